From an optimization exercise on the open Yosys and OpenROAD flow, aimed at small area; shortcuts taken in it are not production practice. At most, simulation tests tie the RTL to the original design; equivalence was not proved. The runs stand in the order in which they began. Some may have run side by side, so a run need not build on the results above it, and the first need not be the original design. Some runs may be left out. An edit can pass the tests and still lose a function that they never use. Only the layout flow was run in runs 1, 2, 4, 15, 16, 18, 21, 40, 41, 47 and 48; the RTL was not checked for function there. Power is estimated from default activity; no workload was simulated.

[constraint.sdc]
create_clock -name core_clock -period 5.0 [get_ports {clock}]
set_input_delay 1.0000 -clock core_clock [delete_from_list [all_inputs] [get_ports {clock}]]
set_output_delay 1.0000 -clock core_clock [all_outputs]
set_load 0.01 [all_outputs]
[design.v]
module ANDarray (regDst, ALUSrc, memToReg, regWrite, memRead, memWrite, branch, ALUOp1, ALUOp2, op);
	input[5:0] op;
	output regDst, ALUSrc, memToReg, regWrite, memRead, memWrite, branch, ALUOp1, ALUOp2;
	wire Rformat, lw, sw, beq;
	assign Rformat = (~op[0]) & (~op[1]) & (~op[2]) & (~op[3]) & (~op[4]) & (~op[5]), lw = (op[0]) & (op[1]) & (~op[2]) & (~op[3]) & (~op[4]) & (op[5]), sw = (op[0]) & (op[1]) & (~op[2]) & (op[3]) & (~op[4]) & (op[5]), beq = (~op[0]) & (~op[1]) & (op[2]) & (~op[3]) & (~op[4]) & (~op[5]);
	assign regDst = Rformat;
	assign ALUSrc = lw | sw;
	assign memToReg =  lw;
	assign regWrite = Rformat | lw;
	assign memRead = lw;
	assign memWrite = sw;
	assign branch = beq;
	assign ALUOp1 = Rformat;
	assign ALUOp2 = beq;
endmodule
module ALUControl(operation, ALUOp, ff);
	input[1:0] ALUOp;
	input [5:0] ff;
	output [2:0] operation;
	wire w0, w1, w2, w3;
	assign w0 = ff[0] | ff[3];
	assign operation[0] = ALUOp[1] & w0;
	assign w1 = ~ff[2];
	assign w2 = ~ALUOp[1];
	assign operation[1] = w2 | w1;
	assign w3 = ff[1] & ALUOp[1];
	assign operation[2] = w3 | ALUOp[0];
endmodule
module ALU32Bit(zero, carryOut, result, a, b, op);
	input [31:0] a, b;
	input [2:0] op;
	output reg [31:0] result;
	output zero, carryOut;
	reg carryOut;
	assign zero = (result == 0) ? 1 : 0;
	always @(a or b or op)
	begin
		carryOut = 1'b0;
		case(op)
			0: result = a & b;
			1: result = a | b;
			2: {carryOut, result[31:0]} = a + b;
			6: {carryOut, result[31:0]} = a - b;
			7: result = a < b ? 1 : 0;
			default: result = 0;
		endcase
	end
endmodule
module ALUUnit(clock, ALUOp, funct, a, b, result, zero, carryOut);
	input clock;
	input [1:0] ALUOp;
	input [5:0] funct;
	input [31:0] a, b;
	output reg [31:0] result;
	output reg zero, carryOut;
	reg [1:0] aluOpQ;
	reg [5:0] functQ;
	reg [31:0] aQ, bQ;
	wire [2:0] operation;
	wire [31:0] aluResult;
	wire aluZero, aluCarry;
	ALUControl ctl(operation, aluOpQ, functQ);
	ALU32Bit alu(aluZero, aluCarry, aluResult, aQ, bQ, operation);
	always @(posedge clock)
	begin
		aluOpQ <= ALUOp;
		functQ <= funct;
		aQ <= a;
		bQ <= b;
		result <= aluResult;
		zero <= aluZero;
		if (operation == 3'd2 || operation == 3'd6)
			carryOut <= aluCarry;
	end
endmodule
[run.sh]
#!/bin/bash
# synth_recipe.tcl (not shown) runs the flow's synth.tcl, then flattens the netlist and writes it again
# the make line also repeats each setting of config.mk as NAME=value (left out here)
make -C /OpenROAD-flow-scripts/flow DESIGN_CONFIG=/design/flow/config.mk WORK_HOME=/design/flow/orfs CLKGATE_MAP_FILE= SYNTH_SCRIPT=/design/flow/synth_recipe.tcl finish
[config.mk]
export PLATFORM = sky130hd
export DESIGN_NAME = ALUUnit
export DESIGN_NICKNAME = ALUUnit
export VERILOG_FILES = /design/flow/design.v
export SDC_FILE = /design/flow/constraint.sdc
export NUM_CORES = 4
export LEC_CHECK = 0
export CAP_MARGIN = 20
export CORE_MARGIN = 2
export CORE_UTILIZATION = 40
export SLEW_MARGIN = 20
==> flow_summary.yaml, run 1 <==
status:
  status: "finished clean"
critical_path:
  worstPathArrival_ns: 4.57
  worstPathRequired_ns: 5.29
  worstSetupPathType: "reg -> reg"
  crit_slowest_cell: "or4_1"
  cp-startpoint: "aQ[10]"
  critical-path-max-stage-delay_ns: 0.63
  path_common_cell: "or4_1"
  startpoint_type: "register"
  r2r_start: "aQ[10]"
  end_kind: "register"
  rr_worst_depth: 13
  path_max_fanout: 11
  crit_chain: "inv_1, ha_1, or4_1, nand2b_1, a21oi_1, or4_1, o221ai_1, a221o_1, or4b_1, nor4b_2, and4b_1, nand3_1, nor3_2"
cts:
  clk_pin_slew_ns: 0.07
  ctsHoldBuffers: 0
  clockRootBuffer: "clkbuf_16"
  cts.repair.resized: 0
  cts_tree: "done"
  cts_max_path_buffers: 2
  cts_buffers: 9
  cts.sink_count: 104
  cts_setup_buffers: 0
  cts_max_level: 3
  clk_latency_ns: 0.36
power:
  total_power_mw: 2.49
  ir_worst_vdd_mv: 0.295
  power_density_nw_per_um2: 282
  leakagePower_nw: 3.89
hold_path:
  hold_start: "aluOpQ[1]"
  min_path_cells: 2
  worstHoldPathType: "reg -> reg"
layout:
  fin_util_pct: 49.2
  design_area_um2: 8810
  area_growth_pct: 21.4
  nets: 1143
  antenna-diode-count: 0
  drive_gt1_share_pct: 6.06
  fin_cells: 1202
logic_synthesis:
  synth_nets: 1057
  yosys_most_used_dff: "dfxtp_1"
  ys_seq_area_share_pct: 28.8
  syn_area_per_cell_um2: 8.23
  synth_edf_count: 1
  synth.area.top_cells: "dfxtp_1 (28%), ha_1 (17%), a21oi_1 (6.1%)"
  ys_ff_latch: 104
  syn-cell-area_um2: 7250
  yosys.area.top_type: "dfxtp_1"
  synthArstFlopShare_pct: 0
  synth_cells: 882
  netlist-cell-type-count: 78
  synth.top_cell.area_share_pct: 28.4
  yosys_warnings: 2
timing:
  slew_violations: 0
  slew_headroom_pct: 39.9
  finalCritPeriodShare_pct: 85.7
  fmax_mhz: 233
  setup_viol: 0
  whs_ns: 0.637
  worst_slew_pin_slew_ns: 0.899
  finClkSkew_ns: 0.0119
  setup_tns_ns: 0
  fin_ws_ns: 0.715
  fin_crit_ns: 4.28
  rsz0062_at_grt: "no"
  final_hold_viol_count: 0
global_routing:
  grt_overflow: 0
  grt_pass1_wl_mm: 34.2
  grt_pass1_vias: 6544
  track_usage_pct: 22.0
  antenna_found_initial: 0
  grt_max_degree: 33
route:
  postRouteAntennaNets: 0
  dr.first_iter.drc_count: 715
  viasPerCell: 5.77
  vias: 6937
  drc: 0
  wl_per_cell_um: 17.9
  routed_wirelength_mm: 21.5
  first_pass_iters: 5
die:
  rows: 49
  initial_utilization_pct: 40.5
  die_x_um: 139
  dieArea_um2: 19200
  die_h_um: 139
  core-area_um2: 17900
  pin_count: 107
place:
  dp_slack_ns: 0.810
  postPlaceCellArea_um2: 8490
  place_congestion: 0.960
  hpwl_mm: 16.3
  io_buffers: 104
  dp.cells: 1186
job:
  cap_viol_max_count: 0
layer usage:
metal,vias to the layer above,global-route usage [%],routed length (um)
met1,3227,31.1,10200
met2,303,33.9,9340
met4,0,6.65,404
met5,-,0,0
met3,33,4.35,1560
li1,3374,-,-
cell usage after synthesis, types with 3 or more instances:
master and count:
a211oi_1 13, o31ai_1 10, nor3_1 17, a2bb2oi_1 3, o211ai_1 15, nand4_1 4, a221o_1 6, nor2b_1 8
o21a_1 4, or2_2 8, clkbuf_1 30, nand2_1 50, a221oi_1 12, inv_1 90, o22ai_1 3, o221ai_1 12
buf_2 5, or3_1 5, o21bai_1 11, a211o_1 10, a31oi_1 10, nand2b_1 10, and2_1 4, o211a_1 3
and3_1 6, a21oi_1 88, o32ai_1 3, nor4_1 11, o221a_2 9, o21ai_0 35, dfxtp_1 103, a2111oi_0 6
xnor2_1 4, ha_1 100, buf_6 3, o2111ai_1 5, nand3_1 20, a21o_1 19, inv_2 3, nor2_1 71
or4_1 5
layout make-up:
| cell class | count | area (um^2) |
|---|---|---|
| Timing Repair Buffer | 116 | 1130 |
| Clock inverter | 6 | 75.1 |
| Fill cell | 1748 | 9090 |
| Multi-Input combinational cell | 644 | 4640 |
| Tap cell | 229 | 287 |
| Sequential cell | 104 | 2090 |
| Inverter | 93 | 349 |
| Clock buffer | 10 | 239 |
worst max-delay path: cells and delay by family, from the launching register on:
kind | cells | cell delay [ns]
adders and majority gates | 1 | 0.45
AOI/OAI and AO/OA | 3 | 0.78
and+or+nand+nor | 8 | 2.55
buffers and inverters | 1 | 0.06
DFF | 1 | 0.38
placed cells by master, fill, tap and decap left out, drive strengths merged, types with 5 or more instances in the layout:
cell           Yosys  routed
clkdlybuf4s50      0     104
dfxtp            103     103
ha               100     100
inv               93      95
a21oi             88      88
nor2              71      71
nand2             50      50
o21ai             36      36
nand3             20      20
a21o              19      19
nor3              18      18
o211ai            15      15
a221oi            14      14
a211oi            13      13
o221ai            12      12
buf               11      12
nor4              11      11
o21bai            11      11
o31ai             10      10
nand2b            10      10
a211o             10      10
a31oi             10      10
clkbuf            30      10
o221a              9       9
or2                9       9
nor2b              8       8
and3               6       6
a221o              6       6
a2111oi            6       6
o2111ai            5       5
or4                5       5
or3                5       5
final timing paths:
path	slack, ns	end
min reg2reg	0.64	result[0]
min	0.64	result[0]
max	0.72	zero
max reg2reg	0.72	zero
report_power, final:
| group | internal, mW | leakage, nW | switching [mW] |
|---|---|---|---|
| clock | 0.409 | 0.151 | 0.329 |
| sequential | 0.910 | 0.878 | 0.0376 |
| combinational | 0.353 | 2.86 | 0.447 |
| total | 1.67 | 3.89 | 0.814 |
state kept, by name, summed over array words and instances (netlist names):
name      cells
carryOut      1
aluOpQ        2
bQ           32
zero          1
functQ        4
aQ           32
result       32
kinds of logic (layout without fill, tap and decap cells):
| kind of cell | count (synthesis) | count (layout) | synth area share (%) |
|---|---|---|---|
| muxes | 3 | 3 | 0.431 |
| adders and majority gates | 102 | 102 | 17.8 |
| DFF | 104 | 104 | 28.8 |
| xor gates and xnor gates | 4 | 4 | 0.483 |
| AOI/OAI and AO/OA | 303 | 303 | 29.3 |
| and+or+nand+nor | 232 | 232 | 15.8 |
| buffers and inverters | 134 | 225 | 7.38 |
==> inputs of run 2 (changes only) <==
==> design.v (replaced) <==
module ALUControl(operation, ALUOp, ff);
	input [1:0] ALUOp;
	input [5:0] ff;
	output [2:0] operation;
	assign operation[0] = ALUOp[1] & (ff[0] | ff[3]);
	assign operation[1] = ~ALUOp[1] | ~ff[2];
	assign operation[2] = (ALUOp[1] & ff[1]) | ALUOp[0];
endmodule
module ALU32Bit(zero, carryOut, result, a, b, op);
	input [31:0] a, b;
	input [2:0] op;
	output [31:0] result;
	output zero, carryOut;
	wire sub = op[2];
	wire [31:0] bx = b ^ {32{sub}};
	wire [32:0] s = {1'b0, a} + {1'b0, bx} + {32'b0, sub};
	wire cout = s[32];
	wire [31:0] g = a & bx;
	wire [31:0] p = a ^ bx;
	wire logic_op = ~op[1] & ~op[2];
	wire arith = op[1] & ~op[0];
	wire slt = op[2] & op[1] & op[0];
	assign result = ({32{logic_op}} & (g | ({32{op[0]}} & p)))
		| ({32{arith}} & s[31:0])
		| {31'b0, slt & ~cout};
	assign carryOut = arith & (cout ^ sub);
	assign zero = ~|result;
endmodule
module ALUUnit(clock, ALUOp, funct, a, b, result, zero, carryOut);
	input clock;
	input [1:0] ALUOp;
	input [5:0] funct;
	input [31:0] a, b;
	output reg [31:0] result;
	output zero;
	output reg carryOut;
	wire [2:0] operation;
	wire [31:0] aluResult;
	wire aluZero, aluCarry;
	reg [31:0] resultQ;
	reg carryQ;
	ALUControl ctl(operation, ALUOp, funct);
	ALU32Bit alu(aluZero, aluCarry, aluResult, a, b, operation);
	always @(posedge clock)
	begin
		resultQ <= aluResult;
		if (operation == 3'd2 || operation == 3'd6)
			carryQ <= aluCarry;
		result <= resultQ;
		carryOut <= carryQ;
	end
	assign zero = ~|result;
endmodule
==> run 2 against run 1 <==
  * Sequential share of layout area is 0.57 points higher
  * Global-route usage fell by 1.3 points
  * Largest cell class unchanged
  * Cell area down 38%
  * First-iteration DRC count shrank 68%
  * Count of clock-buffer cells in the layout increased by 1
  * Non-clock buffer count is 7 lower
  * Still clean on timing, DRC and antenna
  * Critical path type is now in -> reg
  * Worst setup slack worse by 0.075 ns
  * Clock power down 42%
==> flow_summary.yaml, run 2 <==
power:
  ir_worst_vdd_mv: 0.159
  power_density_nw_per_um2: 344
  leakagePower_nw: 2.20
layout:
  largestRegisters: "resultQ x32, result x32"
  final_cell_mix: "clkdlybuf4s50_1 (104), dfxtp_1 (65), nand2_1 (41)"
  nets: 681
  area_growth_pct: 34.2
  antenna-diode-count: 0
  num-fill-cells: 950
  drive_gt1_share_pct: 5.06
  layout_commonest_cell: "clkdlybuf4s50_1"
  fin_util_pct: 55.7
  fin_cells: 706
  register_area_um2: 1330
  multi_input_comb_area_um2: 2670
place:
  dp.cells: 690
  hpwl_mm: 9.00
  place_congestion: 0.911
  io_buffers: 104
route:
  postRouteAntennaNets: 0
  routed_wirelength_mm: 11.5
  drc: 0
  viasPerCell: 5.54
  first_pass_iters: 4
  dr.first_iter.drc_count: 229
  vias: 3911
  wl_per_cell_um: 16.3
critical_path:
  worstPathArrival_ns: 4.55
  startpoint_type: "input port"
  rr_worst_depth: 0
  critical-path-max-stage-delay_ns: 0.56
  cp-startpoint: "funct[1]"
  path_depth: 13
  worstPathRequired_ns: 5.19
  end_kind: "register"
  r2r_end: "carryOut"
  worstSetupPathType: "in -> reg"
  crit_slowest_cell: "clkdlybuf4s50_1"
  path_max_fanout: 12
  critical_path_buf_inv_count: 2
  crit_chain: "clkdlybuf4s50_1, a21oi_4, buf_4, xnor2_1, ha_1, and3_1, o2111ai_1, a31oi_1, o211ai_1, a21oi_1, o2111ai_1, a31o_2, a221o_1"
  r2r_start: "carryQ"
  crit_family: "compound AO/OA/AOI/OAI gates"
  path_common_cell: "o2111ai_1"
  r2r_setup_slack_ns: 4.54
  worstSetupEndpoint: "resultQ[28]"
logic_synthesis:
  synth_cells: 468
  yosysMostFrequentCell: "dfxtp_1"
  synth_nets: 581
  synth_edf_count: 1
  syn-cell-area_um2: 4080
  synthArstFlopShare_pct: 0
  yosys_most_used_dff: "dfxtp_1"
  ys_seq_area_share_pct: 32.6
  syn_area_per_cell_um2: 8.71
  netlist-cell-type-count: 55
  synth.area.top_cells: "dfxtp_1 (32%), ha_1 (12%), xnor2_1 (8.2%)"
  synth_common_cells: "dfxtp_1 (65), nand2_1 (41), ha_1 (39)"
  ys_ff_latch: 66
  yosys.area.top_type: "dfxtp_1"
  synth.top_cell.area_share_pct: 31.9
  yosys_warnings: 1
timing:
  slew_violations: 0
  rsz0062_at_grt: "no"
  worst_slew_pin_slew_ns: 1.07
  finalCritPeriodShare_pct: 87.2
  fin_crit_ns: 4.36
  slew_headroom_pct: 28.0
  setup_viol: 0
  setup_tns_ns: 0
  fmax_mhz: 229
  finClkSkew_ns: 0.00354
  final_hold_viol_count: 0
status:
  status: "finished clean"
die:
  die_x_um: 105
  initial_utilization_pct: 41.5
  dieArea_um2: 11000
  pin_count: 107
  rows: 36
  core-area_um2: 9820
  die_h_um: 105
cts:
  cts_setup_buffers: 0
  clockRootBuffer: "clkbuf_8"
  clk_pin_slew_ns: 0.06
  cts_buffers: 9
  cts_max_path_buffers: 2
  cts_tree: "done"
  ctsHoldBuffers: 0
  clk_latency_ns: 0.31
  cts_max_level: 3
  cts.sink_count: 66
  cts.repair.resized: 0
global_routing:
  grt_overflow: 0
  grt_pass1_wl_mm: 18.1
  grt_max_degree: 38
  grt_pass1_vias: 3589
  antenna_found_initial: 0
  track_usage_pct: 20.7
job:
  cap_viol_max_count: 0
hold_path:
  worstHoldPathType: "reg -> reg"
## run 2: cell types whose count changed after synthesis, moves of 13 or more
| cell | change |
|---|---|
| nor2_1 | -48 |
| inv_1 | -83 |
| xnor2_1 | +34 |
| ha_1 | -61 |
| dfxtp_1 | -38 |
| a21oi_1 | -51 |
| clkbuf_1 | -13 |
## run 2: worst min path at each step
stage | start | to | slack [ns] | depth (start not counted)
after floorplan | resultQ[0] | result[0] | 0.31 | 0
after CTS | resultQ[5] | result[5] | 0.33 | 0
after global routing | resultQ[24] | result[24] | 0.33 | 0
after detailed placement | resultQ[19] | result[19] | 0.31 | 0
after global placement | resultQ[11] | result[11] | 0.31 | 0
final | resultQ[29] | result[29] | 0.33 | 0
## run 2: through the flow
stage	total power [mW]	setup slack, ns	instance area [um^2]	hold slack, ns
final	1.88	0.641	5470	0.325
after global routing	2.01	0.492	5470	0.331
after CTS	1.90	0.700	5470	0.325
after detailed placement	1.46	0.370	5270	0.312
after global placement	1.46	0.379	5270	0.312
after floorplan	1.15	0.986	4080	0.310
## run 2: report_power, final
part           total (mW)  internal [mW]  leakage (nW)  switching (mW)
Clock               0.427          0.255         0.109           0.172
Sequential          0.699          0.657         0.554          0.0424
Combinational       0.758          0.370          1.53           0.388
Total                1.88           1.28          2.20           0.603
## run 2: area by class of cell
class                      count  area share, %
clock inverter                 5          0.937
inverter                       8          0.549
multi-input combinational    374           48.7
clock buffer                  11           2.77
sequential                    66           24.3
timing repair buffer         109           19.7
tap                          133           3.04
## run 2: logic make-up (layout without fill, tap and decap cells)
logic type | Yosys count | after routing | synth area share (%)
AO/OA/AOI/OAI | 161 | 161 | 26.8
AND/OR/NAND/NOR | 126 | 126 | 15.4
flip-flops | 66 | 66 | 32.6
XOR/XNOR | 46 | 46 | 9.88
adder cells (fa/ha/maj) | 40 | 40 | 12.5
buffers and inverters | 28 | 133 | 2.64
multiplexers | 1 | 1 | 0.245
## run 2: layer usage
layer  routed length [um]  vias to the layer above  GRT usage [%]  part of all wire [%]
li1                     -                     1953              -                     -
met1                 5670                     1798           30.3                    49
met2                 5010                      154           32.0                    44
met3                  704                        6           2.62                   6.1
met4                   96                        0           5.05                  0.84
met5                    0                        -              0                     0
==> inputs of run 3 (changes only) <==
--- a/design.v
+++ b/design.v
@@ -13,15 +13,133 @@
 	output zero, carryOut;
 	wire sub = op[2];
 	wire [31:0] bx = b ^ {32{sub}};
-	wire [32:0] s = {1'b0, a} + {1'b0, bx} + {32'b0, sub};
-	wire cout = s[32];
 	wire [31:0] g = a & bx;
 	wire [31:0] p = a ^ bx;
+	wire G0_0 = g[0] | (p[0] & sub);
+	wire G1_1 = g[1] | (p[1] & G0_0);
+	wire G1_3 = g[3] | (p[3] & g[2]);
+	wire P1_3 = p[3] & p[2];
+	wire G1_5 = g[5] | (p[5] & g[4]);
+	wire P1_5 = p[5] & p[4];
+	wire G1_7 = g[7] | (p[7] & g[6]);
+	wire P1_7 = p[7] & p[6];
+	wire G1_9 = g[9] | (p[9] & g[8]);
+	wire P1_9 = p[9] & p[8];
+	wire G1_11 = g[11] | (p[11] & g[10]);
+	wire P1_11 = p[11] & p[10];
+	wire G1_13 = g[13] | (p[13] & g[12]);
+	wire P1_13 = p[13] & p[12];
+	wire G1_15 = g[15] | (p[15] & g[14]);
+	wire P1_15 = p[15] & p[14];
+	wire G1_17 = g[17] | (p[17] & g[16]);
+	wire P1_17 = p[17] & p[16];
+	wire G1_19 = g[19] | (p[19] & g[18]);
+	wire P1_19 = p[19] & p[18];
+	wire G1_21 = g[21] | (p[21] & g[20]);
+	wire P1_21 = p[21] & p[20];
+	wire G1_23 = g[23] | (p[23] & g[22]);
+	wire P1_23 = p[23] & p[22];
+	wire G1_25 = g[25] | (p[25] & g[24]);
+	wire P1_25 = p[25] & p[24];
+	wire G1_27 = g[27] | (p[27] & g[26]);
+	wire P1_27 = p[27] & p[26];
+	wire G1_29 = g[29] | (p[29] & g[28]);
+	wire P1_29 = p[29] & p[28];
+	wire G1_31 = g[31] | (p[31] & g[30]);
+	wire P1_31 = p[31] & p[30];
+	wire G2_3 = G1_3 | (P1_3 & G1_1);
+	wire G2_7 = G1_7 | (P1_7 & G1_5);
+	wire P2_7 = P1_7 & P1_5;
+	wire G2_11 = G1_11 | (P1_11 & G1_9);
+	wire P2_11 = P1_11 & P1_9;
+	wire G2_15 = G1_15 | (P1_15 & G1_13);
+	wire P2_15 = P1_15 & P1_13;
+	wire G2_19 = G1_19 | (P1_19 & G1_17);
+	wire P2_19 = P1_19 & P1_17;
+	wire G2_23 = G1_23 | (P1_23 & G1_21);
+	wire P2_23 = P1_23 & P1_21;
+	wire G2_27 = G1_27 | (P1_27 & G1_25);
+	wire P2_27 = P1_27 & P1_25;
+	wire G2_31 = G1_31 | (P1_31 & G1_29);
+	wire P2_31 = P1_31 & P1_29;
+	wire G3_7 = G2_7 | (P2_7 & G2_3);
+	wire G3_15 = G2_15 | (P2_15 & G2_11);
+	wire P3_15 = P2_15 & P2_11;
+	wire G3_23 = G2_23 | (P2_23 & G2_19);
+	wire P3_23 = P2_23 & P2_19;
+	wire G3_31 = G2_31 | (P2_31 & G2_27);
+	wire P3_31 = P2_31 & P2_27;
+	wire G4_15 = G3_15 | (P3_15 & G3_7);
+	wire G4_31 = G3_31 | (P3_31 & G3_23);
+	wire P4_31 = P3_31 & P3_23;
+	wire G5_31 = G4_31 | (P4_31 & G4_15);
+	wire G6_23 = G3_23 | (P3_23 & G4_15);
+	wire G7_11 = G2_11 | (P2_11 & G3_7);
+	wire G7_19 = G2_19 | (P2_19 & G4_15);
+	wire G7_27 = G2_27 | (P2_27 & G6_23);
+	wire G8_5 = G1_5 | (P1_5 & G2_3);
+	wire G8_9 = G1_9 | (P1_9 & G3_7);
+	wire G8_13 = G1_13 | (P1_13 & G7_11);
+	wire G8_17 = G1_17 | (P1_17 & G4_15);
+	wire G8_21 = G1_21 | (P1_21 & G7_19);
+	wire G8_25 = G1_25 | (P1_25 & G6_23);
+	wire G8_29 = G1_29 | (P1_29 & G7_27);
+	wire G9_2 = g[2] | (p[2] & G1_1);
+	wire G9_4 = g[4] | (p[4] & G2_3);
+	wire G9_6 = g[6] | (p[6] & G8_5);
+	wire G9_8 = g[8] | (p[8] & G3_7);
+	wire G9_10 = g[10] | (p[10] & G8_9);
+	wire G9_12 = g[12] | (p[12] & G7_11);
+	wire G9_14 = g[14] | (p[14] & G8_13);
+	wire G9_16 = g[16] | (p[16] & G4_15);
+	wire G9_18 = g[18] | (p[18] & G8_17);
+	wire G9_20 = g[20] | (p[20] & G7_19);
+	wire G9_22 = g[22] | (p[22] & G8_21);
+	wire G9_24 = g[24] | (p[24] & G6_23);
+	wire G9_26 = g[26] | (p[26] & G8_25);
+	wire G9_28 = g[28] | (p[28] & G7_27);
+	wire G9_30 = g[30] | (p[30] & G8_29);
+	wire [32:0] c;
+	assign c[0] = sub;
+	assign c[1] = G0_0;
+	assign c[2] = G1_1;
+	assign c[3] = G9_2;
+	assign c[4] = G2_3;
+	assign c[5] = G9_4;
+	assign c[6] = G8_5;
+	assign c[7] = G9_6;
+	assign c[8] = G3_7;
+	assign c[9] = G9_8;
+	assign c[10] = G8_9;
+	assign c[11] = G9_10;
+	assign c[12] = G7_11;
+	assign c[13] = G9_12;
+	assign c[14] = G8_13;
+	assign c[15] = G9_14;
+	assign c[16] = G4_15;
+	assign c[17] = G9_16;
+	assign c[18] = G8_17;
+	assign c[19] = G9_18;
+	assign c[20] = G7_19;
+	assign c[21] = G9_20;
+	assign c[22] = G8_21;
+	assign c[23] = G9_22;
+	assign c[24] = G6_23;
+	assign c[25] = G9_24;
+	assign c[26] = G8_25;
+	assign c[27] = G9_26;
+	assign c[28] = G7_27;
+	assign c[29] = G9_28;
+	assign c[30] = G8_29;
+	assign c[31] = G9_30;
+	assign c[32] = G5_31;
+	wire [31:0] s = p ^ c[31:0];
+	wire cout = c[32];
 	wire logic_op = ~op[1] & ~op[2];
 	wire arith = op[1] & ~op[0];
 	wire slt = op[2] & op[1] & op[0];
 	assign result = ({32{logic_op}} & (g | ({32{op[0]}} & p)))
-		| ({32{arith}} & s[31:0])
+		| ({32{arith}} & s)
 		| {31'b0, slt & ~cout};
 	assign carryOut = arith & (cout ^ sub);
 	assign zero = ~|result;
==> run 3 against run 2 <==
  * Worst hold slack worse by 0.0069 ns
  * Critical path type unchanged
  * First-iteration DRC count is 56% lower
  * Wire length is 20% lower
==> flow_summary.yaml, run 3 <==
status:
  status: "finished clean"
timing:
  setup_tns_ns: 0
  final_hold_viol_count: 0
  slew_headroom_pct: 53.1
  finClkSkew_ns: 0.00894
  slew_violations: 0
  fmax_mhz: 221
  worst_slew_pin_slew_ns: 0.697
  finalCritPeriodShare_pct: 90.7
  fin_crit_ns: 4.53
  setup_viol: 0
  rsz0062_at_grt: "no"
critical_path:
  end_kind: "register"
  path_max_fanout: 12
  worstPathRequired_ns: 5.23
  crit_slowest_cell: "clkdlybuf4s50_1"
  worstPathArrival_ns: 4.76
  critical-path-max-stage-delay_ns: 0.52
  crit_chain: "clkdlybuf4s50_1, a21oi_4, mux2i_1, fa_1, a211oi_2, o21ai_2, o2111ai_2, nand2_1, a21o_1, a21o_1, fa_1, nor3b_1, a221o_1"
  rr_worst_depth: 0
  worstSetupPathType: "in -> reg"
  startpoint_type: "input port"
die:
  die_x_um: 99.2
  dieArea_um2: 9840
  die_h_um: 99.2
  core-area_um2: 8760
  initial_utilization_pct: 41.3
  pin_count: 107
  rows: 34
hold_path:
  min_path_cells: 0
  worstHoldPathType: "reg -> reg"
route:
  postRouteAntennaNets: 0
  vias: 3089
  first_pass_iters: 4
  viasPerCell: 5.24
  routed_wirelength_mm: 9.17
  wl_per_cell_um: 15.5
  drc: 0
  dr.first_iter.drc_count: 100
layout:
  area_growth_pct: 38.8
  final_cell_mix: "clkdlybuf4s50_1 (104), dfxtp_1 (65), nand2_1 (34)"
  largestRegisters: "resultQ x32, result x32"
  design_area_um2: 5030
  drive_gt1_share_pct: 7.26
  num-fill-cells: 785
  layout_commonest_cell: "clkdlybuf4s50_1"
  nets: 598
  antenna-diode-count: 0
logic_synthesis:
  yosys_warnings: 1
  synth_nets: 489
  synth_cells: 368
  ys_ff_latch: 66
  netlist-cell-type-count: 45
  synth.top_cell.area_share_pct: 35.9
  synth_common_cells: "dfxtp_1 (65), nand2_1 (34), xnor2_1 (33)"
  ys_seq_area_share_pct: 36.7
  synthArstFlopShare_pct: 0
  yosys_most_used_dff: "dfxtp_1"
  yosys.area.top_type: "dfxtp_1"
  syn_area_per_cell_um2: 9.85
  yosysMostFrequentCell: "dfxtp_1"
  synth.area.top_cells: "dfxtp_1 (36%), ha_1 (11%), fa_1 (8.8%)"
  synth_edf_count: 1
  syn-cell-area_um2: 3620
power:
  leakagePower_nw: 2.03
  power_density_nw_per_um2: 346
  ir_worst_vdd_mv: 0.117
cts:
  cts.sink_count: 66
  cts.repair.resized: 0
  clk_latency_ns: 0.34
  cts_tree: "done"
  clockRootBuffer: "clkbuf_8"
  cts_max_path_buffers: 2
  cts_max_level: 3
  cts_buffers: 9
  cts_setup_buffers: 0
  clk_pin_slew_ns: 0.07
  ctsHoldBuffers: 0
global_routing:
  grt_overflow: 0
  antenna_found_initial: 0
  track_usage_pct: 19.5
  grt_max_degree: 33
  grt_pass1_wl_mm: 15.0
  grt_pass1_vias: 3030
place:
  io_buffers: 104
  place_congestion: 0.814
  hpwl_mm: 7.13
  postPlaceCellArea_um2: 4820
job:
  cap_viol_max_count: 0
[run 3: cell count changes after synthesis, sizes merged, moves of 7 or more]
cell    delta
nor2      -19
fa        +15
inv       +12
a21o      -11
clkbuf    -10
a22oi      -8
nand3      -8
xor2       -8
ha         -7
nand2      -7
[run 3: final timing paths]
check | start | end | slack, ns
setup reg to reg | carryQ | carryOut | 4.48
setup / recovery | ALUOp[1] | resultQ[19] | 0.47
hold / removal | resultQ[28] | result[28] | 0.32
hold reg to reg | resultQ[28] | result[28] | 0.32
[run 3: final cells by class]
cell class | instances | area, um^2 | area share, %
inverters | 21 | 78.8 | 1.57
clock inverters | 6 | 66.3 | 1.32
well taps | 108 | 135 | 2.69
flip-flops and latches | 66 | 1330 | 26.5
repair buffers | 112 | 1110 | 22.1
multi-input cells | 267 | 2170 | 43.1
clock buffers | 10 | 138 | 2.74
[run 3: cell families after synthesis]
group,share of synthesized area (%)
AO/OA/AOI/OAI,20.8
AND/OR/NAND/NOR,10.5
flip-flops,36.7
adder cells (fa/ha/maj),19.9
buffers and inverters,3.80
XOR/XNOR,7.98
multiplexers,0.276
[run 3: where the power goes]
group	switching (mW)	internal (mW)
sequential	0.0441	0.641
clock	0.205	0.243
combinational	0.290	0.317
[run 3: worst max-delay path, delay by kind of cell]
family | cells | cell delay (ns)
adder cells (fa/ha/maj) | 2 | 0.91
buffers and inverters | 1 | 0.52
AND/OR/NAND/NOR | 2 | 0.34
AO/OA/AOI/OAI | 7 | 1.78
multiplexers | 1 | 0.20
[run 3: metal layers]
metal	GRT usage [%]	vias up	part of all wire (%)
li1	-	1544	-
met1	26.9	1449	47
met2	31.2	85	47
met3	3.65	11	4.3
met4	6.43	0	1.4
met5	0	-	0
[run 3: stage by stage]
stage	worst slack, ns	utilization (%)	hold slack, ns	power (mW)	instances
2_1_floorplan	0.862	-	0.310	1.03	368
3_3_place_gp	0.123	55.1	0.310	1.29	574
3_5_place_dp	0.0800	55.1	0.312	1.31	574
4_1_cts	0.446	57.4	0.320	1.76	590
5_1_grt	0.148	57.4	0.326	1.85	590
6_report	0.465	57.4	0.318	1.74	590
==> inputs of run 4 (changes only) <==
==> design.v (replaced) <==
module ALUControl(operation, ALUOp, ff);
	input [1:0] ALUOp;
	input [5:0] ff;
	output [2:0] operation;
	assign operation[0] = ALUOp[1] & (ff[0] | ff[3]);
	assign operation[1] = ~ALUOp[1] | ~ff[2];
	assign operation[2] = (ALUOp[1] & ff[1]) | ALUOp[0];
endmodule
module ALU32Bit(zero, carryOut, result, a, b, op);
	input [31:0] a, b;
	input [2:0] op;
	output [31:0] result;
	output zero, carryOut;
	wire sub = op[2];
	wire [31:0] bx = b ^ {32{sub}};
	wire [31:0] g = a & bx;
	wire [31:0] p = a ^ bx;
	wire G0_0 = g[0] | (p[0] & sub);
	wire G1_1 = g[1] | (p[1] & G0_0);
	wire G2_2 = g[2] | (p[2] & G1_1);
	wire G3_3 = g[3] | (p[3] & G2_2);
	wire G4_4 = g[4] | (p[4] & G3_3);
	wire G5_5 = g[5] | (p[5] & G4_4);
	wire G6_6 = g[6] | (p[6] & G5_5);
	wire G7_7 = g[7] | (p[7] & G6_6);
	wire G8_8 = g[8] | (p[8] & G7_7);
	wire G9_9 = g[9] | (p[9] & G8_8);
	wire G10_10 = g[10] | (p[10] & G9_9);
	wire G11_11 = g[11] | (p[11] & G10_10);
	wire G12_12 = g[12] | (p[12] & G11_11);
	wire G13_13 = g[13] | (p[13] & G12_12);
	wire G14_14 = g[14] | (p[14] & G13_13);
	wire G15_15 = g[15] | (p[15] & G14_14);
	wire G16_16 = g[16] | (p[16] & G15_15);
	wire G17_17 = g[17] | (p[17] & G16_16);
	wire G18_18 = g[18] | (p[18] & G17_17);
	wire G19_19 = g[19] | (p[19] & G18_18);
	wire G20_20 = g[20] | (p[20] & G19_19);
	wire G21_21 = g[21] | (p[21] & G20_20);
	wire G22_22 = g[22] | (p[22] & G21_21);
	wire G23_23 = g[23] | (p[23] & G22_22);
	wire G24_24 = g[24] | (p[24] & G23_23);
	wire G25_25 = g[25] | (p[25] & G24_24);
	wire G26_26 = g[26] | (p[26] & G25_25);
	wire G27_27 = g[27] | (p[27] & G26_26);
	wire G28_28 = g[28] | (p[28] & G27_27);
	wire G29_29 = g[29] | (p[29] & G28_28);
	wire G30_30 = g[30] | (p[30] & G29_29);
	wire G31_31 = g[31] | (p[31] & G30_30);
	wire [32:0] c;
	assign c[0] = sub;
	assign c[1] = G0_0;
	assign c[2] = G1_1;
	assign c[3] = G2_2;
	assign c[4] = G3_3;
	assign c[5] = G4_4;
	assign c[6] = G5_5;
	assign c[7] = G6_6;
	assign c[8] = G7_7;
	assign c[9] = G8_8;
	assign c[10] = G9_9;
	assign c[11] = G10_10;
	assign c[12] = G11_11;
	assign c[13] = G12_12;
	assign c[14] = G13_13;
	assign c[15] = G14_14;
	assign c[16] = G15_15;
	assign c[17] = G16_16;
	assign c[18] = G17_17;
	assign c[19] = G18_18;
	assign c[20] = G19_19;
	assign c[21] = G20_20;
	assign c[22] = G21_21;
	assign c[23] = G22_22;
	assign c[24] = G23_23;
	assign c[25] = G24_24;
	assign c[26] = G25_25;
	assign c[27] = G26_26;
	assign c[28] = G27_27;
	assign c[29] = G28_28;
	assign c[30] = G29_29;
	assign c[31] = G30_30;
	assign c[32] = G31_31;
	wire [31:0] s = p ^ c[31:0];
	wire cout = c[32];
	wire logic_op = ~op[1] & ~op[2];
	wire arith = op[1] & ~op[0];
	wire slt = op[2] & op[1] & op[0];
	assign result = ({32{logic_op}} & (g | ({32{op[0]}} & p)))
		| ({32{arith}} & s)
		| {31'b0, slt & ~cout};
	assign carryOut = arith & (cout ^ sub);
	assign zero = ~|result;
endmodule
module ALUUnit(clock, ALUOp, funct, a, b, result, zero, carryOut);
	input clock;
	input [1:0] ALUOp;
	input [5:0] funct;
	input [31:0] a, b;
	output reg [31:0] result;
	output zero;
	output reg carryOut;
	wire [2:0] operation;
	wire [31:0] aluResult;
	wire aluZero, aluCarry;
	reg [31:0] resultQ;
	reg carryQ;
	ALUControl ctl(operation, ALUOp, funct);
	ALU32Bit alu(aluZero, aluCarry, aluResult, a, b, operation);
	always @(posedge clock)
	begin
		resultQ <= aluResult;
		if (operation == 3'd2 || operation == 3'd6)
			carryQ <= aluCarry;
		result <= resultQ;
		carryOut <= carryQ;
	end
	assign zero = ~|result;
endmodule
==> run 4 against run 3 <==
  * The layout now fails its checks (negative setup slack)
  * Non-clock buffer count is 31 higher
  * Combinational power down 6.8%
  * Sequential cell count unchanged
  * Count of clock-buffer cells in the layout is the same
  * Core utilization rose by 4.8 points
  * Clock skew up 0.0021 ns
  * Cell area grew 1.0%
  * Sequential share of layout area decreased by 0.27 points
  * Area after synthesis down 7.6%
  * Global-route usage down 0.92 points
  * Power rose by 3.4%
  * First-iteration DRC count is 57% lower
==> flow_summary.yaml, run 4 <==
power:
  power_density_nw_per_um2: 354
  p_sw_uw: 512
  p_sw_share_pct: 28.4
  ir_worst_vdd_mv: 0.150
  leakagePower_nw: 2.01
  power.share.clock_pct: 29.6
  p_int_mw: 1.29
  combPwrFrac_pct: 31.5
  total_power_mw: 1.80
  seq_power_share_pct: 38.9
die:
  dieArea_um2: 9120
  core-area_um2: 8180
  die_x_um: 95.5
  rows: 33
  pin_count: 107
  initial_utilization_pct: 41.0
  die_h_um: 95.5
logic_synthesis:
  synth_edf_count: 1
  yosys.area.top_type: "dfxtp_1"
  synth.area.top_cells: "dfxtp_1 (39%), fa_1 (19%), ha_1 (12%)"
  netlist-cell-type-count: 25
  yosys_most_used_dff: "dfxtp_1"
  synth.top_cell.area_share_pct: 38.8
  synth_nets: 429
  yosys_warnings: 1
  synth_cells: 293
  syn_area_per_cell_um2: 11.4
  synthArstFlopShare_pct: 0
  synth_common_cells: "dfxtp_1 (65), xnor2_1 (34), a21oi_1 (32), ha_1 (32)"
  syn-cell-area_um2: 3350
  yosysMostFrequentCell: "dfxtp_1"
  ys_ff_latch: 66
  ys_seq_area_share_pct: 39.7
cts:
  clockRootBuffer: "clkbuf_8"
  cts_max_level: 3
  cts_setup_buffers: 0
  cts_tree: "done"
  clk_latency_ns: 0.35
  cts_buffers: 9
  cts_max_path_buffers: 2
  clk_pin_slew_ns: 0.09
  ctsHoldBuffers: 0
  cts.sink_count: 66
status:
  status: "complete, but fails checks"
  failed_checks: "negative setup slack"
place:
  dp_slack_ns: -9.10
  hpwl_mm: 6.01
  place_congestion: 0.843
  io_buffers: 104
  dp.cells: 528
route:
  drc: 0
  postRouteAntennaNets: 0
  routed_wirelength_mm: 7.77
  viasPerCell: 4.75
  wl_per_cell_um: 14.3
  dr.first_iter.drc_count: 43
  first_pass_iters: 4
  vias: 2586
layout:
  largestRegisters: "resultQ x32, result x32"
  drive_gt1_share_pct: 22.8
  area_growth_pct: 51.7
  antenna-diode-count: 0
  final_cell_mix: "clkdlybuf4s50_1 (97), dfxtp_1 (65), buf_4 (39)"
  fin_util_pct: 62.1
  fin_cells: 544
  nets: 570
  layout_commonest_cell: "clkdlybuf4s50_1"
critical_path:
  r2r_setup_slack_ns: 4.52
  critical-path-max-stage-delay_ns: 0.41
  r2r_end: "carryOut"
  path_max_fanout: 4
  path_common_cell: "fa_2"
  rr_worst_depth: 0
  startpoint_type: "input port"
  worstPathArrival_ns: 13.40
  end_kind: "register"
  worstSetupPathType: "in -> reg"
  crit_slowest_cell: "fa_2"
  worstPathRequired_ns: 5.12
  r2r_start: "carryQ"
job:
  cap_viol_max_count: 0
timing:
  fmax_mhz: 75.3
  worst_slew_pin_slew_ns: 1.03
  setup_viol: 24
  slew_violations: 0
  fin_ws_ns: -8.29
  slew_headroom_pct: 31.3
  finClkSkew_ns: 0.0110
  setup_tns_ns: -108.92
  finalCritPeriodShare_pct: 266
  final_hold_viol_count: 0
  rsz0062_at_grt: "yes"
  fin_crit_ns: 13.29
global_routing:
  track_usage_pct: 18.6
  grt_overflow: 0
  antenna_found_initial: 0
  grt_pass1_vias: 2779
  grt_max_degree: 34
  grt_pass1_wl_mm: 12.7
hold_path:
  holdPathEnd: "result[11]"
  min_path_cells: 0
  worstHoldPathType: "reg -> reg"
  hold_start: "resultQ[11]"
==> run 4: cell count changes after synthesis, sizes merged, moves of 6 or more <==
cell	previous run	this run
inv	19	3
fa	16	31
a221o	15	0
nor3b	9	0
nor3	7	1
a21o	9	0
==> run 4: what timing repair did <==
item	4_1_cts	5_1_grt
pin swaps	5	3
gates resized for setup	20	6
endpoints found under the setup margin	25	24
gates cloned	0	0
==> run 4: how the worst max path moves through the flow <==
stage	start	end	slack (ns)	cells after the start
global route	ALUOp[1]	carryQ	-8.70	36
floorplan	funct[1]	carryQ	-8.46	37
detailed placement	funct[1]	carryQ	-9.10	36
CTS	ALUOp[1]	carryQ	-8.40	36
global placement	funct[1]	carryQ	-9.01	36
finish	ALUOp[1]	carryQ	-8.29	36
==> run 4: final cells by class <==
type                    instances  area (um^2)
repair buffers                143         1330
inverters                       3         11.3
clock inverters                 6         95.1
well taps                     105          131
fillers                       685         3100
clock buffers                  10          149
flip-flops and latches         66         1330
multi-input cells             211         2030
==> run 4: cell families after synthesis <==
group           share of synthesized area, %
xor+xnor                                8.89
simple gates                            6.28
flops                                   39.7
buf+inv                                 3.06
compound gates                          11.2
mux                                    0.299
fa+ha+maj                               30.5
==> run 4: worst max-delay path, delay by kind of cell <==
family	cells	cell delay, ns
buf+inv	1	0.10
fa+ha+maj	31	11.66
mux	1	0.11
simple gates	1	0.15
xor+xnor	1	0.13
compound gates	1	0.20
==> run 4: power groups by stage <==
stage / clock network [mW] / logic (mW) / registers (mW)
2_1_floorplan: 0 / 0.254 / 0.727
3_3_place_gp: 0 / 0.556 / 0.710
3_5_place_dp: 0 / 0.568 / 0.713
4_1_cts: 0.544 / 0.570 / 0.702
5_1_grt: 0.569 / 0.644 / 0.714
6_report: 0.533 / 0.566 / 0.700
==> run 4: metrics by stage <==
stage	hold WS (ns)	area [um^2]
floorplan	0.310	3460
global placement	0.310	4820
detailed placement	0.312	4820
CTS	0.329	5060
global route	0.332	5080
finish	0.327	5080
==> run 4: routing by layer <==
| layer | share of wire (%) | GRT usage, % |
|---|---|---|
| met4 | 1.6 | 8.57 |
| met3 | 4.0 | 2.69 |
| met5 | 0 | 0 |
| met2 | 49 | 31.9 |
| met1 | 45 | 23.2 |
==> inputs of run 5 (changes only) <==
==> design.v (replaced) <==
module ALUControl(operation, ALUOp, ff);
	input [1:0] ALUOp;
	input [5:0] ff;
	output [2:0] operation;
	assign operation[0] = ALUOp[1] & (ff[0] | ff[3]);
	assign operation[1] = ~ALUOp[1] | ~ff[2];
	assign operation[2] = (ALUOp[1] & ff[1]) | ALUOp[0];
endmodule
module ALU32Bit(zero, carryOut, result, a, b, op);
	input [31:0] a, b;
	input [2:0] op;
	output [31:0] result;
	output zero, carryOut;
	wire sub = op[2];
	wire [31:0] bx = b ^ {32{sub}};
	wire [31:0] g = a & bx;
	wire [31:0] p = a ^ bx;
	wire G0_0 = g[0] | (p[0] & sub);
	wire G1_1 = g[1] | (p[1] & G0_0);
	wire G1_3 = g[3] | (p[3] & g[2]);
	wire P1_3 = p[3] & p[2];
	wire G1_5 = g[5] | (p[5] & g[4]);
	wire P1_5 = p[5] & p[4];
	wire G1_7 = g[7] | (p[7] & g[6]);
	wire P1_7 = p[7] & p[6];
	wire G1_9 = g[9] | (p[9] & g[8]);
	wire P1_9 = p[9] & p[8];
	wire G1_11 = g[11] | (p[11] & g[10]);
	wire P1_11 = p[11] & p[10];
	wire G1_13 = g[13] | (p[13] & g[12]);
	wire P1_13 = p[13] & p[12];
	wire G1_15 = g[15] | (p[15] & g[14]);
	wire P1_15 = p[15] & p[14];
	wire G1_17 = g[17] | (p[17] & g[16]);
	wire P1_17 = p[17] & p[16];
	wire G1_19 = g[19] | (p[19] & g[18]);
	wire P1_19 = p[19] & p[18];
	wire G1_21 = g[21] | (p[21] & g[20]);
	wire P1_21 = p[21] & p[20];
	wire G1_23 = g[23] | (p[23] & g[22]);
	wire P1_23 = p[23] & p[22];
	wire G1_25 = g[25] | (p[25] & g[24]);
	wire P1_25 = p[25] & p[24];
	wire G1_27 = g[27] | (p[27] & g[26]);
	wire P1_27 = p[27] & p[26];
	wire G1_29 = g[29] | (p[29] & g[28]);
	wire P1_29 = p[29] & p[28];
	wire G1_31 = g[31] | (p[31] & g[30]);
	wire P1_31 = p[31] & p[30];
	wire G2_2 = g[2] | (p[2] & G1_1);
	wire G2_3 = G1_3 | (P1_3 & G1_1);
	wire G2_6 = g[6] | (p[6] & G1_5);
	wire P2_6 = p[6] & P1_5;
	wire G2_7 = G1_7 | (P1_7 & G1_5);
	wire P2_7 = P1_7 & P1_5;
	wire G2_10 = g[10] | (p[10] & G1_9);
	wire P2_10 = p[10] & P1_9;
	wire G2_11 = G1_11 | (P1_11 & G1_9);
	wire P2_11 = P1_11 & P1_9;
	wire G2_14 = g[14] | (p[14] & G1_13);
	wire P2_14 = p[14] & P1_13;
	wire G2_15 = G1_15 | (P1_15 & G1_13);
	wire P2_15 = P1_15 & P1_13;
	wire G2_18 = g[18] | (p[18] & G1_17);
	wire P2_18 = p[18] & P1_17;
	wire G2_19 = G1_19 | (P1_19 & G1_17);
	wire P2_19 = P1_19 & P1_17;
	wire G2_22 = g[22] | (p[22] & G1_21);
	wire P2_22 = p[22] & P1_21;
	wire G2_23 = G1_23 | (P1_23 & G1_21);
	wire P2_23 = P1_23 & P1_21;
	wire G2_26 = g[26] | (p[26] & G1_25);
	wire P2_26 = p[26] & P1_25;
	wire G2_27 = G1_27 | (P1_27 & G1_25);
	wire P2_27 = P1_27 & P1_25;
	wire G2_30 = g[30] | (p[30] & G1_29);
	wire P2_30 = p[30] & P1_29;
	wire G2_31 = G1_31 | (P1_31 & G1_29);
	wire P2_31 = P1_31 & P1_29;
	wire G3_4 = g[4] | (p[4] & G2_3);
	wire G3_5 = G1_5 | (P1_5 & G2_3);
	wire G3_6 = G2_6 | (P2_6 & G2_3);
	wire G3_7 = G2_7 | (P2_7 & G2_3);
	wire G3_12 = g[12] | (p[12] & G2_11);
	wire P3_12 = p[12] & P2_11;
	wire G3_13 = G1_13 | (P1_13 & G2_11);
	wire P3_13 = P1_13 & P2_11;
	wire G3_14 = G2_14 | (P2_14 & G2_11);
	wire P3_14 = P2_14 & P2_11;
	wire G3_15 = G2_15 | (P2_15 & G2_11);
	wire P3_15 = P2_15 & P2_11;
	wire G3_20 = g[20] | (p[20] & G2_19);
	wire P3_20 = p[20] & P2_19;
	wire G3_21 = G1_21 | (P1_21 & G2_19);
	wire P3_21 = P1_21 & P2_19;
	wire G3_22 = G2_22 | (P2_22 & G2_19);
	wire P3_22 = P2_22 & P2_19;
	wire G3_23 = G2_23 | (P2_23 & G2_19);
	wire P3_23 = P2_23 & P2_19;
	wire G3_28 = g[28] | (p[28] & G2_27);
	wire P3_28 = p[28] & P2_27;
	wire G3_29 = G1_29 | (P1_29 & G2_27);
	wire P3_29 = P1_29 & P2_27;
	wire G3_30 = G2_30 | (P2_30 & G2_27);
	wire P3_30 = P2_30 & P2_27;
	wire G3_31 = G2_31 | (P2_31 & G2_27);
	wire P3_31 = P2_31 & P2_27;
	wire G4_8 = g[8] | (p[8] & G3_7);
	wire G4_9 = G1_9 | (P1_9 & G3_7);
	wire G4_10 = G2_10 | (P2_10 & G3_7);
	wire G4_11 = G2_11 | (P2_11 & G3_7);
	wire G4_12 = G3_12 | (P3_12 & G3_7);
	wire G4_13 = G3_13 | (P3_13 & G3_7);
	wire G4_14 = G3_14 | (P3_14 & G3_7);
	wire G4_15 = G3_15 | (P3_15 & G3_7);
	wire G4_24 = g[24] | (p[24] & G3_23);
	wire P4_24 = p[24] & P3_23;
	wire G4_25 = G1_25 | (P1_25 & G3_23);
	wire P4_25 = P1_25 & P3_23;
	wire G4_26 = G2_26 | (P2_26 & G3_23);
	wire P4_26 = P2_26 & P3_23;
	wire G4_27 = G2_27 | (P2_27 & G3_23);
	wire P4_27 = P2_27 & P3_23;
	wire G4_28 = G3_28 | (P3_28 & G3_23);
	wire P4_28 = P3_28 & P3_23;
	wire G4_29 = G3_29 | (P3_29 & G3_23);
	wire P4_29 = P3_29 & P3_23;
	wire G4_30 = G3_30 | (P3_30 & G3_23);
	wire P4_30 = P3_30 & P3_23;
	wire G4_31 = G3_31 | (P3_31 & G3_23);
	wire P4_31 = P3_31 & P3_23;
	wire G5_16 = g[16] | (p[16] & G4_15);
	wire G5_17 = G1_17 | (P1_17 & G4_15);
	wire G5_18 = G2_18 | (P2_18 & G4_15);
	wire G5_19 = G2_19 | (P2_19 & G4_15);
	wire G5_20 = G3_20 | (P3_20 & G4_15);
	wire G5_21 = G3_21 | (P3_21 & G4_15);
	wire G5_22 = G3_22 | (P3_22 & G4_15);
	wire G5_23 = G3_23 | (P3_23 & G4_15);
	wire G5_24 = G4_24 | (P4_24 & G4_15);
	wire G5_25 = G4_25 | (P4_25 & G4_15);
	wire G5_26 = G4_26 | (P4_26 & G4_15);
	wire G5_27 = G4_27 | (P4_27 & G4_15);
	wire G5_28 = G4_28 | (P4_28 & G4_15);
	wire G5_29 = G4_29 | (P4_29 & G4_15);
	wire G5_30 = G4_30 | (P4_30 & G4_15);
	wire G5_31 = G4_31 | (P4_31 & G4_15);
	wire [32:0] c;
	assign c[0] = sub;
	assign c[1] = G0_0;
	assign c[2] = G1_1;
	assign c[3] = G2_2;
	assign c[4] = G2_3;
	assign c[5] = G3_4;
	assign c[6] = G3_5;
	assign c[7] = G3_6;
	assign c[8] = G3_7;
	assign c[9] = G4_8;
	assign c[10] = G4_9;
	assign c[11] = G4_10;
	assign c[12] = G4_11;
	assign c[13] = G4_12;
	assign c[14] = G4_13;
	assign c[15] = G4_14;
	assign c[16] = G4_15;
	assign c[17] = G5_16;
	assign c[18] = G5_17;
	assign c[19] = G5_18;
	assign c[20] = G5_19;
	assign c[21] = G5_20;
	assign c[22] = G5_21;
	assign c[23] = G5_22;
	assign c[24] = G5_23;
	assign c[25] = G5_24;
	assign c[26] = G5_25;
	assign c[27] = G5_26;
	assign c[28] = G5_27;
	assign c[29] = G5_28;
	assign c[30] = G5_29;
	assign c[31] = G5_30;
	assign c[32] = G5_31;
	wire [31:0] s = p ^ c[31:0];
	wire cout = c[32];
	wire logic_op = ~op[1] & ~op[2];
	wire arith = op[1] & ~op[0];
	wire slt = op[2] & op[1] & op[0];
	assign result = ({32{logic_op}} & (g | ({32{op[0]}} & p)))
		| ({32{arith}} & s)
		| {31'b0, slt & ~cout};
	assign carryOut = arith & (cout ^ sub);
	assign zero = ~|result;
endmodule
module ALUUnit(clock, ALUOp, funct, a, b, result, zero, carryOut);
	input clock;
	input [1:0] ALUOp;
	input [5:0] funct;
	input [31:0] a, b;
	output reg [31:0] result;
	output zero;
	output reg carryOut;
	wire [2:0] operation;
	wire [31:0] aluResult;
	wire aluZero, aluCarry;
	reg [31:0] resultQ;
	reg carryQ;
	ALUControl ctl(operation, ALUOp, funct);
	ALU32Bit alu(aluZero, aluCarry, aluResult, a, b, operation);
	always @(posedge clock)
	begin
		resultQ <= aluResult;
		if (operation == 3'd2 || operation == 3'd6)
			carryQ <= aluCarry;
		result <= resultQ;
		carryOut <= carryQ;
	end
	assign zero = ~|result;
endmodule
==> run 5 against run 4 <==
  * Highest routed layer unchanged
  * Sequential share of layout area fell by 0.11 points
  * Sequential cell count stayed put
  * The run now finishes clean
  * Via count is 33% higher
==> flow_summary.yaml, run 5 <==
die:
  die_h_um: 100
  rows: 35
  core-area_um2: 9110
  initial_utilization_pct: 40.6
  die_x_um: 100
  dieArea_um2: 10000
  pin_count: 107
place:
  hpwl_mm: 7.54
  postPlaceCellArea_um2: 4900
  io_buffers: 104
  dp.cells: 603
  place_congestion: 0.848
critical_path:
  r2r_setup_slack_ns: 4.53
  worstPathRequired_ns: 5.20
  path_max_fanout: 19
  worstPathArrival_ns: 4.45
  end_kind: "register"
  worstSetupPathType: "in -> reg"
  startpoint_type: "input port"
logic_synthesis:
  ys_ff_latch: 66
  yosys_warnings: 1
  synth_cells: 398
  synth.area.top_cells: "dfxtp_1 (35%), ha_1 (11%), xnor2_1 (7.8%)"
  synth_nets: 508
  synthAdderAreaFrac_pct: 13.5
  ys_seq_area_share_pct: 36.0
  synth-xor-area-share_pct: 8.77
  yosysMostFrequentCell: "dfxtp_1"
  synth_mux_area_share_pct: 0.271
  syn-cell-area_um2: 3690
  synthArstFlopShare_pct: 0
  synth.top_cell.area_share_pct: 35.2
  synth_compound_area_share_pct: 23.7
  synth_top_family_by_area: "compound AO/OA/AOI/OAI gates"
  yosys.area.top_type: "dfxtp_1"
  synth_common_cells: "dfxtp_1 (65), xnor2_1 (33), ha_1 (32)"
  netlist-cell-type-count: 54
  synth_edf_count: 1
  yosys_most_used_dff: "dfxtp_1"
  syn_area_per_cell_um2: 9.28
  synthSimpleGateAreaFrac_pct: 14.5
route:
  dr.first_iter.drc_count: 205
  drc: 0
  vias: 3430
  wl_per_cell_um: 16.2
  postRouteAntennaNets: 0
  first_pass_iters: 5
  viasPerCell: 5.54
  routed_wirelength_mm: 10.0
timing:
  slew_violations: 0
  finalCritPeriodShare_pct: 85.0
  setup_viol: 0
  slew_headroom_pct: 49.1
  fmax_mhz: 235
  final_hold_viol_count: 0
  worst_slew_pin_slew_ns: 0.760
  fin_crit_ns: 4.25
  setup_tns_ns: 0
  rsz0062_at_grt: "no"
  finClkSkew_ns: 0.00798
layout:
  final_cell_mix: "clkdlybuf4s50_1 (104), dfxtp_1 (65), xnor2_1 (33)"
  fin_util_pct: 56.0
  drive_gt1_share_pct: 6.10
  design_area_um2: 5100
  largestRegisters: "resultQ x32, result x32"
  num-fill-cells: 854
  antenna-diode-count: 0
  area_growth_pct: 38.1
  layout_commonest_cell: "clkdlybuf4s50_1"
  fin_cells: 619
  nets: 613
cts:
  cts_buffers: 9
  cts_max_level: 3
  clk_pin_slew_ns: 0.08
  ctsHoldBuffers: 0
  clockRootBuffer: "clkbuf_8"
  cts.sink_count: 66
  cts.repair.resized: 0
  cts_max_path_buffers: 2
  cts_setup_buffers: 0
  clk_latency_ns: 0.33
  cts_tree: "done"
global_routing:
  grt_pass1_vias: 3140
  track_usage_pct: 20.0
  grt_overflow: 0
  antenna_found_initial: 0
  grt_pass1_wl_mm: 15.6
  grt_max_degree: 49
power:
  power.share.clock_pct: 24.9
  p_sw_share_pct: 31.5
  power_density_nw_per_um2: 351
  leakagePower_nw: 2.04
  p_int_mw: 1.23
  ir_worst_vdd_mv: 0.157
  p_sw_uw: 564
  seq_power_share_pct: 39.3
  combPwrFrac_pct: 35.8
job:
  cap_viol_max_count: 0
hold_path:
  worstHoldPathType: "reg -> reg"
status:
  status: "finished clean"
## run 5: cell types whose count changed in the layout (fill, tap and decap cells not counted), moves of 9 or more
cell	before	now
fa_2	31	0
nor2_1	1	22
o21ai_0	0	26
inv_1	3	15
buf_4	39	5
o21ai_1	29	0
a221o_1	0	9
nand3_1	0	11
a21o_1	0	14
## run 5: path summary, 6_finish.rpt
kind              cells past startpoint           to       start
setup / recovery                     12  resultQ[29]    ALUOp[1]
hold / removal                        0    result[9]  resultQ[9]
setup reg to reg                      0     carryOut      carryQ
hold reg to reg                       0    result[9]  resultQ[9]
## run 5: cell type report
class | count | area, um^2 | area share, %
well taps | 111 | 139 | 2.72
repair buffers | 110 | 1100 | 21.5
flip-flops and latches | 66 | 1330 | 26.1
clock inverters | 6 | 65.1 | 1.28
multi-input cells | 301 | 2270 | 44.6
inverters | 15 | 56.3 | 1.10
clock buffers | 10 | 138 | 2.70
## run 5: power by group through the flow
stage          Clock [mW]  Sequential [mW]  Combinational (mW)
3_5_place_dp            0            0.718               0.637
4_1_cts             0.459            0.706               0.640
2_1_floorplan           0            0.730               0.338
3_3_place_gp            0            0.716               0.625
5_1_grt             0.483            0.719               0.701
6_report            0.446            0.705               0.641
## run 5: through the flow
stage	total power, mW	setup WS [ns]	hold slack, ns
after detailed placement	1.35	0.414	0.312
after global placement	1.34	0.460	0.310
after global routing	1.90	0.493	0.332
after floorplan	1.07	0.857	0.310
after CTS	1.81	0.771	0.329
final	1.79	0.750	0.327
## run 5: metal layers
metal  vias up  part of all wire [%]  track usage [%]
li1       1698                     -                -
met5         -                     0                0
met2       127                    46             31.7
met1      1587                    46             27.2
met4         0                   1.9             8.01
met3        18                   6.4             3.27
## run 5: worst max-delay path, stage by stage
cell and delay, ns:
clkdlybuf4s50_1 0.53, a21oi_4 0.45, buf_12 0.25, xnor2_1 0.08
ha_1 0.36, nand4_1 0.15, o22ai_1 0.33, o21ai_2 0.14
a2111oi_4 0.51, a211oi_2 0.22, a221oi_2 0.30, o211ai_1 0.12
## run 5: cells by family (layout without fill, tap and decap cells)
| kind of cell | Yosys count | in the layout |
|---|---|---|
| AOI/OAI and AO/OA | 123 | 123 |
| xor gates and xnor gates | 37 | 37 |
| adders and majority gates | 37 | 37 |
| buffers and inverters | 31 | 141 |
| DFF | 66 | 66 |
| muxes | 1 | 1 |
| and+or+nand+nor | 103 | 103 |
==> inputs of run 6 (changes only) <==
==> design.v: back to that of run 3 <==
--- a/config.mk
+++ b/config.mk
@@ -5,6 +5,7 @@
 export SDC_FILE = /design/flow/constraint.sdc
 export NUM_CORES = 4
 export LEC_CHECK = 0
+export ABC_AREA = 1
 export CAP_MARGIN = 20
 export CORE_MARGIN = 2
 export CORE_UTILIZATION = 40
==> run 6 against run 5 <==
  * Non-clock buffer count unchanged
  * Die area up 6.1%
  * First-iteration DRC count is 63% lower
  * Worst hold slack lost 0.012 ns
  * Core utilization decreased by 0.64 points
  * Count of clock-buffer cells in the layout grew 3
  * Synthesized cell count is 13% higher
  * Power rose by 1.4%
  * Final cell count rose by 13%
  * Sequential share of layout area fell by 1.2 points
==> flow_summary.yaml, run 6 <==
status:
  status: "finished clean"
route:
  dr.first_iter.drc_count: 75
  vias: 3236
  wl_per_cell_um: 12.7
  drc: 0
  viasPerCell: 4.64
  routed_wirelength_mm: 8.85
  first_pass_iters: 4
  postRouteAntennaNets: 0
global_routing:
  grt_max_degree: 35
  grt_overflow: 0
  track_usage_pct: 17.5
  grt_busiest_layer: "met2"
  met2_usage_pct: 30.5
  antenna_found_initial: 0
  grt_pass1_vias: 3204
  grt_use_met3_pct: 2.37
  grt_pass1_wl_mm: 14.3
  grt.met1_usage_pct: 21.4
layout:
  fin_util_pct: 55.4
  largestRegisters: "resultQ x32, result x32"
  drive_gt1_share_pct: 8.69
  nets: 680
  area_growth_pct: 35.8
  antenna-diode-count: 0
  layout_commonest_cell: "clkdlybuf4s50_1"
  final_cell_mix: "clkdlybuf4s50_1 (104), inv_1 (81), dfxtp_1 (65)"
  design_area_um2: 5340
  fin_cells: 697
logic_synthesis:
  syn-cell-area_um2: 3930
  synth_cells: 450
  synthArstFlopShare_pct: 0
  ys_ff_latch: 66
  synth_edf_count: 1
  yosys_most_used_dff: "dfxtp_1"
  netlist-cell-type-count: 39
  synth_nets: 571
  synth.top_cell.area_share_pct: 33.1
  syn_area_per_cell_um2: 8.73
  synth_common_cells: "inv_1 (81), dfxtp_1 (65), nand2_1 (48)"
  yosys_warnings: 1
  yosys.area.top_type: "dfxtp_1"
  synth.area.top_cells: "dfxtp_1 (33%), ha_1 (10%), xnor2_1 (8.7%)"
  ys_seq_area_share_pct: 33.9
  yosysMostFrequentCell: "inv_1"
critical_path:
  r2r_setup_slack_ns: 4.54
  end_kind: "register"
  startpoint_type: "input port"
  path_max_fanout: 13
  r2r_start: "carryQ"
  worstPathArrival_ns: 4.25
  worstSetupPathType: "in -> reg"
  rr_worst_depth: 0
  r2r_end: "carryOut"
  worstPathRequired_ns: 5.26
place:
  dp.cells: 681
  dp_slack_ns: 0.614
  place_congestion: 0.763
  postPlaceCellArea_um2: 5110
  io_buffers: 104
  hpwl_mm: 6.95
die:
  initial_utilization_pct: 40.8
  die_h_um: 103
  rows: 36
  dieArea_um2: 10600
  die_x_um: 103
  pin_count: 107
  core-area_um2: 9640
timing:
  final_hold_viol_count: 0
  fmax_mhz: 251
  fin_ws_ns: 1.01
  slew_headroom_pct: 60.5
  worst_slew_pin_slew_ns: 0.592
  whs_ns: 0.315
  finClkSkew_ns: 0.0122
  setup_viol: 0
  setup_tns_ns: 0
  fin_crit_ns: 3.99
  finalCritPeriodShare_pct: 79.7
  rsz0062_at_grt: "no"
  slew_violations: 0
cts:
  cts_setup_buffers: 0
  ctsHoldBuffers: 0
  clk_latency_ns: 0.34
  cts_max_level: 3
  clk_pin_slew_ns: 0.07
  cts.repair.resized: 0
  cts_max_path_buffers: 2
  cts_buffers: 9
  cts_tree: "done"
  cts.sink_count: 66
  clockRootBuffer: "clkbuf_8"
hold_path:
  min_path_cells: 0
  worstHoldPathType: "reg -> reg"
  holdPathEnd: "result[19]"
  hold_start: "resultQ[19]"
power:
  total_power_mw: 1.82
  power_density_nw_per_um2: 341
  leakagePower_nw: 2.38
  ir_worst_vdd_mv: 0.140
job:
  cap_viol_max_count: 0
run 6: cells by family after synthesis:
family	count (synthesis)	share of synthesized area, %
flip-flops	66	33.9
AO/OA/AOI/OAI	88	13.9
buffers and inverters	97	9.87
XOR/XNOR	45	10.0
AND/OR/NAND/NOR	106	13.9
adder cells (fa/ha/maj)	48	18.3
run 6: where the power goes:
part / switching [mW] / leakage [nW] / total, mW / internal [mW]
sequential: 0.0451 / 0.552 / 0.691 / 0.646
combinational: 0.310 / 1.71 / 0.639 / 0.329
clock: 0.199 / 0.115 / 0.487 / 0.288
total: 0.554 / 2.38 / 1.82 / 1.26
run 6: how the worst max path moves through the flow:
stage / to / startpoint / slack, ns / cells after the start
2_1_floorplan: resultQ[30] / funct[1] / 1.48 / 19
3_3_place_gp: resultQ[31] / ALUOp[1] / 0.68 / 21
3_5_place_dp: resultQ[31] / ALUOp[1] / 0.61 / 21
4_1_cts: resultQ[31] / ALUOp[1] / 0.97 / 21
5_1_grt: resultQ[29] / ALUOp[1] / 0.76 / 21
6_report: resultQ[31] / ALUOp[1] / 1.01 / 21
run 6: layout make-up:
| type | instances | area (um^2) |
|---|---|---|
| Fill cell | 945 | 4300 |
| Multi-Input combinational cell | 287 | 2210 |
| Sequential cell | 66 | 1330 |
| Timing Repair Buffer | 110 | 1090 |
| Inverter | 85 | 319 |
| Clock buffer | 13 | 180 |
| Tap cell | 133 | 166 |
| Clock inverter | 3 | 43.8 |
run 6: worst max-delay path, stage by stage:
cell and delay (ns):
clkdlybuf4s50_1 0.47, nand2_1 0.10, inv_2 0.06, nor2_8 0.24
buf_4 0.24, xnor2_1 0.08, ha_1 0.35, nand2_1 0.08
nor2_1 0.10, nand3_1 0.08, nand2_2 0.14, nand2_2 0.08
nand2_4 0.12, nand2_1 0.08, nand2_2 0.10, nand2_2 0.06
nand2_2 0.07, a21oi_2 0.06, fa_1 0.42, xor2_1 0.17
o21ai_0 0.14
run 6: per-layer routing:
metal | wire length (um) | part of all wire, % | vias up
li1 | - | - | 1663
met1 | 3990 | 45 | 1482
met2 | 4310 | 49 | 79
met3 | 372 | 4.2 | 12
met4 | 173 | 2.0 | 0
met5 | 0 | 0 | -
==> inputs of run 7 (changes only) <==
==> flow/run.sh (new file) <==
#!/bin/bash
# Standard ORFS layout, with the port buffers made from the smallest buffer
# instead of the default delay buffer.
set -euo pipefail
export BUFFER_PORTS_ARGS="-buffer_cell sky130_fd_sc_hd__buf_1"
bash standard.sh finish > standard_flow.log 2>&1
==> standard.sh (new file) <==
#!/bin/bash
# synth_recipe.tcl (not shown) runs the flow's synth.tcl, then flattens the netlist and writes it again
# the make line also repeats each setting of config.mk as NAME=value (left out here)
make -C /OpenROAD-flow-scripts/flow DESIGN_CONFIG=/design/flow/config.mk WORK_HOME=/design/flow/orfs CLKGATE_MAP_FILE= SYNTH_SCRIPT=/design/flow/synth_recipe.tcl "${@:-finish}"
--- a/config.mk
+++ b/config.mk
@@ -5,7 +5,6 @@
 export SDC_FILE = /design/flow/constraint.sdc
 export NUM_CORES = 4
 export LEC_CHECK = 0
-export ABC_AREA = 1
 export CAP_MARGIN = 20
 export CORE_MARGIN = 2
 export CORE_UTILIZATION = 40
removed: run.sh
==> run 7 against run 6 <==
  * Clock skew down 0.00093 ns
  * Non-clock buffer count down 1
  * Register-to-register slack worse by 0.07 ns
  * Core utilization down 5.8 points
  * Cell area down 19%
  * Critical path depth down 7
  * Clock power down 8.2%
  * Sequential share of layout area up 5.7 points
  * Wire length up 1.1%
  * Final cell count down 16%
==> flow_summary.yaml, run 7 <==
logic_synthesis:
  yosys_warnings: 1
  yosys_most_used_dff: "dfxtp_1"
  synth_common_cells: "dfxtp_1 (65), nand2_1 (34), xnor2_1 (33)"
  synthArstFlopShare_pct: 0
  syn-cell-area_um2: 3620
  yosys.area.top_type: "dfxtp_1"
  yosysMostFrequentCell: "dfxtp_1"
  ys_seq_area_share_pct: 36.7
  synth_edf_count: 1
  netlist-cell-type-count: 45
  synth_cells: 368
  synth.area.top_cells: "dfxtp_1 (36%), ha_1 (11%), fa_1 (8.8%)"
  ys_ff_latch: 66
  syn_area_per_cell_um2: 9.85
  synth.top_cell.area_share_pct: 35.9
  synth_nets: 489
cts:
  cts_max_level: 3
  cts_buffers: 9
  clockRootBuffer: "clkbuf_8"
  cts.repair.resized: 0
  cts_max_path_buffers: 2
  clk_pin_slew_ns: 0.08
  clk_latency_ns: 0.34
  cts.sink_count: 66
  cts_setup_buffers: 0
  ctsHoldBuffers: 0
  cts_tree: "done"
place:
  place_congestion: 0.840
  hpwl_mm: 6.86
  io_buffers: 104
  dp_slack_ns: 0.510
die:
  die_x_um: 99.2
  core-area_um2: 8760
  dieArea_um2: 9840
  initial_utilization_pct: 41.3
  rows: 34
  pin_count: 107
  die_h_um: 99.2
global_routing:
  grt_overflow: 0
  grt_pass1_wl_mm: 14.7
  grt_pass1_vias: 3071
  antenna_found_initial: 0
  grt_max_degree: 34
  track_usage_pct: 18.9
route:
  viasPerCell: 5.23
  drc: 0
  wl_per_cell_um: 15.2
  vias: 3072
  first_pass_iters: 4
  dr.first_iter.drc_count: 121
  postRouteAntennaNets: 0
  routed_wirelength_mm: 8.95
layout:
  nets: 595
  final_cell_mix: "buf_1 (104), dfxtp_1 (65), nand2_1 (34)"
  layout_commonest_cell: "buf_1"
  antenna-diode-count: 0
  largestRegisters: "resultQ x32, result x32"
  num-fill-cells: 846
  area_growth_pct: 19.8
  drive_gt1_share_pct: 6.68
critical_path:
  worstPathArrival_ns: 4.35
  r2r_end: "carryOut"
  path_max_fanout: 13
  startpoint_type: "input port"
  worstSetupPathType: "in -> reg"
  end_kind: "register"
  worstPathRequired_ns: 5.21
  r2r_start: "carryQ"
  rr_worst_depth: 0
  r2r_setup_slack_ns: 4.47
power:
  ir_worst_vdd_mv: 0.123
  power_density_nw_per_um2: 375
  p_sw_uw: 535
  leakagePower_nw: 1.74
  seq_power_share_pct: 42.0
  p_int_mw: 1.09
  combPwrFrac_pct: 30.5
  p_sw_share_pct: 32.8
  power.share.clock_pct: 27.5
timing:
  final_hold_viol_count: 0
  finalCritPeriodShare_pct: 82.7
  fin_crit_ns: 4.14
  worst_slew_pin_slew_ns: 0.794
  rsz0062_at_grt: "no"
  slew_violations: 0
  finClkSkew_ns: 0.0112
  slew_headroom_pct: 46.9
  setup_tns_ns: 0
  setup_viol: 0
  fmax_mhz: 242
  fin_ws_ns: 0.865
hold_path:
  worstHoldPathType: "reg -> reg"
  min_path_cells: 0
  holdPathEnd: "result[28]"
  hold_start: "resultQ[28]"
job:
  cap_viol_max_count: 0
status:
  status: "finished clean"
[run 7: layout make-up]
cell class / count / area [um^2] / area share (%)
clock buffers: 10 / 138 / 3.17
inverters: 21 / 78.8 / 1.82
well taps: 108 / 135 / 3.11
repair buffers: 109 / 428 / 9.86
flip-flops and latches: 66 / 1330 / 30.7
multi-input cells: 267 / 2170 / 49.9
clock inverters: 6 / 65.1 / 1.50
[run 7: routing by layer]
metal	GRT usage, %	part of all wire, %
met1	25.2	47
met2	31.2	47
met3	3.23	4.8
met4	6.43	1.4
met5	0	0
[run 7: cell families (layout without fill, tap and decap cells)]
kind of cell    count (synthesis)  after routing  share of synthesized area, %
compound gates                109            109                          20.8
simple gates                   76             76                          10.5
flops                          66             66                          36.7
fa+ha+maj                      48             48                          19.9
buf+inv                        35            146                          3.80
xor+xnor                       33             33                          7.98
mux                             1              1                         0.276
[run 7: worst max-delay path by stage]
stage	from	endpoint
finish	ALUOp[1]	resultQ[19]
global route	ALUOp[1]	resultQ[29]
CTS	ALUOp[1]	resultQ[19]
detailed placement	ALUOp[1]	resultQ[29]
global placement	ALUOp[1]	resultQ[19]
floorplan	funct[1]	resultQ[19]
[run 7: power groups by stage]
stage	clock network [mW]	logic (mW)	registers, mW
after floorplan	0	0.320	0.713
after CTS	0.456	0.498	0.685
after detailed placement	0	0.496	0.697
after global placement	0	0.484	0.693
after global routing	0.484	0.563	0.697
final	0.447	0.497	0.684
[run 7: metrics by stage]
stage	hold WS [ns]	cells	power, mW	cell area (um^2)	utilization [%]
3_5_place_dp	0.312	571	1.19	4140	47.2
6_report	0.314	587	1.63	4340	49.5
2_1_floorplan	0.310	368	1.03	3620	-
4_1_cts	0.318	587	1.64	4340	49.5
5_1_grt	0.321	587	1.74	4340	49.5
3_3_place_gp	0.311	571	1.18	4140	47.2
[run 7: critical path, stage by stage]
cell and delay, ns:
buf_1 0.15, a21oi_4 0.48, buf_4 0.31, xnor2_1 0.15
ha_1 0.31, a21oi_1 0.15, o21ai_0 0.11, a21oi_1 0.24
nand2_1 0.21, a21o_1 0.23, a21o_1 0.18, fa_1 0.40
nor3b_1 0.15, a221o_1 0.28
==> inputs of run 8 (changes only) <==
==> flow/run.sh (replaced) <==
#!/bin/bash
set -euo pipefail
export BUFFER_PORTS_ARGS="-buffer_cell sky130_fd_sc_hd__buf_1"
export CTS_ARGS="-sink_clustering_enable -repair_clock_nets -dont_use_dummy_load"
bash standard.sh finish > standard_flow.log 2>&1
==> run 8 against run 7 <==
  * Still clean on timing, DRC and antenna
  * Fmax fell by 0.16%
  * Via count down 1.0%
  * Worst setup slack got worse by 0.0067 ns
  * Wire length is 1.0% lower
  * Critical path type unchanged
==> flow_summary.yaml, run 8 <==
status:
  status: "finished clean"
layout:
  layout_commonest_cell: "buf_1"
  area_growth_pct: 17.6
  drive_gt1_share_pct: 5.30
  fin_util_pct: 48.6
  antenna-diode-count: 0
  largestRegisters: "resultQ x32, result x32"
  final_cell_mix: "buf_1 (104), dfxtp_1 (65), nand2_1 (34)"
  nets: 595
global_routing:
  track_usage_pct: 18.7
  grt_overflow: 0
  grt_max_degree: 34
  grt_pass1_vias: 3056
  antenna_found_initial: 0
  grt_pass1_wl_mm: 14.5
logic_synthesis:
  synthArstFlopShare_pct: 0
  synth_cells: 368
  yosys.area.top_type: "dfxtp_1"
  ys_ff_latch: 66
  synth_edf_count: 1
  synth_mux_area_share_pct: 0.276
  synth_top_family_by_area: "compound AO/OA/AOI/OAI gates"
  yosysMostFrequentCell: "dfxtp_1"
  synth-xor-area-share_pct: 7.98
  synth.area.top_cells: "dfxtp_1 (36%), ha_1 (11%), fa_1 (8.8%)"
  synthAdderAreaFrac_pct: 19.9
  synth_common_cells: "dfxtp_1 (65), nand2_1 (34), xnor2_1 (33)"
  yosys_most_used_dff: "dfxtp_1"
  ys_seq_area_share_pct: 36.7
  yosys_warnings: 1
  synth_nets: 489
  synth_compound_area_share_pct: 20.8
  syn-cell-area_um2: 3620
  synth.top_cell.area_share_pct: 35.9
  netlist-cell-type-count: 45
  syn_area_per_cell_um2: 9.85
  synthSimpleGateAreaFrac_pct: 10.5
place:
  io_buffers: 104
  place_congestion: 0.840
  dp_slack_ns: 0.510
  hpwl_mm: 6.86
route:
  dr.first_iter.drc_count: 134
  first_pass_iters: 6
  viasPerCell: 5.24
  vias: 3040
  drc: 0
  postRouteAntennaNets: 0
  routed_wirelength_mm: 8.86
  wl_per_cell_um: 15.3
timing:
  final_hold_viol_count: 0
  fin_ws_ns: 0.858
  fmax_mhz: 241
  slew_violations: 0
  slew_headroom_pct: 47.4
  rsz0062_at_grt: "no"
  fin_crit_ns: 4.14
  setup_tns_ns: 0
  worst_slew_pin_slew_ns: 0.787
  setup_viol: 0
  finalCritPeriodShare_pct: 82.8
  finClkSkew_ns: 0.0208
cts:
  cts_max_path_buffers: 2
  clk_latency_ns: 0.33
  ctsHoldBuffers: 0
  cts_buffers: 9
  clockRootBuffer: "clkbuf_8"
  cts_max_level: 3
  cts.sink_count: 66
  cts.repair.resized: 0
  cts_setup_buffers: 0
  cts_tree: "done"
  clk_pin_slew_ns: 0.07
die:
  die_h_um: 99.2
  rows: 34
  dieArea_um2: 9840
  die_x_um: 99.2
  initial_utilization_pct: 41.3
  core-area_um2: 8760
  pin_count: 107
critical_path:
  worstSetupPathType: "in -> reg"
  end_kind: "register"
  crit_slowest_cell: "a21oi_4"
  worstPathArrival_ns: 4.36
  path_common_cell: "nand2_1"
  worstPathRequired_ns: 5.22
  path_max_fanout: 13
  crit_chain: "buf_1, a21oi_4, buf_4, xnor2_1, ha_1, nand4_1, nor2_1, o2111ai_2, nand2_1, a21o_1, a41oi_1, fa_1, nand2_1, nand2_1, a221o_1"
  startpoint_type: "input port"
  critical-path-max-stage-delay_ns: 0.47
power:
  power_density_nw_per_um2: 353
  power.share.clock_pct: 21.5
  p_int_mw: 1.01
  seq_power_share_pct: 45.5
  p_sw_share_pct: 32.8
  leakagePower_nw: 1.71
  total_power_mw: 1.50
  p_sw_uw: 492
  ir_worst_vdd_mv: 0.114
  combPwrFrac_pct: 33.0
hold_path:
  worstHoldPathType: "reg -> reg"
job:
  cap_viol_max_count: 0
==> run 8: cell types whose count changed in the layout (fill, tap and decap cells not counted) <==
cell        change
inv_4           -1
clkinv_2        -1
clkinvlp_4      -2
clkinv_4        -1
clkbuf_8        -1
bufinv_16       -1
==> run 8: critical path: cells and delay by family <==
kind,cells,cell delay [ns]
compound gates,5,1.34
xor+xnor,1,0.13
fa+ha+maj,2,0.78
buf+inv,2,0.46
simple gates,5,0.65
==> run 8: metal layers <==
metal	share of wire, %	GRT usage [%]	wire length (um)
met1	46	24.8	4110
met2	47	30.9	4160
met3	5.6	3.51	496
met4	1.1	6.53	95
met5	0	0	0
==> run 8: power by group through the flow <==
stage	registers, mW	logic [mW]	clock network (mW)
5_1_grt	0.697	0.562	0.357
6_report	0.684	0.496	0.323
3_3_place_gp	0.693	0.484	0
3_5_place_dp	0.697	0.496	0
4_1_cts	0.685	0.498	0.333
2_1_floorplan	0.713	0.320	0
==> run 8: logic make-up (layout without fill, tap and decap cells) <==
kind of cell / count (synthesis) / in the layout
xor+xnor: 33 / 33
mux: 1 / 1
compound gates: 109 / 109
buf+inv: 35 / 139
simple gates: 76 / 76
flops: 66 / 66
fa+ha+maj: 48 / 48
==> run 8: final cells by class <==
class	count	area, um^2
Multi-Input combinational cell	267	2170
Inverter	21	78.8
Clock buffer	9	124
Sequential cell	66	1330
Timing Repair Buffer	109	428
Tap cell	108	135
Fill cell	857	4500
==> run 8: final timing paths <==
kind	from	cells past startpoint	slack [ns]	end
setup reg to reg	carryQ	0	4.47	carryOut
setup / recovery	ALUOp[1]	15	0.86	resultQ[29]
hold reg to reg	resultQ[9]	0	0.30	result[9]
hold / removal	resultQ[9]	0	0.30	result[9]
==> run 8: through the flow <==
stage / cell area (um^2) / std cells / hold WS, ns
floorplan: 3620 / 368 / 0.310
CTS: 4260 / 580 / 0.302
global route: 4260 / 580 / 0.297
global placement: 4140 / 571 / 0.311
finish: 4260 / 580 / 0.301
detailed placement: 4140 / 571 / 0.312
==> inputs of run 9 (changes only) <==
==> flow/run.sh (replaced) <==
#!/bin/bash
set -euo pipefail
export BUFFER_PORTS_ARGS="-buffer_cell sky130_fd_sc_hd__buf_1"
export CTS_ARGS="-sink_clustering_enable -repair_clock_nets -dont_use_dummy_load -buf_list sky130_fd_sc_hd__clkbuf_4 -sink_clustering_size 35 -sink_clustering_max_diameter 200"
bash standard.sh finish > standard_flow.log 2>&1
==> run 9 against run 8 <==
  * Register-to-register slack about the same
  * Clock skew up 0.013 ns
  * Global-route usage about the same
  * Sequential power about the same
  * Area after synthesis unchanged
  * Sequential share of layout area up 0.42 points
  * Fmax up 2.0%
  * Count of clock-buffer cells in the layout unchanged
  * First-iteration DRC count down 14%
  * Final cell count unchanged
==> flow_summary.yaml, run 9 <==
logic_synthesis:
  netlist-cell-type-count: 45
  synth_cells: 368
  syn_area_per_cell_um2: 9.85
  synthArstFlopShare_pct: 0
  synth_nets: 489
  synth_common_cells: "dfxtp_1 (65), nand2_1 (34), xnor2_1 (33)"
  syn-cell-area_um2: 3620
  ys_ff_latch: 66
  synth.top_cell.area_share_pct: 35.9
  synth_edf_count: 1
  yosys_most_used_dff: "dfxtp_1"
  yosysMostFrequentCell: "dfxtp_1"
  yosys_warnings: 1
  synth.area.top_cells: "dfxtp_1 (36%), ha_1 (11%), fa_1 (8.8%)"
  yosys.area.top_type: "dfxtp_1"
  ys_seq_area_share_pct: 36.7
route:
  dr.first_iter.drc_count: 115
  wl_per_cell_um: 15.2
  first_pass_iters: 4
  drc: 0
  vias: 3021
  postRouteAntennaNets: 0
  viasPerCell: 5.21
  routed_wirelength_mm: 8.83
layout:
  antenna-diode-count: 0
  largestRegisters: "resultQ x32, result x32"
  design_area_um2: 4210
  area_growth_pct: 16.1
  layout_commonest_cell: "buf_1"
  final_cell_mix: "buf_1 (104), dfxtp_1 (65), nand2_1 (34)"
  drive_gt1_share_pct: 5.30
  nets: 595
hold_path:
  min_path_cells: 0
  holdPathEnd: "result[9]"
  hold_start: "resultQ[9]"
  worstHoldPathType: "reg -> reg"
cts:
  cts.repair.resized: 0
  cts_max_level: 3
  cts_buffers: 9
  clk_latency_ns: 0.40
  cts_tree: "done"
  cts.sink_count: 66
  ctsHoldBuffers: 0
  clk_pin_slew_ns: 0.11
  cts_max_path_buffers: 2
  cts_setup_buffers: 0
  clockRootBuffer: "clkbuf_4"
global_routing:
  grt.met1_usage_pct: 25.1
  grt_pass1_vias: 3047
  grt_max_degree: 34
  antenna_found_initial: 0
  grt_overflow: 0
  grt_busiest_layer: "met2"
  grt_pass1_wl_mm: 14.6
  track_usage_pct: 18.8
  grt_use_met3_pct: 4.08
  met2_usage_pct: 30.6
power:
  p_int_uw: 933
  combPwrFrac_pct: 34.9
  p_sw_uw: 484
  ir_worst_vdd_mv: 0.114
  power_density_nw_per_um2: 337
  seq_power_share_pct: 48.2
  p_sw_share_pct: 34.2
  total_power_mw: 1.42
  power.share.clock_pct: 16.8
  leakagePower_nw: 1.68
place:
  io_buffers: 104
  place_congestion: 0.840
  postPlaceCellArea_um2: 4140
  hpwl_mm: 6.86
critical_path:
  worstPathArrival_ns: 4.33
  path_max_fanout: 13
  r2r_end: "carryOut"
  crit_chain: "buf_1, a21oi_4, mux2i_1, fa_1, a211oi_2, o21ai_2, o2111ai_2, nand2_1, a21o_1, a21o_1, fa_1, nor3b_1, a221o_1"
  rr_worst_depth: 0
  crit_slowest_cell: "fa_1"
  worstSetupPathType: "in -> reg"
  r2r_setup_slack_ns: 4.47
  cp-startpoint: "ALUOp[1]"
  end_kind: "register"
  worstPathRequired_ns: 5.26
  startpoint_type: "input port"
  critical-path-max-stage-delay_ns: 0.49
  r2r_start: "carryQ"
die:
  die_x_um: 99.2
  dieArea_um2: 9840
  pin_count: 107
  rows: 34
  die_h_um: 99.2
  initial_utilization_pct: 41.3
  core-area_um2: 8760
timing:
  slew_violations: 0
  rsz0062_at_grt: "no"
  setup_tns_ns: 0
  fin_crit_ns: 4.06
  setup_viol: 0
  worst_slew_pin_slew_ns: 0.792
  finClkSkew_ns: 0.0334
  finalCritPeriodShare_pct: 81.2
  fmax_mhz: 246
  whs_ns: 0.290
  slew_headroom_pct: 47.0
  final_hold_viol_count: 0
job:
  cap_viol_max_count: 0
status:
  status: "finished clean"
[run 9: power by group through the flow]
stage	Combinational [mW]	Clock (mW)	Sequential [mW]
after global routing	0.562	0.274	0.696
after detailed placement	0.496	0	0.697
after CTS	0.498	0.246	0.684
after global placement	0.484	0	0.693
final	0.495	0.239	0.684
after floorplan	0.320	0	0.713
[run 9: kinds of logic after synthesis]
kind of cell	Yosys count	synth area share [%]
adder cells (fa/ha/maj)	48	19.9
XOR/XNOR	33	7.98
flip-flops	66	36.7
AND/OR/NAND/NOR	76	10.5
buffers and inverters	35	3.80
AO/OA/AOI/OAI	109	20.8
multiplexers	1	0.276
[run 9: worst max-delay path by stage]
stage	end	slack, ns	cells past startpoint
finish	resultQ[19]	0.94	13
floorplan	resultQ[19]	0.86	14
detailed placement	resultQ[29]	0.51	15
CTS	resultQ[19]	0.92	13
global route	resultQ[29]	0.64	15
global placement	resultQ[19]	0.55	13
[run 9: metrics by stage]
stage | worst slack [ns] | util, % | cells
floorplan | 0.862 | - | 368
global placement | 0.553 | 47.2 | 571
detailed placement | 0.510 | 47.2 | 571
CTS | 0.919 | 48.0 | 580
global route | 0.640 | 48.0 | 580
finish | 0.938 | 48.0 | 580
[run 9: final cells by class]
| class | count | area, um^2 |
|---|---|---|
| repair buffers | 109 | 428 |
| clock buffers | 9 | 67.6 |
| flip-flops and latches | 66 | 1330 |
| multi-input cells | 267 | 2170 |
| fillers | 863 | 4560 |
| well taps | 108 | 135 |
| inverters | 21 | 78.8 |
[run 9: worst max-delay path: cells and delay by family]
family / cells / cell delay, ns
simple gates: 2 / 0.34
compound gates: 7 / 1.77
mux: 1 / 0.18
buf+inv: 1 / 0.15
fa+ha+maj: 2 / 0.89
[run 9: layer usage]
| metal | vias up | share of wire, % |
|---|---|---|
| li1 | 1537 | - |
| met1 | 1382 | 46 |
| met2 | 91 | 46 |
| met3 | 11 | 6.5 |
| met4 | 0 | 1.5 |
| met5 | - | 0 |
==> inputs of run 10 (changes only) <==
==> flow/run.sh (replaced) <==
#!/bin/bash
set -euo pipefail
export BUFFER_PORTS_ARGS="-buffer_cell sky130_fd_sc_hd__buf_1"
export CTS_ARGS="-repair_clock_nets -dont_use_dummy_load -buf_list sky130_fd_sc_hd__clkbuf_8"
bash standard.sh finish > standard_flow.log 2>&1
==> run 10 against run 9 <==
  * Largest power group unchanged
  * Final cell count did not move
  * Wire length rose by 0.27%
  * Largest cell class unchanged
  * Highest routed layer unchanged
  * Critical path type unchanged
  * Critical path depth rose by 2
==> flow_summary.yaml, run 10 <==
logic_synthesis:
  syn_area_per_cell_um2: 9.85
  synth_common_cells: "dfxtp_1 (65), nand2_1 (34), xnor2_1 (33)"
  synth.top_cell.area_share_pct: 35.9
  ys_ff_latch: 66
  yosysMostFrequentCell: "dfxtp_1"
  synth_cells: 368
  synth_edf_count: 1
  netlist-cell-type-count: 45
  yosys_most_used_dff: "dfxtp_1"
  synth_nets: 489
  syn-cell-area_um2: 3620
  yosys_warnings: 1
  synthArstFlopShare_pct: 0
  yosys.area.top_type: "dfxtp_1"
  synth.area.top_cells: "dfxtp_1 (36%), ha_1 (11%), fa_1 (8.8%)"
  ys_seq_area_share_pct: 36.7
timing:
  worst_slew_pin_slew_ns: 0.787
  final_hold_viol_count: 0
  rsz0062_at_grt: "no"
  fin_crit_ns: 4.14
  slew_headroom_pct: 47.4
  whs_ns: 0.301
  finalCritPeriodShare_pct: 82.8
  setup_viol: 0
  slew_violations: 0
  finClkSkew_ns: 0.0208
  setup_tns_ns: 0
  fmax_mhz: 241
layout:
  design_area_um2: 4260
  register_area_um2: 1330
  largestRegisters: "resultQ x32, result x32"
  final_cell_mix: "buf_1 (104), dfxtp_1 (65), nand2_1 (34)"
  num-fill-cells: 857
  fin_cells: 580
  multi_input_comb_area_um2: 2170
  drive_gt1_share_pct: 5.30
  area_growth_pct: 17.6
  layout_commonest_cell: "buf_1"
  antenna-diode-count: 0
  nets: 595
critical_path:
  end_kind: "register"
  worstSetupPathType: "in -> reg"
  worstPathRequired_ns: 5.22
  rr_worst_depth: 0
  r2r_setup_slack_ns: 4.47
  path_max_fanout: 13
  worstPathArrival_ns: 4.36
  worstSetupEndpoint: "resultQ[29]"
  r2r_start: "carryQ"
  cp-startpoint: "ALUOp[1]"
  startpoint_type: "input port"
  r2r_end: "carryOut"
die:
  die_h_um: 99.2
  die_x_um: 99.2
  pin_count: 107
  initial_utilization_pct: 41.3
  dieArea_um2: 9840
  core-area_um2: 8760
  rows: 34
route:
  drc: 0
  dr_wl_met3_um: 496
  wl_per_cell_um: 15.3
  route.met2.wl_mm: 4.16
  routedLengthMet1_mm: 4.11
  first_pass_iters: 6
  viasPerCell: 5.24
  routed_wirelength_mm: 8.86
  vias: 3040
  postRouteAntennaNets: 0
  dr.first_iter.drc_count: 134
  top_layer: "met4"
power:
  total_power_mw: 1.50
  ir_worst_vdd_mv: 0.114
  power_density_nw_per_um2: 353
  leakagePower_nw: 1.71
cts:
  cts.repair.resized: 0
  cts_max_path_buffers: 2
  clk_latency_ns: 0.33
  clockRootBuffer: "clkbuf_8"
  cts.sink_count: 66
  cts_setup_buffers: 0
  cts_tree: "done"
  clk_pin_slew_ns: 0.07
  ctsHoldBuffers: 0
  cts_buffers: 9
  cts_max_level: 3
global_routing:
  track_usage_pct: 18.7
  grt_pass1_wl_mm: 14.5
  grt_max_degree: 34
  grt_pass1_vias: 3056
  antenna_found_initial: 0
  grt_overflow: 0
hold_path:
  worstHoldPathType: "reg -> reg"
place:
  io_buffers: 104
  hpwl_mm: 6.86
  postPlaceCellArea_um2: 4140
  place_congestion: 0.840
  dp.cells: 571
status:
  status: "finished clean"
job:
  cap_viol_max_count: 0
[run 10: changes by cell type in the layout (fill, tap and decap cells not counted)]
cell      delta
clkbuf_4     -9
clkbuf_8     +9
[run 10: how the worst min path moves through the flow]
stage	from	end	slack (ns)	cells after the start
after floorplan	resultQ[0]	result[0]	0.31	0
after global placement	resultQ[25]	result[25]	0.31	0
after detailed placement	resultQ[12]	result[12]	0.31	0
after CTS	resultQ[9]	result[9]	0.30	0
after global routing	resultQ[9]	result[9]	0.30	0
final	resultQ[9]	result[9]	0.30	0
[run 10: where the power goes]
group / switching, mW / leakage, nW / internal (mW)
sequential: 0.0429 / 0.552 / 0.642
combinational: 0.287 / 1.09 / 0.209
clock: 0.163 / 0.0647 / 0.160
total: 0.492 / 1.71 / 1.01
[run 10: per-stage QoR]
step                setup WS (ns)  util (%)
floorplan                   0.862         -
global placement            0.553      47.2
detailed placement          0.510      47.2
CTS                         0.843      48.6
global route                0.546      48.6
finish                      0.858      48.6
[run 10: cell type report]
type,count,share of cell area (%)
clock buffers,9,2.91
flip-flops and latches,66,31.2
repair buffers,109,10.0
well taps,108,3.17
multi-input cells,267,50.8
inverters,21,1.85
[run 10: routing by layer]
layer | up-vias | global-route usage, %
met3 | 8 | 3.51
met5 | - | 0
met1 | 1409 | 24.8
met2 | 87 | 30.9
li1 | 1536 | -
met4 | 0 | 6.53
[run 10: cells by family after synthesis]
kind of cell	after synthesis	synth area share, %
buffers and inverters	35	3.80
xor gates and xnor gates	33	7.98
and+or+nand+nor	76	10.5
muxes	1	0.276
adders and majority gates	48	19.9
DFF	66	36.7
AOI/OAI and AO/OA	109	20.8
[run 10: worst max-delay path, stage by stage]
cell	delay [ns]
buf_1	0.15
a21oi_4	0.47
buf_4	0.31
xnor2_1	0.13
ha_1	0.35
nand4_1	0.13
nor2_1	0.15
o2111ai_2	0.16
nand2_1	0.21
a21o_1	0.23
a41oi_1	0.16
fa_1	0.43
nand2_1	0.08
nand2_1	0.08
a221o_1	0.32
==> inputs of run 11 (changes only) <==
==> flow/run.sh (replaced) <==
#!/bin/bash
set -euo pipefail
export BUFFER_PORTS_ARGS="-buffer_cell sky130_fd_sc_hd__buf_1"
export CTS_ARGS="-sink_clustering_enable -repair_clock_nets -dont_use_dummy_load -buf_list sky130_fd_sc_hd__clkbuf_4 -sink_clustering_size 64 -sink_clustering_max_diameter 500 -sink_clustering_levels 1"
bash standard.sh finish > standard_flow.log 2>&1
==> run 11 against run 10 <==
  * Global-route usage about the same
  * Synthesized cell count unchanged
  * Wire length decreased by 0.27%
  * Critical path type unchanged
  * Critical endpoint is now resultQ[19]
  * Largest power group unchanged
==> flow_summary.yaml, run 11 <==
logic_synthesis:
  synth_cells: 368
  synth-xor-area-share_pct: 7.98
  syn_area_per_cell_um2: 9.85
  synth_nets: 489
  synth_common_cells: "dfxtp_1 (65), nand2_1 (34), xnor2_1 (33)"
  ys_ff_latch: 66
  syn-cell-area_um2: 3620
  synth_mux_area_share_pct: 0.276
  synth.area.top_cells: "dfxtp_1 (36%), ha_1 (11%), fa_1 (8.8%)"
  synth_compound_area_share_pct: 20.8
  yosys.area.top_type: "dfxtp_1"
  yosys_warnings: 1
  ys_seq_area_share_pct: 36.7
  synthAdderAreaFrac_pct: 19.9
  synth.top_cell.area_share_pct: 35.9
  netlist-cell-type-count: 45
  synth_edf_count: 1
  synth_top_family_by_area: "compound AO/OA/AOI/OAI gates"
  synthSimpleGateAreaFrac_pct: 10.5
  synthArstFlopShare_pct: 0
  yosys_most_used_dff: "dfxtp_1"
  yosysMostFrequentCell: "dfxtp_1"
timing:
  worst_slew_pin_slew_ns: 0.792
  fin_crit_ns: 4.06
  finalCritPeriodShare_pct: 81.2
  final_hold_viol_count: 0
  slew_headroom_pct: 47.0
  setup_tns_ns: 0
  fin_ws_ns: 0.938
  rsz0062_at_grt: "no"
  setup_viol: 0
  finClkSkew_ns: 0.0334
  slew_violations: 0
  fmax_mhz: 246
critical_path:
  crit_family: "compound AO/OA/AOI/OAI gates"
  crit_slowest_cell: "fa_1"
  worstSetupPathType: "in -> reg"
  worstPathRequired_ns: 5.26
  end_kind: "register"
  crit_chain: "buf_1, a21oi_4, mux2i_1, fa_1, a211oi_2, o21ai_2, o2111ai_2, nand2_1, a21o_1, a21o_1, fa_1, nor3b_1, a221o_1"
  worstPathArrival_ns: 4.33
  critical_path_buf_inv_count: 1
  startpoint_type: "input port"
  r2r_setup_slack_ns: 4.47
  critical-path-max-stage-delay_ns: 0.49
  path_max_fanout: 13
route:
  first_pass_iters: 4
  vias: 3021
  postRouteAntennaNets: 0
  drc: 0
  viasPerCell: 5.21
  routed_wirelength_mm: 8.83
  dr.first_iter.drc_count: 115
  wl_per_cell_um: 15.2
job:
  cap_viol_max_count: 0
global_routing:
  grt_pass1_wl_mm: 14.6
  grt_pass1_vias: 3047
  grt_overflow: 0
  grt_max_degree: 34
  track_usage_pct: 18.8
  antenna_found_initial: 0
cts:
  cts_setup_buffers: 0
  clockRootBuffer: "clkbuf_4"
  cts_tree: "done"
  ctsHoldBuffers: 0
  clk_latency_ns: 0.40
  cts_max_path_buffers: 2
  cts_buffers: 9
  clk_pin_slew_ns: 0.11
  cts.repair.resized: 0
  cts_max_level: 3
  cts.sink_count: 66
layout:
  layout_commonest_cell: "buf_1"
  nets: 595
  antenna-diode-count: 0
  area_growth_pct: 16.1
  largestRegisters: "resultQ x32, result x32"
  final_cell_mix: "buf_1 (104), dfxtp_1 (65), nand2_1 (34)"
  drive_gt1_share_pct: 5.30
die:
  initial_utilization_pct: 41.3
  die_x_um: 99.2
  rows: 34
  dieArea_um2: 9840
  pin_count: 107
  die_h_um: 99.2
  core-area_um2: 8760
place:
  io_buffers: 104
  dp_slack_ns: 0.510
  place_congestion: 0.840
  hpwl_mm: 6.86
hold_path:
  worstHoldPathType: "reg -> reg"
status:
  status: "finished clean"
power:
  power_density_nw_per_um2: 337
  leakagePower_nw: 1.68
  ir_worst_vdd_mv: 0.114
  total_power_mw: 1.42
## run 11: final cells by class
| class | instances | area, um^2 |
|---|---|---|
| tap | 108 | 135 |
| multi-input combinational | 267 | 2170 |
| clock buffer | 9 | 67.6 |
| inverter | 21 | 78.8 |
| timing repair buffer | 109 | 428 |
| sequential | 66 | 1330 |
| fill | 863 | 4560 |
## run 11: worst paths after layout
check / startpoint / to / cells past startpoint
worst max register to register: carryQ / carryOut / 0
worst max-delay path: ALUOp[1] / resultQ[19] / 13
worst min-delay path: resultQ[9] / result[9] / 0
worst min register to register: resultQ[9] / result[9] / 0
## run 11: through the flow
| step | std cells | hold WS [ns] | instance area [um^2] | util [%] |
|---|---|---|---|---|
| finish | 580 | 0.290 | 4210 | 48.0 |
| global route | 580 | 0.281 | 4210 | 48.0 |
| CTS | 580 | 0.291 | 4210 | 48.0 |
| detailed placement | 571 | 0.312 | 4140 | 47.2 |
| global placement | 571 | 0.311 | 4140 | 47.2 |
| floorplan | 368 | 0.310 | 3620 | - |
## run 11: layer usage
metal	wire length [um]	track usage, %	up-vias
li1	-	-	1537
met1	4020	25.1	1382
met2	4110	30.6	91
met3	572	4.08	11
met4	130	5.80	0
met5	0	0	-
## run 11: power by group
group          leakage (nW)  switching, mW  internal [mW]
sequential            0.552         0.0433          0.640
clock                0.0414          0.155         0.0836
combinational          1.09          0.286          0.209
total                  1.68          0.484          0.933
## run 11: logic make-up (layout without fill, tap and decap cells)
| logic type | after synthesis | after routing |
|---|---|---|
| DFF | 66 | 66 |
| muxes | 1 | 1 |
| xor gates and xnor gates | 33 | 33 |
| adders and majority gates | 48 | 48 |
| AOI/OAI and AO/OA | 109 | 109 |
| buffers and inverters | 35 | 139 |
| and+or+nand+nor | 76 | 76 |
==> inputs of run 12 (changes only) <==
==> flow/run.sh (replaced) <==
#!/bin/bash
# Standard ORFS layout with three changes: the combinational logic of the
# standard synthesis is re-mapped by ABC for area (registers untouched),
# the port buffers use the smallest buffer, and CTS builds its tree from
# clkbuf_4 without dummy loads.
set -euo pipefail
export BUFFER_PORTS_ARGS="-buffer_cell sky130_fd_sc_hd__buf_1"
export CTS_ARGS="-sink_clustering_enable -repair_clock_nets -dont_use_dummy_load -buf_list sky130_fd_sc_hd__clkbuf_4"
R=orfs/results/${FLOW_PLATFORM}/ALUUnit/base
bash standard.sh synth > standard_synth.log 2>&1
cp $R/1_2_yosys.v $R/1_2_yosys_std.v
LIB=$FLOW_HOME/platforms/sky130hd/lib/sky130_fd_sc_hd__tt_025C_1v80.lib
DU=""
for c in $(grep -oE "cell *\( *\"?sky130_fd_sc_hd__(lpflow|probe)[a-z0-9_]*" $LIB | grep -oE "sky130_fd_sc_hd__\w+"); do DU="$DU -dont_use $c"; done
YOSYS=${YOSYS_EXE:-yosys}
$YOSYS -p "read_liberty -ignore_miss_func $LIB; \
  setattr -mod -set blackbox 1 sky130_fd_sc_hd__dfxtp_1 sky130_fd_sc_hd__edfxtp_1 sky130_fd_sc_hd__ha_1 sky130_fd_sc_hd__fa_1 sky130_fd_sc_hd__conb_1; \
  read_verilog $R/1_2_yosys_std.v; hierarchy -top $FLOW_TOP; flatten; opt -purge; \
  abc -liberty $LIB -script $PWD/flow/remap.abc $DU; \
  opt_clean -purge; rename -hide w:*.*; stat -liberty $LIB; \
  write_verilog -noattr -nohex -nodec $R/1_2_yosys.v" > remap.log 2>&1
rm -f $R/1_synth.odb $R/1_synth.sdc
bash standard.sh finish > standard_finish.log 2>&1
==> flow/remap.abc (new file) <==
&get -n
&st
&dch
&nf -R 100
&put
==> run 12 against run 11 <==
  * Core utilization up 2.2 points
  * Critical path depth up 8
  * Sequential share of layout area up 0.49 points
  * Sequential cell count unchanged
  * Register-to-register slack better by 0.06 ns
  * Critical path type unchanged
  * Critical endpoint is now resultQ[31]
==> flow_summary.yaml, run 12 <==
timing:
  slew_violations: 0
  worst_slew_pin_slew_ns: 0.795
  slew_headroom_pct: 47.0
  finClkSkew_ns: 0.0111
  whs_ns: 0.322
  setup_viol: 0
  rsz0062_at_grt: "no"
  fin_ws_ns: 0.490
  finalCritPeriodShare_pct: 90.2
  fmax_mhz: 222
  final_hold_viol_count: 0
  fin_crit_ns: 4.51
hold_path:
  worstHoldPathType: "reg -> reg"
power:
  leakagePower_nw: 1.63
  total_power_mw: 1.43
  power_density_nw_per_um2: 346
  ir_worst_vdd_mv: 0.0979
critical_path:
  crit_slowest_cell: "fa_2"
  crit_family: "simple AND/OR/NAND/NOR gates"
  startpoint_type: "input port"
  worstPathArrival_ns: 4.80
  worstSetupPathType: "in -> reg"
  critical_path_buf_inv_count: 4
  crit_chain: "buf_1, a21oi_4, buf_4, xor2_1, clkinv_1, ha_1, nand2_1, nor2_1, and4_1, nand4_1, and2_4, or3_1, nand2_1, clkinv_2, nor2_1, nor2_1, o21a_1, fa_2, xor2_1, nor2_1, a221o_1"
  critical-path-max-stage-delay_ns: 0.38
  path_common_cell: "nor2_1"
  worstPathRequired_ns: 5.29
  path_max_fanout: 8
  end_kind: "register"
global_routing:
  grt_max_degree: 22
  grt_pass1_vias: 2868
  track_usage_pct: 18.0
  antenna_found_initial: 0
  grt_pass1_wl_mm: 13.4
  grt_overflow: 0
logic_synthesis:
  yosys_warnings: 1
  synth_nets: 464
  syn-cell-area_um2: 3440
  synth_cells: 343
  syn_area_per_cell_um2: 10.0
layout:
  nets: 589
  drive_gt1_share_pct: 5.58
  design_area_um2: 4140
  area_growth_pct: 20.4
  final_cell_mix: "buf_1 (104), dfxtp_1 (65), xnor2_1 (33)"
  largestRegisters: "resultQ x32, result x32"
  antenna-diode-count: 0
  layout_commonest_cell: "buf_1"
job:
  cap_viol_max_count: 0
die:
  initial_utilization_pct: 41.7
  die_h_um: 96.7
  rows: 33
  core-area_um2: 8260
  pin_count: 107
  dieArea_um2: 9360
  die_x_um: 96.7
route:
  viasPerCell: 5.08
  vias: 2900
  postRouteAntennaNets: 0
  routed_wirelength_mm: 8.13
  drc: 0
  first_pass_iters: 4
  dr.first_iter.drc_count: 77
  wl_per_cell_um: 14.2
cts:
  ctsHoldBuffers: 0
  cts.repair.resized: 0
  clk_latency_ns: 0.40
  clockRootBuffer: "clkbuf_4"
  cts_setup_buffers: 0
  cts_max_path_buffers: 2
  clk_pin_slew_ns: 0.09
  cts_tree: "done"
  cts_buffers: 9
  cts_max_level: 3
  cts.sink_count: 66
place:
  postPlaceCellArea_um2: 4080
  hpwl_mm: 6.30
  dp_slack_ns: 0.0551
  place_congestion: 0.822
  io_buffers: 104
status:
  status: "finished clean"
run 12: final timing paths:
| kind | from | endpoint | slack (ns) | depth (start not counted) |
|---|---|---|---|---|
| setup reg to reg | carryQ | carryOut | 4.53 | 0 |
| hold / removal | resultQ[25] | result[25] | 0.32 | 0 |
| hold reg to reg | resultQ[25] | result[25] | 0.32 | 0 |
| setup / recovery | ALUOp[1] | resultQ[31] | 0.49 | 21 |
run 12: cell type report:
class | count | area, um^2
multi-input cells | 262 | 2090
flip-flops and latches | 66 | 1330
inverters | 15 | 57.6
clock buffers | 9 | 67.6
fillers | 824 | 4120
repair buffers | 114 | 465
well taps | 105 | 131
run 12: routing by layer:
metal	global-route usage, %	wire (um)	up-vias
met2	31.6	4040	81
met1	22.0	3610	1330
li1	-	-	1478
met3	4.55	355	11
met4	4.88	126	0
met5	0	0	-
run 12: stage by stage:
step	util, %	setup TNS (ns)	instances
5_1_grt	50.2	0	571
2_1_floorplan	-	-0.106	343
6_report	50.2	0	571
4_1_cts	50.2	0	571
3_5_place_dp	49.3	0	562
3_3_place_gp	49.3	0	562
run 12: where the power goes:
group | total, mW | internal, mW | leakage, nW | switching, mW
clock | 0.238 | 0.0834 | 0.0414 | 0.154
combinational | 0.504 | 0.220 | 1.03 | 0.284
sequential | 0.692 | 0.647 | 0.552 | 0.0441
total | 1.43 | 0.951 | 1.63 | 0.483
==> inputs of run 13 (changes only) <==
==> flow/remap.abc (replaced) <==
&get -n
&st
&syn2
&dch -f
&nf -R 30 -p
&put
==> run 13 against run 12 <==
  * Final cell count grew 3.5%
  * Global-route usage up 0.61 points
  * Register-to-register slack got worse by 0.04 ns
  * Sequential cell count unchanged
  * Worst setup slack gained 0.14 ns
  * Worst hold slack better by 0.0018 ns
  * Area after synthesis is the same
  * Highest routed layer unchanged
==> flow_summary.yaml, run 13 <==
route:
  postRouteAntennaNets: 0
  first_pass_iters: 4
  viasPerCell: 5.13
  vias: 3034
  dr.first_iter.drc_count: 135
  drc: 0
  wl_per_cell_um: 14.7
  routed_wirelength_mm: 8.69
critical_path:
  startpoint_type: "input port"
  path_max_fanout: 10
  r2r_start: "carryQ"
  crit_family: "compound AO/OA/AOI/OAI gates"
  end_kind: "register"
  crit_chain: "buf_1, a21oi_4, buf_4, xor2_1, clkinv_1, ha_1, nand2_1, nor2_1, nand3_1, o21ai_0, nand3_1, and2_0, o21a_1, o21a_1, fa_1, nor3_1, a21oi_1, o21ai_0"
  critical_path_buf_inv_count: 3
  worstSetupPathType: "in -> reg"
  worstPathRequired_ns: 5.30
  worstPathArrival_ns: 4.67
  critical-path-max-stage-delay_ns: 0.42
  crit_slowest_cell: "a21oi_4"
  path_depth: 18
  r2r_end: "carryOut"
  r2r_setup_slack_ns: 4.49
  rr_worst_depth: 0
global_routing:
  grt_overflow: 0
  grt_pass1_wl_mm: 14.0
  antenna_found_initial: 0
  track_usage_pct: 18.6
  grt_max_degree: 27
  grt_pass1_vias: 2925
job:
  cap_viol_max_count: 0
cts:
  clockRootBuffer: "clkbuf_4"
  cts_buffers: 9
  clk_latency_ns: 0.37
  clk_pin_slew_ns: 0.10
  ctsHoldBuffers: 0
  cts_tree: "done"
  cts_setup_buffers: 0
  cts.repair.resized: 0
  cts_max_path_buffers: 2
  cts.sink_count: 66
  cts_max_level: 3
hold_path:
  holdPathEnd: "result[29]"
  hold_start: "resultQ[29]"
  min_path_cells: 0
  worstHoldPathType: "reg -> reg"
layout:
  area_growth_pct: 19.9
  antenna-diode-count: 0
  final_cell_mix: "buf_1 (104), dfxtp_1 (65), a21oi_1 (52)"
  drive_gt1_share_pct: 4.32
  layout_commonest_cell: "buf_1"
  largestRegisters: "resultQ x32, result x32"
  nets: 609
die:
  pin_count: 107
  rows: 33
  dieArea_um2: 9360
  die_x_um: 96.7
  die_h_um: 96.7
  core-area_um2: 8260
  initial_utilization_pct: 41.7
timing:
  slew_violations: 0
  setup_tns_ns: 0
  whs_ns: 0.323
  finClkSkew_ns: 0.0122
  worst_slew_pin_slew_ns: 0.869
  rsz0062_at_grt: "no"
  slew_headroom_pct: 41.7
  fmax_mhz: 229
  setup_viol: 0
  finalCritPeriodShare_pct: 87.4
  final_hold_viol_count: 0
  fin_crit_ns: 4.37
logic_synthesis:
  synth_nets: 483
  syn-cell-area_um2: 3440
  yosys_warnings: 1
  synth_cells: 362
  syn_area_per_cell_um2: 9.50
power:
  power_density_nw_per_um2: 339
  ir_worst_vdd_mv: 0.101
  leakagePower_nw: 1.60
  total_power_mw: 1.40
place:
  place_congestion: 0.814
  hpwl_mm: 6.68
  io_buffers: 104
status:
  status: "finished clean"
run 13: cell types whose count changed in the layout (fill, tap and decap cells not counted), sizes merged, moves of 3 or more:
cell	previous run	this run
nor2b	1	4
o21a	2	6
nand2	29	35
o21ai	20	29
nor2	23	19
a221o	13	0
a21o	2	5
a21oi	30	53
xnor2	35	28
xor2	14	6
clkinv	15	18
nor3	1	4
run 13: where the power goes:
part | internal [mW] | total (mW) | leakage, nW | switching [mW]
clock | 0.0838 | 0.240 | 0.0414 | 0.156
combinational | 0.198 | 0.471 | 1.00 | 0.273
sequential | 0.638 | 0.686 | 0.552 | 0.0478
total | 0.920 | 1.40 | 1.60 | 0.477
run 13: worst max-delay path by stage:
stage                   from  slack, ns     endpoint
floorplan           ALUOp[1]       0.05  resultQ[31]
global placement    ALUOp[1]       0.27  resultQ[31]
detailed placement  ALUOp[1]       0.19  resultQ[31]
CTS                 ALUOp[1]       0.61  resultQ[31]
global route        ALUOp[1]       0.23  resultQ[31]
finish              ALUOp[1]       0.63  resultQ[31]
run 13: final cells by class:
class                           instances  area [um^2]
Inverter                               18         67.6
Timing Repair Buffer                  115          473
Sequential cell                        66         1330
Fill cell                             812         4130
Clock buffer                            9         67.6
Tap cell                              105          131
Multi-Input combinational cell        278         2050
run 13: metal layers:
layer | track usage (%) | routed length (um)
met4 | 5.31 | 42
met1 | 25.8 | 3970
met3 | 2.89 | 578
met5 | 0 | 0
met2 | 30.3 | 4100
run 13: stage by stage:
step	cell area (um^2)	worst slack [ns]	utilization (%)	cells
after global routing	4120	0.232	49.9	591
after global placement	4060	0.270	49.1	582
after CTS	4120	0.609	49.9	591
after detailed placement	4060	0.194	49.1	582
after floorplan	3450	0.0459	-	362
final	4120	0.629	49.9	591
==> inputs of run 14 (changes only) <==
==> flow/remap.abc (replaced) <==
&get -n
&st
&deepsyn -T 20
&dch -f
&nf -R 100 -p
&put
==> run 14 against run 13 <==
  * The layout now fails its checks (negative setup slack)
  * Area after synthesis is 4.0% lower
  * Critical path depth is 20 higher
  * Worst setup slack worse by 2.1 ns
  * Cell area is 9.1% higher
  * Power is 7.2% higher
  * Register-to-register slack hardly changed
  * Largest cell class unchanged
  * Largest power group unchanged
  * Highest routed layer unchanged
==> flow_summary.yaml, run 14 <==
logic_synthesis:
  yosys_warnings: 1
  syn-cell-area_um2: 3300
  synth_nets: 440
  synth_cells: 319
  syn_area_per_cell_um2: 10.4
status:
  failed_checks: "negative setup slack"
  status: "complete, but fails checks"
power:
  leakagePower_nw: 1.97
  ir_worst_vdd_mv: 0.123
  power_density_nw_per_um2: 333
die:
  die_h_um: 94.9
  dieArea_um2: 9000
  pin_count: 107
  core-area_um2: 8090
  initial_utilization_pct: 40.8
  rows: 33
  die_x_um: 94.9
timing:
  fmax_mhz: 155
  rsz0062_at_grt: "yes"
  finalCritPeriodShare_pct: 129
  fin_crit_ns: 6.44
  slew_violations: 0
  fin_ws_ns: -1.44
  finClkSkew_ns: 0.0242
  setup_viol: 14
  final_hold_viol_count: 0
  slew_headroom_pct: 51.3
  worst_slew_pin_slew_ns: 0.726
layout:
  design_area_um2: 4500
  layout_commonest_cell: "buf_1"
  fin_util_pct: 55.6
  final_cell_mix: "buf_1 (101), dfxtp_1 (65), buf_4 (59)"
  drive_gt1_share_pct: 19.8
  nets: 617
  largestRegisters: "resultQ x32, result x32"
  register_area_um2: 1330
  fin_cells: 599
  multi_input_comb_area_um2: 2010
  area_growth_pct: 36.3
  antenna-diode-count: 0
  num-fill-cells: 775
route:
  vias: 2951
  viasPerCell: 4.93
  wl_per_cell_um: 14.6
  routed_wirelength_mm: 8.77
  drc: 0
  dr.first_iter.drc_count: 64
  first_pass_iters: 4
  postRouteAntennaNets: 0
critical_path:
  r2r_setup_slack_ns: 4.50
  worstSetupPathType: "in -> reg"
  critical-path-max-stage-delay_ns: 0.35
  end_kind: "register"
  startpoint_type: "input port"
  worstPathRequired_ns: 5.14
  worstPathArrival_ns: 6.58
  path_max_fanout: 5
  path_common_cell: "a21o_1"
  crit_slowest_cell: "fa_2"
  rr_worst_depth: 0
cts:
  cts_max_level: 3
  cts.sink_count: 66
  clk_latency_ns: 0.41
  cts_buffers: 9
  ctsHoldBuffers: 0
  cts_max_path_buffers: 2
  cts_tree: "done"
  clk_pin_slew_ns: 0.10
  clockRootBuffer: "clkbuf_4"
global_routing:
  grt_max_degree: 27
  track_usage_pct: 20.2
  antenna_found_initial: 0
  grt_pass1_wl_mm: 13.6
  grt_pass1_vias: 2948
  grt_overflow: 0
hold_path:
  worstHoldPathType: "reg -> reg"
  min_path_cells: 0
place:
  hpwl_mm: 6.70
  place_congestion: 0.852
  postPlaceCellArea_um2: 4260
  dp_slack_ns: -2.00
  dp.cells: 579
  io_buffers: 104
job:
  cap_viol_max_count: 0
run 14: cell types whose count changed in the layout (fill, tap and decap cells not counted), sizes merged, moves of 4 or more:
cell,previous run,this run
a22o,0,9
nand2,35,25
o21bai,0,4
o21a,6,0
xnor2,28,35
nor2,19,10
o31ai,4,0
a21oi,53,29
o21ai,29,19
buf,115,165
a21o,5,22
run 14: cell type report:
class / count / share of cell area (%)
Clock buffer: 9 / 1.50
Inverter: 18 / 1.50
Multi-Input combinational cell: 235 / 44.7
Sequential cell: 66 / 29.6
Tap cell: 105 / 2.92
Timing Repair Buffer: 166 / 19.8
run 14: repair_timing:
action,in CTS,in global routing
pin swaps,17,22
gates resized for setup,17,7
setup buffers,11,5
setup endpoints to repair,15,16
run 14: worst paths after layout:
path                                   end   startpoint
worst max-delay path                carryQ     ALUOp[1]
worst min-delay path            result[21]  resultQ[21]
worst max register to register    carryOut       carryQ
worst min register to register  result[21]  resultQ[21]
run 14: layer usage:
metal | vias to the layer above | part of all wire [%] | GRT usage [%]
met1 | 1392 | 43 | 23.4
met5 | - | 0 | 0
met4 | 0 | 1.6 | 8.21
li1 | 1469 | - | -
met3 | 15 | 4.2 | 4.47
met2 | 75 | 51 | 36.0
run 14: metrics by stage:
step | hold slack, ns | TNS (ns) | power (mW)
6_report | 0.309 | -12.89 | 1.50
5_1_grt | 0.324 | -17.31 | 1.60
4_1_cts | 0.311 | -13.31 | 1.49
3_5_place_dp | 0.312 | -20.53 | 1.22
3_3_place_gp | 0.310 | -18.95 | 1.21
2_1_floorplan | 0.310 | -28.11 | 0.998
run 14: where the power goes:
part,switching (mW),internal (mW),total (mW)
clock network,0.164,0.0835,0.248
registers,0.0477,0.641,0.688
logic,0.280,0.281,0.561
run 14: critical path: cells and delay by family:
family / cells / cell delay (ns)
buffers and inverters: 2 / 0.24
AND/OR/NAND/NOR: 4 / 0.26
adder cells (fa/ha/maj): 1 / 0.35
XOR/XNOR: 2 / 0.22
AO/OA/AOI/OAI: 29 / 4.51
==> inputs of run 15 (changes only) <==
==> design.v (replaced) <==
module ALUControl(operation, ALUOp, ff);
	input [1:0] ALUOp;
	input [5:0] ff;
	output [2:0] operation;
	assign operation[0] = ALUOp[1] & (ff[0] | ff[3]);
	assign operation[1] = ~ALUOp[1] | ~ff[2];
	assign operation[2] = (ALUOp[1] & ff[1]) | ALUOp[0];
endmodule
module ALU32Bit(zero, carryOut, result, a, b, op);
	input [31:0] a, b;
	input [2:0] op;
	output [31:0] result;
	output zero, carryOut;
	wire sub = op[2];
	wire [31:0] bx = b ^ {32{sub}};
	wire [31:0] g = a & bx;
	wire [31:0] p = a ^ bx;
	wire G0_0 = g[0] | (p[0] & sub);
	wire G1_1 = g[1] | (p[1] & G0_0);
	wire G1_3 = g[3] | (p[3] & g[2]);
	wire P1_3 = p[3] & p[2];
	wire G1_5 = g[5] | (p[5] & g[4]);
	wire P1_5 = p[5] & p[4];
	wire G1_7 = g[7] | (p[7] & g[6]);
	wire P1_7 = p[7] & p[6];
	wire G1_9 = g[9] | (p[9] & g[8]);
	wire P1_9 = p[9] & p[8];
	wire G1_11 = g[11] | (p[11] & g[10]);
	wire P1_11 = p[11] & p[10];
	wire G1_13 = g[13] | (p[13] & g[12]);
	wire P1_13 = p[13] & p[12];
	wire G1_15 = g[15] | (p[15] & g[14]);
	wire P1_15 = p[15] & p[14];
	wire G1_17 = g[17] | (p[17] & g[16]);
	wire P1_17 = p[17] & p[16];
	wire G1_19 = g[19] | (p[19] & g[18]);
	wire P1_19 = p[19] & p[18];
	wire G1_21 = g[21] | (p[21] & g[20]);
	wire P1_21 = p[21] & p[20];
	wire G1_23 = g[23] | (p[23] & g[22]);
	wire P1_23 = p[23] & p[22];
	wire G1_25 = g[25] | (p[25] & g[24]);
	wire P1_25 = p[25] & p[24];
	wire G1_27 = g[27] | (p[27] & g[26]);
	wire P1_27 = p[27] & p[26];
	wire G1_29 = g[29] | (p[29] & g[28]);
	wire P1_29 = p[29] & p[28];
	wire G1_31 = g[31] | (p[31] & g[30]);
	wire P1_31 = p[31] & p[30];
	wire G2_3 = G1_3 | (P1_3 & G1_1);
	wire G2_5 = G1_5 | (P1_5 & G2_3);
	wire G2_7 = G1_7 | (P1_7 & G2_5);
	wire G2_9 = G1_9 | (P1_9 & G2_7);
	wire G2_11 = G1_11 | (P1_11 & G2_9);
	wire G2_13 = G1_13 | (P1_13 & G2_11);
	wire G2_15 = G1_15 | (P1_15 & G2_13);
	wire G2_17 = G1_17 | (P1_17 & G2_15);
	wire G2_19 = G1_19 | (P1_19 & G2_17);
	wire G2_21 = G1_21 | (P1_21 & G2_19);
	wire G2_23 = G1_23 | (P1_23 & G2_21);
	wire G2_25 = G1_25 | (P1_25 & G2_23);
	wire G2_27 = G1_27 | (P1_27 & G2_25);
	wire G2_29 = G1_29 | (P1_29 & G2_27);
	wire G2_31 = G1_31 | (P1_31 & G2_29);
	wire G6_2 = g[2] | (p[2] & G1_1);
	wire G6_4 = g[4] | (p[4] & G2_3);
	wire G6_6 = g[6] | (p[6] & G2_5);
	wire G6_8 = g[8] | (p[8] & G2_7);
	wire G6_10 = g[10] | (p[10] & G2_9);
	wire G6_12 = g[12] | (p[12] & G2_11);
	wire G6_14 = g[14] | (p[14] & G2_13);
	wire G6_16 = g[16] | (p[16] & G2_15);
	wire G6_18 = g[18] | (p[18] & G2_17);
	wire G6_20 = g[20] | (p[20] & G2_19);
	wire G6_22 = g[22] | (p[22] & G2_21);
	wire G6_24 = g[24] | (p[24] & G2_23);
	wire G6_26 = g[26] | (p[26] & G2_25);
	wire G6_28 = g[28] | (p[28] & G2_27);
	wire G6_30 = g[30] | (p[30] & G2_29);
	wire [32:0] c;
	assign c[0] = sub;
	assign c[1] = G0_0;
	assign c[2] = G1_1;
	assign c[3] = G6_2;
	assign c[4] = G2_3;
	assign c[5] = G6_4;
	assign c[6] = G2_5;
	assign c[7] = G6_6;
	assign c[8] = G2_7;
	assign c[9] = G6_8;
	assign c[10] = G2_9;
	assign c[11] = G6_10;
	assign c[12] = G2_11;
	assign c[13] = G6_12;
	assign c[14] = G2_13;
	assign c[15] = G6_14;
	assign c[16] = G2_15;
	assign c[17] = G6_16;
	assign c[18] = G2_17;
	assign c[19] = G6_18;
	assign c[20] = G2_19;
	assign c[21] = G6_20;
	assign c[22] = G2_21;
	assign c[23] = G6_22;
	assign c[24] = G2_23;
	assign c[25] = G6_24;
	assign c[26] = G2_25;
	assign c[27] = G6_26;
	assign c[28] = G2_27;
	assign c[29] = G6_28;
	assign c[30] = G2_29;
	assign c[31] = G6_30;
	assign c[32] = G2_31;
	wire [31:0] s = p ^ c[31:0];
	wire cout = c[32];
	wire logic_op = ~op[1] & ~op[2];
	wire arith = op[1] & ~op[0];
	wire slt = op[2] & op[1] & op[0];
	assign result = ({32{logic_op}} & (g | ({32{op[0]}} & p)))
		| ({32{arith}} & s)
		| {31'b0, slt & ~cout};
	assign carryOut = arith & (cout ^ sub);
	assign zero = ~|result;
endmodule
module ALUUnit(clock, ALUOp, funct, a, b, result, zero, carryOut);
	input clock;
	input [1:0] ALUOp;
	input [5:0] funct;
	input [31:0] a, b;
	output reg [31:0] result;
	output zero;
	output reg carryOut;
	wire [2:0] operation;
	wire [31:0] aluResult;
	wire aluZero, aluCarry;
	reg [31:0] resultQ;
	reg carryQ;
	ALUControl ctl(operation, ALUOp, funct);
	ALU32Bit alu(aluZero, aluCarry, aluResult, a, b, operation);
	always @(posedge clock)
	begin
		resultQ <= aluResult;
		if (operation == 3'd2 || operation == 3'd6)
			carryQ <= aluCarry;
		result <= resultQ;
		carryOut <= carryQ;
	end
	assign zero = ~|result;
endmodule
==> flow/remap.abc (replaced) <==
&get -n
&st
&syn2
&dch -f
&nf -R 30 -p
&put
==> run 15 against run 14 <==
  * The run now finishes clean
  * Area after synthesis grew 5.3%
  * Cell area shrank 6.6%
  * Worst hold slack gained 0.0090 ns
  * First-iteration DRC count grew 100%
  * Die area grew 5.1%
  * Critical endpoint is now resultQ[29]
  * Non-clock buffer count shrank 48
  * Worst setup slack gained 1.9 ns
  * Synthesized cell count grew 12%
==> flow_summary.yaml, run 15 <==
status:
  status: "finished clean"
critical_path:
  startpoint_type: "input port"
  worstPathRequired_ns: 5.26
  end_kind: "register"
  worstPathArrival_ns: 4.81
  worstSetupPathType: "in -> reg"
  path_max_fanout: 4
timing:
  worst_slew_pin_slew_ns: 0.803
  setup_tns_ns: 0
  finClkSkew_ns: 0.0112
  slew_headroom_pct: 46.3
  setup_viol: 0
  fmax_mhz: 220
  slew_violations: 0
  finalCritPeriodShare_pct: 91.0
  final_hold_viol_count: 0
  rsz0062_at_grt: "no"
  fin_crit_ns: 4.55
layout:
  design_area_um2: 4200
  drive_gt1_share_pct: 4.95
  layout_commonest_cell: "buf_1"
  area_growth_pct: 20.8
  largestRegisters: "resultQ x32, result x32"
  antenna-diode-count: 0
  final_cell_mix: "buf_1 (104), dfxtp_1 (65), a21oi_1 (43)"
  nets: 608
cts:
  clk_pin_slew_ns: 0.10
  ctsHoldBuffers: 0
  clockRootBuffer: "clkbuf_4"
  cts.repair.resized: 0
  cts_buffers: 9
  cts_tree: "done"
  cts.sink_count: 66
  cts_max_path_buffers: 2
  cts_setup_buffers: 0
  cts_max_level: 3
  clk_latency_ns: 0.38
die:
  die_h_um: 97.3
  die_x_um: 97.3
  rows: 34
  core-area_um2: 8590
  dieArea_um2: 9460
  initial_utilization_pct: 40.5
  pin_count: 107
power:
  power_density_nw_per_um2: 339
  power.share.clock_pct: 16.8
  seq_power_share_pct: 48.7
  p_sw_uw: 483
  combPwrFrac_pct: 34.5
  total_power_mw: 1.42
  leakagePower_nw: 1.62
  p_sw_share_pct: 33.9
  ir_worst_vdd_mv: 0.108
  p_int_uw: 941
global_routing:
  track_usage_pct: 19.8
  antenna_found_initial: 0
  grt_pass1_vias: 3163
  grt_max_degree: 32
  grt_overflow: 0
  grt_pass1_wl_mm: 14.8
logic_synthesis:
  synth_nets: 479
  synth_cells: 358
  syn_area_per_cell_um2: 9.72
  yosys_warnings: 1
  syn-cell-area_um2: 3480
place:
  io_buffers: 104
  hpwl_mm: 6.94
  place_congestion: 0.793
  postPlaceCellArea_um2: 4130
route:
  viasPerCell: 5.19
  drc: 0
  first_pass_iters: 4
  wl_per_cell_um: 15.0
  top_layer: "met4"
  dr.first_iter.drc_count: 128
  route.met2.wl_mm: 4.36
  dr_wl_met3_um: 411
  routed_wirelength_mm: 8.90
  vias: 3080
  postRouteAntennaNets: 0
  routedLengthMet1_mm: 3.97
hold_path:
  worstHoldPathType: "reg -> reg"
job:
  cap_viol_max_count: 0
run 15: worst max-delay path, stage by stage:
cell	delay, ns
buf_1	0.11
a21o_1	0.22
buf_4	0.18
xnor2_1	0.20
clkinv_1	0.10
ha_1	0.29
nand2_1	0.06
nand2_1	0.09
and3_1	0.16
a221oi_1	0.10
a31o_1	0.28
o41ai_1	0.75
o21bai_1	0.21
o21a_1	0.22
fa_1	0.41
a21o_1	0.17
a22oi_1	0.14
o31ai_1	0.10
run 15: final cells by class:
type                       instances  area (um^2)
clock buffer                       9         67.6
fill                             856         4390
inverter                          34          128
multi-input combinational        258         2030
sequential                        66         1330
tap                              108          135
timing repair buffer             118          508
run 15: final timing paths:
check / cells after the start / endpoint / from / slack, ns
min: 0 / result[16] / resultQ[16] / 0.32
max reg2reg: 0 / carryOut / carryQ / 4.53
min reg2reg: 0 / result[16] / resultQ[16] / 0.32
max: 18 / resultQ[29] / funct[1] / 0.45
run 15: routing by layer:
metal,GRT usage (%),vias up
met2,34.9,95
met1,24.1,1426
met5,0,-
li1,-,1547
met3,3.67,12
met4,7.26,0
run 15: per-stage QoR:
step	utilization, %	setup slack, ns	hold WS (ns)	cells
after floorplan	-	0.0670	0.310	358
after global placement	48.1	0.0905	0.311	584
after detailed placement	48.1	0.0283	0.312	584
after CTS	48.9	0.429	0.315	593
after global routing	48.9	0.234	0.317	593
final	48.9	0.448	0.318	593
run 15: power by group through the flow:
stage	sequential [mW]	combinational (mW)	clock (mW)
after floorplan	0.716	0.302	0
after global placement	0.705	0.480	0
after detailed placement	0.707	0.494	0
after CTS	0.694	0.497	0.249
after global routing	0.706	0.561	0.273
final	0.693	0.492	0.239
==> inputs of run 16 (changes only) <==
--- a/design.v
+++ b/design.v
@@ -48,75 +48,98 @@
 	wire G1_31 = g[31] | (p[31] & g[30]);
 	wire P1_31 = p[31] & p[30];
 	wire G2_3 = G1_3 | (P1_3 & G1_1);
-	wire G2_5 = G1_5 | (P1_5 & G2_3);
-	wire G2_7 = G1_7 | (P1_7 & G2_5);
-	wire G2_9 = G1_9 | (P1_9 & G2_7);
-	wire G2_11 = G1_11 | (P1_11 & G2_9);
-	wire G2_13 = G1_13 | (P1_13 & G2_11);
-	wire G2_15 = G1_15 | (P1_15 & G2_13);
-	wire G2_17 = G1_17 | (P1_17 & G2_15);
-	wire G2_19 = G1_19 | (P1_19 & G2_17);
-	wire G2_21 = G1_21 | (P1_21 & G2_19);
-	wire G2_23 = G1_23 | (P1_23 & G2_21);
-	wire G2_25 = G1_25 | (P1_25 & G2_23);
-	wire G2_27 = G1_27 | (P1_27 & G2_25);
-	wire G2_29 = G1_29 | (P1_29 & G2_27);
-	wire G2_31 = G1_31 | (P1_31 & G2_29);
-	wire G6_2 = g[2] | (p[2] & G1_1);
-	wire G6_4 = g[4] | (p[4] & G2_3);
-	wire G6_6 = g[6] | (p[6] & G2_5);
-	wire G6_8 = g[8] | (p[8] & G2_7);
-	wire G6_10 = g[10] | (p[10] & G2_9);
-	wire G6_12 = g[12] | (p[12] & G2_11);
-	wire G6_14 = g[14] | (p[14] & G2_13);
-	wire G6_16 = g[16] | (p[16] & G2_15);
-	wire G6_18 = g[18] | (p[18] & G2_17);
-	wire G6_20 = g[20] | (p[20] & G2_19);
-	wire G6_22 = g[22] | (p[22] & G2_21);
-	wire G6_24 = g[24] | (p[24] & G2_23);
-	wire G6_26 = g[26] | (p[26] & G2_25);
-	wire G6_28 = g[28] | (p[28] & G2_27);
-	wire G6_30 = g[30] | (p[30] & G2_29);
+	wire G2_7 = G1_7 | (P1_7 & G1_5);
+	wire P2_7 = P1_7 & P1_5;
+	wire G2_11 = G1_11 | (P1_11 & G1_9);
+	wire P2_11 = P1_11 & P1_9;
+	wire G2_15 = G1_15 | (P1_15 & G1_13);
+	wire P2_15 = P1_15 & P1_13;
+	wire G2_19 = G1_19 | (P1_19 & G1_17);
+	wire P2_19 = P1_19 & P1_17;
+	wire G2_23 = G1_23 | (P1_23 & G1_21);
+	wire P2_23 = P1_23 & P1_21;
+	wire G2_27 = G1_27 | (P1_27 & G1_25);
+	wire P2_27 = P1_27 & P1_25;
+	wire G2_31 = G1_31 | (P1_31 & G1_29);
+	wire P2_31 = P1_31 & P1_29;
+	wire G3_7 = G2_7 | (P2_7 & G2_3);
+	wire G3_15 = G2_15 | (P2_15 & G2_11);
+	wire P3_15 = P2_15 & P2_11;
+	wire G3_23 = G2_23 | (P2_23 & G2_19);
+	wire P3_23 = P2_23 & P2_19;
+	wire G3_31 = G2_31 | (P2_31 & G2_27);
+	wire P3_31 = P2_31 & P2_27;
+	wire G4_15 = G3_15 | (P3_15 & G3_7);
+	wire G4_31 = G3_31 | (P3_31 & G3_23);
+	wire P4_31 = P3_31 & P3_23;
+	wire G5_31 = G4_31 | (P4_31 & G4_15);
+	wire G6_23 = G3_23 | (P3_23 & G4_15);
+	wire G7_11 = G2_11 | (P2_11 & G3_7);
+	wire G7_19 = G2_19 | (P2_19 & G4_15);
+	wire G7_27 = G2_27 | (P2_27 & G6_23);
+	wire G8_5 = G1_5 | (P1_5 & G2_3);
+	wire G8_9 = G1_9 | (P1_9 & G3_7);
+	wire G8_13 = G1_13 | (P1_13 & G7_11);
+	wire G8_17 = G1_17 | (P1_17 & G4_15);
+	wire G8_21 = G1_21 | (P1_21 & G7_19);
+	wire G8_25 = G1_25 | (P1_25 & G6_23);
+	wire G8_29 = G1_29 | (P1_29 & G7_27);
+	wire G9_2 = g[2] | (p[2] & G1_1);
+	wire G9_4 = g[4] | (p[4] & G2_3);
+	wire G9_6 = g[6] | (p[6] & G8_5);
+	wire G9_8 = g[8] | (p[8] & G3_7);
+	wire G9_10 = g[10] | (p[10] & G8_9);
+	wire G9_12 = g[12] | (p[12] & G7_11);
+	wire G9_14 = g[14] | (p[14] & G8_13);
+	wire G9_16 = g[16] | (p[16] & G4_15);
+	wire G9_18 = g[18] | (p[18] & G8_17);
+	wire G9_20 = g[20] | (p[20] & G7_19);
+	wire G9_22 = g[22] | (p[22] & G8_21);
+	wire G9_24 = g[24] | (p[24] & G6_23);
+	wire G9_26 = g[26] | (p[26] & G8_25);
+	wire G9_28 = g[28] | (p[28] & G7_27);
+	wire G9_30 = g[30] | (p[30] & G8_29);
 	wire [32:0] c;
 	assign c[0] = sub;
 	assign c[1] = G0_0;
 	assign c[2] = G1_1;
-	assign c[3] = G6_2;
+	assign c[3] = G9_2;
 	assign c[4] = G2_3;
-	assign c[5] = G6_4;
-	assign c[6] = G2_5;
-	assign c[7] = G6_6;
-	assign c[8] = G2_7;
-	assign c[9] = G6_8;
-	assign c[10] = G2_9;
-	assign c[11] = G6_10;
-	assign c[12] = G2_11;
-	assign c[13] = G6_12;
-	assign c[14] = G2_13;
-	assign c[15] = G6_14;
-	assign c[16] = G2_15;
-	assign c[17] = G6_16;
-	assign c[18] = G2_17;
-	assign c[19] = G6_18;
-	assign c[20] = G2_19;
-	assign c[21] = G6_20;
-	assign c[22] = G2_21;
-	assign c[23] = G6_22;
-	assign c[24] = G2_23;
-	assign c[25] = G6_24;
-	assign c[26] = G2_25;
-	assign c[27] = G6_26;
-	assign c[28] = G2_27;
-	assign c[29] = G6_28;
-	assign c[30] = G2_29;
-	assign c[31] = G6_30;
-	assign c[32] = G2_31;
+	assign c[5] = G9_4;
+	assign c[6] = G8_5;
+	assign c[7] = G9_6;
+	assign c[8] = G3_7;
+	assign c[9] = G9_8;
+	assign c[10] = G8_9;
+	assign c[11] = G9_10;
+	assign c[12] = G7_11;
+	assign c[13] = G9_12;
+	assign c[14] = G8_13;
+	assign c[15] = G9_14;
+	assign c[16] = G4_15;
+	assign c[17] = G9_16;
+	assign c[18] = G8_17;
+	assign c[19] = G9_18;
+	assign c[20] = G7_19;
+	assign c[21] = G9_20;
+	assign c[22] = G8_21;
+	assign c[23] = G9_22;
+	assign c[24] = G6_23;
+	assign c[25] = G9_24;
+	assign c[26] = G8_25;
+	assign c[27] = G9_26;
+	assign c[28] = G7_27;
+	assign c[29] = G9_28;
+	assign c[30] = G8_29;
+	assign c[31] = G9_30;
+	assign c[32] = G5_31;
 	wire [31:0] s = p ^ c[31:0];
 	wire cout = c[32];
 	wire logic_op = ~op[1] & ~op[2];
 	wire arith = op[1] & ~op[0];
 	wire slt = op[2] & op[1] & op[0];
-	assign result = ({32{logic_op}} & (g | ({32{op[0]}} & p)))
+	wire [31:0] lg = (a & b) | ({32{op[0]}} & (a | b));
+	assign result = ({32{logic_op}} & lg)
 		| ({32{arith}} & s)
 		| {31'b0, slt & ~cout};
 	assign carryOut = arith & (cout ^ sub);
==> run 16 against run 15 <==
  * Still clean
  * Cell area down 0.77%
  * Non-clock buffer count shrank 7
  * Sequential power about the same
  * Clock skew rose by 0.020 ns
  * Sequential cell count is the same
  * Wire length is 4.2% lower
  * Sequential share of layout area increased by 0.25 points
  * Area after synthesis up 0.86%
  * Worst hold slack got worse by 0.0083 ns
  * Critical endpoint is now resultQ[31]
  * Highest routed layer unchanged
==> flow_summary.yaml, run 16 <==
logic_synthesis:
  synth_nets: 486
  syn-cell-area_um2: 3510
  synth_cells: 365
  syn_area_per_cell_um2: 9.61
  yosys_warnings: 1
critical_path:
  worstPathArrival_ns: 4.58
  end_kind: "register"
  startpoint_type: "input port"
  r2r_start: "carryQ"
  path_common_cell: "o21a_1"
  r2r_setup_slack_ns: 4.52
  worstPathRequired_ns: 5.26
  crit_slowest_cell: "o311ai_0"
  worstSetupPathType: "in -> reg"
  path_max_fanout: 8
  rr_worst_depth: 0
  critical-path-max-stage-delay_ns: 0.42
  crit_chain: "buf_1, a21oi_4, xnor2_1, ha_1, nand2_1, o311ai_0, nand4_1, o31ai_1, a21o_1, a41oi_1, o21a_1, o21a_1, fa_1, xor2_1, o22ai_1"
  crit_family: "compound AO/OA/AOI/OAI gates"
  r2r_end: "carryOut"
  critical_path_buf_inv_count: 1
timing:
  setup_tns_ns: 0
  fmax_mhz: 231
  rsz0062_at_grt: "no"
  final_hold_viol_count: 0
  slew_headroom_pct: 44.5
  whs_ns: 0.310
  fin_crit_ns: 4.32
  finalCritPeriodShare_pct: 86.4
  worst_slew_pin_slew_ns: 0.833
  setup_viol: 0
  finClkSkew_ns: 0.0316
  slew_violations: 0
layout:
  area_growth_pct: 18.8
  multi_input_comb_area_um2: 2140
  fin_util_pct: 48.5
  num-fill-cells: 869
  layout_commonest_cell: "buf_1"
  largestRegisters: "resultQ x32, result x32"
  drive_gt1_share_pct: 3.71
  final_cell_mix: "buf_1 (104), dfxtp_1 (65), o21ai_0 (48)"
  register_area_um2: 1330
  antenna-diode-count: 0
  nets: 608
cts:
  cts_tree: "done"
  cts_buffers: 9
  ctsHoldBuffers: 0
  cts_max_path_buffers: 2
  cts_setup_buffers: 0
  cts_max_level: 3
  cts.sink_count: 66
  clk_pin_slew_ns: 0.11
  clk_latency_ns: 0.41
  cts.repair.resized: 0
  clockRootBuffer: "clkbuf_4"
route:
  first_pass_iters: 4
  wl_per_cell_um: 14.4
  postRouteAntennaNets: 0
  viasPerCell: 5.22
  routed_wirelength_mm: 8.52
  vias: 3095
  drc: 0
  dr.first_iter.drc_count: 53
die:
  rows: 34
  die_h_um: 97.7
  pin_count: 107
  initial_utilization_pct: 40.8
  die_x_um: 97.7
  core-area_um2: 8590
  dieArea_um2: 9540
job:
  cap_viol_max_count: 0
power:
  ir_worst_vdd_mv: 0.107
  power_density_nw_per_um2: 338
  leakagePower_nw: 1.53
  total_power_mw: 1.41
global_routing:
  grt_max_degree: 25
  grt_pass1_vias: 2983
  grt_overflow: 0
  track_usage_pct: 18.4
  antenna_found_initial: 0
  grt_pass1_wl_mm: 14.0
hold_path:
  min_path_cells: 0
  holdPathEnd: "result[31]"
  worstHoldPathType: "reg -> reg"
  hold_start: "resultQ[31]"
place:
  hpwl_mm: 6.51
  io_buffers: 104
  place_congestion: 0.831
status:
  status: "finished clean"
-- run 16: cell types whose count changed in the layout (fill, tap and decap cells not counted), sizes merged, moves of 5 or more --
| cell | before | now |
|---|---|---|
| clkinv | 34 | 14 |
| a21o | 10 | 1 |
| xor2 | 0 | 10 |
| nand2 | 25 | 30 |
| nor3 | 10 | 2 |
| buf | 118 | 111 |
| o22ai | 13 | 20 |
| o21ai | 16 | 48 |
-- run 16: per-layer routing --
metal  part of all wire, %  GRT usage (%)  wire [um]
met3                   4.8           3.24        413
met2                    47           30.5       4030
met5                     0              0          0
met1                    46           23.9       3940
met4                   1.6           6.84        133
-- run 16: area by class of cell --
class / count / area share [%]
clock buffer: 9 / 1.62
inverter: 14 / 1.26
multi-input combinational: 285 / 51.3
sequential: 66 / 31.9
tap: 108 / 3.24
timing repair buffer: 111 / 10.6
-- run 16: worst max path at each step --
stage / slack (ns) / cells past startpoint / from / endpoint
5_1_grt: 0.35 / 15 / ALUOp[1] / resultQ[31]
2_1_floorplan: 0.05 / 14 / ALUOp[1] / resultQ[31]
6_report: 0.68 / 15 / ALUOp[1] / resultQ[31]
3_5_place_dp: 0.25 / 15 / ALUOp[1] / resultQ[31]
3_3_place_gp: 0.27 / 15 / ALUOp[1] / resultQ[31]
4_1_cts: 0.64 / 15 / ALUOp[1] / resultQ[31]
-- run 16: per-stage QoR --
stage | std cells | setup slack [ns] | area, um^2
floorplan | 365 | 0.0506 | 3520
global placement | 584 | 0.271 | 4100
detailed placement | 584 | 0.248 | 4100
CTS | 593 | 0.639 | 4170
global route | 593 | 0.346 | 4170
finish | 593 | 0.679 | 4170
-- run 16: where the power goes --
group | total (mW) | switching, mW | internal [mW]
registers | 0.695 | 0.0500 | 0.645
clock network | 0.244 | 0.161 | 0.0836
logic | 0.468 | 0.270 | 0.198
total | 1.41 | 0.480 | 0.927
==> inputs of run 17 (changes only) <==
==> design.v: back to that of run 5 <==
==> run 17 against run 16 <==
  * Clock power decreased by 3%
  * Global-route usage grew 0.67 points
  * Cell area down 4.1%
  * Critical path depth rose by 1
  * Worst hold slack better by 0.020 ns
  * Count of clock-buffer cells in the layout unchanged
  * Clock skew shrank 0.019 ns
  * Area after synthesis is 4.9% lower
  * Core utilization increased by 0.62 points
  * Highest routed layer unchanged
==> flow_summary.yaml, run 17 <==
status:
  status: "finished clean"
logic_synthesis:
  syn-cell-area_um2: 3340
  synth_nets: 456
  yosys_warnings: 1
  synth_cells: 346
  syn_area_per_cell_um2: 9.64
timing:
  rsz0062_at_grt: "no"
  setup_viol: 0
  finalCritPeriodShare_pct: 86.8
  finClkSkew_ns: 0.0130
  slew_violations: 0
  slew_headroom_pct: 44.4
  setup_tns_ns: 0
  fmax_mhz: 230
  worst_slew_pin_slew_ns: 0.829
  final_hold_viol_count: 0
  fin_crit_ns: 4.34
critical_path:
  worstSetupPathType: "in -> reg"
  crit_slowest_cell: "fa_1"
  path_max_fanout: 8
  worstPathRequired_ns: 5.27
  end_kind: "register"
  rr_worst_depth: 0
  critical-path-max-stage-delay_ns: 0.46
  startpoint_type: "input port"
  crit_chain: "buf_1, a21oi_4, mux2i_1, fa_1, a211oi_1, o31ai_1, and2_0, a41o_1, a41oi_1, buf_4, o31ai_1, and2_0, a21boi_0, buf_4, nor3_1, a221o_1"
  worstPathArrival_ns: 4.61
cts:
  cts_max_path_buffers: 2
  clk_latency_ns: 0.39
  cts_max_level: 3
  cts_buffers: 9
  cts.sink_count: 66
  cts.repair.resized: 0
  cts_setup_buffers: 0
  clockRootBuffer: "clkbuf_4"
  clk_pin_slew_ns: 0.08
  cts_tree: "done"
  ctsHoldBuffers: 0
global_routing:
  grt_pass1_vias: 2751
  track_usage_pct: 19.0
  antenna_found_initial: 0
  grt_max_degree: 36
  grt_pass1_wl_mm: 13.0
  grt_overflow: 0
route:
  viasPerCell: 5.22
  drc: 0
  routed_wirelength_mm: 8.42
  dr.first_iter.drc_count: 93
  wl_per_cell_um: 14.7
  first_pass_iters: 4
  postRouteAntennaNets: 0
  vias: 2978
job:
  cap_viol_max_count: 0
die:
  pin_count: 107
  initial_utilization_pct: 41.0
  dieArea_um2: 9090
  die_h_um: 95.3
  core-area_um2: 8130
  die_x_um: 95.3
  rows: 33
power:
  p_sw_uw: 463
  seq_power_share_pct: 49.4
  p_sw_share_pct: 33.5
  power.share.clock_pct: 17.1
  combPwrFrac_pct: 33.5
  p_int_uw: 919
  leakagePower_nw: 1.52
  power_density_nw_per_um2: 346
  ir_worst_vdd_mv: 0.116
place:
  postPlaceCellArea_um2: 3930
  place_congestion: 0.896
  hpwl_mm: 6.54
  io_buffers: 104
layout:
  register_area_um2: 1330
  design_area_um2: 4000
  num-fill-cells: 801
  layout_commonest_cell: "buf_1"
  multi_input_comb_area_um2: 1980
  antenna-diode-count: 0
  nets: 578
  drive_gt1_share_pct: 3.86
  area_growth_pct: 19.7
  largestRegisters: "resultQ x32, result x32"
  final_cell_mix: "buf_1 (104), dfxtp_1 (65), xnor2_1 (37)"
hold_path:
  min_path_cells: 0
  worstHoldPathType: "reg -> reg"
==> run 17: worst max-delay path, delay by kind of cell <==
family / cells / cell delay [ns]
and+or+nand+nor: 3 / 0.48
adders and majority gates: 1 / 0.46
buffers and inverters: 3 / 0.51
muxes: 1 / 0.16
AOI/OAI and AO/OA: 8 / 2.01
==> run 17: final timing paths <==
path	from	to	slack (ns)
worst max register to register	carryQ	carryOut	4.54
worst min-delay path	resultQ[28]	result[28]	0.33
worst min register to register	resultQ[28]	result[28]	0.33
worst max-delay path	funct[1]	resultQ[26]	0.66
==> run 17: metal layers <==
metal | vias up | part of all wire, % | GRT usage (%)
met5 | - | 0 | 0
met4 | 0 | 1.6 | 7.85
met3 | 9 | 6.5 | 3.32
met2 | 96 | 48 | 31.5
met1 | 1346 | 44 | 24.5
li1 | 1527 | - | -
==> run 17: cell type report <==
type	count	area share [%]
timing repair buffer	111	11.1
inverter	12	1.13
sequential	66	33.3
clock buffer	9	1.69
multi-input combinational	268	49.5
tap	105	3.29
==> run 17: through the flow <==
step,std cells,utilization [%],hold slack (ns),total power [mW],setup slack [ns]
4_1_cts,571,49.1,0.329,1.39,0.686
3_3_place_gp,562,48.3,0.311,1.15,0.344
5_1_grt,571,49.1,0.330,1.48,0.458
2_1_floorplan,346,-,0.310,1.00,0.104
6_report,571,49.1,0.330,1.38,0.661
3_5_place_dp,562,48.3,0.312,1.16,0.293
==> run 17: power by group through the flow <==
stage / logic [mW] / registers (mW) / clock network (mW)
final: 0.463 / 0.683 / 0.236
after global routing: 0.520 / 0.694 / 0.264
after CTS: 0.464 / 0.686 / 0.242
after detailed placement: 0.462 / 0.698 / 0
after global placement: 0.453 / 0.695 / 0
after floorplan: 0.290 / 0.709 / 0
==> inputs of run 18 (changes only) <==
==> design.v (replaced) <==
module ALUControl(operation, ALUOp, ff);
	input [1:0] ALUOp;
	input [5:0] ff;
	output [2:0] operation;
	assign operation[0] = ALUOp[1] & (ff[0] | ff[3]);
	assign operation[1] = ~ALUOp[1] | ~ff[2];
	assign operation[2] = (ALUOp[1] & ff[1]) | ALUOp[0];
endmodule
module ALU32Bit(zero, carryOut, result, a, b, op);
	input [31:0] a, b;
	input [2:0] op;
	output [31:0] result;
	output zero, carryOut;
	wire sub = op[2];
	wire [31:0] bx = b ^ {32{sub}};
	wire [31:0] g = a & bx;
	wire [31:0] p = a ^ bx;
	wire G0_0 = g[0] | (p[0] & sub);
	wire G1_1 = g[1] | (p[1] & G0_0);
	wire G1_2 = g[2] | (p[2] & G1_1);
	wire G1_3 = g[3] | (p[3] & G1_2);
	wire G1_4 = g[4] | (p[4] & G1_3);
	wire G1_5 = g[5] | (p[5] & G1_4);
	wire G1_6 = g[6] | (p[6] & G1_5);
	wire G1_7 = g[7] | (p[7] & G1_6);
	wire G1_8 = g[8] | (p[8] & G1_7);
	wire G1_9 = g[9] | (p[9] & G1_8);
	wire G1_10 = g[10] | (p[10] & G1_9);
	wire G1_11 = g[11] | (p[11] & G1_10);
	wire G1_12 = g[12] | (p[12] & G1_11);
	wire G1_13 = g[13] | (p[13] & G1_12);
	wire G1_14 = g[14] | (p[14] & G1_13);
	wire G1_15 = g[15] | (p[15] & G1_14);
	wire G1_16 = g[16] | (p[16] & G1_15);
	wire G1_17 = g[17] | (p[17] & G1_16);
	wire G1_18 = g[18] | (p[18] & G1_17);
	wire G1_19 = g[19] | (p[19] & G1_18);
	wire G1_20 = g[20] | (p[20] & G1_19);
	wire G1_21 = g[21] | (p[21] & G1_20);
	wire G1_22 = g[22] | (p[22] & G1_21);
	wire G1_23 = g[23] | (p[23] & G1_22);
	wire G1_24 = g[24] | (p[24] & G1_23);
	wire G1_25 = g[25] | (p[25] & G1_24);
	wire G1_26 = g[26] | (p[26] & G1_25);
	wire G1_27 = g[27] | (p[27] & G1_26);
	wire G1_28 = g[28] | (p[28] & G1_27);
	wire G1_29 = g[29] | (p[29] & G1_28);
	wire G1_30 = g[30] | (p[30] & G1_29);
	wire G1_31 = g[31] | (p[31] & G1_30);
	wire [32:0] c;
	assign c[0] = sub;
	assign c[1] = G0_0;
	assign c[2] = G1_1;
	assign c[3] = G1_2;
	assign c[4] = G1_3;
	assign c[5] = G1_4;
	assign c[6] = G1_5;
	assign c[7] = G1_6;
	assign c[8] = G1_7;
	assign c[9] = G1_8;
	assign c[10] = G1_9;
	assign c[11] = G1_10;
	assign c[12] = G1_11;
	assign c[13] = G1_12;
	assign c[14] = G1_13;
	assign c[15] = G1_14;
	assign c[16] = G1_15;
	assign c[17] = G1_16;
	assign c[18] = G1_17;
	assign c[19] = G1_18;
	assign c[20] = G1_19;
	assign c[21] = G1_20;
	assign c[22] = G1_21;
	assign c[23] = G1_22;
	assign c[24] = G1_23;
	assign c[25] = G1_24;
	assign c[26] = G1_25;
	assign c[27] = G1_26;
	assign c[28] = G1_27;
	assign c[29] = G1_28;
	assign c[30] = G1_29;
	assign c[31] = G1_30;
	assign c[32] = G1_31;
	wire [31:0] s = p ^ c[31:0];
	wire cout = c[32];
	wire logic_op = ~op[1] & ~op[2];
	wire arith = op[1] & ~op[0];
	wire slt = op[2] & op[1] & op[0];
	assign result = ({32{logic_op}} & (g | ({32{op[0]}} & p)))
		| ({32{arith}} & s)
		| {31'b0, slt & ~cout};
	assign carryOut = arith & (cout ^ sub);
	assign zero = ~|result;
endmodule
module ALUUnit(clock, ALUOp, funct, a, b, result, zero, carryOut);
	input clock;
	input [1:0] ALUOp;
	input [5:0] funct;
	input [31:0] a, b;
	output reg [31:0] result;
	output zero;
	output reg carryOut;
	wire [2:0] operation;
	wire [31:0] aluResult;
	wire aluZero, aluCarry;
	reg [31:0] resultQ;
	reg carryQ;
	ALUControl ctl(operation, ALUOp, funct);
	ALU32Bit alu(aluZero, aluCarry, aluResult, a, b, operation);
	always @(posedge clock)
	begin
		resultQ <= aluResult;
		if (operation == 3'd2 || operation == 3'd6)
			carryQ <= aluCarry;
		result <= resultQ;
		carryOut <= carryQ;
	end
	assign zero = ~|result;
endmodule
==> run 18 against run 17 <==
  * Now fails the layout checks on negative setup slack
  * Power grew 1.0%
  * Count of clock-buffer cells in the layout is the same
  * Sequential cell count is the same
  * Sequential power grew 2%
  * Via count shrank 14%
  * Critical path type unchanged
==> flow_summary.yaml, run 18 <==
timing:
  finalCritPeriodShare_pct: 266
  setup_viol: 24
  fin_ws_ns: -8.28
  final_hold_viol_count: 0
  fin_crit_ns: 13.28
  worst_slew_pin_slew_ns: 0.527
  slew_violations: 0
  rsz0062_at_grt: "yes"
  slew_headroom_pct: 64.6
  finClkSkew_ns: 0.0219
  fmax_mhz: 75.3
  setup_tns_ns: -107.49
layout:
  largestRegisters: "resultQ x32, result x32"
  antenna-diode-count: 0
  drive_gt1_share_pct: 21.9
  area_growth_pct: 33.4
  multi_input_comb_area_um2: 2010
  num-fill-cells: 747
  final_cell_mix: "buf_1 (102), dfxtp_1 (65), buf_4 (47)"
  design_area_um2: 4310
  register_area_um2: 1330
  nets: 577
  layout_commonest_cell: "buf_1"
logic_synthesis:
  synth_cells: 279
  syn_area_per_cell_um2: 11.6
  synth_nets: 415
  syn-cell-area_um2: 3230
  yosys_warnings: 1
power:
  power_density_nw_per_um2: 324
  leakagePower_nw: 1.68
  total_power_mw: 1.40
  combPwrFrac_pct: 32.6
  ir_worst_vdd_mv: 0.127
  seq_power_share_pct: 50.1
  p_sw_share_pct: 32.1
  power.share.clock_pct: 17.3
  p_int_uw: 948
  p_sw_uw: 448
cts:
  cts_tree: "done"
  clk_latency_ns: 0.40
  cts.sink_count: 66
  clockRootBuffer: "clkbuf_4"
  cts_max_path_buffers: 2
  cts_buffers: 9
  cts_max_level: 3
  clk_pin_slew_ns: 0.10
  ctsHoldBuffers: 0
global_routing:
  track_usage_pct: 18.3
  grt_pass1_vias: 2622
  grt_pass1_wl_mm: 12.2
  antenna_found_initial: 0
  grt_max_degree: 35
  grt_overflow: 0
die:
  core-area_um2: 7770
  die_h_um: 93.8
  die_x_um: 93.8
  pin_count: 107
  dieArea_um2: 8810
  initial_utilization_pct: 41.6
  rows: 32
status:
  status: "complete, but fails checks"
  failed_checks: "negative setup slack"
critical_path:
  worstPathRequired_ns: 5.15
  startpoint_type: "input port"
  end_kind: "register"
  crit_slowest_cell: "fa_2"
  path_max_fanout: 4
  worstPathArrival_ns: 13.43
  worstSetupPathType: "in -> reg"
  crit_family: "adder cells"
  critical-path-max-stage-delay_ns: 0.41
  path_common_cell: "fa_2"
  critical_path_buf_inv_count: 1
route:
  first_pass_iters: 4
  drc: 0
  routed_wirelength_mm: 7.47
  postRouteAntennaNets: 0
  vias: 2569
  wl_per_cell_um: 13.8
  dr.first_iter.drc_count: 42
  viasPerCell: 4.75
place:
  dp_slack_ns: -8.82
  hpwl_mm: 5.74
  io_buffers: 104
  place_congestion: 0.784
  postPlaceCellArea_um2: 4190
job:
  cap_viol_max_count: 0
hold_path:
  worstHoldPathType: "reg -> reg"
[run 18: timing repair]
| action | CTS | global route |
|---|---|---|
| buffers inserted | 1 | 1 |
| pin swaps | 3 | 1 |
| endpoints found under the setup margin | 24 | 24 |
| resized for setup | 30 | 4 |
[run 18: path summary, 6_finish.rpt]
kind	depth (start not counted)	slack, ns	end	start
max	36	-8.28	carryQ	ALUOp[1]
max reg2reg	0	4.47	carryOut	carryQ
min	0	0.31	result[8]	resultQ[8]
min reg2reg	0	0.31	result[8]	resultQ[8]
[run 18: layout make-up]
cell class                 count  share of cell area, %
timing repair buffer         151                   17.7
inverter                       2                  0.174
sequential                    66                   30.9
tap                          102                   2.96
clock buffer                   9                   1.57
multi-input combinational    211                   46.7
[run 18: metrics by stage]
step                util [%]  hold WS [ns]  std cells
floorplan                  -         0.310        279
global placement        53.9         0.310        530
detailed placement      53.9         0.312        530
CTS                     55.2         0.308        540
global route            55.5         0.318        541
finish                  55.5         0.306        541
[run 18: metal layers]
metal  global-route usage, %  share of wire (%)  vias to the layer above  routed length [um]
met2                    29.2                 49                       62                3640
met4                    9.06                2.2                        0                 168
met3                    3.69                4.9                       12                 367
met1                    23.5                 44                     1203                3300
met5                       0                  0                        -                   0
li1                        -                  -                     1292                   -
[run 18: power groups by stage]
stage	clock [mW]	sequential, mW	combinational, mW
2_1_floorplan	0	0.727	0.232
3_3_place_gp	0	0.710	0.433
3_5_place_dp	0	0.713	0.447
4_1_cts	0.254	0.702	0.458
5_1_grt	0.273	0.714	0.528
6_report	0.242	0.699	0.455
==> inputs of run 19 (changes only) <==
==> design.v: back to that of run 5 <==
==> flow/run.sh (replaced) <==
#!/bin/bash
# Standard ORFS layout with three changes: synthesis maps the logic with
# an area-oriented ABC script (flow/synth.abc) in place of ORFS's speed
# script (the registers come out as in the standard synthesis), the port
# buffers use the smallest buffer, and CTS builds its tree from clkbuf_4
# without dummy loads.
set -euo pipefail
export BUFFER_PORTS_ARGS="-buffer_cell sky130_fd_sc_hd__buf_1"
export CTS_ARGS="-sink_clustering_enable -repair_clock_nets -dont_use_dummy_load -buf_list sky130_fd_sc_hd__clkbuf_4"
export MY_ABC_SCRIPT=$PWD/flow/synth.abc
# synth_recipe.tcl with ORFS's ABC script swapped for flow/synth.abc
{
  head -n 1 synth_recipe.tcl
  cat flow/abc_override.tcl
  tail -n +2 synth_recipe.tcl
} > my_synth.tcl
sed -e "s#$PWD/synth_recipe.tcl#$PWD/my_synth.tcl#g" standard.sh > my_standard.sh
grep -q my_synth.tcl my_standard.sh
bash my_standard.sh finish > standard_flow.log 2>&1
==> flow/abc_override.tcl (new file) <==
proc abc {args} {
  set i [lsearch -exact $args -script]
  if { $i >= 0 } { lset args [expr {$i + 1}] $::env(MY_ABC_SCRIPT) }
  yosys abc {*}$args
}
==> flow/synth.abc (new file) <==
&get -n
&st
&dch
&nf -R 1000 -p
&put
removed: flow/remap.abc
==> run 19 against run 18 <==
  * Largest cell class unchanged
  * Now clean on timing, DRC and antenna
  * Fmax grew to 3.3 times the previous value
  * Critical path depth decreased by 22
  * Wire length rose by 11%
  * Critical endpoint unchanged
  * Register-to-register slack gained 0.06 ns
  * Combinational power up 18%
  * Worst hold slack worse by 0.0068 ns
==> flow_summary.yaml, run 19 <==
status:
  status: "finished clean"
logic_synthesis:
  synth_nets: 473
  synth_cells: 363
  synth_edf_count: 1
  yosys_warnings: 1
  synth.area.top_cells: "dfxtp_1 (38%), ha_1 (12%), xnor2_1 (12%)"
  synth.top_cell.area_share_pct: 38.0
  yosys_most_used_dff: "dfxtp_1"
  ys_seq_area_share_pct: 38.9
  synth_common_cells: "dfxtp_1 (65), a21oi_1 (55), xnor2_1 (45)"
  ys_ff_latch: 66
  yosys.area.top_type: "dfxtp_1"
  syn-cell-area_um2: 3420
  synthArstFlopShare_pct: 0
  netlist-cell-type-count: 35
  yosysMostFrequentCell: "dfxtp_1"
  syn_area_per_cell_um2: 9.43
die:
  rows: 33
  initial_utilization_pct: 41.5
  pin_count: 107
  core-area_um2: 8260
  die_x_um: 96.5
  dieArea_um2: 9320
  die_h_um: 96.5
global_routing:
  grt_pass1_wl_mm: 13.0
  grt_pass1_vias: 2823
  antenna_found_initial: 0
  grt_max_degree: 35
  track_usage_pct: 18.1
  grt_overflow: 0
route:
  routedLengthMet1_mm: 3.78
  viasPerCell: 5.30
  postRouteAntennaNets: 0
  wl_per_cell_um: 14.0
  dr.first_iter.drc_count: 102
  route.met2.wl_mm: 3.77
  first_pass_iters: 4
  top_layer: "met4"
  routed_wirelength_mm: 8.27
  drc: 0
  dr_wl_met3_um: 504
  vias: 3123
place:
  place_congestion: 0.791
  dp.cells: 580
  hpwl_mm: 6.20
  dp_slack_ns: 0.523
  io_buffers: 104
job:
  cap_viol_max_count: 0
hold_path:
  worstHoldPathType: "reg -> reg"
layout:
  drive_gt1_share_pct: 3.72
  fin_cells: 589
  antenna-diode-count: 0
  largestRegisters: "resultQ x32, result x32"
  nets: 596
  final_cell_mix: "buf_1 (104), dfxtp_1 (65), a21oi_1 (54)"
  num-fill-cells: 830
  layout_commonest_cell: "buf_1"
  area_growth_pct: 19.7
critical_path:
  end_kind: "register"
  r2r_setup_slack_ns: 4.53
  path_common_cell: "xnor2_1"
  worstPathArrival_ns: 4.18
  path_max_fanout: 10
  crit_chain: "buf_1, a21oi_4, buf_4, xnor2_1, ha_1, nand2_1, nand4b_1, o211a_1, o31ai_1, clkinv_1, nor3b_1, a21oi_1, xnor2_1, nor2_1"
  worstPathRequired_ns: 5.14
  startpoint_type: "input port"
  critical-path-max-stage-delay_ns: 0.40
  worstSetupPathType: "in -> reg"
  crit_slowest_cell: "o31ai_1"
timing:
  fin_crit_ns: 4.04
  worst_slew_pin_slew_ns: 0.562
  slew_violations: 0
  finClkSkew_ns: 0.0222
  setup_tns_ns: 0
  setup_viol: 0
  final_hold_viol_count: 0
  fmax_mhz: 247
  rsz0062_at_grt: "no"
  slew_headroom_pct: 62.3
  fin_ws_ns: 0.959
  finalCritPeriodShare_pct: 80.8
cts:
  ctsHoldBuffers: 0
  cts_max_path_buffers: 2
  cts_tree: "done"
  cts_max_level: 3
  clk_latency_ns: 0.38
  cts.repair.resized: 0
  cts_setup_buffers: 0
  clockRootBuffer: "clkbuf_4"
  cts_buffers: 9
  cts.sink_count: 66
  clk_pin_slew_ns: 0.09
power:
  leakagePower_nw: 1.52
  power_density_nw_per_um2: 357
  ir_worst_vdd_mv: 0.130
==> run 19: final timing paths <==
path,startpoint,end,cells after the start
worst max-delay path,ALUOp[1],carryQ,14
worst max register to register,carryQ,carryOut,0
worst min register to register,resultQ[18],result[18],0
worst min-delay path,resultQ[18],result[18],0
==> run 19: critical path: cells and delay by family <==
kind | cells | cell delay, ns
AOI/OAI and AO/OA | 4 | 1.16
adders and majority gates | 1 | 0.34
buffers and inverters | 3 | 0.76
and+or+nand+nor | 4 | 0.65
xor gates and xnor gates | 2 | 0.25
==> run 19: power breakdown <==
part / switching, mW / total, mW / leakage (nW) / internal, mW
registers: 0.0433 / 0.690 / 0.552 / 0.646
logic: 0.309 / 0.538 / 0.921 / 0.229
clock network: 0.151 / 0.234 / 0.0414 / 0.0834
total: 0.504 / 1.46 / 1.52 / 0.959
==> run 19: per-stage QoR <==
step	hold slack (ns)	instance area, um^2	utilization (%)	power [mW]
6_report	0.299	4100	49.6	1.46
5_1_grt	0.316	4100	49.6	1.58
4_1_cts	0.300	4100	49.6	1.48
3_5_place_dp	0.312	4030	48.8	1.24
3_3_place_gp	0.312	4030	48.8	1.23
2_1_floorplan	0.310	3440	-	1.07
==> run 19: per-layer routing <==
layer / GRT usage [%] / vias to the layer above
met2: 28.7 / 104
met5: 0 / -
met1: 23.6 / 1414
li1: - / 1587
met4: 8.92 / 0
met3: 3.49 / 18
==> run 19: layout make-up <==
class | instances | area (um^2) | share of cell area [%]
Multi-Input combinational cell | 283 | 2050 | 50.1
Sequential cell | 66 | 1330 | 32.5
Timing Repair Buffer | 112 | 463 | 11.3
Tap cell | 105 | 131 | 3.21
Clock buffer | 9 | 67.6 | 1.65
Inverter | 14 | 52.6 | 1.28
==> run 19: cell families after synthesis <==
logic type | synth area share [%]
buf+inv | 1.53
fa+ha+maj | 14.6
mux | 0.292
compound gates | 20.2
xor+xnor | 14.6
flops | 38.9
simple gates | 9.94
==> inputs of run 20 (changes only) <==
==> design.v: back to that of run 3 <==
==> run 20 against run 19 <==
  * Still clean on timing, DRC and antenna
  * Count of clock-buffer cells in the layout stayed put
  * Non-clock buffer count shrank 3
  * Core utilization down 0.65 points
  * Worst setup slack got worse by 0.44 ns
  * Area after synthesis decreased by 1.3%
  * Critical path depth is 2 higher
  * Critical path type unchanged
==> flow_summary.yaml, run 20 <==
die:
  dieArea_um2: 9200
  core-area_um2: 8220
  die_h_um: 95.9
  rows: 33
  initial_utilization_pct: 41.1
  die_x_um: 95.9
  pin_count: 107
layout:
  drive_gt1_share_pct: 3.52
  design_area_um2: 4020
  largestRegisters: "resultQ x32, result x32"
  num-fill-cells: 842
  area_growth_pct: 19.0
  nets: 578
  final_cell_mix: "buf_1 (104), dfxtp_1 (65), a21oi_1 (46)"
  fin_cells: 560
  layout_commonest_cell: "buf_1"
  multi_input_comb_area_um2: 2010
  register_area_um2: 1330
  antenna-diode-count: 0
route:
  drc: 0
  wl_per_cell_um: 13.3
  viasPerCell: 4.91
  vias: 2752
  postRouteAntennaNets: 0
  dr.first_iter.drc_count: 41
  first_pass_iters: 4
  routed_wirelength_mm: 7.42
logic_synthesis:
  yosys_most_used_dff: "dfxtp_1"
  synth_cells: 337
  synth_nets: 458
  synth.area.top_cells: "dfxtp_1 (38%), ha_1 (12%), xnor2_1 (11%)"
  syn_area_per_cell_um2: 10.0
  synthArstFlopShare_pct: 0
  synth_edf_count: 1
  syn-cell-area_um2: 3380
  synth.top_cell.area_share_pct: 38.5
  yosys.area.top_type: "dfxtp_1"
  yosys_warnings: 1
  yosysMostFrequentCell: "dfxtp_1"
  ys_seq_area_share_pct: 39.4
  netlist-cell-type-count: 26
  synth_common_cells: "dfxtp_1 (65), a21oi_1 (47), xnor2_1 (43)"
  ys_ff_latch: 66
place:
  dp.cells: 551
  dp_slack_ns: 0.0947
  hpwl_mm: 5.92
  place_congestion: 0.868
  io_buffers: 104
  postPlaceCellArea_um2: 3960
timing:
  finClkSkew_ns: 0.0130
  setup_tns_ns: 0
  fin_ws_ns: 0.515
  setup_viol: 0
  fin_crit_ns: 4.49
  slew_violations: 0
  rsz0062_at_grt: "no"
  finalCritPeriodShare_pct: 89.7
  worst_slew_pin_slew_ns: 0.776
  fmax_mhz: 223
  slew_headroom_pct: 47.8
  final_hold_viol_count: 0
critical_path:
  critical-path-max-stage-delay_ns: 0.67
  crit_chain: "buf_1, a21oi_4, buf_4, xnor2_1, ha_1, nand2_1, o31ai_1, a31o_1, and3_1, nor2b_1, o21a_1, nor2_1, nor2_1, fa_1, xor2_1, o22ai_1"
  worstSetupPathType: "in -> reg"
  startpoint_type: "input port"
  path_common_cell: "nor2_1"
  worstPathArrival_ns: 4.73
  crit_slowest_cell: "o31ai_1"
  end_kind: "register"
  path_max_fanout: 13
  worstPathRequired_ns: 5.24
global_routing:
  grt_max_degree: 35
  grt_overflow: 0
  track_usage_pct: 17.0
  grt_pass1_wl_mm: 12.0
  grt_pass1_vias: 2608
  antenna_found_initial: 0
power:
  power.share.clock_pct: 16.3
  p_int_uw: 940
  power_density_nw_per_um2: 349
  p_sw_uw: 465
  p_sw_share_pct: 33.1
  combPwrFrac_pct: 34.8
  leakagePower_nw: 1.52
  seq_power_share_pct: 48.9
  ir_worst_vdd_mv: 0.102
status:
  status: "finished clean"
cts:
  cts_buffers: 9
  clk_pin_slew_ns: 0.08
  cts.repair.resized: 0
  cts_max_level: 3
  ctsHoldBuffers: 0
  cts.sink_count: 66
  cts_setup_buffers: 0
  cts_max_path_buffers: 2
  cts_tree: "done"
  clk_latency_ns: 0.38
  clockRootBuffer: "clkbuf_4"
job:
  cap_viol_max_count: 0
hold_path:
  worstHoldPathType: "reg -> reg"
run 20: final cells by class:
| class | count | share of cell area (%) |
|---|---|---|
| Timing Repair Buffer | 109 | 10.6 |
| Sequential cell | 66 | 33.1 |
| Tap cell | 105 | 3.26 |
| Multi-Input combinational cell | 256 | 49.9 |
| Clock buffer | 9 | 1.68 |
| Inverter | 15 | 1.40 |
run 20: final timing paths:
| check | from | to | slack (ns) | cells after the start |
|---|---|---|---|---|
| max | ALUOp[1] | resultQ[31] | 0.51 | 16 |
| min | resultQ[13] | result[13] | 0.33 | 0 |
| max reg2reg | carryQ | carryOut | 4.50 | 0 |
| min reg2reg | resultQ[13] | result[13] | 0.33 | 0 |
run 20: layer usage:
layer  GRT usage [%]  share of wire [%]  vias up
met5               0                  0        -
met4            6.79                1.5        0
met3            2.27                3.6        9
met2            28.3                 48       65
met1            22.4                 47     1235
li1                -                  -     1443
run 20: power by group through the flow:
stage | registers (mW) | logic [mW] | clock network (mW)
2_1_floorplan | 0.723 | 0.311 | 0
3_3_place_gp | 0.699 | 0.479 | 0
3_5_place_dp | 0.702 | 0.491 | 0
4_1_cts | 0.689 | 0.494 | 0.243
5_1_grt | 0.700 | 0.559 | 0.263
6_report | 0.687 | 0.489 | 0.229
run 20: kinds of logic (layout without fill, tap and decap cells):
logic type,after synthesis,in the layout,synth area share [%]
XOR/XNOR,49,49,12.7
AND/OR/NAND/NOR,57,57,7.59
adder cells (fa/ha/maj),48,48,21.3
multiplexers,1,1,0.296
flip-flops,66,66,39.4
AO/OA/AOI/OAI,101,101,17.1
buffers and inverters,15,133,1.67
run 20: through the flow:
step	hold WS [ns]	utilization, %	power, mW
6_report	0.328	49.0	1.40
5_1_grt	0.334	49.0	1.52
4_1_cts	0.329	49.0	1.43
3_5_place_dp	0.312	48.1	1.19
3_3_place_gp	0.310	48.1	1.18
2_1_floorplan	0.310	-	1.03
run 20: worst max-delay path, delay by kind of cell:
kind / cells / cell delay [ns]
compound gates: 5 / 1.69
xor+xnor: 2 / 0.29
fa+ha+maj: 2 / 0.71
buf+inv: 2 / 0.49
simple gates: 5 / 0.54
==> inputs of run 21 (changes only) <==
--- a/design.v
+++ b/design.v
@@ -47,99 +47,145 @@
 	wire P1_29 = p[29] & p[28];
 	wire G1_31 = g[31] | (p[31] & g[30]);
 	wire P1_31 = p[31] & p[30];
+	wire G2_2 = g[2] | (p[2] & G1_1);
 	wire G2_3 = G1_3 | (P1_3 & G1_1);
+	wire G2_6 = g[6] | (p[6] & G1_5);
+	wire P2_6 = p[6] & P1_5;
 	wire G2_7 = G1_7 | (P1_7 & G1_5);
 	wire P2_7 = P1_7 & P1_5;
+	wire G2_10 = g[10] | (p[10] & G1_9);
+	wire P2_10 = p[10] & P1_9;
 	wire G2_11 = G1_11 | (P1_11 & G1_9);
 	wire P2_11 = P1_11 & P1_9;
+	wire G2_14 = g[14] | (p[14] & G1_13);
+	wire P2_14 = p[14] & P1_13;
 	wire G2_15 = G1_15 | (P1_15 & G1_13);
 	wire P2_15 = P1_15 & P1_13;
+	wire G2_18 = g[18] | (p[18] & G1_17);
+	wire P2_18 = p[18] & P1_17;
 	wire G2_19 = G1_19 | (P1_19 & G1_17);
 	wire P2_19 = P1_19 & P1_17;
+	wire G2_22 = g[22] | (p[22] & G1_21);
+	wire P2_22 = p[22] & P1_21;
 	wire G2_23 = G1_23 | (P1_23 & G1_21);
 	wire P2_23 = P1_23 & P1_21;
+	wire G2_26 = g[26] | (p[26] & G1_25);
+	wire P2_26 = p[26] & P1_25;
 	wire G2_27 = G1_27 | (P1_27 & G1_25);
 	wire P2_27 = P1_27 & P1_25;
+	wire G2_30 = g[30] | (p[30] & G1_29);
+	wire P2_30 = p[30] & P1_29;
 	wire G2_31 = G1_31 | (P1_31 & G1_29);
 	wire P2_31 = P1_31 & P1_29;
+	wire G3_4 = g[4] | (p[4] & G2_3);
+	wire G3_5 = G1_5 | (P1_5 & G2_3);
+	wire G3_6 = G2_6 | (P2_6 & G2_3);
 	wire G3_7 = G2_7 | (P2_7 & G2_3);
+	wire G3_12 = g[12] | (p[12] & G2_11);
+	wire P3_12 = p[12] & P2_11;
+	wire G3_13 = G1_13 | (P1_13 & G2_11);
+	wire P3_13 = P1_13 & P2_11;
+	wire G3_14 = G2_14 | (P2_14 & G2_11);
+	wire P3_14 = P2_14 & P2_11;
 	wire G3_15 = G2_15 | (P2_15 & G2_11);
 	wire P3_15 = P2_15 & P2_11;
+	wire G3_20 = g[20] | (p[20] & G2_19);
+	wire P3_20 = p[20] & P2_19;
+	wire G3_21 = G1_21 | (P1_21 & G2_19);
+	wire P3_21 = P1_21 & P2_19;
+	wire G3_22 = G2_22 | (P2_22 & G2_19);
+	wire P3_22 = P2_22 & P2_19;
 	wire G3_23 = G2_23 | (P2_23 & G2_19);
 	wire P3_23 = P2_23 & P2_19;
+	wire G3_28 = g[28] | (p[28] & G2_27);
+	wire P3_28 = p[28] & P2_27;
+	wire G3_29 = G1_29 | (P1_29 & G2_27);
+	wire P3_29 = P1_29 & P2_27;
+	wire G3_30 = G2_30 | (P2_30 & G2_27);
+	wire P3_30 = P2_30 & P2_27;
 	wire G3_31 = G2_31 | (P2_31 & G2_27);
 	wire P3_31 = P2_31 & P2_27;
+	wire G4_8 = g[8] | (p[8] & G3_7);
+	wire G4_9 = G1_9 | (P1_9 & G3_7);
+	wire G4_10 = G2_10 | (P2_10 & G3_7);
+	wire G4_11 = G2_11 | (P2_11 & G3_7);
+	wire G4_12 = G3_12 | (P3_12 & G3_7);
+	wire G4_13 = G3_13 | (P3_13 & G3_7);
+	wire G4_14 = G3_14 | (P3_14 & G3_7);
 	wire G4_15 = G3_15 | (P3_15 & G3_7);
+	wire G4_24 = g[24] | (p[24] & G3_23);
+	wire P4_24 = p[24] & P3_23;
+	wire G4_25 = G1_25 | (P1_25 & G3_23);
+	wire P4_25 = P1_25 & P3_23;
+	wire G4_26 = G2_26 | (P2_26 & G3_23);
+	wire P4_26 = P2_26 & P3_23;
+	wire G4_27 = G2_27 | (P2_27 & G3_23);
+	wire P4_27 = P2_27 & P3_23;
+	wire G4_28 = G3_28 | (P3_28 & G3_23);
+	wire P4_28 = P3_28 & P3_23;
+	wire G4_29 = G3_29 | (P3_29 & G3_23);
+	wire P4_29 = P3_29 & P3_23;
+	wire G4_30 = G3_30 | (P3_30 & G3_23);
+	wire P4_30 = P3_30 & P3_23;
 	wire G4_31 = G3_31 | (P3_31 & G3_23);
 	wire P4_31 = P3_31 & P3_23;
+	wire G5_16 = g[16] | (p[16] & G4_15);
+	wire G5_17 = G1_17 | (P1_17 & G4_15);
+	wire G5_18 = G2_18 | (P2_18 & G4_15);
+	wire G5_19 = G2_19 | (P2_19 & G4_15);
+	wire G5_20 = G3_20 | (P3_20 & G4_15);
+	wire G5_21 = G3_21 | (P3_21 & G4_15);
+	wire G5_22 = G3_22 | (P3_22 & G4_15);
+	wire G5_23 = G3_23 | (P3_23 & G4_15);
+	wire G5_24 = G4_24 | (P4_24 & G4_15);
+	wire G5_25 = G4_25 | (P4_25 & G4_15);
+	wire G5_26 = G4_26 | (P4_26 & G4_15);
+	wire G5_27 = G4_27 | (P4_27 & G4_15);
+	wire G5_28 = G4_28 | (P4_28 & G4_15);
+	wire G5_29 = G4_29 | (P4_29 & G4_15);
+	wire G5_30 = G4_30 | (P4_30 & G4_15);
 	wire G5_31 = G4_31 | (P4_31 & G4_15);
-	wire G6_23 = G3_23 | (P3_23 & G4_15);
-	wire G7_11 = G2_11 | (P2_11 & G3_7);
-	wire G7_19 = G2_19 | (P2_19 & G4_15);
-	wire G7_27 = G2_27 | (P2_27 & G6_23);
-	wire G8_5 = G1_5 | (P1_5 & G2_3);
-	wire G8_9 = G1_9 | (P1_9 & G3_7);
-	wire G8_13 = G1_13 | (P1_13 & G7_11);
-	wire G8_17 = G1_17 | (P1_17 & G4_15);
-	wire G8_21 = G1_21 | (P1_21 & G7_19);
-	wire G8_25 = G1_25 | (P1_25 & G6_23);
-	wire G8_29 = G1_29 | (P1_29 & G7_27);
-	wire G9_2 = g[2] | (p[2] & G1_1);
-	wire G9_4 = g[4] | (p[4] & G2_3);
-	wire G9_6 = g[6] | (p[6] & G8_5);
-	wire G9_8 = g[8] | (p[8] & G3_7);
-	wire G9_10 = g[10] | (p[10] & G8_9);
-	wire G9_12 = g[12] | (p[12] & G7_11);
-	wire G9_14 = g[14] | (p[14] & G8_13);
-	wire G9_16 = g[16] | (p[16] & G4_15);
-	wire G9_18 = g[18] | (p[18] & G8_17);
-	wire G9_20 = g[20] | (p[20] & G7_19);
-	wire G9_22 = g[22] | (p[22] & G8_21);
-	wire G9_24 = g[24] | (p[24] & G6_23);
-	wire G9_26 = g[26] | (p[26] & G8_25);
-	wire G9_28 = g[28] | (p[28] & G7_27);
-	wire G9_30 = g[30] | (p[30] & G8_29);
 	wire [32:0] c;
 	assign c[0] = sub;
 	assign c[1] = G0_0;
 	assign c[2] = G1_1;
-	assign c[3] = G9_2;
+	assign c[3] = G2_2;
 	assign c[4] = G2_3;
-	assign c[5] = G9_4;
-	assign c[6] = G8_5;
-	assign c[7] = G9_6;
+	assign c[5] = G3_4;
+	assign c[6] = G3_5;
+	assign c[7] = G3_6;
 	assign c[8] = G3_7;
-	assign c[9] = G9_8;
-	assign c[10] = G8_9;
-	assign c[11] = G9_10;
-	assign c[12] = G7_11;
-	assign c[13] = G9_12;
-	assign c[14] = G8_13;
-	assign c[15] = G9_14;
+	assign c[9] = G4_8;
+	assign c[10] = G4_9;
+	assign c[11] = G4_10;
+	assign c[12] = G4_11;
+	assign c[13] = G4_12;
+	assign c[14] = G4_13;
+	assign c[15] = G4_14;
 	assign c[16] = G4_15;
-	assign c[17] = G9_16;
-	assign c[18] = G8_17;
-	assign c[19] = G9_18;
-	assign c[20] = G7_19;
-	assign c[21] = G9_20;
-	assign c[22] = G8_21;
-	assign c[23] = G9_22;
-	assign c[24] = G6_23;
-	assign c[25] = G9_24;
-	assign c[26] = G8_25;
-	assign c[27] = G9_26;
-	assign c[28] = G7_27;
-	assign c[29] = G9_28;
-	assign c[30] = G8_29;
-	assign c[31] = G9_30;
+	assign c[17] = G5_16;
+	assign c[18] = G5_17;
+	assign c[19] = G5_18;
+	assign c[20] = G5_19;
+	assign c[21] = G5_20;
+	assign c[22] = G5_21;
+	assign c[23] = G5_22;
+	assign c[24] = G5_23;
+	assign c[25] = G5_24;
+	assign c[26] = G5_25;
+	assign c[27] = G5_26;
+	assign c[28] = G5_27;
+	assign c[29] = G5_28;
+	assign c[30] = G5_29;
+	assign c[31] = G5_30;
 	assign c[32] = G5_31;
 	wire [31:0] s = p ^ c[31:0];
 	wire cout = c[32];
 	wire logic_op = ~op[1] & ~op[2];
 	wire arith = op[1] & ~op[0];
 	wire slt = op[2] & op[1] & op[0];
-	assign result = ({32{logic_op}} & (g | ({32{op[0]}} & p)))
-		| ({32{arith}} & s)
+	wire ep = arith | (logic_op & op[0]);
+	assign result = (({32{ep}} & p) ^ (({32{arith}} & c[31:0]) | ({32{logic_op}} & g)))
 		| {31'b0, slt & ~cout};
 	assign carryOut = arith & (cout ^ sub);
 	assign zero = ~|result;
==> run 21 against run 20 <==
  * Still clean on timing, DRC and antenna
  * Critical path depth is 1 lower
  * Clock skew is 0.013 ns higher
  * Power up 3.0%
  * Sequential power rose by 7.7%
  * Count of clock-buffer cells in the layout unchanged
  * Worst hold slack worse by 0.027 ns
  * Sequential cell count unchanged
  * Area after synthesis decreased by 2.3%
  * Die area is 2.2% lower
  * Clock power is 5% higher
  * Largest power group unchanged
==> flow_summary.yaml, run 21 <==
global_routing:
  grt_overflow: 0
  grt_pass1_vias: 2698
  antenna_found_initial: 0
  grt_max_degree: 37
  track_usage_pct: 17.6
  grt_pass1_wl_mm: 12.2
timing:
  final_hold_viol_count: 0
  fin_ws_ns: 1.01
  fin_crit_ns: 3.99
  fmax_mhz: 250
  finalCritPeriodShare_pct: 79.9
  slew_violations: 0
  worst_slew_pin_slew_ns: 0.713
  setup_viol: 0
  finClkSkew_ns: 0.0264
  slew_headroom_pct: 52.5
  rsz0062_at_grt: "no"
  whs_ns: 0.301
  setup_tns_ns: 0
logic_synthesis:
  synth.area.top_cells: "dfxtp_1 (39%), ha_1 (12%), xnor2_1 (11%)"
  synth_nets: 453
  yosys.area.top_type: "dfxtp_1"
  yosys_warnings: 1
  synth.top_cell.area_share_pct: 39.4
  yosys_most_used_dff: "dfxtp_1"
  ys_seq_area_share_pct: 40.3
  synth_edf_count: 1
  synth_cells: 348
  netlist-cell-type-count: 36
  syn-cell-area_um2: 3300
  yosysMostFrequentCell: "dfxtp_1"
  synthArstFlopShare_pct: 0
  syn_area_per_cell_um2: 9.49
  ys_ff_latch: 66
  synth_common_cells: "dfxtp_1 (65), nand2_1 (49), xnor2_1 (43)"
cts:
  cts_buffers: 9
  clockRootBuffer: "clkbuf_4"
  cts_setup_buffers: 0
  cts.repair.resized: 0
  cts.sink_count: 66
  clk_latency_ns: 0.39
  clk_pin_slew_ns: 0.09
  cts_max_level: 3
  cts_tree: "done"
  cts_max_path_buffers: 2
  ctsHoldBuffers: 0
hold_path:
  worstHoldPathType: "reg -> reg"
  min_path_cells: 0
place:
  io_buffers: 104
  place_congestion: 0.800
  hpwl_mm: 5.71
  dp_slack_ns: 0.636
  dp.cells: 561
layout:
  antenna-diode-count: 0
  drive_gt1_share_pct: 3.01
  largestRegisters: "resultQ x32, result x32"
  num-fill-cells: 842
  area_growth_pct: 19.5
  nets: 572
  final_cell_mix: "buf_1 (104), dfxtp_1 (65), nand2_1 (49)"
  layout_commonest_cell: "buf_1"
  fin_cells: 570
route:
  first_pass_iters: 5
  route.met2.wl_mm: 3.50
  dr_wl_met3_um: 422
  top_layer: "met4"
  dr.first_iter.drc_count: 121
  drc: 0
  wl_per_cell_um: 13.5
  viasPerCell: 5.08
  vias: 2898
  routed_wirelength_mm: 7.67
  routedLengthMet1_mm: 3.72
  postRouteAntennaNets: 0
job:
  cap_viol_max_count: 0
critical_path:
  startpoint_type: "input port"
  rr_worst_depth: 0
  end_kind: "register"
  worstPathRequired_ns: 5.32
  path_max_fanout: 36
  worstPathArrival_ns: 4.31
  worstSetupPathType: "in -> reg"
die:
  rows: 33
  die_h_um: 94.9
  die_x_um: 94.9
  dieArea_um2: 9000
  pin_count: 107
  initial_utilization_pct: 40.8
  core-area_um2: 8090
power:
  power_density_nw_per_um2: 367
  leakagePower_nw: 1.53
  ir_worst_vdd_mv: 0.237
status:
  status: "finished clean"
==> run 21: cell count changes in the layout (fill, tap and decap cells not counted), moves of 4 or more <==
cell      previous run  this run
a22oi_1              0         7
clkinv_1            15         3
a31oi_1              0         6
a22o_1               0         5
o22ai_1             22         1
a21o_1               4         9
a21oi_1             46        36
nand2_1             26        49
xor2_1               6        21
fa_1                16         0
nand3_1              3         7
==> run 21: area by class of cell <==
type / instances / area (um^2) / share of cell area (%)
timing repair buffer: 108 / 433 / 11.0
sequential: 66 / 1330 / 33.7
tap: 105 / 131 / 3.33
inverter: 3 / 11.3 / 0.285
clock buffer: 9 / 67.6 / 1.71
multi-input combinational: 279 / 1970 / 50.0
==> run 21: worst paths after layout <==
kind | from | endpoint | slack, ns
max reg2reg | carryQ | carryOut | 4.53
max | ALUOp[1] | resultQ[29] | 1.01
min reg2reg | resultQ[5] | result[5] | 0.30
min | resultQ[5] | result[5] | 0.30
==> run 21: cells by family (layout without fill, tap and decap cells) <==
group | count (synthesis) | after routing | synth area share [%]
compound gates | 91 | 91 | 17.2
xor+xnor | 64 | 64 | 17.0
fa+ha+maj | 32 | 32 | 12.1
simple gates | 91 | 91 | 12.7
buf+inv | 3 | 120 | 0.341
flops | 66 | 66 | 40.3
mux | 1 | 1 | 0.341
==> run 21: layer usage <==
layer / GRT usage, % / up-vias
met5: 0 / -
met4: 4.47 / 0
met3: 4.79 / 2
met2: 28.4 / 89
met1: 23.3 / 1311
li1: - / 1496
==> run 21: worst max-delay path, cell delays in order <==
cell and delay (ns):
buf_1 0.17, a21oi_4 0.21, buf_12 0.26, xnor2_1 0.11, ha_1 0.31, a21oi_1 0.09, o21ai_0 0.40, nand4b_1 0.15
o211ai_1 0.23, a221o_1 0.49, nand2_1 0.21, nor3b_1 0.30, a211o_1 0.13, o21a_1 0.13, xnor2_1 0.12
==> run 21: through the flow <==
step	power, mW	util, %	area [um^2]
floorplan	1.06	-	3310
global placement	1.21	47.9	3880
detailed placement	1.22	47.9	3880
CTS	1.46	48.8	3950
global route	1.55	48.8	3950
finish	1.45	48.8	3950
==> run 21: report_power, final <==
group | total, mW | internal, mW | switching (mW)
registers | 0.740 | 0.682 | 0.0571
logic | 0.468 | 0.196 | 0.272
clock network | 0.240 | 0.0836 | 0.157
==> inputs of run 22 (changes only) <==
==> design.v (replaced) <==
module ALUControl(operation, ALUOp, ff);
	input [1:0] ALUOp;
	input [5:0] ff;
	output [2:0] operation;
	assign operation[0] = ALUOp[1] & (ff[0] | ff[3]);
	assign operation[1] = ~ALUOp[1] | ~ff[2];
	assign operation[2] = (ALUOp[1] & ff[1]) | ALUOp[0];
endmodule
module ALU32Bit(zero, carryOut, result, a, b, op);
	input [31:0] a, b;
	input [2:0] op;
	output [31:0] result;
	output zero, carryOut;
	wire sub = op[2];
	wire [31:0] bx = b ^ {32{sub}};
	wire [31:0] g = a & bx;
	wire [31:0] p = a ^ bx;
	wire G0_0 = g[0] | (p[0] & sub);
	wire G1_1 = g[1] | (p[1] & G0_0);
	wire G1_3 = g[3] | (p[3] & g[2]);
	wire P1_3 = p[3] & p[2];
	wire G1_5 = g[5] | (p[5] & g[4]);
	wire P1_5 = p[5] & p[4];
	wire G1_7 = g[7] | (p[7] & g[6]);
	wire P1_7 = p[7] & p[6];
	wire G1_9 = g[9] | (p[9] & g[8]);
	wire P1_9 = p[9] & p[8];
	wire G1_11 = g[11] | (p[11] & g[10]);
	wire P1_11 = p[11] & p[10];
	wire G1_13 = g[13] | (p[13] & g[12]);
	wire P1_13 = p[13] & p[12];
	wire G1_15 = g[15] | (p[15] & g[14]);
	wire P1_15 = p[15] & p[14];
	wire G1_17 = g[17] | (p[17] & g[16]);
	wire P1_17 = p[17] & p[16];
	wire G1_19 = g[19] | (p[19] & g[18]);
	wire P1_19 = p[19] & p[18];
	wire G1_21 = g[21] | (p[21] & g[20]);
	wire P1_21 = p[21] & p[20];
	wire G1_23 = g[23] | (p[23] & g[22]);
	wire P1_23 = p[23] & p[22];
	wire G1_25 = g[25] | (p[25] & g[24]);
	wire P1_25 = p[25] & p[24];
	wire G1_27 = g[27] | (p[27] & g[26]);
	wire P1_27 = p[27] & p[26];
	wire G1_29 = g[29] | (p[29] & g[28]);
	wire P1_29 = p[29] & p[28];
	wire G1_31 = g[31] | (p[31] & g[30]);
	wire P1_31 = p[31] & p[30];
	wire G2_3 = G1_3 | (P1_3 & G1_1);
	wire G2_7 = G1_7 | (P1_7 & G1_5);
	wire P2_7 = P1_7 & P1_5;
	wire G2_11 = G1_11 | (P1_11 & G1_9);
	wire P2_11 = P1_11 & P1_9;
	wire G2_15 = G1_15 | (P1_15 & G1_13);
	wire P2_15 = P1_15 & P1_13;
	wire G2_19 = G1_19 | (P1_19 & G1_17);
	wire P2_19 = P1_19 & P1_17;
	wire G2_23 = G1_23 | (P1_23 & G1_21);
	wire P2_23 = P1_23 & P1_21;
	wire G2_27 = G1_27 | (P1_27 & G1_25);
	wire P2_27 = P1_27 & P1_25;
	wire G2_31 = G1_31 | (P1_31 & G1_29);
	wire P2_31 = P1_31 & P1_29;
	wire G3_7 = G2_7 | (P2_7 & G2_3);
	wire G3_15 = G2_15 | (P2_15 & G2_11);
	wire P3_15 = P2_15 & P2_11;
	wire G3_23 = G2_23 | (P2_23 & G2_19);
	wire P3_23 = P2_23 & P2_19;
	wire G3_31 = G2_31 | (P2_31 & G2_27);
	wire P3_31 = P2_31 & P2_27;
	wire G4_15 = G3_15 | (P3_15 & G3_7);
	wire G4_31 = G3_31 | (P3_31 & G3_23);
	wire P4_31 = P3_31 & P3_23;
	wire G5_31 = G4_31 | (P4_31 & G4_15);
	wire G6_23 = G3_23 | (P3_23 & G4_15);
	wire G7_11 = G2_11 | (P2_11 & G3_7);
	wire G7_19 = G2_19 | (P2_19 & G4_15);
	wire G7_27 = G2_27 | (P2_27 & G6_23);
	wire G8_5 = G1_5 | (P1_5 & G2_3);
	wire G8_9 = G1_9 | (P1_9 & G3_7);
	wire G8_13 = G1_13 | (P1_13 & G7_11);
	wire G8_17 = G1_17 | (P1_17 & G4_15);
	wire G8_21 = G1_21 | (P1_21 & G7_19);
	wire G8_25 = G1_25 | (P1_25 & G6_23);
	wire G8_29 = G1_29 | (P1_29 & G7_27);
	wire G9_2 = g[2] | (p[2] & G1_1);
	wire G9_4 = g[4] | (p[4] & G2_3);
	wire G9_6 = g[6] | (p[6] & G8_5);
	wire G9_8 = g[8] | (p[8] & G3_7);
	wire G9_10 = g[10] | (p[10] & G8_9);
	wire G9_12 = g[12] | (p[12] & G7_11);
	wire G9_14 = g[14] | (p[14] & G8_13);
	wire G9_16 = g[16] | (p[16] & G4_15);
	wire G9_18 = g[18] | (p[18] & G8_17);
	wire G9_20 = g[20] | (p[20] & G7_19);
	wire G9_22 = g[22] | (p[22] & G8_21);
	wire G9_24 = g[24] | (p[24] & G6_23);
	wire G9_26 = g[26] | (p[26] & G8_25);
	wire G9_28 = g[28] | (p[28] & G7_27);
	wire G9_30 = g[30] | (p[30] & G8_29);
	wire [32:0] c;
	assign c[0] = sub;
	assign c[1] = G0_0;
	assign c[2] = G1_1;
	assign c[3] = G9_2;
	assign c[4] = G2_3;
	assign c[5] = G9_4;
	assign c[6] = G8_5;
	assign c[7] = G9_6;
	assign c[8] = G3_7;
	assign c[9] = G9_8;
	assign c[10] = G8_9;
	assign c[11] = G9_10;
	assign c[12] = G7_11;
	assign c[13] = G9_12;
	assign c[14] = G8_13;
	assign c[15] = G9_14;
	assign c[16] = G4_15;
	assign c[17] = G9_16;
	assign c[18] = G8_17;
	assign c[19] = G9_18;
	assign c[20] = G7_19;
	assign c[21] = G9_20;
	assign c[22] = G8_21;
	assign c[23] = G9_22;
	assign c[24] = G6_23;
	assign c[25] = G9_24;
	assign c[26] = G8_25;
	assign c[27] = G9_26;
	assign c[28] = G7_27;
	assign c[29] = G9_28;
	assign c[30] = G8_29;
	assign c[31] = G9_30;
	assign c[32] = G5_31;
	wire [31:0] s = p ^ c[31:0];
	wire cout = c[32];
	wire logic_op = ~op[1] & ~op[2];
	wire arith = op[1] & ~op[0];
	wire slt = op[2] & op[1] & op[0];
	wire ep = arith | (logic_op & op[0]);
	assign result = (({32{ep}} & p) ^ (({32{arith}} & c[31:0]) | ({32{logic_op}} & g)))
		| {31'b0, slt & ~cout};
	assign carryOut = arith & (cout ^ sub);
	assign zero = ~|result;
endmodule
module ALUUnit(clock, ALUOp, funct, a, b, result, zero, carryOut);
	input clock;
	input [1:0] ALUOp;
	input [5:0] funct;
	input [31:0] a, b;
	output reg [31:0] result;
	output zero;
	output reg carryOut;
	wire [2:0] operation;
	wire [31:0] aluResult;
	wire aluZero, aluCarry;
	reg [31:0] resultQ;
	reg carryQ;
	ALUControl ctl(operation, ALUOp, funct);
	ALU32Bit alu(aluZero, aluCarry, aluResult, a, b, operation);
	always @(posedge clock)
	begin
		resultQ <= aluResult;
		if (operation == 3'd2 || operation == 3'd6)
			carryQ <= aluCarry;
		result <= resultQ;
		carryOut <= carryQ;
	end
	assign zero = ~|result;
endmodule
==> run 22 against run 21 <==
  * Worst hold slack better by 0.020 ns
  * Critical endpoint is now carryQ
  * Largest cell class unchanged
  * Synthesized cell count is 3.4% lower
  * Final cell count is 2.5% lower
  * Worst setup slack worse by 0.33 ns
  * Power is 1.5% lower
  * Core utilization is 0.93 points higher
  * Register-to-register slack hardly changed
  * Sequential share of layout area is 0.93 points higher
==> flow_summary.yaml, run 22 <==
layout:
  num-fill-cells: 800
  layout_commonest_cell: "buf_1"
  drive_gt1_share_pct: 3.52
  largestRegisters: "resultQ x32, result x32"
  area_growth_pct: 19.9
  nets: 561
  final_cell_mix: "buf_1 (104), dfxtp_1 (65), nand2_1 (50)"
  antenna-diode-count: 0
timing:
  fin_crit_ns: 4.32
  slew_violations: 0
  setup_tns_ns: 0
  slew_headroom_pct: 56.0
  finClkSkew_ns: 0.0187
  finalCritPeriodShare_pct: 86.4
  fmax_mhz: 232
  rsz0062_at_grt: "no"
  whs_ns: 0.322
  worst_slew_pin_slew_ns: 0.656
  setup_viol: 0
  final_hold_viol_count: 0
hold_path:
  worstHoldPathType: "reg -> reg"
  hold_start: "resultQ[3]"
cts:
  clockRootBuffer: "clkbuf_4"
  ctsHoldBuffers: 0
  cts_tree: "done"
  cts.repair.resized: 0
  cts_setup_buffers: 0
  cts.sink_count: 66
  cts_buffers: 9
  clk_latency_ns: 0.39
  cts_max_path_buffers: 2
  clk_pin_slew_ns: 0.10
  cts_max_level: 3
route:
  routed_wirelength_mm: 7.39
  viasPerCell: 5.10
  first_pass_iters: 4
  drc: 0
  wl_per_cell_um: 13.3
  postRouteAntennaNets: 0
  vias: 2837
  dr.first_iter.drc_count: 85
logic_synthesis:
  yosys_most_used_dff: "dfxtp_1"
  synth.top_cell.area_share_pct: 40.6
  ys_ff_latch: 66
  synth_cells: 336
  yosysMostFrequentCell: "dfxtp_1"
  yosys_warnings: 1
  ys_seq_area_share_pct: 41.6
  synth.area.top_cells: "dfxtp_1 (41%), ha_1 (13%), xnor2_1 (11%)"
  synthArstFlopShare_pct: 0
  netlist-cell-type-count: 26
  synth_edf_count: 1
  synth_common_cells: "dfxtp_1 (65), nand2_1 (51), xnor2_1 (40)"
  syn_area_per_cell_um2: 9.53
  synth_nets: 441
  syn-cell-area_um2: 3200
  yosys.area.top_type: "dfxtp_1"
power:
  power_density_nw_per_um2: 371
  leakagePower_nw: 1.48
  ir_worst_vdd_mv: 0.119
critical_path:
  critical_path_buf_inv_count: 1
  cp-startpoint: "ALUOp[1]"
  r2r_start: "carryQ"
  crit_slowest_cell: "a21oi_4"
  r2r_end: "carryOut"
  worstSetupPathType: "in -> reg"
  r2r_setup_slack_ns: 4.53
  worstSetupEndpoint: "carryQ"
  end_kind: "register"
  worstPathRequired_ns: 5.14
  path_max_fanout: 10
  critical-path-max-stage-delay_ns: 0.43
  path_depth: 16
  worstPathArrival_ns: 4.46
  crit_chain: "buf_1, a21oi_4, xnor2_1, ha_1, a21oi_1, o21ai_0, a21oi_1, nor3_1, nor2_1, nor3_1, nor3_1, o31a_1, o21ai_0, a31oi_1, o21ai_0, a21oi_1"
  crit_family: "compound AO/OA/AOI/OAI gates"
  rr_worst_depth: 0
  startpoint_type: "input port"
global_routing:
  grt_max_degree: 34
  grt_pass1_wl_mm: 11.5
  grt_pass1_vias: 2575
  grt_overflow: 0
  track_usage_pct: 17.0
  antenna_found_initial: 0
place:
  io_buffers: 104
  hpwl_mm: 5.52
  place_congestion: 0.818
status:
  status: "finished clean"
die:
  initial_utilization_pct: 41.5
  dieArea_um2: 8740
  pin_count: 107
  die_h_um: 93.5
  die_x_um: 93.5
  rows: 32
  core-area_um2: 7730
job:
  cap_viol_max_count: 0
==> run 22: how the worst min path moves through the flow <==
stage / endpoint / slack, ns / cells past startpoint
after CTS: result[3] / 0.33 / 0
after global routing: result[11] / 0.33 / 0
after floorplan: result[0] / 0.31 / 0
final: result[3] / 0.32 / 0
after global placement: result[19] / 0.31 / 0
after detailed placement: result[30] / 0.31 / 0
==> run 22: layout make-up <==
class                      instances  area [um^2]  share of cell area [%]
clock buffer                       9         67.6                    1.76
inverter                           1         3.75                  0.0978
multi-input combinational        269         1880                    49.0
sequential                        66         1330                    34.7
tap                              102          128                    3.32
timing repair buffer             109          428                    11.1
==> run 22: logic make-up after synthesis <==
family | Yosys count | synth area share [%]
AOI/OAI and AO/OA | 87 | 16.5
xor gates and xnor gates | 64 | 17.5
adders and majority gates | 32 | 12.5
buffers and inverters | 1 | 0.117
DFF | 66 | 41.6
muxes | 1 | 0.352
and+or+nand+nor | 85 | 11.5
==> run 22: through the flow <==
stage | power (mW) | worst slack (ns) | std cells | utilization, % | area, um^2
6_report | 1.43 | 0.681 | 556 | 49.7 | 3840
4_1_cts | 1.44 | 0.621 | 556 | 49.7 | 3840
3_3_place_gp | 1.19 | 0.271 | 547 | 48.8 | 3770
2_1_floorplan | 1.04 | 0.474 | 336 | - | 3210
3_5_place_dp | 1.20 | 0.219 | 547 | 48.8 | 3770
5_1_grt | 1.52 | 0.208 | 556 | 49.7 | 3840
==> run 22: layer usage <==
layer | track usage [%] | vias to the layer above | share of wire [%]
met2 | 28.5 | 96 | 48
met5 | 0 | - | 0
met4 | 7.72 | 0 | 0.85
li1 | - | 1439 | -
met1 | 21.4 | 1296 | 45
met3 | 3.06 | 6 | 6.1
==> run 22: where the power goes <==
| group | internal [mW] | leakage, nW | switching [mW] | total [mW] |
|---|---|---|---|---|
| Sequential | 0.682 | 0.557 | 0.0557 | 0.738 |
| Clock | 0.0837 | 0.0414 | 0.153 | 0.237 |
| Combinational | 0.186 | 0.880 | 0.265 | 0.451 |
| Total | 0.952 | 1.48 | 0.473 | 1.43 |
==> inputs of run 23 (changes only) <==
--- a/config.mk
+++ b/config.mk
@@ -7,5 +7,5 @@
 export LEC_CHECK = 0
 export CAP_MARGIN = 20
 export CORE_MARGIN = 2
-export CORE_UTILIZATION = 40
+export CORE_UTILIZATION = 65
 export SLEW_MARGIN = 20
==> run 23 against run 22 <==
  * Via count about the same
  * Synthesized cell count unchanged
  * Power down 0.58%
  * Largest cell class unchanged
  * Highest routed layer unchanged
==> flow_summary.yaml, run 23 <==
logic_synthesis:
  synth.area.top_cells: "dfxtp_1 (41%), ha_1 (13%), xnor2_1 (11%)"
  yosys_most_used_dff: "dfxtp_1"
  syn_area_per_cell_um2: 9.53
  yosys.area.top_type: "dfxtp_1"
  ys_seq_area_share_pct: 41.6
  netlist-cell-type-count: 26
  synth.top_cell.area_share_pct: 40.6
  synth_cells: 336
  synth_common_cells: "dfxtp_1 (65), nand2_1 (51), xnor2_1 (40)"
  synth_nets: 441
  synthArstFlopShare_pct: 0
  yosysMostFrequentCell: "dfxtp_1"
  ys_ff_latch: 66
  yosys_warnings: 1
  synth_edf_count: 1
  syn-cell-area_um2: 3200
cts:
  cts_max_path_buffers: 2
  cts_max_level: 3
  clockRootBuffer: "clkbuf_4"
  cts_setup_buffers: 0
  cts.sink_count: 66
  cts_tree: "done"
  clk_latency_ns: 0.41
  cts_buffers: 9
  ctsHoldBuffers: 0
  clk_pin_slew_ns: 0.09
  cts.repair.resized: 0
hold_path:
  worstHoldPathType: "reg -> reg"
  hold_start: "resultQ[28]"
timing:
  worst_slew_pin_slew_ns: 0.716
  slew_headroom_pct: 52.2
  rsz0062_at_grt: "no"
  slew_violations: 0
  setup_tns_ns: 0
  setup_viol: 0
  finalCritPeriodShare_pct: 90.1
  fmax_mhz: 222
  finClkSkew_ns: 0.0187
  fin_crit_ns: 4.50
  final_hold_viol_count: 0
place:
  hpwl_mm: 5.33
  place_congestion: 0.873
  postPlaceCellArea_um2: 3720
  io_buffers: 104
die:
  core-area_um2: 4720
  pin_count: 107
  initial_utilization_pct: 67.8
  die_x_um: 74.2
  dieArea_um2: 5510
  die_h_um: 74.2
  rows: 25
layout:
  layout_commonest_cell: "buf_1"
  area_growth_pct: 18.7
  nets: 561
  design_area_um2: 3800
  num-fill-cells: 333
  drive_gt1_share_pct: 3.30
  antenna-diode-count: 0
  final_cell_mix: "buf_1 (104), dfxtp_1 (65), nand2_1 (51)"
  largestRegisters: "resultQ x32, result x32"
global_routing:
  grt_pass1_wl_mm: 11.2
  grt_pass1_vias: 2698
  track_usage_pct: 26.8
  grt_max_degree: 33
  antenna_found_initial: 0
  grt_overflow: 0
critical_path:
  cp-startpoint: "ALUOp[1]"
  r2r_start: "carryQ"
  worstPathArrival_ns: 4.74
  r2r_setup_slack_ns: 4.54
  startpoint_type: "input port"
  end_kind: "register"
  path_max_fanout: 13
  worstSetupPathType: "in -> reg"
  worstPathRequired_ns: 5.24
route:
  vias: 2838
  postRouteAntennaNets: 0
  first_pass_iters: 4
  viasPerCell: 5.45
  wl_per_cell_um: 13.4
  routed_wirelength_mm: 6.98
  dr.first_iter.drc_count: 156
  drc: 0
job:
  cap_viol_max_count: 0
power:
  total_power_mw: 1.42
  ir_worst_vdd_mv: 0.162
  leakagePower_nw: 1.48
  power_density_nw_per_um2: 373
status:
  status: "finished clean"
run 23: final timing paths:
| path | end | depth (start not counted) |
|---|---|---|
| worst max-delay path | carryQ | 16 |
| worst min-delay path | result[28] | 0 |
| worst max register to register | carryOut | 0 |
| worst min register to register | result[28] | 0 |
run 23: per-layer routing:
metal  track usage [%]  vias up  share of wire, %
met5                 0        -                 0
met4              13.5        0               1.8
met3              7.45       16               7.5
met2              47.5      106                51
met1              29.3     1270                40
li1                  -     1446                 -
run 23: power by group:
group	switching, mW	leakage [nW]	total, mW	internal (mW)
registers	0.0527	0.557	0.735	0.682
clock network	0.143	0.0414	0.226	0.0833
logic	0.269	0.883	0.456	0.187
run 23: area by class of cell:
type	instances	area [um^2]	area share [%]
Timing Repair Buffer	109	435	11.5
Inverter	1	3.75	0.0987
Tap cell	67	83.8	2.21
Multi-Input combinational cell	269	1880	49.4
Clock buffer	9	67.6	1.78
Sequential cell	66	1330	35.0
run 23: worst max-delay path: stages:
cell and delay, ns:
buf_1 0.17, a21oi_4 0.50, xnor2_1 0.18, ha_1 0.26, a21oi_1 0.19, o21ai_0 0.24
a21oi_1 0.30, nor3_1 0.10, nor2_1 0.32, nor3_1 0.11, nor3_1 0.38, o31a_1 0.29
o21ai_0 0.18, a31oi_1 0.27, o21ai_0 0.11, a21oi_1 0.16
run 23: per-stage QoR:
step                setup slack [ns]  utilization (%)  hold slack, ns  std cells
floorplan                      0.474                -           0.310        336
global placement               0.301             78.7           0.310        511
detailed placement             0.207             78.7           0.312        511
CTS                            0.585             80.2           0.318        520
global route                   0.156             80.5           0.319        521
finish                         0.496             80.5           0.321        521
run 23: cell families (layout without fill, tap and decap cells):
logic type,Yosys count,count (layout),share of synthesized area [%]
AOI/OAI and AO/OA,87,87,16.5
and+or+nand+nor,85,85,11.5
DFF,66,66,41.6
xor gates and xnor gates,64,64,17.5
adders and majority gates,32,32,12.5
muxes,1,1,0.352
buffers and inverters,1,119,0.117
==> inputs of run 24 (changes only) <==
--- a/flow/run.sh
+++ b/flow/run.sh
@@ -6,7 +6,7 @@
 # without dummy loads.
 set -euo pipefail
 export BUFFER_PORTS_ARGS="-buffer_cell sky130_fd_sc_hd__buf_1"
-export CTS_ARGS="-sink_clustering_enable -repair_clock_nets -dont_use_dummy_load -buf_list sky130_fd_sc_hd__clkbuf_4"
+export CTS_ARGS="-sink_clustering_enable -repair_clock_nets -dont_use_dummy_load -buf_list {sky130_fd_sc_hd__clkbuf_2 sky130_fd_sc_hd__clkbuf_4 sky130_fd_sc_hd__clkbuf_8}"
 export MY_ABC_SCRIPT=$PWD/flow/synth.abc
 # synth_recipe.tcl with ORFS's ABC script swapped for flow/synth.abc
 {
==> flow/synth.abc (replaced) <==
&get -n
&st
&dch
&nf -R 1000 -p -E 100
&put
--- a/config.mk
+++ b/config.mk
@@ -7,5 +7,5 @@
 export LEC_CHECK = 0
 export CAP_MARGIN = 20
 export CORE_MARGIN = 2
-export CORE_UTILIZATION = 65
+export CORE_UTILIZATION = 40
 export SLEW_MARGIN = 20
==> run 24 against run 23 <==
  * Still clean on timing, DRC and antenna
  * Register-to-register slack about the same
  * Critical path depth increased by 2
  * Count of clock-buffer cells in the layout did not move
  * Cell area increased by 1.9%
  * Sequential share of layout area down 0.66 points
  * Power increased by 6.6%
  * Clock skew shrank 0.0076 ns
  * Fmax fell by 3.6%
==> flow_summary.yaml, run 24 <==
status:
  status: "finished clean"
die:
  die_x_um: 92.8
  dieArea_um2: 8610
  core-area_um2: 7690
  initial_utilization_pct: 41.0
  pin_count: 107
  die_h_um: 92.8
  rows: 32
logic_synthesis:
  ys_ff_latch: 66
  syn_area_per_cell_um2: 9.97
  syn-cell-area_um2: 3150
  synth-xor-area-share_pct: 17.8
  synthArstFlopShare_pct: 0
  ys_seq_area_share_pct: 42.2
  yosys.area.top_type: "dfxtp_1"
  synth_mux_area_share_pct: 0.357
  synth_edf_count: 1
  synth.top_cell.area_share_pct: 41.3
  synth_compound_area_share_pct: 14.9
  synth_nets: 421
  yosys_most_used_dff: "dfxtp_1"
  yosysMostFrequentCell: "dfxtp_1"
  netlist-cell-type-count: 28
  synth_cells: 316
  synth_top_family_by_area: "XOR/XNOR gates"
  synth_common_cells: "dfxtp_1 (65), nand2_1 (41), xnor2_1 (33)"
  synthAdderAreaFrac_pct: 12.7
  synthSimpleGateAreaFrac_pct: 11.6
  synth.area.top_cells: "dfxtp_1 (41%), ha_1 (13%), xnor2_1 (9.2%)"
  yosys_warnings: 1
job:
  cap_viol_max_count: 0
critical_path:
  critical-path-max-stage-delay_ns: 0.41
  end_kind: "register"
  worstSetupPathType: "in -> reg"
  path_common_cell: "buf_4"
  crit_slowest_cell: "a2111oi_0"
  path_max_fanout: 7
  crit_family: "compound AO/OA/AOI/OAI gates"
  critical_path_buf_inv_count: 4
  crit_chain: "buf_1, a21oi_4, buf_4, xnor2_1, ha_1, and4_1, a221oi_1, buf_4, nor3_1, a2111oi_0, buf_4, nor4_1, nor4_2, o21ai_0, a31oi_1, nor2_1, a222oi_1, xor2_1"
  worstPathArrival_ns: 4.92
  startpoint_type: "input port"
  worstPathRequired_ns: 5.25
global_routing:
  grt_pass1_wl_mm: 11.7
  grt_max_degree: 34
  track_usage_pct: 17.0
  antenna_found_initial: 0
  grt_overflow: 0
  grt_pass1_vias: 2669
timing:
  finalCritPeriodShare_pct: 93.5
  fin_ws_ns: 0.326
  final_hold_viol_count: 0
  rsz0062_at_grt: "no"
  fin_crit_ns: 4.67
  setup_viol: 0
  finClkSkew_ns: 0.0111
  slew_headroom_pct: 54.6
  worst_slew_pin_slew_ns: 0.677
  fmax_mhz: 214
  slew_violations: 0
cts:
  clk_pin_slew_ns: 0.06
  clockRootBuffer: "clkbuf_8"
  cts.sink_count: 66
  cts_setup_buffers: 0
  clk_latency_ns: 0.32
  cts_max_level: 3
  cts.repair.resized: 0
  cts_buffers: 9
  cts_tree: "done"
  cts_max_path_buffers: 2
  ctsHoldBuffers: 0
route:
  routed_wirelength_mm: 7.19
  dr.first_iter.drc_count: 186
  first_pass_iters: 7
  wl_per_cell_um: 13.3
  viasPerCell: 5.19
  drc: 0
  postRouteAntennaNets: 0
  vias: 2800
power:
  ir_worst_vdd_mv: 0.118
  power_density_nw_per_um2: 390
  leakagePower_nw: 1.49
layout:
  layout_commonest_cell: "buf_1"
  largestRegisters: "resultQ x32, result x32"
  antenna-diode-count: 0
  fin_cells: 539
  drive_gt1_share_pct: 4.58
  final_cell_mix: "buf_1 (104), dfxtp_1 (65), nand2_1 (40)"
  nets: 544
  area_growth_pct: 22.9
place:
  place_congestion: 0.857
  hpwl_mm: 5.34
  io_buffers: 104
  dp_slack_ns: -0.104
  dp.cells: 530
hold_path:
  worstHoldPathType: "reg -> reg"
## run 24: power by group
part / total, mW / leakage, nW / internal (mW) / switching, mW
registers: 0.744 / 0.557 / 0.686 / 0.0581
logic: 0.442 / 0.867 / 0.186 / 0.256
clock network: 0.323 / 0.0647 / 0.160 / 0.163
total: 1.51 / 1.49 / 1.03 / 0.478
## run 24: area by class of cell
type / count / area, um^2
tap: 102 / 128
multi-input combinational: 247 / 1830
inverter: 3 / 11.3
sequential: 66 / 1330
fill: 786 / 3810
clock buffer: 9 / 124
timing repair buffer: 112 / 450
## run 24: per-layer routing
| layer | vias to the layer above | share of wire [%] | GRT usage (%) |
|---|---|---|---|
| li1 | 1408 | - | - |
| met1 | 1270 | 45 | 21.1 |
| met2 | 103 | 47 | 28.0 |
| met3 | 19 | 5.6 | 2.93 |
| met4 | 0 | 2.8 | 9.31 |
| met5 | - | 0 | 0 |
## run 24: worst paths after layout
path	from	depth (start not counted)	endpoint	slack, ns
max reg2reg	carryQ	0	carryOut	4.53
min reg2reg	resultQ[19]	0	result[19]	0.31
min	resultQ[19]	0	result[19]	0.31
max	ALUOp[1]	18	resultQ[31]	0.33
## run 24: per-stage QoR
stage	util (%)	total power, mW	hold slack, ns	setup TNS, ns	instance area [um^2]
detailed placement	48.7	1.20	0.312	-0.104	3740
global placement	48.7	1.19	0.310	-0.0419	3740
floorplan	-	1.04	0.310	0	3160
global route	50.4	1.61	0.321	0	3870
CTS	50.3	1.52	0.316	0	3860
finish	50.4	1.51	0.313	0	3870
## run 24: cells by family (layout without fill, tap and decap cells)
logic type / count (synthesis) / in the layout
AO/OA/AOI/OAI: 69 / 69
buffers and inverters: 3 / 124
XOR/XNOR: 64 / 64
multiplexers: 1 / 1
flip-flops: 66 / 66
AND/OR/NAND/NOR: 81 / 81
adder cells (fa/ha/maj): 32 / 32
==> inputs of run 25 (changes only) <==
--- a/flow/run.sh
+++ b/flow/run.sh
@@ -6,7 +6,7 @@
 # without dummy loads.
 set -euo pipefail
 export BUFFER_PORTS_ARGS="-buffer_cell sky130_fd_sc_hd__buf_1"
-export CTS_ARGS="-sink_clustering_enable -repair_clock_nets -dont_use_dummy_load -buf_list {sky130_fd_sc_hd__clkbuf_2 sky130_fd_sc_hd__clkbuf_4 sky130_fd_sc_hd__clkbuf_8}"
+export CTS_ARGS="-sink_clustering_enable -repair_clock_nets -dont_use_dummy_load -buf_list sky130_fd_sc_hd__clkbuf_16"
 export MY_ABC_SCRIPT=$PWD/flow/synth.abc
 # synth_recipe.tcl with ORFS's ABC script swapped for flow/synth.abc
 {
==> run 25 against run 24 <==
  * Still clean
  * Combinational power is essentially flat
  * Core utilization grew 1.3 points
  * Clock skew shrank 0.0020 ns
  * Register-to-register slack is essentially flat
  * Area after synthesis is the same
  * Critical path depth is the same
  * First-iteration DRC count grew 1.1%
  * Global-route usage shrank 0.12 points
  * Sequential cell count is the same
  * Critical endpoint unchanged
  * Highest routed layer unchanged
==> flow_summary.yaml, run 25 <==
cts:
  clockRootBuffer: "clkbuf_16"
  cts_tree: "done"
  ctsHoldBuffers: 0
  cts.sink_count: 66
  clk_latency_ns: 0.31
  cts_max_level: 3
  cts_buffers: 9
  cts_setup_buffers: 0
  cts.repair.resized: 0
  cts_max_path_buffers: 2
  clk_pin_slew_ns: 0.05
job:
  cap_viol_max_count: 0
place:
  hpwl_mm: 5.34
  io_buffers: 104
  place_congestion: 0.857
  postPlaceCellArea_um2: 3740
layout:
  num-fill-cells: 773
  final_cell_mix: "buf_1 (104), dfxtp_1 (65), nand2_1 (40)"
  nets: 544
  design_area_um2: 3980
  layout_commonest_cell: "buf_1"
  area_growth_pct: 26.1
  drive_gt1_share_pct: 4.58
  antenna-diode-count: 0
  largestRegisters: "resultQ x32, result x32"
timing:
  finClkSkew_ns: 0.00907
  slew_violations: 0
  rsz0062_at_grt: "no"
  finalCritPeriodShare_pct: 93.9
  setup_viol: 0
  fin_crit_ns: 4.69
  final_hold_viol_count: 0
  slew_headroom_pct: 53.4
  whs_ns: 0.316
  fmax_mhz: 213
  worst_slew_pin_slew_ns: 0.695
logic_synthesis:
  yosysMostFrequentCell: "dfxtp_1"
  synth.area.top_cells: "dfxtp_1 (41%), ha_1 (13%), xnor2_1 (9.2%)"
  synth.top_cell.area_share_pct: 41.3
  syn-cell-area_um2: 3150
  yosys.area.top_type: "dfxtp_1"
  yosys_warnings: 1
  ys_seq_area_share_pct: 42.2
  netlist-cell-type-count: 28
  syn_area_per_cell_um2: 9.97
  synthArstFlopShare_pct: 0
  synth_common_cells: "dfxtp_1 (65), nand2_1 (41), xnor2_1 (33)"
  synth_cells: 316
  ys_ff_latch: 66
  synth_nets: 421
  yosys_most_used_dff: "dfxtp_1"
  synth_edf_count: 1
route:
  first_pass_iters: 8
  vias: 2805
  viasPerCell: 5.20
  dr.first_iter.drc_count: 188
  postRouteAntennaNets: 0
  routed_wirelength_mm: 7.14
  wl_per_cell_um: 13.2
  drc: 0
hold_path:
  worstHoldPathType: "reg -> reg"
  holdPathEnd: "result[19]"
  min_path_cells: 0
  hold_start: "resultQ[19]"
critical_path:
  worstPathRequired_ns: 5.23
  worstPathArrival_ns: 4.93
  worstSetupPathType: "in -> reg"
  r2r_start: "carryQ"
  startpoint_type: "input port"
  end_kind: "register"
  rr_worst_depth: 0
  r2r_setup_slack_ns: 4.53
  path_max_fanout: 7
  r2r_end: "carryOut"
global_routing:
  grt_pass1_vias: 2688
  grt_overflow: 0
  antenna_found_initial: 0
  grt_max_degree: 34
  grt_pass1_wl_mm: 11.7
  track_usage_pct: 16.9
die:
  dieArea_um2: 8610
  rows: 32
  die_x_um: 92.8
  pin_count: 107
  initial_utilization_pct: 41.0
  core-area_um2: 7690
  die_h_um: 92.8
power:
  power_density_nw_per_um2: 423
  ir_worst_vdd_mv: 0.154
  leakagePower_nw: 1.54
status:
  status: "finished clean"
-- run 25: kinds of logic after synthesis --
| kind of cell | share of synthesized area (%) |
|---|---|
| simple gates | 11.6 |
| compound gates | 14.9 |
| flops | 42.2 |
| xor+xnor | 17.8 |
| fa+ha+maj | 12.7 |
| buf+inv | 0.357 |
| mux | 0.357 |
-- run 25: worst max-delay path, cell delays in order --
cell and delay (ns):
buf_1 0.12, a21oi_4 0.29, buf_4 0.23, xnor2_1 0.13, ha_1 0.29, and4_1 0.19, a221oi_1 0.32, buf_4 0.18
nor3_1 0.05, a2111oi_0 0.41, buf_4 0.19, nor4_1 0.05, nor4_2 0.30, o21ai_0 0.20, a31oi_1 0.27, nor2_1 0.10
a222oi_1 0.40, xor2_1 0.20
-- run 25: cell type report --
type / instances / area (um^2) / area share [%]
Clock buffer: 9 / 225 / 5.67
Multi-Input combinational cell: 247 / 1830 / 46.0
Timing Repair Buffer: 112 / 450 / 11.3
Tap cell: 102 / 128 / 3.21
Sequential cell: 66 / 1330 / 33.5
Inverter: 3 / 11.3 / 0.283
-- run 25: worst max path at each step --
stage                        start           to  cells past startpoint
after floorplan           ALUOp[1]  resultQ[31]                     15
after global placement    ALUOp[1]  resultQ[31]                     18
after detailed placement  ALUOp[1]  resultQ[31]                     18
after CTS                 ALUOp[1]  resultQ[31]                     18
after global routing      ALUOp[1]  resultQ[31]                     18
final                     ALUOp[1]  resultQ[31]                     18
-- run 25: metrics by stage --
step,cells,TNS (ns),setup WS [ns],power [mW],util [%]
final,539,0,0.307,1.68,51.7
after global routing,539,0,0.0631,1.79,51.7
after CTS,539,0,0.174,1.70,51.6
after detailed placement,530,-0.104,-0.104,1.20,48.7
after global placement,530,-0.0419,-0.0419,1.19,48.7
after floorplan,316,0,0.0584,1.04,-
-- run 25: metal layers --
metal | vias to the layer above | wire length, um | GRT usage, %
met5 | - | 0 | 0
met4 | 0 | 150 | 8.95
met3 | 14 | 436 | 2.44
met2 | 98 | 3390 | 28.0
met1 | 1289 | 3160 | 21.2
li1 | 1404 | - | -
-- run 25: power breakdown --
part | switching [mW] | internal (mW) | total (mW) | leakage [nW]
combinational | 0.256 | 0.186 | 0.442 | 0.867
clock | 0.181 | 0.313 | 0.494 | 0.111
sequential | 0.0580 | 0.688 | 0.746 | 0.557
total | 0.495 | 1.19 | 1.68 | 1.54
==> inputs of run 26 (changes only) <==
--- a/flow/run.sh
+++ b/flow/run.sh
@@ -6,7 +6,7 @@
 # without dummy loads.
 set -euo pipefail
 export BUFFER_PORTS_ARGS="-buffer_cell sky130_fd_sc_hd__buf_1"
-export CTS_ARGS="-sink_clustering_enable -repair_clock_nets -dont_use_dummy_load -buf_list sky130_fd_sc_hd__clkbuf_16"
+export CTS_ARGS="-repair_clock_nets -dont_use_dummy_load -buf_list sky130_fd_sc_hd__clkbuf_8 -sink_clustering_enable -sink_clustering_size 30 -sink_clustering_max_diameter 400 -sink_clustering_levels 2"
 export MY_ABC_SCRIPT=$PWD/flow/synth.abc
 # synth_recipe.tcl with ORFS's ABC script swapped for flow/synth.abc
 {
==> run 26 against run 25 <==
  * Critical path depth stayed put
  * Clock skew up 0.0020 ns
  * Fmax rose by 0.42%
  * Power fell by 10%
  * Area after synthesis stayed put
  * First-iteration DRC count down 1.1%
  * Sequential share of layout area increased by 0.88 points
  * Sequential power is essentially flat
==> flow_summary.yaml, run 26 <==
logic_synthesis:
  syn_area_per_cell_um2: 9.97
  ys_seq_area_share_pct: 42.2
  synth_nets: 421
  synthArstFlopShare_pct: 0
  synth_edf_count: 1
  yosys_most_used_dff: "dfxtp_1"
  synth.area.top_cells: "dfxtp_1 (41%), ha_1 (13%), xnor2_1 (9.2%)"
  syn-cell-area_um2: 3150
  synth_common_cells: "dfxtp_1 (65), nand2_1 (41), xnor2_1 (33)"
  ys_ff_latch: 66
  synth.top_cell.area_share_pct: 41.3
  yosys.area.top_type: "dfxtp_1"
  yosysMostFrequentCell: "dfxtp_1"
  yosys_warnings: 1
  synth_cells: 316
  netlist-cell-type-count: 28
timing:
  slew_violations: 0
  slew_headroom_pct: 54.6
  finalCritPeriodShare_pct: 93.5
  fin_crit_ns: 4.67
  final_hold_viol_count: 0
  worst_slew_pin_slew_ns: 0.677
  fmax_mhz: 214
  setup_viol: 0
  rsz0062_at_grt: "no"
  finClkSkew_ns: 0.0111
  whs_ns: 0.313
place:
  place_congestion: 0.857
  dp.cells: 530
  hpwl_mm: 5.34
  io_buffers: 104
critical_path:
  path_max_fanout: 7
  worstSetupPathType: "in -> reg"
  r2r_start: "carryQ"
  startpoint_type: "input port"
  end_kind: "register"
  worstPathArrival_ns: 4.92
  cp-startpoint: "ALUOp[1]"
  r2r_setup_slack_ns: 4.53
  worstPathRequired_ns: 5.25
layout:
  final_cell_mix: "buf_1 (104), dfxtp_1 (65), nand2_1 (40)"
  nets: 544
  antenna-diode-count: 0
  num-fill-cells: 786
  fin_util_pct: 50.4
  layout_commonest_cell: "buf_1"
  largestRegisters: "resultQ x32, result x32"
  fin_cells: 539
  area_growth_pct: 22.9
  drive_gt1_share_pct: 4.58
power:
  seq_power_share_pct: 49.3
  p_sw_share_pct: 31.6
  total_power_mw: 1.51
  leakagePower_nw: 1.49
  power_density_nw_per_um2: 390
  ir_worst_vdd_mv: 0.118
  p_int_mw: 1.03
  power.share.clock_pct: 21.4
  combPwrFrac_pct: 29.3
  p_sw_uw: 478
die:
  pin_count: 107
  core-area_um2: 7690
  die_x_um: 92.8
  die_h_um: 92.8
  initial_utilization_pct: 41.0
  dieArea_um2: 8610
  rows: 32
route:
  vias: 2800
  postRouteAntennaNets: 0
  viasPerCell: 5.19
  first_pass_iters: 7
  dr.first_iter.drc_count: 186
  wl_per_cell_um: 13.3
  routed_wirelength_mm: 7.19
  drc: 0
cts:
  clk_latency_ns: 0.32
  cts_max_level: 3
  ctsHoldBuffers: 0
  clockRootBuffer: "clkbuf_8"
  cts_max_path_buffers: 2
  cts.sink_count: 66
  clk_pin_slew_ns: 0.06
  cts_tree: "done"
  cts_setup_buffers: 0
  cts_buffers: 9
  cts.repair.resized: 0
global_routing:
  grt_overflow: 0
  track_usage_pct: 17.0
  grt_max_degree: 34
  grt_pass1_wl_mm: 11.7
  grt_pass1_vias: 2669
  antenna_found_initial: 0
status:
  status: "finished clean"
hold_path:
  hold_start: "resultQ[19]"
  worstHoldPathType: "reg -> reg"
job:
  cap_viol_max_count: 0
[run 26: changes by cell type in the layout (fill, tap and decap cells not counted)]
cell	delta
clkbuf_8	+9
clkbuf_16	-9
[run 26: per-layer routing]
layer  vias up  global-route usage, %  wire length (um)
met5         -                      0                 0
met4         0                   9.31               203
met3        19                   2.93               405
met2       103                   28.0              3340
met1      1270                   21.1              3240
li1       1408                      -                 -
[run 26: stage by stage]
step	area (um^2)	TNS, ns	setup slack [ns]
floorplan	3160	0	0.0584
global placement	3740	-0.0419	-0.0419
detailed placement	3740	-0.104	-0.104
CTS	3860	0	0.209
global route	3870	0	0.0670
finish	3870	0	0.326
[run 26: logic make-up after synthesis]
logic type / share of synthesized area (%)
buffers and inverters: 0.357
AND/OR/NAND/NOR: 11.6
XOR/XNOR: 17.8
multiplexers: 0.357
AO/OA/AOI/OAI: 14.9
adder cells (fa/ha/maj): 12.7
flip-flops: 42.2
[run 26: area by class of cell]
| type | instances | area, um^2 | share of cell area, % |
|---|---|---|---|
| sequential | 66 | 1330 | 34.4 |
| multi-input combinational | 247 | 1830 | 47.2 |
| inverter | 3 | 11.3 | 0.291 |
| tap | 102 | 128 | 3.29 |
| clock buffer | 9 | 124 | 3.20 |
| timing repair buffer | 112 | 450 | 11.6 |
[run 26: final timing paths]
check                end  cells after the start
max          resultQ[31]                     18
min reg2reg   result[19]                      0
min           result[19]                      0
max reg2reg     carryOut                      0
[run 26: power by group through the flow]
| stage | logic (mW) | registers (mW) | clock network [mW] |
|---|---|---|---|
| 2_1_floorplan | 0.255 | 0.781 | 0 |
| 3_3_place_gp | 0.435 | 0.755 | 0 |
| 3_5_place_dp | 0.440 | 0.758 | 0 |
| 4_1_cts | 0.443 | 0.747 | 0.334 |
| 5_1_grt | 0.498 | 0.758 | 0.357 |
| 6_report | 0.442 | 0.744 | 0.323 |
[run 26: worst max-delay path: stages]
cell and delay [ns]:
buf_1 0.12, a21oi_4 0.29, buf_4 0.23, xnor2_1 0.13
ha_1 0.29, and4_1 0.19, a221oi_1 0.30, buf_4 0.18
nor3_1 0.04, a2111oi_0 0.41, buf_4 0.19, nor4_1 0.05
nor4_2 0.30, o21ai_0 0.19, a31oi_1 0.28, nor2_1 0.10
a222oi_1 0.40, xor2_1 0.20
==> inputs of run 27 (changes only) <==
--- a/flow/run.sh
+++ b/flow/run.sh
@@ -6,7 +6,7 @@
 # without dummy loads.
 set -euo pipefail
 export BUFFER_PORTS_ARGS="-buffer_cell sky130_fd_sc_hd__buf_1"
-export CTS_ARGS="-repair_clock_nets -dont_use_dummy_load -buf_list sky130_fd_sc_hd__clkbuf_8 -sink_clustering_enable -sink_clustering_size 30 -sink_clustering_max_diameter 400 -sink_clustering_levels 2"
+export CTS_ARGS="-sink_clustering_enable -repair_clock_nets -dont_use_dummy_load -buf_list sky130_fd_sc_hd__clkbuf_4"
 export MY_ABC_SCRIPT=$PWD/flow/synth.abc
 # synth_recipe.tcl with ORFS's ABC script swapped for flow/synth.abc
 {
--- a/config.mk
+++ b/config.mk
@@ -8,4 +8,5 @@
 export CAP_MARGIN = 20
 export CORE_MARGIN = 2
 export CORE_UTILIZATION = 40
+export GPL_TIMING_DRIVEN = 0
 export SLEW_MARGIN = 20
==> run 27 against run 26 <==
  * Sequential cell count unchanged
  * Register-to-register slack barely moved
  * Die area stayed put
  * Largest power group unchanged
  * Via count fell by 0.79%
  * Largest cell class unchanged
  * Critical path depth is 1 lower
  * Critical path type unchanged
  * Critical endpoint unchanged
==> flow_summary.yaml, run 27 <==
route:
  wl_per_cell_um: 13.9
  dr.first_iter.drc_count: 199
  viasPerCell: 5.19
  routed_wirelength_mm: 7.41
  postRouteAntennaNets: 0
  first_pass_iters: 6
  drc: 0
  vias: 2778
cts:
  clockRootBuffer: "clkbuf_4"
  cts.repair.resized: 2
  ctsHoldBuffers: 0
  cts.sink_count: 66
  cts_setup_buffers: 3
  cts_buffers: 9
  clk_pin_slew_ns: 0.10
  cts_tree: "done"
  clk_latency_ns: 0.38
  cts_max_path_buffers: 2
  cts_max_level: 3
global_routing:
  grt_pass1_wl_mm: 11.6
  track_usage_pct: 17.0
  antenna_found_initial: 0
  grt_overflow: 0
  grt_max_degree: 34
  grt_pass1_vias: 2621
logic_synthesis:
  yosys_most_used_dff: "dfxtp_1"
  synth.top_cell.area_share_pct: 41.3
  synth.area.top_cells: "dfxtp_1 (41%), ha_1 (13%), xnor2_1 (9.2%)"
  synth_cells: 316
  yosysMostFrequentCell: "dfxtp_1"
  yosys.area.top_type: "dfxtp_1"
  syn_area_per_cell_um2: 9.97
  synth_common_cells: "dfxtp_1 (65), nand2_1 (41), xnor2_1 (33)"
  syn-cell-area_um2: 3150
  ys_seq_area_share_pct: 42.2
  ys_ff_latch: 66
  yosys_warnings: 1
  synth_edf_count: 1
  netlist-cell-type-count: 28
  synth_nets: 421
  synthArstFlopShare_pct: 0
layout:
  largestRegisters: "resultQ x32, result x32"
  fin_util_pct: 49.7
  layout_commonest_cell: "buf_1"
  num-fill-cells: 780
  area_growth_pct: 21.2
  final_cell_mix: "buf_1 (104), dfxtp_1 (65), nand2_1 (40)"
  design_area_um2: 3820
  antenna-diode-count: 0
  nets: 540
  drive_gt1_share_pct: 4.39
  fin_cells: 535
critical_path:
  r2r_end: "carryOut"
  worstSetupPathType: "in -> reg"
  r2r_setup_slack_ns: 4.54
  worstPathRequired_ns: 5.31
  rr_worst_depth: 0
  path_max_fanout: 18
  worstPathArrival_ns: 4.93
  end_kind: "register"
  r2r_start: "carryQ"
  startpoint_type: "input port"
die:
  die_h_um: 92.8
  dieArea_um2: 8610
  initial_utilization_pct: 41.0
  die_x_um: 92.8
  pin_count: 107
  rows: 32
  core-area_um2: 7690
power:
  power_density_nw_per_um2: 374
  power.share.clock_pct: 16.6
  total_power_mw: 1.43
  ir_worst_vdd_mv: 0.104
  p_int_uw: 954
  combPwrFrac_pct: 31.4
  seq_power_share_pct: 52.0
  p_sw_share_pct: 33.3
  leakagePower_nw: 1.46
  p_sw_uw: 476
timing:
  slew_headroom_pct: 49.1
  setup_tns_ns: 0
  fin_crit_ns: 4.62
  worst_slew_pin_slew_ns: 0.764
  fin_ws_ns: 0.375
  fmax_mhz: 216
  finClkSkew_ns: 0.0232
  whs_ns: 0.309
  setup_viol: 0
  final_hold_viol_count: 0
  finalCritPeriodShare_pct: 92.5
  rsz0062_at_grt: "no"
  slew_violations: 0
hold_path:
  hold_start: "resultQ[23]"
  worstHoldPathType: "reg -> reg"
  min_path_cells: 0
  holdPathEnd: "result[23]"
place:
  place_congestion: 0.872
  hpwl_mm: 5.42
  postPlaceCellArea_um2: 3710
  dp.cells: 523
  io_buffers: 104
  dp_slack_ns: -1.04
status:
  status: "finished clean"
job:
  cap_viol_max_count: 0
-- run 27: cell counts after synthesis --
Identical to the previous run, type by type.
-- run 27: cell type report --
type | count | area, um^2 | share of cell area [%]
multi-input cells | 247 | 1840 | 48.2
inverters | 3 | 11.3 | 0.295
flip-flops and latches | 66 | 1330 | 34.8
well taps | 102 | 128 | 3.34
clock buffers | 9 | 67.6 | 1.77
repair buffers | 108 | 440 | 11.5
-- run 27: cell families (layout without fill, tap and decap cells) --
group	Yosys count	in the layout	synth area share (%)
and+or+nand+nor	81	81	11.6
muxes	1	1	0.357
buffers and inverters	3	120	0.357
xor gates and xnor gates	64	64	17.8
adders and majority gates	32	32	12.7
DFF	66	66	42.2
AOI/OAI and AO/OA	69	69	14.9
-- run 27: metal layers --
metal | share of wire (%) | global-route usage [%] | vias to the layer above | wire length [um]
met5 | 0 | 0 | - | 0
met4 | 1.7 | 8.09 | 0 | 128
met3 | 4.7 | 2.44 | 14 | 346
met2 | 48 | 28.7 | 93 | 3560
met1 | 46 | 21.3 | 1274 | 3370
li1 | - | - | 1397 | -
-- run 27: power by group through the flow --
stage          Combinational [mW]  Clock (mW)  Sequential, mW
2_1_floorplan               0.255           0           0.781
4_1_cts                     0.445       0.246           0.746
5_1_grt                     0.500       0.268           0.759
3_5_place_dp                0.437           0           0.759
3_3_place_gp                0.427           0           0.755
6_report                    0.448       0.238           0.744
-- run 27: how the worst max path moves through the flow --
stage / start / end / slack, ns / cells past startpoint
floorplan: ALUOp[1] / resultQ[31] / 0.06 / 15
global placement: ALUOp[1] / resultQ[31] / -1.27 / 16
detailed placement: ALUOp[1] / resultQ[31] / -1.04 / 17
CTS: ALUOp[1] / resultQ[31] / 0.06 / 17
global route: ALUOp[1] / resultQ[31] / 0.03 / 17
finish: ALUOp[1] / resultQ[31] / 0.38 / 17
-- run 27: worst max-delay path, cell delays in order --
cell and delay [ns]:
buf_1 0.15, a21oi_4 0.29, buf_16 0.21, xnor2_1 0.14, ha_1 0.28, a21o_1 0.21, a21o_1 0.19, a221oi_2 0.34
nor3_1 0.12, a2111oi_2 0.35, nor4_1 0.14, nor4_2 0.36, o21ai_0 0.18, a31oi_1 0.25, nor2_1 0.10, a222oi_1 0.45
xor2_1 0.17
==> inputs of run 28 (changes only) <==
==> config.mk (replaced) <==
export PLATFORM = sky130hd
export DESIGN_NAME = ALUUnit
export DESIGN_NICKNAME = ALUUnit
export VERILOG_FILES = /design/flow/design.v
export SDC_FILE = /design/flow/constraint.sdc
export NUM_CORES = 4
export LEC_CHECK = 0
export CAP_MARGIN = 0
export CORE_MARGIN = 2
export CORE_UTILIZATION = 40
export SLEW_MARGIN = 0
==> run 28 against run 27 <==
  * Sequential share of layout area is 0.11 points higher
  * Count of clock-buffer cells in the layout unchanged
  * Clock power fell by 2%
  * Final cell count up 0.75%
  * Via count increased by 0.54%
  * Combinational power shrank 2%
  * Register-to-register slack barely moved
  * Die area is the same
  * Clock skew decreased by 0.0063 ns
  * Synthesized cell count unchanged
  * Wire length down 3.4%
  * Critical endpoint unchanged
==> flow_summary.yaml, run 28 <==
status:
  status: "finished clean"
power:
  total_power_mw: 1.42
  p_sw_uw: 464
  power.share.clock_pct: 16.5
  power_density_nw_per_um2: 372
  p_sw_share_pct: 32.7
  p_int_uw: 954
  leakagePower_nw: 1.46
  seq_power_share_pct: 52.4
  ir_worst_vdd_mv: 0.116
  combPwrFrac_pct: 31.1
logic_synthesis:
  ys_seq_area_share_pct: 42.2
  yosys.area.top_type: "dfxtp_1"
  yosysMostFrequentCell: "dfxtp_1"
  yosys_most_used_dff: "dfxtp_1"
  synth.area.top_cells: "dfxtp_1 (41%), ha_1 (13%), xnor2_1 (9.2%)"
  synth_edf_count: 1
  synth_common_cells: "dfxtp_1 (65), nand2_1 (41), xnor2_1 (33)"
  syn-cell-area_um2: 3150
  synth_cells: 316
  ys_ff_latch: 66
  netlist-cell-type-count: 28
  yosys_warnings: 1
  synth_nets: 421
  synth.top_cell.area_share_pct: 41.3
  synthArstFlopShare_pct: 0
  syn_area_per_cell_um2: 9.97
route:
  dr.first_iter.drc_count: 208
  drc: 0
  vias: 2793
  postRouteAntennaNets: 0
  wl_per_cell_um: 13.3
  first_pass_iters: 5
  routed_wirelength_mm: 7.16
  viasPerCell: 5.18
critical_path:
  critical_path_buf_inv_count: 4
  worstPathRequired_ns: 5.29
  end_kind: "register"
  path_common_cell: "buf_4"
  worstSetupPathType: "in -> reg"
  critical-path-max-stage-delay_ns: 0.43
  crit_chain: "buf_1, a21oi_4, buf_4, xnor2_1, ha_1, and4_1, a221oi_1, buf_4, nor3_1, a2111oi_0, buf_4, nor4_1, nor4_1, o21ai_0, a31oi_1, nor2_1, a222oi_1, xor2_1"
  crit_slowest_cell: "a2111oi_0"
  worstPathArrival_ns: 5.08
  crit_family: "compound AO/OA/AOI/OAI gates"
  startpoint_type: "input port"
  path_max_fanout: 7
job:
  cap_viol_max_count: 0
global_routing:
  grt_pass1_vias: 2663
  antenna_found_initial: 0
  track_usage_pct: 16.9
  grt_pass1_wl_mm: 11.6
  grt_max_degree: 34
  grt_overflow: 0
layout:
  antenna-diode-count: 0
  drive_gt1_share_pct: 4.12
  layout_commonest_cell: "buf_1"
  largestRegisters: "resultQ x32, result x32"
  final_cell_mix: "buf_1 (104), dfxtp_1 (65), nand2_1 (41)"
  design_area_um2: 3810
  area_growth_pct: 20.8
  nets: 544
cts:
  clk_latency_ns: 0.37
  clockRootBuffer: "clkbuf_4"
  ctsHoldBuffers: 0
  cts_setup_buffers: 0
  cts.repair.resized: 0
  cts.sink_count: 66
  clk_pin_slew_ns: 0.09
  cts_max_path_buffers: 2
  cts_max_level: 3
  cts_buffers: 9
  cts_tree: "done"
die:
  die_x_um: 92.8
  initial_utilization_pct: 41.0
  pin_count: 107
  dieArea_um2: 8610
  core-area_um2: 7690
  rows: 32
  die_h_um: 92.8
timing:
  worst_slew_pin_slew_ns: 1.18
  slew_headroom_pct: 21.1
  rsz0062_at_grt: "no"
  setup_viol: 0
  final_hold_viol_count: 0
  fmax_mhz: 209
  slew_violations: 0
  finClkSkew_ns: 0.0169
  fin_crit_ns: 4.79
  finalCritPeriodShare_pct: 95.7
place:
  hpwl_mm: 5.34
  place_congestion: 0.857
  io_buffers: 104
  postPlaceCellArea_um2: 3740
hold_path:
  worstHoldPathType: "reg -> reg"
run 28: changes by cell type in the layout (fill, tap and decap cells not counted), sizes merged:
cell	change
buf	+4
run 28: final timing paths:
path,from,end,cells after the start,slack [ns]
min reg2reg,resultQ[19],result[19],0,0.31
max,ALUOp[1],resultQ[31],18,0.21
max reg2reg,carryQ,carryOut,0,4.53
min,resultQ[19],result[19],0,0.31
run 28: final cells by class:
cell class / count / area [um^2]
Inverter: 3 / 11.3
Fill cell: 798 / 3880
Tap cell: 102 / 128
Sequential cell: 66 / 1330
Clock buffer: 9 / 67.6
Multi-Input combinational cell: 247 / 1820
Timing Repair Buffer: 112 / 450
run 28: logic make-up after synthesis:
kind of cell / count (synthesis) / share of synthesized area [%]
XOR/XNOR: 64 / 17.8
AND/OR/NAND/NOR: 81 / 11.6
adder cells (fa/ha/maj): 32 / 12.7
multiplexers: 1 / 0.357
buffers and inverters: 3 / 0.357
flip-flops: 66 / 42.2
AO/OA/AOI/OAI: 69 / 14.9
run 28: metal layers:
layer	vias to the layer above	global-route usage (%)	part of all wire [%]
met5	-	0	0
met4	0	8.95	1.9
met3	12	2.93	5.1
met2	85	27.8	48
met1	1289	21.1	45
li1	1407	-	-
run 28: stage by stage:
stage | TNS [ns] | instances | worst slack, ns | hold slack [ns] | util [%]
6_report | 0 | 539 | 0.213 | 0.311 | 49.5
5_1_grt | 0 | 539 | 0.000735 | 0.316 | 49.5
3_3_place_gp | -0.0419 | 530 | -0.0419 | 0.310 | 48.7
4_1_cts | 0 | 539 | 0.273 | 0.314 | 49.5
3_5_place_dp | -0.104 | 530 | -0.104 | 0.312 | 48.7
2_1_floorplan | 0 | 316 | 0.0584 | 0.310 | -
run 28: power by group through the flow:
stage / registers, mW / clock network (mW) / logic (mW)
global placement: 0.755 / 0 / 0.435
CTS: 0.746 / 0.247 / 0.443
global route: 0.757 / 0.272 / 0.496
detailed placement: 0.758 / 0 / 0.440
floorplan: 0.781 / 0 / 0.255
finish: 0.742 / 0.234 / 0.441
==> inputs of run 29 (changes only) <==
--- a/config.mk
+++ b/config.mk
@@ -5,7 +5,7 @@
 export SDC_FILE = /design/flow/constraint.sdc
 export NUM_CORES = 4
 export LEC_CHECK = 0
-export CAP_MARGIN = 0
+export CAP_MARGIN = 20
 export CORE_MARGIN = 2
 export CORE_UTILIZATION = 40
-export SLEW_MARGIN = 0
+export SLEW_MARGIN = 20
==> run 29 against run 28 <==
  * Final cell count stayed put
  * First-iteration DRC count is 7.7% higher
  * Sequential share of layout area hardly changed
  * Global-route usage stayed put
  * Sequential cell count stayed put
  * Clock skew hardly changed
  * Core utilization hardly changed
  * Via count stayed put
  * Area after synthesis stayed put
  * Highest routed layer unchanged
==> flow_summary.yaml, run 29 <==
status:
  status: "finished clean"
place:
  io_buffers: 104
  place_congestion: 0.857
  dp.cells: 530
  dp_slack_ns: -0.104
  postPlaceCellArea_um2: 3740
  hpwl_mm: 5.34
cts:
  cts_buffers: 9
  cts.repair.resized: 0
  cts_tree: "done"
  cts_max_level: 3
  cts.sink_count: 66
  clockRootBuffer: "clkbuf_4"
  clk_latency_ns: 0.37
  cts_setup_buffers: 0
  cts_max_path_buffers: 2
  clk_pin_slew_ns: 0.09
  ctsHoldBuffers: 0
global_routing:
  antenna_found_initial: 0
  track_usage_pct: 16.9
  grt_overflow: 0
  grt_pass1_vias: 2663
  grt_max_degree: 34
  grt_pass1_wl_mm: 11.6
timing:
  slew_headroom_pct: 54.3
  finalCritPeriodShare_pct: 95.6
  whs_ns: 0.311
  setup_viol: 0
  final_hold_viol_count: 0
  fin_ws_ns: 0.221
  finClkSkew_ns: 0.0168
  slew_violations: 0
  worst_slew_pin_slew_ns: 0.681
  setup_tns_ns: 0
  fmax_mhz: 209
  fin_crit_ns: 4.78
  rsz0062_at_grt: "no"
logic_synthesis:
  ys_ff_latch: 66
  synth_edf_count: 1
  yosys_most_used_dff: "dfxtp_1"
  yosysMostFrequentCell: "dfxtp_1"
  synthAdderAreaFrac_pct: 12.7
  synthArstFlopShare_pct: 0
  syn_area_per_cell_um2: 9.97
  synth_mux_area_share_pct: 0.357
  synth.area.top_cells: "dfxtp_1 (41%), ha_1 (13%), xnor2_1 (9.2%)"
  yosys.area.top_type: "dfxtp_1"
  synth_cells: 316
  synth_nets: 421
  synthSimpleGateAreaFrac_pct: 11.6
  synth_top_family_by_area: "XOR/XNOR gates"
  synth.top_cell.area_share_pct: 41.3
  synth-xor-area-share_pct: 17.8
  synth_common_cells: "dfxtp_1 (65), nand2_1 (41), xnor2_1 (33)"
  netlist-cell-type-count: 28
  yosys_warnings: 1
  syn-cell-area_um2: 3150
  ys_seq_area_share_pct: 42.2
  synth_compound_area_share_pct: 14.9
power:
  combPwrFrac_pct: 31.1
  seq_power_share_pct: 52.4
  total_power_mw: 1.42
  ir_worst_vdd_mv: 0.116
  leakagePower_nw: 1.46
  power_density_nw_per_um2: 372
  power.share.clock_pct: 16.5
  p_sw_uw: 464
  p_sw_share_pct: 32.7
  p_int_uw: 954
critical_path:
  worstPathArrival_ns: 5.07
  startpoint_type: "input port"
  worstPathRequired_ns: 5.29
  rr_worst_depth: 0
  end_kind: "register"
  path_max_fanout: 7
  worstSetupPathType: "in -> reg"
route:
  first_pass_iters: 6
  postRouteAntennaNets: 0
  routed_wirelength_mm: 7.15
  wl_per_cell_um: 13.3
  vias: 2793
  viasPerCell: 5.18
  drc: 0
  dr.first_iter.drc_count: 224
die:
  core-area_um2: 7690
  die_x_um: 92.8
  initial_utilization_pct: 41.0
  pin_count: 107
  die_h_um: 92.8
  dieArea_um2: 8610
  rows: 32
layout:
  final_cell_mix: "buf_1 (104), dfxtp_1 (65), nand2_1 (40)"
  drive_gt1_share_pct: 4.35
  num-fill-cells: 797
  area_growth_pct: 20.9
  fin_util_pct: 49.6
  design_area_um2: 3810
  largestRegisters: "resultQ x32, result x32"
  nets: 544
  fin_cells: 539
  antenna-diode-count: 0
  layout_commonest_cell: "buf_1"
hold_path:
  min_path_cells: 0
  worstHoldPathType: "reg -> reg"
job:
  cap_viol_max_count: 0
[run 29: cells by family (layout without fill, tap and decap cells)]
group	count (synthesis)	in the layout
compound gates	69	69
flops	66	66
buf+inv	3	124
fa+ha+maj	32	32
xor+xnor	64	64
mux	1	1
simple gates	81	81
[run 29: metal layers]
| layer | routed length, um | up-vias | global-route usage [%] |
|---|---|---|---|
| met5 | 0 | - | 0 |
| met4 | 140 | 0 | 8.95 |
| met3 | 378 | 12 | 2.93 |
| met2 | 3380 | 84 | 27.8 |
| met1 | 3240 | 1290 | 21.1 |
| li1 | - | 1407 | - |
[run 29: layout make-up]
class | instances | area [um^2] | share of cell area, %
multi-input cells | 247 | 1820 | 47.8
flip-flops and latches | 66 | 1330 | 34.9
repair buffers | 112 | 450 | 11.8
well taps | 102 | 128 | 3.35
clock buffers | 9 | 67.6 | 1.77
inverters | 3 | 11.3 | 0.295
[run 29: path summary, 6_finish.rpt]
path / startpoint / to / slack, ns
setup / recovery: ALUOp[1] / resultQ[31] / 0.22
hold / removal: resultQ[13] / result[13] / 0.31
setup reg to reg: carryQ / carryOut / 4.53
hold reg to reg: resultQ[13] / result[13] / 0.31
[run 29: critical path, stage by stage]
cell       delay [ns]
buf_1            0.12
a21oi_4          0.29
buf_4            0.23
xnor2_1          0.13
ha_1             0.29
and4_1           0.19
a221oi_1         0.32
buf_4            0.18
nor3_1           0.05
a2111oi_0        0.43
buf_4            0.20
nor4_1           0.05
nor4_1           0.42
o21ai_0          0.22
a31oi_1          0.26
nor2_1           0.10
a222oi_1         0.40
xor2_1           0.20
[run 29: power groups by stage]
stage	Sequential (mW)	Clock [mW]	Combinational [mW]
3_5_place_dp	0.758	0	0.440
2_1_floorplan	0.781	0	0.255
4_1_cts	0.746	0.247	0.443
5_1_grt	0.757	0.272	0.496
3_3_place_gp	0.755	0	0.435
6_report	0.743	0.235	0.441
==> inputs of run 30 (changes only) <==
--- a/design.v
+++ b/design.v
@@ -138,9 +138,10 @@
 	wire logic_op = ~op[1] & ~op[2];
 	wire arith = op[1] & ~op[0];
 	wire slt = op[2] & op[1] & op[0];
-	wire ep = arith | (logic_op & op[0]);
-	assign result = (({32{ep}} & p) ^ (({32{arith}} & c[31:0]) | ({32{logic_op}} & g)))
-		| {31'b0, slt & ~cout};
+	wire or_op = logic_op & op[0];
+	wire z = ~arith & ~or_op;
+	wire [31:0] y = ({32{arith}} & c[31:0]) | ({32{logic_op}} & g) | ({32{z}} & p);
+	assign result = (p ^ y) | {31'b0, slt & ~cout};
 	assign carryOut = arith & (cout ^ sub);
 	assign zero = ~|result;
 endmodule
==> flow/synth.abc (replaced) <==
&get -n
&st
&dch 
&nf -R 1000 -p -E 100
&put
==> run 30 against run 29 <==
  * Non-clock buffer count grew 1
  * Clock power down 2%
  * Critical path depth is 1 lower
==> flow_summary.yaml, run 30 <==
hold_path:
  hold_start: "resultQ[2]"
  worstHoldPathType: "reg -> reg"
  min_path_cells: 0
  holdPathEnd: "result[2]"
timing:
  worst_slew_pin_slew_ns: 0.729
  setup_viol: 0
  fmax_mhz: 218
  rsz0062_at_grt: "no"
  slew_violations: 0
  fin_ws_ns: 0.409
  final_hold_viol_count: 0
  finClkSkew_ns: 0.0153
  finalCritPeriodShare_pct: 91.8
  slew_headroom_pct: 51.1
  setup_tns_ns: 0
  fin_crit_ns: 4.59
power:
  ir_worst_vdd_mv: 0.112
  total_power_mw: 1.44
  leakagePower_nw: 1.40
  power_density_nw_per_um2: 376
cts:
  clk_pin_slew_ns: 0.07
  clockRootBuffer: "clkbuf_4"
  clk_latency_ns: 0.38
  ctsHoldBuffers: 0
  cts_setup_buffers: 0
  cts_max_level: 3
  cts_tree: "done"
  cts.sink_count: 66
  cts_max_path_buffers: 2
  cts.repair.resized: 0
  cts_buffers: 9
global_routing:
  grt_overflow: 0
  grt_max_degree: 33
  grt_pass1_vias: 2553
  antenna_found_initial: 0
  track_usage_pct: 16.9
  grt_pass1_wl_mm: 11.3
layout:
  final_cell_mix: "buf_1 (104), dfxtp_1 (65), xnor2_1 (47)"
  largestRegisters: "resultQ x32, result x32"
  num-fill-cells: 780
  area_growth_pct: 22.1
  fin_util_pct: 50.0
  design_area_um2: 3840
  layout_commonest_cell: "buf_1"
  nets: 536
  drive_gt1_share_pct: 5.36
  antenna-diode-count: 0
critical_path:
  crit_slowest_cell: "a221oi_2"
  path_max_fanout: 5
  worstSetupPathType: "in -> reg"
  r2r_end: "carryOut"
  worstPathRequired_ns: 5.31
  worstPathArrival_ns: 4.90
  crit_chain: "buf_1, a21oi_4, xnor2_1, ha_1, a21oi_1, o21ai_0, a221oi_2, nor3_1, a2111oi_2, nor4_1, nor4_1, o21ai_0, a31oi_1, nor2_1, a222oi_1, nand3b_1, o21ai_0"
  rr_worst_depth: 0
  startpoint_type: "input port"
  critical_path_buf_inv_count: 1
  end_kind: "register"
  r2r_start: "carryQ"
  critical-path-max-stage-delay_ns: 0.42
  crit_family: "compound AO/OA/AOI/OAI gates"
  r2r_setup_slack_ns: 4.53
  path_common_cell: "o21ai_0"
logic_synthesis:
  yosys_warnings: 1
  yosys_most_used_dff: "dfxtp_1"
  ys_seq_area_share_pct: 42.3
  yosysMostFrequentCell: "dfxtp_1"
  synth.top_cell.area_share_pct: 41.4
  yosys.area.top_type: "dfxtp_1"
  syn-cell-area_um2: 3150
  netlist-cell-type-count: 25
  syn_area_per_cell_um2: 10.3
  synth_common_cells: "dfxtp_1 (65), xnor2_1 (47), ha_1 (32)"
  ys_ff_latch: 66
  synth_edf_count: 1
  synth.area.top_cells: "dfxtp_1 (41%), xnor2_1 (13%), ha_1 (13%)"
  synth_nets: 412
  synth_cells: 307
  synthArstFlopShare_pct: 0
status:
  status: "finished clean"
die:
  die_x_um: 92.7
  die_h_um: 92.7
  pin_count: 107
  dieArea_um2: 8590
  rows: 32
  initial_utilization_pct: 40.9
  core-area_um2: 7690
place:
  postPlaceCellArea_um2: 3770
  io_buffers: 104
  hpwl_mm: 5.54
  place_congestion: 0.812
  dp_slack_ns: -0.0222
route:
  dr_wl_met3_um: 507
  routed_wirelength_mm: 7.22
  top_layer: "met4"
  viasPerCell: 5.26
  postRouteAntennaNets: 0
  route.met2.wl_mm: 3.41
  first_pass_iters: 6
  dr.first_iter.drc_count: 133
  wl_per_cell_um: 13.6
  drc: 0
  vias: 2794
  routedLengthMet1_mm: 3.24
job:
  cap_viol_max_count: 0
[run 30: changes by cell type in the layout (fill, tap and decap cells not counted), moves of 4 or more]
cell	previous run	this run
xor2_1	31	0
nand2_1	40	11
o21ai_0	11	29
nand3b_1	0	16
xnor2_1	33	47
a221oi_1	1	10
a21oi_1	22	17
nor2_1	13	17
[run 30: power breakdown]
group	leakage (nW)	switching, mW	internal [mW]
Clock	0.0414	0.148	0.0833
Sequential	0.557	0.0553	0.684
Combinational	0.805	0.269	0.204
[run 30: worst max-delay path by stage]
stage             start          end  cells after the start
3_5_place_dp   ALUOp[1]  resultQ[31]                     18
5_1_grt        ALUOp[1]  resultQ[31]                     17
2_1_floorplan  ALUOp[1]  resultQ[31]                     16
6_report       ALUOp[1]  resultQ[31]                     17
4_1_cts        ALUOp[1]  resultQ[31]                     17
3_3_place_gp   ALUOp[1]  resultQ[31]                     18
[run 30: area by class of cell]
type                            instances  area (um^2)  share of cell area [%]
Sequential cell                        66         1330                    34.6
Inverter                                1         3.75                  0.0977
Tap cell                              102          128                    3.32
Multi-Input combinational cell        240         1840                    47.9
Timing Repair Buffer                  113          470                    12.2
Clock buffer                            9         67.6                    1.76
[run 30: per-stage QoR]
step,hold WS (ns),cells
finish,0.324,531
global route,0.331,531
global placement,0.311,522
detailed placement,0.312,522
CTS,0.327,531
floorplan,0.310,307
[run 30: cells by family after synthesis]
| group | after synthesis | share of synthesized area (%) |
|---|---|---|
| buffers and inverters | 1 | 0.119 |
| adder cells (fa/ha/maj) | 32 | 12.7 |
| flip-flops | 66 | 42.3 |
| AO/OA/AOI/OAI | 90 | 19.3 |
| multiplexers | 1 | 0.358 |
| XOR/XNOR | 47 | 13.1 |
| AND/OR/NAND/NOR | 70 | 12.1 |
[run 30: routing by layer]
metal	vias up	GRT usage, %
li1	1439	-
met1	1247	20.7
met2	104	28.4
met3	4	5.13
met4	0	5.64
met5	-	0
==> inputs of run 31 (changes only) <==
--- a/design.v
+++ b/design.v
@@ -138,10 +138,9 @@
 	wire logic_op = ~op[1] & ~op[2];
 	wire arith = op[1] & ~op[0];
 	wire slt = op[2] & op[1] & op[0];
-	wire or_op = logic_op & op[0];
-	wire z = ~arith & ~or_op;
-	wire [31:0] y = ({32{arith}} & c[31:0]) | ({32{logic_op}} & g) | ({32{z}} & p);
-	assign result = (p ^ y) | {31'b0, slt & ~cout};
+	wire ep = arith | (logic_op & op[0]);
+	assign result = (({32{ep}} & p) ^ (({32{arith}} & c[31:0]) | ({32{logic_op}} & g)))
+		| {31'b0, slt & ~cout};
 	assign carryOut = arith & (cout ^ sub);
 	assign zero = ~|result;
 endmodule
==> flow/synth.abc (replaced) <==
&get -n
&st
&dch
&nf -R 1000 -p -E 100
&put
--- a/config.mk
+++ b/config.mk
@@ -8,4 +8,5 @@
 export CAP_MARGIN = 20
 export CORE_MARGIN = 2
 export CORE_UTILIZATION = 40
+export PLACE_DENSITY = 0.75
 export SLEW_MARGIN = 20
==> run 31 against run 30 <==
  * Critical path type unchanged
  * Largest power group unchanged
  * Still clean on timing, DRC and antenna
  * Worst hold slack got worse by 0.013 ns
  * Sequential share of layout area decreased by 0.13 points
  * Non-clock buffer count increased by 5
==> flow_summary.yaml, run 31 <==
job:
  cap_viol_max_count: 0
logic_synthesis:
  yosys_warnings: 1
  yosys.area.top_type: "dfxtp_1"
  synth_common_cells: "dfxtp_1 (65), nand2_1 (41), xnor2_1 (33)"
  synthArstFlopShare_pct: 0
  synth_cells: 316
  ys_ff_latch: 66
  ys_seq_area_share_pct: 42.2
  syn_area_per_cell_um2: 9.97
  synth.top_cell.area_share_pct: 41.3
  synth-xor-area-share_pct: 17.8
  yosys_most_used_dff: "dfxtp_1"
  synth.area.top_cells: "dfxtp_1 (41%), ha_1 (13%), xnor2_1 (9.2%)"
  synth_top_family_by_area: "XOR/XNOR gates"
  netlist-cell-type-count: 28
  yosysMostFrequentCell: "dfxtp_1"
  synthSimpleGateAreaFrac_pct: 11.6
  synthAdderAreaFrac_pct: 12.7
  synth_compound_area_share_pct: 14.9
  syn-cell-area_um2: 3150
  synth_edf_count: 1
  synth_nets: 421
  synth_mux_area_share_pct: 0.357
route:
  drc: 0
  postRouteAntennaNets: 0
  top_layer: "met4"
  routedLengthMet1_mm: 3.22
  routed_wirelength_mm: 7.40
  dr.first_iter.drc_count: 141
  first_pass_iters: 6
  dr_wl_met3_um: 492
  vias: 2802
  wl_per_cell_um: 13.6
  viasPerCell: 5.14
  route.met2.wl_mm: 3.53
critical_path:
  worstSetupPathType: "in -> reg"
  cp-startpoint: "funct[1]"
  worstPathArrival_ns: 4.97
  worstPathRequired_ns: 5.31
  path_max_fanout: 7
  r2r_end: "carryOut"
  startpoint_type: "input port"
  end_kind: "register"
  rr_worst_depth: 0
  r2r_start: "carryQ"
  r2r_setup_slack_ns: 4.53
place:
  hpwl_mm: 5.54
  place_congestion: 0.851
  dp_slack_ns: -0.0887
  io_buffers: 104
  dp.cells: 531
  postPlaceCellArea_um2: 3750
layout:
  final_cell_mix: "buf_1 (104), dfxtp_1 (65), nand2_1 (40)"
  register_area_um2: 1330
  drive_gt1_share_pct: 5.64
  num-fill-cells: 757
  multi_input_comb_area_um2: 1820
  nets: 550
  antenna-diode-count: 0
  design_area_um2: 3860
  layout_commonest_cell: "buf_1"
  largestRegisters: "resultQ x32, result x32"
  area_growth_pct: 22.4
  fin_util_pct: 50.2
  fin_cells: 545
die:
  die_x_um: 92.8
  dieArea_um2: 8610
  die_h_um: 92.8
  rows: 32
  core-area_um2: 7690
  pin_count: 107
  initial_utilization_pct: 41.0
cts:
  clockRootBuffer: "clkbuf_4"
  clk_latency_ns: 0.39
  cts_tree: "done"
  ctsHoldBuffers: 0
  cts_max_path_buffers: 2
  cts_max_level: 3
  cts.sink_count: 66
  clk_pin_slew_ns: 0.09
  cts_buffers: 9
power:
  p_int_uw: 959
  seq_power_share_pct: 51.7
  combPwrFrac_pct: 31.9
  power.share.clock_pct: 16.4
  power_density_nw_per_um2: 371
  ir_worst_vdd_mv: 0.121
  leakagePower_nw: 1.49
  p_sw_uw: 473
  p_sw_share_pct: 33.0
  total_power_mw: 1.43
hold_path:
  min_path_cells: 0
  worstHoldPathType: "reg -> reg"
  holdPathEnd: "result[19]"
  hold_start: "resultQ[19]"
timing:
  finalCritPeriodShare_pct: 93.1
  worst_slew_pin_slew_ns: 0.770
  setup_viol: 0
  finClkSkew_ns: 0.0181
  fin_crit_ns: 4.66
  fmax_mhz: 215
  fin_ws_ns: 0.343
  slew_violations: 0
  whs_ns: 0.311
  slew_headroom_pct: 48.3
  setup_tns_ns: 0
  final_hold_viol_count: 0
  rsz0062_at_grt: "no"
global_routing:
  grt_pass1_wl_mm: 11.4
  antenna_found_initial: 0
  grt_overflow: 0
  grt_pass1_vias: 2666
  track_usage_pct: 16.9
  grt_max_degree: 34
status:
  status: "finished clean"
[run 31: power by group through the flow]
stage	combinational [mW]	clock, mW	sequential, mW
after CTS	0.453	0.245	0.742
after global routing	0.506	0.264	0.755
after floorplan	0.255	0	0.781
after global placement	0.438	0	0.748
final	0.457	0.235	0.740
after detailed placement	0.451	0	0.755
[run 31: critical path, stage by stage]
cell and delay, ns:
buf_1 0.11, a21oi_4 0.27, buf_4 0.17, xnor2_1 0.11, ha_1 0.28, a21oi_1 0.14
o21ai_0 0.18, a221oi_1 0.31, buf_4 0.17, nor3_1 0.05, a2111oi_1 0.37, buf_4 0.18
nor4_1 0.05, nor4_1 0.31, buf_4 0.17, o21ai_0 0.11, a31oi_1 0.26, nor2_1 0.10
a222oi_1 0.42, xor2_1 0.19
[run 31: area by class of cell]
type	count	share of cell area, %
Inverter	3	0.292
Clock buffer	9	1.75
Tap cell	102	3.31
Sequential cell	66	34.5
Timing Repair Buffer	118	12.8
Multi-Input combinational cell	247	47.3
[run 31: metal layers]
layer / vias up / track usage (%)
met3: 10 / 4.07
li1: 1417 / -
met4: 0 / 10.0
met1: 1261 / 19.7
met5: - / 0
met2: 114 / 27.9
[run 31: cell families after synthesis]
kind of cell / Yosys count
buffers and inverters: 3
AND/OR/NAND/NOR: 81
flip-flops: 66
XOR/XNOR: 64
adder cells (fa/ha/maj): 32
multiplexers: 1
AO/OA/AOI/OAI: 69
[run 31: worst max path at each step]
stage	slack (ns)	cells after the start	end
final	0.34	20	resultQ[31]
after global routing	0.02	20	resultQ[31]
after CTS	0.31	19	resultQ[31]
after detailed placement	-0.09	19	resultQ[31]
after global placement	-0.09	19	resultQ[31]
after floorplan	0.06	15	resultQ[31]
[run 31: repair_timing]
action | 4_1_cts | 5_1_grt
resized for setup | 0 | 1
setup endpoints to repair | 0 | 2
setup buffers | 0 | 5
==> inputs of run 32 (changes only) <==
--- a/config.mk
+++ b/config.mk
@@ -7,6 +7,6 @@
 export LEC_CHECK = 0
 export CAP_MARGIN = 20
 export CORE_MARGIN = 2
-export CORE_UTILIZATION = 40
-export PLACE_DENSITY = 0.75
+export CORE_UTILIZATION = 55
+export PLACE_DENSITY_LB_ADDON = 0.2
 export SLEW_MARGIN = 20
==> run 32 against run 31 <==
  * Combinational power hardly changed
  * Worst hold slack got worse by 0.0012 ns
  * Synthesized cell count did not move
  * Sequential power is essentially flat
  * Area after synthesis unchanged
  * Clock skew increased by 0.0062 ns
  * Wire length is 1.6% lower
  * Critical path type unchanged
  * Critical endpoint unchanged
  * Largest power group unchanged
  * Highest routed layer unchanged
==> flow_summary.yaml, run 32 <==
global_routing:
  antenna_found_initial: 0
  grt_max_degree: 34
  grt_overflow: 0
  track_usage_pct: 24.0
  grt_pass1_vias: 2684
  grt_pass1_wl_mm: 11.7
logic_synthesis:
  synth_nets: 421
  synth.top_cell.area_share_pct: 41.3
  syn_area_per_cell_um2: 9.97
  synth_edf_count: 1
  synth.area.top_cells: "dfxtp_1 (41%), ha_1 (13%), xnor2_1 (9.2%)"
  yosys.area.top_type: "dfxtp_1"
  synthArstFlopShare_pct: 0
  synth_common_cells: "dfxtp_1 (65), nand2_1 (41), xnor2_1 (33)"
  synth_cells: 316
  syn-cell-area_um2: 3150
  yosysMostFrequentCell: "dfxtp_1"
  yosys_most_used_dff: "dfxtp_1"
  ys_seq_area_share_pct: 42.2
  yosys_warnings: 1
  ys_ff_latch: 66
  netlist-cell-type-count: 28
critical_path:
  crit_slowest_cell: "a222oi_1"
  worstSetupPathType: "in -> reg"
  r2r_setup_slack_ns: 4.55
  crit_family: "compound AO/OA/AOI/OAI gates"
  worstSetupEndpoint: "resultQ[31]"
  path_depth: 19
  rr_worst_depth: 0
  r2r_end: "carryOut"
  r2r_start: "carryQ"
  worstPathRequired_ns: 5.33
  path_common_cell: "buf_4"
  cp-startpoint: "ALUOp[1]"
  path_max_fanout: 5
  worstPathArrival_ns: 4.85
  startpoint_type: "input port"
  crit_chain: "buf_1, a21oi_4, buf_4, xnor2_1, ha_1, a21oi_1, o21ai_0, a221oi_1, buf_4, nor3_1, a2111oi_1, buf_4, nor4_1, nor4_2, o21ai_0, a31oi_1, nor2_1, a222oi_1, xor2_1"
  critical_path_buf_inv_count: 4
  end_kind: "register"
  critical-path-max-stage-delay_ns: 0.41
die:
  core-area_um2: 5510
  die_h_um: 79.7
  dieArea_um2: 6350
  initial_utilization_pct: 57.2
  pin_count: 107
  die_x_um: 79.7
  rows: 27
cts:
  clockRootBuffer: "clkbuf_4"
  cts.sink_count: 66
  cts_buffers: 9
  clk_latency_ns: 0.40
  ctsHoldBuffers: 0
  cts_max_level: 3
  cts_max_path_buffers: 2
  clk_pin_slew_ns: 0.10
  cts_tree: "done"
timing:
  fin_crit_ns: 4.52
  slew_headroom_pct: 50.9
  slew_violations: 0
  setup_tns_ns: 0
  fmax_mhz: 221
  setup_viol: 0
  worst_slew_pin_slew_ns: 0.732
  final_hold_viol_count: 0
  finalCritPeriodShare_pct: 90.5
  rsz0062_at_grt: "no"
  finClkSkew_ns: 0.0242
layout:
  layout_commonest_cell: "buf_1"
  multi_input_comb_area_um2: 1830
  fin_util_pct: 68.9
  nets: 546
  fin_cells: 511
  area_growth_pct: 20.4
  num-fill-cells: 478
  antenna-diode-count: 0
  register_area_um2: 1330
  drive_gt1_share_pct: 4.78
  largestRegisters: "resultQ x32, result x32"
  final_cell_mix: "buf_1 (104), dfxtp_1 (65), nand2_1 (41)"
route:
  postRouteAntennaNets: 0
  vias: 2861
  wl_per_cell_um: 14.3
  first_pass_iters: 5
  viasPerCell: 5.60
  dr.first_iter.drc_count: 215
  drc: 0
  routed_wirelength_mm: 7.29
power:
  leakagePower_nw: 1.48
  ir_worst_vdd_mv: 0.184
  power_density_nw_per_um2: 377
status:
  status: "finished clean"
hold_path:
  hold_start: "resultQ[21]"
  worstHoldPathType: "reg -> reg"
place:
  dp.cells: 499
  hpwl_mm: 5.49
  place_congestion: 0.827
  io_buffers: 104
job:
  cap_viol_max_count: 0
## run 32: changes by cell type in the layout (fill, tap and decap cells not counted), sizes merged
cell,change
buf,-4
## run 32: worst min-delay path by stage
stage	to	cells past startpoint
after floorplan	result[0]	0
after global placement	result[9]	0
after detailed placement	result[13]	0
after CTS	result[21]	0
after global routing	result[21]	0
final	result[21]	0
## run 32: cell type report
class	count	share of cell area, %
well taps	72	2.37
clock buffers	9	1.78
repair buffers	114	12.3
multi-input cells	247	48.2
flip-flops and latches	66	35.1
inverters	3	0.297
## run 32: metrics by stage
stage | setup WS [ns] | power, mW | hold WS (ns) | cell area [um^2]
final | 0.475 | 1.43 | 0.310 | 3790
after global routing | 0.0446 | 1.53 | 0.314 | 3790
after CTS | 0.293 | 1.44 | 0.312 | 3760
after detailed placement | -0.0915 | 1.20 | 0.312 | 3700
after global placement | 0.0163 | 1.18 | 0.310 | 3700
after floorplan | 0.0584 | 1.04 | 0.310 | 3160
## run 32: layer usage
metal / global-route usage (%) / wire length (um)
met1: 28.8 / 3010
met4: 10.7 / 115
met3: 6.67 / 547
met2: 39.7 / 3610
met5: 0 / 0
## run 32: power by group
part	switching (mW)	internal, mW	total [mW]
clock	0.155	0.0835	0.239
sequential	0.0541	0.685	0.739
combinational	0.265	0.188	0.454
total	0.475	0.957	1.43
## run 32: logic make-up after synthesis
group | Yosys count | share of synthesized area, %
buffers and inverters | 3 | 0.357
multiplexers | 1 | 0.357
flip-flops | 66 | 42.2
AND/OR/NAND/NOR | 81 | 11.6
adder cells (fa/ha/maj) | 32 | 12.7
XOR/XNOR | 64 | 17.8
AO/OA/AOI/OAI | 69 | 14.9
## run 32: repair_timing
action,in CTS,in global routing
endpoints found under the setup margin,0,5
resized for setup,0,2
buffers inserted,0,3
==> inputs of run 33 (changes only) <==
--- a/config.mk
+++ b/config.mk
@@ -7,6 +7,5 @@
 export LEC_CHECK = 0
 export CAP_MARGIN = 20
 export CORE_MARGIN = 2
-export CORE_UTILIZATION = 55
-export PLACE_DENSITY_LB_ADDON = 0.2
+export CORE_UTILIZATION = 30
 export SLEW_MARGIN = 20
==> run 33 against run 32 <==
  * Still clean
  * Combinational power about the same
  * Area after synthesis unchanged
  * Clock power about the same
  * Global-route usage decreased by 10 points
  * Critical path depth increased by 1
  * Worst setup slack got worse by 0.20 ns
  * Register-to-register slack got worse by 0.03 ns
  * Power decreased by 0.14%
  * Core utilization decreased by 31 points
  * Synthesized cell count unchanged
  * Sequential cell count unchanged
  * Wire length increased by 4.7%
  * Critical endpoint unchanged
  * Highest routed layer unchanged
==> flow_summary.yaml, run 33 <==
logic_synthesis:
  synth_edf_count: 1
  yosysMostFrequentCell: "dfxtp_1"
  yosys_most_used_dff: "dfxtp_1"
  netlist-cell-type-count: 28
  synth.top_cell.area_share_pct: 41.3
  yosys_warnings: 1
  syn-cell-area_um2: 3150
  synth_nets: 421
  synthArstFlopShare_pct: 0
  synth_common_cells: "dfxtp_1 (65), nand2_1 (41), xnor2_1 (33)"
  synth.area.top_cells: "dfxtp_1 (41%), ha_1 (13%), xnor2_1 (9.2%)"
  ys_ff_latch: 66
  synth_cells: 316
  syn_area_per_cell_um2: 9.97
  ys_seq_area_share_pct: 42.2
  yosys.area.top_type: "dfxtp_1"
hold_path:
  hold_start: "resultQ[1]"
  worstHoldPathType: "reg -> reg"
job:
  cap_viol_max_count: 0
route:
  routed_wirelength_mm: 7.63
  drc: 0
  first_pass_iters: 5
  vias: 2822
  viasPerCell: 4.90
  wl_per_cell_um: 13.2
  dr.first_iter.drc_count: 146
  postRouteAntennaNets: 0
global_routing:
  grt_pass1_vias: 2719
  track_usage_pct: 13.6
  grt_pass1_wl_mm: 12.0
  grt_overflow: 0
  antenna_found_initial: 0
  grt_max_degree: 34
critical_path:
  cp-startpoint: "funct[1]"
  worstPathArrival_ns: 5.04
  path_max_fanout: 5
  r2r_start: "carryQ"
  worstSetupPathType: "in -> reg"
  startpoint_type: "input port"
  end_kind: "register"
  worstPathRequired_ns: 5.32
layout:
  layout_commonest_cell: "buf_1"
  area_growth_pct: 23.0
  design_area_um2: 3880
  nets: 547
  drive_gt1_share_pct: 5.00
  largestRegisters: "resultQ x32, result x32"
  final_cell_mix: "buf_1 (104), dfxtp_1 (65), nand2_1 (40)"
  antenna-diode-count: 0
power:
  power_density_nw_per_um2: 369
  total_power_mw: 1.43
  ir_worst_vdd_mv: 0.103
  leakagePower_nw: 1.48
cts:
  ctsHoldBuffers: 0
  clockRootBuffer: "clkbuf_4"
  clk_pin_slew_ns: 0.09
  clk_latency_ns: 0.40
  cts.sink_count: 66
  cts_max_level: 3
  cts_buffers: 9
  cts_tree: "done"
  cts_max_path_buffers: 2
die:
  core-area_um2: 10300
  pin_count: 107
  die_x_um: 107
  die_h_um: 107
  dieArea_um2: 11300
  initial_utilization_pct: 30.7
  rows: 37
timing:
  fin_ws_ns: 0.276
  whs_ns: 0.325
  rsz0062_at_grt: "no"
  fin_crit_ns: 4.72
  setup_tns_ns: 0
  slew_violations: 0
  fmax_mhz: 212
  setup_viol: 0
  finalCritPeriodShare_pct: 94.5
  finClkSkew_ns: 0.0214
  worst_slew_pin_slew_ns: 0.689
  slew_headroom_pct: 53.8
  final_hold_viol_count: 0
place:
  dp_slack_ns: -0.119
  postPlaceCellArea_um2: 3790
  place_congestion: 0.831
  io_buffers: 104
  hpwl_mm: 5.98
status:
  status: "finished clean"
run 33: cell counts after synthesis:
Identical to the previous run, type by type.
run 33: area by class of cell:
type | count | area [um^2]
sequential | 66 | 1330
clock buffer | 9 | 67.6
tap | 136 | 170
fill | 1078 | 6400
inverter | 3 | 11.3
multi-input combinational | 247 | 1820
timing repair buffer | 115 | 473
run 33: per-layer routing:
metal,vias to the layer above,wire (um),track usage [%]
li1,1409,-,-
met1,1304,3360,16.0
met2,96,3660,22.8
met3,13,477,3.74
met4,0,142,6.86
met5,-,0,0
run 33: report_power, final:
part / total, mW / internal (mW) / switching [mW]
Combinational: 0.451 / 0.189 / 0.263
Sequential: 0.742 / 0.685 / 0.0572
Clock: 0.236 / 0.0835 / 0.152
Total: 1.43 / 0.957 / 0.472
run 33: worst max-delay path: stages:
cell and delay, ns:
buf_1 0.12, a21oi_4 0.26, buf_4 0.17, xnor2_1 0.11, ha_1 0.27, a21oi_1 0.16
o21ai_0 0.19, a221oi_1 0.36, buf_4 0.18, nor3_1 0.04, a2111oi_0 0.39, buf_4 0.19
nor4_1 0.05, nor4_1 0.32, buf_4 0.18, o21ai_0 0.12, a31oi_1 0.25, nor2_1 0.10
a222oi_1 0.38, xor2_1 0.20
run 33: timing repair:
item,4_1_cts,5_1_grt
buffers inserted,0,2
endpoints found under the setup margin,0,1
gates resized for setup,0,0
run 33: worst paths after layout:
kind	endpoint	slack (ns)	cells past startpoint
worst min-delay path	result[1]	0.33	0
worst min register to register	result[1]	0.33	0
worst max-delay path	resultQ[31]	0.28	20
worst max register to register	carryOut	4.52	0
run 33: cells by family after synthesis:
family / count (synthesis) / synth area share (%)
AO/OA/AOI/OAI: 69 / 14.9
buffers and inverters: 3 / 0.357
multiplexers: 1 / 0.357
AND/OR/NAND/NOR: 81 / 11.6
XOR/XNOR: 64 / 17.8
adder cells (fa/ha/maj): 32 / 12.7
flip-flops: 66 / 42.2
run 33: per-stage QoR:
step,instances,util [%]
floorplan,316,-
global placement,565,36.9
detailed placement,565,36.9
CTS,574,37.5
global route,576,37.7
finish,576,37.7
==> inputs of run 34 (changes only) <==
==> flow/synth.abc (replaced) <==
&get -n
&st
&dch
&nf -R 50 -p -E 100
&put
--- a/config.mk
+++ b/config.mk
@@ -7,5 +7,5 @@
 export LEC_CHECK = 0
 export CAP_MARGIN = 20
 export CORE_MARGIN = 2
-export CORE_UTILIZATION = 30
+export CORE_UTILIZATION = 40
 export SLEW_MARGIN = 20
==> run 34 against run 33 <==
  * Largest cell class unchanged
  * Worst setup slack got worse by 0.055 ns
  * Synthesized cell count did not move
  * Sequential power barely moved
  * Clock power is essentially flat
  * Global-route usage increased by 3.3 points
  * Sequential share of layout area increased by 0.59 points
  * First-iteration DRC count is 53% higher
  * Area after synthesis is the same
  * Critical endpoint unchanged
  * Register-to-register slack about the same
  * Critical path depth is 2 lower
==> flow_summary.yaml, run 34 <==
cts:
  cts.sink_count: 66
  cts_tree: "done"
  clockRootBuffer: "clkbuf_4"
  clk_latency_ns: 0.37
  cts_buffers: 9
  clk_pin_slew_ns: 0.09
  cts_setup_buffers: 0
  ctsHoldBuffers: 0
  cts.repair.resized: 0
  cts_max_path_buffers: 2
  cts_max_level: 3
logic_synthesis:
  synth_edf_count: 1
  synth_cells: 316
  syn_area_per_cell_um2: 9.97
  ys_seq_area_share_pct: 42.2
  netlist-cell-type-count: 28
  ys_ff_latch: 66
  synth.area.top_cells: "dfxtp_1 (41%), ha_1 (13%), xnor2_1 (9.2%)"
  synth_common_cells: "dfxtp_1 (65), nand2_1 (41), xnor2_1 (33)"
  synth.top_cell.area_share_pct: 41.3
  yosys_most_used_dff: "dfxtp_1"
  yosysMostFrequentCell: "dfxtp_1"
  synth_nets: 421
  yosys_warnings: 1
  yosys.area.top_type: "dfxtp_1"
  syn-cell-area_um2: 3150
  synthArstFlopShare_pct: 0
die:
  die_h_um: 92.8
  pin_count: 107
  core-area_um2: 7690
  die_x_um: 92.8
  initial_utilization_pct: 41.0
  dieArea_um2: 8610
  rows: 32
timing:
  fin_crit_ns: 4.78
  setup_viol: 0
  rsz0062_at_grt: "no"
  finalCritPeriodShare_pct: 95.6
  worst_slew_pin_slew_ns: 0.681
  slew_headroom_pct: 54.3
  final_hold_viol_count: 0
  setup_tns_ns: 0
  fmax_mhz: 209
  finClkSkew_ns: 0.0168
  slew_violations: 0
global_routing:
  grt_overflow: 0
  grt_max_degree: 34
  grt_busiest_layer: "met2"
  grt_pass1_vias: 2663
  grt_pass1_wl_mm: 11.6
  grt_use_met3_pct: 2.93
  antenna_found_initial: 0
  track_usage_pct: 16.9
  grt.met1_usage_pct: 21.1
  met2_usage_pct: 27.8
critical_path:
  worstPathRequired_ns: 5.29
  r2r_end: "carryOut"
  end_kind: "register"
  path_max_fanout: 7
  r2r_setup_slack_ns: 4.53
  crit_chain: "buf_1, a21oi_4, buf_4, xnor2_1, ha_1, and4_1, a221oi_1, buf_4, nor3_1, a2111oi_0, buf_4, nor4_1, nor4_1, o21ai_0, a31oi_1, nor2_1, a222oi_1, xor2_1"
  r2r_start: "carryQ"
  worstPathArrival_ns: 5.07
  critical-path-max-stage-delay_ns: 0.43
  startpoint_type: "input port"
  crit_family: "compound AO/OA/AOI/OAI gates"
  crit_slowest_cell: "a2111oi_0"
  critical_path_buf_inv_count: 4
  worstSetupPathType: "in -> reg"
  path_common_cell: "buf_4"
  rr_worst_depth: 0
hold_path:
  min_path_cells: 0
  worstHoldPathType: "reg -> reg"
  hold_start: "resultQ[13]"
  holdPathEnd: "result[13]"
layout:
  layout_commonest_cell: "buf_1"
  nets: 544
  register_area_um2: 1330
  area_growth_pct: 20.9
  num-fill-cells: 797
  final_cell_mix: "buf_1 (104), dfxtp_1 (65), nand2_1 (40)"
  antenna-diode-count: 0
  drive_gt1_share_pct: 4.35
  multi_input_comb_area_um2: 1820
  largestRegisters: "resultQ x32, result x32"
power:
  ir_worst_vdd_mv: 0.116
  leakagePower_nw: 1.46
  power_density_nw_per_um2: 372
  total_power_mw: 1.42
route:
  routed_wirelength_mm: 7.15
  vias: 2793
  postRouteAntennaNets: 0
  first_pass_iters: 6
  drc: 0
  wl_per_cell_um: 13.3
  viasPerCell: 5.18
  dr.first_iter.drc_count: 224
job:
  cap_viol_max_count: 0
place:
  io_buffers: 104
  hpwl_mm: 5.34
  place_congestion: 0.857
status:
  status: "finished clean"
run 34: through the flow:
stage | setup slack (ns) | instances | instance area [um^2] | hold slack, ns | util, %
6_report | 0.221 | 539 | 3810 | 0.311 | 49.6
5_1_grt | 0.000735 | 539 | 3810 | 0.316 | 49.6
4_1_cts | 0.273 | 539 | 3810 | 0.314 | 49.5
3_5_place_dp | -0.104 | 530 | 3740 | 0.312 | 48.7
3_3_place_gp | -0.0419 | 530 | 3740 | 0.310 | 48.7
2_1_floorplan | 0.0584 | 316 | 3160 | 0.310 | -
run 34: logic make-up after synthesis:
family / synth area share, %
AOI/OAI and AO/OA: 14.9
xor gates and xnor gates: 17.8
adders and majority gates: 12.7
buffers and inverters: 0.357
DFF: 42.2
muxes: 0.357
and+or+nand+nor: 11.6
run 34: worst max-delay path by stage:
stage / start / end / slack, ns / depth (start not counted)
floorplan: ALUOp[1] / resultQ[31] / 0.06 / 15
global placement: ALUOp[1] / resultQ[31] / -0.04 / 18
detailed placement: ALUOp[1] / resultQ[31] / -0.10 / 18
CTS: ALUOp[1] / resultQ[31] / 0.27 / 18
global route: ALUOp[1] / resultQ[31] / 0.0007 / 18
finish: ALUOp[1] / resultQ[31] / 0.22 / 18
run 34: power by group:
group / switching [mW] / internal [mW] / leakage (nW) / total, mW
Combinational: 0.256 / 0.185 / 0.866 / 0.441
Sequential: 0.0576 / 0.685 / 0.557 / 0.743
Clock: 0.151 / 0.0838 / 0.0414 / 0.235
run 34: layout make-up:
type / count / area share, %
sequential: 66 / 34.9
timing repair buffer: 112 / 11.8
clock buffer: 9 / 1.77
multi-input combinational: 247 / 47.8
inverter: 3 / 0.295
tap: 102 / 3.35
run 34: per-layer routing:
layer	vias to the layer above	share of wire [%]
met5	-	0
met1	1290	45
met3	12	5.3
li1	1407	-
met4	0	2.0
met2	84	47
==> inputs of run 35 (changes only) <==
==> flow/synth.abc (replaced) <==
&get -n
&st
&dch
&nf -R 200 -p -E 100
&put
==> run 35 against run 34 <==
  * Still clean
  * Cell area is the same
  * Worst setup slack is the same
  * Non-clock buffer count is the same
  * Power is the same
  * Via count is the same
  * Global-route usage is the same
  * Critical path depth is the same
  * Sequential cell count is the same
  * Synthesized cell count is the same
  * Clock power is essentially flat
  * Fmax is the same
  * Critical path type unchanged
  * Largest cell class unchanged
  * Largest power group unchanged
==> flow_summary.yaml, run 35 <==
layout:
  largestRegisters: "resultQ x32, result x32"
  final_cell_mix: "buf_1 (104), dfxtp_1 (65), nand2_1 (40)"
  area_growth_pct: 20.9
  nets: 544
  num-fill-cells: 797
  antenna-diode-count: 0
  fin_util_pct: 49.6
  design_area_um2: 3810
  drive_gt1_share_pct: 4.35
  layout_commonest_cell: "buf_1"
logic_synthesis:
  syn-cell-area_um2: 3150
  netlist-cell-type-count: 28
  synth_cells: 316
  ys_seq_area_share_pct: 42.2
  synth.area.top_cells: "dfxtp_1 (41%), ha_1 (13%), xnor2_1 (9.2%)"
  synth_common_cells: "dfxtp_1 (65), nand2_1 (41), xnor2_1 (33)"
  yosys_most_used_dff: "dfxtp_1"
  synth_nets: 421
  yosysMostFrequentCell: "dfxtp_1"
  yosys_warnings: 1
  synthArstFlopShare_pct: 0
  ys_ff_latch: 66
  yosys.area.top_type: "dfxtp_1"
  syn_area_per_cell_um2: 9.97
  synth_edf_count: 1
  synth.top_cell.area_share_pct: 41.3
timing:
  finalCritPeriodShare_pct: 95.6
  slew_violations: 0
  worst_slew_pin_slew_ns: 0.681
  fin_crit_ns: 4.78
  setup_tns_ns: 0
  final_hold_viol_count: 0
  rsz0062_at_grt: "no"
  setup_viol: 0
  fmax_mhz: 209
  fin_ws_ns: 0.221
  slew_headroom_pct: 54.3
  finClkSkew_ns: 0.0168
critical_path:
  path_max_fanout: 7
  worstSetupPathType: "in -> reg"
  crit_slowest_cell: "a2111oi_0"
  startpoint_type: "input port"
  worstPathRequired_ns: 5.29
  path_common_cell: "buf_4"
  critical-path-max-stage-delay_ns: 0.43
  end_kind: "register"
  crit_chain: "buf_1, a21oi_4, buf_4, xnor2_1, ha_1, and4_1, a221oi_1, buf_4, nor3_1, a2111oi_0, buf_4, nor4_1, nor4_1, o21ai_0, a31oi_1, nor2_1, a222oi_1, xor2_1"
  rr_worst_depth: 0
  worstPathArrival_ns: 5.07
die:
  pin_count: 107
  core-area_um2: 7690
  rows: 32
  initial_utilization_pct: 41.0
  dieArea_um2: 8610
  die_x_um: 92.8
  die_h_um: 92.8
place:
  dp_slack_ns: -0.104
  hpwl_mm: 5.34
  io_buffers: 104
  postPlaceCellArea_um2: 3740
  place_congestion: 0.857
cts:
  clk_latency_ns: 0.37
  cts_setup_buffers: 0
  cts_buffers: 9
  cts.sink_count: 66
  cts.repair.resized: 0
  ctsHoldBuffers: 0
  cts_max_level: 3
  clockRootBuffer: "clkbuf_4"
  cts_max_path_buffers: 2
  clk_pin_slew_ns: 0.09
  cts_tree: "done"
route:
  first_pass_iters: 6
  viasPerCell: 5.18
  dr.first_iter.drc_count: 224
  wl_per_cell_um: 13.3
  routed_wirelength_mm: 7.15
  drc: 0
  vias: 2793
  postRouteAntennaNets: 0
job:
  cap_viol_max_count: 0
global_routing:
  grt_pass1_wl_mm: 11.6
  antenna_found_initial: 0
  grt_overflow: 0
  grt_max_degree: 34
  grt_pass1_vias: 2663
  track_usage_pct: 16.9
hold_path:
  min_path_cells: 0
  worstHoldPathType: "reg -> reg"
power:
  leakagePower_nw: 1.46
  ir_worst_vdd_mv: 0.116
  power_density_nw_per_um2: 372
  total_power_mw: 1.42
status:
  status: "finished clean"
run 35: path summary, 6_finish.rpt:
check | startpoint | slack, ns | end
min | resultQ[13] | 0.31 | result[13]
max | ALUOp[1] | 0.22 | resultQ[31]
max reg2reg | carryQ | 4.53 | carryOut
min reg2reg | resultQ[13] | 0.31 | result[13]
run 35: cell families (layout without fill, tap and decap cells):
| kind of cell | count (synthesis) | after routing | synth area share, % |
|---|---|---|---|
| simple gates | 81 | 81 | 11.6 |
| compound gates | 69 | 69 | 14.9 |
| flops | 66 | 66 | 42.2 |
| xor+xnor | 64 | 64 | 17.8 |
| fa+ha+maj | 32 | 32 | 12.7 |
| buf+inv | 3 | 124 | 0.357 |
| mux | 1 | 1 | 0.357 |
run 35: power breakdown:
group	internal [mW]	total, mW	switching, mW
clock	0.0838	0.235	0.151
sequential	0.685	0.743	0.0576
combinational	0.185	0.441	0.256
total	0.954	1.42	0.464
run 35: metal layers:
layer / track usage (%) / share of wire, %
met5: 0 / 0
met4: 8.95 / 2.0
met3: 2.93 / 5.3
met2: 27.8 / 47
met1: 21.1 / 45
run 35: layout make-up:
class | count | area [um^2] | area share (%)
Sequential cell | 66 | 1330 | 34.9
Clock buffer | 9 | 67.6 | 1.77
Inverter | 3 | 11.3 | 0.295
Timing Repair Buffer | 112 | 450 | 11.8
Multi-Input combinational cell | 247 | 1820 | 47.8
Tap cell | 102 | 128 | 3.35
run 35: metrics by stage:
stage,std cells,hold WS (ns)
after floorplan,316,0.310
after global placement,530,0.310
after detailed placement,530,0.312
after CTS,539,0.314
after global routing,539,0.316
final,539,0.311
run 35: worst max-delay path, delay by kind of cell:
family                     cells  cell delay [ns]
adders and majority gates      1             0.29
xor gates and xnor gates       2             0.33
and+or+nand+nor                5             0.81
AOI/OAI and AO/OA              6             1.92
buffers and inverters          4             0.73
==> inputs of run 36 (changes only) <==
==> flow/synth.abc (replaced) <==
&get -n
&st
&dch
&nf -R 10 -p -E 100
&put
==> run 36 against run 35 <==
  * Final cell count down 0.74%
  * Worst setup slack gained 0.45 ns
  * Largest power group unchanged
  * Area after synthesis rose by 0.40%
  * Critical path type unchanged
  * Highest routed layer unchanged
==> flow_summary.yaml, run 36 <==
logic_synthesis:
  synthArstFlopShare_pct: 0
  netlist-cell-type-count: 29
  yosys.area.top_type: "dfxtp_1"
  synthSimpleGateAreaFrac_pct: 11.3
  synth_cells: 314
  syn-cell-area_um2: 3160
  ys_seq_area_share_pct: 42.1
  synth_nets: 419
  yosys_warnings: 1
  yosys_most_used_dff: "dfxtp_1"
  synth_edf_count: 1
  synth.top_cell.area_share_pct: 41.1
  synth_mux_area_share_pct: 0
  ys_ff_latch: 66
  synthAdderAreaFrac_pct: 12.7
  synth_compound_area_share_pct: 16.1
  synth_common_cells: "dfxtp_1 (65), nand2_1 (38), xnor2_1 (33)"
  synth.area.top_cells: "dfxtp_1 (41%), ha_1 (13%), xnor2_1 (9.1%)"
  syn_area_per_cell_um2: 10.1
  synth-xor-area-share_pct: 17.7
  synth_top_family_by_area: "XOR/XNOR gates"
  yosysMostFrequentCell: "dfxtp_1"
timing:
  fmax_mhz: 231
  finClkSkew_ns: 0.0173
  setup_viol: 0
  fin_crit_ns: 4.33
  slew_headroom_pct: 53.5
  worst_slew_pin_slew_ns: 0.693
  final_hold_viol_count: 0
  slew_violations: 0
  finalCritPeriodShare_pct: 86.6
  rsz0062_at_grt: "no"
  setup_tns_ns: 0
route:
  first_pass_iters: 4
  wl_per_cell_um: 13.2
  viasPerCell: 5.13
  vias: 2745
  routed_wirelength_mm: 7.06
  postRouteAntennaNets: 0
  dr.first_iter.drc_count: 131
  drc: 0
global_routing:
  track_usage_pct: 16.7
  antenna_found_initial: 0
  grt_pass1_wl_mm: 11.3
  grt_max_degree: 34
  grt_overflow: 0
  grt_pass1_vias: 2589
critical_path:
  end_kind: "register"
  startpoint_type: "input port"
  worstPathArrival_ns: 4.54
  path_max_fanout: 12
  worstPathRequired_ns: 5.21
  worstSetupPathType: "in -> reg"
cts:
  cts_max_path_buffers: 2
  cts.repair.resized: 0
  cts_setup_buffers: 0
  ctsHoldBuffers: 0
  cts_buffers: 9
  clk_pin_slew_ns: 0.09
  clockRootBuffer: "clkbuf_4"
  cts_max_level: 3
  cts.sink_count: 66
  cts_tree: "done"
  clk_latency_ns: 0.39
power:
  power_density_nw_per_um2: 370
  leakagePower_nw: 1.47
  total_power_mw: 1.41
  power.share.clock_pct: 16.0
  p_sw_share_pct: 32.3
  p_int_uw: 953
  p_sw_uw: 454
  ir_worst_vdd_mv: 0.0938
  combPwrFrac_pct: 31.5
  seq_power_share_pct: 52.5
die:
  die_x_um: 92.9
  pin_count: 107
  initial_utilization_pct: 41.2
  dieArea_um2: 8640
  die_h_um: 92.9
  core-area_um2: 7690
  rows: 32
layout:
  design_area_um2: 3810
  num-fill-cells: 764
  layout_commonest_cell: "buf_1"
  antenna-diode-count: 0
  nets: 540
  final_cell_mix: "buf_1 (104), dfxtp_1 (65), nand2_1 (38)"
  largestRegisters: "resultQ x32, result x32"
  area_growth_pct: 20.3
  drive_gt1_share_pct: 3.70
place:
  postPlaceCellArea_um2: 3740
  hpwl_mm: 5.43
  io_buffers: 104
  place_congestion: 0.859
job:
  cap_viol_max_count: 0
status:
  status: "finished clean"
hold_path:
  worstHoldPathType: "reg -> reg"
[run 36: cell types whose count changed after synthesis, sizes merged, moves of 2 or more]
cell,change
nand2,-3
a31oi,+2
o31a,+2
o21ai,-2
nor4,-2
nor3,-2
[run 36: power by group through the flow]
stage	Sequential, mW	Clock, mW	Combinational (mW)
detailed placement	0.753	0	0.442
global placement	0.750	0	0.436
CTS	0.740	0.238	0.445
finish	0.739	0.225	0.443
global route	0.757	0.261	0.495
floorplan	0.781	0	0.258
[run 36: cell families after synthesis]
group                      after synthesis
and+or+nand+nor                         78
AOI/OAI and AO/OA                       72
DFF                                     66
xor gates and xnor gates                64
adders and majority gates               32
buffers and inverters                    2
[run 36: layer usage]
layer / GRT usage, % / part of all wire, %
met1: 19.6 / 44
met2: 28.3 / 49
met3: 3.09 / 4.9
met4: 9.68 / 2.0
met5: 0 / 0
[run 36: metrics by stage]
stage,worst slack (ns),utilization [%],hold WS (ns),instances
3_5_place_dp,0.297,48.6,0.312,526
5_1_grt,0.277,49.5,0.330,535
2_1_floorplan,0.127,-,0.310,314
3_3_place_gp,0.378,48.6,0.310,526
6_report,0.668,49.5,0.318,535
4_1_cts,0.688,49.5,0.320,535
[run 36: path summary, 6_finish.rpt]
path                end   startpoint  depth (start not counted)  slack [ns]
max              carryQ     ALUOp[1]                         14        0.67
min          result[29]  resultQ[29]                          0        0.32
max reg2reg    carryOut       carryQ                          0        4.53
min reg2reg  result[29]  resultQ[29]                          0        0.32
[run 36: critical path: stages]
cell,delay [ns]
buf_1,0.16
a21oi_4,0.48
xnor2_1,0.12
ha_1,0.31
a31oi_1,0.10
o21ai_0,0.35
a221oi_1,0.25
o31a_1,0.39
o31a_1,0.34
o21ai_0,0.27
a31oi_1,0.16
o21ai_0,0.32
nor2_1,0.07
a211oi_1,0.22
[run 36: layout make-up]
type	instances	area, um^2	share of cell area [%]
Tap cell	102	128	3.35
Timing Repair Buffer	110	435	11.4
Clock buffer	9	67.6	1.78
Multi-Input combinational cell	246	1840	48.3
Sequential cell	66	1330	35.0
Inverter	2	7.51	0.197
==> inputs of run 37 (changes only) <==
==> flow/synth.abc (replaced) <==
&get -n
&st
&dch
&nf -R 0 -p -E 100
&put
==> run 37 against run 36 <==
  * Critical path depth unchanged
  * Synthesized cell count increased by 0.96%
  * First-iteration DRC count decreased by 2.3%
  * Clock power increased by 2%
  * Sequential share of layout area increased by 0.081 points
  * Core utilization decreased by 0.37 points
  * Worst setup slack improved by 0.21 ns
  * Fmax increased by 5.2%
  * Sequential power about the same
  * Largest cell class unchanged
==> flow_summary.yaml, run 37 <==
critical_path:
  crit_chain: "buf_1, a21oi_4, buf_4, xnor2_1, ha_1, a21o_1, a21o_1, a221oi_1, o31a_1, o31a_1, o31a_1, o31ai_1, nor2_1, a211oi_1"
  critical_path_buf_inv_count: 2
  r2r_end: "carryOut"
  startpoint_type: "input port"
  path_max_fanout: 12
  worstSetupEndpoint: "carryQ"
  worstPathArrival_ns: 4.34
  cp-startpoint: "ALUOp[1]"
  crit_slowest_cell: "o31a_1"
  worstPathRequired_ns: 5.22
  end_kind: "register"
  critical-path-max-stage-delay_ns: 0.41
  path_common_cell: "o31a_1"
  worstSetupPathType: "in -> reg"
  rr_worst_depth: 0
  path_depth: 14
  r2r_start: "carryQ"
  r2r_setup_slack_ns: 4.52
  crit_family: "compound AO/OA/AOI/OAI gates"
route:
  route.met2.wl_mm: 3.48
  first_pass_iters: 5
  postRouteAntennaNets: 0
  routedLengthMet1_mm: 3.04
  routed_wirelength_mm: 7.02
  top_layer: "met4"
  dr.first_iter.drc_count: 128
  drc: 0
  wl_per_cell_um: 13.1
  viasPerCell: 5.10
  vias: 2726
  dr_wl_met3_um: 317
cts:
  cts_buffers: 9
  ctsHoldBuffers: 0
  cts_max_level: 3
  cts.repair.resized: 0
  clk_pin_slew_ns: 0.10
  cts_tree: "done"
  cts_setup_buffers: 0
  clockRootBuffer: "clkbuf_4"
  cts.sink_count: 66
  cts_max_path_buffers: 2
  clk_latency_ns: 0.39
logic_synthesis:
  syn_area_per_cell_um2: 10.0
  ys_seq_area_share_pct: 41.9
  yosys_most_used_dff: "dfxtp_1"
  synth.area.top_cells: "dfxtp_1 (41%), ha_1 (13%), xnor2_1 (9.1%)"
  synth_cells: 317
  ys_ff_latch: 66
  yosysMostFrequentCell: "dfxtp_1"
  syn-cell-area_um2: 3180
  netlist-cell-type-count: 32
  yosys_warnings: 1
  synth.top_cell.area_share_pct: 41.0
  synth_common_cells: "dfxtp_1 (65), nand2_1 (41), xnor2_1 (33)"
  synth_nets: 422
  yosys.area.top_type: "dfxtp_1"
  synth_edf_count: 1
  synthArstFlopShare_pct: 0
power:
  ir_worst_vdd_mv: 0.109
  p_int_uw: 951
  p_sw_uw: 460
  power_density_nw_per_um2: 372
  seq_power_share_pct: 52.3
  power.share.clock_pct: 16.2
  leakagePower_nw: 1.45
  combPwrFrac_pct: 31.4
  p_sw_share_pct: 32.6
timing:
  final_hold_viol_count: 0
  finalCritPeriodShare_pct: 82.4
  setup_viol: 0
  rsz0062_at_grt: "no"
  slew_violations: 0
  finClkSkew_ns: 0.0144
  setup_tns_ns: 0
  fin_crit_ns: 4.12
  fmax_mhz: 243
  worst_slew_pin_slew_ns: 0.754
  slew_headroom_pct: 49.7
global_routing:
  grt_overflow: 0
  grt_pass1_wl_mm: 11.6
  grt_pass1_vias: 2587
  antenna_found_initial: 0
  grt_max_degree: 34
  track_usage_pct: 17.2
place:
  place_congestion: 0.868
  postPlaceCellArea_um2: 3730
  hpwl_mm: 5.39
  io_buffers: 104
die:
  die_x_um: 93.1
  pin_count: 107
  initial_utilization_pct: 41.1
  core-area_um2: 7730
  dieArea_um2: 8670
  rows: 32
  die_h_um: 93.1
layout:
  drive_gt1_share_pct: 3.23
  register_area_um2: 1330
  multi_input_comb_area_um2: 1850
  num-fill-cells: 772
  nets: 540
  final_cell_mix: "buf_1 (104), dfxtp_1 (65), nand2_1 (40)"
  layout_commonest_cell: "buf_1"
  design_area_um2: 3800
  largestRegisters: "resultQ x32, result x32"
  antenna-diode-count: 0
  area_growth_pct: 19.6
status:
  status: "finished clean"
hold_path:
  min_path_cells: 0
  worstHoldPathType: "reg -> reg"
job:
  cap_viol_max_count: 0
==> run 37: cell types whose count changed after synthesis, sizes merged, moves of 2 or more <==
cell | previous run | this run
a21o | 7 | 5
nand2 | 38 | 41
nor2 | 14 | 16
o21ai | 9 | 7
==> run 37: routing by layer <==
metal | vias up | GRT usage, %
li1 | 1407 | -
met1 | 1225 | 20.9
met2 | 78 | 28.5
met5 | - | 0
met3 | 16 | 3.38
met4 | 0 | 9.56
==> run 37: worst min path at each step <==
| stage | start | end | slack [ns] |
|---|---|---|---|
| floorplan | resultQ[0] | result[0] | 0.31 |
| global placement | resultQ[6] | result[6] | 0.31 |
| detailed placement | resultQ[19] | result[19] | 0.31 |
| CTS | resultQ[29] | result[29] | 0.31 |
| global route | resultQ[29] | result[29] | 0.32 |
| finish | resultQ[29] | result[29] | 0.31 |
==> run 37: final cells by class <==
type | count | share of cell area, %
multi-input cells | 249 | 48.7
inverters | 2 | 0.198
flip-flops and latches | 66 | 35.1
repair buffers | 107 | 10.9
well taps | 102 | 3.36
clock buffers | 9 | 1.78
==> run 37: power groups by stage <==
stage | sequential, mW | combinational (mW) | clock, mW
finish | 0.739 | 0.444 | 0.229
floorplan | 0.781 | 0.261 | 0
detailed placement | 0.754 | 0.443 | 0
global placement | 0.750 | 0.437 | 0
CTS | 0.741 | 0.446 | 0.242
global route | 0.757 | 0.500 | 0.272
==> run 37: kinds of logic (layout without fill, tap and decap cells) <==
family | after synthesis | count (layout) | synth area share, %
AO/OA/AOI/OAI | 73 | 73 | 16.4
XOR/XNOR | 64 | 64 | 17.7
adder cells (fa/ha/maj) | 32 | 32 | 12.6
buffers and inverters | 2 | 118 | 0.236
flip-flops | 66 | 66 | 41.9
AND/OR/NAND/NOR | 80 | 80 | 11.2
==> run 37: per-stage QoR <==
step	power (mW)	cells	util, %	hold slack (ns)	setup WS [ns]
after CTS	1.43	535	49.1	0.314	0.933
after floorplan	1.04	317	-	0.310	0.0396
after global placement	1.19	526	48.2	0.310	0.587
after detailed placement	1.20	526	48.2	0.312	0.491
after global routing	1.53	535	49.1	0.317	0.668
final	1.41	535	49.1	0.312	0.880
==> inputs of run 38 (changes only) <==
==> flow/synth.abc (replaced) <==
&get -n
&st
&dch
&nf -R 20 -p -E 100
&put
==> run 38 against run 37 <==
  * Combinational power up 1%
  * Largest power group unchanged
  * Critical endpoint is now resultQ[31]
  * Highest routed layer unchanged
  * Core utilization up 0.68 points
  * Via count up 0.51%
  * Critical path type unchanged
  * Final cell count up 0.93%
==> flow_summary.yaml, run 38 <==
status:
  status: "finished clean"
layout:
  nets: 545
  area_growth_pct: 21.2
  largestRegisters: "resultQ x32, result x32"
  layout_commonest_cell: "buf_1"
  fin_util_pct: 49.8
  drive_gt1_share_pct: 3.88
  fin_cells: 540
  antenna-diode-count: 0
  final_cell_mix: "buf_1 (104), dfxtp_1 (65), nand2_1 (43)"
route:
  viasPerCell: 5.07
  routed_wirelength_mm: 7.06
  postRouteAntennaNets: 0
  first_pass_iters: 5
  wl_per_cell_um: 13.1
  drc: 0
  vias: 2740
  dr.first_iter.drc_count: 104
logic_synthesis:
  netlist-cell-type-count: 30
  synth.area.top_cells: "dfxtp_1 (41%), ha_1 (13%), xnor2_1 (9.1%)"
  ys_ff_latch: 66
  yosys_warnings: 1
  syn_area_per_cell_um2: 9.94
  synth_common_cells: "dfxtp_1 (65), nand2_1 (43), xnor2_1 (33)"
  synth_cells: 318
  synth_nets: 423
  synthArstFlopShare_pct: 0
  ys_seq_area_share_pct: 42.1
  synth.top_cell.area_share_pct: 41.2
  synth_edf_count: 1
  yosys_most_used_dff: "dfxtp_1"
  yosys.area.top_type: "dfxtp_1"
  syn-cell-area_um2: 3160
  yosysMostFrequentCell: "dfxtp_1"
timing:
  fin_crit_ns: 4.57
  slew_headroom_pct: 53.7
  rsz0062_at_grt: "no"
  worst_slew_pin_slew_ns: 0.690
  setup_viol: 0
  setup_tns_ns: 0
  finClkSkew_ns: 0.0145
  slew_violations: 0
  final_hold_viol_count: 0
  whs_ns: 0.322
  fmax_mhz: 219
  finalCritPeriodShare_pct: 91.5
cts:
  clk_latency_ns: 0.38
  cts_max_path_buffers: 2
  ctsHoldBuffers: 0
  cts_setup_buffers: 0
  cts_tree: "done"
  clockRootBuffer: "clkbuf_4"
  cts_buffers: 9
  clk_pin_slew_ns: 0.09
  cts.sink_count: 66
  cts_max_level: 3
  cts.repair.resized: 0
critical_path:
  startpoint_type: "input port"
  worstSetupPathType: "in -> reg"
  r2r_start: "carryQ"
  path_max_fanout: 6
  worstPathArrival_ns: 4.87
  r2r_end: "carryOut"
  rr_worst_depth: 0
  r2r_setup_slack_ns: 4.53
  worstPathRequired_ns: 5.30
  end_kind: "register"
global_routing:
  grt_pass1_vias: 2655
  grt_max_degree: 34
  met2_usage_pct: 28.0
  grt.met1_usage_pct: 20.2
  grt_overflow: 0
  antenna_found_initial: 0
  grt_use_met3_pct: 3.01
  grt_pass1_wl_mm: 11.4
  grt_busiest_layer: "met2"
  track_usage_pct: 16.8
die:
  initial_utilization_pct: 41.1
  die_h_um: 92.9
  pin_count: 107
  core-area_um2: 7690
  die_x_um: 92.9
  rows: 32
  dieArea_um2: 8630
job:
  cap_viol_max_count: 0
hold_path:
  hold_start: "resultQ[28]"
  holdPathEnd: "result[28]"
  min_path_cells: 0
  worstHoldPathType: "reg -> reg"
place:
  hpwl_mm: 5.36
  place_congestion: 0.879
  io_buffers: 104
  dp.cells: 530
power:
  power_density_nw_per_um2: 370
  leakagePower_nw: 1.46
  ir_worst_vdd_mv: 0.0999
## run 38: area by class of cell
class | count | area (um^2)
clock buffer | 9 | 67.6
sequential | 66 | 1330
multi-input combinational | 249 | 1830
tap | 102 | 128
inverter | 3 | 11.3
timing repair buffer | 111 | 463
fill | 789 | 3860
## run 38: cells by family after synthesis
| family | Yosys count | share of synthesized area [%] |
|---|---|---|
| adders and majority gates | 32 | 12.7 |
| buffers and inverters | 3 | 0.356 |
| xor gates and xnor gates | 64 | 17.7 |
| DFF | 66 | 42.1 |
| AOI/OAI and AO/OA | 71 | 15.6 |
| and+or+nand+nor | 82 | 11.6 |
## run 38: power by group
group / switching (mW) / internal, mW / total [mW] / leakage, nW
logic: 0.262 / 0.187 / 0.449 / 0.861
registers: 0.0533 / 0.685 / 0.739 / 0.557
clock network: 0.146 / 0.0836 / 0.230 / 0.0414
## run 38: worst max path at each step
stage | from | to | cells after the start
after floorplan | ALUOp[1] | resultQ[31] | 15
after global placement | ALUOp[1] | resultQ[31] | 17
after detailed placement | ALUOp[1] | resultQ[31] | 17
after CTS | ALUOp[1] | resultQ[31] | 17
after global routing | ALUOp[1] | resultQ[31] | 17
final | ALUOp[1] | resultQ[31] | 17
## run 38: worst max-delay path, cell delays in order
cell,delay (ns)
buf_1,0.16
a21oi_4,0.32
buf_4,0.19
xnor2_1,0.12
ha_1,0.29
a21o_1,0.17
a31oi_1,0.19
nor2_1,0.06
a2111oi_0,0.38
o31a_1,0.28
nor4_1,0.08
nor4_1,0.48
o21ai_0,0.20
a31oi_1,0.26
nor2_1,0.09
a222oi_1,0.41
xor2_1,0.20
## run 38: through the flow
stage | cell area [um^2] | power (mW) | worst slack, ns
2_1_floorplan | 3170 | 1.04 | 0.435
3_3_place_gp | 3730 | 1.19 | 0.187
3_5_place_dp | 3730 | 1.20 | 0.0501
4_1_cts | 3800 | 1.43 | 0.447
5_1_grt | 3830 | 1.52 | 0.0611
6_report | 3830 | 1.42 | 0.427
## run 38: layer usage
layer | vias up | wire length [um]
met5 | - | 0
met4 | 0 | 181
met3 | 14 | 380
met2 | 95 | 3380
met1 | 1219 | 3120
li1 | 1412 | -
==> inputs of run 39 (changes only) <==
==> flow/synth.abc (replaced) <==
&get -n
&st
&dch
&nf -R 5 -p -E 100
&put
==> run 39 against run 38 <==
  * Still clean on timing, DRC and antenna
  * Worst setup slack improved by 0.45 ns
  * Critical path depth decreased by 3
  * Core utilization decreased by 0.68 points
  * Sequential share of layout area increased by 0.30 points
  * Clock skew about the same
  * Wire length decreased by 0.48%
  * Synthesized cell count decreased by 0.31%
  * Cell area decreased by 0.85%
  * Sequential cell count unchanged
  * Count of clock-buffer cells in the layout unchanged
  * First-iteration DRC count increased by 23%
  * Largest power group unchanged
==> flow_summary.yaml, run 39 <==
cts:
  cts_tree: "done"
  cts_buffers: 9
  cts_max_level: 3
  clockRootBuffer: "clkbuf_4"
  cts_setup_buffers: 0
  cts_max_path_buffers: 2
  ctsHoldBuffers: 0
  cts.repair.resized: 0
  clk_latency_ns: 0.39
  cts.sink_count: 66
  clk_pin_slew_ns: 0.10
global_routing:
  track_usage_pct: 17.2
  antenna_found_initial: 0
  grt_max_degree: 34
  grt_pass1_vias: 2587
  grt_pass1_wl_mm: 11.6
  grt_overflow: 0
logic_synthesis:
  ys_seq_area_share_pct: 41.9
  synth_edf_count: 1
  synth.top_cell.area_share_pct: 41.0
  yosys_most_used_dff: "dfxtp_1"
  synth.area.top_cells: "dfxtp_1 (41%), ha_1 (13%), xnor2_1 (9.1%)"
  yosys_warnings: 1
  synth_nets: 422
  ys_ff_latch: 66
  syn_area_per_cell_um2: 10.0
  yosysMostFrequentCell: "dfxtp_1"
  synth_common_cells: "dfxtp_1 (65), nand2_1 (41), xnor2_1 (33)"
  yosys.area.top_type: "dfxtp_1"
  netlist-cell-type-count: 32
  synthArstFlopShare_pct: 0
  synth_cells: 317
  syn-cell-area_um2: 3180
route:
  first_pass_iters: 5
  dr.first_iter.drc_count: 128
  wl_per_cell_um: 13.1
  postRouteAntennaNets: 0
  vias: 2726
  drc: 0
  routed_wirelength_mm: 7.02
  viasPerCell: 5.10
layout:
  nets: 540
  layout_commonest_cell: "buf_1"
  fin_cells: 535
  design_area_um2: 3800
  num-fill-cells: 772
  area_growth_pct: 19.6
  antenna-diode-count: 0
  largestRegisters: "resultQ x32, result x32"
  final_cell_mix: "buf_1 (104), dfxtp_1 (65), nand2_1 (40)"
  drive_gt1_share_pct: 3.23
timing:
  slew_violations: 0
  fmax_mhz: 243
  fin_ws_ns: 0.880
  finClkSkew_ns: 0.0144
  slew_headroom_pct: 49.7
  finalCritPeriodShare_pct: 82.4
  setup_tns_ns: 0
  worst_slew_pin_slew_ns: 0.754
  fin_crit_ns: 4.12
  setup_viol: 0
  final_hold_viol_count: 0
  rsz0062_at_grt: "no"
critical_path:
  crit_chain: "buf_1, a21oi_4, buf_4, xnor2_1, ha_1, a21o_1, a21o_1, a221oi_1, o31a_1, o31a_1, o31a_1, o31ai_1, nor2_1, a211oi_1"
  critical-path-max-stage-delay_ns: 0.41
  path_common_cell: "o31a_1"
  r2r_end: "carryOut"
  worstSetupPathType: "in -> reg"
  rr_worst_depth: 0
  crit_slowest_cell: "o31a_1"
  worstPathRequired_ns: 5.22
  crit_family: "compound AO/OA/AOI/OAI gates"
  worstSetupEndpoint: "carryQ"
  r2r_setup_slack_ns: 4.52
  path_depth: 14
  cp-startpoint: "ALUOp[1]"
  end_kind: "register"
  worstPathArrival_ns: 4.34
  path_max_fanout: 12
  critical_path_buf_inv_count: 2
  r2r_start: "carryQ"
  startpoint_type: "input port"
die:
  pin_count: 107
  initial_utilization_pct: 41.1
  dieArea_um2: 8670
  die_x_um: 93.1
  rows: 32
  die_h_um: 93.1
  core-area_um2: 7730
hold_path:
  worstHoldPathType: "reg -> reg"
job:
  cap_viol_max_count: 0
place:
  place_congestion: 0.868
  hpwl_mm: 5.39
  io_buffers: 104
  dp_slack_ns: 0.491
  dp.cells: 526
  postPlaceCellArea_um2: 3730
power:
  power_density_nw_per_um2: 372
  leakagePower_nw: 1.45
  ir_worst_vdd_mv: 0.109
status:
  status: "finished clean"
run 39: changes by cell type after synthesis, moves of 2 or more:
cell     delta
o21ai_0     -3
nor2_1      +3
nand2_1     -2
nand3_1     -2
nor4_1      -2
run 39: routing by layer:
layer  part of all wire, %  GRT usage (%)
met3                   4.5           3.38
met5                     0              0
met4                   2.5           9.56
met1                    43           20.9
met2                    50           28.5
run 39: final cells by class:
class	instances	area, um^2	share of cell area (%)
clock buffer	9	67.6	1.78
inverter	2	7.51	0.198
multi-input combinational	249	1850	48.7
sequential	66	1330	35.1
tap	102	128	3.36
timing repair buffer	107	413	10.9
run 39: metrics by stage:
step | utilization (%) | power [mW] | hold WS, ns
after floorplan | - | 1.04 | 0.310
after global placement | 48.2 | 1.19 | 0.310
after detailed placement | 48.2 | 1.20 | 0.312
after CTS | 49.1 | 1.43 | 0.314
after global routing | 49.1 | 1.53 | 0.317
final | 49.1 | 1.41 | 0.312
run 39: kinds of logic after synthesis:
kind of cell | after synthesis | synth area share (%)
buffers and inverters | 2 | 0.236
XOR/XNOR | 64 | 17.7
flip-flops | 66 | 41.9
AO/OA/AOI/OAI | 73 | 16.4
AND/OR/NAND/NOR | 80 | 11.2
adder cells (fa/ha/maj) | 32 | 12.6
run 39: worst min-delay path by stage:
stage	from	endpoint	depth (start not counted)
detailed placement	resultQ[19]	result[19]	0
CTS	resultQ[29]	result[29]	0
floorplan	resultQ[0]	result[0]	0
global route	resultQ[29]	result[29]	0
finish	resultQ[29]	result[29]	0
global placement	resultQ[6]	result[6]	0
run 39: power by group:
group          total (mW)  switching, mW  internal, mW
Combinational       0.444          0.260         0.184
Sequential          0.739         0.0544         0.684
Clock               0.229          0.145        0.0835
==> inputs of run 40 (changes only) <==
==> design.v (replaced) <==
module ALUControl(operation, ALUOp, ff);
	input [1:0] ALUOp;
	input [5:0] ff;
	output [2:0] operation;
	assign operation[0] = ALUOp[1] & (ff[0] | ff[3]);
	assign operation[1] = ~ALUOp[1] | ~ff[2];
	assign operation[2] = (ALUOp[1] & ff[1]) | ALUOp[0];
endmodule
module ALU32Bit(zero, carryOut, result, a, b, op);
	input [31:0] a, b;
	input [2:0] op;
	output [31:0] result;
	output zero, carryOut;
	wire sub = op[2];
	wire [31:0] bx = b ^ {32{sub}};
	wire [31:0] g = a & bx;
	wire [31:0] p = a ^ bx;
	wire G0_0 = g[0] | (p[0] & sub);
	wire G1_1 = g[1] | (p[1] & G0_0);
	wire G1_9 = g[9] | (p[9] & g[8]);
	wire P1_9 = p[9] & p[8];
	wire G1_17 = g[17] | (p[17] & g[16]);
	wire P1_17 = p[17] & p[16];
	wire G1_25 = g[25] | (p[25] & g[24]);
	wire P1_25 = p[25] & p[24];
	wire G2_2 = g[2] | (p[2] & G1_1);
	wire G2_10 = g[10] | (p[10] & G1_9);
	wire P2_10 = p[10] & P1_9;
	wire G2_18 = g[18] | (p[18] & G1_17);
	wire P2_18 = p[18] & P1_17;
	wire G2_26 = g[26] | (p[26] & G1_25);
	wire P2_26 = p[26] & P1_25;
	wire G3_3 = g[3] | (p[3] & G2_2);
	wire G3_11 = g[11] | (p[11] & G2_10);
	wire P3_11 = p[11] & P2_10;
	wire G3_19 = g[19] | (p[19] & G2_18);
	wire P3_19 = p[19] & P2_18;
	wire G3_27 = g[27] | (p[27] & G2_26);
	wire P3_27 = p[27] & P2_26;
	wire G4_4 = g[4] | (p[4] & G3_3);
	wire G4_12 = g[12] | (p[12] & G3_11);
	wire P4_12 = p[12] & P3_11;
	wire G4_20 = g[20] | (p[20] & G3_19);
	wire P4_20 = p[20] & P3_19;
	wire G4_28 = g[28] | (p[28] & G3_27);
	wire P4_28 = p[28] & P3_27;
	wire G5_5 = g[5] | (p[5] & G4_4);
	wire G5_13 = g[13] | (p[13] & G4_12);
	wire P5_13 = p[13] & P4_12;
	wire G5_21 = g[21] | (p[21] & G4_20);
	wire P5_21 = p[21] & P4_20;
	wire G5_29 = g[29] | (p[29] & G4_28);
	wire P5_29 = p[29] & P4_28;
	wire G6_6 = g[6] | (p[6] & G5_5);
	wire G6_14 = g[14] | (p[14] & G5_13);
	wire P6_14 = p[14] & P5_13;
	wire G6_22 = g[22] | (p[22] & G5_21);
	wire P6_22 = p[22] & P5_21;
	wire G6_30 = g[30] | (p[30] & G5_29);
	wire P6_30 = p[30] & P5_29;
	wire G7_7 = g[7] | (p[7] & G6_6);
	wire G7_15 = g[15] | (p[15] & G6_14);
	wire P7_15 = p[15] & P6_14;
	wire G7_23 = g[23] | (p[23] & G6_22);
	wire P7_23 = p[23] & P6_22;
	wire G7_31 = g[31] | (p[31] & G6_30);
	wire P7_31 = p[31] & P6_30;
	wire G8_15 = G7_15 | (P7_15 & G7_7);
	wire G8_8 = g[8] | (p[8] & G7_7);
	wire G8_9 = G1_9 | (P1_9 & G7_7);
	wire G8_10 = G2_10 | (P2_10 & G7_7);
	wire G8_11 = G3_11 | (P3_11 & G7_7);
	wire G8_12 = G4_12 | (P4_12 & G7_7);
	wire G8_13 = G5_13 | (P5_13 & G7_7);
	wire G8_14 = G6_14 | (P6_14 & G7_7);
	wire G9_23 = G7_23 | (P7_23 & G8_15);
	wire G9_16 = g[16] | (p[16] & G8_15);
	wire G9_17 = G1_17 | (P1_17 & G8_15);
	wire G9_18 = G2_18 | (P2_18 & G8_15);
	wire G9_19 = G3_19 | (P3_19 & G8_15);
	wire G9_20 = G4_20 | (P4_20 & G8_15);
	wire G9_21 = G5_21 | (P5_21 & G8_15);
	wire G9_22 = G6_22 | (P6_22 & G8_15);
	wire G10_31 = G7_31 | (P7_31 & G9_23);
	wire G10_24 = g[24] | (p[24] & G9_23);
	wire G10_25 = G1_25 | (P1_25 & G9_23);
	wire G10_26 = G2_26 | (P2_26 & G9_23);
	wire G10_27 = G3_27 | (P3_27 & G9_23);
	wire G10_28 = G4_28 | (P4_28 & G9_23);
	wire G10_29 = G5_29 | (P5_29 & G9_23);
	wire G10_30 = G6_30 | (P6_30 & G9_23);
	wire [32:0] c;
	assign c[0] = sub;
	assign c[1] = G0_0;
	assign c[2] = G1_1;
	assign c[3] = G2_2;
	assign c[4] = G3_3;
	assign c[5] = G4_4;
	assign c[6] = G5_5;
	assign c[7] = G6_6;
	assign c[8] = G7_7;
	assign c[9] = G8_8;
	assign c[10] = G8_9;
	assign c[11] = G8_10;
	assign c[12] = G8_11;
	assign c[13] = G8_12;
	assign c[14] = G8_13;
	assign c[15] = G8_14;
	assign c[16] = G8_15;
	assign c[17] = G9_16;
	assign c[18] = G9_17;
	assign c[19] = G9_18;
	assign c[20] = G9_19;
	assign c[21] = G9_20;
	assign c[22] = G9_21;
	assign c[23] = G9_22;
	assign c[24] = G9_23;
	assign c[25] = G10_24;
	assign c[26] = G10_25;
	assign c[27] = G10_26;
	assign c[28] = G10_27;
	assign c[29] = G10_28;
	assign c[30] = G10_29;
	assign c[31] = G10_30;
	assign c[32] = G10_31;
	wire [31:0] s = p ^ c[31:0];
	wire cout = c[32];
	wire logic_op = ~op[1] & ~op[2];
	wire arith = op[1] & ~op[0];
	wire slt = op[2] & op[1] & op[0];
	wire or_op = logic_op & op[0];
	wire z = ~arith & ~or_op;
	wire [31:0] y = ({32{arith}} & c[31:0]) | ({32{logic_op}} & g) | ({32{z}} & p);
	assign result = (p ^ y) | {31'b0, slt & ~cout};
	assign carryOut = arith & (cout ^ sub);
	assign zero = ~|result;
endmodule
module ALUUnit(clock, ALUOp, funct, a, b, result, zero, carryOut);
	input clock;
	input [1:0] ALUOp;
	input [5:0] funct;
	input [31:0] a, b;
	output reg [31:0] result;
	output zero;
	output reg carryOut;
	wire [2:0] operation;
	wire [31:0] aluResult;
	wire aluZero, aluCarry;
	reg [31:0] resultQ;
	reg carryQ;
	ALUControl ctl(operation, ALUOp, funct);
	ALU32Bit alu(aluZero, aluCarry, aluResult, a, b, operation);
	always @(posedge clock)
	begin
		resultQ <= aluResult;
		if (operation == 3'd2 || operation == 3'd6)
			carryQ <= aluCarry;
		result <= resultQ;
		carryOut <= carryQ;
	end
	assign zero = ~|result;
endmodule
==> flow/synth.abc (replaced) <==
&get -n
&st
&dch
&nf -R 0 -p -E 100
&put
==> run 40 against run 39 <==
  * Clock power grew 2%
  * Critical path type unchanged
  * Sequential share of layout area shrank 1.2 points
  * Register-to-register slack gained 0.02 ns
  * Cell area grew 3.7%
  * Worst setup slack lost 0.27 ns
  * Synthesized cell count shrank 4.1%
  * Die area grew 2.4%
  * Still clean
  * Power grew 7.7%
==> flow_summary.yaml, run 40 <==
status:
  status: "finished clean"
place:
  io_buffers: 104
  postPlaceCellArea_um2: 3870
  hpwl_mm: 5.67
  place_congestion: 0.745
logic_synthesis:
  yosys.area.top_type: "dfxtp_1"
  synth_cells: 304
  synth.top_cell.area_share_pct: 40.0
  syn-cell-area_um2: 3260
  synth.area.top_cells: "dfxtp_1 (40%), xnor2_1 (15%), ha_1 (12%)"
  ys_ff_latch: 66
  synthArstFlopShare_pct: 0
  syn_area_per_cell_um2: 10.7
  yosys_warnings: 1
  synth_edf_count: 1
  synth_common_cells: "dfxtp_1 (65), xnor2_1 (56), ha_1 (32)"
  yosys_most_used_dff: "dfxtp_1"
  ys_seq_area_share_pct: 40.9
  yosysMostFrequentCell: "dfxtp_1"
  netlist-cell-type-count: 32
  synth_nets: 409
global_routing:
  grt_pass1_vias: 2695
  track_usage_pct: 17.0
  grt_pass1_wl_mm: 11.9
  grt_max_degree: 33
  antenna_found_initial: 0
  grt_overflow: 0
cts:
  cts_tree: "done"
  cts.repair.resized: 0
  cts_buffers: 9
  cts.sink_count: 66
  cts_max_level: 3
  cts_setup_buffers: 0
  ctsHoldBuffers: 0
  clockRootBuffer: "clkbuf_4"
  clk_latency_ns: 0.38
  cts_max_path_buffers: 2
  clk_pin_slew_ns: 0.08
die:
  die_x_um: 94.2
  pin_count: 107
  core-area_um2: 7810
  rows: 32
  dieArea_um2: 8880
  initial_utilization_pct: 41.7
  die_h_um: 94.2
layout:
  largestRegisters: "resultQ x32, result x32"
  antenna-diode-count: 0
  drive_gt1_share_pct: 5.15
  layout_commonest_cell: "buf_1"
  design_area_um2: 3940
  final_cell_mix: "buf_1 (104), dfxtp_1 (65), xnor2_1 (56)"
  fin_util_pct: 50.4
  nets: 534
  area_growth_pct: 20.9
  num-fill-cells: 781
route:
  vias: 2801
  wl_per_cell_um: 13.9
  viasPerCell: 5.29
  drc: 0
  routed_wirelength_mm: 7.35
  postRouteAntennaNets: 0
  first_pass_iters: 6
  dr.first_iter.drc_count: 154
timing:
  setup_viol: 0
  final_hold_viol_count: 0
  fin_crit_ns: 4.39
  slew_headroom_pct: 62.4
  finalCritPeriodShare_pct: 87.8
  worst_slew_pin_slew_ns: 0.561
  setup_tns_ns: 0
  finClkSkew_ns: 0.0131
  slew_violations: 0
  rsz0062_at_grt: "no"
  fmax_mhz: 228
critical_path:
  startpoint_type: "input port"
  worstPathArrival_ns: 4.69
  end_kind: "register"
  worstPathRequired_ns: 5.31
  path_max_fanout: 8
  rr_worst_depth: 0
  worstSetupPathType: "in -> reg"
hold_path:
  worstHoldPathType: "reg -> reg"
  min_path_cells: 0
power:
  power_density_nw_per_um2: 386
  ir_worst_vdd_mv: 0.112
  leakagePower_nw: 1.56
job:
  cap_viol_max_count: 0
-- run 40: cell count changes after synthesis, moves of 6 or more --
cell	change
nor2_1	-7
o21bai_1	+6
a222oi_1	+7
xnor2_1	+23
a21o_1	+19
xor2_1	-30
a221oi_1	+7
nand2_1	-36
nand3b_1	+6
a21oi_1	-12
-- run 40: final timing paths --
| kind | startpoint | end | slack, ns |
|---|---|---|---|
| worst max-delay path | ALUOp[1] | resultQ[30] | 0.61 |
| worst max register to register | carryQ | carryOut | 4.54 |
| worst min register to register | resultQ[20] | result[20] | 0.31 |
| worst min-delay path | resultQ[20] | result[20] | 0.31 |
-- run 40: critical path, cell delays in order --
cell and delay, ns:
buf_1 0.13, a21oi_4 0.31, buf_4 0.21, xnor2_1 0.13, ha_1 0.28, clkinv_1 0.05
o21bai_1 0.09, a21o_1 0.20, a21o_1 0.19, a21o_1 0.18, a21o_1 0.19, a21o_1 0.22
a31o_1 0.32, a221oi_2 0.27, buf_4 0.19, nor2_1 0.06, a222oi_1 0.41, mux2i_1 0.23
-- run 40: kinds of logic after synthesis --
kind of cell             after synthesis  share of synthesized area (%)
adder cells (fa/ha/maj)               32                           12.3
flip-flops                            66                           40.9
multiplexers                           1                          0.307
XOR/XNOR                              57                           15.3
buffers and inverters                  5                          0.577
AND/OR/NAND/NOR                       50                           8.69
AO/OA/AOI/OAI                         93                           21.9
-- run 40: layout make-up --
cell class	count	area, um^2	area share [%]
timing repair buffer	114	465	11.8
inverter	5	18.8	0.477
tap	102	128	3.24
sequential	66	1330	33.8
clock buffer	9	67.6	1.72
multi-input combinational	233	1930	48.9
-- run 40: through the flow --
step	power [mW]	setup WS, ns	hold slack, ns	instances
final	1.52	0.612	0.312	529
after CTS	1.54	0.592	0.311	529
after detailed placement	1.30	0.229	0.312	520
after global placement	1.29	0.252	0.311	520
after floorplan	1.13	0.0533	0.310	304
after global routing	1.63	0.353	0.319	529
-- run 40: where the power goes --
part / internal, mW / switching (mW) / total (mW)
Clock: 0.0835 / 0.150 / 0.233
Sequential: 0.705 / 0.0617 / 0.767
Combinational: 0.237 / 0.283 / 0.520
-- run 40: routing by layer --
layer	vias to the layer above	track usage, %	part of all wire [%]
met4	0	7.37	1.6
li1	1427	-	-
met3	13	3.05	6.3
met1	1265	21.1	45
met2	96	29.0	47
met5	-	0	0
==> inputs of run 41 (changes only) <==
==> design.v (replaced) <==
module ALUControl(operation, ALUOp, ff);
	input [1:0] ALUOp;
	input [5:0] ff;
	output [2:0] operation;
	assign operation[0] = ALUOp[1] & (ff[0] | ff[3]);
	assign operation[1] = ~ALUOp[1] | ~ff[2];
	assign operation[2] = (ALUOp[1] & ff[1]) | ALUOp[0];
endmodule
module ALU32Bit(zero, carryOut, result, a, b, op);
	input [31:0] a, b;
	input [2:0] op;
	output [31:0] result;
	output zero, carryOut;
	wire sub = op[2];
	wire [31:0] bx = b ^ {32{sub}};
	wire [31:0] g = a & bx;
	wire [31:0] p = a ^ bx;
	wire G0_0 = g[0] | (p[0] & sub);
	wire G1_1 = g[1] | (p[1] & G0_0);
	wire G1_13 = g[13] | (p[13] & g[12]);
	wire P1_13 = p[13] & p[12];
	wire G1_23 = g[23] | (p[23] & g[22]);
	wire P1_23 = p[23] & p[22];
	wire G2_2 = g[2] | (p[2] & G1_1);
	wire G2_14 = g[14] | (p[14] & G1_13);
	wire P2_14 = p[14] & P1_13;
	wire G2_24 = g[24] | (p[24] & G1_23);
	wire P2_24 = p[24] & P1_23;
	wire G3_3 = g[3] | (p[3] & G2_2);
	wire G3_15 = g[15] | (p[15] & G2_14);
	wire P3_15 = p[15] & P2_14;
	wire G3_25 = g[25] | (p[25] & G2_24);
	wire P3_25 = p[25] & P2_24;
	wire G4_4 = g[4] | (p[4] & G3_3);
	wire G4_16 = g[16] | (p[16] & G3_15);
	wire P4_16 = p[16] & P3_15;
	wire G4_26 = g[26] | (p[26] & G3_25);
	wire P4_26 = p[26] & P3_25;
	wire G5_5 = g[5] | (p[5] & G4_4);
	wire G5_17 = g[17] | (p[17] & G4_16);
	wire P5_17 = p[17] & P4_16;
	wire G5_27 = g[27] | (p[27] & G4_26);
	wire P5_27 = p[27] & P4_26;
	wire G6_6 = g[6] | (p[6] & G5_5);
	wire G6_18 = g[18] | (p[18] & G5_17);
	wire P6_18 = p[18] & P5_17;
	wire G6_28 = g[28] | (p[28] & G5_27);
	wire P6_28 = p[28] & P5_27;
	wire G7_7 = g[7] | (p[7] & G6_6);
	wire G7_19 = g[19] | (p[19] & G6_18);
	wire P7_19 = p[19] & P6_18;
	wire G7_29 = g[29] | (p[29] & G6_28);
	wire P7_29 = p[29] & P6_28;
	wire G8_8 = g[8] | (p[8] & G7_7);
	wire G8_20 = g[20] | (p[20] & G7_19);
	wire P8_20 = p[20] & P7_19;
	wire G8_30 = g[30] | (p[30] & G7_29);
	wire P8_30 = p[30] & P7_29;
	wire G9_9 = g[9] | (p[9] & G8_8);
	wire G9_21 = g[21] | (p[21] & G8_20);
	wire P9_21 = p[21] & P8_20;
	wire G9_31 = g[31] | (p[31] & G8_30);
	wire P9_31 = p[31] & P8_30;
	wire G10_10 = g[10] | (p[10] & G9_9);
	wire G11_11 = g[11] | (p[11] & G10_10);
	wire G12_21 = G9_21 | (P9_21 & G11_11);
	wire G12_12 = g[12] | (p[12] & G11_11);
	wire G12_13 = G1_13 | (P1_13 & G11_11);
	wire G12_14 = G2_14 | (P2_14 & G11_11);
	wire G12_15 = G3_15 | (P3_15 & G11_11);
	wire G12_16 = G4_16 | (P4_16 & G11_11);
	wire G12_17 = G5_17 | (P5_17 & G11_11);
	wire G12_18 = G6_18 | (P6_18 & G11_11);
	wire G12_19 = G7_19 | (P7_19 & G11_11);
	wire G12_20 = G8_20 | (P8_20 & G11_11);
	wire G13_31 = G9_31 | (P9_31 & G12_21);
	wire G13_22 = g[22] | (p[22] & G12_21);
	wire G13_23 = G1_23 | (P1_23 & G12_21);
	wire G13_24 = G2_24 | (P2_24 & G12_21);
	wire G13_25 = G3_25 | (P3_25 & G12_21);
	wire G13_26 = G4_26 | (P4_26 & G12_21);
	wire G13_27 = G5_27 | (P5_27 & G12_21);
	wire G13_28 = G6_28 | (P6_28 & G12_21);
	wire G13_29 = G7_29 | (P7_29 & G12_21);
	wire G13_30 = G8_30 | (P8_30 & G12_21);
	wire [32:0] c;
	assign c[0] = sub;
	assign c[1] = G0_0;
	assign c[2] = G1_1;
	assign c[3] = G2_2;
	assign c[4] = G3_3;
	assign c[5] = G4_4;
	assign c[6] = G5_5;
	assign c[7] = G6_6;
	assign c[8] = G7_7;
	assign c[9] = G8_8;
	assign c[10] = G9_9;
	assign c[11] = G10_10;
	assign c[12] = G11_11;
	assign c[13] = G12_12;
	assign c[14] = G12_13;
	assign c[15] = G12_14;
	assign c[16] = G12_15;
	assign c[17] = G12_16;
	assign c[18] = G12_17;
	assign c[19] = G12_18;
	assign c[20] = G12_19;
	assign c[21] = G12_20;
	assign c[22] = G12_21;
	assign c[23] = G13_22;
	assign c[24] = G13_23;
	assign c[25] = G13_24;
	assign c[26] = G13_25;
	assign c[27] = G13_26;
	assign c[28] = G13_27;
	assign c[29] = G13_28;
	assign c[30] = G13_29;
	assign c[31] = G13_30;
	assign c[32] = G13_31;
	wire [31:0] s = p ^ c[31:0];
	wire cout = c[32];
	wire logic_op = ~op[1] & ~op[2];
	wire arith = op[1] & ~op[0];
	wire slt = op[2] & op[1] & op[0];
	wire or_op = logic_op & op[0];
	wire z = ~arith & ~or_op;
	wire [31:0] y = ({32{arith}} & c[31:0]) | ({32{logic_op}} & g) | ({32{z}} & p);
	assign result = (p ^ y) | {31'b0, slt & ~cout};
	assign carryOut = arith & (cout ^ sub);
	assign zero = ~|result;
endmodule
module ALUUnit(clock, ALUOp, funct, a, b, result, zero, carryOut);
	input clock;
	input [1:0] ALUOp;
	input [5:0] funct;
	input [31:0] a, b;
	output reg [31:0] result;
	output zero;
	output reg carryOut;
	wire [2:0] operation;
	wire [31:0] aluResult;
	wire aluZero, aluCarry;
	reg [31:0] resultQ;
	reg carryQ;
	ALUControl ctl(operation, ALUOp, funct);
	ALU32Bit alu(aluZero, aluCarry, aluResult, a, b, operation);
	always @(posedge clock)
	begin
		resultQ <= aluResult;
		if (operation == 3'd2 || operation == 3'd6)
			carryQ <= aluCarry;
		result <= resultQ;
		carryOut <= carryQ;
	end
	assign zero = ~|result;
endmodule
==> run 41 against run 40 <==
  * Highest routed layer unchanged
  * Wire length up 1.6%
  * Die area down 1.5%
  * Still clean
  * Global-route usage up 0.34 points
  * Cell area down 1.2%
  * Clock power up 3%
==> flow_summary.yaml, run 41 <==
status:
  status: "finished clean"
hold_path:
  hold_start: "resultQ[29]"
  worstHoldPathType: "reg -> reg"
die:
  die_h_um: 93.5
  core-area_um2: 7730
  initial_utilization_pct: 41.5
  die_x_um: 93.5
  rows: 32
  pin_count: 107
  dieArea_um2: 8740
critical_path:
  worstPathArrival_ns: 4.82
  worstPathRequired_ns: 5.26
  r2r_start: "carryQ"
  path_max_fanout: 7
  end_kind: "register"
  startpoint_type: "input port"
  worstSetupPathType: "in -> reg"
  cp-startpoint: "ALUOp[1]"
cts:
  cts_tree: "done"
  clk_pin_slew_ns: 0.09
  cts.sink_count: 66
  cts.repair.resized: 0
  clk_latency_ns: 0.39
  cts_max_level: 3
  clockRootBuffer: "clkbuf_4"
  cts_setup_buffers: 0
  ctsHoldBuffers: 0
  cts_max_path_buffers: 2
  cts_buffers: 9
logic_synthesis:
  yosys.area.top_type: "dfxtp_1"
  syn-cell-area_um2: 3200
  netlist-cell-type-count: 31
  ys_ff_latch: 66
  synth.area.top_cells: "dfxtp_1 (41%), xnor2_1 (14%), ha_1 (13%)"
  yosys_most_used_dff: "dfxtp_1"
  synthArstFlopShare_pct: 0
  synth_cells: 295
  synth_nets: 400
  yosys_warnings: 1
  synth.top_cell.area_share_pct: 40.6
  syn_area_per_cell_um2: 10.9
  yosysMostFrequentCell: "dfxtp_1"
  synth_edf_count: 1
  ys_seq_area_share_pct: 41.6
  synth_common_cells: "dfxtp_1 (65), xnor2_1 (53), ha_1 (32)"
power:
  combPwrFrac_pct: 33.1
  leakagePower_nw: 1.57
  p_int_mw: 1.01
  p_sw_uw: 487
  p_sw_share_pct: 32.6
  ir_worst_vdd_mv: 0.124
  total_power_mw: 1.49
  seq_power_share_pct: 50.8
  power_density_nw_per_um2: 384
  power.share.clock_pct: 16.1
timing:
  final_hold_viol_count: 0
  finalCritPeriodShare_pct: 91.2
  fin_ws_ns: 0.441
  worst_slew_pin_slew_ns: 0.669
  rsz0062_at_grt: "no"
  fin_crit_ns: 4.56
  fmax_mhz: 219
  whs_ns: 0.317
  slew_headroom_pct: 55.3
  finClkSkew_ns: 0.0119
  setup_tns_ns: 0
  setup_viol: 0
  slew_violations: 0
layout:
  final_cell_mix: "buf_1 (104), dfxtp_1 (65), xnor2_1 (53)"
  largestRegisters: "resultQ x32, result x32"
  design_area_um2: 3890
  fin_cells: 516
  nets: 521
  drive_gt1_share_pct: 4.59
  antenna-diode-count: 0
  num-fill-cells: 763
  layout_commonest_cell: "buf_1"
  area_growth_pct: 21.4
  fin_util_pct: 50.3
route:
  drc: 0
  routed_wirelength_mm: 7.47
  dr.first_iter.drc_count: 175
  first_pass_iters: 6
  vias: 2738
  wl_per_cell_um: 14.5
  postRouteAntennaNets: 0
  viasPerCell: 5.31
place:
  dp.cells: 507
  io_buffers: 104
  place_congestion: 0.803
  hpwl_mm: 5.50
  dp_slack_ns: 0.0536
  postPlaceCellArea_um2: 3810
job:
  cap_viol_max_count: 0
global_routing:
  grt_pass1_wl_mm: 11.8
  grt_overflow: 0
  grt_pass1_vias: 2532
  grt_max_degree: 34
  antenna_found_initial: 0
  track_usage_pct: 17.4
## run 41: changes by cell type after synthesis, sizes merged, moves of 6 or more
cell,delta
nand2,+9
a21oi,-6
mux2i,+7
nand3b,-6
## run 41: cell families after synthesis
kind of cell	count (synthesis)	share of synthesized area (%)
muxes	8	2.50
DFF	66	41.6
adders and majority gates	32	12.5
AOI/OAI and AO/OA	81	20.2
buffers and inverters	3	0.352
and+or+nand+nor	51	8.13
xor gates and xnor gates	54	14.8
## run 41: worst paths after layout
check,slack (ns),depth (start not counted),endpoint
worst max-delay path,0.44,20,resultQ[24]
worst min-delay path,0.32,0,result[29]
worst min register to register,0.32,0,result[29]
worst max register to register,4.51,0,carryOut
## run 41: final cells by class
| class | instances | area, um^2 | area share, % |
|---|---|---|---|
| flip-flops and latches | 66 | 1330 | 34.2 |
| clock buffers | 9 | 67.6 | 1.74 |
| inverters | 3 | 11.3 | 0.290 |
| well taps | 102 | 128 | 3.28 |
| repair buffers | 110 | 448 | 11.5 |
| multi-input cells | 226 | 1900 | 48.9 |
## run 41: critical path, cell delays in order
cell      delay (ns)
buf_1           0.11
a21oi_4         0.21
xnor2_1         0.10
ha_1            0.34
a31oi_1         0.23
o21bai_1        0.13
a21o_1          0.18
a21o_1          0.17
a21o_1          0.18
a21o_1          0.19
a21o_1          0.19
a21o_1          0.17
a21o_1          0.17
a21o_1          0.16
a21o_1          0.24
a311oi_4        0.27
buf_4           0.22
o21bai_1        0.08
a222oi_1        0.35
xnor2_1         0.12
## run 41: power by group through the flow
| stage | registers [mW] | logic [mW] | clock network, mW |
|---|---|---|---|
| 6_report | 0.759 | 0.495 | 0.240 |
| 5_1_grt | 0.775 | 0.551 | 0.272 |
| 4_1_cts | 0.761 | 0.498 | 0.250 |
| 3_5_place_dp | 0.773 | 0.496 | 0 |
| 3_3_place_gp | 0.769 | 0.489 | 0 |
| 2_1_floorplan | 0.797 | 0.303 | 0 |
## run 41: per-layer routing
| metal | GRT usage [%] | up-vias | routed length [um] |
|---|---|---|---|
| met3 | 3.22 | 11 | 343 |
| met1 | 21.8 | 1261 | 3390 |
| met5 | 0 | - | 0 |
| li1 | - | 1378 | - |
| met4 | 7.72 | 0 | 138 |
| met2 | 29.1 | 88 | 3600 |
==> inputs of run 42 (changes only) <==
==> design.v: back to that of run 30 <==
==> run 42 against run 41 <==
  * Critical endpoint is now carryQ
  * First-iteration DRC count decreased by 27%
  * Sequential power decreased by 3.7%
  * Still clean on timing, DRC and antenna
  * Worst setup slack improved by 0.39 ns
  * Via count increased by 3.5%
  * Critical path type unchanged
  * Clock skew increased by 0.023 ns
  * Cell area decreased by 2.5%
  * Synthesized cell count increased by 5.1%
  * Critical path depth decreased by 7
  * Non-clock buffer count unchanged
  * Largest power group unchanged
  * Worst hold slack got worse by 0.026 ns
==> flow_summary.yaml, run 42 <==
logic_synthesis:
  ys_seq_area_share_pct: 42.3
  synth_common_cells: "dfxtp_1 (65), xnor2_1 (45), ha_1 (32)"
  yosys.area.top_type: "dfxtp_1"
  synth_nets: 415
  ys_ff_latch: 66
  yosys_warnings: 1
  synth_cells: 310
  synth_edf_count: 1
  yosysMostFrequentCell: "dfxtp_1"
  syn_area_per_cell_um2: 10.2
  netlist-cell-type-count: 30
  syn-cell-area_um2: 3150
  synth.area.top_cells: "dfxtp_1 (41%), ha_1 (13%), xnor2_1 (13%)"
  synth.top_cell.area_share_pct: 41.4
  synthArstFlopShare_pct: 0
  yosys_most_used_dff: "dfxtp_1"
layout:
  num-fill-cells: 789
  drive_gt1_share_pct: 3.96
  antenna-diode-count: 0
  final_cell_mix: "buf_1 (104), dfxtp_1 (65), xnor2_1 (45)"
  largestRegisters: "resultQ x32, result x32"
  area_growth_pct: 20.5
  layout_commonest_cell: "buf_1"
  multi_input_comb_area_um2: 1830
  register_area_um2: 1330
  nets: 536
die:
  pin_count: 107
  die_h_um: 92.7
  dieArea_um2: 8590
  core-area_um2: 7690
  rows: 32
  initial_utilization_pct: 40.9
  die_x_um: 92.7
critical_path:
  worstSetupPathType: "in -> reg"
  startpoint_type: "input port"
  crit_chain: "buf_1, a21oi_4, xnor2_1, ha_1, a31oi_1, o21ai_0, a221oi_1, o31a_1, o31a_1, o31a_1, o31ai_1, nor2_1, a211oi_1"
  end_kind: "register"
  critical-path-max-stage-delay_ns: 0.42
  path_common_cell: "o31a_1"
  path_max_fanout: 6
  crit_slowest_cell: "o21ai_0"
  worstPathRequired_ns: 5.20
  worstPathArrival_ns: 4.38
timing:
  fmax_mhz: 240
  finClkSkew_ns: 0.0348
  slew_violations: 0
  finalCritPeriodShare_pct: 83.5
  worst_slew_pin_slew_ns: 0.731
  slew_headroom_pct: 51.3
  fin_ws_ns: 0.827
  final_hold_viol_count: 0
  setup_viol: 0
  fin_crit_ns: 4.17
  setup_tns_ns: 0
  rsz0062_at_grt: "no"
hold_path:
  worstHoldPathType: "reg -> reg"
route:
  drc: 0
  dr.first_iter.drc_count: 128
  viasPerCell: 5.34
  first_pass_iters: 4
  wl_per_cell_um: 14.2
  vias: 2835
  routed_wirelength_mm: 7.52
  postRouteAntennaNets: 0
power:
  p_sw_uw: 475
  p_sw_share_pct: 33.1
  seq_power_share_pct: 50.9
  ir_worst_vdd_mv: 0.0992
  power_density_nw_per_um2: 378
  power.share.clock_pct: 16.7
  combPwrFrac_pct: 32.4
  p_int_uw: 960
  total_power_mw: 1.43
  leakagePower_nw: 1.42
job:
  cap_viol_max_count: 0
place:
  place_congestion: 0.838
  hpwl_mm: 5.66
  dp_slack_ns: 0.492
  io_buffers: 104
cts:
  clk_latency_ns: 0.40
  ctsHoldBuffers: 0
  cts_tree: "done"
  clockRootBuffer: "clkbuf_4"
  cts_setup_buffers: 0
  cts_max_path_buffers: 2
  cts_buffers: 9
  cts.repair.resized: 0
  clk_pin_slew_ns: 0.11
  cts_max_level: 3
  cts.sink_count: 66
global_routing:
  grt_pass1_vias: 2674
  grt_max_degree: 35
  grt_pass1_wl_mm: 12.1
  grt_overflow: 0
  antenna_found_initial: 0
  track_usage_pct: 18.0
status:
  status: "finished clean"
[run 42: layout make-up]
| cell class | count | share of cell area (%) |
|---|---|---|
| repair buffers | 110 | 11.5 |
| flip-flops and latches | 66 | 35.1 |
| well taps | 102 | 3.37 |
| clock buffers | 9 | 1.78 |
| multi-input cells | 243 | 48.2 |
| inverters | 1 | 0.0990 |
[run 42: cell families after synthesis]
family	after synthesis	synth area share, %
buffers and inverters	1	0.119
DFF	66	42.3
and+or+nand+nor	69	10.5
adders and majority gates	32	12.7
muxes	4	1.27
xor gates and xnor gates	45	12.5
AOI/OAI and AO/OA	93	20.6
[run 42: critical path, delay by kind of cell]
kind / cells / cell delay, ns
buf+inv: 1 / 0.24
fa+ha+maj: 1 / 0.33
simple gates: 1 / 0.07
xor+xnor: 1 / 0.14
compound gates: 9 / 2.58
[run 42: per-layer routing]
metal	track usage, %	part of all wire [%]
met5	0	0
met4	10.0	2.8
met3	3.58	6.8
met2	29.9	47
met1	21.9	43
[run 42: final timing paths]
kind | end | from | depth (start not counted) | slack (ns)
worst max-delay path | carryQ | ALUOp[1] | 13 | 0.83
worst min-delay path | result[20] | resultQ[20] | 0 | 0.29
worst max register to register | carryOut | carryQ | 0 | 4.53
worst min register to register | result[20] | resultQ[20] | 0 | 0.29
[run 42: metrics by stage]
stage,cells,hold slack [ns],utilization (%),cell area (um^2)
6_report,531,0.291,49.3,3790
5_1_grt,531,0.312,49.3,3790
3_3_place_gp,522,0.310,48.4,3720
3_5_place_dp,522,0.312,48.4,3720
4_1_cts,531,0.295,49.3,3790
2_1_floorplan,310,0.310,-,3160
[run 42: power groups by stage]
stage                     combinational, mW  sequential, mW  clock [mW]
after floorplan                       0.278           0.773           0
after global placement                0.456           0.742           0
after detailed placement              0.463           0.746           0
after CTS                             0.465           0.733       0.251
after global routing                  0.521           0.746       0.271
final                                 0.464           0.731       0.240
==> inputs of run 43 (changes only) <==
==> flow/synth.abc (replaced) <==
&get -n
&st
&dch -f
&nf -R 0 -p -E 100
&put
==> run 43 against run 42 <==
  * Wire length grew 0.45%
  * Power shrank 1.7%
  * Fmax shrank 0.18%
  * Critical path depth grew 2
  * Synthesized cell count grew 0.32%
  * Critical path type unchanged
  * Largest power group unchanged
==> flow_summary.yaml, run 43 <==
timing:
  worst_slew_pin_slew_ns: 0.946
  setup_tns_ns: 0
  fin_ws_ns: 0.819
  finalCritPeriodShare_pct: 83.6
  setup_viol: 0
  finClkSkew_ns: 0.0158
  slew_headroom_pct: 36.9
  rsz0062_at_grt: "no"
  fmax_mhz: 239
  fin_crit_ns: 4.18
  slew_violations: 0
  final_hold_viol_count: 0
layout:
  area_growth_pct: 20.3
  largestRegisters: "resultQ x32, result x32"
  num-fill-cells: 784
  layout_commonest_cell: "buf_1"
  antenna-diode-count: 0
  drive_gt1_share_pct: 3.73
  final_cell_mix: "buf_1 (104), dfxtp_1 (65), xnor2_1 (42)"
  fin_cells: 531
  fin_util_pct: 49.2
  nets: 536
logic_synthesis:
  yosys.area.top_type: "dfxtp_1"
  synth-xor-area-share_pct: 11.7
  synth.area.top_cells: "dfxtp_1 (41%), ha_1 (13%), xnor2_1 (12%)"
  synth_cells: 311
  netlist-cell-type-count: 30
  synth_top_family_by_area: "compound AO/OA/AOI/OAI gates"
  synth_common_cells: "dfxtp_1 (65), xnor2_1 (42), ha_1 (32)"
  synthArstFlopShare_pct: 0
  synth_compound_area_share_pct: 21.3
  yosys_warnings: 1
  syn-cell-area_um2: 3140
  synth_nets: 416
  ys_seq_area_share_pct: 42.4
  yosysMostFrequentCell: "dfxtp_1"
  ys_ff_latch: 66
  synthSimpleGateAreaFrac_pct: 10.8
  synth_mux_area_share_pct: 0.956
  syn_area_per_cell_um2: 10.1
  yosys_most_used_dff: "dfxtp_1"
  synth_edf_count: 1
  synthAdderAreaFrac_pct: 12.7
  synth.top_cell.area_share_pct: 41.4
place:
  dp_slack_ns: 0.447
  hpwl_mm: 5.79
  place_congestion: 0.860
  dp.cells: 522
  io_buffers: 104
route:
  drc: 0
  wl_per_cell_um: 14.2
  first_pass_iters: 9
  postRouteAntennaNets: 0
  vias: 2893
  dr.first_iter.drc_count: 119
  viasPerCell: 5.45
  routed_wirelength_mm: 7.56
status:
  status: "finished clean"
critical_path:
  worstPathRequired_ns: 5.29
  startpoint_type: "input port"
  crit_chain: "buf_1, a21oi_4, buf_4, xnor2_1, ha_1, a21o_1, a31oi_1, nor2_1, a2111oi_0, o31a_1, o31a_1, o31a_1, o21ai_0, a222oi_1, xnor2_1"
  end_kind: "register"
  path_max_fanout: 15
  crit_slowest_cell: "a2111oi_0"
  critical-path-max-stage-delay_ns: 0.38
  worstPathArrival_ns: 4.47
  worstSetupPathType: "in -> reg"
  path_common_cell: "o31a_1"
global_routing:
  grt_overflow: 0
  antenna_found_initial: 0
  grt_pass1_vias: 2590
  grt_pass1_wl_mm: 11.6
  track_usage_pct: 17.4
  grt_max_degree: 24
hold_path:
  worstHoldPathType: "reg -> reg"
cts:
  cts.repair.resized: 0
  cts_buffers: 9
  clockRootBuffer: "clkbuf_4"
  cts_setup_buffers: 0
  clk_latency_ns: 0.39
  cts_tree: "done"
  cts.sink_count: 66
  ctsHoldBuffers: 0
  clk_pin_slew_ns: 0.10
  cts_max_path_buffers: 2
  cts_max_level: 3
die:
  rows: 32
  initial_utilization_pct: 40.9
  dieArea_um2: 8580
  core-area_um2: 7690
  die_x_um: 92.6
  pin_count: 107
  die_h_um: 92.6
power:
  ir_worst_vdd_mv: 0.114
  leakagePower_nw: 1.43
  power_density_nw_per_um2: 373
  total_power_mw: 1.41
job:
  cap_viol_max_count: 0
## run 43: changes by cell type after synthesis, sizes merged, moves of 2 or more
cell / delta
o21ai: +2
xnor2: -3
and3: +2
a22oi: -2
nand3: +2
a222oi: +2
a221oi: -5
## run 43: logic make-up after synthesis
group           count (synthesis)
compound gates                 96
xor+xnor                       42
buf+inv                         1
flops                          66
mux                             3
fa+ha+maj                      32
simple gates                   71
## run 43: power by group
part / total, mW / switching [mW] / internal (mW)
Sequential: 0.723 / 0.0507 / 0.672
Combinational: 0.456 / 0.264 / 0.192
Clock: 0.232 / 0.148 / 0.0836
## run 43: through the flow
step / area (um^2) / hold slack (ns)
final: 3780 / 0.312
after global routing: 3780 / 0.309
after CTS: 3780 / 0.312
after detailed placement: 3710 / 0.312
after global placement: 3710 / 0.311
after floorplan: 3150 / 0.310
## run 43: final timing paths
check	from	cells after the start	end	slack [ns]
setup / recovery	ALUOp[1]	15	resultQ[30]	0.82
hold reg to reg	resultQ[27]	0	result[27]	0.31
setup reg to reg	carryQ	0	carryOut	4.52
hold / removal	resultQ[27]	0	result[27]	0.31
## run 43: cell type report
class | count | area (um^2) | area share, %
Clock buffer | 9 | 67.6 | 1.79
Multi-Input combinational cell | 244 | 1820 | 48.2
Inverter | 1 | 3.75 | 0.0993
Sequential cell | 66 | 1330 | 35.2
Tap cell | 102 | 128 | 3.38
Timing Repair Buffer | 109 | 428 | 11.3
## run 43: critical path, delay by kind of cell
kind | cells | cell delay [ns]
AOI/OAI and AO/OA | 9 | 2.30
and+or+nand+nor | 1 | 0.06
buffers and inverters | 2 | 0.47
xor gates and xnor gates | 2 | 0.31
adders and majority gates | 1 | 0.30
## run 43: layer usage
layer	vias to the layer above	track usage [%]	part of all wire (%)
met2	111	30.1	49
met4	0	9.68	2.9
met1	1312	20.7	43
met3	21	2.52	5.5
met5	-	0	0
li1	1449	-	-
==> inputs of run 44 (changes only) <==
==> flow/synth.abc (replaced) <==
&get -n
&st
&syn2
&dch
&nf -R 0 -p -E 100
&put
==> run 44 against run 43 <==
  * Still clean
  * Synthesized cell count grew 11%
  * Count of clock-buffer cells in the layout is the same
  * Sequential power shrank 2.8%
  * Core utilization shrank 0.24 points
  * Combinational power grew 4.4%
  * Final cell count grew 7.2%
  * Register-to-register slack is essentially flat
  * Cell area grew 4.8%
  * Non-clock buffer count grew 2
  * Fmax shrank 8.6%
  * Critical path type unchanged
==> flow_summary.yaml, run 44 <==
critical_path:
  crit_family: "compound AO/OA/AOI/OAI gates"
  worstPathArrival_ns: 4.71
  crit_chain: "buf_1, a21oi_4, xnor2_1, ha_1, clkinv_1, o31a_1, o41ai_1, a31oi_1, nor4_1, nor2_1, o31ai_1, xnor2_1, nor2_1"
  path_max_fanout: 5
  cp-startpoint: "ALUOp[1]"
  worstSetupPathType: "in -> reg"
  critical_path_buf_inv_count: 2
  r2r_setup_slack_ns: 4.53
  end_kind: "register"
  r2r_end: "carryOut"
  critical-path-max-stage-delay_ns: 0.75
  worstPathRequired_ns: 5.13
  crit_slowest_cell: "o41ai_1"
  startpoint_type: "input port"
  rr_worst_depth: 0
  r2r_start: "carryQ"
cts:
  cts_max_path_buffers: 2
  cts_setup_buffers: 0
  cts.repair.resized: 0
  cts_tree: "done"
  cts.sink_count: 66
  clockRootBuffer: "clkbuf_4"
  clk_pin_slew_ns: 0.09
  cts_buffers: 9
  clk_latency_ns: 0.40
  ctsHoldBuffers: 0
  cts_max_level: 3
route:
  dr_wl_met3_um: 508
  postRouteAntennaNets: 0
  route.met2.wl_mm: 3.77
  top_layer: "met4"
  drc: 0
  dr.first_iter.drc_count: 94
  viasPerCell: 5.36
  first_pass_iters: 4
  vias: 3050
  wl_per_cell_um: 14.7
  routed_wirelength_mm: 8.34
  routedLengthMet1_mm: 3.87
logic_synthesis:
  syn-cell-area_um2: 3300
  synth.area.top_cells: "dfxtp_1 (39%), ha_1 (12%), xnor2_1 (9.0%)"
  synthArstFlopShare_pct: 0
  netlist-cell-type-count: 40
  ys_ff_latch: 66
  synth_mux_area_share_pct: 1.52
  synth_common_cells: "dfxtp_1 (65), xnor2_1 (34), a21oi_1 (32), ha_1 (32), o21ai_0 (27)"
  synth_nets: 449
  yosys_warnings: 1
  synth-xor-area-share_pct: 9.28
  synth_edf_count: 1
  yosysMostFrequentCell: "dfxtp_1"
  yosys.area.top_type: "dfxtp_1"
  syn_area_per_cell_um2: 9.60
  yosys_most_used_dff: "dfxtp_1"
  synth.top_cell.area_share_pct: 39.4
  synth_compound_area_share_pct: 26.4
  synthSimpleGateAreaFrac_pct: 9.85
  synth_top_family_by_area: "compound AO/OA/AOI/OAI gates"
  ys_seq_area_share_pct: 40.3
  synthAdderAreaFrac_pct: 12.1
  synth_cells: 344
layout:
  layout_commonest_cell: "buf_1"
  nets: 571
  fin_cells: 569
  antenna-diode-count: 0
  largestRegisters: "resultQ x32, result x32"
  final_cell_mix: "buf_1 (104), dfxtp_1 (65), xnor2_1 (34)"
  drive_gt1_share_pct: 3.88
  num-fill-cells: 825
  area_growth_pct: 19.8
timing:
  setup_viol: 0
  final_hold_viol_count: 0
  fmax_mhz: 219
  fin_ws_ns: 0.425
  worst_slew_pin_slew_ns: 0.906
  slew_violations: 0
  fin_crit_ns: 4.57
  finalCritPeriodShare_pct: 91.5
  finClkSkew_ns: 0.0245
  slew_headroom_pct: 38.8
  setup_tns_ns: 0
  rsz0062_at_grt: "no"
die:
  rows: 33
  die_h_um: 94.9
  dieArea_um2: 9000
  initial_utilization_pct: 40.8
  die_x_um: 94.9
  pin_count: 107
  core-area_um2: 8090
hold_path:
  min_path_cells: 0
  worstHoldPathType: "reg -> reg"
  hold_start: "resultQ[2]"
  holdPathEnd: "result[2]"
status:
  status: "finished clean"
place:
  dp_slack_ns: 0.0261
  place_congestion: 0.803
  hpwl_mm: 6.17
  dp.cells: 560
  io_buffers: 104
global_routing:
  grt_pass1_wl_mm: 13.2
  grt_overflow: 0
  track_usage_pct: 18.9
  grt_pass1_vias: 2900
  grt_max_degree: 33
  antenna_found_initial: 0
job:
  cap_viol_max_count: 0
power:
  leakagePower_nw: 1.55
  ir_worst_vdd_mv: 0.108
  total_power_mw: 1.42
  power_density_nw_per_um2: 360
-- run 44: cell types whose count changed after synthesis, sizes merged, moves of 3 or more --
cell,previous run,this run
nand3,19,9
xnor2,42,34
a22oi,0,4
o22a,0,3
a21o,8,16
a211oi,4,8
nand2,13,20
o21bai,0,3
clkinv,1,5
a21oi,18,32
and3,3,0
nor2,19,25
a222oi,16,6
-- run 44: final cells by class --
cell class / instances / area (um^2) / share of cell area, %
Multi-Input combinational cell: 273 / 1970 / 49.7
Sequential cell: 66 / 1330 / 33.6
Timing Repair Buffer: 111 / 443 / 11.2
Tap cell: 105 / 131 / 3.32
Clock buffer: 9 / 67.6 / 1.71
Inverter: 5 / 18.8 / 0.474
-- run 44: cell families (layout without fill, tap and decap cells) --
group / Yosys count / count (layout)
AOI/OAI and AO/OA: 129 / 129
muxes: 5 / 5
xor gates and xnor gates: 35 / 35
and+or+nand+nor: 72 / 72
DFF: 66 / 66
adders and majority gates: 32 / 32
buffers and inverters: 5 / 125
-- run 44: worst max-delay path by stage --
stage | to | slack (ns) | cells after the start
floorplan | carryQ | 0.27 | 12
global placement | carryQ | 0.17 | 13
detailed placement | carryQ | 0.03 | 13
CTS | carryQ | 0.44 | 13
global route | carryQ | 0.12 | 13
finish | carryQ | 0.43 | 13
-- run 44: per-layer routing --
metal  vias up  global-route usage, %
met5         -                      0
met4         0                   10.1
met3        14                   3.11
met2       105                   30.8
met1      1364                   23.9
li1       1567                      -
-- run 44: stage by stage --
step	utilization (%)	hold WS (ns)	cell area (um^2)
5_1_grt	48.9	0.330	3960
3_3_place_gp	48.1	0.310	3890
3_5_place_dp	48.1	0.312	3890
2_1_floorplan	-	0.310	3310
6_report	48.9	0.319	3960
4_1_cts	48.9	0.318	3960
-- run 44: report_power, final --
part / switching, mW / total, mW / internal (mW)
clock network: 0.161 / 0.244 / 0.0836
logic: 0.276 / 0.476 / 0.200
registers: 0.0463 / 0.703 / 0.657
total: 0.483 / 1.42 / 0.941
==> inputs of run 45 (changes only) <==
==> flow/synth.abc (replaced) <==
&get -n
&st
&dch
&nf -R 0 -p -E 100
&st
&dch
&nf -R 0 -p -E 100
&put
==> run 45 against run 44 <==
  * Synthesized cell count fell by 6.4%
  * Sequential power fell by 2%
  * Sequential cell count did not move
  * Clock skew fell by 0.0064 ns
  * Count of clock-buffer cells in the layout did not move
  * Highest routed layer unchanged
==> flow_summary.yaml, run 45 <==
status:
  status: "finished clean"
logic_synthesis:
  synth_mux_area_share_pct: 4.41
  synthAdderAreaFrac_pct: 12.6
  yosys_most_used_dff: "dfxtp_1"
  synthSimpleGateAreaFrac_pct: 11.1
  ys_ff_latch: 66
  synth_compound_area_share_pct: 20.2
  netlist-cell-type-count: 32
  synth-xor-area-share_pct: 8.82
  synth_nets: 427
  synth.top_cell.area_share_pct: 40.9
  yosys.area.top_type: "dfxtp_1"
  syn-cell-area_um2: 3180
  synth_top_family_by_area: "compound AO/OA/AOI/OAI gates"
  synth.area.top_cells: "dfxtp_1 (41%), ha_1 (13%), xnor2_1 (8.8%)"
  synthArstFlopShare_pct: 0
  syn_area_per_cell_um2: 9.87
  synth_edf_count: 1
  yosysMostFrequentCell: "dfxtp_1"
  synth_common_cells: "dfxtp_1 (65), ha_1 (32), xnor2_1 (32)"
  ys_seq_area_share_pct: 41.9
  synth_cells: 322
  yosys_warnings: 1
timing:
  slew_headroom_pct: 56.5
  rsz0062_at_grt: "no"
  slew_violations: 0
  setup_tns_ns: 0
  final_hold_viol_count: 0
  fmax_mhz: 235
  fin_crit_ns: 4.25
  worst_slew_pin_slew_ns: 0.651
  whs_ns: 0.318
  finalCritPeriodShare_pct: 85.1
  setup_viol: 0
  finClkSkew_ns: 0.0182
critical_path:
  worstSetupPathType: "in -> reg"
  worstPathRequired_ns: 5.10
  cp-startpoint: "ALUOp[1]"
  crit_family: "compound AO/OA/AOI/OAI gates"
  r2r_end: "carryOut"
  crit_chain: "buf_1, a21oi_4, xnor2_1, ha_1, a31oi_1, o21a_1, o21a_1, o31a_1, o31ai_1, a221oi_1, o21ai_0, a31o_1, a211oi_1"
  worstPathArrival_ns: 4.36
  critical-path-max-stage-delay_ns: 0.45
  critical_path_buf_inv_count: 1
  rr_worst_depth: 0
  path_common_cell: "o21a_1"
  r2r_start: "carryQ"
  end_kind: "register"
  r2r_setup_slack_ns: 4.53
  path_max_fanout: 11
  startpoint_type: "input port"
  crit_slowest_cell: "a21oi_4"
layout:
  nets: 548
  multi_input_comb_area_um2: 1830
  antenna-diode-count: 0
  largestRegisters: "resultQ x32, result x32"
  drive_gt1_share_pct: 3.85
  register_area_um2: 1330
  final_cell_mix: "buf_1 (104), dfxtp_1 (65), xnor2_1 (32), ha_1 (32), nand2_1 (29)"
  area_growth_pct: 20.9
  num-fill-cells: 775
  layout_commonest_cell: "buf_1"
cts:
  cts_tree: "done"
  clockRootBuffer: "clkbuf_4"
  cts_setup_buffers: 0
  cts_buffers: 9
  cts_max_path_buffers: 2
  cts.sink_count: 66
  clk_pin_slew_ns: 0.11
  ctsHoldBuffers: 0
  clk_latency_ns: 0.39
  cts_max_level: 3
  cts.repair.resized: 0
global_routing:
  antenna_found_initial: 0
  grt_max_degree: 33
  grt_pass1_wl_mm: 12.1
  track_usage_pct: 17.9
  grt_pass1_vias: 2708
  grt_overflow: 0
hold_path:
  holdPathEnd: "result[20]"
  hold_start: "resultQ[20]"
  worstHoldPathType: "reg -> reg"
  min_path_cells: 0
power:
  ir_worst_vdd_mv: 0.128
  total_power_mw: 1.36
  power_density_nw_per_um2: 354
  leakagePower_nw: 1.54
route:
  wl_per_cell_um: 13.9
  drc: 0
  dr.first_iter.drc_count: 113
  postRouteAntennaNets: 0
  routedLengthMet1_mm: 3.54
  top_layer: "met4"
  route.met2.wl_mm: 3.50
  vias: 2865
  viasPerCell: 5.28
  routed_wirelength_mm: 7.56
  first_pass_iters: 5
  dr_wl_met3_um: 380
die:
  core-area_um2: 7730
  pin_count: 107
  dieArea_um2: 8680
  initial_utilization_pct: 41.1
  die_x_um: 93.2
  rows: 32
  die_h_um: 93.2
place:
  place_congestion: 0.839
  hpwl_mm: 5.81
  io_buffers: 104
job:
  cap_viol_max_count: 0
## run 45: cell count changes after synthesis, moves of 4 or more
| cell | delta |
|---|---|
| nand3_1 | +8 |
| a211oi_1 | -7 |
| a222oi_1 | +6 |
| o21ai_0 | -4 |
| a221oi_1 | -4 |
| mux2i_1 | +9 |
| nand2_1 | +9 |
| a32oi_1 | +5 |
| a21o_1 | -4 |
| a21oi_1 | -13 |
| nor2_1 | -14 |
## run 45: where the power goes
part / switching (mW) / internal (mW) / total, mW
Clock: 0.159 / 0.0836 / 0.243
Sequential: 0.0425 / 0.644 / 0.686
Combinational: 0.249 / 0.181 / 0.431
Total: 0.451 / 0.909 / 1.36
## run 45: kinds of logic after synthesis
logic type                 count (synthesis)
AOI/OAI and AO/OA                         94
xor gates and xnor gates                  32
adders and majority gates                 32
buffers and inverters                      8
DFF                                       66
muxes                                     14
and+or+nand+nor                           76
## run 45: per-layer routing
metal	vias to the layer above	track usage, %
li1	1464	-
met1	1297	22.3
met2	91	29.5
met3	13	3.79
met4	0	8.33
met5	-	0
## run 45: area by class of cell
type | instances | area share (%)
inverter | 8 | 0.781
sequential | 66 | 34.6
clock buffer | 9 | 1.76
timing repair buffer | 110 | 11.8
tap | 102 | 3.32
multi-input combinational | 248 | 47.7
## run 45: worst max-delay path by stage
stage                        end  cells past startpoint
after floorplan           carryQ                     12
after global placement    carryQ                     13
after detailed placement  carryQ                     13
after CTS                 carryQ                     13
after global routing      carryQ                     15
final                     carryQ                     13
## run 45: per-stage QoR
stage | area (um^2) | utilization (%) | cells | setup WS (ns)
6_report | 3840 | 49.7 | 543 | 0.746
5_1_grt | 3840 | 49.7 | 543 | 0.420
4_1_cts | 3840 | 49.7 | 543 | 0.782
3_5_place_dp | 3780 | 48.9 | 534 | 0.388
3_3_place_gp | 3750 | 48.5 | 533 | 0.416
2_1_floorplan | 3180 | - | 322 | 0.148
==> inputs of run 46 (changes only) <==
--- a/flow/run.sh
+++ b/flow/run.sh
@@ -7,6 +7,7 @@
 set -euo pipefail
 export BUFFER_PORTS_ARGS="-buffer_cell sky130_fd_sc_hd__buf_1"
 export CTS_ARGS="-sink_clustering_enable -repair_clock_nets -dont_use_dummy_load -buf_list sky130_fd_sc_hd__clkbuf_4"
+export RECOVER_POWER=100
 export MY_ABC_SCRIPT=$PWD/flow/synth.abc
 # synth_recipe.tcl with ORFS's ABC script swapped for flow/synth.abc
 {
==> flow/synth.abc (replaced) <==
&get -n
&st
&dch
&nf -R 0 -p -E 100
&put
==> run 46 against run 45 <==
  * Largest power group unchanged
  * Clock skew rose by 0.016 ns
  * Still clean on timing, DRC and antenna
  * Final cell count down 2.2%
  * Largest cell class unchanged
  * Critical path type unchanged
  * Combinational power grew 7.4%
  * Count of clock-buffer cells in the layout unchanged
  * Critical path depth unchanged
  * Non-clock buffer count unchanged
  * Sequential share of layout area grew 0.55 points
==> flow_summary.yaml, run 46 <==
timing:
  setup_tns_ns: 0
  finalCritPeriodShare_pct: 83.0
  fin_crit_ns: 4.15
  rsz0062_at_grt: "no"
  final_hold_viol_count: 0
  slew_violations: 0
  worst_slew_pin_slew_ns: 1.10
  fin_ws_ns: 0.848
  fmax_mhz: 241
  slew_headroom_pct: 26.7
  finClkSkew_ns: 0.0340
  whs_ns: 0.292
  setup_viol: 0
job:
  cap_viol_max_count: 0
power:
  ir_worst_vdd_mv: 0.0991
  power_density_nw_per_um2: 379
  leakagePower_nw: 1.42
route:
  first_pass_iters: 4
  dr.first_iter.drc_count: 133
  routed_wirelength_mm: 7.52
  viasPerCell: 5.31
  postRouteAntennaNets: 0
  vias: 2819
  drc: 0
  wl_per_cell_um: 14.2
logic_synthesis:
  synthArstFlopShare_pct: 0
  yosys.area.top_type: "dfxtp_1"
  syn_area_per_cell_um2: 10.2
  ys_seq_area_share_pct: 42.3
  yosys_warnings: 1
  synth.area.top_cells: "dfxtp_1 (41%), ha_1 (13%), xnor2_1 (13%)"
  synth_nets: 415
  yosys_most_used_dff: "dfxtp_1"
  synth_edf_count: 1
  synth_cells: 310
  ys_ff_latch: 66
  synth_common_cells: "dfxtp_1 (65), xnor2_1 (45), ha_1 (32)"
  netlist-cell-type-count: 30
  yosysMostFrequentCell: "dfxtp_1"
  synth.top_cell.area_share_pct: 41.4
  syn-cell-area_um2: 3150
die:
  rows: 32
  initial_utilization_pct: 40.9
  dieArea_um2: 8590
  core-area_um2: 7690
  pin_count: 107
  die_h_um: 92.7
  die_x_um: 92.7
global_routing:
  grt_pass1_wl_mm: 12.1
  grt_pass1_vias: 2674
  antenna_found_initial: 0
  grt_max_degree: 35
  track_usage_pct: 18.0
  grt_overflow: 0
cts:
  cts.sink_count: 66
  cts_setup_buffers: 0
  cts_tree: "done"
  cts_max_path_buffers: 2
  ctsHoldBuffers: 0
  clk_latency_ns: 0.40
  clockRootBuffer: "clkbuf_4"
  cts_buffers: 9
  clk_pin_slew_ns: 0.11
  cts_max_level: 3
  cts.repair.resized: 0
hold_path:
  worstHoldPathType: "reg -> reg"
place:
  io_buffers: 104
  hpwl_mm: 5.66
  place_congestion: 0.838
  postPlaceCellArea_um2: 3720
  dp_slack_ns: 0.492
critical_path:
  worstPathArrival_ns: 4.35
  worstSetupPathType: "in -> reg"
  startpoint_type: "input port"
  end_kind: "register"
  worstPathRequired_ns: 5.20
  path_max_fanout: 6
layout:
  nets: 536
  drive_gt1_share_pct: 3.50
  antenna-diode-count: 0
  layout_commonest_cell: "buf_1"
  design_area_um2: 3780
  largestRegisters: "resultQ x32, result x32"
  final_cell_mix: "buf_1 (103), dfxtp_1 (65), xnor2_1 (45)"
  area_growth_pct: 20.2
status:
  status: "finished clean"
[run 46: final cells by class]
cell class                      count  area, um^2
Clock buffer                        9        67.6
Fill cell                         790        3900
Inverter                            1        3.75
Multi-Input combinational cell    243        1830
Sequential cell                    66        1330
Tap cell                          102         128
Timing Repair Buffer              110         428
[run 46: cells by family (layout without fill, tap and decap cells)]
logic type	Yosys count	count (layout)	synth area share, %
flip-flops	66	66	42.3
AND/OR/NAND/NOR	69	69	10.5
XOR/XNOR	45	45	12.5
adder cells (fa/ha/maj)	32	32	12.7
AO/OA/AOI/OAI	93	93	20.6
buffers and inverters	1	120	0.119
multiplexers	4	4	1.27
[run 46: worst paths after layout]
path / slack [ns] / endpoint / startpoint / depth (start not counted)
min: 0.29 / result[20] / resultQ[20] / 0
max reg2reg: 4.53 / carryOut / carryQ / 0
min reg2reg: 0.29 / result[20] / resultQ[20] / 0
max: 0.85 / carryQ / ALUOp[1] / 13
[run 46: through the flow]
step	power, mW	utilization, %	cells
after floorplan	1.05	-	310
after global placement	1.20	48.4	522
after detailed placement	1.21	48.4	522
after CTS	1.45	49.3	531
after global routing	1.54	49.2	531
final	1.43	49.2	531
[run 46: metal layers]
| layer | wire [um] | part of all wire [%] | vias to the layer above | track usage [%] |
|---|---|---|---|---|
| met5 | 0 | 0 | - | 0 |
| met4 | 213 | 2.8 | 0 | 10.0 |
| met3 | 422 | 5.6 | 18 | 3.58 |
| met2 | 3570 | 47 | 100 | 29.9 |
| met1 | 3320 | 44 | 1256 | 21.9 |
| li1 | - | - | 1445 | - |
[run 46: critical path, stage by stage]
cell	delay, ns
clkbuf_1	0.24
a21oi_4	0.13
xnor2_1	0.14
ha_1	0.33
a31oi_1	0.11
o21ai_0	0.40
a221oi_1	0.26
o31a_1	0.39
o31a_1	0.34
o31a_1	0.34
o31ai_1	0.38
nor2_1	0.07
a211oi_1	0.20
[run 46: power by group]
part,internal (mW),switching (mW),total [mW]
Combinational,0.196,0.267,0.463
Clock,0.0836,0.156,0.239
Sequential,0.679,0.0518,0.731
Total,0.959,0.475,1.43
==> inputs of run 47 (changes only) <==
--- a/design.v
+++ b/design.v
@@ -47,91 +47,137 @@
 	wire P1_29 = p[29] & p[28];
 	wire G1_31 = g[31] | (p[31] & g[30]);
 	wire P1_31 = p[31] & p[30];
+	wire G2_2 = g[2] | (p[2] & G1_1);
 	wire G2_3 = G1_3 | (P1_3 & G1_1);
+	wire G2_6 = g[6] | (p[6] & G1_5);
+	wire P2_6 = p[6] & P1_5;
 	wire G2_7 = G1_7 | (P1_7 & G1_5);
 	wire P2_7 = P1_7 & P1_5;
+	wire G2_10 = g[10] | (p[10] & G1_9);
+	wire P2_10 = p[10] & P1_9;
 	wire G2_11 = G1_11 | (P1_11 & G1_9);
 	wire P2_11 = P1_11 & P1_9;
+	wire G2_14 = g[14] | (p[14] & G1_13);
+	wire P2_14 = p[14] & P1_13;
 	wire G2_15 = G1_15 | (P1_15 & G1_13);
 	wire P2_15 = P1_15 & P1_13;
+	wire G2_18 = g[18] | (p[18] & G1_17);
+	wire P2_18 = p[18] & P1_17;
 	wire G2_19 = G1_19 | (P1_19 & G1_17);
 	wire P2_19 = P1_19 & P1_17;
+	wire G2_22 = g[22] | (p[22] & G1_21);
+	wire P2_22 = p[22] & P1_21;
 	wire G2_23 = G1_23 | (P1_23 & G1_21);
 	wire P2_23 = P1_23 & P1_21;
+	wire G2_26 = g[26] | (p[26] & G1_25);
+	wire P2_26 = p[26] & P1_25;
 	wire G2_27 = G1_27 | (P1_27 & G1_25);
 	wire P2_27 = P1_27 & P1_25;
+	wire G2_30 = g[30] | (p[30] & G1_29);
+	wire P2_30 = p[30] & P1_29;
 	wire G2_31 = G1_31 | (P1_31 & G1_29);
 	wire P2_31 = P1_31 & P1_29;
+	wire G3_4 = g[4] | (p[4] & G2_3);
+	wire G3_5 = G1_5 | (P1_5 & G2_3);
+	wire G3_6 = G2_6 | (P2_6 & G2_3);
 	wire G3_7 = G2_7 | (P2_7 & G2_3);
+	wire G3_12 = g[12] | (p[12] & G2_11);
+	wire P3_12 = p[12] & P2_11;
+	wire G3_13 = G1_13 | (P1_13 & G2_11);
+	wire P3_13 = P1_13 & P2_11;
+	wire G3_14 = G2_14 | (P2_14 & G2_11);
+	wire P3_14 = P2_14 & P2_11;
 	wire G3_15 = G2_15 | (P2_15 & G2_11);
 	wire P3_15 = P2_15 & P2_11;
+	wire G3_20 = g[20] | (p[20] & G2_19);
+	wire P3_20 = p[20] & P2_19;
+	wire G3_21 = G1_21 | (P1_21 & G2_19);
+	wire P3_21 = P1_21 & P2_19;
+	wire G3_22 = G2_22 | (P2_22 & G2_19);
+	wire P3_22 = P2_22 & P2_19;
 	wire G3_23 = G2_23 | (P2_23 & G2_19);
 	wire P3_23 = P2_23 & P2_19;
+	wire G3_28 = g[28] | (p[28] & G2_27);
+	wire P3_28 = p[28] & P2_27;
+	wire G3_29 = G1_29 | (P1_29 & G2_27);
+	wire P3_29 = P1_29 & P2_27;
+	wire G3_30 = G2_30 | (P2_30 & G2_27);
+	wire P3_30 = P2_30 & P2_27;
 	wire G3_31 = G2_31 | (P2_31 & G2_27);
 	wire P3_31 = P2_31 & P2_27;
+	wire G4_8 = g[8] | (p[8] & G3_7);
+	wire G4_9 = G1_9 | (P1_9 & G3_7);
+	wire G4_10 = G2_10 | (P2_10 & G3_7);
+	wire G4_11 = G2_11 | (P2_11 & G3_7);
+	wire G4_12 = G3_12 | (P3_12 & G3_7);
+	wire G4_13 = G3_13 | (P3_13 & G3_7);
+	wire G4_14 = G3_14 | (P3_14 & G3_7);
 	wire G4_15 = G3_15 | (P3_15 & G3_7);
+	wire G4_24 = g[24] | (p[24] & G3_23);
+	wire P4_24 = p[24] & P3_23;
+	wire G4_25 = G1_25 | (P1_25 & G3_23);
+	wire P4_25 = P1_25 & P3_23;
+	wire G4_26 = G2_26 | (P2_26 & G3_23);
+	wire P4_26 = P2_26 & P3_23;
+	wire G4_27 = G2_27 | (P2_27 & G3_23);
+	wire P4_27 = P2_27 & P3_23;
+	wire G4_28 = G3_28 | (P3_28 & G3_23);
+	wire P4_28 = P3_28 & P3_23;
+	wire G4_29 = G3_29 | (P3_29 & G3_23);
+	wire P4_29 = P3_29 & P3_23;
+	wire G4_30 = G3_30 | (P3_30 & G3_23);
+	wire P4_30 = P3_30 & P3_23;
 	wire G4_31 = G3_31 | (P3_31 & G3_23);
 	wire P4_31 = P3_31 & P3_23;
+	wire G5_16 = g[16] | (p[16] & G4_15);
+	wire G5_17 = G1_17 | (P1_17 & G4_15);
+	wire G5_18 = G2_18 | (P2_18 & G4_15);
+	wire G5_19 = G2_19 | (P2_19 & G4_15);
+	wire G5_20 = G3_20 | (P3_20 & G4_15);
+	wire G5_21 = G3_21 | (P3_21 & G4_15);
+	wire G5_22 = G3_22 | (P3_22 & G4_15);
+	wire G5_23 = G3_23 | (P3_23 & G4_15);
+	wire G5_24 = G4_24 | (P4_24 & G4_15);
+	wire G5_25 = G4_25 | (P4_25 & G4_15);
+	wire G5_26 = G4_26 | (P4_26 & G4_15);
+	wire G5_27 = G4_27 | (P4_27 & G4_15);
+	wire G5_28 = G4_28 | (P4_28 & G4_15);
+	wire G5_29 = G4_29 | (P4_29 & G4_15);
+	wire G5_30 = G4_30 | (P4_30 & G4_15);
 	wire G5_31 = G4_31 | (P4_31 & G4_15);
-	wire G6_23 = G3_23 | (P3_23 & G4_15);
-	wire G7_11 = G2_11 | (P2_11 & G3_7);
-	wire G7_19 = G2_19 | (P2_19 & G4_15);
-	wire G7_27 = G2_27 | (P2_27 & G6_23);
-	wire G8_5 = G1_5 | (P1_5 & G2_3);
-	wire G8_9 = G1_9 | (P1_9 & G3_7);
-	wire G8_13 = G1_13 | (P1_13 & G7_11);
-	wire G8_17 = G1_17 | (P1_17 & G4_15);
-	wire G8_21 = G1_21 | (P1_21 & G7_19);
-	wire G8_25 = G1_25 | (P1_25 & G6_23);
-	wire G8_29 = G1_29 | (P1_29 & G7_27);
-	wire G9_2 = g[2] | (p[2] & G1_1);
-	wire G9_4 = g[4] | (p[4] & G2_3);
-	wire G9_6 = g[6] | (p[6] & G8_5);
-	wire G9_8 = g[8] | (p[8] & G3_7);
-	wire G9_10 = g[10] | (p[10] & G8_9);
-	wire G9_12 = g[12] | (p[12] & G7_11);
-	wire G9_14 = g[14] | (p[14] & G8_13);
-	wire G9_16 = g[16] | (p[16] & G4_15);
-	wire G9_18 = g[18] | (p[18] & G8_17);
-	wire G9_20 = g[20] | (p[20] & G7_19);
-	wire G9_22 = g[22] | (p[22] & G8_21);
-	wire G9_24 = g[24] | (p[24] & G6_23);
-	wire G9_26 = g[26] | (p[26] & G8_25);
-	wire G9_28 = g[28] | (p[28] & G7_27);
-	wire G9_30 = g[30] | (p[30] & G8_29);
 	wire [32:0] c;
 	assign c[0] = sub;
 	assign c[1] = G0_0;
 	assign c[2] = G1_1;
-	assign c[3] = G9_2;
+	assign c[3] = G2_2;
 	assign c[4] = G2_3;
-	assign c[5] = G9_4;
-	assign c[6] = G8_5;
-	assign c[7] = G9_6;
+	assign c[5] = G3_4;
+	assign c[6] = G3_5;
+	assign c[7] = G3_6;
 	assign c[8] = G3_7;
-	assign c[9] = G9_8;
-	assign c[10] = G8_9;
-	assign c[11] = G9_10;
-	assign c[12] = G7_11;
-	assign c[13] = G9_12;
-	assign c[14] = G8_13;
-	assign c[15] = G9_14;
+	assign c[9] = G4_8;
+	assign c[10] = G4_9;
+	assign c[11] = G4_10;
+	assign c[12] = G4_11;
+	assign c[13] = G4_12;
+	assign c[14] = G4_13;
+	assign c[15] = G4_14;
 	assign c[16] = G4_15;
-	assign c[17] = G9_16;
-	assign c[18] = G8_17;
-	assign c[19] = G9_18;
-	assign c[20] = G7_19;
-	assign c[21] = G9_20;
-	assign c[22] = G8_21;
-	assign c[23] = G9_22;
-	assign c[24] = G6_23;
-	assign c[25] = G9_24;
-	assign c[26] = G8_25;
-	assign c[27] = G9_26;
-	assign c[28] = G7_27;
-	assign c[29] = G9_28;
-	assign c[30] = G8_29;
-	assign c[31] = G9_30;
+	assign c[17] = G5_16;
+	assign c[18] = G5_17;
+	assign c[19] = G5_18;
+	assign c[20] = G5_19;
+	assign c[21] = G5_20;
+	assign c[22] = G5_21;
+	assign c[23] = G5_22;
+	assign c[24] = G5_23;
+	assign c[25] = G5_24;
+	assign c[26] = G5_25;
+	assign c[27] = G5_26;
+	assign c[28] = G5_27;
+	assign c[29] = G5_28;
+	assign c[30] = G5_29;
+	assign c[31] = G5_30;
 	assign c[32] = G5_31;
 	wire [31:0] s = p ^ c[31:0];
 	wire cout = c[32];
--- a/flow/run.sh
+++ b/flow/run.sh
@@ -7,7 +7,6 @@
 set -euo pipefail
 export BUFFER_PORTS_ARGS="-buffer_cell sky130_fd_sc_hd__buf_1"
 export CTS_ARGS="-sink_clustering_enable -repair_clock_nets -dont_use_dummy_load -buf_list sky130_fd_sc_hd__clkbuf_4"
-export RECOVER_POWER=100
 export MY_ABC_SCRIPT=$PWD/flow/synth.abc
 # synth_recipe.tcl with ORFS's ABC script swapped for flow/synth.abc
 {
==> flow/synth.abc (replaced) <==
&get -n
&st
&dch -f
&nf -R 0 -p -E 100
&put
==> run 47 against run 46 <==
  * Register-to-register slack barely moved
  * Via count rose by 10%
  * Clock power rose by 3%
  * Sequential power rose by 2.9%
  * Largest power group unchanged
  * Synthesized cell count rose by 8.1%
  * Largest cell class unchanged
  * Still clean
  * Fmax rose by 6.6%
  * Die area rose by 6.4%
  * Worst setup slack improved by 0.26 ns
  * Highest routed layer unchanged
  * Global-route usage rose by 1.2 points
==> flow_summary.yaml, run 47 <==
status:
  status: "finished clean"
global_routing:
  grt_max_degree: 28
  grt_pass1_wl_mm: 13.5
  track_usage_pct: 19.3
  antenna_found_initial: 0
  grt_pass1_vias: 2947
  grt_overflow: 0
layout:
  antenna-diode-count: 0
  fin_util_pct: 49.2
  drive_gt1_share_pct: 4.19
  design_area_um2: 4020
  nets: 561
  layout_commonest_cell: "buf_1"
  largestRegisters: "resultQ x32, result x32"
  num-fill-cells: 812
  final_cell_mix: "buf_1 (104), dfxtp_1 (65), xnor2_1 (52)"
  area_growth_pct: 19.8
place:
  dp_slack_ns: 0.725
  io_buffers: 104
  hpwl_mm: 6.24
  postPlaceCellArea_um2: 3950
  place_congestion: 0.789
route:
  postRouteAntennaNets: 0
  first_pass_iters: 6
  dr.first_iter.drc_count: 190
  routed_wirelength_mm: 8.42
  viasPerCell: 5.55
  vias: 3105
  drc: 0
  wl_per_cell_um: 15.1
cts:
  cts_max_path_buffers: 2
  cts.sink_count: 66
  cts_buffers: 9
  ctsHoldBuffers: 0
  cts_max_level: 3
  clk_latency_ns: 0.42
  cts_setup_buffers: 0
  clk_pin_slew_ns: 0.12
  cts.repair.resized: 0
  cts_tree: "done"
  clockRootBuffer: "clkbuf_4"
logic_synthesis:
  synthAdderAreaFrac_pct: 11.9
  synth_top_family_by_area: "compound AO/OA/AOI/OAI gates"
  ys_ff_latch: 66
  synth_mux_area_share_pct: 1.79
  syn_area_per_cell_um2: 10.0
  synthArstFlopShare_pct: 0
  synth.area.top_cells: "dfxtp_1 (39%), xnor2_1 (14%), ha_1 (12%)"
  synth-xor-area-share_pct: 13.6
  netlist-cell-type-count: 41
  synth_edf_count: 1
  ys_seq_area_share_pct: 39.7
  syn-cell-area_um2: 3360
  yosysMostFrequentCell: "dfxtp_1"
  yosys.area.top_type: "dfxtp_1"
  yosys_most_used_dff: "dfxtp_1"
  synth.top_cell.area_share_pct: 38.8
  synth_common_cells: "dfxtp_1 (65), xnor2_1 (52), ha_1 (32)"
  synth_nets: 440
  yosys_warnings: 1
  synth_compound_area_share_pct: 21.9
  synth_cells: 335
  synthSimpleGateAreaFrac_pct: 10.1
die:
  initial_utilization_pct: 41.0
  dieArea_um2: 9140
  core-area_um2: 8180
  die_x_um: 95.6
  rows: 33
  pin_count: 107
  die_h_um: 95.6
critical_path:
  worstPathRequired_ns: 5.29
  startpoint_type: "input port"
  end_kind: "register"
  worstSetupPathType: "in -> reg"
  path_max_fanout: 16
  worstPathArrival_ns: 4.18
timing:
  final_hold_viol_count: 0
  setup_viol: 0
  fmax_mhz: 257
  whs_ns: 0.312
  finalCritPeriodShare_pct: 77.9
  fin_crit_ns: 3.90
  slew_headroom_pct: 54.7
  rsz0062_at_grt: "no"
  worst_slew_pin_slew_ns: 0.678
  setup_tns_ns: 0
  slew_violations: 0
  finClkSkew_ns: 0.0194
  fin_ws_ns: 1.10
power:
  ir_worst_vdd_mv: 0.125
  power_density_nw_per_um2: 383
  leakagePower_nw: 1.49
hold_path:
  worstHoldPathType: "reg -> reg"
job:
  cap_viol_max_count: 0
[run 47: changes by cell type in the layout (fill, tap and decap cells not counted), moves of 3 or more]
cell / change
o21bai_1: +3
o21ai_0: -5
a222oi_1: +6
nor2_1: -6
clkinv_1: +8
a221oi_1: -3
clkbuf_1: -3
nand3_1: -8
o311ai_0: +3
xnor2_1: +7
nand2_1: +6
o31a_1: -3
[run 47: area by class of cell]
cell class | count | area (um^2) | area share, %
well taps | 105 | 131 | 3.27
multi-input cells | 260 | 2020 | 50.3
flip-flops and latches | 66 | 1330 | 33.1
inverters | 9 | 33.8 | 0.840
clock buffers | 9 | 67.6 | 1.68
repair buffers | 110 | 435 | 10.8
[run 47: where the power goes]
group / internal [mW] / switching [mW] / leakage [nW]
Sequential: 0.696 / 0.0561 / 0.557
Combinational: 0.228 / 0.311 / 0.887
Clock: 0.0836 / 0.164 / 0.0414
Total: 1.01 / 0.531 / 1.49
[run 47: worst max-delay path, cell delays in order]
cell      delay [ns]
buf_1           0.17
a21oi_4         0.41
buf_4           0.36
xnor2_1         0.11
ha_1            0.40
nand2_1         0.09
o21ai_0         0.41
a41o_1          0.35
nor2b_1         0.28
clkinv_1        0.12
o311ai_0        0.13
a222oi_1        0.17
xnor2_1         0.18
[run 47: path summary, 6_finish.rpt]
path          startpoint          end  cells after the start  slack, ns
max             ALUOp[1]  resultQ[28]                     13       1.10
max reg2reg       carryQ     carryOut                      0       4.52
min reg2reg  resultQ[10]   result[10]                      0       0.31
min          resultQ[10]   result[10]                      0       0.31
[run 47: per-layer routing]
metal | GRT usage [%] | wire, um | vias up | part of all wire, %
met5 | 0 | 0 | - | 0
met4 | 12.4 | 328 | 0 | 3.9
met3 | 3.72 | 547 | 22 | 6.5
met2 | 30.7 | 3900 | 127 | 46
met1 | 23.7 | 3650 | 1420 | 43
li1 | - | - | 1536 | -
[run 47: kinds of logic after synthesis]
logic type      Yosys count
xor+xnor                 52
mux                       6
compound gates          101
flops                    66
simple gates             69
buf+inv                   9
fa+ha+maj                32
[run 47: metrics by stage]
step                cells  power, mW
floorplan             335       1.12
global placement      550       1.29
detailed placement    550       1.30
CTS                   559       1.55
global route          559       1.65
finish                559       1.54
==> inputs of run 48 (changes only) <==
==> design.v (replaced) <==
module ALUControl(operation, ALUOp, ff);
	input [1:0] ALUOp;
	input [5:0] ff;
	output [2:0] operation;
	assign operation[0] = ALUOp[1] & (ff[0] | ff[3]);
	assign operation[1] = ~ALUOp[1] | ~ff[2];
	assign operation[2] = (ALUOp[1] & ff[1]) | ALUOp[0];
endmodule
module ALU32Bit(zero, carryOut, result, a, b, op);
	input [31:0] a, b;
	input [2:0] op;
	output [31:0] result;
	output zero, carryOut;
	wire sub = op[2];
	wire [31:0] bx = b ^ {32{sub}};
	wire [31:0] g = a & bx;
	wire [31:0] p = a ^ bx;
	wire G0_0 = g[0] | (p[0] & sub);
	wire G1_1 = g[1] | (p[1] & G0_0);
	wire G1_3 = g[3] | (p[3] & g[2]);
	wire P1_3 = p[3] & p[2];
	wire G1_5 = g[5] | (p[5] & g[4]);
	wire P1_5 = p[5] & p[4];
	wire G1_7 = g[7] | (p[7] & g[6]);
	wire P1_7 = p[7] & p[6];
	wire G1_9 = g[9] | (p[9] & g[8]);
	wire P1_9 = p[9] & p[8];
	wire G1_11 = g[11] | (p[11] & g[10]);
	wire P1_11 = p[11] & p[10];
	wire G1_13 = g[13] | (p[13] & g[12]);
	wire P1_13 = p[13] & p[12];
	wire G1_15 = g[15] | (p[15] & g[14]);
	wire P1_15 = p[15] & p[14];
	wire G1_17 = g[17] | (p[17] & g[16]);
	wire P1_17 = p[17] & p[16];
	wire G1_19 = g[19] | (p[19] & g[18]);
	wire P1_19 = p[19] & p[18];
	wire G1_21 = g[21] | (p[21] & g[20]);
	wire P1_21 = p[21] & p[20];
	wire G1_23 = g[23] | (p[23] & g[22]);
	wire P1_23 = p[23] & p[22];
	wire G1_25 = g[25] | (p[25] & g[24]);
	wire P1_25 = p[25] & p[24];
	wire G1_27 = g[27] | (p[27] & g[26]);
	wire P1_27 = p[27] & p[26];
	wire G1_29 = g[29] | (p[29] & g[28]);
	wire P1_29 = p[29] & p[28];
	wire G1_31 = g[31] | (p[31] & g[30]);
	wire P1_31 = p[31] & p[30];
	wire G2_3 = G1_3 | (P1_3 & G1_1);
	wire G2_5 = G1_5 | (P1_5 & G1_3);
	wire P2_5 = P1_5 & P1_3;
	wire G2_7 = G1_7 | (P1_7 & G1_5);
	wire P2_7 = P1_7 & P1_5;
	wire G2_9 = G1_9 | (P1_9 & G1_7);
	wire P2_9 = P1_9 & P1_7;
	wire G2_11 = G1_11 | (P1_11 & G1_9);
	wire P2_11 = P1_11 & P1_9;
	wire G2_13 = G1_13 | (P1_13 & G1_11);
	wire P2_13 = P1_13 & P1_11;
	wire G2_15 = G1_15 | (P1_15 & G1_13);
	wire P2_15 = P1_15 & P1_13;
	wire G2_17 = G1_17 | (P1_17 & G1_15);
	wire P2_17 = P1_17 & P1_15;
	wire G2_19 = G1_19 | (P1_19 & G1_17);
	wire P2_19 = P1_19 & P1_17;
	wire G2_21 = G1_21 | (P1_21 & G1_19);
	wire P2_21 = P1_21 & P1_19;
	wire G2_23 = G1_23 | (P1_23 & G1_21);
	wire P2_23 = P1_23 & P1_21;
	wire G2_25 = G1_25 | (P1_25 & G1_23);
	wire P2_25 = P1_25 & P1_23;
	wire G2_27 = G1_27 | (P1_27 & G1_25);
	wire P2_27 = P1_27 & P1_25;
	wire G2_29 = G1_29 | (P1_29 & G1_27);
	wire P2_29 = P1_29 & P1_27;
	wire G2_31 = G1_31 | (P1_31 & G1_29);
	wire P2_31 = P1_31 & P1_29;
	wire G3_5 = G2_5 | (P2_5 & G1_1);
	wire G3_7 = G2_7 | (P2_7 & G2_3);
	wire G3_9 = G2_9 | (P2_9 & G2_5);
	wire P3_9 = P2_9 & P2_5;
	wire G3_11 = G2_11 | (P2_11 & G2_7);
	wire P3_11 = P2_11 & P2_7;
	wire G3_13 = G2_13 | (P2_13 & G2_9);
	wire P3_13 = P2_13 & P2_9;
	wire G3_15 = G2_15 | (P2_15 & G2_11);
	wire P3_15 = P2_15 & P2_11;
	wire G3_17 = G2_17 | (P2_17 & G2_13);
	wire P3_17 = P2_17 & P2_13;
	wire G3_19 = G2_19 | (P2_19 & G2_15);
	wire P3_19 = P2_19 & P2_15;
	wire G3_21 = G2_21 | (P2_21 & G2_17);
	wire P3_21 = P2_21 & P2_17;
	wire G3_23 = G2_23 | (P2_23 & G2_19);
	wire P3_23 = P2_23 & P2_19;
	wire G3_25 = G2_25 | (P2_25 & G2_21);
	wire P3_25 = P2_25 & P2_21;
	wire G3_27 = G2_27 | (P2_27 & G2_23);
	wire P3_27 = P2_27 & P2_23;
	wire G3_29 = G2_29 | (P2_29 & G2_25);
	wire P3_29 = P2_29 & P2_25;
	wire G3_31 = G2_31 | (P2_31 & G2_27);
	wire P3_31 = P2_31 & P2_27;
	wire G4_9 = G3_9 | (P3_9 & G1_1);
	wire G4_11 = G3_11 | (P3_11 & G2_3);
	wire G4_13 = G3_13 | (P3_13 & G3_5);
	wire G4_15 = G3_15 | (P3_15 & G3_7);
	wire G4_17 = G3_17 | (P3_17 & G3_9);
	wire P4_17 = P3_17 & P3_9;
	wire G4_19 = G3_19 | (P3_19 & G3_11);
	wire P4_19 = P3_19 & P3_11;
	wire G4_21 = G3_21 | (P3_21 & G3_13);
	wire P4_21 = P3_21 & P3_13;
	wire G4_23 = G3_23 | (P3_23 & G3_15);
	wire P4_23 = P3_23 & P3_15;
	wire G4_25 = G3_25 | (P3_25 & G3_17);
	wire P4_25 = P3_25 & P3_17;
	wire G4_27 = G3_27 | (P3_27 & G3_19);
	wire P4_27 = P3_27 & P3_19;
	wire G4_29 = G3_29 | (P3_29 & G3_21);
	wire P4_29 = P3_29 & P3_21;
	wire G4_31 = G3_31 | (P3_31 & G3_23);
	wire P4_31 = P3_31 & P3_23;
	wire G5_17 = G4_17 | (P4_17 & G1_1);
	wire G5_19 = G4_19 | (P4_19 & G2_3);
	wire G5_21 = G4_21 | (P4_21 & G3_5);
	wire G5_23 = G4_23 | (P4_23 & G3_7);
	wire G5_25 = G4_25 | (P4_25 & G4_9);
	wire G5_27 = G4_27 | (P4_27 & G4_11);
	wire G5_29 = G4_29 | (P4_29 & G4_13);
	wire G5_31 = G4_31 | (P4_31 & G4_15);
	wire G6_2 = g[2] | (p[2] & G1_1);
	wire G6_4 = g[4] | (p[4] & G2_3);
	wire G6_6 = g[6] | (p[6] & G3_5);
	wire G6_8 = g[8] | (p[8] & G3_7);
	wire G6_10 = g[10] | (p[10] & G4_9);
	wire G6_12 = g[12] | (p[12] & G4_11);
	wire G6_14 = g[14] | (p[14] & G4_13);
	wire G6_16 = g[16] | (p[16] & G4_15);
	wire G6_18 = g[18] | (p[18] & G5_17);
	wire G6_20 = g[20] | (p[20] & G5_19);
	wire G6_22 = g[22] | (p[22] & G5_21);
	wire G6_24 = g[24] | (p[24] & G5_23);
	wire G6_26 = g[26] | (p[26] & G5_25);
	wire G6_28 = g[28] | (p[28] & G5_27);
	wire G6_30 = g[30] | (p[30] & G5_29);
	wire [32:0] c;
	assign c[0] = sub;
	assign c[1] = G0_0;
	assign c[2] = G1_1;
	assign c[3] = G6_2;
	assign c[4] = G2_3;
	assign c[5] = G6_4;
	assign c[6] = G3_5;
	assign c[7] = G6_6;
	assign c[8] = G3_7;
	assign c[9] = G6_8;
	assign c[10] = G4_9;
	assign c[11] = G6_10;
	assign c[12] = G4_11;
	assign c[13] = G6_12;
	assign c[14] = G4_13;
	assign c[15] = G6_14;
	assign c[16] = G4_15;
	assign c[17] = G6_16;
	assign c[18] = G5_17;
	assign c[19] = G6_18;
	assign c[20] = G5_19;
	assign c[21] = G6_20;
	assign c[22] = G5_21;
	assign c[23] = G6_22;
	assign c[24] = G5_23;
	assign c[25] = G6_24;
	assign c[26] = G5_25;
	assign c[27] = G6_26;
	assign c[28] = G5_27;
	assign c[29] = G6_28;
	assign c[30] = G5_29;
	assign c[31] = G6_30;
	assign c[32] = G5_31;
	wire [31:0] s = p ^ c[31:0];
	wire cout = c[32];
	wire logic_op = ~op[1] & ~op[2];
	wire arith = op[1] & ~op[0];
	wire slt = op[2] & op[1] & op[0];
	wire or_op = logic_op & op[0];
	wire z = ~arith & ~or_op;
	wire [31:0] y = ({32{arith}} & c[31:0]) | ({32{logic_op}} & g) | ({32{z}} & p);
	assign result = (p ^ y) | {31'b0, slt & ~cout};
	assign carryOut = arith & (cout ^ sub);
	assign zero = ~|result;
endmodule
module ALUUnit(clock, ALUOp, funct, a, b, result, zero, carryOut);
	input clock;
	input [1:0] ALUOp;
	input [5:0] funct;
	input [31:0] a, b;
	output reg [31:0] result;
	output zero;
	output reg carryOut;
	wire [2:0] operation;
	wire [31:0] aluResult;
	wire aluZero, aluCarry;
	reg [31:0] resultQ;
	reg carryQ;
	ALUControl ctl(operation, ALUOp, funct);
	ALU32Bit alu(aluZero, aluCarry, aluResult, a, b, operation);
	always @(posedge clock)
	begin
		resultQ <= aluResult;
		if (operation == 3'd2 || operation == 3'd6)
			carryQ <= aluCarry;
		result <= resultQ;
		carryOut <= carryQ;
	end
	assign zero = ~|result;
endmodule
==> run 48 against run 47 <==
  * Global-route usage down 0.37 points
  * Count of clock-buffer cells in the layout unchanged
  * Core utilization up 0.065 points
  * Combinational power about the same
==> flow_summary.yaml, run 48 <==
logic_synthesis:
  synthArstFlopShare_pct: 0
  netlist-cell-type-count: 34
  yosys_warnings: 1
  synth_cells: 357
  synth.area.top_cells: "dfxtp_1 (38%), xnor2_1 (12%), ha_1 (12%)"
  yosysMostFrequentCell: "dfxtp_1"
  syn_area_per_cell_um2: 9.66
  syn-cell-area_um2: 3450
  synth_edf_count: 1
  ys_seq_area_share_pct: 38.6
  ys_ff_latch: 66
  synth.top_cell.area_share_pct: 37.7
  yosys_most_used_dff: "dfxtp_1"
  synth_common_cells: "dfxtp_1 (65), xnor2_1 (47), nand2_1 (33)"
  yosys.area.top_type: "dfxtp_1"
  synth_nets: 462
timing:
  rsz0062_at_grt: "no"
  worst_slew_pin_slew_ns: 0.870
  setup_tns_ns: 0
  whs_ns: 0.314
  finalCritPeriodShare_pct: 73.3
  setup_viol: 0
  final_hold_viol_count: 0
  fmax_mhz: 273
  slew_headroom_pct: 42.0
  fin_crit_ns: 3.66
  finClkSkew_ns: 0.0139
  slew_violations: 0
cts:
  cts_max_level: 3
  cts_setup_buffers: 0
  cts.sink_count: 66
  clockRootBuffer: "clkbuf_4"
  cts_max_path_buffers: 2
  clk_pin_slew_ns: 0.10
  cts_tree: "done"
  cts.repair.resized: 0
  cts_buffers: 9
  clk_latency_ns: 0.40
  ctsHoldBuffers: 0
layout:
  antenna-diode-count: 0
  fin_util_pct: 49.3
  area_growth_pct: 18.5
  nets: 582
  largestRegisters: "resultQ x32, result x32"
  multi_input_comb_area_um2: 2130
  fin_cells: 580
  design_area_um2: 4090
  drive_gt1_share_pct: 3.16
  register_area_um2: 1330
  final_cell_mix: "buf_1 (104), dfxtp_1 (65), xnor2_1 (47)"
  layout_commonest_cell: "buf_1"
  num-fill-cells: 805
die:
  dieArea_um2: 9380
  rows: 33
  core-area_um2: 8300
  die_x_um: 96.9
  initial_utilization_pct: 41.6
  die_h_um: 96.9
  pin_count: 107
route:
  drc: 0
  routed_wirelength_mm: 8.74
  viasPerCell: 5.55
  first_pass_iters: 7
  wl_per_cell_um: 15.1
  vias: 3220
  postRouteAntennaNets: 0
  dr.first_iter.drc_count: 204
critical_path:
  end_kind: "register"
  r2r_end: "carryOut"
  worstPathArrival_ns: 3.98
  path_max_fanout: 15
  cp-startpoint: "ALUOp[1]"
  rr_worst_depth: 0
  worstPathRequired_ns: 5.31
  r2r_start: "carryQ"
  worstSetupPathType: "in -> reg"
  startpoint_type: "input port"
  r2r_setup_slack_ns: 4.53
place:
  dp.cells: 571
  io_buffers: 104
  hpwl_mm: 6.76
  postPlaceCellArea_um2: 4020
  place_congestion: 0.830
status:
  status: "finished clean"
job:
  cap_viol_max_count: 0
global_routing:
  grt_pass1_wl_mm: 14.6
  antenna_found_initial: 0
  track_usage_pct: 18.9
  grt_overflow: 0
  grt_max_degree: 35
  grt_pass1_vias: 3209
hold_path:
  worstHoldPathType: "reg -> reg"
  min_path_cells: 0
  holdPathEnd: "result[28]"
  hold_start: "resultQ[28]"
power:
  ir_worst_vdd_mv: 0.116
  power_density_nw_per_um2: 371
  leakagePower_nw: 1.51
[run 48: worst max-delay path by stage]
stage	end	slack (ns)	cells past startpoint
floorplan	resultQ[24]	0.71	9
global placement	resultQ[28]	0.99	12
detailed placement	resultQ[30]	0.91	12
CTS	resultQ[28]	1.35	12
global route	resultQ[28]	1.01	12
finish	resultQ[28]	1.34	12
[run 48: cell families (layout without fill, tap and decap cells)]
family / after synthesis / count (layout) / share of synthesized area, %
AOI/OAI and AO/OA: 111 / 111 / 22.3
xor gates and xnor gates: 47 / 47 / 11.9
adders and majority gates: 32 / 32 / 11.6
buffers and inverters: 1 / 119 / 0.109
DFF: 66 / 66 / 38.6
muxes: 11 / 11 / 3.19
and+or+nand+nor: 89 / 89 / 12.3
[run 48: metrics by stage]
step / setup slack [ns] / power, mW
global placement: 0.988 / 1.28
CTS: 1.35 / 1.53
floorplan: 0.714 / 1.11
finish: 1.34 / 1.51
detailed placement: 0.914 / 1.29
global route: 1.01 / 1.63
[run 48: critical path: stages]
cell,delay (ns)
buf_1,0.16
a21oi_4,0.51
buf_4,0.39
xnor2_1,0.16
ha_1,0.31
a21oi_1,0.25
o21a_1,0.18
o21ai_0,0.13
a21oi_1,0.16
o221ai_1,0.17
a222oi_1,0.39
xnor2_1,0.16
[run 48: area by class of cell]
cell class / count / area share (%)
tap: 105 / 3.21
clock buffer: 9 / 1.65
timing repair buffer: 109 / 10.5
sequential: 66 / 32.6
inverter: 1 / 0.0918
multi-input combinational: 290 / 52.0
[run 48: report_power, final]
part,internal (mW),switching (mW)
registers,0.685,0.0528
logic,0.222,0.317
clock network,0.0835,0.154
total,0.991,0.524
[run 48: metal layers]
layer | part of all wire, % | global-route usage, % | vias up
met5 | 0 | 0 | -
met4 | 1.6 | 7.58 | 0
met3 | 6.0 | 4.12 | 12
met2 | 45 | 30.0 | 117
met1 | 47 | 25.0 | 1472
li1 | - | - | 1619
==> inputs of run 49 (changes only) <==
==> design.v: back to that of run 30 <==
--- a/flow/run.sh
+++ b/flow/run.sh
@@ -7,6 +7,7 @@
 set -euo pipefail
 export BUFFER_PORTS_ARGS="-buffer_cell sky130_fd_sc_hd__buf_1"
 export CTS_ARGS="-sink_clustering_enable -repair_clock_nets -dont_use_dummy_load -buf_list sky130_fd_sc_hd__clkbuf_4"
+export RECOVER_POWER=100
 export MY_ABC_SCRIPT=$PWD/flow/synth.abc
 # synth_recipe.tcl with ORFS's ABC script swapped for flow/synth.abc
 {
==> run 49 against run 48 <==
  * Die area shrank 8.6%
  * Worst setup slack worse by 0.52 ns
  * Wire length is 14% lower
  * Register-to-register slack about the same
  * Sequential share of layout area grew 2.7 points
  * Cell area down 7.7%
  * Synthesized cell count decreased by 13%
  * Area after synthesis decreased by 8.9%
  * Sequential cell count stayed put
  * Critical path depth grew 3
  * Highest routed layer unchanged
==> flow_summary.yaml, run 49 <==
power:
  ir_worst_vdd_mv: 0.114
  p_sw_share_pct: 32.8
  p_int_uw: 947
  seq_power_share_pct: 51.3
  combPwrFrac_pct: 32.2
  leakagePower_nw: 1.43
  p_sw_uw: 462
  power.share.clock_pct: 16.4
  power_density_nw_per_um2: 374
global_routing:
  grt_overflow: 0
  antenna_found_initial: 0
  track_usage_pct: 17.4
  grt_busiest_layer: "met2"
  grt_pass1_wl_mm: 11.6
  grt_pass1_vias: 2590
  grt_use_met3_pct: 2.52
  grt.met1_usage_pct: 20.7
  grt_max_degree: 24
  met2_usage_pct: 30.1
layout:
  register_area_um2: 1330
  nets: 536
  layout_commonest_cell: "buf_1"
  drive_gt1_share_pct: 3.26
  largestRegisters: "resultQ x32, result x32"
  antenna-diode-count: 0
  multi_input_comb_area_um2: 1820
  num-fill-cells: 786
  area_growth_pct: 20.0
  fin_cells: 531
  final_cell_mix: "buf_1 (103), dfxtp_1 (65), xnor2_1 (42)"
logic_synthesis:
  synthArstFlopShare_pct: 0
  synth_common_cells: "dfxtp_1 (65), xnor2_1 (42), ha_1 (32)"
  synth_edf_count: 1
  syn-cell-area_um2: 3140
  synth_cells: 311
  yosys_warnings: 1
  yosysMostFrequentCell: "dfxtp_1"
  synth.top_cell.area_share_pct: 41.4
  ys_seq_area_share_pct: 42.4
  syn_area_per_cell_um2: 10.1
  ys_ff_latch: 66
  synth_nets: 416
  synth.area.top_cells: "dfxtp_1 (41%), ha_1 (13%), xnor2_1 (12%)"
  yosys_most_used_dff: "dfxtp_1"
  yosys.area.top_type: "dfxtp_1"
  netlist-cell-type-count: 30
die:
  die_h_um: 92.6
  die_x_um: 92.6
  core-area_um2: 7690
  pin_count: 107
  initial_utilization_pct: 40.9
  dieArea_um2: 8580
  rows: 32
critical_path:
  worstSetupPathType: "in -> reg"
  path_max_fanout: 15
  worstPathRequired_ns: 5.29
  startpoint_type: "input port"
  worstPathArrival_ns: 4.48
  end_kind: "register"
timing:
  slew_violations: 0
  worst_slew_pin_slew_ns: 1.20
  final_hold_viol_count: 0
  finClkSkew_ns: 0.0144
  setup_viol: 0
  fmax_mhz: 239
  rsz0062_at_grt: "no"
  slew_headroom_pct: 20.1
  fin_crit_ns: 4.18
  fin_ws_ns: 0.815
  finalCritPeriodShare_pct: 83.7
  setup_tns_ns: 0
cts:
  cts_setup_buffers: 0
  ctsHoldBuffers: 0
  cts_tree: "done"
  cts.sink_count: 66
  clk_latency_ns: 0.39
  clk_pin_slew_ns: 0.10
  cts.repair.resized: 0
  clockRootBuffer: "clkbuf_4"
  cts_buffers: 9
  cts_max_level: 3
  cts_max_path_buffers: 2
place:
  hpwl_mm: 5.79
  dp.cells: 522
  place_congestion: 0.860
  io_buffers: 104
  dp_slack_ns: 0.447
route:
  postRouteAntennaNets: 0
  wl_per_cell_um: 14.2
  dr.first_iter.drc_count: 114
  viasPerCell: 5.45
  routed_wirelength_mm: 7.52
  vias: 2894
  first_pass_iters: 5
  drc: 0
job:
  cap_viol_max_count: 0
status:
  status: "finished clean"
hold_path:
  worstHoldPathType: "reg -> reg"
[run 49: power by group through the flow]
stage | Sequential (mW) | Clock [mW] | Combinational, mW
floorplan | 0.763 | 0 | 0.273
global placement | 0.734 | 0 | 0.445
detailed placement | 0.738 | 0 | 0.453
CTS | 0.726 | 0.244 | 0.455
global route | 0.739 | 0.261 | 0.507
finish | 0.723 | 0.231 | 0.454
[run 49: worst max-delay path, stage by stage]
cell       delay (ns)
clkbuf_1         0.17
a21oi_4          0.26
buf_4            0.31
xnor2_1          0.15
ha_1             0.30
a21o_1           0.20
a31oi_1          0.23
nor2_1           0.06
a2111oi_0        0.38
o31a_1           0.28
o31a_1           0.24
o31a_1           0.22
o21ai_0          0.12
a222oi_1         0.38
xnor2_1          0.16
[run 49: layout make-up]
| cell class | count | area share (%) |
|---|---|---|
| clock buffer | 9 | 1.79 |
| sequential | 66 | 35.3 |
| tap | 102 | 3.38 |
| timing repair buffer | 109 | 11.1 |
| inverter | 1 | 0.0995 |
| multi-input combinational | 244 | 48.3 |
[run 49: per-stage QoR]
step           power [mW]  hold slack (ns)  cell area (um^2)  util, %
2_1_floorplan        1.04            0.310              3150        -
3_5_place_dp         1.19            0.312              3710     48.3
5_1_grt              1.51            0.309              3770     49.1
4_1_cts              1.42            0.312              3780     49.2
3_3_place_gp         1.18            0.311              3710     48.3
6_report             1.41            0.315              3770     49.1
[run 49: cell families (layout without fill, tap and decap cells)]
group                      after synthesis  in the layout  synth area share, %
DFF                                     66             66                 42.4
AOI/OAI and AO/OA                       96             96                 21.3
xor gates and xnor gates                42             42                 11.7
muxes                                    3              3                0.956
buffers and inverters                    1            119                0.119
and+or+nand+nor                         71             71                 10.8
adders and majority gates               32             32                 12.7
[run 49: layer usage]
| metal | up-vias | part of all wire (%) |
|---|---|---|
| met5 | - | 0 |
| met4 | 0 | 3.2 |
| met3 | 22 | 5.4 |
| met2 | 116 | 49 |
| met1 | 1306 | 43 |
| li1 | 1450 | - |
[run 49: worst paths after layout]
check / from / to / slack, ns / cells past startpoint
setup / recovery: ALUOp[1] / resultQ[30] / 0.82 / 15
setup reg to reg: carryQ / carryOut / 4.52 / 0
hold / removal: resultQ[27] / result[27] / 0.31 / 0
hold reg to reg: resultQ[27] / result[27] / 0.31 / 0
==> inputs of run 50 (changes only) <==
--- a/config.mk
+++ b/config.mk
@@ -5,7 +5,7 @@
 export SDC_FILE = /design/flow/constraint.sdc
 export NUM_CORES = 4
 export LEC_CHECK = 0
-export CAP_MARGIN = 20
+export CAP_MARGIN = 0
 export CORE_MARGIN = 2
 export CORE_UTILIZATION = 40
-export SLEW_MARGIN = 20
+export SLEW_MARGIN = 0
==> run 50 against run 49 <==
  * Sequential cell count is the same
  * Fmax is the same
  * Worst setup slack is the same
  * Synthesized cell count is the same
  * Sequential share of layout area is the same
  * Clock skew is the same
  * Wire length is the same
  * Worst hold slack is the same
  * Non-clock buffer count is the same
  * Sequential power is essentially flat
  * Critical endpoint unchanged
  * Largest cell class unchanged
==> flow_summary.yaml, run 50 <==
status:
  status: "finished clean"
layout:
  fin_cells: 531
  layout_commonest_cell: "buf_1"
  largestRegisters: "resultQ x32, result x32"
  fin_util_pct: 49.1
  antenna-diode-count: 0
  area_growth_pct: 20.0
  drive_gt1_share_pct: 3.26
  final_cell_mix: "buf_1 (103), dfxtp_1 (65), xnor2_1 (42)"
  nets: 536
job:
  cap_viol_max_count: 0
critical_path:
  path_max_fanout: 15
  critical_path_buf_inv_count: 2
  worstSetupPathType: "in -> reg"
  worstPathArrival_ns: 4.48
  critical-path-max-stage-delay_ns: 0.38
  crit_family: "compound AO/OA/AOI/OAI gates"
  end_kind: "register"
  crit_slowest_cell: "a2111oi_0"
  worstPathRequired_ns: 5.29
  startpoint_type: "input port"
  crit_chain: "clkbuf_1, a21oi_4, buf_4, xnor2_1, ha_1, a21o_1, a31oi_1, nor2_1, a2111oi_0, o31a_1, o31a_1, o31a_1, o21ai_0, a222oi_1, xnor2_1"
  path_common_cell: "o31a_1"
die:
  initial_utilization_pct: 40.9
  core-area_um2: 7690
  pin_count: 107
  dieArea_um2: 8580
  die_h_um: 92.6
  die_x_um: 92.6
  rows: 32
timing:
  finalCritPeriodShare_pct: 83.7
  rsz0062_at_grt: "no"
  slew_violations: 0
  slew_headroom_pct: 20.1
  fmax_mhz: 239
  final_hold_viol_count: 0
  setup_viol: 0
  setup_tns_ns: 0
  finClkSkew_ns: 0.0144
  fin_crit_ns: 4.18
  worst_slew_pin_slew_ns: 1.20
cts:
  clk_latency_ns: 0.39
  cts_max_path_buffers: 2
  clockRootBuffer: "clkbuf_4"
  ctsHoldBuffers: 0
  cts_setup_buffers: 0
  clk_pin_slew_ns: 0.10
  cts_buffers: 9
  cts.repair.resized: 0
  cts_max_level: 3
  cts.sink_count: 66
  cts_tree: "done"
place:
  hpwl_mm: 5.79
  place_congestion: 0.860
  dp.cells: 522
  io_buffers: 104
logic_synthesis:
  netlist-cell-type-count: 30
  syn-cell-area_um2: 3140
  yosys_most_used_dff: "dfxtp_1"
  synth_cells: 311
  yosysMostFrequentCell: "dfxtp_1"
  ys_ff_latch: 66
  syn_area_per_cell_um2: 10.1
  synth_edf_count: 1
  synth_nets: 416
  ys_seq_area_share_pct: 42.4
  yosys.area.top_type: "dfxtp_1"
  synth.area.top_cells: "dfxtp_1 (41%), ha_1 (13%), xnor2_1 (12%)"
  synthArstFlopShare_pct: 0
  synth.top_cell.area_share_pct: 41.4
  yosys_warnings: 1
  synth_common_cells: "dfxtp_1 (65), xnor2_1 (42), ha_1 (32)"
route:
  dr.first_iter.drc_count: 114
  first_pass_iters: 5
  wl_per_cell_um: 14.2
  viasPerCell: 5.45
  route.met2.wl_mm: 3.67
  drc: 0
  vias: 2894
  postRouteAntennaNets: 0
  dr_wl_met3_um: 407
  routed_wirelength_mm: 7.52
  top_layer: "met4"
  routedLengthMet1_mm: 3.20
power:
  leakagePower_nw: 1.43
  power_density_nw_per_um2: 374
  ir_worst_vdd_mv: 0.114
global_routing:
  antenna_found_initial: 0
  grt_pass1_wl_mm: 11.6
  grt_overflow: 0
  track_usage_pct: 17.4
  grt_pass1_vias: 2590
  grt_max_degree: 24
hold_path:
  worstHoldPathType: "reg -> reg"
[run 50: cell counts in the layout (fill, tap and decap cells not counted)]
No cell type changed its count.
[run 50: worst paths after layout]
kind	depth (start not counted)	slack [ns]	start	endpoint
worst max register to register	0	4.52	carryQ	carryOut
worst min register to register	0	0.31	resultQ[27]	result[27]
worst max-delay path	15	0.82	ALUOp[1]	resultQ[30]
worst min-delay path	0	0.31	resultQ[27]	result[27]
[run 50: cell families (layout without fill, tap and decap cells)]
group	Yosys count	count (layout)	synth area share, %
compound gates	96	96	21.3
simple gates	71	71	10.8
flops	66	66	42.4
xor+xnor	42	42	11.7
fa+ha+maj	32	32	12.7
mux	3	3	0.956
buf+inv	1	119	0.119
[run 50: final cells by class]
class	count	area (um^2)
multi-input combinational	244	1820
sequential	66	1330
tap	102	128
clock buffer	9	67.6
inverter	1	3.75
timing repair buffer	109	420
fill	786	3920
[run 50: per-layer routing]
layer  vias up  track usage, %
li1       1450               -
met1      1306            20.7
met5         -               0
met3        22            2.52
met4         0            9.68
met2       116            30.1
[run 50: through the flow]
stage	hold slack, ns	total power [mW]	setup WS, ns	cell area, um^2
after floorplan	0.310	1.04	0.402	3150
after global placement	0.311	1.18	0.494	3710
after detailed placement	0.312	1.19	0.447	3710
after CTS	0.312	1.42	0.828	3780
after global routing	0.309	1.51	0.515	3770
final	0.315	1.41	0.815	3770
[run 50: power by group]
group	leakage, nW	switching [mW]	total, mW	internal [mW]
logic	0.828	0.263	0.454	0.191
registers	0.556	0.0507	0.723	0.673
clock network	0.0414	0.147	0.231	0.0836
total	1.43	0.462	1.41	0.947
==> inputs of run 51 (changes only) <==
--- a/flow/run.sh
+++ b/flow/run.sh
@@ -8,6 +8,8 @@
 export BUFFER_PORTS_ARGS="-buffer_cell sky130_fd_sc_hd__buf_1"
 export CTS_ARGS="-sink_clustering_enable -repair_clock_nets -dont_use_dummy_load -buf_list sky130_fd_sc_hd__clkbuf_4"
 export RECOVER_POWER=100
+export SKIP_CTS_REPAIR_TIMING=1
+export SKIP_INCREMENTAL_REPAIR=1
 export MY_ABC_SCRIPT=$PWD/flow/synth.abc
 # synth_recipe.tcl with ORFS's ABC script swapped for flow/synth.abc
 {
--- a/config.mk
+++ b/config.mk
@@ -5,7 +5,7 @@
 export SDC_FILE = /design/flow/constraint.sdc
 export NUM_CORES = 4
 export LEC_CHECK = 0
-export CAP_MARGIN = 0
+export CAP_MARGIN = 20
 export CORE_MARGIN = 2
 export CORE_UTILIZATION = 40
-export SLEW_MARGIN = 0
+export SLEW_MARGIN = 20
==> run 51 against run 50 <==
  * Clock power hardly changed
  * Fmax stayed put
  * Cell area stayed put
  * Combinational power hardly changed
  * Count of clock-buffer cells in the layout stayed put
  * Final cell count stayed put
  * Critical path depth stayed put
  * Critical endpoint unchanged
==> flow_summary.yaml, run 51 <==
status:
  status: "finished clean"
die:
  initial_utilization_pct: 40.9
  dieArea_um2: 8580
  die_x_um: 92.6
  pin_count: 107
  rows: 32
  die_h_um: 92.6
  core-area_um2: 7690
global_routing:
  grt_max_degree: 24
  grt_pass1_wl_mm: 11.6
  antenna_found_initial: 0
  grt_pass1_vias: 2590
  track_usage_pct: 17.4
  grt_overflow: 0
logic_synthesis:
  synth_common_cells: "dfxtp_1 (65), xnor2_1 (42), ha_1 (32)"
  synth_nets: 416
  yosysMostFrequentCell: "dfxtp_1"
  netlist-cell-type-count: 30
  synth_edf_count: 1
  synth_cells: 311
  synthArstFlopShare_pct: 0
  syn_area_per_cell_um2: 10.1
  yosys_warnings: 1
  synth.top_cell.area_share_pct: 41.4
  syn-cell-area_um2: 3140
  yosys.area.top_type: "dfxtp_1"
  yosys_most_used_dff: "dfxtp_1"
  synth.area.top_cells: "dfxtp_1 (41%), ha_1 (13%), xnor2_1 (12%)"
  ys_ff_latch: 66
  ys_seq_area_share_pct: 42.4
timing:
  slew_headroom_pct: 20.1
  finClkSkew_ns: 0.0144
  final_hold_viol_count: 0
  slew_violations: 0
  setup_tns_ns: 0
  fmax_mhz: 239
  fin_crit_ns: 4.18
  setup_viol: 0
  worst_slew_pin_slew_ns: 1.20
  fin_ws_ns: 0.815
  finalCritPeriodShare_pct: 83.7
layout:
  register_area_um2: 1330
  num-fill-cells: 786
  nets: 536
  layout_commonest_cell: "buf_1"
  drive_gt1_share_pct: 3.26
  final_cell_mix: "buf_1 (103), dfxtp_1 (65), xnor2_1 (42)"
  antenna-diode-count: 0
  largestRegisters: "resultQ x32, result x32"
  multi_input_comb_area_um2: 1820
  area_growth_pct: 20.0
power:
  power_density_nw_per_um2: 374
  leakagePower_nw: 1.43
  ir_worst_vdd_mv: 0.114
critical_path:
  worstSetupPathType: "in -> reg"
  critical-path-max-stage-delay_ns: 0.38
  worstPathArrival_ns: 4.48
  end_kind: "register"
  r2r_end: "carryOut"
  rr_worst_depth: 0
  crit_slowest_cell: "a2111oi_0"
  r2r_setup_slack_ns: 4.52
  startpoint_type: "input port"
  crit_chain: "clkbuf_1, a21oi_4, buf_4, xnor2_1, ha_1, a21o_1, a31oi_1, nor2_1, a2111oi_0, o31a_1, o31a_1, o31a_1, o21ai_0, a222oi_1, xnor2_1"
  worstPathRequired_ns: 5.29
  r2r_start: "carryQ"
  path_common_cell: "o31a_1"
  path_max_fanout: 15
place:
  hpwl_mm: 5.79
  place_congestion: 0.860
  io_buffers: 104
  dp_slack_ns: 0.447
route:
  wl_per_cell_um: 14.2
  first_pass_iters: 5
  viasPerCell: 5.45
  drc: 0
  postRouteAntennaNets: 0
  routed_wirelength_mm: 7.52
  dr.first_iter.drc_count: 114
  vias: 2894
cts:
  clk_latency_ns: 0.39
  cts_buffers: 9
  cts.sink_count: 66
  cts_tree: "done"
  clk_pin_slew_ns: 0.10
  cts_max_level: 3
  clockRootBuffer: "clkbuf_4"
  cts_max_path_buffers: 2
hold_path:
  worstHoldPathType: "reg -> reg"
  holdPathEnd: "result[27]"
  hold_start: "resultQ[27]"
  min_path_cells: 0
job:
  cap_viol_max_count: 0
run 51: through the flow:
stage / cell area (um^2) / utilization [%] / cells / hold WS, ns / total power [mW]
after floorplan: 3150 / - / 311 / 0.310 / 1.04
final: 3770 / 49.1 / 531 / 0.315 / 1.41
after global placement: 3710 / 48.3 / 522 / 0.311 / 1.18
after global routing: 3770 / 49.1 / 531 / 0.309 / 1.51
after detailed placement: 3710 / 48.3 / 522 / 0.312 / 1.19
after CTS: 3780 / 49.2 / 531 / 0.312 / 1.42
run 51: final cells by class:
cell class | count | share of cell area [%]
multi-input combinational | 244 | 48.3
clock buffer | 9 | 1.79
tap | 102 | 3.38
inverter | 1 | 0.0995
timing repair buffer | 109 | 11.1
sequential | 66 | 35.3
run 51: critical path, delay by kind of cell:
family / cells / cell delay (ns)
buf+inv: 2 / 0.48
xor+xnor: 2 / 0.31
compound gates: 9 / 2.31
fa+ha+maj: 1 / 0.30
simple gates: 1 / 0.06
run 51: worst max path at each step:
stage               cells past startpoint  slack [ns]     endpoint     start
floorplan                              12        0.40       carryQ  funct[1]
global placement                       13        0.49       carryQ  ALUOp[1]
detailed placement                     15        0.45  resultQ[30]  ALUOp[1]
CTS                                    15        0.83  resultQ[30]  ALUOp[1]
global route                           15        0.52  resultQ[30]  ALUOp[1]
finish                                 15        0.82  resultQ[30]  ALUOp[1]
run 51: cell families (layout without fill, tap and decap cells):
logic type                 after synthesis  count (layout)  synth area share [%]
xor gates and xnor gates                42              42                  11.7
DFF                                     66              66                  42.4
AOI/OAI and AO/OA                       96              96                  21.3
buffers and inverters                    1             119                 0.119
adders and majority gates               32              32                  12.7
and+or+nand+nor                         71              71                  10.8
muxes                                    3               3                 0.956
run 51: routing by layer:
metal  global-route usage [%]  share of wire (%)  up-vias
li1                         -                  -     1450
met1                     20.7                 43     1306
met2                     30.1                 49      116
met3                     2.52                5.4       22
met4                     9.68                3.2        0
met5                        0                  0        -
run 51: power breakdown:
group	internal [mW]	leakage [nW]	switching, mW	total, mW
sequential	0.673	0.556	0.0507	0.723
combinational	0.191	0.828	0.263	0.454
clock	0.0836	0.0414	0.147	0.231
total	0.947	1.43	0.462	1.41
==> inputs of run 52 (changes only) <==
--- a/flow/run.sh
+++ b/flow/run.sh
@@ -8,8 +8,6 @@
 export BUFFER_PORTS_ARGS="-buffer_cell sky130_fd_sc_hd__buf_1"
 export CTS_ARGS="-sink_clustering_enable -repair_clock_nets -dont_use_dummy_load -buf_list sky130_fd_sc_hd__clkbuf_4"
 export RECOVER_POWER=100
-export SKIP_CTS_REPAIR_TIMING=1
-export SKIP_INCREMENTAL_REPAIR=1
 export MY_ABC_SCRIPT=$PWD/flow/synth.abc
 # synth_recipe.tcl with ORFS's ABC script swapped for flow/synth.abc
 {
--- a/config.mk
+++ b/config.mk
@@ -8,4 +8,5 @@
 export CAP_MARGIN = 20
 export CORE_MARGIN = 2
 export CORE_UTILIZATION = 40
+export GPL_TIMING_DRIVEN = 0
 export SLEW_MARGIN = 20
==> run 52 against run 51 <==
  * Sequential power about the same
  * Global-route usage increased by 0.20 points
  * Combinational power about the same
  * Non-clock buffer count decreased by 4
  * Critical path type unchanged
  * Largest power group unchanged
==> flow_summary.yaml, run 52 <==
logic_synthesis:
  synth_compound_area_share_pct: 21.3
  yosys_warnings: 1
  synth.area.top_cells: "dfxtp_1 (41%), ha_1 (13%), xnor2_1 (12%)"
  synth_mux_area_share_pct: 0.956
  netlist-cell-type-count: 30
  synth_nets: 416
  synth_top_family_by_area: "compound AO/OA/AOI/OAI gates"
  synthSimpleGateAreaFrac_pct: 10.8
  yosys_most_used_dff: "dfxtp_1"
  ys_ff_latch: 66
  synth_common_cells: "dfxtp_1 (65), xnor2_1 (42), ha_1 (32)"
  syn_area_per_cell_um2: 10.1
  synth_edf_count: 1
  synth_cells: 311
  synthAdderAreaFrac_pct: 12.7
  ys_seq_area_share_pct: 42.4
  syn-cell-area_um2: 3140
  yosysMostFrequentCell: "dfxtp_1"
  synthArstFlopShare_pct: 0
  yosys.area.top_type: "dfxtp_1"
  synth-xor-area-share_pct: 11.7
  synth.top_cell.area_share_pct: 41.4
global_routing:
  grt_overflow: 0
  grt_pass1_wl_mm: 11.6
  track_usage_pct: 17.6
  antenna_found_initial: 0
  grt_max_degree: 35
  grt_pass1_vias: 2520
power:
  combPwrFrac_pct: 32.3
  ir_worst_vdd_mv: 0.101
  total_power_mw: 1.41
  p_sw_uw: 467
  seq_power_share_pct: 51.0
  p_int_uw: 947
  p_sw_share_pct: 33.0
  power_density_nw_per_um2: 375
  power.share.clock_pct: 16.7
  leakagePower_nw: 1.42
place:
  hpwl_mm: 5.58
  dp.cells: 518
  dp_slack_ns: -0.116
  postPlaceCellArea_um2: 3710
  io_buffers: 104
  place_congestion: 0.833
cts:
  clk_pin_slew_ns: 0.11
  cts.sink_count: 66
  cts_buffers: 9
  cts_tree: "done"
  clockRootBuffer: "clkbuf_4"
  cts.repair.resized: 0
  clk_latency_ns: 0.40
  ctsHoldBuffers: 0
  cts_max_path_buffers: 2
  cts_setup_buffers: 0
  cts_max_level: 3
timing:
  finalCritPeriodShare_pct: 95.0
  whs_ns: 0.314
  fin_ws_ns: 0.250
  finClkSkew_ns: 0.0199
  slew_violations: 0
  worst_slew_pin_slew_ns: 0.999
  fin_crit_ns: 4.75
  rsz0062_at_grt: "no"
  fmax_mhz: 211
  final_hold_viol_count: 0
  slew_headroom_pct: 33.4
  setup_tns_ns: 0
  setup_viol: 0
die:
  die_x_um: 92.6
  die_h_um: 92.6
  pin_count: 107
  initial_utilization_pct: 40.9
  dieArea_um2: 8580
  rows: 32
  core-area_um2: 7690
critical_path:
  crit_slowest_cell: "a21oi_4"
  path_common_cell: "o31a_1"
  worstPathRequired_ns: 5.22
  crit_family: "compound AO/OA/AOI/OAI gates"
  critical_path_buf_inv_count: 2
  worstPathArrival_ns: 4.97
  end_kind: "register"
  crit_chain: "clkbuf_1, a21oi_4, buf_16, xnor2_1, ha_1, a31oi_1, o21a_1, o311a_1, o31a_1, o31a_1, o31a_1, o31ai_1, nor2_1, a211oi_1"
  critical-path-max-stage-delay_ns: 0.64
  worstSetupPathType: "in -> reg"
  startpoint_type: "input port"
  path_max_fanout: 18
layout:
  design_area_um2: 3770
  antenna-diode-count: 0
  num-fill-cells: 741
  largestRegisters: "resultQ x32, result x32"
  fin_cells: 527
  final_cell_mix: "buf_1 (103), dfxtp_1 (65), xnor2_1 (42)"
  register_area_um2: 1330
  area_growth_pct: 20.1
  fin_util_pct: 49.1
  drive_gt1_share_pct: 2.82
  nets: 532
  multi_input_comb_area_um2: 1830
  layout_commonest_cell: "buf_1"
route:
  drc: 0
  wl_per_cell_um: 14.3
  postRouteAntennaNets: 0
  dr.first_iter.drc_count: 131
  first_pass_iters: 5
  routed_wirelength_mm: 7.53
  vias: 2862
  viasPerCell: 5.43
hold_path:
  worstHoldPathType: "reg -> reg"
status:
  status: "finished clean"
job:
  cap_viol_max_count: 0
[run 52: cell types whose count changed in the layout (fill, tap and decap cells not counted)]
cell	before	now
buf_4	3	0
clkbuf_1	3	1
buf_16	0	1
nor2_2	1	0
nor2_4	0	1
[run 52: logic make-up after synthesis]
| family | after synthesis |
|---|---|
| mux | 3 |
| compound gates | 96 |
| xor+xnor | 42 |
| flops | 66 |
| buf+inv | 1 |
| fa+ha+maj | 32 |
| simple gates | 71 |
[run 52: layout make-up]
type / count / share of cell area (%)
Inverter: 1 / 0.0995
Clock buffer: 9 / 1.79
Sequential cell: 66 / 35.3
Tap cell: 102 / 3.38
Multi-Input combinational cell: 244 / 48.4
Timing Repair Buffer: 105 / 11.1
[run 52: power groups by stage]
| stage | combinational [mW] | clock, mW | sequential, mW |
|---|---|---|---|
| 5_1_grt | 0.510 | 0.266 | 0.736 |
| 3_5_place_dp | 0.452 | 0 | 0.737 |
| 4_1_cts | 0.456 | 0.247 | 0.724 |
| 3_3_place_gp | 0.441 | 0 | 0.734 |
| 6_report | 0.456 | 0.236 | 0.722 |
| 2_1_floorplan | 0.273 | 0 | 0.763 |
[run 52: metal layers]
| layer | GRT usage, % | wire length [um] |
|---|---|---|
| met1 | 21.2 | 3270 |
| met2 | 29.9 | 3600 |
| met5 | 0 | 0 |
| met4 | 9.31 | 218 |
| met3 | 3.25 | 449 |
[run 52: worst paths after layout]
| kind | start | to | slack [ns] | cells after the start |
|---|---|---|---|---|
| worst max-delay path | ALUOp[1] | carryQ | 0.25 | 14 |
| worst min-delay path | resultQ[11] | result[11] | 0.31 | 0 |
| worst max register to register | carryQ | carryOut | 4.51 | 0 |
| worst min register to register | resultQ[11] | result[11] | 0.31 | 0 |
==> inputs of run 53 (changes only) <==
--- a/config.mk
+++ b/config.mk
@@ -8,5 +8,6 @@
 export CAP_MARGIN = 20
 export CORE_MARGIN = 2
 export CORE_UTILIZATION = 40
+export GPL_ROUTABILITY_DRIVEN = 0
 export GPL_TIMING_DRIVEN = 0
 export SLEW_MARGIN = 20
==> run 53 against run 52 <==
  * Clock power about the same
  * Critical endpoint unchanged
  * Clock skew is the same
  * Highest routed layer unchanged
  * Final cell count unchanged
  * Sequential share of layout area unchanged
  * Sequential power is essentially flat
  * Cell area is the same
  * Non-clock buffer count stayed put
==> flow_summary.yaml, run 53 <==
logic_synthesis:
  yosysMostFrequentCell: "dfxtp_1"
  ys_ff_latch: 66
  synth.area.top_cells: "dfxtp_1 (41%), ha_1 (13%), xnor2_1 (12%)"
  synth.top_cell.area_share_pct: 41.4
  yosys_most_used_dff: "dfxtp_1"
  syn-cell-area_um2: 3140
  synth_edf_count: 1
  yosys_warnings: 1
  synthArstFlopShare_pct: 0
  synth_common_cells: "dfxtp_1 (65), xnor2_1 (42), ha_1 (32)"
  syn_area_per_cell_um2: 10.1
  synth_nets: 416
  yosys.area.top_type: "dfxtp_1"
  synth_cells: 311
  netlist-cell-type-count: 30
  ys_seq_area_share_pct: 42.4
cts:
  cts_tree: "done"
  ctsHoldBuffers: 0
  cts_max_path_buffers: 2
  clk_pin_slew_ns: 0.11
  cts.sink_count: 66
  clockRootBuffer: "clkbuf_4"
  cts_buffers: 9
  cts.repair.resized: 0
  cts_setup_buffers: 0
  cts_max_level: 3
  clk_latency_ns: 0.40
die:
  core-area_um2: 7690
  pin_count: 107
  dieArea_um2: 8580
  initial_utilization_pct: 40.9
  die_x_um: 92.6
  die_h_um: 92.6
  rows: 32
route:
  wl_per_cell_um: 14.3
  first_pass_iters: 5
  postRouteAntennaNets: 0
  dr.first_iter.drc_count: 131
  routed_wirelength_mm: 7.53
  vias: 2862
  viasPerCell: 5.43
  drc: 0
timing:
  worst_slew_pin_slew_ns: 0.999
  fmax_mhz: 211
  fin_crit_ns: 4.75
  slew_violations: 0
  rsz0062_at_grt: "no"
  finClkSkew_ns: 0.0199
  fin_ws_ns: 0.250
  finalCritPeriodShare_pct: 95.0
  final_hold_viol_count: 0
  setup_viol: 0
  slew_headroom_pct: 33.4
  setup_tns_ns: 0
place:
  hpwl_mm: 5.58
  dp_slack_ns: -0.116
  postPlaceCellArea_um2: 3710
  io_buffers: 104
global_routing:
  antenna_found_initial: 0
  grt_pass1_wl_mm: 11.6
  track_usage_pct: 17.6
  grt_overflow: 0
  grt_pass1_vias: 2520
  grt_max_degree: 35
critical_path:
  crit_slowest_cell: "a21oi_4"
  critical-path-max-stage-delay_ns: 0.64
  crit_family: "compound AO/OA/AOI/OAI gates"
  path_max_fanout: 18
  rr_worst_depth: 0
  path_common_cell: "o31a_1"
  worstSetupPathType: "in -> reg"
  critical_path_buf_inv_count: 2
  startpoint_type: "input port"
  worstPathArrival_ns: 4.97
  worstPathRequired_ns: 5.22
  crit_chain: "clkbuf_1, a21oi_4, buf_16, xnor2_1, ha_1, a31oi_1, o21a_1, o311a_1, o31a_1, o31a_1, o31a_1, o31ai_1, nor2_1, a211oi_1"
  path_depth: 14
  end_kind: "register"
hold_path:
  worstHoldPathType: "reg -> reg"
  min_path_cells: 0
layout:
  design_area_um2: 3770
  fin_util_pct: 49.1
  final_cell_mix: "buf_1 (103), dfxtp_1 (65), xnor2_1 (42)"
  largestRegisters: "resultQ x32, result x32"
  area_growth_pct: 20.1
  layout_commonest_cell: "buf_1"
  nets: 532
  antenna-diode-count: 0
  num-fill-cells: 741
  drive_gt1_share_pct: 2.82
power:
  ir_worst_vdd_mv: 0.101
  power_density_nw_per_um2: 375
  leakagePower_nw: 1.42
status:
  status: "finished clean"
job:
  cap_viol_max_count: 0
==> run 53: through the flow <==
step | instances | total power [mW] | hold slack [ns]
2_1_floorplan | 311 | 1.04 | 0.310
6_report | 527 | 1.41 | 0.314
4_1_cts | 527 | 1.43 | 0.320
3_5_place_dp | 518 | 1.19 | 0.312
5_1_grt | 527 | 1.51 | 0.320
3_3_place_gp | 517 | 1.18 | 0.311
==> run 53: logic make-up (layout without fill, tap and decap cells) <==
logic type               count (synthesis)  in the layout  share of synthesized area [%]
flip-flops                              66             66                           42.4
adder cells (fa/ha/maj)                 32             32                           12.7
multiplexers                             3              3                          0.956
XOR/XNOR                                42             42                           11.7
AND/OR/NAND/NOR                         71             71                           10.8
AO/OA/AOI/OAI                           96             96                           21.3
buffers and inverters                    1            115                          0.119
==> run 53: report_power, final <==
| group | internal, mW | total (mW) | switching [mW] |
|---|---|---|---|
| registers | 0.672 | 0.722 | 0.0493 |
| clock network | 0.0835 | 0.236 | 0.153 |
| logic | 0.192 | 0.456 | 0.265 |
==> run 53: final cells by class <==
class	instances	area, um^2	share of cell area (%)
timing repair buffer	105	418	11.1
sequential	66	1330	35.3
tap	102	128	3.38
clock buffer	9	67.6	1.79
inverter	1	3.75	0.0995
multi-input combinational	244	1830	48.4
==> run 53: path summary, 6_finish.rpt <==
kind | startpoint | end | slack [ns]
setup / recovery | ALUOp[1] | carryQ | 0.25
hold reg to reg | resultQ[11] | result[11] | 0.31
setup reg to reg | carryQ | carryOut | 4.51
hold / removal | resultQ[11] | result[11] | 0.31
==> run 53: routing by layer <==
layer  GRT usage (%)  vias up  routed length, um
li1                -     1443                  -
met1            21.2     1293               3270
met2            29.9      108               3600
met3            3.25       18                449
met4            9.31        0                218
met5               0        -                  0
==> inputs of run 54 (changes only) <==
--- a/flow/run.sh
+++ b/flow/run.sh
@@ -1,9 +1,11 @@
 #!/bin/bash
-# Standard ORFS layout with three changes: synthesis maps the logic with
-# an area-oriented ABC script (flow/synth.abc) in place of ORFS's speed
-# script (the registers come out as in the standard synthesis), the port
-# buffers use the smallest buffer, and CTS builds its tree from clkbuf_4
-# without dummy loads.
+# Standard ORFS layout with four changes: synthesis maps the logic with an
+# area-oriented ABC script (flow/synth.abc) in place of ORFS's speed script
+# (the registers come out as in the standard synthesis), the port buffers
+# use the smallest buffer, CTS builds its tree from clkbuf_4 without dummy
+# loads, and global routing's power recovery downsizes gates off the
+# critical paths. Each tool's output is in the ORFS logs under orfs/logs;
+# make's own output is in standard_flow.log.
 set -euo pipefail
 export BUFFER_PORTS_ARGS="-buffer_cell sky130_fd_sc_hd__buf_1"
 export CTS_ARGS="-sink_clustering_enable -repair_clock_nets -dont_use_dummy_load -buf_list sky130_fd_sc_hd__clkbuf_4"
--- a/config.mk
+++ b/config.mk
@@ -8,6 +8,4 @@
 export CAP_MARGIN = 20
 export CORE_MARGIN = 2
 export CORE_UTILIZATION = 40
-export GPL_ROUTABILITY_DRIVEN = 0
-export GPL_TIMING_DRIVEN = 0
 export SLEW_MARGIN = 20
==> run 54 against run 53 <==
  * Core utilization is essentially flat
  * Fmax grew 14%
  * Worst hold slack is essentially flat
  * Cell area is essentially flat
  * Clock power shrank 2%
  * Largest cell class unchanged
  * Final cell count grew 0.76%
  * Via count grew 1.1%
  * Count of clock-buffer cells in the layout is the same
  * Synthesized cell count is the same
  * Register-to-register slack is essentially flat
  * Critical endpoint is now resultQ[30]
  * Wire length shrank 0.12%
  * Combinational power is essentially flat
==> flow_summary.yaml, run 54 <==
cts:
  cts_tree: "done"
  clk_pin_slew_ns: 0.10
  cts_setup_buffers: 0
  cts.repair.resized: 0
  cts_max_path_buffers: 2
  cts_max_level: 3
  clk_latency_ns: 0.39
  cts.sink_count: 66
  clockRootBuffer: "clkbuf_4"
  cts_buffers: 9
  ctsHoldBuffers: 0
layout:
  area_growth_pct: 20.0
  largestRegisters: "resultQ x32, result x32"
  drive_gt1_share_pct: 3.26
  register_area_um2: 1330
  layout_commonest_cell: "buf_1"
  multi_input_comb_area_um2: 1820
  final_cell_mix: "buf_1 (103), dfxtp_1 (65), xnor2_1 (42)"
  antenna-diode-count: 0
  fin_cells: 531
  nets: 536
  num-fill-cells: 786
route:
  wl_per_cell_um: 14.2
  postRouteAntennaNets: 0
  first_pass_iters: 5
  dr.first_iter.drc_count: 114
  viasPerCell: 5.45
  vias: 2894
  drc: 0
  routed_wirelength_mm: 7.52
status:
  status: "finished clean"
logic_synthesis:
  netlist-cell-type-count: 30
  synth.top_cell.area_share_pct: 41.4
  synth.area.top_cells: "dfxtp_1 (41%), ha_1 (13%), xnor2_1 (12%)"
  syn_area_per_cell_um2: 10.1
  ys_ff_latch: 66
  yosys.area.top_type: "dfxtp_1"
  synth_common_cells: "dfxtp_1 (65), xnor2_1 (42), ha_1 (32)"
  synth_nets: 416
  syn-cell-area_um2: 3140
  synth_edf_count: 1
  synthArstFlopShare_pct: 0
  yosysMostFrequentCell: "dfxtp_1"
  yosys_most_used_dff: "dfxtp_1"
  synth_cells: 311
  yosys_warnings: 1
  ys_seq_area_share_pct: 42.4
global_routing:
  grt_max_degree: 24
  grt_overflow: 0
  grt_pass1_vias: 2590
  grt_pass1_wl_mm: 11.6
  track_usage_pct: 17.4
  antenna_found_initial: 0
timing:
  rsz0062_at_grt: "no"
  setup_tns_ns: 0
  final_hold_viol_count: 0
  fmax_mhz: 239
  worst_slew_pin_slew_ns: 1.20
  finClkSkew_ns: 0.0144
  finalCritPeriodShare_pct: 83.7
  whs_ns: 0.315
  slew_violations: 0
  slew_headroom_pct: 20.1
  setup_viol: 0
  fin_ws_ns: 0.815
  fin_crit_ns: 4.18
die:
  initial_utilization_pct: 40.9
  die_h_um: 92.6
  pin_count: 107
  dieArea_um2: 8580
  rows: 32
  core-area_um2: 7690
  die_x_um: 92.6
place:
  io_buffers: 104
  place_congestion: 0.860
  hpwl_mm: 5.79
  dp_slack_ns: 0.447
  dp.cells: 522
critical_path:
  worstPathArrival_ns: 4.48
  worstSetupPathType: "in -> reg"
  path_common_cell: "o31a_1"
  startpoint_type: "input port"
  crit_slowest_cell: "a2111oi_0"
  rr_worst_depth: 0
  critical-path-max-stage-delay_ns: 0.38
  path_max_fanout: 15
  end_kind: "register"
  r2r_setup_slack_ns: 4.52
  worstPathRequired_ns: 5.29
  crit_chain: "clkbuf_1, a21oi_4, buf_4, xnor2_1, ha_1, a21o_1, a31oi_1, nor2_1, a2111oi_0, o31a_1, o31a_1, o31a_1, o21ai_0, a222oi_1, xnor2_1"
  r2r_start: "carryQ"
  r2r_end: "carryOut"
power:
  total_power_mw: 1.41
  leakagePower_nw: 1.43
  power_density_nw_per_um2: 374
  ir_worst_vdd_mv: 0.114
hold_path:
  worstHoldPathType: "reg -> reg"
  holdPathEnd: "result[27]"
  min_path_cells: 0
  hold_start: "resultQ[27]"
job:
  cap_viol_max_count: 0
[run 54: metal layers]
layer,wire (um),up-vias,GRT usage [%]
li1,-,1450,-
met5,0,-,0
met3,407,22,2.52
met2,3670,116,30.1
met4,237,0,9.68
met1,3200,1306,20.7
[run 54: worst max path at each step]
stage                        endpoint  cells past startpoint     start
final                     resultQ[30]                     15  ALUOp[1]
after global routing      resultQ[30]                     15  ALUOp[1]
after CTS                 resultQ[30]                     15  ALUOp[1]
after detailed placement  resultQ[30]                     15  ALUOp[1]
after global placement         carryQ                     13  ALUOp[1]
after floorplan                carryQ                     12  funct[1]
[run 54: final cells by class]
class | count | share of cell area [%]
clock buffers | 9 | 1.79
inverters | 1 | 0.0995
multi-input cells | 244 | 48.3
flip-flops and latches | 66 | 35.3
well taps | 102 | 3.38
repair buffers | 109 | 11.1
[run 54: through the flow]
stage / util [%] / instance area [um^2]
global route: 49.1 / 3770
CTS: 49.2 / 3780
detailed placement: 48.3 / 3710
floorplan: - / 3150
global placement: 48.3 / 3710
finish: 49.1 / 3770
[run 54: logic make-up (layout without fill, tap and decap cells)]
family / count (synthesis) / in the layout / synth area share, %
and+or+nand+nor: 71 / 71 / 10.8
xor gates and xnor gates: 42 / 42 / 11.7
muxes: 3 / 3 / 0.956
buffers and inverters: 1 / 119 / 0.119
AOI/OAI and AO/OA: 96 / 96 / 21.3
DFF: 66 / 66 / 42.4
adders and majority gates: 32 / 32 / 12.7
[run 54: critical path, delay by kind of cell]
family,cells,cell delay [ns]
AO/OA/AOI/OAI,9,2.31
AND/OR/NAND/NOR,1,0.06
buffers and inverters,2,0.48
adder cells (fa/ha/maj),1,0.30
XOR/XNOR,2,0.31
[run 54: power breakdown]
group          switching, mW  internal (mW)
clock                  0.147         0.0836
sequential            0.0507          0.673
combinational          0.263          0.191
total                  0.462          0.947

-- what the ideal ports hide --
Ports are ideal in the flow. The routed layouts listed here were re-timed in OpenROAD. Step 1 assumes that a clkbuf_16 drives the clock port and a buf_2 every other input. Step 2 adds t to the input delays and takes it off the output delays; t is the mean of the earliest and latest rising clock arrival at the registers after step 1. Input paths then give back, and output paths get back, about the clock's delay inside the block. Three values: no drivers, after step 1, after step 2; two values: the first two.
run	t, ns	slack for setup (ns)	worst hold slack (ns)	worst setup path after step 2	worst data-port slew with drivers (ns)
run 1	0.402	0.715 / 0.715 / 0.715	0.637 / 0.637 / 0.637	register to register	0.04
run 2	0.340	0.641 / 0.647 / 0.307	0.325 / 0.325 / 0.325	input to register	0.04
run 3	0.371	0.465 / 0.476 / 0.105	0.318 / 0.318 / 0.318	input to register	0.06
run 4	0.371	-8.286 / -8.287 / -8.658	0.327 / 0.327 / 0.327	input to register	0.04
run 5	0.353	0.750 / 0.756 / 0.403	0.327 / 0.327 / 0.327	input to register	0.05
run 6	0.360	1.014 / 1.019 / 0.659	0.315 / 0.315 / 0.315	input to register	0.06
run 7	0.362	0.865 / 0.875 / 0.512	0.314 / 0.314 / 0.314	input to register	0.05
run 8	0.351	0.858 / 0.868 / 0.518	0.301 / 0.301 / 0.301	input to register	0.05
run 9	0.412	0.938 / 0.946 / 0.534	0.290 / 0.290 / 0.290	input to register	0.05
run 10	0.351	0.858 / 0.868 / 0.518	0.301 / 0.301 / 0.301	input to register	0.05
run 11	0.412	0.938 / 0.946 / 0.534	0.290 / 0.290 / 0.290	input to register	0.05
run 12	0.424	0.490 / 0.495 / 0.071	0.322 / 0.322 / 0.322	input to register	0.04
run 13	0.392	0.629 / 0.633 / 0.241	0.323 / 0.323 / 0.323	input to register	0.04
run 14	0.420	-1.441 / -1.447 / -1.867	0.309 / 0.309 / 0.309	input to register	0.05
run 15	0.400	0.448 / 0.454 / 0.054	0.318 / 0.318 / 0.318	input to register	0.03
run 16	0.419	0.679 / 0.687 / 0.268	0.310 / 0.310 / 0.310	input to register	0.04
run 17	0.414	0.661 / 0.667 / 0.253	0.330 / 0.330 / 0.330	input to register	0.04
run 18	0.413	-8.276 / -8.294 / -8.707	0.306 / 0.306 / 0.306	input to register	0.06
run 19	0.405	0.959 / 0.964 / 0.558	0.299 / 0.299 / 0.299	input to register	0.04
run 20	0.398	0.515 / 0.521 / 0.123	0.328 / 0.328 / 0.328	input to register	0.04
run 21	0.405	1.006 / 1.014 / 0.609	0.301 / 0.301 / 0.301	input to register	0.04
run 22	0.396	0.681 / 0.688 / 0.291	0.322 / 0.322 / 0.322	input to register	0.03
run 23	0.420	0.496 / 0.501 / 0.081	0.321 / 0.321 / 0.321	input to register	0.04
run 24	0.350	0.326 / 0.334 / -0.016	0.313 / 0.313 / 0.313	input to register	0.04
run 25	0.340	0.307 / 0.319 / -0.021	0.316 / 0.316 / 0.316	input to register	0.04
run 26	0.350	0.326 / 0.334 / -0.016	0.313 / 0.313 / 0.313	input to register	0.04
run 27	0.392	0.375 / 0.380 / -0.012	0.309 / 0.309 / 0.309	input to register	0.03
run 28	0.389	0.213 / 0.219 / -0.169	0.311 / 0.311 / 0.311	input to register	0.04
run 29	0.390	0.221 / 0.227 / -0.163	0.311 / 0.311 / 0.311	input to register	0.04
run 30	0.412	0.409 / 0.417 / 0.005	0.324 / 0.324 / 0.324	input to register	0.04
run 31	0.417	0.343 / 0.348 / -0.069	0.311 / 0.311 / 0.311	input to register	0.04
run 32	0.411	0.475 / 0.473 / 0.062	0.310 / 0.310 / 0.310	input to register	0.04
run 33	0.427	0.276 / 0.284 / -0.143	0.325 / 0.325 / 0.325	input to register	0.04
run 34	0.390	0.221 / 0.227 / -0.163	0.311 / 0.311 / 0.311	input to register	0.04
run 35	0.390	0.221 / 0.227 / -0.163	0.311 / 0.311 / 0.311	input to register	0.04
run 36	0.404	0.668 / 0.674 / 0.270	0.318 / 0.318 / 0.318	input to register	0.05
run 37	0.409	0.880 / 0.887 / 0.478	0.312 / 0.312 / 0.312	input to register	0.04
run 38	0.397	0.427 / 0.432 / 0.034	0.322 / 0.322 / 0.322	input to register	0.04
run 39	0.409	0.880 / 0.887 / 0.478	0.312 / 0.312 / 0.312	input to register	0.04
run 40	0.400	0.612 / 0.613 / 0.213	0.312 / 0.312 / 0.312	input to register	0.05
run 41	0.415	0.441 / 0.450 / 0.035	0.317 / 0.317 / 0.317	input to register	0.04
run 42	0.410	0.827 / 0.833 / 0.422	0.291 / 0.291 / 0.291	input to register	0.03
run 43	0.400	0.819 / 0.827 / 0.426	0.312 / 0.312 / 0.312	input to register	0.04
run 44	0.422	0.425 / 0.431 / 0.008	0.319 / 0.319 / 0.319	input to register	0.04
run 45	0.411	0.746 / 0.751 / 0.340	0.318 / 0.318 / 0.318	input to register	0.03
run 46	0.411	0.848 / 0.853 / 0.442	0.292 / 0.292 / 0.292	input to register	0.03
run 47	0.430	1.105 / 1.113 / 0.683	0.312 / 0.312 / 0.312	input to register	0.04
run 48	0.418	1.336 / 1.342 / 0.924	0.314 / 0.314 / 0.314	input to register	0.04
run 49	0.403	0.815 / 0.822 / 0.419	0.315 / 0.315 / 0.315	input to register	0.04
run 50	0.403	0.815 / 0.822 / 0.419	0.315 / 0.315 / 0.315	input to register	0.04
run 51	0.403	0.815 / 0.822 / 0.419	0.315 / 0.315 / 0.315	input to register	0.04
run 52	0.416	0.250 / 0.258 / -0.159	0.314 / 0.314 / 0.314	input to register	0.04
run 53	0.416	0.250 / 0.258 / -0.159	0.314 / 0.314 / 0.314	input to register	0.04
run 54	0.403	0.815 / 0.822 / 0.419	0.315 / 0.315 / 0.315	input to register	0.04
With both steps, setup timing fails in 12 of these runs, where it was met with ideal ports. The setup slack of run 18, which loses most, moves by -0.018 ns with the drivers and by -0.431 ns with both steps.
